From an optimization exercise on the open Yosys and OpenROAD flow, aimed at small area; shortcuts taken in it are not production practice. Where RTL was checked, it was by simulation tests only, not by an equivalence proof against the original. Order is by start time. A run may have started before the one above it ended, and the first run may already hold edits. Some runs may be left out. An edit can pass the tests and still lose a function that they never use. The RTL of runs 7 and 8 was laid out without a check of its function.

**flow/design.v**
```verilog
`timescale 1ns / 1ps
module pattern_rom(
    input clka,
    input rst,
    input ena,
    input wea,
    input [7:0] addra,
    input [27:0] dina,
    output reg [27:0] douta
    );
    reg [27:0] mem [0:255];
    initial $readmemh("pattern.hex", mem);
    always @ (posedge clka)
        if (rst)
            douta <= 28'd0;
        else if (ena)
            douta <= mem[addra];
endmodule
`timescale 1ns / 1ps
module masterCLK #(
    parameter [26:0] N0 = 27'd1408,       
    parameter [26:0] N1 = 27'd1200,       
    parameter [26:0] N2 = 27'd1000,       
    parameter [26:0] N3 = 27'd800,        
    parameter [26:0] N4 = 27'd602,        
    parameter [26:0] N5 = 27'd400,        
    parameter [26:0] N6 = 27'd200,        
    parameter [26:0] NSCROLL = 27'd500,   
    parameter [26:0] NFAST = 27'd3,       
    parameter [26:0] NBLINK = 27'd333,    
    parameter [26:0] NINIT = 27'd3        
    )(
    input clk, 
    input rst,
    output reg clock0,       
    output reg clock1,       
    output reg clock2,       
    output reg clock3,       
    output reg clock4,       
    output reg clock5,       
    output reg clock6,       
    output reg clockScroll,  
    output reg clockFast,    
    output reg clockBlink,   
    output reg clockInit,    
    output scrollRise,
    output fastRise,
    output initRise
    );
     reg [26:0] counter0;
     reg [26:0] counter1;
     reg [26:0] counter2;
     reg [26:0] counter3;
     reg [26:0] counter4;
     reg [26:0] counter5;
     reg [26:0] counter6;
     reg [26:0] counterScroll;
     reg [26:0] counterBlink;
	  reg [26:0] fastCounter;
     reg [26:0] counterInit;
    assign scrollRise = ~rst & (counterScroll == NSCROLL) & ~clockScroll;
    assign fastRise   = ~rst & (fastCounter == NFAST) & ~clockFast;
    assign initRise   = ~rst & (counterInit == NINIT) & ~clockInit;
    always @ (posedge clk) 
    begin
        if (rst)
            begin
                clock0 <= 0;       
                clock1 <= 0;       
                clock2 <= 0;       
                clock3 <= 0;       
                clock4 <= 0;       
                clock5 <= 0;       
                clock6 <= 0;       
                clockScroll <= 0;  
                clockFast <= 0;    
                clockBlink <= 0;   
                clockInit <= 0;
                counter0 <= 'd0;
                counter1 <= 'd0;
                counter2 <= 'd0;
                counter3 <= 'd0;
                counter4 <= 'd0;
                counter5 <= 'd0;
                counter6 <= 'd0;
                counterScroll <= 'd0;
                counterBlink <= 'd0;
				    fastCounter <= 'd0;
                counterInit <= 'd0;
            end
        else
            begin
                if (counter0 == N0)  
                begin
                    clock0 <= ~clock0;
                    counter0 <= 'd0;
                end
                else
					counter0 <= counter0 + 'd1;
                if (counter1 == N1)  
                begin
                    clock1 <= ~clock1;
                    counter1 <= 'd0;
                end
                else
					counter1 <= counter1 + 'd1; 
                if (counter2 == N2)  
                begin
                    clock2 <= ~clock2;
                    counter2 <= 'd0;
                end
                else
                    counter2 <= counter2 + 'd1;
                if (counter3 == N3)  
                begin
                    clock3 <= ~clock3;
                    counter3 <= 'd0;
                end
                else
                    counter3 <= counter3 + 'd1;
                if (counter4 == N4)  
                begin
                    clock4 <= ~clock4;
                    counter4 <= 'd0;
                end
                else
                    counter4 <= counter4 + 'd1;
                if (counter5 == N5)  
                begin
                    clock5 <= ~clock5;
                    counter5 <= 'd0;
                end
                else
                    counter5 <= counter5 + 'd1;
                if (counter6 == N6)  
                begin
                    clock6 <= ~clock6;
                    counter6 <= 'd0;
                end
                else
                    counter6 <= counter6 + 'd1;
                if (counterScroll == NSCROLL)
                begin
                    clockScroll <= ~clockScroll;
				    counterScroll <= 'd0;
                end
                else
					counterScroll <= counterScroll + 'd1;  
                if (fastCounter == NFAST)
                begin
                    clockFast <= ~clockFast;
				    fastCounter <= 'd0;
                end
                else
					fastCounter <= fastCounter + 'd1;
                if (counterBlink == NBLINK) 
                begin
                    clockBlink <= ~clockBlink;
                    counterBlink <= 'd0;
                end
                else
                    counterBlink <= counterBlink + 'd1;
                if (counterInit == NINIT)
                begin
                    clockInit <= ~clockInit;
				    counterInit <= 'd0;
                end
                else
					counterInit <= counterInit + 'd1;
            end      
    end              
endmodule
`timescale 1ns / 1ps
module levels(
    input clk, 
    input [7:0] sw,
    input clock0,       
    input clock1,       
    input clock2,       
    input clock3,       
    input clock4,       
    input clock5,       
    input clock6,       
    output reg validStart,
    output reg clkOut,
    output lvlRise           
    );
    reg clkNext;
    always @ (*)
    begin
                case(sw)
                    8'b00000001: clkNext = clock0;
                    8'b00000011: clkNext = clock1;
                    8'b00000111: clkNext = clock2;
                    8'b00001111: clkNext = clock3;
                    8'b00011111: clkNext = clock4;
                    8'b00111111: clkNext = clock5;
                    8'b01111111: clkNext = clock6;
                    default:     clkNext = clock0;
                endcase
    end
    assign lvlRise = clkNext & ~clkOut;
    always @ (posedge clk)
    begin
                case(sw)
                    8'b00000001: 
                            begin
                                clkOut <= clock0;
                                validStart <= 1;
                            end
                    8'b00000011: 
                            begin
                                clkOut <= clock1;
                                validStart <= 1;
                            end
                    8'b00000111: 
                            begin
                                clkOut <= clock2;
                                validStart <= 1;
                            end
                    8'b00001111: 
                            begin
                                clkOut <= clock3;
                                validStart <= 1;
                            end
                    8'b00011111: 
                            begin
                                clkOut <= clock4;
                                validStart <= 1;
                            end
                    8'b00111111: 
                            begin
                                clkOut <= clock5;
                                validStart <= 1;
                            end
                    8'b01111111:
                            begin
                                clkOut <= clock6;
                                validStart <= 1;
                            end
                    default: 
                            begin
                                clkOut <= clock0;
                                validStart <= 0;
                            end
                endcase
    end
endmodule
`timescale 1ns / 1ps
module mainMenu(
    input clk,
    input rst,
    input btnM,
    input btnR,
    input btnL,
    input validStart,
    input [1:0] prevState,
    input newGameFlag,
	 input gameOver,
    output reg [1:0] state
    );
    always @ (posedge clk)
    if (rst || newGameFlag)
    begin
        state <= 2'b00;
    end
    else
        begin
            case(prevState)
                    2'b00:  
                        begin
                            if (btnM == 1 && validStart == 1 && gameOver == 0)
                                state <= 2'b01;  
                            else if (btnR == 1)
                                state <= 2'b10;  
                            else
                                state <= prevState;
                        end
                    2'b01:  
                        begin
                           state <= prevState;
                        end
                    2'b10:  
                        begin
                            if (btnL == 1)
                                state <= 2'b00;  
                            else
                                state <= prevState;
                        end
                    default: 
                            begin
                                state <= 2'b00;  
                            end
            endcase
    end
endmodule
`timescale 1ns / 1ps
module gameplay(
    input clk,            
	 input rst,            
    input lvlEn,          
    input initEn,         
    input fastEn,         
    input scrollEn,       
    input [1:0] state,
    input [1:0] random,
	input btnR,
	input btnM,
	input btnL,
	input btnU,
	input btnD,
	input hint,
    output reg [3:0] an,
    output reg [6:0] out,
	 output reg newGameFlag,
	 output reg gameOverOut
    );
    reg [27:0] assigne [49:0];  
    integer index;
    reg [7:0] sel0;  
    reg [7:0] sel1;  
    reg [7:0] sel2;  
    reg [7:0] sel3;  
    wire [27:0] outa0;
	wire [27:0] outa1;
	wire [27:0] outa2;
	wire [27:0] outa3;
    pattern_rom bm0(
        .clka(clk), .rst(rst), .ena(lvlEn),
        .wea(1'b0),
        .addra(sel0),
        .dina(28'b0),
        .douta(outa0)
    );
	 pattern_rom bm1(
        .clka(clk), .rst(rst), .ena(lvlEn),
        .wea(1'b0),
        .addra(sel1),
        .dina(28'b0),
        .douta(outa1)
    );
	 pattern_rom bm2(
        .clka(clk), .rst(rst), .ena(lvlEn),
        .wea(1'b0),
        .addra(sel2),
        .dina(28'b0),
        .douta(outa2)
    );
	 pattern_rom bm3(
        .clka(clk), .rst(rst), .ena(lvlEn),
        .wea(1'b0),
        .addra(sel3),
        .dina(28'b0),
        .douta(outa3)
    );
	reg [6:0] nameText0;
	reg [6:0] nameText1;
	reg [6:0] nameText2;
	reg [6:0] nameText3; 
	wire [6:0] hsvalueText0 = 7'b1000000;
	wire [6:0] hsvalueText1 = 7'b1000000;
	reg [6:0] hsvalueText2;
	reg [6:0] hsvalueText3;
	reg [6:0] hsCount;
	reg [1:0] textSel;
	reg [6:0] newhsCount;
	reg [2:0] newhsTextSel;
	reg [5:0] oldhs;
	reg [5:0] score;
	reg [6:0] temphsvalueText2;  
	reg [6:0] temphsvalueText3;  
	reg [1:0] trackInitial;
	reg [4:0] letterSel;
	wire [6:0] alphabet0 = 7'b0100000;
	wire [6:0] alphabet1 = 7'b0000011;
	wire [6:0] alphabet2 = 7'b1000110;
	wire [6:0] alphabet3 = 7'b0100001;
	wire [6:0] alphabet4 = 7'b0000110;
	wire [6:0] alphabet5 = 7'b0001110;
	wire [6:0] alphabet6 = 7'b1000010;
	wire [6:0] alphabet7 = 7'b0001001;
	wire [6:0] alphabet8 = 7'b1001111;
	wire [6:0] alphabet9 = 7'b1100001;
	wire [6:0] alphabet10 = 7'b0001010;
	wire [6:0] alphabet11 = 7'b1000111;
	wire [6:0] alphabet12 = 7'b1101010;
	wire [6:0] alphabet13 = 7'b1001000;
	wire [6:0] alphabet14 = 7'b1000000;
	wire [6:0] alphabet15 = 7'b0001100;
	wire [6:0] alphabet16 = 7'b0011000;
	wire [6:0] alphabet17 = 7'b1001100;
	wire [6:0] alphabet18 = 7'b0010010;
	wire [6:0] alphabet19 = 7'b0000111;
	wire [6:0] alphabet20 = 7'b1000001;
	wire [6:0] alphabet21 = 7'b1010001;
	wire [6:0] alphabet22 = 7'b1010101;
	wire [6:0] alphabet23 = 7'b0001001;
	wire [6:0] alphabet24 = 7'b0010001;
	wire [6:0] alphabet25 = 7'b0110100;
	reg gameOver;
    always @ (posedge clk) if (rst) begin index <= 0; sel0 <= 8'd0; sel1 <= 8'd50; sel2 <= 8'd100; sel3 <= 8'd150; end
    else if (initEn) begin
		if (gameOver == 1)
		begin
			index <= 0;
		end
		else if (state == 'b01 && index < 50) 
		begin
        sel0 <= sel0 + 1; 
		  sel1 <= sel1 + 1;
		  sel2 <= sel2 + 1;
		  sel3 <= sel3 + 1;
		  index <= index + 1;
		  case(random)
				2'b00: assigne[index] <= outa0;
				2'b01: assigne[index] <= outa1;
				2'b10: assigne[index] <= outa2;
				2'b11: assigne[index] <= outa3;
		  endcase
		end
	 end
	reg display;
	reg on;
	reg [5:0] loop;
	reg [5:0] max; 
	reg [27:0] msg;	 
	integer timer;
	reg allCorrect;
	reg [2:0] quickPause;
	reg newRd;
	reg timeUp;
	reg mistake;
	reg prevHint;
   reg scoreSet;
	always @ (posedge clk) if (rst) begin scoreSet <= 0; temphsvalueText2 <= 7'b1000000; temphsvalueText3 <= 7'b1000000; gameOver <= 0; max <= 6'b001001; score <= 0; timer <= 3; quickPause <= 3'b111; newRd <= 0; display <= 1; on <= 0; loop <= 0; prevHint <= 0; timeUp <= 0; end
    else if (lvlEn) begin
    if (gameOver == 1 && score > 0 && scoreSet == 0)
    begin
	 scoreSet <= 1;
                                if (score >= 'b010100)  
                                begin
                                    temphsvalueText2 <= 'b0100100;  
                                    if ((score - 'b010100) == 'b001001)  
                                        temphsvalueText3 <= 'b0011000;
                                    else if ((score - 'b010100) == 'b001000)  
                                        temphsvalueText3 <= 'b0000000;
                                    else if ((score - 'b010100) == 'b000111)  
                                        temphsvalueText3 <= 'b1111000;
                                    else if ((score - 'b010100) == 'b000110)  
                                        temphsvalueText3 <= 'b0000010;
                                    else if ((score - 'b010100) == 'b000101)  
                                        temphsvalueText3 <= 'b0010010;
                                    else if ((score - 'b010100) == 'b000100)  
                                        temphsvalueText3 <= 'b0011001;
                                    else if ((score - 'b010100) == 'b000011)  
                                        temphsvalueText3 <= 'b0110000;
                                    else if ((score - 'b010100) == 'b000010)  
                                        temphsvalueText3 <= 'b0100100;
                                    else if ((score - 'b010100) == 'b000001)  
                                        temphsvalueText3 <= 'b1111001;
                                    else if ((score - 'b010100) == 'b000000)  
                                        temphsvalueText3 <= 'b1000000;
                                end
                                else if (score >= 'b001010)  
                                begin
                                    temphsvalueText2 <= 'b1111001;  
                                    if ((score - 'b001010) == 'b001001)  
                                        temphsvalueText3 <= 'b0011000;
                                    else if ((score - 'b001010) == 'b001000)  
                                        temphsvalueText3 <= 'b0000000;
                                    else if ((score - 'b001010) == 'b000111)  
                                        temphsvalueText3 <= 'b1111000;
                                    else if ((score - 'b001010) == 'b000110)  
                                        temphsvalueText3 <= 'b0000010;
                                    else if ((score - 'b001010) == 'b000101)  
                                        temphsvalueText3 <= 'b0010010;
                                    else if ((score - 'b001010) == 'b000100)  
                                        temphsvalueText3 <= 'b0011001;
                                    else if ((score - 'b001010) == 'b000011)  
                                        temphsvalueText3 <= 'b0110000;
                                    else if ((score - 'b001010) == 'b000010)  
                                        temphsvalueText3 <= 'b0100100;
                                    else if ((score - 'b001010) == 'b000001)  
                                        temphsvalueText3 <= 'b1111001;
                                    else if ((score - 'b001010) == 'b000000)  
                                        temphsvalueText3 <= 'b1000000;
                                end
                                else
                                begin
                                    if ((score) == 'b001001)  
                                        temphsvalueText3 <= 'b0011000;
                                    else if ((score) == 'b001000)  
                                        temphsvalueText3 <= 'b0000000;
                                    else if ((score) == 'b000111)  
                                        temphsvalueText3 <= 'b1111000;
                                    else if ((score) == 'b000110)  
                                        temphsvalueText3 <= 'b0000010;
                                    else if ((score) == 'b000101)  
                                        temphsvalueText3 <= 'b0010010;
                                    else if ((score ) == 'b000100)  
                                        temphsvalueText3 <= 'b0011001;
                                    else if ((score) == 'b000011)  
                                        temphsvalueText3 <= 'b0110000;
                                    else if ((score) == 'b000010)  
                                        temphsvalueText3 <= 'b0100100;
                                    else if ((score) == 'b000001)  
                                        temphsvalueText3 <= 'b1111001;
                                    else if ((score) == 'b000000)  
                                        temphsvalueText3 <= 'b1000000;
                                end
    end
    else if (gameOver == 1 && score < oldhs && newhsTextSel >= 'b011)
    begin
        gameOver <= 0;
        max <= 'b000001; 
        score <= 0;
		  scoreSet <= 0;
        temphsvalueText2 <= 'b1000000;
        temphsvalueText3 <= 'b1000000;
    end
    else if (gameOver == 1 && score >= oldhs && newGameFlag == 1)
    begin
        gameOver <= 0;
        max <= 'b000001; 
        score <= 0;
		  scoreSet <= 0;
        temphsvalueText2 <= 'b1000000;
        temphsvalueText3 <= 'b1000000;
    end
	 if (state == 'b01 && index >= 50 && gameOver == 0)  
			begin
				if (newRd == 1)
				begin
					timer <= 3;
					quickPause <= 'b111;
					newRd <= 0;
				end
			else
				begin
					if (display == 1)  
					begin
						if (on == 0)
						begin
							on <= 1;
					   end
						else
						begin
							if (loop < max - 1)  
								loop <= loop + 1;
							else
							begin
								loop <= 0;
								max <= max + 1;
								display <= 0;
							end
							on <= 0;
					   end
						timer <= timer + 3;
					end
					else  
					begin
					   if (hint == 1 && prevHint == 0)
						begin
							newRd <= 1;
							display <= 1;
							max <= max - 1;
							prevHint <= 1;
						end
						if (allCorrect == 1)
						begin
							quickPause <= quickPause - 1;
							if (quickPause == 0)
							begin
								newRd <= 1;
								display <= 1;
							end
						end
						else if (timer > 0)
							timer <= timer - 1;
						else if ((hint == 0 && prevHint == 1) || mistake == 1 || timer == 0)  
						begin
							timeUp <= 1;
							quickPause <= quickPause - 1;
							if (quickPause == 0)
							begin
								newRd <= 1;
								prevHint <= 0;
								display <= 1;
								gameOver <= 1;
								score <= max - 2;
							end
						end
					end
				end
			end
	 end
	 integer verify;
	 reg [5:0] numRight;
	 reg press;
	 reg correct;
	 always @ (posedge clk) if (rst) begin verify <= 0; numRight <= 0; press <= 0; correct <= 0; allCorrect <= 0; mistake <= 0; msg <= 28'hfffffff; end
    else if (initEn) begin
	   if (newRd == 1 || gameOver == 1)
		begin
			verify <= 0;
			numRight <= 'b000000;
			press <= 0;
			correct <= 0;
			allCorrect <= 0;
			mistake <= 0;
			msg <= 'b1111111111111111111111111111;  
		end
		else if (state == 'b01 && display == 0)
		begin
		   if (timeUp == 1)
			begin
				msg <= 'b1000111100000000100100000110;  
			end
			else if (numRight == max - 1)
			begin
				msg <= 'b1000010100000010000000100001;  
				allCorrect <= 1;
			end
			else if (btnR && assigne[verify] == 'b1001100111100100001110000110 && ~btnM && ~btnL && ~btnU && ~btnD)
			begin
				press <= 1;
				correct <= 1;
				msg <= 'b1001100111100100001110000110;
			end
			else if (btnM && assigne[verify] == 'b1101010111100110000001111111 && ~btnR && ~btnL && ~btnU && ~btnD)
			begin
				press <= 1;
				correct <= 1;
				msg <= 'b1101010111100110000001111111;
			end
			else if (btnL && assigne[verify] == 'b1000111000011000011100000111 && ~btnM && ~btnR && ~btnU && ~btnD)
			begin
				press <= 1;
				correct <= 1;
				msg <= 'b1000111000011000011100000111;
			end
			else if (btnU && assigne[verify] == 'b1000001000110011111111111111 && ~btnM && ~btnL && ~btnR && ~btnD)
			begin
				press <= 1;
				correct <= 1;
				msg <= 'b1000001000110011111111111111;
			end
			else if (btnD && assigne[verify] == 'b1000000100000010101011001000 && ~btnM && ~btnL && ~btnU && ~btnR)
			begin
				press <= 1;
				correct <= 1;
				msg <= 'b1000000100000010101011001000;
			end
			else if (~btnD && ~btnM && ~btnL && ~btnU && ~btnR)  
			begin
				press <= 0;
				msg <= 'b1111111111111111111111111111;  
			end
			else  
			begin
				press <= 1;
				mistake <= 1;
				msg <= 'b1000111100000000100100000110;  
			end
			if (press == 0)
			begin
				if (correct == 1)
				begin
					numRight <= numRight + 1;
					verify <= verify + 1;
					correct <= 0;
				end
			end
		end
	 end
    reg [6:0] r;
    reg [6:0] mr;
    reg [6:0] ml;
    reg [6:0] l;
    reg [4:0] inner;
    always @ (posedge clk)
    if (rst) begin r <= 7'h7f; mr <= 7'h7f; ml <= 7'h7f; l <= 7'h7f; inner <= 0; end
    else if (scrollEn) begin
		if (state == 'b00)
		begin
                    case(inner)
                        'b00000: r <= 7'b1010101;
                        'b00001: r <= 7'b0000110;
                        'b00010: r <= 7'b1000111;
                        'b00011: r <= 7'b1000110;
                        'b00100: r <= 7'b1000000;
                        'b00101: r <= 7'b1101010;
                        'b00110: r <= 7'b0000110;
                        'b00111: r <= 7'b1111111;  
                        'b01000: r <= 7'b0000111;
                        'b01001: r <= 7'b1000000;
                        'b01010: r <= 7'b1111111;  
                        'b01011: r <= 7'b0010010;
                        'b01100: r <= 7'b1001111;
                        'b01101: r <= 7'b1101010;
                        'b01110: r <= 7'b1000000;
                        'b01111: r <= 7'b1001000;
                        'b10000: r <= 7'b1111111;  
                        'b10001: r <= 7'b0010010;
                        'b10010: r <= 7'b0100000;
                        'b10011: r <= 7'b0010001;
                        'b10100: r <= 7'b0010010;
                        'b10101: r <= 7'b1111111;  
                        'b10110: r <= 7'b1111111;  
                        'b10111: r <= 7'b1111111;  
                        'b11000: r <= 7'b1111111;  
                        'b11001: r <= 7'b1111111;  
                        'b11010: r <= 7'b1111111;  
                        'b11011: r <= 7'b1111111;  
                        'b11100: r <= 7'b1111111;  
                        'b11101: r <= 7'b1111111;  
                        'b11110: r <= 7'b1111111;  
                        'b11111: r <= 7'b1111111;  
                    endcase
                    inner <= inner + 1;
                    mr <= r;
                    ml <= mr;
                    l <= ml;
			end
    end
	reg [1:0] cnt;
	reg [0:0] btnDPrev;
	reg [0:0] btnUPrev;
	reg [0:0] btnRPrev;
	reg [0:0] btnMPrev;
	reg [0:0] btnLPrev;
	always @ (posedge clk) 
	if (rst) begin newGameFlag <= 0; btnDPrev <= 0; btnUPrev <= 0; btnRPrev <= 0; btnMPrev <= 0; btnLPrev <= 0; letterSel <= 0; trackInitial <= 0; nameText0 <= 7'b0100000; nameText1 <= 7'b0100000; nameText2 <= 7'b0100000; nameText3 <= 7'h7f; end
    else if (fastEn) begin
		if (gameOver == 1 && score >= oldhs && newhsTextSel >= 'b101) begin
			case(trackInitial)
				'b00:
				begin
					case (letterSel)
						'b00000:
						begin
							if (btnD == 1 && btnDPrev == 0)
							begin
								letterSel <= letterSel + 1;
								nameText0 <= alphabet1;
								btnDPrev <= 'b1;
							end
							else if (btnR == 1 && btnRPrev == 0)
							begin
								trackInitial <= trackInitial + 1;
								letterSel <= 'b00000;
								btnRPrev <= 1;
							end
							else if (btnM == 1 && btnMPrev == 0)
							begin
								btnMPrev <= 1;
								newGameFlag <= 1;
							end
							if (btnR == 0)
							begin
								btnRPrev <= 0;
							end
							if (btnM == 0)
							begin
								newGameFlag <= 0;
								btnMPrev <= 'b0;
							end
							if (btnD == 0)
							begin
								btnDPrev <= 'b0;
							end
							if (btnU == 0)
							begin
								btnUPrev <= 'b0;
							end
							if (btnL == 0)
							begin
								btnLPrev <= 'b0;
							end
						end
						'b00001:
						begin
							if (btnD == 1 && btnDPrev == 0)
							begin
								letterSel <= letterSel + 1;
								nameText0 <= alphabet2;
								btnDPrev <= 'b1;
							end
							else if (btnU == 1 && btnUPrev == 0)
							begin
								letterSel <= letterSel - 1;
								nameText0 <= alphabet0;
								btnUPrev <= 'b1;
							end
							else if (btnM == 1 && btnMPrev == 0)
							begin
								btnMPrev <= 1;
								newGameFlag <= 1;
							end
							else if (btnR == 1 && btnRPrev == 0)
							begin
								btnRPrev <= 1;
								trackInitial <= trackInitial + 1;
								letterSel <= 'b00000;
							end
							if (btnR == 0)
							begin
								btnRPrev <= 0;
							end
							if (btnM == 0)
							begin
								newGameFlag <= 0;
								btnMPrev <= 'b0;
							end
							if (btnD == 0)
							begin
								btnDPrev <= 'b0;
							end
							if (btnU == 0)
							begin
								btnUPrev <= 'b0;								
							end
							if (btnL == 0)
							begin
								btnLPrev <= 'b0;
							end
						end
						'b00010:
						begin
							if (btnD == 1 && btnDPrev == 0)
							begin
								letterSel <= letterSel + 1;
								nameText0 <= alphabet3;
								btnDPrev <= 'b1;
							end
							else if (btnU == 1 && btnUPrev == 0)
							begin
								letterSel <= letterSel - 1;
								nameText0 <= alphabet1;
								btnUPrev <= 'b1;
							end
							else if (btnM == 1 && btnMPrev == 0)
							begin
								btnMPrev <= 1;
								newGameFlag <= 1;
							end
							else if (btnR == 1 && btnRPrev == 0)
							begin
								trackInitial <= trackInitial + 1;
								letterSel <= 'b00000;
								btnRPrev <= 1;
							end
							if (btnR == 0)
							begin
								btnRPrev <= 0;
							end
							if (btnM == 0)
							begin
								newGameFlag <= 0;
								btnMPrev <= 'b0;
							end
							if (btnD == 0)
							begin
								btnDPrev <= 'b0;
							end
							if (btnU == 0)
							begin
								btnUPrev <= 'b0;
							end
							if (btnL == 0)
							begin
								btnLPrev <= 'b0;
							end
						end
						'b00011:
						begin
							if (btnD == 1 && btnDPrev == 0)
							begin
								letterSel <= letterSel + 1;
								nameText0 <= alphabet4;
								btnDPrev <= 'b1;
							end
							else if (btnU == 1 && btnUPrev == 0)
							begin
								letterSel <= letterSel - 1;
								nameText0 <= alphabet2;
								btnUPrev <= 'b1;
							end
							else if (btnM == 1 && btnMPrev == 0)
							begin
								btnMPrev <= 1;
								newGameFlag <= 1;
							end
							else if (btnR == 1 && btnRPrev == 0)
							begin
								trackInitial <= trackInitial + 1;
								letterSel <= 'b00000;
								btnRPrev <= 1;
							end
							if (btnR == 0)
							begin
								btnRPrev <= 0;
							end
							if (btnM == 0)
							begin
								newGameFlag <= 0;
								btnMPrev <= 'b0;
							end
							if (btnD == 0)
							begin
								btnDPrev <= 'b0;
							end
							if (btnU == 0)
							begin
								btnUPrev <= 'b0;
							end
							if (btnL == 0)
							begin
								btnLPrev <= 'b0;
							end
						end
						'b00100:
						begin
							if (btnD == 1 && btnDPrev == 0)
							begin
								letterSel <= letterSel + 1;
								nameText0 <= alphabet5;
								btnDPrev <= 'b1;
							end
							else if (btnU == 1 && btnUPrev == 0)
							begin
								letterSel <= letterSel - 1;
								nameText0 <= alphabet3;
								btnUPrev <= 'b1;
							end
							else if (btnM == 1 && btnMPrev == 0)
							begin
								btnMPrev <= 1;
								newGameFlag <= 1;
							end
							else if (btnR == 1 && btnRPrev == 0)
							begin
								trackInitial <= trackInitial + 1;
								letterSel <= 'b00000;
								btnRPrev <= 1;
							end
							if (btnR == 0)
							begin
								btnRPrev <= 0;
							end
							if (btnM == 0)
							begin
								newGameFlag <= 0;
								btnMPrev <= 'b0;
							end
							if (btnD == 0)
							begin
								btnDPrev <= 'b0;
							end
							if (btnU == 0)
							begin
								btnUPrev <= 'b0;
							end
							if (btnL == 0)
							begin
								btnLPrev <= 'b0;
							end
						end
						'b00101:
						begin
							if (btnD == 1 && btnDPrev == 0)
							begin
								letterSel <= letterSel + 1;
								nameText0 <= alphabet6;
								btnDPrev <= 'b1;
							end
							else if (btnU == 1 && btnUPrev == 0)
							begin
								letterSel <= letterSel - 1;
								nameText0 <= alphabet4;
								btnUPrev <= 'b1;
							end
							else if (btnM == 1 && btnMPrev == 0)
							begin
								btnMPrev <= 1;
								newGameFlag <= 1;
							end
							else if (btnR == 1 && btnRPrev == 0)
							begin
								trackInitial <= trackInitial + 1;
								letterSel <= 'b00000;
								btnRPrev <= 1;
							end
							if (btnR == 0)
							begin
								btnRPrev <= 0;
							end
							if (btnM == 0)
							begin
								newGameFlag <= 0;
								btnMPrev <= 'b0;
							end
							if (btnD == 0)
							begin
								btnDPrev <= 'b0;
							end
							if (btnU == 0)
							begin
								btnUPrev <= 'b0;
							end
							if (btnL == 0)
							begin
								btnLPrev <= 'b0;
							end
						end
						'b00110:
						begin
							if (btnD == 1 && btnDPrev == 0)
							begin
								letterSel <= letterSel + 1;
								nameText0 <= alphabet7;
								btnDPrev <= 'b1;
							end
							else if (btnU == 1 && btnUPrev == 0)
							begin
								letterSel <= letterSel - 1;
								nameText0 <= alphabet5;
								btnUPrev <= 'b1;
							end
							else if (btnM == 1 && btnMPrev == 0)
							begin
								btnMPrev <= 1;
								newGameFlag <= 1;
							end
							else if (btnR == 1 && btnRPrev == 0)
							begin
								trackInitial <= trackInitial + 1;
								letterSel <= 'b00000;
								btnRPrev <= 1;
							end
							if (btnR == 0)
							begin
								btnRPrev <= 0;
							end
							if (btnM == 0)
							begin
								newGameFlag <= 0;
								btnMPrev <= 'b0;
							end
							if (btnD == 0)
							begin
								btnDPrev <= 'b0;
							end
							if (btnU == 0)
							begin
								btnUPrev <= 'b0;
							end
							if (btnL == 0)
							begin
								btnLPrev <= 'b0;
							end
						end
						'b00111:
						begin
							if (btnD == 1 && btnDPrev == 0)
							begin
								letterSel <= letterSel + 1;
								nameText0 <= alphabet8;
								btnDPrev <= 'b1;
							end
							else if (btnU == 1 && btnUPrev == 0)
							begin
								letterSel <= letterSel - 1;
								nameText0 <= alphabet6;
								btnUPrev <= 'b1;
							end
							else if (btnM == 1 && btnMPrev == 0)
							begin
								btnMPrev <= 1;
								newGameFlag <= 1;
							end
							else if (btnR == 1 && btnRPrev == 0)
							begin
								trackInitial <= trackInitial + 1;
								letterSel <= 'b00000;
								btnRPrev <= 1;
							end
							if (btnR == 0)
							begin
								btnRPrev <= 0;
							end
							if (btnM == 0)
							begin
								newGameFlag <= 0;
								btnMPrev <= 'b0;
							end
							if (btnD == 0)
							begin
								btnDPrev <= 'b0;
							end
							if (btnU == 0)
							begin
								btnUPrev <= 'b0;
							end
							if (btnL == 0)
							begin
								btnLPrev <= 'b0;
							end
						end
						'b01000:
						begin
							if (btnD == 1 && btnDPrev == 0)
							begin
								letterSel <= letterSel + 1;
								nameText0 <= alphabet9;
								btnDPrev <= 'b1;
							end
							else if (btnU == 1 && btnUPrev == 0)
							begin
								letterSel <= letterSel - 1;
								nameText0 <= alphabet7;
								btnUPrev <= 'b1;
							end
							else if (btnM == 1 && btnMPrev == 0)
							begin
								btnMPrev <= 1;
								newGameFlag <= 1;
							end
							else if (btnR == 1 && btnRPrev == 0)
							begin
								trackInitial <= trackInitial + 1;
								letterSel <= 'b00000;
								btnRPrev <= 1;
							end
							if (btnR == 0)
							begin
								btnRPrev <= 0;
							end
							if (btnM == 0)
							begin
								newGameFlag <= 0;
								btnMPrev <= 'b0;
							end
							if (btnD == 0)
							begin
								btnDPrev <= 'b0;
							end
							if (btnU == 0)
							begin
								btnUPrev <= 'b0;
							end
							if (btnL == 0)
							begin
								btnLPrev <= 'b0;
							end
						end
						'b01001:
						begin
							if (btnD == 1 && btnDPrev == 0)
							begin
								letterSel <= letterSel + 1;
								nameText0 <= alphabet10;
								btnDPrev <= 'b1;
							end
							else if (btnU == 1 && btnUPrev == 0)
							begin
								letterSel <= letterSel - 1;
								nameText0 <= alphabet8;
								btnUPrev <= 'b1;
							end
							else if (btnM == 1 && btnMPrev == 0)
							begin
								btnMPrev <= 1;
								newGameFlag <= 1;
							end
							else if (btnR == 1 && btnRPrev == 0)
							begin
								trackInitial <= trackInitial + 1;
								letterSel <= 'b00000;
								btnRPrev <= 1;
							end
							if (btnR == 0)
							begin
								btnRPrev <= 0;
							end
							if (btnM == 0)
							begin
								newGameFlag <= 0;
								btnMPrev <= 'b0;
							end
							if (btnD == 0)
							begin
								btnDPrev <= 'b0;
							end
							if (btnU == 0)
							begin
								btnUPrev <= 'b0;
							end
							if (btnL == 0)
							begin
								btnLPrev <= 'b0;
							end
						end
						'b01010:
						begin
							if (btnD == 1 && btnDPrev == 0)
							begin
								letterSel <= letterSel + 1;
								nameText0 <= alphabet11;
								btnDPrev <= 'b1;
							end
							else if (btnU == 1 && btnUPrev == 0)
							begin
								letterSel <= letterSel - 1;
								nameText0 <= alphabet9;
								btnUPrev <= 'b1;
							end
							else if (btnM == 1 && btnMPrev == 0)
							begin
								btnMPrev <= 1;
								newGameFlag <= 1;
							end
							else if (btnR == 1 && btnRPrev == 0)
							begin
								trackInitial <= trackInitial + 1;
								letterSel <= 'b00000;
								btnRPrev <= 1;
							end
							if (btnR == 0)
							begin
								btnRPrev <= 0;
							end
							if (btnM == 0)
							begin
								newGameFlag <= 0;
								btnMPrev <= 'b0;
							end
							if (btnD == 0)
							begin
								btnDPrev <= 'b0;
							end
							if (btnU == 0)
							begin
								btnUPrev <= 'b0;
							end
							if (btnL == 0)
							begin
								btnLPrev <= 'b0;
							end
						end
						'b01011:
						begin
							if (btnD == 1 && btnDPrev == 0)
							begin
								letterSel <= letterSel + 1;
								nameText0 <= alphabet12;
								btnDPrev <= 'b1;
							end
							else if (btnU == 1 && btnUPrev == 0)
							begin
								letterSel <= letterSel - 1;
								nameText0 <= alphabet10;
								btnUPrev <= 'b1;
							end
							else if (btnM == 1 && btnMPrev == 0)
							begin
								btnMPrev <= 1;
								newGameFlag <= 1;
							end
							else if (btnR == 1 && btnRPrev == 0)
							begin
								trackInitial <= trackInitial + 1;
								letterSel <= 'b00000;
								btnRPrev <= 1;
							end
							if (btnR == 0)
							begin
								btnRPrev <= 0;
							end
							if (btnM == 0)
							begin
								newGameFlag <= 0;
								btnMPrev <= 'b0;
							end
							if (btnD == 0)
							begin
								btnDPrev <= 'b0;
							end
							if (btnU == 0)
							begin
								btnUPrev <= 'b0;
							end
							if (btnL == 0)
							begin
								btnLPrev <= 'b0;
							end
						end
						'b01100:
						begin
							if (btnD == 1 && btnDPrev == 0)
							begin
								letterSel <= letterSel + 1;
								nameText0 <= alphabet13;
								btnDPrev <= 'b1;
							end
							else if (btnU == 1 && btnUPrev == 0)
							begin
								letterSel <= letterSel - 1;
								nameText0 <= alphabet11;
								btnUPrev <= 'b1;
							end
							else if (btnM == 1 && btnMPrev == 0)
							begin
								btnMPrev <= 1;
								newGameFlag <= 1;
							end
							else if (btnR == 1 && btnRPrev == 0)
							begin
								trackInitial <= trackInitial + 1;
								letterSel <= 'b00000;
								btnRPrev <= 1;
							end
							if (btnR == 0)
							begin
								btnRPrev <= 0;
							end
							if (btnM == 0)
							begin
								newGameFlag <= 0;
								btnMPrev <= 'b0;
							end
							if (btnD == 0)
							begin
								btnDPrev <= 'b0;
							end
							if (btnU == 0)
							begin
								btnUPrev <= 'b0;
							end
							if (btnL == 0)
							begin
								btnLPrev <= 'b0;
							end
						end
						'b01101:
						begin
							if (btnD == 1 && btnDPrev == 0)
							begin
								letterSel <= letterSel + 1;
								nameText0 <= alphabet14;
								btnDPrev <= 'b1;
							end
							else if (btnU == 1 && btnUPrev == 0)
							begin
								letterSel <= letterSel - 1;
								nameText0 <= alphabet12;
								btnUPrev <= 'b1;
							end
							else if (btnM == 1 && btnMPrev == 0)
							begin
								btnMPrev <= 1;
								newGameFlag <= 1;
							end
							else if (btnR == 1 && btnRPrev == 0)
							begin
								trackInitial <= trackInitial + 1;
								letterSel <= 'b00000;
								btnRPrev <= 1;
							end
							if (btnR == 0)
							begin
								btnRPrev <= 0;
							end
							if (btnM == 0)
							begin
								newGameFlag <= 0;
								btnMPrev <= 'b0;
							end
							if (btnD == 0)
							begin
								btnDPrev <= 'b0;
							end
							if (btnU == 0)
							begin
								btnUPrev <= 'b0;
							end
							if (btnL == 0)
							begin
								btnLPrev <= 'b0;
							end
						end
						'b01110:
						begin
							if (btnD == 1 && btnDPrev == 0)
							begin
								letterSel <= letterSel + 1;
								nameText0 <= alphabet15;
								btnDPrev <= 'b1;
							end
							else if (btnU == 1 && btnUPrev == 0)
							begin
								letterSel <= letterSel - 1;
								nameText0 <= alphabet13;
								btnUPrev <= 'b1;
							end
							else if (btnM == 1 && btnMPrev == 0)
							begin
								btnMPrev <= 1;
								newGameFlag <= 1;
							end
							else if (btnR == 1 && btnRPrev == 0)
							begin
								trackInitial <= trackInitial + 1;
								letterSel <= 'b00000;
								btnRPrev <= 1;
							end
							if (btnR == 0)
							begin
								btnRPrev <= 0;
							end
							if (btnM == 0)
							begin
								newGameFlag <= 0;
								btnMPrev <= 'b0;
							end
							if (btnD == 0)
							begin
								btnDPrev <= 'b0;
							end
							if (btnU == 0)
							begin
								btnUPrev <= 'b0;
							end
							if (btnL == 0)
							begin
								btnLPrev <= 'b0;
							end
						end
						'b01111:
						begin
							if (btnD == 1 && btnDPrev == 0)
							begin
								letterSel <= letterSel + 1;
								nameText0 <= alphabet16;
								btnDPrev <= 'b1;
							end
							else if (btnU == 1 && btnUPrev == 0)
							begin
								letterSel <= letterSel - 1;
								nameText0 <= alphabet14;
								btnUPrev <= 'b1;
							end
							else if (btnM == 1 && btnMPrev == 0)
							begin
								btnMPrev <= 1;
								newGameFlag <= 1;
							end
							else if (btnR == 1 && btnRPrev == 0)
							begin
								trackInitial <= trackInitial + 1;
								letterSel <= 'b00000;
								btnRPrev <= 1;
							end
							if (btnR == 0)
							begin
								btnRPrev <= 0;
							end
							if (btnM == 0)
							begin
								newGameFlag <= 0;
								btnMPrev <= 'b0;
							end
							if (btnD == 0)
							begin
								btnDPrev <= 'b0;
							end
							if (btnU == 0)
							begin
								btnUPrev <= 'b0;
							end
							if (btnL == 0)
							begin
								btnLPrev <= 'b0;
							end
						end
						'b10000:
						begin
							if (btnD == 1 && btnDPrev == 0)
							begin
								letterSel <= letterSel + 1;
								nameText0 <= alphabet17;
								btnDPrev <= 'b1;
							end
							else if (btnU == 1 && btnUPrev == 0)
							begin
								letterSel <= letterSel - 1;
								nameText0 <= alphabet15;
								btnUPrev <= 'b1;
							end
							else if (btnM == 1 && btnMPrev == 0)
							begin
								btnMPrev <= 1;
								newGameFlag <= 1;
							end
							else if (btnR == 1 && btnRPrev == 0)
							begin
								trackInitial <= trackInitial + 1;
								letterSel <= 'b00000;
								btnRPrev <= 1;
							end
							if (btnR == 0)
							begin
								btnRPrev <= 0;
							end
							if (btnM == 0)
							begin
								newGameFlag <= 0;
								btnMPrev <= 'b0;
							end
							if (btnD == 0)
							begin
								btnDPrev <= 'b0;
							end
							if (btnU == 0)
							begin
								btnUPrev <= 'b0;
							end
							if (btnL == 0)
							begin
								btnLPrev <= 'b0;
							end
						end
						'b10001:
						begin
							if (btnD == 1 && btnDPrev == 0)
							begin
								letterSel <= letterSel + 1;
								nameText0 <= alphabet18;
								btnDPrev <= 'b1;
							end
							else if (btnU == 1 && btnUPrev == 0)
							begin
								letterSel <= letterSel - 1;
								nameText0 <= alphabet16;
								btnUPrev <= 'b1;
							end
							else if (btnM == 1 && btnMPrev == 0)
							begin
								btnMPrev <= 1;
								newGameFlag <= 1;
							end
							else if (btnR == 1 && btnRPrev == 0)
							begin
								trackInitial <= trackInitial + 1;
								letterSel <= 'b00000;
								btnRPrev <= 1;
							end
							if (btnR == 0)
							begin
								btnRPrev <= 0;
							end
							if (btnM == 0)
							begin
								newGameFlag <= 0;
								btnMPrev <= 'b0;
							end
							if (btnD == 0)
							begin
								btnDPrev <= 'b0;
							end
							if (btnU == 0)
							begin
								btnUPrev <= 'b0;
							end
							if (btnL == 0)
							begin
								btnLPrev <= 'b0;
							end
						end
						'b10010:
						begin
							if (btnD == 1 && btnDPrev == 0)
							begin
								letterSel <= letterSel + 1;
								nameText0 <= alphabet19;
								btnDPrev <= 'b1;
							end
							else if (btnU == 1 && btnUPrev == 0)
							begin
								letterSel <= letterSel - 1;
								nameText0 <= alphabet17;
								btnUPrev <= 'b1;
							end
							else if (btnM == 1 && btnMPrev == 0)
							begin
								btnMPrev <= 1;
								newGameFlag <= 1;
							end
							else if (btnR == 1 && btnRPrev == 0)
							begin
								trackInitial <= trackInitial + 1;
								letterSel <= 'b00000;
								btnRPrev <= 1;
							end
							if (btnR == 0)
							begin
								btnRPrev <= 0;
							end
							if (btnM == 0)
							begin
								newGameFlag <= 0;
								btnMPrev <= 'b0;
							end
							if (btnD == 0)
							begin
								btnDPrev <= 'b0;
							end
							if (btnU == 0)
							begin
								btnUPrev <= 'b0;
							end
							if (btnL == 0)
							begin
								btnLPrev <= 'b0;
							end
						end
						'b10011:
						begin
							if (btnD == 1 && btnDPrev == 0)
							begin
								letterSel <= letterSel + 1;
								nameText0 <= alphabet20;
								btnDPrev <= 'b1;
							end
							else if (btnU == 1 && btnUPrev == 0)
							begin
								letterSel <= letterSel - 1;
								nameText0 <= alphabet18;
								btnUPrev <= 'b1;
							end
							else if (btnM == 1 && btnMPrev == 0)
							begin
								btnMPrev <= 1;
								newGameFlag <= 1;
							end
							else if (btnR == 1 && btnRPrev == 0)
							begin
								trackInitial <= trackInitial + 1;
								letterSel <= 'b00000;
								btnRPrev <= 1;
							end
							if (btnR == 0)
							begin
								btnRPrev <= 0;
							end
							if (btnM == 0)
							begin
								newGameFlag <= 0;
								btnMPrev <= 'b0;
							end
							if (btnD == 0)
							begin
								btnDPrev <= 'b0;
							end
							if (btnU == 0)
							begin
								btnUPrev <= 'b0;
							end
							if (btnL == 0)
							begin
								btnLPrev <= 'b0;
							end
						end
						'b10100:
						begin
							if (btnD == 1 && btnDPrev == 0)
							begin
								letterSel <= letterSel + 1;
								nameText0 <= alphabet21;
								btnDPrev <= 'b1;
							end
							else if (btnU == 1 && btnUPrev == 0)
							begin
								letterSel <= letterSel - 1;
								nameText0 <= alphabet19;
								btnUPrev <= 'b1;
							end
							else if (btnM == 1 && btnMPrev == 0)
							begin
								btnMPrev <= 1;
								newGameFlag <= 1;
							end
							else if (btnR == 1 && btnRPrev == 0)
							begin
								trackInitial <= trackInitial + 1;
								letterSel <= 'b00000;
								btnRPrev <= 1;
							end
							if (btnR == 0)
							begin
								btnRPrev <= 0;
							end
							if (btnM == 0)
							begin
								newGameFlag <= 0;
								btnMPrev <= 'b0;
							end
							if (btnD == 0)
							begin
								btnDPrev <= 'b0;
							end
							if (btnU == 0)
							begin
								btnUPrev <= 'b0;
							end
							if (btnL == 0)
							begin
								btnLPrev <= 'b0;
							end
						end
						'b10101:
						begin
							if (btnD == 1 && btnDPrev == 0)
							begin
								letterSel <= letterSel + 1;
								nameText0 <= alphabet22;
								btnDPrev <= 'b1;
							end
							else if (btnU == 1 && btnUPrev == 0)
							begin
								letterSel <= letterSel - 1;
								nameText0 <= alphabet20;
								btnUPrev <= 'b1;
							end
							else if (btnM == 1 && btnMPrev == 0)
							begin
								btnMPrev <= 1;
								newGameFlag <= 1;
							end
							else if (btnR == 1 && btnRPrev == 0)
							begin
								trackInitial <= trackInitial + 1;
								letterSel <= 'b00000;
								btnRPrev <= 1;
							end
							if (btnR == 0)
							begin
								btnRPrev <= 0;
							end
							if (btnM == 0)
							begin
								newGameFlag <= 0;
								btnMPrev <= 'b0;
							end
							if (btnD == 0)
							begin
								btnDPrev <= 'b0;
							end
							if (btnU == 0)
							begin
								btnUPrev <= 'b0;
							end
							if (btnL == 0)
							begin
								btnLPrev <= 'b0;
							end
						end
						'b10110:
						begin
							if (btnD == 1 && btnDPrev == 0)
							begin
								letterSel <= letterSel + 1;
								nameText0 <= alphabet23;
								btnDPrev <= 'b1;
							end
							else if (btnU == 1 && btnUPrev == 0)
							begin
								letterSel <= letterSel - 1;
								nameText0 <= alphabet21;
								btnUPrev <= 'b1;
							end
							else if (btnM == 1 && btnMPrev == 0)
							begin
								btnMPrev <= 1;
								newGameFlag <= 1;
							end
							else if (btnR == 1 && btnRPrev == 0)
							begin
								trackInitial <= trackInitial + 1;
								letterSel <= 'b00000;
								btnRPrev <= 1;
							end
							if (btnR == 0)
							begin
								btnRPrev <= 0;
							end
							if (btnM == 0)
							begin
								newGameFlag <= 0;
								btnMPrev <= 'b0;
							end
							if (btnD == 0)
							begin
								btnDPrev <= 'b0;
							end
							if (btnU == 0)
							begin
								btnUPrev <= 'b0;
							end
							if (btnL == 0)
							begin
								btnLPrev <= 'b0;
							end
						end
						'b10111:
						begin
							if (btnD == 1 && btnDPrev == 0)
							begin
								letterSel <= letterSel + 1;
								nameText0 <= alphabet24;
								btnDPrev <= 'b1;
							end
							else if (btnU == 1 && btnUPrev == 0)
							begin
								letterSel <= letterSel - 1;
								nameText0 <= alphabet22;
								btnUPrev <= 'b1;
							end
							else if (btnM == 1 && btnMPrev == 0)
							begin
								btnMPrev <= 1;
								newGameFlag <= 1;
							end
							else if (btnR == 1 && btnRPrev == 0)
							begin
								trackInitial <= trackInitial + 1;
								letterSel <= 'b00000;
								btnRPrev <= 1;
							end
							if (btnR == 0)
							begin
								btnRPrev <= 0;
							end
							if (btnM == 0)
							begin
								newGameFlag <= 0;
								btnMPrev <= 'b0;
							end
							if (btnD == 0)
							begin
								btnDPrev <= 'b0;
							end
							if (btnU == 0)
							begin
								btnUPrev <= 'b0;
							end
							if (btnL == 0)
							begin
								btnLPrev <= 'b0;
							end
						end
						'b11000:
						begin
							if (btnD == 1 && btnDPrev == 0)
							begin
								letterSel <= letterSel + 1;
								nameText0 <= alphabet25;
								btnDPrev <= 'b1;
							end
							else if (btnU == 1 && btnUPrev == 0)
							begin
								letterSel <= letterSel - 1;
								nameText0 <= alphabet23;
								btnUPrev <= 'b1;
							end
							else if (btnM == 1 && btnMPrev == 0)
							begin
								btnMPrev <= 1;
								newGameFlag <= 1;
							end
							else if (btnR == 1 && btnRPrev == 0)
							begin
								trackInitial <= trackInitial + 1;
								letterSel <= 'b00000;
								btnRPrev <= 1;
							end
							if (btnR == 0)
							begin
								btnRPrev <= 0;
							end
							if (btnM == 0)
							begin
								newGameFlag <= 0;
								btnMPrev <= 'b0;
							end
							if (btnD == 0)
							begin
								btnDPrev <= 'b0;
							end
							if (btnU == 0)
							begin
								btnUPrev <= 'b0;
							end
							if (btnL == 0)
							begin
								btnLPrev <= 'b0;
							end
						end
						'b11001:
						begin							
							if (btnU == 1 && btnUPrev == 0)
							begin
								letterSel <= letterSel - 1;
								nameText0 <= alphabet24;
								btnUPrev <= 'b1;
							end
							else if (btnM == 1 && btnMPrev == 0)
							begin
								btnMPrev <= 1;
								newGameFlag <= 1;
							end
							else if (btnR == 1 && btnRPrev == 0)
							begin
								trackInitial <= trackInitial + 1;
								letterSel <= 'b00000;
								btnRPrev <= 1;
							end
							if (btnR == 0)
							begin
								btnRPrev <= 0;
							end
							if (btnM == 0)
							begin
								newGameFlag <= 0;
								btnMPrev <= 'b0;
							end
							if (btnU == 0)
							begin
								btnUPrev <= 'b0;
							end
							if (btnD == 0)
							begin
								btnDPrev <= 'b0;
							end
							if (btnL == 0)
							begin
								btnLPrev <= 'b0;
							end
						end
					endcase
				end
				'b01:
				begin
					case (letterSel)
						'b00000:
						begin
							if (btnD == 1 && btnDPrev == 0)
							begin
								letterSel <= letterSel + 1;
								nameText1 <= alphabet1;
								btnDPrev <= 'b1;
							end
							else if (btnR == 1 && btnRPrev == 0)
							begin
								btnRPrev <= 1;
								trackInitial <= trackInitial + 1;
								letterSel <= 'b00000;
							end							
							else if (btnM == 1 && btnMPrev == 0)
							begin
								btnMPrev <= 1;
								newGameFlag <= 1;
							end
							else if (btnL == 1 && btnLPrev == 0)
							begin
								btnLPrev <= 1;
								trackInitial <= trackInitial - 1;
								letterSel <= 'b00000;
							end
							if (btnR == 0)
							begin
								btnRPrev <= 'b0;
							end
							if (btnL == 0)
							begin
								btnLPrev <= 'b0;						
							end
							if (btnM == 0)
							begin
								newGameFlag <= 0;
								btnMPrev <= 'b0;
							end
							if (btnD == 0)
							begin
								btnDPrev <= 'b0;
							end
							if (btnU == 0)
							begin
								btnUPrev <= 'b0;
							end
						end
						'b00001:
						begin
							if (btnD == 1 && btnDPrev == 0)
							begin
								letterSel <= letterSel + 1;
								nameText1 <= alphabet2;
								btnDPrev <= 'b1;
							end
							else if (btnU == 1 && btnUPrev == 0)
							begin
								letterSel <= letterSel - 1;
								nameText1 <= alphabet0;
								btnUPrev <= 'b1;
							end
							else if (btnM == 1 && btnMPrev == 0)
							begin
								btnMPrev <= 1;
								newGameFlag <= 1;
							end
							else if (btnL == 1 && btnLPrev == 0)
							begin
								btnLPrev <= 1;
								trackInitial <= trackInitial - 1;
								letterSel <= 'b00000;
							end
							else if (btnR == 1 && btnRPrev == 0)
							begin
								btnRPrev <= 1;
								trackInitial <= trackInitial + 1;
								letterSel <= 'b00000;
							end
							if (btnR == 0)
							begin
								btnRPrev <= 0;
							end
							if (btnL == 0)
							begin
								btnLPrev <= 'b0;						
							end
							if (btnM == 0)
							begin
								newGameFlag <= 0;
								btnMPrev <= 'b0;
							end
							if (btnD == 0)
							begin
								btnDPrev <= 'b0;
							end
							if (btnU == 0)
							begin
								btnUPrev <= 'b0;
							end
						end
						'b00010:
						begin
							if (btnD == 1 && btnDPrev == 0)
							begin
								letterSel <= letterSel + 1;
								nameText1 <= alphabet3;
								btnDPrev <= 'b1;
							end
							else if (btnU == 1 && btnUPrev == 0)
							begin
								letterSel <= letterSel - 1;
								nameText1 <= alphabet1;
								btnUPrev <= 'b1;
							end
							else if (btnM == 1 && btnMPrev == 0)
							begin
								btnMPrev <= 1;
								newGameFlag <= 1;
							end
							else if (btnL == 1 && btnLPrev == 0)
							begin
								btnLPrev <= 1;
								trackInitial <= trackInitial - 1;
								letterSel <= 'b00000;
							end
							else if (btnR == 1 && btnRPrev == 0)
							begin
								btnRPrev <= 1;
								trackInitial <= trackInitial + 1;
								letterSel <= 'b00000;
							end
							if (btnR == 0)
							begin
								btnRPrev <= 0;
							end
							if (btnL == 0)
							begin
								btnLPrev <= 'b0;						
							end
							if (btnM == 0)
							begin
								newGameFlag <= 0;
								btnMPrev <= 'b0;
							end
							if (btnD == 0)
							begin
								btnDPrev <= 'b0;
							end
							if (btnU == 0)
							begin
								btnUPrev <= 'b0;
							end
						end
						'b00011:
						begin
							if (btnD == 1 && btnDPrev == 0)
							begin
								letterSel <= letterSel + 1;
								nameText1 <= alphabet4;
								btnDPrev <= 'b1;
							end
							else if (btnU == 1 && btnUPrev == 0)
							begin
								letterSel <= letterSel - 1;
								nameText1 <= alphabet2;
								btnUPrev <= 'b1;
							end
							else if (btnM == 1 && btnMPrev == 0)
							begin
								btnMPrev <= 1;
								newGameFlag <= 1;
							end
							else if (btnL == 1 && btnLPrev == 0)
							begin
								btnLPrev <= 1;
								trackInitial <= trackInitial - 1;
								letterSel <= 'b00000;
							end
							else if (btnR == 1 && btnRPrev == 0)
							begin
								btnRPrev <= 1;
								trackInitial <= trackInitial + 1;
								letterSel <= 'b00000;
							end
							if (btnR == 0)
							begin
								btnRPrev <= 0;
							end
							if (btnL == 0)
							begin
								btnLPrev <= 'b0;						
							end
							if (btnM == 0)
							begin
								newGameFlag <= 0;
								btnMPrev <= 'b0;
							end
							if (btnD == 0)
							begin
								btnDPrev <= 'b0;
							end
							if (btnU == 0)
							begin
								btnUPrev <= 'b0;
							end
						end
						'b00100:
						begin
							if (btnD == 1 && btnDPrev == 0)
							begin
								letterSel <= letterSel + 1;
								nameText1 <= alphabet5;
								btnDPrev <= 'b1;
							end
							else if (btnU == 1 && btnUPrev == 0)
							begin
								letterSel <= letterSel - 1;
								nameText1 <= alphabet3;
								btnUPrev <= 'b1;
							end
							else if (btnM == 1 && btnMPrev == 0)
							begin
								btnMPrev <= 1;
								newGameFlag <= 1;
							end
							else if (btnL == 1 && btnLPrev == 0)
							begin
								btnLPrev <= 1;
								trackInitial <= trackInitial - 1;
								letterSel <= 'b00000;
							end
							else if (btnR == 1 && btnRPrev == 0)
							begin
								btnRPrev <= 1;
								trackInitial <= trackInitial + 1;
								letterSel <= 'b00000;
							end
							if (btnR == 0)
							begin
								btnRPrev <= 0;
							end
							if (btnL == 0)
							begin
								btnLPrev <= 'b0;						
							end
							if (btnM == 0)
							begin
								newGameFlag <= 0;
								btnMPrev <= 'b0;
							end
							if (btnD == 0)
							begin
								btnDPrev <= 'b0;
							end
							if (btnU == 0)
							begin
								btnUPrev <= 'b0;
							end
						end
						'b00101:
						begin
							if (btnD == 1 && btnDPrev == 0)
							begin
								letterSel <= letterSel + 1;
								nameText1 <= alphabet6;
								btnDPrev <= 'b1;
							end
							else if (btnU == 1 && btnUPrev == 0)
							begin
								letterSel <= letterSel - 1;
								nameText1 <= alphabet4;
								btnUPrev <= 'b1;
							end
							else if (btnM == 1 && btnMPrev == 0)
							begin
								btnMPrev <= 1;
								newGameFlag <= 1;
							end
							else if (btnL == 1 && btnLPrev == 0)
							begin
								btnLPrev <= 1;
								trackInitial <= trackInitial - 1;
								letterSel <= 'b00000;
							end
							else if (btnR == 1 && btnRPrev == 0)
							begin
								btnRPrev <= 1;
								trackInitial <= trackInitial + 1;
								letterSel <= 'b00000;
							end
							if (btnR == 0)
							begin
								btnRPrev <= 0;
							end
							if (btnL == 0)
							begin
								btnLPrev <= 'b0;						
							end
							if (btnM == 0)
							begin
								newGameFlag <= 0;
								btnMPrev <= 'b0;
							end
							if (btnD == 0)
							begin
								btnDPrev <= 'b0;
							end
							if (btnU == 0)
							begin
								btnUPrev <= 'b0;
							end
						end
						'b00110:
						begin
							if (btnD == 1 && btnDPrev == 0)
							begin
								letterSel <= letterSel + 1;
								nameText1 <= alphabet7;
								btnDPrev <= 'b1;
							end
							else if (btnU == 1 && btnUPrev == 0)
							begin
								letterSel <= letterSel - 1;
								nameText1 <= alphabet5;
								btnUPrev <= 'b1;
							end
							else if (btnM == 1 && btnMPrev == 0)
							begin
								btnMPrev <= 1;
								newGameFlag <= 1;
							end
							else if (btnL == 1 && btnLPrev == 0)
							begin
								btnLPrev <= 1;
								trackInitial <= trackInitial - 1;
								letterSel <= 'b00000;
							end
							else if (btnR == 1 && btnRPrev == 0)
							begin
								btnRPrev <= 1;
								trackInitial <= trackInitial + 1;
								letterSel <= 'b00000;
							end
							if (btnR == 0)
							begin
								btnRPrev <= 0;
							end
							if (btnL == 0)
							begin
								btnLPrev <= 'b0;						
							end
							if (btnM == 0)
							begin
								newGameFlag <= 0;
								btnMPrev <= 'b0;
							end
							if (btnD == 0)
							begin
								btnDPrev <= 'b0;
							end
							if (btnU == 0)
							begin
								btnUPrev <= 'b0;
							end
						end
						'b00111:
						begin
							if (btnD == 1 && btnDPrev == 0)
							begin
								letterSel <= letterSel + 1;
								nameText1 <= alphabet8;
								btnDPrev <= 'b1;
							end
							else if (btnU == 1 && btnUPrev == 0)
							begin
								letterSel <= letterSel - 1;
								nameText1 <= alphabet6;
								btnUPrev <= 'b1;
							end
							else if (btnM == 1 && btnMPrev == 0)
							begin
								btnMPrev <= 1;
								newGameFlag <= 1;
							end
							else if (btnL == 1 && btnLPrev == 0)
							begin
								btnLPrev <= 1;
								trackInitial <= trackInitial - 1;
								letterSel <= 'b00000;
							end
							else if (btnR == 1 && btnRPrev == 0)
							begin
								btnRPrev <= 1;
								trackInitial <= trackInitial + 1;
								letterSel <= 'b00000;
							end
							if (btnR == 0)
							begin
								btnRPrev <= 0;
							end
							if (btnL == 0)
							begin
								btnLPrev <= 'b0;						
							end
							if (btnM == 0)
							begin
								newGameFlag <= 0;
								btnMPrev <= 'b0;
							end
							if (btnD == 0)
							begin
								btnDPrev <= 'b0;
							end
							if (btnU == 0)
							begin
								btnUPrev <= 'b0;
							end
						end
						'b01000:
						begin
							if (btnD == 1 && btnDPrev == 0)
							begin
								letterSel <= letterSel + 1;
								nameText1 <= alphabet9;
								btnDPrev <= 'b1;
							end
							else if (btnU == 1 && btnUPrev == 0)
							begin
								letterSel <= letterSel - 1;
								nameText1 <= alphabet7;
								btnUPrev <= 'b1;
							end
							else if (btnM == 1 && btnMPrev == 0)
							begin
								btnMPrev <= 1;
								newGameFlag <= 1;
							end
							else if (btnL == 1 && btnLPrev == 0)
							begin
								btnLPrev <= 1;
								trackInitial <= trackInitial - 1;
								letterSel <= 'b00000;
							end
							else if (btnR == 1 && btnRPrev == 0)
							begin
								btnRPrev <= 1;
								trackInitial <= trackInitial + 1;
								letterSel <= 'b00000;
							end
							if (btnR == 0)
							begin
								btnRPrev <= 0;
							end
							if (btnL == 0)
							begin
								btnLPrev <= 'b0;						
							end
							if (btnM == 0)
							begin
								newGameFlag <= 0;
								btnMPrev <= 'b0;
							end
							if (btnD == 0)
							begin
								btnDPrev <= 'b0;
							end
							if (btnU == 0)
							begin
								btnUPrev <= 'b0;
							end
						end
						'b01001:
						begin
							if (btnD == 1 && btnDPrev == 0)
							begin
								letterSel <= letterSel + 1;
								nameText1 <= alphabet10;
								btnDPrev <= 'b1;
							end
							else if (btnU == 1 && btnUPrev == 0)
							begin
								letterSel <= letterSel - 1;
								nameText1 <= alphabet8;
								btnUPrev <= 'b1;
							end
							else if (btnM == 1 && btnMPrev == 0)
							begin
								btnMPrev <= 1;
								newGameFlag <= 1;
							end
							else if (btnL == 1 && btnLPrev == 0)
							begin
								btnLPrev <= 1;
								trackInitial <= trackInitial - 1;
								letterSel <= 'b00000;
							end
							else if (btnR == 1 && btnRPrev == 0)
							begin
								btnRPrev <= 1;
								trackInitial <= trackInitial + 1;
								letterSel <= 'b00000;
							end
							if (btnR == 0)
							begin
								btnRPrev <= 0;
							end
							if (btnL == 0)
							begin
								btnLPrev <= 'b0;						
							end
							if (btnM == 0)
							begin
								newGameFlag <= 0;
								btnMPrev <= 'b0;
							end
							if (btnD == 0)
							begin
								btnDPrev <= 'b0;
							end
							if (btnU == 0)
							begin
								btnUPrev <= 'b0;
							end
						end
						'b01010:
						begin
							if (btnD == 1 && btnDPrev == 0)
							begin
								letterSel <= letterSel + 1;
								nameText1 <= alphabet11;
								btnDPrev <= 'b1;
							end
							else if (btnU == 1 && btnUPrev == 0)
							begin
								letterSel <= letterSel - 1;
								nameText1 <= alphabet9;
								btnUPrev <= 'b1;
							end
							else if (btnM == 1 && btnMPrev == 0)
							begin
								btnMPrev <= 1;
								newGameFlag <= 1;
							end
							else if (btnL == 1 && btnLPrev == 0)
							begin
								btnLPrev <= 1;
								trackInitial <= trackInitial - 1;
								letterSel <= 'b00000;
							end
							else if (btnR == 1 && btnRPrev == 0)
							begin
								btnRPrev <= 1;
								trackInitial <= trackInitial + 1;
								letterSel <= 'b00000;
							end
							if (btnR == 0)
							begin
								btnRPrev <= 0;
							end
							if (btnL == 0)
							begin
								btnLPrev <= 'b0;						
							end
							if (btnM == 0)
							begin
								newGameFlag <= 0;
								btnMPrev <= 'b0;
							end
							if (btnD == 0)
							begin
								btnDPrev <= 'b0;
							end
							if (btnU == 0)
							begin
								btnUPrev <= 'b0;
							end
						end
						'b01011:
						begin
							if (btnD == 1 && btnDPrev == 0)
							begin
								letterSel <= letterSel + 1;
								nameText1 <= alphabet12;
								btnDPrev <= 'b1;
							end
							else if (btnU == 1 && btnUPrev == 0)
							begin
								letterSel <= letterSel - 1;
								nameText1 <= alphabet10;
								btnUPrev <= 'b1;
							end
							else if (btnM == 1 && btnMPrev == 0)
							begin
								btnMPrev <= 1;
								newGameFlag <= 1;
							end
							else if (btnL == 1 && btnLPrev == 0)
							begin
								btnLPrev <= 1;
								trackInitial <= trackInitial - 1;
								letterSel <= 'b00000;
							end
							else if (btnR == 1 && btnRPrev == 0)
							begin
								btnRPrev <= 1;
								trackInitial <= trackInitial + 1;
								letterSel <= 'b00000;
							end
							if (btnR == 0)
							begin
								btnRPrev <= 0;
							end
							if (btnL == 0)
							begin
								btnLPrev <= 'b0;						
							end
							if (btnM == 0)
							begin
								newGameFlag <= 0;
								btnMPrev <= 'b0;
							end
							if (btnD == 0)
							begin
								btnDPrev <= 'b0;
							end
							if (btnU == 0)
							begin
								btnUPrev <= 'b0;
							end
						end
						'b01100:
						begin
							if (btnD == 1 && btnDPrev == 0)
							begin
								letterSel <= letterSel + 1;
								nameText1 <= alphabet13;
								btnDPrev <= 'b1;
							end
							else if (btnU == 1 && btnUPrev == 0)
							begin
								letterSel <= letterSel - 1;
								nameText1 <= alphabet11;
								btnUPrev <= 'b1;
							end
							else if (btnM == 1 && btnMPrev == 0)
							begin
								btnMPrev <= 1;
								newGameFlag <= 1;
							end
							else if (btnL == 1 && btnLPrev == 0)
							begin
								btnLPrev <= 1;
								trackInitial <= trackInitial - 1;
								letterSel <= 'b00000;
							end
							else if (btnR == 1 && btnRPrev == 0)
							begin
								btnRPrev <= 1;
								trackInitial <= trackInitial + 1;
								letterSel <= 'b00000;
							end
							if (btnR == 0)
							begin
								btnRPrev <= 0;
							end
							if (btnL == 0)
							begin
								btnLPrev <= 'b0;						
							end
							if (btnM == 0)
							begin
								newGameFlag <= 0;
								btnMPrev <= 'b0;
							end
							if (btnD == 0)
							begin
								btnDPrev <= 'b0;
							end
							if (btnU == 0)
							begin
								btnUPrev <= 'b0;
							end
						end
						'b01101:
						begin
							if (btnD == 1 && btnDPrev == 0)
							begin
								letterSel <= letterSel + 1;
								nameText1 <= alphabet14;
								btnDPrev <= 'b1;
							end
							else if (btnU == 1 && btnUPrev == 0)
							begin
								letterSel <= letterSel - 1;
								nameText1 <= alphabet12;
								btnUPrev <= 'b1;
							end
							else if (btnM == 1 && btnMPrev == 0)
							begin
								btnMPrev <= 1;
								newGameFlag <= 1;
							end
							else if (btnL == 1 && btnLPrev == 0)
							begin
								btnLPrev <= 1;
								trackInitial <= trackInitial - 1;
								letterSel <= 'b00000;
							end
							else if (btnR == 1 && btnRPrev == 0)
							begin
								btnRPrev <= 1;
								trackInitial <= trackInitial + 1;
								letterSel <= 'b00000;
							end
							if (btnR == 0)
							begin
								btnRPrev <= 0;
							end
							if (btnL == 0)
							begin
								btnLPrev <= 'b0;						
							end
							if (btnM == 0)
							begin
								newGameFlag <= 0;
								btnMPrev <= 'b0;
							end
							if (btnD == 0)
							begin
								btnDPrev <= 'b0;
							end
							if (btnU == 0)
							begin
								btnUPrev <= 'b0;
							end
						end
						'b01110:
						begin
							if (btnD == 1 && btnDPrev == 0)
							begin
								letterSel <= letterSel + 1;
								nameText1 <= alphabet15;
								btnDPrev <= 'b1;
							end
							else if (btnU == 1 && btnUPrev == 0)
							begin
								letterSel <= letterSel - 1;
								nameText1 <= alphabet13;
								btnUPrev <= 'b1;
							end
							else if (btnM == 1 && btnMPrev == 0)
							begin
								btnMPrev <= 1;
								newGameFlag <= 1;
							end
							else if (btnL == 1 && btnLPrev == 0)
							begin
								btnLPrev <= 1;
								trackInitial <= trackInitial - 1;
								letterSel <= 'b00000;
							end
							else if (btnR == 1 && btnRPrev == 0)
							begin
								btnRPrev <= 1;
								trackInitial <= trackInitial + 1;
								letterSel <= 'b00000;
							end
							if (btnR == 0)
							begin
								btnRPrev <= 0;
							end
							if (btnL == 0)
							begin
								btnLPrev <= 'b0;						
							end
							if (btnM == 0)
							begin
								newGameFlag <= 0;
								btnMPrev <= 'b0;
							end
							if (btnD == 0)
							begin
								btnDPrev <= 'b0;
							end
							if (btnU == 0)
							begin
								btnUPrev <= 'b0;
							end
						end
						'b01111:
						begin
							if (btnD == 1 && btnDPrev == 0)
							begin
								letterSel <= letterSel + 1;
								nameText1 <= alphabet16;
								btnDPrev <= 'b1;
							end
							else if (btnU == 1 && btnUPrev == 0)
							begin
								letterSel <= letterSel - 1;
								nameText1 <= alphabet14;
								btnUPrev <= 'b1;
							end
							else if (btnM == 1 && btnMPrev == 0)
							begin
								btnMPrev <= 1;
								newGameFlag <= 1;
							end
							else if (btnL == 1 && btnLPrev == 0)
							begin
								btnLPrev <= 1;
								trackInitial <= trackInitial - 1;
								letterSel <= 'b00000;
							end
							else if (btnR == 1 && btnRPrev == 0)
							begin
								btnRPrev <= 1;
								trackInitial <= trackInitial + 1;
								letterSel <= 'b00000;
							end
							if (btnR == 0)
							begin
								btnRPrev <= 0;
							end
							if (btnL == 0)
							begin
								btnLPrev <= 'b0;						
							end
							if (btnM == 0)
							begin
								newGameFlag <= 0;
								btnMPrev <= 'b0;
							end
							if (btnD == 0)
							begin
								btnDPrev <= 'b0;
							end
							if (btnU == 0)
							begin
								btnUPrev <= 'b0;
							end
						end
						'b10000:
						begin
							if (btnD == 1 && btnDPrev == 0)
							begin
								letterSel <= letterSel + 1;
								nameText1 <= alphabet17;
								btnDPrev <= 'b1;
							end
							else if (btnU == 1 && btnUPrev == 0)
							begin
								letterSel <= letterSel - 1;
								nameText1 <= alphabet15;
								btnUPrev <= 'b1;
							end
							else if (btnM == 1 && btnMPrev == 0)
							begin
								btnMPrev <= 1;
								newGameFlag <= 1;
							end
							else if (btnL == 1 && btnLPrev == 0)
							begin
								btnLPrev <= 1;
								trackInitial <= trackInitial - 1;
								letterSel <= 'b00000;
							end
							else if (btnR == 1 && btnRPrev == 0)
							begin
								btnRPrev <= 1;
								trackInitial <= trackInitial + 1;
								letterSel <= 'b00000;
							end
							if (btnR == 0)
							begin
								btnRPrev <= 0;
							end
							if (btnL == 0)
							begin
								btnLPrev <= 'b0;						
							end
							if (btnM == 0)
							begin
								newGameFlag <= 0;
								btnMPrev <= 'b0;
							end
							if (btnD == 0)
							begin
								btnDPrev <= 'b0;
							end
							if (btnU == 0)
							begin
								btnUPrev <= 'b0;
							end
						end
						'b10001:
						begin
							if (btnD == 1 && btnDPrev == 0)
							begin
								letterSel <= letterSel + 1;
								nameText1 <= alphabet18;
								btnDPrev <= 'b1;
							end
							else if (btnU == 1 && btnUPrev == 0)
							begin
								letterSel <= letterSel - 1;
								nameText1 <= alphabet16;
								btnUPrev <= 'b1;
							end
							else if (btnM == 1 && btnMPrev == 0)
							begin
								btnMPrev <= 1;
								newGameFlag <= 1;
							end
							else if (btnL == 1 && btnLPrev == 0)
							begin
								btnLPrev <= 1;
								trackInitial <= trackInitial - 1;
								letterSel <= 'b00000;
							end
							else if (btnR == 1 && btnRPrev == 0)
							begin
								btnRPrev <= 1;
								trackInitial <= trackInitial + 1;
								letterSel <= 'b00000;
							end
							if (btnR == 0)
							begin
								btnRPrev <= 0;
							end
							if (btnL == 0)
							begin
								btnLPrev <= 'b0;						
							end
							if (btnM == 0)
							begin
								newGameFlag <= 0;
								btnMPrev <= 'b0;
							end
							if (btnD == 0)
							begin
								btnDPrev <= 'b0;
							end
							if (btnU == 0)
							begin
								btnUPrev <= 'b0;
							end
						end
						'b10010:
						begin
							if (btnD == 1 && btnDPrev == 0)
							begin
								letterSel <= letterSel + 1;
								nameText1 <= alphabet19;
								btnDPrev <= 'b1;
							end
							else if (btnU == 1 && btnUPrev == 0)
							begin
								letterSel <= letterSel - 1;
								nameText1 <= alphabet17;
								btnUPrev <= 'b1;
							end
							else if (btnM == 1 && btnMPrev == 0)
							begin
								btnMPrev <= 1;
								newGameFlag <= 1;
							end
							else if (btnL == 1 && btnLPrev == 0)
							begin
								btnLPrev <= 1;
								trackInitial <= trackInitial - 1;
								letterSel <= 'b00000;
							end
							else if (btnR == 1 && btnRPrev == 0)
							begin
								btnRPrev <= 1;
								trackInitial <= trackInitial + 1;
								letterSel <= 'b00000;
							end
							if (btnR == 0)
							begin
								btnRPrev <= 0;
							end
							if (btnL == 0)
							begin
								btnLPrev <= 'b0;						
							end
							if (btnM == 0)
							begin
								newGameFlag <= 0;
								btnMPrev <= 'b0;
							end
							if (btnD == 0)
							begin
								btnDPrev <= 'b0;
							end
							if (btnU == 0)
							begin
								btnUPrev <= 'b0;
							end
						end
						'b10011:
						begin
							if (btnD == 1 && btnDPrev == 0)
							begin
								letterSel <= letterSel + 1;
								nameText1 <= alphabet20;
								btnDPrev <= 'b1;
							end
							else if (btnU == 1 && btnUPrev == 0)
							begin
								letterSel <= letterSel - 1;
								nameText1 <= alphabet18;
								btnUPrev <= 'b1;
							end
							else if (btnM == 1 && btnMPrev == 0)
							begin
								btnMPrev <= 1;
								newGameFlag <= 1;
							end
							else if (btnL == 1 && btnLPrev == 0)
							begin
								btnLPrev <= 1;
								trackInitial <= trackInitial - 1;
								letterSel <= 'b00000;
							end
							else if (btnR == 1 && btnRPrev == 0)
							begin
								btnRPrev <= 1;
								trackInitial <= trackInitial + 1;
								letterSel <= 'b00000;
							end
							if (btnR == 0)
							begin
								btnRPrev <= 0;
							end
							if (btnL == 0)
							begin
								btnLPrev <= 'b0;						
							end
							if (btnM == 0)
							begin
								newGameFlag <= 0;
								btnMPrev <= 'b0;
							end
							if (btnD == 0)
							begin
								btnDPrev <= 'b0;
							end
							if (btnU == 0)
							begin
								btnUPrev <= 'b0;
							end
						end
						'b10100:
						begin
							if (btnD == 1 && btnDPrev == 0)
							begin
								letterSel <= letterSel + 1;
								nameText1 <= alphabet21;
								btnDPrev <= 'b1;
							end
							else if (btnU == 1 && btnUPrev == 0)
							begin
								letterSel <= letterSel - 1;
								nameText1 <= alphabet19;
								btnUPrev <= 'b1;
							end
							else if (btnM == 1 && btnMPrev == 0)
							begin
								btnMPrev <= 1;
								newGameFlag <= 1;
							end
							else if (btnL == 1 && btnLPrev == 0)
							begin
								btnLPrev <= 1;
								trackInitial <= trackInitial - 1;
								letterSel <= 'b00000;
							end
							else if (btnR == 1 && btnRPrev == 0)
							begin
								btnRPrev <= 1;
								trackInitial <= trackInitial + 1;
								letterSel <= 'b00000;
							end
							if (btnR == 0)
							begin
								btnRPrev <= 0;
							end
							if (btnL == 0)
							begin
								btnLPrev <= 'b0;						
							end
							if (btnM == 0)
							begin
								newGameFlag <= 0;
								btnMPrev <= 'b0;
							end
							if (btnD == 0)
							begin
								btnDPrev <= 'b0;
							end
							if (btnU == 0)
							begin
								btnUPrev <= 'b0;
							end
						end
						'b10101:
						begin
							if (btnD == 1 && btnDPrev == 0)
							begin
								letterSel <= letterSel + 1;
								nameText1 <= alphabet22;
								btnDPrev <= 'b1;
							end
							else if (btnU == 1 && btnUPrev == 0)
							begin
								letterSel <= letterSel - 1;
								nameText1 <= alphabet20;
								btnUPrev <= 'b1;
							end
							else if (btnM == 1 && btnMPrev == 0)
							begin
								btnMPrev <= 1;
								newGameFlag <= 1;
							end
							else if (btnL == 1 && btnLPrev == 0)
							begin
								btnLPrev <= 1;
								trackInitial <= trackInitial - 1;
								letterSel <= 'b00000;
							end
							else if (btnR == 1 && btnRPrev == 0)
							begin
								btnRPrev <= 1;
								trackInitial <= trackInitial + 1;
								letterSel <= 'b00000;
							end
							if (btnR == 0)
							begin
								btnRPrev <= 0;
							end
							if (btnL == 0)
							begin
								btnLPrev <= 'b0;						
							end
							if (btnM == 0)
							begin
								newGameFlag <= 0;
								btnMPrev <= 'b0;
							end
							if (btnD == 0)
							begin
								btnDPrev <= 'b0;
							end
							if (btnU == 0)
							begin
								btnUPrev <= 'b0;
							end
						end
						'b10110:
						begin
							if (btnD == 1 && btnDPrev == 0)
							begin
								letterSel <= letterSel + 1;
								nameText1 <= alphabet23;
								btnDPrev <= 'b1;
							end
							else if (btnU == 1 && btnUPrev == 0)
							begin
								letterSel <= letterSel - 1;
								nameText1 <= alphabet21;
								btnUPrev <= 'b1;
							end
							else if (btnM == 1 && btnMPrev == 0)
							begin
								btnMPrev <= 1;
								newGameFlag <= 1;
							end
							else if (btnL == 1 && btnLPrev == 0)
							begin
								btnLPrev <= 1;
								trackInitial <= trackInitial - 1;
								letterSel <= 'b00000;
							end
							else if (btnR == 1 && btnRPrev == 0)
							begin
								btnRPrev <= 1;
								trackInitial <= trackInitial + 1;
								letterSel <= 'b00000;
							end
							if (btnR == 0)
							begin
								btnRPrev <= 0;
							end
							if (btnL == 0)
							begin
								btnLPrev <= 'b0;						
							end
							if (btnM == 0)
							begin
								newGameFlag <= 0;
								btnMPrev <= 'b0;
							end
							if (btnD == 0)
							begin
								btnDPrev <= 'b0;
							end
							if (btnU == 0)
							begin
								btnUPrev <= 'b0;
							end
						end
						'b10111:
						begin
							if (btnD == 1 && btnDPrev == 0)
							begin
								letterSel <= letterSel + 1;
								nameText1 <= alphabet24;
								btnDPrev <= 'b1;
							end
							else if (btnU == 1 && btnUPrev == 0)
							begin
								letterSel <= letterSel - 1;
								nameText1 <= alphabet22;
								btnUPrev <= 'b1;
							end
							else if (btnM == 1 && btnMPrev == 0)
							begin
								btnMPrev <= 1;
								newGameFlag <= 1;
							end
							else if (btnL == 1 && btnLPrev == 0)
							begin
								btnLPrev <= 1;
								trackInitial <= trackInitial - 1;
								letterSel <= 'b00000;
							end
							else if (btnR == 1 && btnRPrev == 0)
							begin
								btnRPrev <= 1;
								trackInitial <= trackInitial + 1;
								letterSel <= 'b00000;
							end
							if (btnR == 0)
							begin
								btnRPrev <= 0;
							end
							if (btnL == 0)
							begin
								btnLPrev <= 'b0;						
							end
							if (btnM == 0)
							begin
								newGameFlag <= 0;
								btnMPrev <= 'b0;
							end
							if (btnD == 0)
							begin
								btnDPrev <= 'b0;
							end
							if (btnU == 0)
							begin
								btnUPrev <= 'b0;
							end
						end
						'b11000:
						begin
							if (btnD == 1 && btnDPrev == 0)
							begin
								letterSel <= letterSel + 1;
								nameText1 <= alphabet25;
								btnDPrev <= 'b1;
							end
							else if (btnU == 1 && btnUPrev == 0)
							begin
								letterSel <= letterSel - 1;
								nameText1 <= alphabet23;
								btnUPrev <= 'b1;
							end
							else if (btnM == 1 && btnMPrev == 0)
							begin
								btnMPrev <= 1;
								newGameFlag <= 1;
							end
							else if (btnL == 1 && btnLPrev == 0)
							begin
								btnLPrev <= 1;
								trackInitial <= trackInitial - 1;
								letterSel <= 'b00000;
							end
							else if (btnR == 1 && btnRPrev == 0)
							begin
								btnRPrev <= 1;
								trackInitial <= trackInitial + 1;
								letterSel <= 'b00000;
							end
							if (btnR == 0)
							begin
								btnRPrev <= 0;
							end
							if (btnL == 0)
							begin
								btnLPrev <= 'b0;						
							end
							if (btnM == 0)
							begin
								newGameFlag <= 0;
								btnMPrev <= 'b0;
							end
							if (btnD == 0)
							begin
								btnDPrev <= 'b0;
							end
							if (btnU == 0)
							begin
								btnUPrev <= 'b0;
							end
						end
						'b11001:
						begin
							if (btnU == 1 && btnUPrev == 0)
							begin
								letterSel <= letterSel - 1;
								nameText1 <= alphabet24;
								btnUPrev <= 'b1;
							end
							else if (btnM == 1 && btnMPrev == 0)
							begin
								btnMPrev <= 1;
								newGameFlag <= 1;
							end
							else if (btnL == 1 && btnLPrev == 0)
							begin
								btnLPrev <= 1;
								trackInitial <= trackInitial - 1;
								letterSel <= 'b00000;
							end
							else if (btnR == 1 && btnRPrev == 0)
							begin
								btnRPrev <= 1;
								trackInitial <= trackInitial + 1;
								letterSel <= 'b00000;
							end
							if (btnR == 0)
							begin
								btnRPrev <= 0;
							end
							if (btnL == 0)
							begin
								btnLPrev <= 'b0;						
							end
							if (btnM == 0)
							begin
								newGameFlag <= 0;
								btnMPrev <= 'b0;
							end
							if (btnU == 0)
							begin
								btnUPrev <= 'b0;
							end
							if (btnD == 0)
							begin
								btnDPrev <= 'b0;
							end
						end
					endcase
				end
				'b10:
				begin
					case (letterSel)
						'b00000:
						begin
							if (btnD == 1 && btnDPrev == 0)
							begin
								letterSel <= letterSel + 1;
								nameText2 <= alphabet1;
								btnDPrev <= 'b1;
							end
							else if (btnL == 1 && btnLPrev == 0)
							begin
								btnLPrev <= 1;
								trackInitial <= trackInitial - 1;
								letterSel <= 'b00000;
							end
							else if (btnM == 1 && btnMPrev == 0)
							begin
								btnMPrev <= 1;
								newGameFlag <= 1;
							end
							if (btnL == 0)
							begin
								btnLPrev <= 'b0;
							end
							if (btnM == 0)
							begin
								newGameFlag <= 0;
								btnMPrev <= 'b0;
							end
							if (btnD == 0)
							begin
								btnDPrev <= 'b0;
							end
							if (btnU == 0)
							begin
								btnUPrev <= 'b0;
							end
							if (btnR == 0)
							begin
								btnRPrev <= 'b0;
							end
						end
						'b00001:
						begin
							if (btnD == 1 && btnDPrev == 0)
							begin
								letterSel <= letterSel + 1;
								nameText2 <= alphabet2;
								btnDPrev <= 'b1;
							end
							else if (btnU == 1 && btnUPrev == 0)
							begin
								letterSel <= letterSel - 1;
								nameText2 <= alphabet0;
								btnUPrev <= 'b1;
							end
							else if (btnM == 1 && btnMPrev == 0)
							begin
								btnMPrev <= 1;
								newGameFlag <= 1;
							end
							else if (btnL == 1 && btnLPrev == 0)
							begin
								btnLPrev <= 1;
								trackInitial <= trackInitial -1;
								letterSel <= 'b00000;								
							end
							if (btnL == 0)
							begin
								btnLPrev <= 'b0;
							end
							if (btnM == 0)
							begin
								newGameFlag <= 0;
								btnMPrev <= 'b0;
							end
							if (btnD == 0)
							begin
								btnDPrev <= 'b0;
							end
							if (btnU == 0)
							begin
								btnUPrev <= 'b0;
							end
							if (btnR == 0)
							begin
								btnRPrev <= 'b0;
							end
						end
						'b00010:
						begin
							if (btnD == 1 && btnDPrev == 0)
							begin
								letterSel <= letterSel + 1;
								nameText2 <= alphabet3;
								btnDPrev <= 'b1;
							end
							else if (btnU == 1 && btnUPrev == 0)
							begin
								letterSel <= letterSel - 1;
								nameText2 <= alphabet1;
								btnUPrev <= 'b1;
							end
							else if (btnM == 1 && btnMPrev == 0)
							begin
								btnMPrev <= 1;
								newGameFlag <= 1;
							end
							else if (btnL == 1 && btnLPrev == 0)
							begin
								btnLPrev <= 1;
								trackInitial <= trackInitial -1;
								letterSel <= 'b00000;								
							end
							if (btnL == 0)
							begin
								btnLPrev <= 'b0;
							end
							if (btnR == 0)
							begin
								btnRPrev <= 'b0;
							end
							if (btnM == 0)
							begin
								newGameFlag <= 0;
								btnMPrev <= 'b0;
							end
							if (btnD == 0)
							begin
								btnDPrev <= 'b0;
							end
							if (btnU == 0)
							begin
								btnUPrev <= 'b0;
							end
						end
						'b00011:
						begin
							if (btnD == 1 && btnDPrev == 0)
							begin
								letterSel <= letterSel + 1;
								nameText2 <= alphabet4;
								btnDPrev <= 'b1;
							end
							else if (btnU == 1 && btnUPrev == 0)
							begin
								letterSel <= letterSel - 1;
								nameText2 <= alphabet2;
								btnUPrev <= 'b1;
							end
							else if (btnM == 1 && btnMPrev == 0)
							begin
								btnMPrev <= 1;
								newGameFlag <= 1;
							end
							else if (btnL == 1 && btnLPrev == 0)
							begin
								btnLPrev <= 1;
								trackInitial <= trackInitial -1;
								letterSel <= 'b00000;								
							end
							if (btnL == 0)
							begin
								btnLPrev <= 'b0;
							end
							if (btnR == 0)
							begin
								btnRPrev <= 'b0;
							end
							if (btnM == 0)
							begin
								newGameFlag <= 0;
								btnMPrev <= 'b0;
							end
							if (btnD == 0)
							begin
								btnDPrev <= 'b0;
							end
							if (btnU == 0)
							begin
								btnUPrev <= 'b0;
							end
						end
						'b00100:
						begin
							if (btnD == 1 && btnDPrev == 0)
							begin
								letterSel <= letterSel + 1;
								nameText2 <= alphabet5;
								btnDPrev <= 'b1;
							end
							else if (btnU == 1 && btnUPrev == 0)
							begin
								letterSel <= letterSel - 1;
								nameText2 <= alphabet3;
								btnUPrev <= 'b1;
							end
							else if (btnM == 1 && btnMPrev == 0)
							begin
								btnMPrev <= 1;
								newGameFlag <= 1;
							end
							else if (btnL == 1 && btnLPrev == 0)
							begin
								btnLPrev <= 1;
								trackInitial <= trackInitial -1;								
								letterSel <= 'b00000;
							end
							if (btnL == 0)
							begin
								btnLPrev <= 'b0;
							end
							if (btnR == 0)
							begin
								btnRPrev <= 'b0;
							end
							if (btnM == 0)
							begin
								newGameFlag <= 0;
								btnMPrev <= 'b0;
							end
							if (btnD == 0)
							begin
								btnDPrev <= 'b0;
							end
							if (btnU == 0)
							begin
								btnUPrev <= 'b0;
							end
						end
						'b00101:
						begin
							if (btnD == 1 && btnDPrev == 0)
							begin
								letterSel <= letterSel + 1;
								nameText2 <= alphabet6;
								btnDPrev <= 'b1;
							end
							else if (btnU == 1 && btnUPrev == 0)
							begin
								letterSel <= letterSel - 1;
								nameText2 <= alphabet4;
								btnUPrev <= 'b1;
							end
							else if (btnM == 1 && btnMPrev == 0)
							begin
								btnMPrev <= 1;
								newGameFlag <= 1;
							end
							else if (btnL == 1 && btnLPrev == 0)
							begin
								btnLPrev <= 1;
								trackInitial <= trackInitial -1;
								letterSel <= 'b00000;								
							end
							if (btnL == 0)
							begin
								btnLPrev <= 'b0;
							end
							if (btnR == 0)
							begin
								btnRPrev <= 'b0;
							end
							if (btnM == 0)
							begin
								newGameFlag <= 0;
								btnMPrev <= 'b0;
							end
							if (btnD == 0)
							begin
								btnDPrev <= 'b0;
							end
							if (btnU == 0)
							begin
								btnUPrev <= 'b0;
							end
						end
						'b00110:
						begin
							if (btnD == 1 && btnDPrev == 0)
							begin
								letterSel <= letterSel + 1;
								nameText2 <= alphabet7;
								btnDPrev <= 'b1;
							end
							else if (btnU == 1 && btnUPrev == 0)
							begin
								letterSel <= letterSel - 1;
								nameText2 <= alphabet5;
								btnUPrev <= 'b1;
							end
							else if (btnM == 1 && btnMPrev == 0)
							begin
								btnMPrev <= 1;
								newGameFlag <= 1;
							end
							else if (btnL == 1 && btnLPrev == 0)
							begin
								btnLPrev <= 1;
								trackInitial <= trackInitial -1;
								letterSel <= 'b00000;								
							end
							if (btnL == 0)
							begin
								btnLPrev <= 'b0;
							end
							if (btnR == 0)
							begin
								btnRPrev <= 'b0;
							end
							if (btnM == 0)
							begin
								newGameFlag <= 0;
								btnMPrev <= 'b0;
							end
							if (btnD == 0)
							begin
								btnDPrev <= 'b0;
							end
							if (btnU == 0)
							begin
								btnUPrev <= 'b0;
							end
						end
						'b00111:
						begin
							if (btnD == 1 && btnDPrev == 0)
							begin
								letterSel <= letterSel + 1;
								nameText2 <= alphabet8;
								btnDPrev <= 'b1;
							end
							else if (btnU == 1 && btnUPrev == 0)
							begin
								letterSel <= letterSel - 1;
								nameText2 <= alphabet6;
								btnUPrev <= 'b1;
							end
							else if (btnM == 1 && btnMPrev == 0)
							begin
								btnMPrev <= 1;
								newGameFlag <= 1;
							end
							else if (btnL == 1 && btnLPrev == 0)
							begin
								btnLPrev <= 1;
								trackInitial <= trackInitial -1;
								letterSel <= 'b00000;								
							end
							if (btnL == 0)
							begin
								btnLPrev <= 'b0;
							end
							if (btnR == 0)
							begin
								btnRPrev <= 'b0;
							end
							if (btnM == 0)
							begin
								newGameFlag <= 0;
								btnMPrev <= 'b0;
							end
							if (btnD == 0)
							begin
								btnDPrev <= 'b0;
							end
							if (btnU == 0)
							begin
								btnUPrev <= 'b0;
							end
						end
						'b01000:
						begin
							if (btnD == 1 && btnDPrev == 0)
							begin
								letterSel <= letterSel + 1;
								nameText2 <= alphabet9;
								btnDPrev <= 'b1;
							end
							else if (btnU == 1 && btnUPrev == 0)
							begin
								letterSel <= letterSel - 1;
								nameText2 <= alphabet7;
								btnUPrev <= 'b1;
							end
							else if (btnM == 1 && btnMPrev == 0)
							begin
								btnMPrev <= 1;
								newGameFlag <= 1;
							end
							else if (btnL == 1 && btnLPrev == 0)
							begin
								btnLPrev <= 1;
								trackInitial <= trackInitial -1;
								letterSel <= 'b00000;								
							end
							if (btnL == 0)
							begin
								btnLPrev <= 'b0;
							end
							if (btnR == 0)
							begin
								btnRPrev <= 'b0;
							end
							if (btnM == 0)
							begin
								newGameFlag <= 0;
								btnMPrev <= 'b0;
							end
							if (btnD == 0)
							begin
								btnDPrev <= 'b0;
							end
							if (btnU == 0)
							begin
								btnUPrev <= 'b0;
							end
						end
						'b01001:
						begin
							if (btnD == 1 && btnDPrev == 0)
							begin
								letterSel <= letterSel + 1;
								nameText2 <= alphabet10;
								btnDPrev <= 'b1;
							end
							else if (btnU == 1 && btnUPrev == 0)
							begin
								letterSel <= letterSel - 1;
								nameText2 <= alphabet8;
								btnUPrev <= 'b1;
							end
							else if (btnM == 1 && btnMPrev == 0)
							begin
								btnMPrev <= 1;
								newGameFlag <= 1;
							end
							else if (btnL == 1 && btnLPrev == 0)
							begin
								btnLPrev <= 1;
								trackInitial <= trackInitial -1;
								letterSel <= 'b00000;								
							end
							if (btnL == 0)
							begin
								btnLPrev <= 'b0;
							end
							if (btnR == 0)
							begin
								btnRPrev <= 'b0;
							end
							if (btnM == 0)
							begin
								newGameFlag <= 0;
								btnMPrev <= 'b0;
							end
							if (btnD == 0)
							begin
								btnDPrev <= 'b0;
							end
							if (btnU == 0)
							begin
								btnUPrev <= 'b0;
							end
						end
						'b01010:
						begin
							if (btnD == 1 && btnDPrev == 0)
							begin
								letterSel <= letterSel + 1;
								nameText2 <= alphabet11;
								btnDPrev <= 'b1;
							end
							else if (btnU == 1 && btnUPrev == 0)
							begin
								letterSel <= letterSel - 1;
								nameText2 <= alphabet9;
								btnUPrev <= 'b1;
							end
							else if (btnM == 1 && btnMPrev == 0)
							begin
								btnMPrev <= 1;
								newGameFlag <= 1;
							end
							else if (btnL == 1 && btnLPrev == 0)
							begin
								btnLPrev <= 1;
								trackInitial <= trackInitial -1;								
								letterSel <= 'b00000;
							end
							if (btnL == 0)
							begin
								btnLPrev <= 'b0;
							end
							if (btnR == 0)
							begin
								btnRPrev <= 'b0;
							end
							if (btnM == 0)
							begin
								newGameFlag <= 0;
								btnMPrev <= 'b0;
							end
							if (btnD == 0)
							begin
								btnDPrev <= 'b0;
							end
							if (btnU == 0)
							begin
								btnUPrev <= 'b0;
							end
						end
						'b01011:
						begin
							if (btnD == 1 && btnDPrev == 0)
							begin
								letterSel <= letterSel + 1;
								nameText2 <= alphabet12;
								btnDPrev <= 'b1;
							end
							else if (btnU == 1 && btnUPrev == 0)
							begin
								letterSel <= letterSel - 1;
								nameText2 <= alphabet10;
								btnUPrev <= 'b1;
							end
							else if (btnM == 1 && btnMPrev == 0)
							begin
								btnMPrev <= 1;
								newGameFlag <= 1;
							end
							else if (btnL == 1 && btnLPrev == 0)
							begin
								btnLPrev <= 1;
								trackInitial <= trackInitial -1;
								letterSel <= 'b00000;								
							end
							if (btnL == 0)
							begin
								btnLPrev <= 'b0;
							end
							if (btnR == 0)
							begin
								btnRPrev <= 'b0;
							end
							if (btnM == 0)
							begin
								newGameFlag <= 0;
								btnMPrev <= 'b0;
							end
							if (btnD == 0)
							begin
								btnDPrev <= 'b0;
							end
							if (btnU == 0)
							begin
								btnUPrev <= 'b0;
							end
						end
						'b01100:
						begin
							if (btnD == 1 && btnDPrev == 0)
							begin
								letterSel <= letterSel + 1;
								nameText2 <= alphabet13;
								btnDPrev <= 'b1;
							end
							else if (btnU == 1 && btnUPrev == 0)
							begin
								letterSel <= letterSel - 1;
								nameText2 <= alphabet11;
								btnUPrev <= 'b1;
							end
							else if (btnM == 1 && btnMPrev == 0)
							begin
								btnMPrev <= 1;
								newGameFlag <= 1;
							end
							else if (btnL == 1 && btnLPrev == 0)
							begin
								btnLPrev <= 1;
								trackInitial <= trackInitial -1;								
								letterSel <= 'b00000;
							end
							if (btnL == 0)
							begin
								btnLPrev <= 'b0;
							end
							if (btnR == 0)
							begin
								btnRPrev <= 'b0;
							end
							if (btnM == 0)
							begin
								newGameFlag <= 0;
								btnMPrev <= 'b0;
							end
							if (btnD == 0)
							begin
								btnDPrev <= 'b0;
							end
							if (btnU == 0)
							begin
								btnUPrev <= 'b0;
							end
						end
						'b01101:
						begin
							if (btnD == 1 && btnDPrev == 0)
							begin
								letterSel <= letterSel + 1;
								nameText2 <= alphabet14;
								btnDPrev <= 'b1;
							end
							else if (btnU == 1 && btnUPrev == 0)
							begin
								letterSel <= letterSel - 1;
								nameText2 <= alphabet12;
								btnUPrev <= 'b1;
							end
							else if (btnM == 1 && btnMPrev == 0)
							begin
								btnMPrev <= 1;
								newGameFlag <= 1;
							end
							else if (btnL == 1 && btnLPrev == 0)
							begin
								btnLPrev <= 1;
								trackInitial <= trackInitial -1;	
								letterSel <= 'b00000;							
							end
							if (btnL == 0)
							begin
								btnLPrev <= 'b0;
							end
							if (btnR == 0)
							begin
								btnRPrev <= 'b0;
							end
							if (btnM == 0)
							begin
								newGameFlag <= 0;
								btnMPrev <= 'b0;
							end
							if (btnD == 0)
							begin
								btnDPrev <= 'b0;
							end
							if (btnU == 0)
							begin
								btnUPrev <= 'b0;
							end
						end
						'b01110:
						begin
							if (btnD == 1 && btnDPrev == 0)
							begin
								letterSel <= letterSel + 1;
								nameText2 <= alphabet15;
								btnDPrev <= 'b1;
							end
							else if (btnU == 1 && btnUPrev == 0)
							begin
								letterSel <= letterSel - 1;
								nameText2 <= alphabet13;
								btnUPrev <= 'b1;
							end
							else if (btnM == 1 && btnMPrev == 0)
							begin
								btnMPrev <= 1;
								newGameFlag <= 1;
							end
							else if (btnL == 1 && btnLPrev == 0)
							begin
								btnLPrev <= 1;
								trackInitial <= trackInitial -1;	
								letterSel <= 'b00000;							
							end
							if (btnL == 0)
							begin
								btnLPrev <= 'b0;
							end
							if (btnR == 0)
							begin
								btnRPrev <= 'b0;
							end
							if (btnM == 0)
							begin
								newGameFlag <= 0;
								btnMPrev <= 'b0;
							end
							if (btnD == 0)
							begin
								btnDPrev <= 'b0;
							end
							if (btnU == 0)
							begin
								btnUPrev <= 'b0;
							end
						end
						'b01111:
						begin
							if (btnD == 1 && btnDPrev == 0)
							begin
								letterSel <= letterSel + 1;
								nameText2 <= alphabet16;
								btnDPrev <= 'b1;
							end
							else if (btnU == 1 && btnUPrev == 0)
							begin
								letterSel <= letterSel - 1;
								nameText2 <= alphabet14;
								btnUPrev <= 'b1;
							end
							else if (btnM == 1 && btnMPrev == 0)
							begin
								btnMPrev <= 1;
								newGameFlag <= 1;
							end
							else if (btnL == 1 && btnLPrev == 0)
							begin
								btnLPrev <= 1;
								trackInitial <= trackInitial -1;								
								letterSel <= 'b00000;
							end
							if (btnL == 0)
							begin
								btnLPrev <= 'b0;
							end
							if (btnR == 0)
							begin
								btnRPrev <= 'b0;
							end
							if (btnM == 0)
							begin
								newGameFlag <= 0;
								btnMPrev <= 'b0;
							end
							if (btnD == 0)
							begin
								btnDPrev <= 'b0;
							end
							if (btnU == 0)
							begin
								btnUPrev <= 'b0;
							end
						end
						'b10000:
						begin
							if (btnD == 1 && btnDPrev == 0)
							begin
								letterSel <= letterSel + 1;
								nameText2 <= alphabet17;
								btnDPrev <= 'b1;
							end
							else if (btnU == 1 && btnUPrev == 0)
							begin
								letterSel <= letterSel - 1;
								nameText2 <= alphabet15;
								btnUPrev <= 'b1;
							end
							else if (btnM == 1 && btnMPrev == 0)
							begin
								btnMPrev <= 1;
								newGameFlag <= 1;
							end
							else if (btnL == 1 && btnLPrev == 0)
							begin
								btnLPrev <= 1;
								trackInitial <= trackInitial -1;	
								letterSel <= 'b00000;							
							end
							if (btnL == 0)
							begin
								btnLPrev <= 'b0;
							end
							if (btnR == 0)
							begin
								btnRPrev <= 'b0;
							end
							if (btnM == 0)
							begin
								newGameFlag <= 0;
								btnMPrev <= 'b0;
							end
							if (btnD == 0)
							begin
								btnDPrev <= 'b0;
							end
							if (btnU == 0)
							begin
								btnUPrev <= 'b0;
							end
						end
						'b10001:
						begin
							if (btnD == 1 && btnDPrev == 0)
							begin
								letterSel <= letterSel + 1;
								nameText2 <= alphabet18;
								btnDPrev <= 'b1;
							end
							else if (btnU == 1 && btnUPrev == 0)
							begin
								letterSel <= letterSel - 1;
								nameText2 <= alphabet16;
								btnUPrev <= 'b1;
							end
							else if (btnM == 1 && btnMPrev == 0)
							begin
								btnMPrev <= 1;
								newGameFlag <= 1;
							end
							else if (btnL == 1 && btnLPrev == 0)
							begin
								btnLPrev <= 1;
								trackInitial <= trackInitial -1;	
								letterSel <= 'b00000;							
							end
							if (btnL == 0)
							begin
								btnLPrev <= 'b0;
							end
							if (btnR == 0)
							begin
								btnRPrev <= 'b0;
							end
							if (btnM == 0)
							begin
								newGameFlag <= 0;
								btnMPrev <= 'b0;
							end
							if (btnD == 0)
							begin
								btnDPrev <= 'b0;
							end
							if (btnU == 0)
							begin
								btnUPrev <= 'b0;
							end
						end
						'b10010:
						begin
							if (btnD == 1 && btnDPrev == 0)
							begin
								letterSel <= letterSel + 1;
								nameText2 <= alphabet19;
								btnDPrev <= 'b1;
							end
							else if (btnU == 1 && btnUPrev == 0)
							begin
								letterSel <= letterSel - 1;
								nameText2 <= alphabet17;
								btnUPrev <= 'b1;
							end
							else if (btnM == 1 && btnMPrev == 0)
							begin
								btnMPrev <= 1;
								newGameFlag <= 1;
							end
							else if (btnL == 1 && btnLPrev == 0)
							begin
								btnLPrev <= 1;
								trackInitial <= trackInitial -1;	
								letterSel <= 'b00000;							
							end
							if (btnL == 0)
							begin
								btnLPrev <= 'b0;
							end
							if (btnR == 0)
							begin
								btnRPrev <= 'b0;
							end
							if (btnM == 0)
							begin
								newGameFlag <= 0;
								btnMPrev <= 'b0;
							end
							if (btnD == 0)
							begin
								btnDPrev <= 'b0;
							end
							if (btnU == 0)
							begin
								btnUPrev <= 'b0;
							end
						end
						'b10011:
						begin
							if (btnD == 1 && btnDPrev == 0)
							begin
								letterSel <= letterSel + 1;
								nameText2 <= alphabet20;
								btnDPrev <= 'b1;
							end
							else if (btnU == 1 && btnUPrev == 0)
							begin
								letterSel <= letterSel - 1;
								nameText2 <= alphabet18;
								btnUPrev <= 'b1;
							end
							else if (btnM == 1 && btnMPrev == 0)
							begin
								btnMPrev <= 1;
								newGameFlag <= 1;
							end
							else if (btnL == 1 && btnLPrev == 0)
							begin
								btnLPrev <= 1;
								trackInitial <= trackInitial -1;
								letterSel <= 'b00000;								
							end
							if (btnL == 0)
							begin
								btnLPrev <= 'b0;
							end
							if (btnR == 0)
							begin
								btnRPrev <= 'b0;
							end
							if (btnM == 0)
							begin
								newGameFlag <= 0;
								btnMPrev <= 'b0;
							end
							if (btnD == 0)
							begin
								btnDPrev <= 'b0;
							end
							if (btnU == 0)
							begin
								btnUPrev <= 'b0;
							end
						end
						'b10100:
						begin
							if (btnD == 1 && btnDPrev == 0)
							begin
								letterSel <= letterSel + 1;
								nameText2 <= alphabet21;
								btnDPrev <= 'b1;
							end
							else if (btnU == 1 && btnUPrev == 0)
							begin
								letterSel <= letterSel - 1;
								nameText2 <= alphabet19;
								btnUPrev <= 'b1;
							end
							else if (btnM == 1 && btnMPrev == 0)
							begin
								btnMPrev <= 1;
								newGameFlag <= 1;
							end
							else if (btnL == 1 && btnLPrev == 0)
							begin
								btnLPrev <= 1;
								trackInitial <= trackInitial -1;	
								letterSel <= 'b00000;							
							end
							if (btnL == 0)
							begin
								btnLPrev <= 'b0;
							end
							if (btnR == 0)
							begin
								btnRPrev <= 'b0;
							end
							if (btnM == 0)
							begin
								newGameFlag <= 0;
								btnMPrev <= 'b0;
							end
							if (btnD == 0)
							begin
								btnDPrev <= 'b0;
							end
							if (btnU == 0)
							begin
								btnUPrev <= 'b0;
							end
						end
						'b10101:
						begin
							if (btnD == 1 && btnDPrev == 0)
							begin
								letterSel <= letterSel + 1;
								nameText2 <= alphabet22;
								btnDPrev <= 'b1;
							end
							else if (btnU == 1 && btnUPrev == 0)
							begin
								letterSel <= letterSel - 1;
								nameText2 <= alphabet20;
								btnUPrev <= 'b1;
							end
							else if (btnM == 1 && btnMPrev == 0)
							begin
								btnMPrev <= 1;
								newGameFlag <= 1;
							end
							else if (btnL == 1 && btnLPrev == 0)
							begin
								btnLPrev <= 1;
								trackInitial <= trackInitial -1;
								letterSel <= 'b00000;								
							end
							if (btnL == 0)
							begin
								btnLPrev <= 'b0;
							end
							if (btnR == 0)
							begin
								btnRPrev <= 'b0;
							end
							if (btnM == 0)
							begin
								newGameFlag <= 0;
								btnMPrev <= 'b0;
							end
							if (btnD == 0)
							begin
								btnDPrev <= 'b0;
							end
							if (btnU == 0)
							begin
								btnUPrev <= 'b0;
							end
						end
						'b10110:
						begin
							if (btnD == 1 && btnDPrev == 0)
							begin
								letterSel <= letterSel + 1;
								nameText2 <= alphabet23;
								btnDPrev <= 'b1;
							end
							else if (btnU == 1 && btnUPrev == 0)
							begin
								letterSel <= letterSel - 1;
								nameText2 <= alphabet21;
								btnUPrev <= 'b1;
							end
							else if (btnM == 1 && btnMPrev == 0)
							begin
								btnMPrev <= 1;
								newGameFlag <= 1;
							end
							else if (btnL == 1 && btnLPrev == 0)
							begin
								btnLPrev <= 1;
								trackInitial <= trackInitial -1;	
								letterSel <= 'b00000;							
							end
							if (btnL == 0)
							begin
								btnLPrev <= 'b0;
							end
							if (btnR == 0)
							begin
								btnRPrev <= 'b0;
							end
							if (btnM == 0)
							begin
								newGameFlag <= 0;
								btnMPrev <= 'b0;
							end
							if (btnD == 0)
							begin
								btnDPrev <= 'b0;
							end
							if (btnU == 0)
							begin
								btnUPrev <= 'b0;
							end
						end
						'b10111:
						begin
							if (btnD == 1 && btnDPrev == 0)
							begin
								letterSel <= letterSel + 1;
								nameText2 <= alphabet24;
								btnDPrev <= 'b1;
							end
							else if (btnU == 1 && btnUPrev == 0)
							begin
								letterSel <= letterSel - 1;
								nameText2 <= alphabet22;
								btnUPrev <= 'b1;
							end
							else if (btnM == 1 && btnMPrev == 0)
							begin
								btnMPrev <= 1;
								newGameFlag <= 1;
							end
							else if (btnL == 1 && btnLPrev == 0)
							begin
								btnLPrev <= 1;
								trackInitial <= trackInitial -1;	
								letterSel <= 'b00000;							
							end
							if (btnL == 0)
							begin
								btnLPrev <= 'b0;
							end
							if (btnR == 0)
							begin
								btnRPrev <= 'b0;
							end
							if (btnM == 0)
							begin
								newGameFlag <= 0;
								btnMPrev <= 'b0;
							end
							if (btnD == 0)
							begin
								btnDPrev <= 'b0;
							end
							if (btnU == 0)
							begin
								btnUPrev <= 'b0;
							end
						end
						'b11000:
						begin
							if (btnD == 1 && btnDPrev == 0)
							begin
								letterSel <= letterSel + 1;
								nameText2 <= alphabet25;
								btnDPrev <= 'b1;
							end
							else if (btnU == 1 && btnUPrev == 0)
							begin
								letterSel <= letterSel - 1;
								nameText2 <= alphabet23;
								btnUPrev <= 'b1;
							end
							else if (btnM == 1 && btnMPrev == 0)
							begin
								btnMPrev <= 1;
								newGameFlag <= 1;
							end
							else if (btnL == 1 && btnLPrev == 0)
							begin
								btnLPrev <= 1;
								trackInitial <= trackInitial -1;	
								letterSel <= 'b00000;							
							end
							if (btnL == 0)
							begin
								btnLPrev <= 'b0;
							end
							if (btnR == 0)
							begin
								btnRPrev <= 'b0;
							end
							if (btnM == 0)
							begin
								newGameFlag <= 0;
								btnMPrev <= 'b0;
							end
							if (btnD == 0)
							begin
								btnDPrev <= 'b0;
							end
							if (btnU == 0)
							begin
								btnUPrev <= 'b0;
							end
						end
						'b11001:
						begin							
							if (btnU == 1 && btnUPrev == 0)
							begin
								letterSel <= letterSel - 1;
								nameText2 <= alphabet24;
								btnUPrev <= 'b1;
							end
							else if (btnM == 1 && btnMPrev == 0)
							begin
								btnMPrev <= 1;
								newGameFlag <= 1;
							end
							else if (btnL == 1 && btnLPrev == 0)
							begin
								btnLPrev <= 1;
								trackInitial <= trackInitial -1;	
								letterSel <= 'b00000;							
							end
							if (btnL == 0)
							begin
								btnLPrev <= 'b0;
							end
							if (btnR == 0)
							begin
								btnRPrev <= 'b0;
							end
							if (btnM == 0)
							begin
								newGameFlag <= 0;
								btnMPrev <= 'b0;
							end
							if (btnU == 0)
							begin
								btnUPrev <= 'b0;
							end
							if (btnD == 0)
							begin
								btnDPrev <= 'b0;
							end
						end
					endcase
				end
			endcase
		end 
        else if (gameOver == 1 && score < oldhs)
        begin
            if (newhsTextSel == 'b011)
            begin
                newGameFlag <= 1;
            end
		  end
		  else if (gameOver == 0 && btnM == 0)
		  begin
				newGameFlag <= 0;
				btnMPrev <= 0;
				letterSel <= 'b00000;
				trackInitial <= 2'b00;
				nameText0 <= 7'b0100000;
				nameText1 <= 7'b0100000;
				nameText2 <= 7'b0100000;
				nameText3 <= 7'b1111111; 
		  end
	end
	always @ (posedge clk) if (rst) begin gameOverOut <= 0; out <= 7'h7f; an <= 4'hf; cnt <= 0; newhsTextSel <= 0; newhsCount <= 0; hsCount <= 0; textSel <= 0; oldhs <= 0; hsvalueText2 <= 7'b1000000; hsvalueText3 <= 7'b1000000; end
    else if (fastEn) begin
		gameOverOut <= gameOver;
		if (state == 'b00)
		begin
                newhsTextSel <= 'b000;
                newhsCount <= 5'b00000;
                hsCount <= 5'b00000;
                textSel <= 'b00;
	        case(cnt)        
	        	'b00: begin
	                out <= r;
	                an <= 4'b1110;
	      	        cnt <= cnt + 1;
				end
	        	'b01: begin
	                out <= mr;
	                an <= 4'b1101;
	                cnt <= cnt + 1;
				end
	        	'b10: begin
	                out <= ml;
	                an <= 4'b1011;
	                cnt <= cnt + 1;
	            end
	        	'b11: begin
	                out <= l;
	                an <= 4'b0111;
	                cnt <= cnt + 1;
	            end             
	        endcase
		end
		else if (state == 'b10)
		begin
		    case(textSel)
		    	'b00:
		    	begin
				    case(cnt)        
			        	'b00: begin
			                out <= 'b0001001;  
			                an <= 4'b1110;
			      	       	cnt <= cnt + 1;
						end
			        	'b01: begin
			                out <= 'b1000010;  
			                an <= 4'b1101;
			                cnt <= cnt + 1;
						end
			        	'b10: begin
			                out <= 'b1001111;  
			                an <= 4'b1011;
			                cnt <= cnt + 1;
			            end
			        	'b11: begin
			                out <= 'b0001001;  
			                an <= 4'b0111;
			                cnt <= cnt + 1;
			            end             
			        endcase
			    end
			    'b01:
		    	begin
				    case(cnt)        
			        	'b00: begin
			                out <= 'b1001100;  
			                an <= 4'b1110;
			      	        cnt <= cnt + 1;
						end
			        	'b01: begin
			                out <= 'b1000000;  
			                an <= 4'b1101;
			                cnt <= cnt + 1;
						end
			        	'b10: begin
			                out <= 'b1000110;  
			                an <= 4'b1011;
			                cnt <= cnt + 1;
			            end
			        	'b11: begin
			                out <= 'b0010010;  
			                an <= 4'b0111;
			                cnt <= cnt + 1;
			            end             
			        endcase
			    end
			    'b10:
		    	begin
				    case(cnt)        
			        	'b00: begin
			                out <= nameText3;
			                an <= 4'b1110;
			      	        cnt <= cnt + 1;
						end
			        	'b01: begin
			                out <= nameText2;
			                an <= 4'b1101;
			                cnt <= cnt + 1;
						end
			        	'b10: begin
			                out <= nameText1;
			                an <= 4'b1011;
			                cnt <= cnt + 1;
			            end
			        	'b11: begin
			                out <= nameText0;
			                an <= 4'b0111;
			                cnt <= cnt + 1;
			            end             
			        endcase
			    end
			    'b11:
		    	begin
				    case(cnt)        
			        	'b00: begin
			                out <= hsvalueText3;
			                an <= 4'b1110;
			      	        cnt <= cnt + 1;
						end
			        	'b01: begin
			                out <= hsvalueText2;
			                an <= 4'b1101;
			                cnt <= cnt + 1;
						end
			        	'b10: begin
			                out <= hsvalueText1;
			                an <= 4'b1011;
			                cnt <= cnt + 1;
			            end
			        	'b11: begin
			                out <= hsvalueText0;
			                an <= 4'b0111;
			                cnt <= cnt + 1;
			            end             
			        endcase
			    end
	        endcase
	        if (hsCount != 5'b11111)
	        begin
	        	hsCount <= hsCount + 1;
	        end
	        else
	        begin
	        	hsCount <= 5'b00000;
	        	textSel <= textSel + 1;
	        end
		end
		else if (gameOver == 1)
		begin
			if (score >= oldhs)
			begin
				oldhs <= score;
				hsvalueText2 <= temphsvalueText2;
				hsvalueText3 <= temphsvalueText3;
				case(newhsTextSel)
			    	'b000:
			    	begin
					    case(cnt)        
				        	'b00: begin
				                out <= 'b1111111;  
				                an <= 4'b1110;
				      	       	cnt <= cnt + 1;
							end
				        	'b01: begin
				                out <= 'b1010101;  
				                an <= 4'b1101;
				                cnt <= cnt + 1;
							end
				        	'b10: begin
				                out <= 'b0000110;  
				                an <= 4'b1011;
				                cnt <= cnt + 1;
				            end
				        	'b11: begin
				                out <= 'b1001000;  
				                an <= 4'b0111;
				                cnt <= cnt + 1;
				            end             
				        endcase
				    end
				    'b001:
			    	begin
					    case(cnt)        
				        	'b00: begin
				                out <= 'b0001001;  
				                an <= 4'b1110;
				      	       	cnt <= cnt + 1;
							end
				        	'b01: begin
				                out <= 'b1000010;  
				                an <= 4'b1101;
				                cnt <= cnt + 1;
							end
				        	'b10: begin
				                out <= 'b1001111;  
				                an <= 4'b1011;
				                cnt <= cnt + 1;
				            end
				        	'b11: begin
				                out <= 'b0001001;  
				                an <= 4'b0111;
				                cnt <= cnt + 1;
				            end             
				        endcase
				    end
				    'b010:
			    	begin
					    case(cnt)        
				        	'b00: begin
				                out <= 'b1001100;  
				                an <= 4'b1110;
				      	        cnt <= cnt + 1;
							end
				        	'b01: begin
				                out <= 'b1000000;  
				                an <= 4'b1101;
				                cnt <= cnt + 1;
							end
				        	'b10: begin
				                out <= 'b1000110;  
				                an <= 4'b1011;
				                cnt <= cnt + 1;
				            end
				        	'b11: begin
				                out <= 'b0010010;  
				                an <= 4'b0111;
				                cnt <= cnt + 1;
				            end             
				        endcase
				    end
				    'b011:
				    begin
				    	case(cnt)        
				        	'b00: begin
				                out <= temphsvalueText3;  
				                an <= 4'b1110;
				      	        cnt <= cnt + 1;
							end
				        	'b01: begin
				                out <= temphsvalueText2;  
				                an <= 4'b1101;
				                cnt <= cnt + 1;
							end
				        	'b10: begin				        	
				                out <= 'b1000000;  
				                an <= 4'b1011;
				                cnt <= cnt + 1;
				            end
				        	'b11: begin
				                out <= 'b1000000;  
				                an <= 4'b0111;
				                cnt <= cnt + 1;
				            end             
				        endcase
				    end
				    'b100:
				    begin
				    	case(cnt)        
				        	'b00: begin
				                out <= 'b1001100;  
				                an <= 4'b1110;
				      	        cnt <= cnt + 1;
							end
				        	'b01: begin
				                out <= 'b0000111;  
				                an <= 4'b1101;
				                cnt <= cnt + 1;
							end
				        	'b10: begin				        	
				                out <= 'b1001000;  
				                an <= 4'b1011;
				                cnt <= cnt + 1;
				            end
				        	'b11: begin
				                out <= 'b0000110;  
				                an <= 4'b0111;
				                cnt <= cnt + 1;
				            end             
				        endcase
				    end
				    'b101:
				    begin
				    	case(cnt)        
				        	'b00: begin
				                out <= 'b0000110;  
				                an <= 4'b1110;
				      	        cnt <= cnt + 1;
							end
				        	'b01: begin
				                out <= 'b1101010;  
				                an <= 4'b1101;
				                cnt <= cnt + 1;
							end
				        	'b10: begin				        	
				                out <= 'b0100000;  
				                an <= 4'b1011;
				                cnt <= cnt + 1;
				            end
				        	'b11: begin
				                out <= 'b1001000;  
				                an <= 4'b0111;
				                cnt <= cnt + 1;
				            end             
				        endcase
				    end
				    'b110:				 				     
				    begin
				    	case(cnt)        
				        	'b00: begin
				                out <= 'b1111111;  
				                an <= 4'b1110;
				      	        cnt <= cnt + 1;
							end
				        	'b01: begin
				                out <= nameText2; 
				                an <= 4'b1101;
				                cnt <= cnt + 1;
							end
				        	'b10: begin				        	
				                out <= nameText1; 
				                an <= 4'b1011;
				                cnt <= cnt + 1;
				            end
				        	'b11: begin
				                out <= nameText0; 
				                an <= 4'b0111;
				                cnt <= cnt + 1;
				            end             
				        endcase
				    end
				endcase
			end
			else
			begin
				case (newhsTextSel)
					'b000:
					begin
						case(cnt)        
				        	'b00: begin
				                out <= 'b1001100;  
				                an <= 4'b1110;
				      	        cnt <= cnt + 1;
							end
				        	'b01: begin
				                out <= 'b1000001;  
				                an <= 4'b1101;
				                cnt <= cnt + 1;
							end
				        	'b10: begin				        	
				                out <= 'b1000000;  
				                an <= 4'b1011;
				                cnt <= cnt + 1;
				            end
				        	'b11: begin
				                out <= 'b0010001;  
				                an <= 4'b0111;
				                cnt <= cnt + 1;
				            end             
				        endcase
						 end
					'b001:
					begin
						case(cnt)        
				        	'b00: begin
				                out <= 'b1001100;  
				                an <= 4'b1110;
				      	        cnt <= cnt + 1;
							end
				        	'b01: begin
				                out <= 'b1000000;  
				                an <= 4'b1101;
				                cnt <= cnt + 1;
							end
				        	'b10: begin
				                out <= 'b1000110;  
				                an <= 4'b1011;
				                cnt <= cnt + 1;
				            end
				        	'b11: begin
				                out <= 'b0010010;  
				                an <= 4'b0111;
				                cnt <= cnt + 1;
				            end             
				        endcase
					end
					'b010:
					begin
						case(cnt)        
				        	'b00: begin
				                out <= temphsvalueText3;  
				                an <= 4'b1110;
				      	        cnt <= cnt + 1;
							end
				        	'b01: begin
				                out <= temphsvalueText2;  
				                an <= 4'b1101;
				                cnt <= cnt + 1;
							end
				        	'b10: begin				        	
				                out <= 'b1000000;  
				                an <= 4'b1011;
				                cnt <= cnt + 1;
				            end
				        	'b11: begin
				                out <= 'b1000000;  
				                an <= 4'b0111;
				                cnt <= cnt + 1;
				            end             
				        endcase
					end
				endcase
			end
			if (newhsCount != 5'b11111)
	        begin
	        	newhsCount <= newhsCount + 1;
	        end
	        else if (newhsTextSel < 'b110)
	        begin
	        	newhsCount <= 5'b00000;
	        	newhsTextSel <= newhsTextSel + 1;
	        end
		end
		else if (on == 0)
		begin
			if (display == 1)		 
			begin
				out <= 7'b1111111;	 
				an <= 4'b1111;
			end
			else						 
			begin
				case(cnt)
					'b00: begin
						out <= msg[6:0];
						an <= 4'b1110;
						cnt <= cnt + 1;
					end
					'b01: begin
						out <= msg[13:7];
						an <= 4'b1101;
						cnt <= cnt + 1;
					end
					'b10: begin
						out <= msg[20:14];
						an <= 4'b1011;
						cnt <= cnt + 1;
					end
					'b11: begin
						out <= msg[27:21];
						an <= 4'b0111;
						cnt <= cnt + 1;
					end
				endcase
			end
		end
		else	 
		begin
			case(cnt)
				'b00: begin
					out <= assigne[loop][6:0];
					an <= 4'b1110;
					cnt <= cnt + 1;
				end
				'b01: begin
					out <= assigne[loop][13:7];
					an <= 4'b1101;
					cnt <= cnt + 1;
				end
				'b10: begin
					out <= assigne[loop][20:14];
					an <= 4'b1011;
					cnt <= cnt + 1;
				end
				'b11: begin
					out <= assigne[loop][27:21];
					an <= 4'b0111;
					cnt <= cnt + 1;
				end
			endcase
		end
	end
endmodule
`timescale 1ns / 1ps
module master #(
    parameter DIV_W = 3
    )(
    input clk,
    input rst,
	 input btnM, input btnL, input btnR, input btnU, input btnD,
	 input [7:0] sw,
	 output [7:0] led,
    output [6:0] out,
    output [3:0] an
    );
	 reg [1:0] random;
    wire clock0;       
    wire clock1;       
    wire clock2;       
    wire clock3;       
    wire clock4;       
    wire clock5;       
    wire clock6;       
    wire clockScroll;
    wire clockFast;
    wire clockBlink;
    wire clockInit;
    wire scrollRise, fastRise, initRise, lvlRise;
    wire validStart;
	 wire [1:0] state;
	 wire gameOver;
	 wire clkOut;
    wire newGameFlag;
   wire [DIV_W:0] clk_dv_inc;
   reg [DIV_W-1:0]  clk_dv;
   reg         clk_en;
   reg         clk_en_d;
   reg [7:0]   inst_wd;
   reg         inst_vldR;
	reg         inst_vldM;
	reg         inst_vldL;
	reg         inst_vldU;
	reg         inst_vldD;
   reg [2:0]   step_dR;
	reg [2:0]   step_dM;
	reg [2:0]   step_dL;
	reg [2:0]   step_dU;
	reg [2:0]   step_dD;
	reg rOut;
	reg mOut;
	reg lOut;
	reg uOut;
	reg dOut;
   assign clk_dv_inc = clk_dv + 1;
   always @ (posedge clk)
     if (rst)
       begin
          clk_dv   <= 0;
          clk_en   <= 1'b0;
          clk_en_d <= 1'b0;
       end
     else
       begin
          clk_dv   <= clk_dv_inc[DIV_W-1:0];
          clk_en   <= clk_dv_inc[DIV_W];
          clk_en_d <= clk_en;
       end
   always @ (posedge clk)
     if (rst)
       begin
          step_dR[2:0]  <= 0;
			 step_dM[2:0]  <= 0;
			 step_dL[2:0]  <= 0;
			 step_dU[2:0]  <= 0;
			 step_dD[2:0]  <= 0;
       end
     else if (clk_en)
       begin
          step_dR[2:0]  <= {btnR, step_dR[2:1]};
			 step_dM[2:0]  <= {btnM, step_dM[2:1]};
			 step_dL[2:0]  <= {btnL, step_dL[2:1]};
			 step_dU[2:0]  <= {btnU, step_dU[2:1]};
			 step_dD[2:0]  <= {btnD, step_dD[2:1]};
       end
   always @ (posedge clk)
     if (rst)
	  begin
       inst_vldR <= 1'b0;
		 inst_vldM <= 1'b0;
		 inst_vldL <= 1'b0;
		 inst_vldU <= 1'b0;
		 inst_vldD <= 1'b0;
	  end
     else
	  begin
       inst_vldR <= ~step_dR[0] & step_dR[1] & clk_en_d;
		 inst_vldM <= ~step_dM[0] & step_dM[1] & clk_en_d;
		 inst_vldL <= ~step_dL[0] & step_dL[1] & clk_en_d;
		 inst_vldU <= ~step_dU[0] & step_dU[1] & clk_en_d;
		 inst_vldD <= ~step_dD[0] & step_dD[1] & clk_en_d;
	  end
   always @ (posedge clk)
    if (rst)
    begin
        rOut <= 0; mOut <= 0; lOut <= 0; uOut <= 0; dOut <= 0;
    end
    else
    begin
        if (inst_vldR)
				rOut <= 1;
		  else
				rOut <= 0;
		  if (inst_vldM)
				mOut <= 1;
		  else
				mOut <= 0;
		  if (inst_vldL)
				lOut <= 1;
		  else
				lOut <= 0;
		  if (inst_vldU)
				uOut <= 1;
		  else
				uOut <= 0;
		  if (inst_vldD)
				dOut <= 1;
		  else
				dOut <= 0;
    end   
	 always @ (posedge clk)
	 if (rst)
		random <= 2'b00;
	 else
	 begin
		if (btnR || btnL || btnM || btnU || btnD)
			random <= random + 1;
	 end
    assign led = sw;
    masterCLK myCLK (
          .clk (clk),
		    .rst (rst),
          .clock0 (clock0),       
          .clock1 (clock1),       
          .clock2 (clock2),       
          .clock3 (clock3),       
          .clock4 (clock4),       
          .clock5 (clock5),       
          .clock6 (clock6),       
          .clockScroll(clockScroll),  
          .clockFast(clockFast),      
          .clockBlink(clockBlink),    
          .clockInit(clockInit),      
          .scrollRise(scrollRise),
          .fastRise(fastRise),
          .initRise(initRise)
        );
    levels theLevels(
        .clk(clk), 
        .sw (sw),
        .clock0(clock0),       
        .clock1(clock1),       
        .clock2(clock2),       
        .clock3(clock3),       
        .clock4(clock4),       
        .clock5(clock5),       
        .clock6(clock6),       
        .validStart(validStart),
        .clkOut(clkOut),
        .lvlRise(lvlRise)
    );
    mainMenu mm(
        .clk (clk),
        .rst (rst),
        .btnM (mOut),
        .btnR(rOut),
        .btnL(lOut),
        .validStart(validStart),
        .prevState (state),
		  .newGameFlag(newGameFlag),
		  .gameOver(gameOver),
        .state(state)
    );
	gameplay gp(
    .clk(clk),
    .rst(rst),
    .lvlEn(lvlRise),
    .initEn(initRise),
    .fastEn(fastRise),
    .scrollEn(scrollRise),
    .state(state),
	 .random(random),
	 .btnR(rOut),
	 .btnM(mOut),
	 .btnL(lOut),
	 .btnU(uOut),
	 .btnD(dOut),
	 .hint(sw[7]),
    .an(an),
    .out(out),
	 .newGameFlag(newGameFlag),
	 .gameOverOut(gameOver)
    );			
endmodule
```
**flow/pattern.hex**
```
8e18707
8233fff
8102ac8
8102ac8
d5e607f
8e18707
8233fff
8102ac8
8102ac8
8233fff
d5e607f
d5e607f
8e18707
8e18707
8e18707
8102ac8
8e18707
8233fff
d5e607f
8e18707
8102ac8
8233fff
8233fff
8e18707
d5e607f
8102ac8
8233fff
8102ac8
99e4386
d5e607f
8e18707
99e4386
8e18707
8e18707
d5e607f
8102ac8
8233fff
8233fff
8233fff
99e4386
8e18707
8e18707
8102ac8
99e4386
d5e607f
d5e607f
8102ac8
99e4386
8233fff
8e18707
99e4386
8102ac8
8102ac8
8233fff
8102ac8
d5e607f
8233fff
99e4386
d5e607f
8102ac8
8e18707
99e4386
8233fff
8233fff
99e4386
8102ac8
8e18707
8102ac8
8102ac8
8102ac8
8102ac8
99e4386
d5e607f
8102ac8
d5e607f
8233fff
8102ac8
99e4386
d5e607f
8233fff
d5e607f
8233fff
8233fff
99e4386
8e18707
d5e607f
d5e607f
8233fff
99e4386
8102ac8
8102ac8
8102ac8
d5e607f
8e18707
8e18707
99e4386
99e4386
8e18707
8102ac8
8233fff
99e4386
8e18707
99e4386
8102ac8
8e18707
8102ac8
8e18707
8e18707
8233fff
8233fff
8233fff
99e4386
d5e607f
d5e607f
d5e607f
8102ac8
8e18707
8233fff
8102ac8
8e18707
d5e607f
8e18707
8233fff
8102ac8
d5e607f
8102ac8
8102ac8
d5e607f
99e4386
8e18707
8e18707
d5e607f
8e18707
8e18707
8e18707
99e4386
d5e607f
8e18707
99e4386
99e4386
d5e607f
99e4386
8102ac8
8e18707
99e4386
d5e607f
d5e607f
8233fff
d5e607f
99e4386
8e18707
8102ac8
d5e607f
8233fff
8233fff
8102ac8
8233fff
d5e607f
d5e607f
99e4386
8102ac8
99e4386
8102ac8
d5e607f
8102ac8
8233fff
d5e607f
8233fff
99e4386
8233fff
99e4386
8233fff
8102ac8
8102ac8
8233fff
d5e607f
d5e607f
8233fff
8102ac8
8e18707
d5e607f
8e18707
8e18707
8233fff
8e18707
d5e607f
99e4386
d5e607f
8102ac8
d5e607f
8233fff
8102ac8
d5e607f
d5e607f
d5e607f
8233fff
8e18707
99e4386
8233fff
8e18707
0000000
0000000
0000000
0000000
0000000
0000000
0000000
0000000
0000000
0000000
0000000
0000000
0000000
0000000
0000000
0000000
0000000
0000000
0000000
0000000
0000000
0000000
0000000
0000000
0000000
0000000
0000000
0000000
0000000
0000000
0000000
0000000
0000000
0000000
0000000
0000000
0000000
0000000
0000000
0000000
0000000
0000000
0000000
0000000
0000000
0000000
0000000
0000000
0000000
0000000
0000000
0000000
0000000
0000000
0000000
0000000
```
**flow/run.sh**
```bash
#!/bin/bash
# synth_recipe.tcl (not shown) runs the flow's synth.tcl, then flattens the netlist and writes it again
# the make line also repeats each setting of config.mk as NAME=value (left out here)
make -C /OpenROAD-flow-scripts/flow DESIGN_CONFIG=/design/flow/config.mk WORK_HOME=/design/flow/orfs CLKGATE_MAP_FILE= SYNTH_SCRIPT=/design/flow/synth_recipe.tcl finish
```
**flow/config.mk**
```make
export PLATFORM = sky130hd
export DESIGN_NAME = master
export DESIGN_NICKNAME = master
export VERILOG_FILES = /design/flow/design.v
export SDC_FILE = /design/flow/constraint.sdc
export NUM_CORES = 4
export LEC_CHECK = 0
export CAP_MARGIN = 20
export CORE_MARGIN = 2
export CORE_UTILIZATION = 40
export SLEW_MARGIN = 20
export SYNTH_MEMORY_MAX_BITS = 16384
```
**flow/constraint.sdc**
```tcl
create_clock -name core_clock -period 10.0 [get_ports {clk}]
set_input_delay 2.0000 -clock core_clock [delete_from_list [all_inputs] [get_ports {clk}]]
set_output_delay 2.0000 -clock core_clock [all_outputs]
set_load 0.01 [all_outputs]
```
==> results of run 1 <==
## critical path: stages, from the launching register on
cell	delay, ns
dfxtp_4	0.59
buf_4	0.64
buf_4	0.77
mux4_2	0.47
a22o_1	0.26
a221oi_1	0.58
o211ai_1	0.50
or4b_4	0.68
nor4_4	0.44
o21bai_1	0.28
or4_1	0.20
a21oi_1	0.06
## layout make-up
cell class / instances / area share [%]
clock inverters: 92 / 0.938
repair buffers: 248 / 2.04
multi-input cells: 6931 / 47.9
flip-flops and latches: 1589 / 40.2
inverters: 161 / 0.596
clock buffers: 222 / 4.60
diodes: 1 / 0.00246
well taps: 3026 / 3.72
## worst paths after layout
path	to	slack [ns]	startpoint	cells past startpoint
worst max-delay path	gp.mistake	4.32	register	11
worst min-delay path	inst_vldM	0.42	step_dM[0]	1
worst max register to register	gp.mistake	4.32	register	11
worst min register to register	inst_vldM	0.42	step_dM[0]	1
## cell families (layout without fill, tap and decap cells)
| group | after synthesis | in the layout | share of synthesized area, % |
|---|---|---|---|
| simple gates | 3273 | 3273 | 16.1 |
| buf+inv | 907 | 723 | 3.99 |
| other cells | 0 | 1 | 0 |
| compound gates | 2454 | 2454 | 16.8 |
| mux | 676 | 676 | 13.5 |
| flops | 1589 | 1589 | 43.9 |
| xor+xnor | 347 | 347 | 3.27 |
| fa+ha+maj | 181 | 181 | 2.44 |
## layout by cell type (no fill, tap or decap), types with 79 or more instances in the layout
cell / netlist / final
mux2i_1: 177 / 177
buf_4: 20 / 207
o22ai_1: 97 / 97
edfxtp_1: 900 / 900
nand2_1: 1027 / 1026
a211oi_1: 150 / 149
mux4_2: 461 / 461
xor2_1: 212 / 212
a22oi_1: 113 / 113
nand2b_1: 80 / 79
o21ai_0: 575 / 573
a21oi_1: 696 / 689
xnor2_1: 135 / 135
dfxtp_1: 689 / 662
nand3_1: 336 / 335
a31oi_1: 129 / 129
nor2_1: 1047 / 995
clkbuf_16: 0 / 172
inv_1: 144 / 144
nor2b_1: 94 / 91
nand4_1: 98 / 98
nor3_1: 165 / 165
o211ai_1: 127 / 127
and3_1: 94 / 93
ha_1: 181 / 179
## metal layers
| metal | track usage, % | up-vias |
|---|---|---|
| met5 | 0 | - |
| met2 | 40.7 | 4777 |
| met3 | 5.87 | 865 |
| met1 | 37.6 | 39200 |
| li1 | - | 34900 |
| met4 | 10.8 | 6 |
## per-stage QoR
step | util, % | hold slack (ns) | instances | worst slack (ns)
floorplan | - | 0.396 | 9427 | 4.87
detailed placement | 41.6 | 0.414 | 12000 | 3.89
finish | 44.1 | 0.421 | 12300 | 4.32
CTS | 44.1 | 0.419 | 12300 | 4.58
global route | 44.1 | 0.443 | 12300 | 4.31
global placement | 41.6 | 0.407 | 12000 | 3.92
## registers in the layout (all words and copies together), names as in the netlist, 8 cells and up, named ones only
signal	flops
myCLK.counter0	27
gp.bm3.douta	18
myCLK.counter5	27
gp.bm2.douta	18
gp.bm0.douta	18
myCLK.counter4	27
myCLK.counterInit	27
myCLK.counter1	27
gp.sel0	8
gp.timer	32
gp.sel2	8
gp.sel1	8
myCLK.counter2	27
gp.assigne	900
gp.bm1.douta	18
gp.msg	21
gp.index	32
gp.sel3	8
myCLK.counter3	27
myCLK.fastCounter	27
myCLK.counterScroll	27
myCLK.counter6	27
==> results.txt, run 1 <==
Max clock buf depth: 3
initial antenna violation count: 5
yosys warns: 6
Register Area: 40900 um2
first-pass GRT wire length: 492000 um
Initial DRC Count: 11900
area grow syn2layout: 9.45%
min Tclk post-route: 5.68 ns
WS Path Type: register to register
Antenna Nets Post-Route: 0
Std-Cell Rows: 176
Hold Crit Class: register to register
DRC violations left: 0
Worst setup EP type: register
Met3 Routed Length: 36000 um
Met1 Routed Length: 134000 um
period utilization: 56.8%
Crit path required time: 10.70 ns
WL/cell: 26.9 um
Synthesized Nets: 9623
Post-synth EDFFs: 900
ys flop type: edfxtp_1
H-tree lvl count: 4
clk_skew: 0.0583 ns
relative slew slack: 25.1%
Post-CTS Resized: 0
maxcap violations: 0
multi-input logic area: 48800 um2
TritonCTS Buffers: 169
vias in the first global route: 75600
Worst-Margin Slew: 1.11 ns
initial core utilization: 40.3%
final hold violations: 0
synth top area cells: edfxtp_1 29%, dfxtp_1 15%, mux4_2 11%, nor2_1 4.2%, nand2_1 4.1%
Setup Viol. Count Final: 0
Mapped Cells: 9427
dpl hpwl: 220000 um
pin count of the biggest net entering global routing: 137
Root Driver: clkbuf_16
Yosys cell types: 98
Startpoint Class: register
total track usage: 27.0%
Core ar.: 231000 um2
Slew Limit Fails: 0
CTS tree: yes
Fillers: 21500
Top Ports: 34
Clock Latency Late Sink: 0.85 ns
WL met2: 145000 um
Synth top area share: 29.1%
final non-filler cell area: 102000 um2
most frequent cell after synthesis: nor2_1
die width: 486 um
Overflow after GRT: 0
CTS Sinks: 1589
IO Port Bufs: 33
worst path arrival time: 6.38 ns
mean post-synth cell area: 9.86 um2
sequential area share after synthesis: 43.9%
Async S/R FF share, synth: 0%
FMAX: 176 MHz
status: timing/DRC/antenna clean
Clk pin slew, worst setup/hold paths: 0.06 ns
flops & latches, synth: 1589
placed cell area: 96000 um2
Final nets: 9296
Post-CTS Hold Buffers: 0
Die Y: 486 um
Synth top cells by count: 1047 x nor2_1, 1027 x nand2_1, 900 x edfxtp_1
critical-path maximum fanout: 53
Setup TNS: 0 ns
Die ar.: 236000 um2
Top Layer Used: met5
RSZ-0062 raised after global routing: no
Routed WL: 330000 um
Vias: 79700
Via density: 6.50
largest area contributor in the netlist: edfxtp_1
Post-Syn Area: 93000 um2
share of cells above drive strength 1: 12.5%
1st-pass router iterations: 9
Final GP Congestion: 1.01
postcts setup bufs: 0
Power of run 1 is not shown: the default activity estimate is doubtful for this run.
==> run 2, diff against run 1 <==
==> flow/design.v (replaced) <==
`timescale 1ns / 1ps
module pattern_rom(
    input  [7:0] addr,
    output [2:0] code
    );
    reg [27:0] mem [0:255];
    initial $readmemh("pattern.hex", mem);
    wire [27:0] w = mem[addr];
    assign code = {w[7], w[3], w[0]};
endmodule
`timescale 1ns / 1ps
module divider #(parameter W = 11, parameter [W-1:0] N = 1408) (
    input clk,
    input rst,
    output reg clock,
    output wrap
    );
    reg [W-1:0] counter;
    assign wrap = (counter & N) == N;
    always @ (posedge clk)
        if (rst) begin
            counter <= 0;
            clock <= 1'b0;
        end else if (wrap) begin
            counter <= 0;
            clock <= ~clock;
        end else
            counter <= counter + 1'b1;
endmodule
module masterCLK(
    input clk,
    input rst,
    output clock0, output clock1, output clock2, output clock3,
    output clock4, output clock5, output clock6,
    output scrollRise
    );
    wire w0, w1, w2, w3, w4, w5, w6, ws;
    wire clockScroll;
    divider #(11, 11'd1408) d0 (clk, rst, clock0, w0);
    divider #(11, 11'd1200) d1 (clk, rst, clock1, w1);
    divider #(10, 10'd1000) d2 (clk, rst, clock2, w2);
    divider #(10, 10'd800)  d3 (clk, rst, clock3, w3);
    divider #(10, 10'd602)  d4 (clk, rst, clock4, w4);
    divider #(9,  9'd400)   d5 (clk, rst, clock5, w5);
    divider #(8,  8'd200)   d6 (clk, rst, clock6, w6);
    divider #(9,  9'd500)   ds (clk, rst, clockScroll, ws);
    assign scrollRise = ws & ~clockScroll;
endmodule
`timescale 1ns / 1ps
module levels(
    input clk,
    input [7:0] sw,
    input clock0, input clock1, input clock2, input clock3,
    input clock4, input clock5, input clock6,
    output reg validStart,
    output lvlRise           
    );
    reg clkOut;
    reg clkNext;
    reg valid;
    always @ (*)
        case (sw)
            8'b00000001: begin clkNext = clock0; valid = 1'b1; end
            8'b00000011: begin clkNext = clock1; valid = 1'b1; end
            8'b00000111: begin clkNext = clock2; valid = 1'b1; end
            8'b00001111: begin clkNext = clock3; valid = 1'b1; end
            8'b00011111: begin clkNext = clock4; valid = 1'b1; end
            8'b00111111: begin clkNext = clock5; valid = 1'b1; end
            8'b01111111: begin clkNext = clock6; valid = 1'b1; end
            default:     begin clkNext = clock0; valid = 1'b0; end
        endcase
    assign lvlRise = clkNext & ~clkOut;
    always @ (posedge clk) begin
        clkOut <= clkNext;
        validStart <= valid;
    end
endmodule
`timescale 1ns / 1ps
module mainMenu(
    input clk,
    input rst,
    input btnM,
    input btnR,
    input btnL,
    input validStart,
    input newGameFlag,
    input gameOver,
    output reg [1:0] state
    );
    always @ (posedge clk)
        if (rst || newGameFlag)
            state <= 2'b00;
        else
            case (state)
                2'b00: if (btnM && validStart && !gameOver) state <= 2'b01;
                       else if (btnR) state <= 2'b10;
                2'b01: ;
                2'b10: if (btnL) state <= 2'b00;
                default: state <= 2'b00;
            endcase
endmodule
`timescale 1ns / 1ps
module gameplay(
    input clk,
    input rst,
    input lvlEn,
    input fastEn,         
    input scrollEn,
    input [1:0] state,
    input [1:0] random,
    input btnR,
    input btnM,
    input btnL,
    input btnU,
    input btnD,
    input hint,
    output [3:0] an,
    output reg [6:0] out,
    output reg newGameFlag,
    output reg gameOverOut
    );
    localparam [2:0] C_UP = 3'b111, C_DOWN = 3'b110, C_LEFT = 3'b001,
                     C_RITE = 3'b100, C_MID = 3'b011, C_ZERO = 3'b000;
    localparam [2:0] M_BLANK = 3'b000, M_LOSE = 3'b010, M_GOOD = 3'b101;
    reg [2:0] assigne [0:49];
    reg [5:0] index;
    reg [7:0] sel;
    reg [7:0] snap;
    reg       snapV;
    reg gameOver;
    reg display, on, newRd, timeUp, prevHint, scoreSet, allCorrect;
    reg [5:0] loop, max, score, oldhs;
    reg [8:0] timer;
    reg [2:0] quickPause;
    reg [2:0] newhsTextSel;
    always @ (posedge clk)
        if (rst)
            snapV <= 1'b0;
        else if (lvlEn) begin
            snapV <= 1'b1;
            snap <= sel;
        end
    reg [7:0] offs;
    always @ (*)
        case (random)
            2'b00: offs = 8'd0;
            2'b01: offs = 8'd50;
            2'b10: offs = 8'd100;
            2'b11: offs = 8'd150;
        endcase
    wire [2:0] romCode;
    pattern_rom rom (.addr(snap + offs), .code(romCode));
    wire [2:0] newCode = snapV ? romCode : C_ZERO;
    always @ (posedge clk)
        if (rst) begin
            index <= 6'd0;
            sel <= 8'd0;
        end else if (fastEn) begin
            if (gameOver)
                index <= 6'd0;
            else if (state == 2'b01 && index < 6'd50) begin
                sel <= sel + 8'd1;
                index <= index + 6'd1;
                assigne[index] <= newCode;
            end
        end
    reg [5:0] numRight;
    wire [2:0] rd = assigne[on ? loop : numRight];
    always @ (posedge clk)
        if (rst) begin
            scoreSet <= 1'b0; gameOver <= 1'b0; max <= 6'd9; score <= 6'd0;
            timer <= 9'd3; quickPause <= 3'b111; newRd <= 1'b0; display <= 1'b1;
            on <= 1'b0; loop <= 6'd0; prevHint <= 1'b0; timeUp <= 1'b0;
        end else if (lvlEn) begin
            if (gameOver && score > 0 && !scoreSet)
                scoreSet <= 1'b1;
            else if ((gameOver && score < oldhs && newhsTextSel >= 3'b011) ||
                     (gameOver && score >= oldhs && newGameFlag)) begin
                gameOver <= 1'b0;
                max <= 6'd1;
                score <= 6'd0;
                scoreSet <= 1'b0;
            end
            if (state == 2'b01 && index >= 6'd50 && !gameOver) begin
                if (newRd) begin
                    timer <= 9'd3;
                    quickPause <= 3'b111;
                    newRd <= 1'b0;
                end else if (display) begin
                    if (!on)
                        on <= 1'b1;
                    else begin
                        if (loop < max - 1)
                            loop <= loop + 6'd1;
                        else begin
                            loop <= 6'd0;
                            max <= max + 6'd1;
                            display <= 1'b0;
                        end
                        on <= 1'b0;
                    end
                    timer <= timer + 9'd3;
                end else begin
                    if (hint && !prevHint) begin
                        newRd <= 1'b1;
                        display <= 1'b1;
                        max <= max - 6'd1;
                        prevHint <= 1'b1;
                    end
                    if (allCorrect) begin
                        quickPause <= quickPause - 3'd1;
                        if (quickPause == 3'd0) begin
                            newRd <= 1'b1;
                            display <= 1'b1;
                        end
                    end else if (timer != 9'd0)
                        timer <= timer - 9'd1;
                    else begin
                        timeUp <= 1'b1;
                        quickPause <= quickPause - 3'd1;
                        if (quickPause == 3'd0) begin
                            newRd <= 1'b1;
                            prevHint <= 1'b0;
                            display <= 1'b1;
                            gameOver <= 1'b1;
                            score <= max - 6'd2;
                        end
                    end
                end
            end
        end
    reg press, correct;
    reg [2:0] msg;
    wire oneBtn = ({btnR, btnM, btnL, btnU, btnD} == 5'b10000) ||
                  ({btnR, btnM, btnL, btnU, btnD} == 5'b01000) ||
                  ({btnR, btnM, btnL, btnU, btnD} == 5'b00100) ||
                  ({btnR, btnM, btnL, btnU, btnD} == 5'b00010) ||
                  ({btnR, btnM, btnL, btnU, btnD} == 5'b00001);
    wire [2:0] btnCode = btnR ? C_RITE : btnM ? C_MID : btnL ? C_LEFT :
                         btnU ? C_UP : C_DOWN;
    wire noBtn = ~(btnR | btnM | btnL | btnU | btnD);
    always @ (posedge clk)
        if (rst) begin
            numRight <= 6'd0; press <= 1'b0; correct <= 1'b0;
            allCorrect <= 1'b0; msg <= M_BLANK;
        end else if (fastEn) begin
            if (newRd || gameOver) begin
                numRight <= 6'd0; press <= 1'b0; correct <= 1'b0;
                allCorrect <= 1'b0; msg <= M_BLANK;
            end else if (state == 2'b01 && !display) begin
                if (timeUp)
                    msg <= M_LOSE;
                else if (numRight == max - 1) begin
                    msg <= M_GOOD;
                    allCorrect <= 1'b1;
                end else if (oneBtn && rd == btnCode) begin
                    press <= 1'b1;
                    correct <= 1'b1;
                    msg <= btnCode;
                end else if (noBtn) begin
                    press <= 1'b0;
                    msg <= M_BLANK;
                end else begin
                    press <= 1'b1;
                    msg <= M_LOSE;
                end
                if (!press && correct) begin
                    numRight <= numRight + 6'd1;
                    correct <= 1'b0;
                end
            end
        end
    reg [4:0] inner;
    always @ (posedge clk)
        if (rst)
            inner <= 5'd0;
        else if (scrollEn && state == 2'b00)
            inner <= inner + 5'd1;
    function [6:0] welcome;
        input [4:0] i;
        case (i)
            5'd0:  welcome = 7'b1010101;  
            5'd1:  welcome = 7'b0000110;  
            5'd2:  welcome = 7'b1000111;  
            5'd3:  welcome = 7'b1000110;  
            5'd4:  welcome = 7'b1000000;  
            5'd5:  welcome = 7'b1101010;  
            5'd6:  welcome = 7'b0000110;  
            5'd8:  welcome = 7'b0000111;  
            5'd9:  welcome = 7'b1000000;  
            5'd11: welcome = 7'b0010010;  
            5'd12: welcome = 7'b1001111;  
            5'd13: welcome = 7'b1101010;  
            5'd14: welcome = 7'b1000000;  
            5'd15: welcome = 7'b1001000;  
            5'd17: welcome = 7'b0010010;  
            5'd18: welcome = 7'b0100000;  
            5'd19: welcome = 7'b0010001;  
            5'd20: welcome = 7'b0010010;  
            default: welcome = 7'b1111111;
        endcase
    endfunction
    reg btnDPrev, btnUPrev, btnRPrev, btnMPrev, btnLPrev;
    reg [4:0] letterSel;
    reg [1:0] trackInitial;
    reg [4:0] name0, name1, name2;    
    wire nameEdit = gameOver && score >= oldhs && newhsTextSel >= 3'b101;
    wire dEv = btnD && !btnDPrev && letterSel != 5'd25;
    wire uEv = btnU && !btnUPrev && letterSel != 5'd0;
    wire mEv = btnM && !btnMPrev;
    wire rEv = btnR && !btnRPrev && trackInitial != 2'd2;
    wire lEv = btnL && !btnLPrev && trackInitial != 2'd0;
    wire ls0 = letterSel == 5'd0;
    reg [4:0] newLetter;
    always @ (*)
        newLetter = dEv ? letterSel + 5'd1 : letterSel - 5'd1;
    always @ (posedge clk)
        if (rst) begin
            newGameFlag <= 1'b0;
            btnDPrev <= 1'b0; btnUPrev <= 1'b0; btnRPrev <= 1'b0;
            btnMPrev <= 1'b0; btnLPrev <= 1'b0;
            letterSel <= 5'd0; trackInitial <= 2'd0;
            name0 <= 5'd0; name1 <= 5'd0; name2 <= 5'd0;
        end else if (fastEn) begin
            if (nameEdit) begin
                if (trackInitial != 2'd3 && letterSel <= 5'd25) begin
                    if (dEv || uEv) begin
                        letterSel <= newLetter;
                        case (trackInitial)
                            2'd0: name0 <= newLetter;
                            2'd1: name1 <= newLetter;
                            default: name2 <= newLetter;
                        endcase
                        if (dEv) btnDPrev <= 1'b1;
                        else btnUPrev <= 1'b1;
                    end else if (ls0 && rEv) begin
                        trackInitial <= trackInitial + 2'd1;
                        letterSel <= 5'd0;
                        btnRPrev <= 1'b1;
                    end else if (ls0 && trackInitial == 2'd2 && lEv) begin
                        trackInitial <= trackInitial - 2'd1;
                        letterSel <= 5'd0;
                        btnLPrev <= 1'b1;
                    end else if (mEv) begin
                        btnMPrev <= 1'b1;
                        newGameFlag <= 1'b1;
                    end else if (lEv) begin
                        trackInitial <= trackInitial - 2'd1;
                        letterSel <= 5'd0;
                        btnLPrev <= 1'b1;
                    end else if (!ls0 && rEv) begin
                        trackInitial <= trackInitial + 2'd1;
                        letterSel <= 5'd0;
                        btnRPrev <= 1'b1;
                    end
                    if (!btnR) btnRPrev <= 1'b0;
                    if (!btnM) begin newGameFlag <= 1'b0; btnMPrev <= 1'b0; end
                    if (!btnD) btnDPrev <= 1'b0;
                    if (!btnU) btnUPrev <= 1'b0;
                    if (!btnL) btnLPrev <= 1'b0;
                end
            end else if (gameOver && score < oldhs) begin
                if (newhsTextSel == 3'b011)
                    newGameFlag <= 1'b1;
            end else if (!gameOver && !btnM) begin
                newGameFlag <= 1'b0;
                btnMPrev <= 1'b0;
                letterSel <= 5'd0;
                trackInitial <= 2'd0;
                name0 <= 5'd0; name1 <= 5'd0; name2 <= 5'd0;
            end
        end
    function [6:0] alphabet;
        input [4:0] i;
        case (i)
            5'd0:  alphabet = 7'b0100000;
            5'd1:  alphabet = 7'b0000011;
            5'd2:  alphabet = 7'b1000110;
            5'd3:  alphabet = 7'b0100001;
            5'd4:  alphabet = 7'b0000110;
            5'd5:  alphabet = 7'b0001110;
            5'd6:  alphabet = 7'b1000010;
            5'd7:  alphabet = 7'b0001001;
            5'd8:  alphabet = 7'b1001111;
            5'd9:  alphabet = 7'b1100001;
            5'd10: alphabet = 7'b0001010;
            5'd11: alphabet = 7'b1000111;
            5'd12: alphabet = 7'b1101010;
            5'd13: alphabet = 7'b1001000;
            5'd14: alphabet = 7'b1000000;
            5'd15: alphabet = 7'b0001100;
            5'd16: alphabet = 7'b0011000;
            5'd17: alphabet = 7'b1001100;
            5'd18: alphabet = 7'b0010010;
            5'd19: alphabet = 7'b0000111;
            5'd20: alphabet = 7'b1000001;
            5'd21: alphabet = 7'b1010001;
            5'd22: alphabet = 7'b1010101;
            5'd23: alphabet = 7'b0001001;
            5'd24: alphabet = 7'b0010001;
            5'd25: alphabet = 7'b0110100;
            default: alphabet = 7'bxxxxxxx;
        endcase
    endfunction
    function [6:0] digit;
        input [3:0] d;
        case (d)
            4'd0: digit = 7'b1000000;
            4'd1: digit = 7'b1111001;
            4'd2: digit = 7'b0100100;
            4'd3: digit = 7'b0110000;
            4'd4: digit = 7'b0011001;
            4'd5: digit = 7'b0010010;
            4'd6: digit = 7'b0000010;
            4'd7: digit = 7'b1111000;
            4'd8: digit = 7'b0000000;
            4'd9: digit = 7'b0011000;
            default: digit = 7'bxxxxxxx;
        endcase
    endfunction
    function [27:0] word;
        input isMsg;
        input [2:0] c;
        case ({isMsg, c})
            {1'b0, C_UP}, {1'b1, C_UP}:     word = 28'h8233fff;
            {1'b0, C_DOWN}, {1'b1, C_DOWN}: word = 28'h8102ac8;
            {1'b0, C_LEFT}, {1'b1, C_LEFT}: word = 28'h8e18707;
            {1'b0, C_RITE}, {1'b1, C_RITE}: word = 28'h99e4386;
            {1'b0, C_MID}, {1'b1, C_MID}:   word = 28'hd5e607f;
            {1'b0, C_ZERO}:                 word = 28'h0000000;
            {1'b1, M_BLANK}:                word = 28'hfffffff;
            {1'b1, M_LOSE}:                 word = 28'h8f00906;
            {1'b1, M_GOOD}:                 word = 28'h8502021;
            default:                        word = 28'hxxxxxxx;
        endcase
    endfunction
    reg [1:0] cnt;
    reg blank;                     
    reg [6:0] hsCount;             
    reg [4:0] newhsCount;
    reg hsSet;                     
    assign an = blank ? 4'b1111 : ~(4'b0001 << (cnt - 2'd1));
    wire [5:0] num = (state == 2'b10) ? (hsSet ? oldhs : 6'd0)
                                      : (scoreSet ? score : 6'd0);
    wire [6:0] tens = num >= 6'd20 ? 7'b0100100 :
                      num >= 6'd10 ? 7'b1111001 : 7'b1000000;
    wire [3:0] onesVal = num >= 6'd20 ? num - 6'd20 :
                         num >= 6'd10 ? num - 6'd10 : num;
    wire [6:0] ones = num >= 6'd30 ? 7'b1000000 : digit(onesVal);
    localparam [6:0] SP = 7'b1111111, cH = 7'b0001001, cG = 7'b1000010,
        cI = 7'b1001111, cR = 7'b1001100, cO = 7'b1000000, cC = 7'b1000110,
        cS = 7'b0010010, cW = 7'b1010101, cE = 7'b0000110, cN = 7'b1001000,
        cT = 7'b0000111, cM = 7'b1101010, cA = 7'b0100000, cU = 7'b1000001,
        cY = 7'b0010001, c0 = 7'b1000000;
    function [6:0] screen;
        input [2:0] s;
        input [1:0] c;
        input [6:0] n2, n1, n0, o, t;
        case ({s, c})
            {3'd0, 2'd0}: screen = cH; {3'd0, 2'd1}: screen = cG;
            {3'd0, 2'd2}: screen = cI; {3'd0, 2'd3}: screen = cH;
            {3'd1, 2'd0}: screen = cR; {3'd1, 2'd1}: screen = cO;
            {3'd1, 2'd2}: screen = cC; {3'd1, 2'd3}: screen = cS;
            {3'd2, 2'd0}: screen = SP; {3'd2, 2'd1}: screen = n2;
            {3'd2, 2'd2}: screen = n1; {3'd2, 2'd3}: screen = n0;
            {3'd3, 2'd0}: screen = o;  {3'd3, 2'd1}: screen = t;
            {3'd3, 2'd2}: screen = c0; {3'd3, 2'd3}: screen = c0;
            {3'd4, 2'd0}: screen = SP; {3'd4, 2'd1}: screen = cW;
            {3'd4, 2'd2}: screen = cE; {3'd4, 2'd3}: screen = cN;
            {3'd5, 2'd0}: screen = cR; {3'd5, 2'd1}: screen = cT;
            {3'd5, 2'd2}: screen = cN; {3'd5, 2'd3}: screen = cE;
            {3'd6, 2'd0}: screen = cE; {3'd6, 2'd1}: screen = cM;
            {3'd6, 2'd2}: screen = cA; {3'd6, 2'd3}: screen = cN;
            {3'd7, 2'd0}: screen = cR; {3'd7, 2'd1}: screen = cU;
            {3'd7, 2'd2}: screen = cO; {3'd7, 2'd3}: screen = cY;
        endcase
    endfunction
    reg [2:0] scr;
    reg useScr, upd;
    reg [6:0] val;
    wire [27:0] wd = word(!on, on ? rd : msg);
    wire highScore = score >= oldhs;
    always @ (*) begin
        scr = 3'd0; useScr = 1'b0; upd = 1'b0;
        val = SP;
        if (state == 2'b00) begin
            upd = 1'b1;
            val = welcome(inner - 5'd1 - {3'd0, cnt});
        end else if (state == 2'b10) begin
            upd = 1'b1; useScr = 1'b1;
            scr = {1'b0, hsCount[6:5]};
        end else if (gameOver) begin
            useScr = 1'b1;
            if (highScore) begin
                upd = newhsTextSel != 3'd7;
                case (newhsTextSel)
                    3'd0: scr = 3'd4;
                    3'd1: scr = 3'd0;
                    3'd2: scr = 3'd1;
                    3'd3: scr = 3'd3;
                    3'd4: scr = 3'd5;
                    3'd5: scr = 3'd6;
                    default: scr = 3'd2;
                endcase
            end else begin
                upd = newhsTextSel < 3'd3;
                case (newhsTextSel)
                    3'd0: scr = 3'd7;
                    3'd1: scr = 3'd1;
                    default: scr = 3'd3;
                endcase
            end
        end else if (!on && display) begin
            upd = 1'b0;
        end else begin
            upd = 1'b1;
            val = wd[7*cnt +: 7];
        end
        if (useScr)
            val = screen(scr, cnt, alphabet(name2), alphabet(name1),
                         alphabet(name0), ones, tens);
    end
    always @ (posedge clk)
        if (rst) begin
            gameOverOut <= 1'b0; out <= 7'h7f; blank <= 1'b1; cnt <= 2'd0;
            newhsTextSel <= 3'd0; newhsCount <= 5'd0; hsCount <= 7'd0;
            oldhs <= 6'd0; hsSet <= 1'b0;
        end else if (fastEn) begin
            gameOverOut <= gameOver;
            if (state == 2'b00) begin
                newhsTextSel <= 3'd0;
                newhsCount <= 5'd0;
                hsCount <= 7'd0;
            end else if (state == 2'b10)
                hsCount <= hsCount + 7'd1;
            else if (gameOver) begin
                if (highScore) begin
                    oldhs <= score;
                    hsSet <= scoreSet;
                end
                if (newhsCount != 5'b11111)
                    newhsCount <= newhsCount + 5'd1;
                else if (newhsTextSel < 3'b110) begin
                    newhsCount <= 5'd0;
                    newhsTextSel <= newhsTextSel + 3'd1;
                end
            end else if (!on && display) begin
                out <= 7'b1111111;
                blank <= 1'b1;
            end
            if (upd) begin
                out <= val;
                blank <= 1'b0;
                cnt <= cnt + 2'd1;
            end
        end
endmodule
`timescale 1ns / 1ps
module master(
    input clk,
    input rst,
    input btnM, input btnL, input btnR, input btnU, input btnD,
    input [7:0] sw,
    output [7:0] led,
    output [6:0] out,
    output [3:0] an
    );
    reg [2:0] clk_dv;
    reg       clk_en;
    reg [2:0] step_dR, step_dM, step_dL, step_dU, step_dD;
    reg [1:0] random;
    always @ (posedge clk)
        if (rst) begin
            clk_dv <= 3'd0;
            clk_en <= 1'b0;
        end else begin
            clk_dv <= clk_dv + 3'd1;
            clk_en <= (clk_dv == 3'd7);
        end
    always @ (posedge clk)
        if (rst) begin
            step_dR <= 0; step_dM <= 0; step_dL <= 0; step_dU <= 0; step_dD <= 0;
        end else if (clk_en) begin
            step_dR <= {btnR, step_dR[2:1]};
            step_dM <= {btnM, step_dM[2:1]};
            step_dL <= {btnL, step_dL[2:1]};
            step_dU <= {btnU, step_dU[2:1]};
            step_dD <= {btnD, step_dD[2:1]};
        end
    wire fastEn = (clk_dv == 3'd3);
    wire rOut = fastEn & ~step_dR[0] & step_dR[1];
    wire mOut = fastEn & ~step_dM[0] & step_dM[1];
    wire lOut = fastEn & ~step_dL[0] & step_dL[1];
    wire uOut = fastEn & ~step_dU[0] & step_dU[1];
    wire dOut = fastEn & ~step_dD[0] & step_dD[1];
    always @ (posedge clk)
        if (rst)
            random <= 2'b00;
        else if (btnR || btnL || btnM || btnU || btnD)
            random <= random + 2'd1;
    assign led = sw;
    wire clock0, clock1, clock2, clock3, clock4, clock5, clock6;
    wire scrollRise, lvlRise, validStart;
    wire [1:0] state;
    wire gameOver, newGameFlag;
    masterCLK myCLK (
        .clk(clk), .rst(rst),
        .clock0(clock0), .clock1(clock1), .clock2(clock2), .clock3(clock3),
        .clock4(clock4), .clock5(clock5), .clock6(clock6),
        .scrollRise(scrollRise)
    );
    levels theLevels (
        .clk(clk), .sw(sw),
        .clock0(clock0), .clock1(clock1), .clock2(clock2), .clock3(clock3),
        .clock4(clock4), .clock5(clock5), .clock6(clock6),
        .validStart(validStart), .lvlRise(lvlRise)
    );
    mainMenu mm (
        .clk(clk), .rst(rst),
        .btnM(mOut), .btnR(rOut), .btnL(lOut),
        .validStart(validStart),
        .newGameFlag(newGameFlag), .gameOver(gameOver),
        .state(state)
    );
    gameplay gp (
        .clk(clk), .rst(rst),
        .lvlEn(lvlRise), .fastEn(fastEn), .scrollEn(scrollRise),
        .state(state), .random(random),
        .btnR(rOut), .btnM(mOut), .btnL(lOut), .btnU(uOut), .btnD(dOut),
        .hint(sw[7]),
        .an(an), .out(out),
        .newGameFlag(newGameFlag), .gameOverOut(gameOver)
    );
endmodule
==> results.txt, run 2 <==
min Tclk post-route: 5.43 ns (was 5.68 ns)
die width: 250 um (was 486 um)
worst hold start: clk_dv[0] (was step_dM[0])
Die Y: 250 um (was 486 um)
status: timing/DRC/antenna clean (unchanged)
Largest regs: gp.assigne (150), myCLK.d0.counter (11), myCLK.d1.counter (11) (was gp.assigne (900), gp.index (32), gp.timer (32))
Max clock buf depth: 3 (unchanged)
Setup crit start: gp.cnt[0]
Final GP Congestion: 0.901 (was 1.01)
reg-to-reg slack, setup: 4.59 ns (was 4.32 ns)
cell count of the worst reg-to-reg path: 20 (was 11)
Yosys cell types: 95 (was 98)
postcts setup bufs: 0 (unchanged)
dpl hpwl: 44500 um (was 220000 um)
Hold Crit Class: register to register (unchanged)
Post-CTS Hold Buffers: 0 (unchanged)
Antenna Nets Post-Route: 0 (unchanged)
Top Ports: 34 (unchanged)
commonest non-fill, non-tap cell in the layout: nor2_1 (was nand2_1)
total track usage: 20.1% (was 27.0%)
synth top area cells: dfxtp_1 22%, edfxtp_1 20%, ha_1 6.2%, nor2_1 5.8%, nand2_1 4.4% (was edfxtp_1 29%, dfxtp_1 15%, mux4_2 11%, nor2_1 4.2%, nand2_1 4.1%)
Clk pin slew, worst setup/hold paths: 0.06 ns (about the same)
most frequent cell after synthesis: nor2_1 (unchanged)
sequential area share after synthesis: 41.2% (was 43.9%)
Synth top cells by count: 374 x nor2_1, 281 x nand2_1, 262 x dfxtp_1 (was 1047 x nor2_1, 1027 x nand2_1, 900 x edfxtp_1)
CTS tree: yes (unchanged)
Root Driver: clkbuf_16 (unchanged)
Core ar.: 60100 um2 (was 231000 um2)
Synth top area share: 21.7% (was 29.1%)
Mapped Cells: 2747 (was 9427)
yosys warns: 13 (was 6)
most frequent cells in the layout: 374 x nor2_1, 281 x nand2_1, 261 x dfxtp_1 (was 1026 x nand2_1, 995 x nor2_1, 900 x edfxtp_1)
worst path arrival time: 3.43 ns (was 6.38 ns)
Synthesized Nets: 2885 (was 9623)
Hold Crit Depth: 1 (unchanged)
Largest register FFs: 150 (was 900)
Setup Viol. Count Final: 0 (unchanged)
Largest Register: gp.assigne (unchanged)
period utilization: 54.3% (was 56.8%)
Die ar.: 62500 um2 (was 236000 um2)
FMAX: 184 MHz (was 176 MHz)
flops & latches, synth: 420 (was 1589)
# diodes: 0 (was 1)
IO Port Bufs: 33 (unchanged)
CTS Sinks: 420 (was 1589)
clk_skew: 0.0195 ns (was 0.0583 ns)
first-pass GRT wire length: 104000 um (was 492000 um)
pin count of the biggest net entering global routing: 59 (was 137)
reg2reg start: gp.loop[0]
critical-path maximum fanout: 28 (was 53)
Setup TNS: 0 ns (unchanged)
Final nets: 2838 (was 9296)
H-tree lvl count: 2 (was 4)
Async S/R FF share, synth: 0% (unchanged)
Slew Limit Fails: 0 (unchanged)
Initial DRC Count: 1771 (was 11900)
1st-pass router iterations: 7 (was 9)
TritonCTS Buffers: 47 (was 169)
Post-CTS Resized: 0 (unchanged)
final hold violations: 0 (unchanged)
Post-Syn Area: 24200 um2 (was 93000 um2)
Post-synth EDFFs: 158 (was 900)
vias in the first global route: 19400 (was 75600)
Overflow after GRT: 0 (unchanged)
Startpoint Class: register (unchanged)
Std-Cell Rows: 90 (was 176)
share of cells above drive strength 1: 7.05% (was 12.5%)
area grow syn2layout: 10.1% (was 9.45%)
maxcap violations: 0 (unchanged)
DRC violations left: 0 (unchanged)
initial core utilization: 40.3% (about the same)
mean post-synth cell area: 8.82 um2 (was 9.86 um2)
Clock Latency Late Sink: 0.58 ns (was 0.85 ns)
Worst setup EP type: output port (was register)
Routed WL: 64400 um (was 330000 um)
WS Path Type: register to output port (was register to register)
relative slew slack: 22.3% (was 25.1%)
Worst-Margin Slew: 1.15 ns (was 1.11 ns)
initial antenna violation count: 0 (was 5)
Vias: 20500 (was 79700)
WL/cell: 18.3 um (was 26.9 um)
Crit path required time: 8.00 ns (was 10.70 ns)
Via density: 5.83 (was 6.50)
ys flop type: dfxtp_1 (was edfxtp_1)
largest area contributor in the netlist: dfxtp_1 (was edfxtp_1)
RSZ-0062 raised after global routing: no (unchanged)
## run 2: cell count changes in the layout (fill, tap and decap cells not counted), moves of 420 or more
cell      before  now
mux4_2       461   15
a21oi_1      689  154
nor2_1       995  374
o21ai_0      573  153
nand2_1     1026  281
edfxtp_1     900  158
## run 2: final cells by class
cell class / count / area (um2)
clock buffer: 56 / 1280
clock inverter: 31 / 303
fill: 5803 / 33500
inverter: 101 / 379
multi-input combinational: 2070 / 13200
sequential: 420 / 9990
tap: 782 / 978
timing repair buffer: 60 / 534
## run 2: cells by family (layout without fill, tap and decap cells)
group	count (synthesis)	count (layout)	synth area share [%]
buffers and inverters	257	248	4.42
flip-flops	420	420	41.2
adder cells (fa/ha/maj)	123	123	6.45
AO/OA/AOI/OAI	664	664	17.9
XOR/XNOR	128	128	4.68
AND/OR/NAND/NOR	1048	1048	19.9
multiplexers	107	107	5.41
## run 2: routing by layer
metal  wire, um  vias up  global-route usage [%]  part of all wire (%)
li1           -     9834                       -                     -
met1      28900     9898                    27.3                    45
met2      29900      702                    33.0                    46
met3       4200       90                    3.13                   6.5
met4       1400        0                    5.97                   2.2
met5          0        -                       0                     0
## run 2: critical path, cell delays in order, from the launching register on
cell	delay, ns
dfxtp_1	0.93
clkinv_1	0.62
ha_1	0.58
nand2b_1	0.16
clkdlybuf4s50_1	0.54
## run 2: metrics by stage
step / instance area (um2) / instances / hold WS (ns) / utilization, % / setup WS (ns)
6_report: 26700 / 3520 / 0.422 / 44.4 / 4.57
5_1_grt: 26700 / 3520 / 0.451 / 44.4 / 4.13
4_1_cts: 26700 / 3520 / 0.425 / 44.3 / 4.62
3_5_place_dp: 25100 / 3433 / 0.412 / 41.7 / 4.65
3_3_place_gp: 25100 / 3433 / 0.400 / 41.7 / 4.73
2_1_floorplan: 24200 / 2747 / 0.390 / - / 4.33
## run 2: worst paths after layout
path                to
min reg2reg  clk_dv[0]
max              an[3]
max reg2reg  gp.out[4]
min          clk_dv[0]
Power of run 2 is not shown: the default activity estimate is doubtful for this run.
==> run 3, diff against run 2 <==
--- a/flow/design.v
+++ b/flow/design.v
@@ -9,41 +9,97 @@
     assign code = {w[7], w[3], w[0]};
 endmodule
 `timescale 1ns / 1ps
-module divider #(parameter W = 11, parameter [W-1:0] N = 1408) (
-    input clk,
-    input rst,
-    output reg clock,
-    output wrap
-    );
-    reg [W-1:0] counter;
-    assign wrap = (counter & N) == N;
-    always @ (posedge clk)
-        if (rst) begin
-            counter <= 0;
-            clock <= 1'b0;
-        end else if (wrap) begin
-            counter <= 0;
-            clock <= ~clock;
-        end else
-            counter <= counter + 1'b1;
-endmodule
 module masterCLK(
     input clk,
     input rst,
-    output clock0, output clock1, output clock2, output clock3,
-    output clock4, output clock5, output clock6,
+    output reg clock0, output reg clock1, output reg clock2, output reg clock3,
+    output reg clock4, output reg clock5, output reg clock6,
     output scrollRise
     );
-    wire w0, w1, w2, w3, w4, w5, w6, ws;
-    wire clockScroll;
-    divider #(11, 11'd1408) d0 (clk, rst, clock0, w0);
-    divider #(11, 11'd1200) d1 (clk, rst, clock1, w1);
-    divider #(10, 10'd1000) d2 (clk, rst, clock2, w2);
-    divider #(10, 10'd800)  d3 (clk, rst, clock3, w3);
-    divider #(10, 10'd602)  d4 (clk, rst, clock4, w4);
-    divider #(9,  9'd400)   d5 (clk, rst, clock5, w5);
-    divider #(8,  8'd200)   d6 (clk, rst, clock6, w6);
-    divider #(9,  9'd500)   ds (clk, rst, clockScroll, ws);
+    reg clockScroll;
+    reg [1:0] c3, c9;
+    wire c3last = c3[1];
+    wire c9last = c9[1];
+    always @ (posedge clk)
+        if (rst) begin
+            c3 <= 2'b00;
+            c9 <= 2'b00;
+        end else begin
+            c3 <= {c3[0], ~(c3[1] | c3[0])};
+            if (c3last)
+                c9 <= {c9[0], ~(c9[1] | c9[0])};
+        end
+    reg [10:0] c1409;
+    wire c1409last = c1409[0] & ~c1409[1] & ~c1409[4] & c1409[5] & c1409[7] & ~c1409[8] & ~c1409[9] & c1409[10];
+    always @ (posedge clk)
+        if (rst || c1409last)
+            c1409 <= 11'h18;
+        else
+            c1409 <= {c1409[9:0], ~(c1409[10] ^ c1409[8])};
+    reg [10:0] c1201;
+    wire c1201last = ~c1201[0] & c1201[1] & c1201[3] & c1201[4] & ~c1201[5] & ~c1201[6] & ~c1201[8] & ~c1201[10];
+    always @ (posedge clk)
+        if (rst || c1201last)
+            c1201 <= 11'h0;
+        else
+            c1201 <= {c1201[9:0], ~(c1201[10] ^ c1201[8])};
+    reg [9:0] c1001;
+    wire c1001last = c1001[0] & c1001[1] & c1001[2] & c1001[4] & c1001[5] & ~c1001[6] & c1001[7] & c1001[8];
+    always @ (posedge clk)
+        if (rst || c1001last)
+            c1001 <= 10'h1bb;
+        else
+            c1001 <= {c1001[8:0], ~(c1001[9] ^ c1001[6])};
+    reg [8:0] c401;
+    wire c401last = c401[0] & c401[1] & c401[2] & c401[4] & c401[5] & c401[6] & c401[8];
+    always @ (posedge clk)
+        if (rst || c401last)
+            c401 <= 9'h6;
+        else
+            c401 <= {c401[7:0], ~(c401[8] ^ c401[4])};
+    reg [6:0] c67;
+    wire c67last = ~c67[1] & c67[2] & ~c67[4] & c67[5];
+    always @ (posedge clk)
+        if (rst || c67last)
+            c67 <= 7'hc;
+        else
+            c67 <= {c67[5:0], ~(c67[6] ^ c67[5])};
+    reg [6:0] c89;
+    wire c89last = ~c89[2] & ~c89[3] & ~c89[4] & c89[5] & ~c89[6];
+    always @ (posedge clk)
+        if (rst || c89last)
+            c89 <= 7'h0;
+        else
+            c89 <= {c89[5:0], ~(c89[6] ^ c89[5])};
+    reg [7:0] c167;
+    wire c167last = c167[2] & c167[4] & c167[5] & c167[6] & c167[7];
+    always @ (posedge clk)
+        if (rst || c167last)
+            c167 <= 8'h49;
+        else
+            c167 <= {c167[6:0], ~(c167[7] ^ c167[5] ^ c167[4] ^ c167[3])};
+    wire w0 = c1409last;
+    wire w1 = c1201last;
+    wire w2 = c1001last;
+    wire w3 = c9last & c3last & c89last;
+    wire w4 = c9last & c3last & c67last;
+    wire w5 = c401last;
+    wire w6 = c3last & c67last;
+    wire ws = c3last & c167last;
+    always @ (posedge clk)
+        if (rst) begin
+            clock0 <= 1'b0; clock1 <= 1'b0; clock2 <= 1'b0; clock3 <= 1'b0;
+            clock4 <= 1'b0; clock5 <= 1'b0; clock6 <= 1'b0; clockScroll <= 1'b0;
+        end else begin
+            clock0 <= clock0 ^ w0;
+            clock1 <= clock1 ^ w1;
+            clock2 <= clock2 ^ w2;
+            clock3 <= clock3 ^ w3;
+            clock4 <= clock4 ^ w4;
+            clock5 <= clock5 ^ w5;
+            clock6 <= clock6 ^ w6;
+            clockScroll <= clockScroll ^ ws;
+        end
     assign scrollRise = ws & ~clockScroll;
 endmodule
 `timescale 1ns / 1ps
@@ -115,7 +171,7 @@
     input btnD,
     input hint,
     output [3:0] an,
-    output reg [6:0] out,
+    output reg [6:0] out,   
     output reg newGameFlag,
     output reg gameOverOut
     );
@@ -276,30 +332,6 @@
             inner <= 5'd0;
         else if (scrollEn && state == 2'b00)
             inner <= inner + 5'd1;
-    function [6:0] welcome;
-        input [4:0] i;
-        case (i)
-            5'd0:  welcome = 7'b1010101;  
-            5'd1:  welcome = 7'b0000110;  
-            5'd2:  welcome = 7'b1000111;  
-            5'd3:  welcome = 7'b1000110;  
-            5'd4:  welcome = 7'b1000000;  
-            5'd5:  welcome = 7'b1101010;  
-            5'd6:  welcome = 7'b0000110;  
-            5'd8:  welcome = 7'b0000111;  
-            5'd9:  welcome = 7'b1000000;  
-            5'd11: welcome = 7'b0010010;  
-            5'd12: welcome = 7'b1001111;  
-            5'd13: welcome = 7'b1101010;  
-            5'd14: welcome = 7'b1000000;  
-            5'd15: welcome = 7'b1001000;  
-            5'd17: welcome = 7'b0010010;  
-            5'd18: welcome = 7'b0100000;  
-            5'd19: welcome = 7'b0010001;  
-            5'd20: welcome = 7'b0010010;  
-            default: welcome = 7'b1111111;
-        endcase
-    endfunction
     reg btnDPrev, btnUPrev, btnRPrev, btnMPrev, btnLPrev;
     reg [4:0] letterSel;
     reg [1:0] trackInitial;
@@ -370,119 +402,157 @@
                 name0 <= 5'd0; name1 <= 5'd0; name2 <= 5'd0;
             end
         end
-    function [6:0] alphabet;
+    localparam [5:0] kA = 6'd0, kC = 6'd2, kD = 6'd3, kE = 6'd4, kF = 6'd5,
+        kG = 6'd6, kH = 6'd7, kI = 6'd8, kL = 6'd11, kM = 6'd12, kN = 6'd13,
+        kO = 6'd14, kP = 6'd15, kR = 6'd17, kS = 6'd18, kT = 6'd19, kU = 6'd20,
+        kW = 6'd22, kY = 6'd24,
+        kSP = 6'd32, k1 = 6'd33, k2 = 6'd34, k3 = 6'd35, k4 = 6'd36,
+        k6 = 6'd38, k7 = 6'd39, k8 = 6'd40, k9 = 6'd41;
+    function [6:0] glyph;
+        input [5:0] k;
+        case (k)
+            6'd0:  glyph = 7'b0100000;
+            6'd1:  glyph = 7'b0000011;
+            6'd2:  glyph = 7'b1000110;
+            6'd3:  glyph = 7'b0100001;
+            6'd4:  glyph = 7'b0000110;
+            6'd5:  glyph = 7'b0001110;
+            6'd6:  glyph = 7'b1000010;
+            6'd7:  glyph = 7'b0001001;
+            6'd8:  glyph = 7'b1001111;
+            6'd9:  glyph = 7'b1100001;
+            6'd10: glyph = 7'b0001010;
+            6'd11: glyph = 7'b1000111;
+            6'd12: glyph = 7'b1101010;
+            6'd13: glyph = 7'b1001000;
+            6'd14: glyph = 7'b1000000;
+            6'd15: glyph = 7'b0001100;
+            6'd16: glyph = 7'b0011000;
+            6'd17: glyph = 7'b1001100;
+            6'd18: glyph = 7'b0010010;
+            6'd19: glyph = 7'b0000111;
+            6'd20: glyph = 7'b1000001;
+            6'd21: glyph = 7'b1010001;
+            6'd22: glyph = 7'b1010101;
+            6'd23: glyph = 7'b0001001;
+            6'd24: glyph = 7'b0010001;
+            6'd25: glyph = 7'b0110100;
+            6'd32: glyph = 7'b1111111;
+            6'd33: glyph = 7'b1111001;
+            6'd34: glyph = 7'b0100100;
+            6'd35: glyph = 7'b0110000;
+            6'd36: glyph = 7'b0011001;
+            6'd38: glyph = 7'b0000010;
+            6'd39: glyph = 7'b1111000;
+            6'd40: glyph = 7'b0000000;
+            6'd41: glyph = 7'b0011000;
+            default: glyph = 7'bxxxxxxx;
+        endcase
+    endfunction
+    function [5:0] welcome;
         input [4:0] i;
         case (i)
-            5'd0:  alphabet = 7'b0100000;
-            5'd1:  alphabet = 7'b0000011;
-            5'd2:  alphabet = 7'b1000110;
-            5'd3:  alphabet = 7'b0100001;
-            5'd4:  alphabet = 7'b0000110;
-            5'd5:  alphabet = 7'b0001110;
-            5'd6:  alphabet = 7'b1000010;
-            5'd7:  alphabet = 7'b0001001;
-            5'd8:  alphabet = 7'b1001111;
-            5'd9:  alphabet = 7'b1100001;
-            5'd10: alphabet = 7'b0001010;
-            5'd11: alphabet = 7'b1000111;
-            5'd12: alphabet = 7'b1101010;
-            5'd13: alphabet = 7'b1001000;
-            5'd14: alphabet = 7'b1000000;
-            5'd15: alphabet = 7'b0001100;
-            5'd16: alphabet = 7'b0011000;
-            5'd17: alphabet = 7'b1001100;
-            5'd18: alphabet = 7'b0010010;
-            5'd19: alphabet = 7'b0000111;
-            5'd20: alphabet = 7'b1000001;
-            5'd21: alphabet = 7'b1010001;
-            5'd22: alphabet = 7'b1010101;
-            5'd23: alphabet = 7'b0001001;
-            5'd24: alphabet = 7'b0010001;
-            5'd25: alphabet = 7'b0110100;
-            default: alphabet = 7'bxxxxxxx;
+            5'd0:  welcome = kW;
+            5'd1:  welcome = kE;
+            5'd2:  welcome = kL;
+            5'd3:  welcome = kC;
+            5'd4:  welcome = kO;
+            5'd5:  welcome = kM;
+            5'd6:  welcome = kE;
+            5'd8:  welcome = kT;
+            5'd9:  welcome = kO;
+            5'd11: welcome = kS;
+            5'd12: welcome = kI;
+            5'd13: welcome = kM;
+            5'd14: welcome = kO;
+            5'd15: welcome = kN;
+            5'd17: welcome = kS;
+            5'd18: welcome = kA;
+            5'd19: welcome = kY;
+            5'd20: welcome = kS;
+            default: welcome = kSP;
         endcase
     endfunction
-    function [6:0] digit;
+    function [5:0] digit;
         input [3:0] d;
         case (d)
-            4'd0: digit = 7'b1000000;
-            4'd1: digit = 7'b1111001;
-            4'd2: digit = 7'b0100100;
-            4'd3: digit = 7'b0110000;
-            4'd4: digit = 7'b0011001;
-            4'd5: digit = 7'b0010010;
-            4'd6: digit = 7'b0000010;
-            4'd7: digit = 7'b1111000;
-            4'd8: digit = 7'b0000000;
-            4'd9: digit = 7'b0011000;
-            default: digit = 7'bxxxxxxx;
+            4'd0: digit = kO;
+            4'd1: digit = k1;
+            4'd2: digit = k2;
+            4'd3: digit = k3;
+            4'd4: digit = k4;
+            4'd5: digit = kS;
+            4'd6: digit = k6;
+            4'd7: digit = k7;
+            4'd8: digit = k8;
+            4'd9: digit = k9;
+            default: digit = 6'bxxxxxx;
         endcase
     endfunction
-    function [27:0] word;
+    function [5:0] wordChar;
         input isMsg;
         input [2:0] c;
+        input [1:0] p;
         case ({isMsg, c})
-            {1'b0, C_UP}, {1'b1, C_UP}:     word = 28'h8233fff;
-            {1'b0, C_DOWN}, {1'b1, C_DOWN}: word = 28'h8102ac8;
-            {1'b0, C_LEFT}, {1'b1, C_LEFT}: word = 28'h8e18707;
-            {1'b0, C_RITE}, {1'b1, C_RITE}: word = 28'h99e4386;
-            {1'b0, C_MID}, {1'b1, C_MID}:   word = 28'hd5e607f;
-            {1'b0, C_ZERO}:                 word = 28'h0000000;
-            {1'b1, M_BLANK}:                word = 28'hfffffff;
-            {1'b1, M_LOSE}:                 word = 28'h8f00906;
-            {1'b1, M_GOOD}:                 word = 28'h8502021;
-            default:                        word = 28'hxxxxxxx;
+            {1'b0, C_UP}, {1'b1, C_UP}:     wordChar = p == 2'd3 ? kU : p == 2'd2 ? kP : kSP;
+            {1'b0, C_DOWN}, {1'b1, C_DOWN}: wordChar = p == 2'd3 ? kO : p == 2'd2 ? kO : p == 2'd1 ? kW : kN;
+            {1'b0, C_LEFT}, {1'b1, C_LEFT}: wordChar = p == 2'd3 ? kL : p == 2'd2 ? kE : p == 2'd1 ? kF : kT;
+            {1'b0, C_RITE}, {1'b1, C_RITE}: wordChar = p == 2'd3 ? kR : p == 2'd2 ? k1 : p == 2'd1 ? kT : kE;
+            {1'b0, C_MID}, {1'b1, C_MID}:   wordChar = p == 2'd3 ? kM : p == 2'd2 ? k1 : p == 2'd1 ? kO : kSP;
+            {1'b0, C_ZERO}:                 wordChar = k8;
+            {1'b1, M_BLANK}:                wordChar = kSP;
+            {1'b1, M_LOSE}:                 wordChar = p == 2'd3 ? kL : p == 2'd2 ? kO : p == 2'd1 ? kS : kE;
+            {1'b1, M_GOOD}:                 wordChar = p == 2'd3 ? kG : p == 2'd2 ? kO : p == 2'd1 ? kO : kD;
+            default:                        wordChar = 6'bxxxxxx;
         endcase
     endfunction
     reg [1:0] cnt;
     reg blank;                     
+    reg [5:0] outChar;
     reg [6:0] hsCount;             
     reg [4:0] newhsCount;
     reg hsSet;                     
     assign an = blank ? 4'b1111 : ~(4'b0001 << (cnt - 2'd1));
+    always @ (*) out = glyph(outChar);
     wire [5:0] num = (state == 2'b10) ? (hsSet ? oldhs : 6'd0)
                                       : (scoreSet ? score : 6'd0);
-    wire [6:0] tens = num >= 6'd20 ? 7'b0100100 :
-                      num >= 6'd10 ? 7'b1111001 : 7'b1000000;
-    wire [3:0] onesVal = num >= 6'd20 ? num - 6'd20 :
-                         num >= 6'd10 ? num - 6'd10 : num;
-    wire [6:0] ones = num >= 6'd30 ? 7'b1000000 : digit(onesVal);
-    localparam [6:0] SP = 7'b1111111, cH = 7'b0001001, cG = 7'b1000010,
-        cI = 7'b1001111, cR = 7'b1001100, cO = 7'b1000000, cC = 7'b1000110,
-        cS = 7'b0010010, cW = 7'b1010101, cE = 7'b0000110, cN = 7'b1001000,
-        cT = 7'b0000111, cM = 7'b1101010, cA = 7'b0100000, cU = 7'b1000001,
-        cY = 7'b0010001, c0 = 7'b1000000;
-    function [6:0] screen;
+    reg [1:0] tensVal;
+    reg [3:0] onesVal;
+    always @ (*) begin
+        if (num >= 6'd30) begin tensVal = 2'd2; onesVal = 4'd0; end
+        else if (num >= 6'd20) begin tensVal = 2'd2; onesVal = num - 6'd20; end
+        else if (num >= 6'd10) begin tensVal = 2'd1; onesVal = num - 6'd10; end
+        else begin tensVal = 2'd0; onesVal = num[3:0]; end
+    end
+    function [5:0] fixedChar;
         input [2:0] s;
         input [1:0] c;
-        input [6:0] n2, n1, n0, o, t;
         case ({s, c})
-            {3'd0, 2'd0}: screen = cH; {3'd0, 2'd1}: screen = cG;
-            {3'd0, 2'd2}: screen = cI; {3'd0, 2'd3}: screen = cH;
-            {3'd1, 2'd0}: screen = cR; {3'd1, 2'd1}: screen = cO;
-            {3'd1, 2'd2}: screen = cC; {3'd1, 2'd3}: screen = cS;
-            {3'd2, 2'd0}: screen = SP; {3'd2, 2'd1}: screen = n2;
-            {3'd2, 2'd2}: screen = n1; {3'd2, 2'd3}: screen = n0;
-            {3'd3, 2'd0}: screen = o;  {3'd3, 2'd1}: screen = t;
-            {3'd3, 2'd2}: screen = c0; {3'd3, 2'd3}: screen = c0;
-            {3'd4, 2'd0}: screen = SP; {3'd4, 2'd1}: screen = cW;
-            {3'd4, 2'd2}: screen = cE; {3'd4, 2'd3}: screen = cN;
-            {3'd5, 2'd0}: screen = cR; {3'd5, 2'd1}: screen = cT;
-            {3'd5, 2'd2}: screen = cN; {3'd5, 2'd3}: screen = cE;
-            {3'd6, 2'd0}: screen = cE; {3'd6, 2'd1}: screen = cM;
-            {3'd6, 2'd2}: screen = cA; {3'd6, 2'd3}: screen = cN;
-            {3'd7, 2'd0}: screen = cR; {3'd7, 2'd1}: screen = cU;
-            {3'd7, 2'd2}: screen = cO; {3'd7, 2'd3}: screen = cY;
+            {3'd0, 2'd0}: fixedChar = kH; {3'd0, 2'd1}: fixedChar = kG;
+            {3'd0, 2'd2}: fixedChar = kI; {3'd0, 2'd3}: fixedChar = kH;
+            {3'd1, 2'd0}: fixedChar = kR; {3'd1, 2'd1}: fixedChar = kO;
+            {3'd1, 2'd2}: fixedChar = kC; {3'd1, 2'd3}: fixedChar = kS;
+            {3'd2, 2'd0}: fixedChar = kSP;
+            {3'd4, 2'd0}: fixedChar = kSP; {3'd4, 2'd1}: fixedChar = kW;
+            {3'd4, 2'd2}: fixedChar = kE; {3'd4, 2'd3}: fixedChar = kN;
+            {3'd5, 2'd0}: fixedChar = kR; {3'd5, 2'd1}: fixedChar = kT;
+            {3'd5, 2'd2}: fixedChar = kN; {3'd5, 2'd3}: fixedChar = kE;
+            {3'd6, 2'd0}: fixedChar = kE; {3'd6, 2'd1}: fixedChar = kM;
+            {3'd6, 2'd2}: fixedChar = kA; {3'd6, 2'd3}: fixedChar = kN;
+            {3'd7, 2'd0}: fixedChar = kR; {3'd7, 2'd1}: fixedChar = kU;
+            {3'd7, 2'd2}: fixedChar = kO; {3'd7, 2'd3}: fixedChar = kY;
+            default: fixedChar = 6'bxxxxxx;
         endcase
     endfunction
     reg [2:0] scr;
     reg useScr, upd;
-    reg [6:0] val;
-    wire [27:0] wd = word(!on, on ? rd : msg);
+    reg [5:0] val;
     wire highScore = score >= oldhs;
+    wire [4:0] nameSel = cnt == 2'd1 ? name2 : cnt == 2'd2 ? name1 : name0;
+    wire [3:0] digSel = cnt == 2'd0 ? onesVal : cnt == 2'd1 ? {2'd0, tensVal} : 4'd0;
     always @ (*) begin
         scr = 3'd0; useScr = 1'b0; upd = 1'b0;
-        val = SP;
+        val = kSP;
         if (state == 2'b00) begin
             upd = 1'b1;
             val = welcome(inner - 5'd1 - {3'd0, cnt});
@@ -514,15 +584,15 @@
             upd = 1'b0;
         end else begin
             upd = 1'b1;
-            val = wd[7*cnt +: 7];
+            val = wordChar(!on, on ? rd : msg, cnt);
         end
         if (useScr)
-            val = screen(scr, cnt, alphabet(name2), alphabet(name1),
-                         alphabet(name0), ones, tens);
+            val = (scr == 3'd2 && cnt != 2'd0) ? {1'b0, nameSel} :
+                  (scr == 3'd3) ? digit(digSel) : fixedChar(scr, cnt);
     end
     always @ (posedge clk)
         if (rst) begin
-            gameOverOut <= 1'b0; out <= 7'h7f; blank <= 1'b1; cnt <= 2'd0;
+            gameOverOut <= 1'b0; outChar <= kSP; blank <= 1'b1; cnt <= 2'd0;
             newhsTextSel <= 3'd0; newhsCount <= 5'd0; hsCount <= 7'd0;
             oldhs <= 6'd0; hsSet <= 1'b0;
         end else if (fastEn) begin
@@ -545,11 +615,11 @@
                     newhsTextSel <= newhsTextSel + 3'd1;
                 end
             end else if (!on && display) begin
-                out <= 7'b1111111;
+                outChar <= kSP;
                 blank <= 1'b1;
             end
             if (upd) begin
-                out <= val;
+                outChar <= val;
                 blank <= 1'b0;
                 cnt <= cnt + 2'd1;
             end
--- a/flow/config.mk
+++ b/flow/config.mk
@@ -5,6 +5,7 @@
 export SDC_FILE = /design/flow/constraint.sdc
 export NUM_CORES = 4
 export LEC_CHECK = 0
+export ABC_AREA = 1
 export CAP_MARGIN = 20
 export CORE_MARGIN = 2
 export CORE_UTILIZATION = 40
==> results.txt, run 3 <==
status: timing/DRC/antenna clean (unchanged)
Final nets: 2904 (was 2838)
IO Port Bufs: 33 (unchanged)
commonest non-fill, non-tap cell in the layout: nand2_1 (was nor2_1)
Worst setup EP type: output port (unchanged)
Crit path max-delay family: buffers and inverters (unchanged)
Root Driver: clkbuf_16 (unchanged)
Largest regs: gp.assigne (150), myCLK.c1201 (11), myCLK.c1409 (11) (was gp.assigne (150), myCLK.d0.counter (11), myCLK.d1.counter (11))
final hold violations: 0 (unchanged)
Post-CTS Resized: 0 (unchanged)
TritonCTS Buffers: 45 (was 47)
WS Path Type: primary input to output port (was register to output port)
Crit path buffers/inverters: 2 (unchanged)
Initial DRC Count: 1354 (was 1771)
Max clock buf depth: 3 (unchanged)
total track usage: 19.5% (was 20.1%)
die width: 235 um (was 250 um)
yosys warns: 6 (was 13)
H-tree lvl count: 2 (unchanged)
Post-synth EDFFs: 158 (unchanged)
period utilization: 51.8% (was 54.3%)
Via density: 5.27 (was 5.83)
Async S/R FF share, synth: 0% (unchanged)
Die Y: 235 um (was 250 um)
critical path's slowest cell: clkdlybuf4s50_1 (was dfxtp_1)
Post-Syn Area: 21400 um2 (was 24200 um2)
maxcap violations: 0 (unchanged)
most frequent cell after synthesis: nand2_1 (was nor2_1)
Core ar.: 52800 um2 (was 60100 um2)
pin count of the biggest net entering global routing: 81 (was 59)
Synth top cells by count: 541 x nand2_1, 386 x inv_1, 312 x nor2_1 (was 374 x nor2_1, 281 x nand2_1, 262 x dfxtp_1)
postcts setup bufs: 0 (unchanged)
min Tclk post-route: 5.18 ns (was 5.43 ns)
Synthesized Nets: 2901 (was 2885)
Slew Limit Fails: 0 (unchanged)
Mapped Cells: 2788 (was 2747)
vias in the first global route: 17800 (was 19400)
Worst-Margin Slew: 0.983 ns (was 1.15 ns)
first-pass GRT wire length: 89600 um (was 104000 um)
sequential area share after synthesis: 44.3% (was 41.2%)
Cell Chain, Critical Path: clkdlybuf4s50_1 -> clkdlybuf4s50_1 (was clkinv_1 -> ha_1 -> nand2b_1 -> clkdlybuf4s50_1)
largest area contributor in the netlist: edfxtp_1 (was dfxtp_1)
# diodes: 0 (unchanged)
1st-pass router iterations: 6 (was 7)
worst path arrival time: 3.18 ns (was 3.43 ns)
flops & latches, synth: 394 (was 420)
dpl hpwl: 37200 um (was 44500 um)
mean post-synth cell area: 7.67 um2 (was 8.82 um2)
most frequent cells in the layout: 541 x nand2_1, 386 x inv_1, 312 x nor2_1 (was 374 x nor2_1, 281 x nand2_1, 261 x dfxtp_1)
CTS tree: yes (unchanged)
ys flop type: dfxtp_1 (unchanged)
area grow syn2layout: 10.9% (was 10.1%)
Synth top area share: 22.2% (was 21.7%)
Crit path required time: 8.00 ns (about the same)
Die ar.: 55400 um2 (was 62500 um2)
CTS Sinks: 394 (was 420)
critical-path maximum fanout: 6 (was 28)
relative slew slack: 34.3% (was 22.3%)
initial antenna violation count: 0 (unchanged)
RSZ-0062 raised after global routing: no (unchanged)
Setup Viol. Count Final: 0 (unchanged)
reg-to-reg slack, setup: 4.93 ns (was 4.59 ns)
Std-Cell Rows: 84 (was 90)
clk_skew: 0.0280 ns (was 0.0195 ns)
worst stage delay on the critical path: 0.59 ns (was 0.93 ns)
Yosys cell types: 63 (was 95)
Fillers: 5327 (was 5803)
Clock Latency Late Sink: 0.59 ns (was 0.58 ns)
Hold Crit Class: register to register (unchanged)
Setup TNS: 0 ns (unchanged)
Routed WL: 54400 um (was 64400 um)
Top Ports: 34 (unchanged)
Vias: 18500 (was 20500)
Final GP Congestion: 0.888 (was 0.901)
synth top area cells: edfxtp_1 22%, dfxtp_1 22%, nand2_1 9.5%, inv_1 6.8%, nand3_1 6.4% (was dfxtp_1 22%, edfxtp_1 20%, ha_1 6.2%, nor2_1 5.8%, nand2_1 4.4%)
Register Area: 9470 um2 (was 9990 um2)
share of cells above drive strength 1: 5.63% (was 7.05%)
Clk pin slew, worst setup/hold paths: 0.06 ns (about the same)
Post-CTS Hold Buffers: 0 (unchanged)
multi-input logic area: 9990 um2 (was 13200 um2)
Overflow after GRT: 0 (unchanged)
Largest Register: gp.assigne (unchanged)
Largest register FFs: 150 (unchanged)
Startpoint Class: primary input (was register)
initial core utilization: 40.6% (was 40.3%)
WL/cell: 15.5 um (was 18.3 um)
Antenna Nets Post-Route: 0 (unchanged)
FMAX: 193 MHz (was 184 MHz)
DRC violations left: 0 (unchanged)
Most common cell on crit path: clkdlybuf4s50_1
[run 3: worst paths after layout]
check	to	cells after the start	from
setup / recovery	led[7]	2	sw[7]
hold / removal	myCLK.c1201[3]	2	myCLK.c1201[2]
setup reg to reg	out[1]	32	gp.on
hold reg to reg	myCLK.c1201[3]	2	myCLK.c1201[2]
[run 3: routing by layer]
| metal | share of wire, % | track usage [%] |
|---|---|---|
| met5 | 0 | 0 |
| met4 | 2.4 | 5.98 |
| met3 | 5.8 | 2.81 |
| met2 | 46 | 33.0 |
| met1 | 45 | 25.7 |
[run 3: final cells by class]
cell class | count | area share [%]
clock buffers | 59 | 5.13
clock inverters | 22 | 1.03
inverters | 401 | 6.36
multi-input cells | 1903 | 42.1
flip-flops and latches | 394 | 39.9
well taps | 688 | 3.63
repair buffers | 46 | 1.87
[run 3: tightest hold or removal path, stage by stage (launching register included)]
cell and delay [ns]:
dfxtp_1 0.29, inv_1 0.04, nor2_1 0.03
[run 3: cell families (layout without fill, tap and decap cells)]
logic type | Yosys count | count (layout) | synth area share, %
AO/OA/AOI/OAI | 472 | 472 | 12.5
adder cells (fa/ha/maj) | 98 | 98 | 5.84
XOR/XNOR | 37 | 37 | 1.51
buffers and inverters | 491 | 528 | 9.27
AND/OR/NAND/NOR | 1296 | 1296 | 26.6
flip-flops | 394 | 394 | 44.3
[run 3: metrics by stage]
step	std cells	hold WS, ns	worst slack, ns	instance area [um2]	utilization (%)
6_report	3513	0.405	4.82	23700	45.0
3_3_place_gp	3431	0.396	4.64	22200	42.2
3_5_place_dp	3431	0.401	4.47	22200	42.2
4_1_cts	3512	0.410	4.81	23700	44.9
5_1_grt	3513	0.419	4.31	23700	45.0
2_1_floorplan	2788	0.390	4.48	21400	-
Power of run 3 is not shown: the default activity estimate is doubtful for this run.
==> run 4, diff against run 3 <==
--- a/flow/config.mk
+++ b/flow/config.mk
@@ -8,6 +8,6 @@
 export ABC_AREA = 1
 export CAP_MARGIN = 20
 export CORE_MARGIN = 2
-export CORE_UTILIZATION = 40
+export CORE_UTILIZATION = 70
 export SLEW_MARGIN = 20
 export SYNTH_MEMORY_MAX_BITS = 16384
==> results.txt, run 4 <==
share of cells above drive strength 1: 5.22% (was 5.63%)
Post-Syn Area: 21400 um2 (unchanged)
reg-to-reg slack, setup: 4.35 ns (was 4.93 ns)
initial antenna violation count: 0 (unchanged)
critical-path maximum fanout: 72 (was 6)
Vias: 19200 (was 18500)
Core ar.: 30300 um2 (was 52800 um2)
critical path's slowest cell: dfxtp_1 (was clkdlybuf4s50_1)
Yosys cell types: 63 (unchanged)
area grow syn2layout: 8.26% (was 10.9%)
Largest regs: gp.assigne (150), myCLK.c1201 (11), myCLK.c1409 (11) (unchanged)
Most common cell on crit path: nand2_1 (was clkdlybuf4s50_1)
placed cell area: 21900 um2 (was 22200 um2)
period utilization: 56.5% (was 51.8%)
Startpoint Class: register (was primary input)
WS Path Type: register to register (was primary input to output port)
relative slew slack: 27.2% (was 34.3%)
Synth top area share: 22.2% (unchanged)
Clk pin slew, worst setup/hold paths: 0.07 ns (was 0.06 ns)
IO Port Bufs: 33 (unchanged)
worst stage delay on the critical path: 1.04 ns (was 0.59 ns)
Initial DRC Count: 1861 (was 1354)
synth top area cells: edfxtp_1 22%, dfxtp_1 22%, nand2_1 9.5%, inv_1 6.8%, nand3_1 6.4% (unchanged)
Post-CTS Resized: 0 (unchanged)
# diodes: 0 (unchanged)
vias in the first global route: 18500 (was 17800)
TritonCTS Buffers: 40 (was 45)
Crit path max-delay family: simple AND/OR/NAND/NOR gates (was buffers and inverters)
min Tclk post-route: 5.65 ns (was 5.18 ns)
ys flop type: dfxtp_1 (unchanged)
CTS Sinks: 394 (unchanged)
initial core utilization: 70.5% (was 40.6%)
Std-Cell Rows: 64 (was 84)
RR Endpoint: out[1] (unchanged)
Worst setup EP type: register (was output port)
Setup TNS: 0 ns (unchanged)
Register Area: 9470 um2 (unchanged)
die width: 179 um (was 235 um)
1st-pass router iterations: 8 (was 6)
Die Y: 179 um (was 235 um)
clk_skew: 0.0229 ns (was 0.0280 ns)
RSZ-0062 raised after global routing: no (unchanged)
CP endpoint: out[1] (was led[7])
Crit path required time: 10.45 ns (was 8.00 ns)
Mapped Cells: 2788 (unchanged)
Antenna Nets Post-Route: 0 (unchanged)
Overflow after GRT: 0 (unchanged)
most frequent cell after synthesis: nand2_1 (unchanged)
Crit path buffers/inverters: 3 (was 2)
Largest register FFs: 150 (unchanged)
first-pass GRT wire length: 89100 um (was 89600 um)
Fillers: 2209 (was 5327)
flops & latches, synth: 394 (unchanged)
status: timing/DRC/antenna clean (unchanged)
Final GP Congestion: 0.948 (was 0.888)
mean post-synth cell area: 7.67 um2 (unchanged)
WP depth: 31 (was 2)
CTS tree: yes (unchanged)
final non-filler cell area: 23200 um2 (was 23700 um2)
Setup crit start: gp.on (was sw[7])
total track usage: 34.4% (was 19.5%)
Finished Layout Cells: 3210 (was 3513)
reg2reg start: gp.on (unchanged)
Async S/R FF share, synth: 0% (unchanged)
Post-synth EDFFs: 158 (unchanged)
Synthesized Nets: 2901 (unchanged)
Slew Limit Fails: 0 (unchanged)
most frequent cells in the layout: 541 x nand2_1, 386 x inv_1, 312 x nor2_1 (unchanged)
Root Driver: clkbuf_16 (unchanged)
multi-input logic area: 9980 um2 (was 9990 um2)
WL/cell: 17.2 um (was 15.5 um)
DRC violations left: 0 (unchanged)
FMAX: 177 MHz (was 193 MHz)
worst path arrival time: 6.10 ns (was 3.18 ns)
commonest non-fill, non-tap cell in the layout: nand2_1 (unchanged)
Max clock buf depth: 3 (unchanged)
yosys warns: 6 (unchanged)
Largest Register: gp.assigne (unchanged)
Die ar.: 32000 um2 (was 55400 um2)
Synth top cells by count: 541 x nand2_1, 386 x inv_1, 312 x nor2_1 (unchanged)
Via density: 6.00 (was 5.27)
final hold violations: 0 (unchanged)
Setup Viol. Count Final: 0 (unchanged)
dpl hpwl: 37600 um (was 37200 um)
maxcap violations: 0 (unchanged)
Worst-Margin Slew: 1.09 ns (was 0.983 ns)
Post-CTS Hold Buffers: 0 (unchanged)
Hold Crit Class: register to register (unchanged)
postcts setup bufs: 0 (unchanged)
sequential area share after synthesis: 44.3% (unchanged)
Routed WL: 55100 um (was 54400 um)
largest area contributor in the netlist: edfxtp_1 (unchanged)
pin count of the biggest net entering global routing: 80 (was 81)
H-tree lvl count: 2 (unchanged)
Clock Latency Late Sink: 0.55 ns (was 0.59 ns)
Final nets: 2896 (was 2904)
placed instance count: 3137 (was 3431)
worst hold start: myCLK.c401[3] (was myCLK.c1201[2])
Top Ports: 34 (unchanged)
cell count of the worst reg-to-reg path: 31 (was 32)
[run 4: cell counts after synthesis]
Identical to the previous run, type by type.
[run 4: per-layer routing]
metal  part of all wire, %  GRT usage [%]
met1                    40           43.5
met2                    48           58.6
met3                   8.2           5.07
met4                   4.0           15.5
met5                     0              0
[run 4: kinds of logic (layout without fill, tap and decap cells)]
group	count (synthesis)	count (layout)	share of synthesized area (%)
fa+ha+maj	98	98	5.84
buf+inv	491	517	9.27
flops	394	394	44.3
simple gates	1296	1296	26.6
xor+xnor	37	37	1.51
compound gates	472	472	12.5
[run 4: layout make-up]
cell class	count	area share, %
clock buffer	56	4.80
clock inverter	17	0.832
inverter	401	6.52
multi-input combinational	1903	43.1
sequential	394	40.9
tap	396	2.14
timing repair buffer	43	1.73
[run 4: worst min-delay path, stage by stage (launching register included)]
cell	delay, ns
dfxtp_1	0.30
inv_1	0.04
nor2_1	0.03
[run 4: worst min-delay path by stage]
stage / to / slack, ns / cells after the start
after global placement: myCLK.c1201[8] / 0.39 / 2
after CTS: myCLK.c1201[8] / 0.41 / 2
final: myCLK.c401[4] / 0.41 / 2
after detailed placement: myCLK.c167[1] / 0.41 / 2
after floorplan: clk_dv[0] / 0.39 / 1
after global routing: myCLK.c1201[8] / 0.43 / 2
[run 4: per-stage QoR]
step / setup slack, ns / utilization (%) / hold slack, ns
after floorplan: 4.48 / - / 0.390
final: 4.35 / 76.3 / 0.409
after detailed placement: 4.50 / 72.0 / 0.405
after global routing: 3.82 / 76.3 / 0.431
after CTS: 4.52 / 76.3 / 0.410
after global placement: 4.54 / 72.0 / 0.394
Power of run 4 is not shown: the default activity estimate is doubtful for this run.
==> run 5, diff against run 4 <==
==> flow/flow/run.sh (new file) <==
#!/bin/bash
# Own layout flow: the standard synthesis, then the combinational logic
# of its netlist is mapped again by ABC for area (flip-flops, their names and
# cell types are kept as the standard synthesis made them), then the standard flow's
# standard layout from floorplan to finish on that netlist.
set -euo pipefail
W=$PWD
R=$W/orfs/results/${FLOW_PLATFORM:-sky130hd}/master/base
L=$W/orfs/logs/${FLOW_PLATFORM:-sky130hd}/master/base
YOSYS=$(command -v yosys || echo /OpenROAD-flow-scripts/tools/install/yosys/bin/yosys)

bash standard.sh synth > $W/standard_synth.log 2>&1

# the don't-use cells that ORFS gave ABC
grep -o -- '-dont_use [A-Za-z0-9_]*' $L/1_2_yosys.log | sort -u | tr '\n' ' ' > $W/dont_use.txt || true

cp $R/1_2_yosys.v $W/1_2_yosys_standard.v
REABC_IN=$W/1_2_yosys_standard.v REABC_OUT=$R/1_2_yosys.v \
REABC_LIB=$FLOW_HOME/platforms/sky130hd/lib/sky130_fd_sc_hd__tt_025C_1v80.lib \
REABC_DONTUSE=$W/dont_use.txt REABC_SCRIPT=$W/flow/area.abc \
  $YOSYS -c $W/flow/reabc.tcl > $W/reabc.log 2>&1

# lay out the new netlist
rm -f $R/1_synth.odb $R/1_synth.sdc
touch $R/1_2_yosys.v
bash standard.sh finish > $W/standard_finish.log 2>&1
==> flow/flow/area.abc (new file) <==
strash
&get -n
&dch -f
&nf -R 1000
&put
==> flow/flow/reabc.tcl (new file) <==
# Map the combinational logic of the standard synthesis netlist again with
# ABC, for area. Flip-flop cells are black boxes here, so they keep their
# instance names and cell types; nothing merges or removes them.
set lib $::env(REABC_LIB)
yosys read_liberty -ignore_miss_func $lib
yosys setattr -mod -set blackbox 1 sky130_fd_sc_hd__df* sky130_fd_sc_hd__edf* sky130_fd_sc_hd__sdf* sky130_fd_sc_hd__sedf* sky130_fd_sc_hd__dl*
yosys read_verilog $::env(REABC_IN)
yosys hierarchy -top master
yosys tee -o $::env(REABC_OUT).before.stat stat -liberty $lib
yosys flatten
yosys hierarchy -top master
yosys opt_clean -purge
yosys abc -script $::env(REABC_SCRIPT) -liberty $lib {*}[exec cat $::env(REABC_DONTUSE)]
yosys opt_clean -purge
# cell definitions again (black boxes), for the tie cells, buffers and check
yosys read_liberty -lib -overwrite $lib
yosys hilomap -singleton -hicell sky130_fd_sc_hd__conb_1 HI -locell sky130_fd_sc_hd__conb_1 LO
yosys insbuf -buf sky130_fd_sc_hd__buf_4 A X
yosys splitnets
yosys opt_clean -purge
yosys tee -o $::env(REABC_OUT).after.stat stat -liberty $lib
yosys check -assert
yosys write_verilog -noattr -nohex -nodec $::env(REABC_OUT)
==> flow/standard.sh (new file) <==
#!/bin/bash
# synth_recipe.tcl (not shown) runs the flow's synth.tcl, then flattens the netlist and writes it again
# the make line also repeats each setting of config.mk as NAME=value (left out here)
make -C /OpenROAD-flow-scripts/flow DESIGN_CONFIG=/design/flow/config.mk WORK_HOME=/design/flow/orfs CLKGATE_MAP_FILE= SYNTH_SCRIPT=/design/flow/synth_recipe.tcl "${@:-finish}"
--- a/flow/config.mk
+++ b/flow/config.mk
@@ -8,6 +8,6 @@
 export ABC_AREA = 1
 export CAP_MARGIN = 20
 export CORE_MARGIN = 2
-export CORE_UTILIZATION = 70
+export CORE_UTILIZATION = 40
 export SLEW_MARGIN = 20
 export SYNTH_MEMORY_MAX_BITS = 16384
removed: flow/run.sh
==> results.txt, run 5 <==
Worst-Margin Slew: 1.10 ns (was 1.09 ns)
Root Driver: clkbuf_16 (unchanged)
Antenna Nets Post-Route: 0 (unchanged)
RSZ-0062 raised after global routing: no (unchanged)
Fillers: 4275 (was 2209)
first-pass GRT wire length: 78700 um (was 89100 um)
CTS tree: yes (unchanged)
final setup margin: 2.39 ns (was 4.35 ns)
Largest Register: gp.assigne (unchanged)
Die ar.: 47300 um2 (was 32000 um2)
Std-Cell Rows: 78 (was 64)
placed cell area: 19500 um2 (was 21900 um2)
vias in the first global route: 15000 (was 18500)
Final GP Congestion: 0.901 (was 0.948)
TritonCTS Buffers: 44 (was 40)
status: timing/DRC/antenna clean (unchanged)
Mapped Cells: 1957 (was 2788)
yosys warns: 6 (unchanged)
commonest non-fill, non-tap cell in the layout: nor2_1 (was nand2_1)
met1 usage: 27.6% (was 43.5%)
Setup WS pre-CTS: 2.53 ns (was 4.50 ns)
postcts setup bufs: 0 (unchanged)
Final nets: 2066 (was 2896)
final non-filler cell area: 20900 um2 (was 23200 um2)
FMAX: 131 MHz (was 177 MHz)
Setup Viol. Count Final: 0 (unchanged)
mean post-synth cell area: 9.33 um2 (was 7.67 um2)
Post-CTS Hold Buffers: 0 (unchanged)
H-tree lvl count: 2 (unchanged)
critical path's slowest cell: dfxtp_1 (unchanged)
worst path arrival time: 8.06 ns (was 6.10 ns)
Max clock buf depth: 3 (unchanged)
Post-CTS Resized: 0 (unchanged)
WS Path Type: register to register (unchanged)
IO Port Bufs: 33 (unchanged)
initial core utilization: 40.4% (was 70.5%)
WL/cell: 17.9 um (was 17.2 um)
CTS Sinks: 394 (unchanged)
Worst setup EP type: register (unchanged)
total track usage: 20.4% (was 34.4%)
dpl hpwl: 31700 um (was 37600 um)
Die Y: 218 um (was 179 um)
Startpoint Class: register (unchanged)
Routed WL: 48100 um (was 55100 um)
Crit path buffers/inverters: 1 (was 3)
Overflow after GRT: 0 (unchanged)
Crit path max-delay family: compound AO/OA/AOI/OAI gates (was simple AND/OR/NAND/NOR gates)
period utilization: 76.1% (was 56.5%)
Slew Limit Fails: 0 (unchanged)
worst stage delay on the critical path: 1.00 ns (was 1.04 ns)
most frequent cells in the layout: 280 x nor2_1, 236 x dfxtp_1, 200 x nand2_1 (was 541 x nand2_1, 386 x inv_1, 312 x nor2_1)
Clk pin slew, worst setup/hold paths: 0.06 ns (was 0.07 ns)
Vias: 15400 (was 19200)
initial antenna violation count: 0 (unchanged)
Clock Latency Late Sink: 0.58 ns (was 0.55 ns)
met2 Usage GRT: 33.3% (was 58.6%)
Cell Chain, Critical Path: mux2_2 -> buf_4 -> a21oi_1 -> a221oi_1 -> a21oi_1 -> a221oi_1 -> a21oi_1 -> a21oi_1 -> mux2i_1 -> and3_1 -> or2_0 -> or4_1 -> o21a_1 -> a221oi_1 -> o31ai_1 -> and2_0 -> nor3_1 -> o21ai_0 -> a221oi_1 -> o22ai_1
Initial DRC Count: 1487 (was 1861)
clk_skew: 0.0177 ns (was 0.0229 ns)
Via density: 5.76 (was 6.00)
Synthesized Nets: 1972 (was 2901)
min Tclk post-route: 7.61 ns (was 5.65 ns)
pin count of the biggest net entering global routing: 75 (was 80)
# diodes: 0 (unchanged)
global routing usage on met3: 2.45% (was 5.07%)
Core ar.: 45200 um2 (was 30300 um2)
area grow syn2layout: 14.5% (was 8.26%)
final hold violations: 0 (unchanged)
Largest regs: gp.assigne (150), myCLK.c1201 (11), myCLK.c1409 (11) (unchanged)
Setup TNS: 0 ns (unchanged)
Hold Crit Class: register to register (unchanged)
Crit path required time: 10.45 ns (about the same)
share of cells above drive strength 1: 4.52% (was 5.22%)
Top Usage Layer GRT: met2 (unchanged)
Largest register FFs: 150 (unchanged)
1st-pass router iterations: 6 (was 8)
maxcap violations: 0 (unchanged)
die width: 218 um (was 179 um)
relative slew slack: 26.2% (was 27.2%)
Top Ports: 34 (unchanged)
Post-Syn Area: 18300 um2 (was 21400 um2)
DRC violations left: 0 (unchanged)
critical-path maximum fanout: 44 (was 72)
[run 5: worst register-to-register path, stage by stage, from the launching register on]
cell      delay, ns
dfxtp_1        1.00
mux2_2         0.91
buf_4          0.45
a21oi_1        0.12
a221oi_1       0.28
a21oi_1        0.09
a221oi_1       0.29
a21oi_1        0.06
a21oi_1        0.48
mux2i_1        0.28
and3_1         0.30
or2_0          0.24
or4_1          0.68
o21a_1         0.25
a221oi_1       0.27
o31ai_1        0.13
and2_0         0.28
nor3_1         0.58
o21ai_0        0.24
a221oi_1       0.42
o22ai_1        0.13
[run 5: path summary, 6_finish.rpt]
kind         slack (ns)  cells past startpoint     endpoint         from
max                2.39                     20       out[3]        gp.on
min                0.41                      1  myCLK.c3[0]  myCLK.c3[0]
max reg2reg        2.39                     20       out[3]        gp.on
min reg2reg        0.41                      1  myCLK.c3[0]  myCLK.c3[0]
[run 5: final cells by class]
type / instances / area [um2] / area share [%]
Clock buffer: 56 / 1200 / 5.73
Tap cell: 600 / 751 / 3.59
Multi-Input combinational cell: 1529 / 8670 / 41.5
Sequential cell: 394 / 9470 / 45.3
Clock inverter: 20 / 210 / 1.01
Inverter: 26 / 97.6 / 0.467
Timing Repair Buffer: 56 / 500 / 2.40
[run 5: routing by layer]
layer,vias to the layer above,routed length (um)
li1,7487,-
met1,7406,22100
met2,465,22200
met3,90,2430
met4,0,1330
met5,-,0
[run 5: metrics by stage]
stage / util, % / hold slack, ns / instances
floorplan: - / 0.383 / 1957
global route: 46.2 / 0.424 / 2681
global placement: 43.1 / 0.392 / 2605
CTS: 46.2 / 0.411 / 2681
detailed placement: 43.1 / 0.403 / 2605
finish: 46.2 / 0.410 / 2681
Power of run 5 is not shown: the default activity estimate is doubtful for this run.
==> run 6, diff against run 5 <==
--- a/flow/config.mk
+++ b/flow/config.mk
@@ -8,6 +8,6 @@
 export ABC_AREA = 1
 export CAP_MARGIN = 20
 export CORE_MARGIN = 2
-export CORE_UTILIZATION = 40
+export CORE_UTILIZATION = 70
 export SLEW_MARGIN = 20
 export SYNTH_MEMORY_MAX_BITS = 16384
==> results.txt, run 6 <==
Crit path required time: 10.44 ns (was 10.45 ns)
share of cells above drive strength 1: 4.05% (was 4.52%)
dpl hpwl: 31600 um (was 31700 um)
Hold Crit Class: register to register (unchanged)
Cell Chain, Critical Path: mux2i_4 -> buf_4 -> o21ai_0 -> o22ai_1 -> a21oi_1 -> a221oi_1 -> a21oi_1 -> a21oi_1 -> mux2i_1 -> and3_1 -> or2_0 -> or4_1 -> o21a_1 -> a221oi_1 -> o31ai_1 -> and2_0 -> nor2b_1 -> or3_1 -> and2_0 -> o31ai_1 -> a21oi_1 -> o32ai_1 (was mux2_2 -> buf_4 -> a21oi_1 -> a221oi_1 -> a21oi_1 -> a221oi_1 -> a21oi_1 -> a21oi_1 -> mux2i_1 -> and3_1 -> or2_0 -> or4_1 -> o21a_1 -> a221oi_1 -> o31ai_1 -> and2_0 -> nor3_1 -> o21ai_0 -> a221oi_1 -> o22ai_1)
Overflow after GRT: 0 (unchanged)
Worst setup EP type: register (unchanged)
Std-Cell Rows: 59 (was 78)
# diodes: 0 (unchanged)
RSZ-0062 raised after global routing: no (unchanged)
commonest non-fill, non-tap cell in the layout: nor2_1 (unchanged)
worst path arrival time: 8.08 ns (was 8.06 ns)
Largest regs: gp.assigne (150), myCLK.c1201 (11), myCLK.c1409 (11) (unchanged)
Worst-Margin Slew: 1.00 ns (was 1.10 ns)
Clk pin slew, worst setup/hold paths: 0.06 ns (about the same)
Antenna Nets Post-Route: 0 (unchanged)
mean post-synth cell area: 9.33 um2 (unchanged)
Most common cell on crit path: a21oi_1
initial core utilization: 70.6% (was 40.4%)
Setup TNS: 0 ns (unchanged)
final hold violations: 0 (unchanged)
Final nets: 2061 (was 2066)
min Tclk post-route: 7.64 ns (was 7.61 ns)
1st-pass router iterations: 6 (unchanged)
initial antenna violation count: 0 (unchanged)
Vias: 16200 (was 15400)
most frequent cells in the layout: 280 x nor2_1, 236 x dfxtp_1, 200 x nand2_1 (unchanged)
Root Driver: clkbuf_16 (unchanged)
worst stage delay on the critical path: 0.98 ns (was 1.00 ns)
Largest register FFs: 150 (unchanged)
total track usage: 34.8% (was 20.4%)
Post-CTS Resized: 0 (unchanged)
relative slew slack: 33.0% (was 26.2%)
Die Y: 165 um (was 218 um)
yosys warns: 6 (unchanged)
vias in the first global route: 14900 (was 15000)
critical path's slowest cell: dfxtp_1 (unchanged)
Synthesized Nets: 1972 (unchanged)
Max clock buf depth: 3 (unchanged)
Slew Limit Fails: 0 (unchanged)
clk_skew: 0.0267 ns (was 0.0177 ns)
Final GP Congestion: 1.01 (was 0.901)
Startpoint Class: register (unchanged)
Crit path buffers/inverters: 1 (unchanged)
Die ar.: 27400 um2 (was 47300 um2)
IO Port Bufs: 33 (unchanged)
Setup crit start: gp.on (unchanged)
DRC violations left: 0 (unchanged)
worst hold start: myCLK.c3[0] (unchanged)
Largest Register: gp.assigne (unchanged)
CTS Sinks: 394 (unchanged)
area grow syn2layout: 12.1% (was 14.5%)
Core ar.: 25800 um2 (was 45200 um2)
Initial DRC Count: 2230 (was 1487)
Mapped Cells: 1957 (unchanged)
Setup Viol. Count Final: 0 (unchanged)
period utilization: 76.4% (was 76.1%)
Post-CTS Hold Buffers: 0 (unchanged)
Top Ports: 34 (unchanged)
critical-path maximum fanout: 50 (was 44)
maxcap violations: 0 (unchanged)
Crit path max-delay family: compound AO/OA/AOI/OAI gates (unchanged)
CTS tree: yes (unchanged)
reg2reg start: gp.on (unchanged)
status: timing/DRC/antenna clean (unchanged)
WS Path Type: register to register (unchanged)
H-tree lvl count: 2 (unchanged)
Via density: 6.70 (was 5.76)
postcts setup bufs: 0 (unchanged)
WL/cell: 20.0 um (was 17.9 um)
pin count of the biggest net entering global routing: 72 (was 75)
Routed WL: 48300 um (was 48100 um)
Post-Syn Area: 18300 um2 (unchanged)
FMAX: 131 MHz (about the same)
Clock Latency Late Sink: 0.54 ns (was 0.58 ns)
die width: 165 um (was 218 um)
first-pass GRT wire length: 75800 um (was 78700 um)
TritonCTS Buffers: 40 (was 44)
[run 6: changes by cell type in the layout (fill, tap and decap cells not counted), sizes merged]
| cell | previous run | this run |
|---|---|---|
| clkbuf | 56 | 64 |
| inv | 2 | 1 |
| bufinv | 4 | 3 |
| buf | 24 | 23 |
| clkinvlp | 1 | 0 |
| clkinv | 39 | 29 |
[run 6: metal layers]
metal	GRT usage, %	share of wire (%)	routed length, um
met2	55.8	46	22200
met5	0	0	0
met1	47.1	40	19200
met3	7.04	11	5280
met4	13.0	3.4	1640
[run 6: area by class of cell]
class | instances | area, um2
Timing Repair Buffer | 55 | 493
Tap cell | 335 | 419
Inverter | 26 | 97.6
Fill cell | 1667 | 5380
Multi-Input combinational cell | 1529 | 8680
Sequential cell | 394 | 9470
Clock buffer | 64 | 1180
Clock inverter | 7 | 125
[run 6: path summary, 6_finish.rpt]
kind	slack, ns	cells after the start	end
worst min register to register	0.41	1	myCLK.c3[0]
worst max register to register	2.36	22	out[1]
worst min-delay path	0.41	1	myCLK.c3[0]
worst max-delay path	2.36	22	out[1]
[run 6: through the flow]
stage / instance area (um2) / setup WS [ns] / util, % / cells / hold WS, ns
floorplan: 18300 / 1.81 / - / 1957 / 0.383
global placement: 19100 / 2.90 / 74.1 / 2339 / 0.392
detailed placement: 19100 / 2.61 / 74.1 / 2339 / 0.394
CTS: 20500 / 2.59 / 79.2 / 2410 / 0.414
global route: 20500 / 1.97 / 79.2 / 2410 / 0.432
finish: 20500 / 2.36 / 79.2 / 2410 / 0.412
[run 6: worst reg2reg max path: stages (launching register included)]
cell	delay [ns]
dfxtp_1	0.98
mux2i_4	0.85
buf_4	0.60
o21ai_0	0.18
o22ai_1	0.22
a21oi_1	0.10
a221oi_1	0.49
a21oi_1	0.08
a21oi_1	0.30
mux2i_1	0.21
and3_1	0.30
or2_0	0.26
or4_1	0.68
o21a_1	0.26
a221oi_1	0.27
o31ai_1	0.13
and2_0	0.29
nor2b_1	0.25
or3_1	0.42
and2_0	0.23
o31ai_1	0.09
a21oi_1	0.10
o32ai_1	0.26
Power of run 6 is not shown: the default activity estimate is doubtful for this run.
==> run 7, diff against run 6 <==
--- a/flow/design.v
+++ b/flow/design.v
@@ -178,7 +178,6 @@
     localparam [2:0] C_UP = 3'b111, C_DOWN = 3'b110, C_LEFT = 3'b001,
                      C_RITE = 3'b100, C_MID = 3'b011, C_ZERO = 3'b000;
     localparam [2:0] M_BLANK = 3'b000, M_LOSE = 3'b010, M_GOOD = 3'b101;
-    reg [2:0] assigne [0:49];
     reg [5:0] index;
     reg [7:0] sel;
     reg [7:0] snap;
@@ -207,6 +206,7 @@
     wire [2:0] romCode;
     pattern_rom rom (.addr(snap + offs), .code(romCode));
     wire [2:0] newCode = snapV ? romCode : C_ZERO;
+    wire store = fastEn && !gameOver && state == 2'b01 && index < 6'd50;
     always @ (posedge clk)
         if (rst) begin
             index <= 6'd0;
@@ -217,11 +217,29 @@
             else if (state == 2'b01 && index < 6'd50) begin
                 sel <= sel + 8'd1;
                 index <= index + 6'd1;
-                assigne[index] <= newCode;
             end
         end
+    reg [152:0] ring;
+    reg [5:0] u;
+    always @ (posedge clk) begin
+        ring <= {ring[149:0], store ? newCode : ring[152:150]};
+        if (store && index == 6'd0)
+            u <= 6'd0;
+        else
+            u <= (u >= 6'd19) ? u - 6'd19 : u + 6'd32;
+    end
     reg [5:0] numRight;
-    wire [2:0] rd = assigne[on ? loop : numRight];
+    wire [5:0] rdp = on ? loop : numRight;
+    wire [6:0] rdiff = {1'b0, u} - {1'b0, rdp};
+    wire [5:0] rj = rdiff[6] ? rdiff[5:0] + 6'd51 : rdiff[5:0];
+    wire [2:0] slot8 [0:50];
+    genvar gk;
+    generate
+        for (gk = 0; gk < 51; gk = gk + 1) begin : g_slot
+            assign slot8[gk] = ring[3 * ((8 * gk) % 51) +: 3];
+        end
+    endgenerate
+    wire [2:0] rd = slot8[rj];
     always @ (posedge clk)
         if (rst) begin
             scoreSet <= 1'b0; gameOver <= 1'b0; max <= 6'd9; score <= 6'd0;
@@ -408,47 +426,72 @@
         kW = 6'd22, kY = 6'd24,
         kSP = 6'd32, k1 = 6'd33, k2 = 6'd34, k3 = 6'd35, k4 = 6'd36,
         k6 = 6'd38, k7 = 6'd39, k8 = 6'd40, k9 = 6'd41;
-    function [6:0] glyph;
-        input [5:0] k;
-        case (k)
-            6'd0:  glyph = 7'b0100000;
-            6'd1:  glyph = 7'b0000011;
-            6'd2:  glyph = 7'b1000110;
-            6'd3:  glyph = 7'b0100001;
-            6'd4:  glyph = 7'b0000110;
-            6'd5:  glyph = 7'b0001110;
-            6'd6:  glyph = 7'b1000010;
-            6'd7:  glyph = 7'b0001001;
-            6'd8:  glyph = 7'b1001111;
-            6'd9:  glyph = 7'b1100001;
-            6'd10: glyph = 7'b0001010;
-            6'd11: glyph = 7'b1000111;
-            6'd12: glyph = 7'b1101010;
-            6'd13: glyph = 7'b1001000;
-            6'd14: glyph = 7'b1000000;
-            6'd15: glyph = 7'b0001100;
-            6'd16: glyph = 7'b0011000;
-            6'd17: glyph = 7'b1001100;
-            6'd18: glyph = 7'b0010010;
-            6'd19: glyph = 7'b0000111;
-            6'd20: glyph = 7'b1000001;
-            6'd21: glyph = 7'b1010001;
-            6'd22: glyph = 7'b1010101;
-            6'd23: glyph = 7'b0001001;
-            6'd24: glyph = 7'b0010001;
-            6'd25: glyph = 7'b0110100;
-            6'd32: glyph = 7'b1111111;
-            6'd33: glyph = 7'b1111001;
-            6'd34: glyph = 7'b0100100;
-            6'd35: glyph = 7'b0110000;
-            6'd36: glyph = 7'b0011001;
-            6'd38: glyph = 7'b0000010;
-            6'd39: glyph = 7'b1111000;
-            6'd40: glyph = 7'b0000000;
-            6'd41: glyph = 7'b0011000;
-            default: glyph = 7'bxxxxxxx;
-        endcase
-    endfunction
+    localparam [447:0] GLYPHS = {
+        7'b1111111,  
+        7'b1111111,  
+        7'b1111111,  
+        7'b1111111,  
+        7'b1111111,  
+        7'b1111111,  
+        7'b1111111,  
+        7'b1111111,  
+        7'b1111111,  
+        7'b1111111,  
+        7'b1111111,  
+        7'b1111111,  
+        7'b1111111,  
+        7'b1111111,  
+        7'b1111111,  
+        7'b1111111,  
+        7'b1111111,  
+        7'b1111111,  
+        7'b1111111,  
+        7'b1111111,  
+        7'b1111111,  
+        7'b1111111,  
+        7'b0011000,  
+        7'b0000000,  
+        7'b1111000,  
+        7'b0000010,  
+        7'b1111111,  
+        7'b0011001,  
+        7'b0110000,  
+        7'b0100100,  
+        7'b1111001,  
+        7'b1111111,  
+        7'b1111111,  
+        7'b1111111,  
+        7'b1111111,  
+        7'b1111111,  
+        7'b1111111,  
+        7'b1111111,  
+        7'b0110100,  
+        7'b0010001,  
+        7'b0001001,  
+        7'b1010101,  
+        7'b1010001,  
+        7'b1000001,  
+        7'b0000111,  
+        7'b0010010,  
+        7'b1001100,  
+        7'b0011000,  
+        7'b0001100,  
+        7'b1000000,  
+        7'b1001000,  
+        7'b1101010,  
+        7'b1000111,  
+        7'b0001010,  
+        7'b1100001,  
+        7'b1001111,  
+        7'b0001001,  
+        7'b1000010,  
+        7'b0001110,  
+        7'b0000110,  
+        7'b0100001,  
+        7'b1000110,  
+        7'b0000011,  
+        7'b0100000   
+    };
     function [5:0] welcome;
         input [4:0] i;
         case (i)
@@ -513,7 +556,7 @@
     reg [4:0] newhsCount;
     reg hsSet;                     
     assign an = blank ? 4'b1111 : ~(4'b0001 << (cnt - 2'd1));
-    always @ (*) out = glyph(outChar);
+    always @ (*) out = GLYPHS[7 * outChar +: 7];
     wire [5:0] num = (state == 2'b10) ? (hsSet ? oldhs : 6'd0)
                                       : (scoreSet ? score : 6'd0);
     reg [1:0] tensVal;
--- a/flow/config.mk
+++ b/flow/config.mk
@@ -9,5 +9,6 @@
 export CAP_MARGIN = 20
 export CORE_MARGIN = 2
 export CORE_UTILIZATION = 70
+export CTS_BUF_LIST = sky130_fd_sc_hd__clkbuf_8
 export SLEW_MARGIN = 20
 export SYNTH_MEMORY_MAX_BITS = 16384
==> results.txt, run 7 <==
status: timing/DRC/antenna clean (unchanged)
Synthesized Nets: 1973 (was 1972)
worst path arrival time: 7.34 ns (was 8.08 ns)
cell count of the worst reg-to-reg path: 24 (was 22)
Die ar.: 25400 um2 (was 27400 um2)
Crit path buffers/inverters: 0 (was 1)
WHS: 0.345 ns (was 0.412 ns)
Largest regs: gp.ring (153), myCLK.c1201 (11), myCLK.c1409 (11) (was gp.assigne (150), myCLK.c1201 (11), myCLK.c1409 (11))
clk_skew: 0.0457 ns (was 0.0267 ns)
yosys warns: 6 (unchanged)
Overflow after GRT: 0 (unchanged)
1st-pass router iterations: 10 (was 6)
dpl hpwl: 33200 um (was 31600 um)
Post-Syn Area: 16900 um2 (was 18300 um2)
min Tclk post-route: 6.88 ns (was 7.64 ns)
CTS Sinks: 396 (was 394)
relative slew slack: 19.8% (was 33.0%)
Initial DRC Count: 2953 (was 2230)
Setup TNS: 0 ns (unchanged)
Slew Limit Fails: 0 (unchanged)
period utilization: 68.8% (was 76.4%)
Crit path required time: 10.46 ns (was 10.44 ns)
WS Path Type: register to register (unchanged)
Mapped Cells: 1958 (was 1957)
Worst setup EP type: register (unchanged)
TritonCTS Buffers: 59 (was 40)
WL/cell: 21.3 um (was 20.0 um)
reg-to-reg slack, setup: 3.12 ns (was 2.36 ns)
FMAX: 145 MHz (was 131 MHz)
Setup Viol. Count Final: 0 (unchanged)
DRC violations left: 0 (unchanged)
Most common cell on crit path: o21ai_0 (was a21oi_1)
Finished Layout Cells: 2419 (was 2410)
Final GP Congestion: 0.963 (was 1.01)
share of cells above drive strength 1: 4.81% (was 4.05%)
IO Port Bufs: 33 (unchanged)
reg2reg start: gp.on (unchanged)
first-pass GRT wire length: 80700 um (was 75800 um)
area grow syn2layout: 12.2% (was 12.1%)
placed cell area: 17600 um2 (was 19100 um2)
Die Y: 159 um (was 165 um)
total track usage: 38.7% (was 34.8%)
Max clock buf depth: 3 (unchanged)
Top Ports: 34 (unchanged)
final hold violations: 0 (unchanged)
Post-CTS Resized: 0 (unchanged)
initial antenna violation count: 0 (unchanged)
mean post-synth cell area: 8.63 um2 (was 9.33 um2)
Final nets: 2066 (was 2061)
RR Endpoint: gp.outChar[1] (was out[1])
Cell Chain, Critical Path: mux2i_1 -> nor2_1 -> o21ai_0 -> nand3_1 -> a31oi_1 -> a31o_1 -> o21ai_0 -> and2_0 -> nand2_1 -> nor3_1 -> nor4_1 -> o211ai_1 -> nor2_1 -> o2111ai_1 -> nor2_1 -> mux2_1 -> nand2b_1 -> nor2b_1 -> and2_0 -> or3_1 -> o21ai_0 -> o21ai_0 -> nand4_1 -> a21oi_1 (was mux2i_4 -> buf_4 -> o21ai_0 -> o22ai_1 -> a21oi_1 -> a221oi_1 -> a21oi_1 -> a21oi_1 -> mux2i_1 -> and3_1 -> or2_0 -> or4_1 -> o21a_1 -> a221oi_1 -> o31ai_1 -> and2_0 -> nor2b_1 -> or3_1 -> and2_0 -> o31ai_1 -> a21oi_1 -> o32ai_1)
Routed WL: 51600 um (was 48300 um)
Clk pin slew, worst setup/hold paths: 0.07 ns (was 0.06 ns)
RSZ-0062 raised after global routing: no (unchanged)
Worst-Margin Slew: 1.20 ns (was 1.00 ns)
pin count of the biggest net entering global routing: 84 (was 72)
Post-CTS Hold Buffers: 0 (unchanged)
most frequent cells in the layout: 388 x dfxtp_1, 264 x nor2_1, 194 x nand2_1 (was 280 x nor2_1, 236 x dfxtp_1, 200 x nand2_1)
initial core utilization: 71.5% (was 70.6%)
critical-path maximum fanout: 20 (was 50)
postcts setup bufs: 0 (unchanged)
Startpoint Class: register (unchanged)
Hold Crit Class: register to register (unchanged)
Root Driver: clkbuf_8 (was clkbuf_16)
H-tree lvl count: 2 (unchanged)
final non-filler cell area: 19000 um2 (was 20500 um2)
Hold Crit Depth: 0 (was 1)
Largest Register: gp.ring (was gp.assigne)
worst hold start: gp.ring[78] (was myCLK.c3[0])
Crit path max-delay family: simple AND/OR/NAND/NOR gates (was compound AO/OA/AOI/OAI gates)
Std-Cell Rows: 56 (was 59)
WP depth: 24 (was 22)
vias in the first global route: 15500 (was 14900)
placed instance count: 2309 (was 2339)
Clock Latency Late Sink: 0.63 ns (was 0.54 ns)
Antenna Nets Post-Route: 0 (unchanged)
maxcap violations: 0 (unchanged)
Vias: 16500 (was 16200)
Largest register FFs: 153 (was 150)
commonest non-fill, non-tap cell in the layout: dfxtp_1 (was nor2_1)
Core ar.: 23600 um2 (was 25800 um2)
die width: 159 um (was 165 um)
worst stage delay on the critical path: 0.80 ns (was 0.98 ns)
CTS tree: yes (unchanged)
Via density: 6.83 (was 6.70)
critical path's slowest cell: dfxtp_1 (unchanged)
# diodes: 0 (unchanged)
Worst Hold End: gp.ring[81] (was myCLK.c3[0])
-- run 7: cell count changes in the layout (fill, tap and decap cells not counted), moves of 9 or more --
cell,previous run,this run
nand4_1,7,18
inv_1,0,14
clkbuf_16,41,0
buf_4,23,8
nor3_1,72,85
a22o_1,6,15
a31oi_1,26,38
nand3_1,51,73
clkbuf_8,7,72
clkbuf_1,16,0
a21oi_1,184,138
dfxtp_1,236,388
edfxtp_1,158,8
nor2_1,280,264
-- run 7: routing by layer --
layer	vias up	part of all wire [%]	global-route usage (%)	wire, um
li1	7377	-	-	-
met1	7592	38	49.8	19700
met2	1262	46	63.3	23700
met3	282	11	6.69	5430
met4	0	5.4	19.2	2790
met5	-	0	0	0
-- run 7: worst max path at each step --
stage          slack, ns       endpoint  start
6_report            3.12  gp.outChar[1]  gp.on
5_1_grt             2.57  gp.outChar[2]  gp.on
4_1_cts             3.35  gp.outChar[2]  gp.on
3_5_place_dp        3.38  gp.outChar[1]  gp.on
3_3_place_gp        3.57  gp.outChar[2]  gp.on
2_1_floorplan       4.47  gp.outChar[2]  gp.on
-- run 7: area by class of cell --
type	count	area, um2
Clock buffer	72	991
Clock inverter	38	334
Fill cell	1425	4660
Inverter	26	97.6
Multi-Input combinational cell	1528	8740
Sequential cell	396	8010
Tap cell	319	399
Timing Repair Buffer	40	380
-- run 7: stage by stage --
stage,setup WS [ns],utilization [%]
floorplan,4.47,-
global placement,3.57,74.6
detailed placement,3.38,74.6
CTS,3.35,80.2
global route,2.57,80.3
finish,3.12,80.3
Power of run 7 is not shown: the default activity estimate is doubtful for this run.
==> run 8, diff against run 7 <==
--- a/flow/config.mk
+++ b/flow/config.mk
@@ -9,6 +9,6 @@
 export CAP_MARGIN = 20
 export CORE_MARGIN = 2
 export CORE_UTILIZATION = 70
-export CTS_BUF_LIST = sky130_fd_sc_hd__clkbuf_8
+export CTS_BUF_LIST = sky130_fd_sc_hd__clkbuf_4
 export SLEW_MARGIN = 20
 export SYNTH_MEMORY_MAX_BITS = 16384
==> results.txt, run 8 <==
status: timing/DRC/antenna clean (unchanged)
Largest register FFs: 153 (unchanged)
Met3 Routed Length: 5450 um (was 5430 um)
Die Y: 159 um (unchanged)
WL met2: 24000 um (was 23700 um)
Met1 Routed Length: 20100 um (was 19700 um)
Worst-Margin Slew: 1.21 ns (was 1.20 ns)
WS Path Type: register to register (unchanged)
total track usage: 39.8% (was 38.7%)
initial antenna violation count: 1 (was 0)
yosys warns: 6 (unchanged)
Max clock buf depth: 3 (unchanged)
Top Ports: 34 (unchanged)
Core ar.: 23600 um2 (unchanged)
Largest Register: gp.ring (unchanged)
maxcap violations: 0 (unchanged)
TritonCTS Buffers: 93 (was 59)
postcts setup bufs: 0 (unchanged)
Mapped Cells: 1958 (unchanged)
1st-pass router iterations: 9 (was 10)
CP endpoint: gp.outChar[2] (was gp.outChar[1])
CTS tree: yes (unchanged)
clk_skew: 0.0793 ns (was 0.0457 ns)
commonest non-fill, non-tap cell in the layout: dfxtp_1 (unchanged)
most frequent cells in the layout: 388 x dfxtp_1, 264 x nor2_1, 194 x nand2_1 (unchanged)
Synthesized Nets: 1973 (unchanged)
area grow syn2layout: 11.2% (was 12.2%)
Post-Syn Area: 16900 um2 (unchanged)
Die ar.: 25400 um2 (unchanged)
initial core utilization: 71.5% (unchanged)
RR Endpoint: gp.outChar[2] (was gp.outChar[1])
Std-Cell Rows: 56 (unchanged)
worst stage delay on the critical path: 0.79 ns (was 0.80 ns)
Vias: 16800 (was 16500)
Final nets: 2100 (was 2066)
critical-path maximum fanout: 20 (unchanged)
reg2reg start: gp.on (unchanged)
pin count of the biggest net entering global routing: 84 (unchanged)
Post-CTS Resized: 0 (unchanged)
worst path arrival time: 7.57 ns (was 7.34 ns)
Setup Viol. Count Final: 0 (unchanged)
Setup crit start: gp.on (unchanged)
relative slew slack: 18.7% (was 19.8%)
Startpoint Class: register (unchanged)
final hold violations: 0 (unchanged)
Clock Latency Late Sink: 0.76 ns (was 0.63 ns)
Setup TNS: 0 ns (unchanged)
cell count of the worst reg-to-reg path: 24 (unchanged)
Post-CTS Hold Buffers: 0 (unchanged)
H-tree lvl count: 3 (was 2)
Most common cell on crit path: nor2_1 (was o21ai_0)
Hold Crit Class: register to register (unchanged)
Top Layer Used: met4 (unchanged)
first-pass GRT wire length: 82900 um (was 80700 um)
Final GP Congestion: 0.963 (unchanged)
CTS Sinks: 396 (unchanged)
Via density: 6.81 (was 6.83)
period utilization: 69.3% (was 68.8%)
Largest regs: gp.ring (153), myCLK.c1201 (11), myCLK.c1409 (11) (unchanged)
Slew Limit Fails: 0 (unchanged)
RSZ-0062 raised after global routing: no (unchanged)
Antenna Nets Post-Route: 0 (unchanged)
WL/cell: 21.3 um (about the same)
die width: 159 um (unchanged)
DRC violations left: 0 (unchanged)
min Tclk post-route: 6.93 ns (was 6.88 ns)
share of cells above drive strength 1: 7.12% (was 4.81%)
Initial DRC Count: 2931 (was 2953)
vias in the first global route: 16100 (was 15500)
Clk pin slew, worst setup/hold paths: 0.07 ns (about the same)
critical path's slowest cell: dfxtp_1 (unchanged)
Cell Chain, Critical Path: mux2i_1 -> nor2_1 -> o21ai_0 -> nand3_1 -> a31oi_1 -> a31o_1 -> nor2_1 -> mux2_1 -> or2_0 -> nor2_1 -> nor2_1 -> nand3_1 -> nor3_1 -> o22ai_1 -> nor2_1 -> mux2_1 -> nand2b_1 -> nor2b_1 -> nor3_1 -> a221oi_1 -> a41o_1 -> a211oi_1 -> a21oi_1 -> nor2_1 (was mux2i_1 -> nor2_1 -> o21ai_0 -> nand3_1 -> a31oi_1 -> a31o_1 -> o21ai_0 -> and2_0 -> nand2_1 -> nor3_1 -> nor4_1 -> o211ai_1 -> nor2_1 -> o2111ai_1 -> nor2_1 -> mux2_1 -> nand2b_1 -> nor2b_1 -> and2_0 -> or3_1 -> o21ai_0 -> o21ai_0 -> nand4_1 -> a21oi_1)
Crit path required time: 10.64 ns (was 10.46 ns)
dpl hpwl: 33200 um (unchanged)
reg-to-reg slack, setup: 3.07 ns (was 3.12 ns)
FMAX: 144 MHz (was 145 MHz)
Root Driver: clkbuf_4 (was clkbuf_8)
IO Port Bufs: 33 (unchanged)
mean post-synth cell area: 8.63 um2 (unchanged)
Routed WL: 52500 um (was 51600 um)
Overflow after GRT: 0 (unchanged)
Worst setup EP type: register (unchanged)
[run 8: how the worst min path moves through the flow]
stage                     cells past startpoint      endpoint  slack, ns         start
after floorplan                               0  gp.ring[103]       0.32  gp.ring[100]
after global placement                        0  gp.ring[138]       0.33  gp.ring[135]
after detailed placement                      0  gp.ring[133]       0.34  gp.ring[130]
after CTS                                     0  gp.ring[120]       0.32  gp.ring[117]
after global routing                          0   gp.ring[16]       0.33   gp.ring[13]
final                                         0  gp.ring[106]       0.32  gp.ring[103]
[run 8: worst max-delay path, delay by kind of cell (launching register included)]
family           cells  cell delay, ns
AO/OA/AOI/OAI        8            1.96
AND/OR/NAND/NOR     13            2.97
multiplexers         3            1.12
flip-flops           1            0.79
[run 8: stage by stage]
step | std cells | util (%) | cell area, um2 | setup WS (ns) | hold WS, ns
final | 2468 | 79.6 | 18800 | 3.07 | 0.317
after global routing | 2468 | 79.6 | 18800 | 2.56 | 0.327
after CTS | 2467 | 79.5 | 18800 | 3.32 | 0.324
after detailed placement | 2309 | 74.6 | 17600 | 3.38 | 0.337
after global placement | 2309 | 74.6 | 17600 | 3.57 | 0.334
after floorplan | 1958 | - | 16900 | 4.47 | 0.323
[run 8: metal layers]
metal  global-route usage (%)  vias up
met3                     9.14      314
met2                     64.5     1285
met5                        0        -
met4                     20.2        0
li1                         -     7483
met1                     50.2     7718
[run 8: layout make-up]
class                      count  area, um2
clock buffer                 128        961
sequential                   396       8010
clock inverter                30        201
inverter                      26       97.6
antenna                        1       2.50
fill                        1480       4820
multi-input combinational   1528       8740
timing repair buffer          40        380
tap                          319        399
Power of run 8 is not shown: the default activity estimate is doubtful for this run.
==> run 9, diff against run 8 <==
--- a/flow/design.v
+++ b/flow/design.v
@@ -184,7 +184,9 @@
     reg       snapV;
     reg gameOver;
     reg display, on, newRd, timeUp, prevHint, scoreSet, allCorrect;
-    reg [5:0] loop, max, score, oldhs;
+    reg [5:0] loop, max, oldhs;
+    reg scoreAdj;
+    wire [5:0] score = gameOver ? max - 6'd2 + {5'd0, scoreAdj} : 6'd0;
     reg [8:0] timer;
     reg [2:0] quickPause;
     reg [2:0] newhsTextSel;
@@ -242,7 +244,7 @@
     wire [2:0] rd = slot8[rj];
     always @ (posedge clk)
         if (rst) begin
-            scoreSet <= 1'b0; gameOver <= 1'b0; max <= 6'd9; score <= 6'd0;
+            scoreSet <= 1'b0; gameOver <= 1'b0; max <= 6'd9; scoreAdj <= 1'b0;
             timer <= 9'd3; quickPause <= 3'b111; newRd <= 1'b0; display <= 1'b1;
             on <= 1'b0; loop <= 6'd0; prevHint <= 1'b0; timeUp <= 1'b0;
         end else if (lvlEn) begin
@@ -252,7 +254,6 @@
                      (gameOver && score >= oldhs && newGameFlag)) begin
                 gameOver <= 1'b0;
                 max <= 6'd1;
-                score <= 6'd0;
                 scoreSet <= 1'b0;
             end
             if (state == 2'b01 && index >= 6'd50 && !gameOver) begin
@@ -297,7 +298,7 @@
                             prevHint <= 1'b0;
                             display <= 1'b1;
                             gameOver <= 1'b1;
-                            score <= max - 6'd2;
+                            scoreAdj <= hint && !prevHint;
                         end
                     end
                 end
--- a/flow/config.mk
+++ b/flow/config.mk
@@ -9,6 +9,8 @@
 export CAP_MARGIN = 20
 export CORE_MARGIN = 2
 export CORE_UTILIZATION = 70
-export CTS_BUF_LIST = sky130_fd_sc_hd__clkbuf_4
+export CTS_BUF_LIST = sky130_fd_sc_hd__clkbuf_8
+export CTS_CLUSTER_DIAMETER = 60
+export CTS_CLUSTER_SIZE = 16
 export SLEW_MARGIN = 20
 export SYNTH_MEMORY_MAX_BITS = 16384
==> results.txt, run 9 <==
Root Driver: clkbuf_8 (was clkbuf_4)
dpl hpwl: 31100 um (was 33200 um)
Synthesized Nets: 1945 (was 1973)
Std-Cell Rows: 56 (unchanged)
min Tclk post-route: 7.26 ns (was 6.93 ns)
Setup TNS: 0 ns (unchanged)
Fillers: 1688 (was 1480)
critical-path maximum fanout: 26 (was 20)
vias in the first global route: 14200 (was 16100)
worst path arrival time: 7.73 ns (was 7.57 ns)
CTS Sinks: 391 (was 396)
Post-CTS Resized: 0 (unchanged)
status: timing/DRC/antenna clean (unchanged)
Largest register FFs: 153 (unchanged)
mean post-synth cell area: 8.67 um2 (was 8.63 um2)
most frequent cells in the layout: 383 x dfxtp_1, 241 x nor2_1, 171 x nand2_1 (was 388 x dfxtp_1, 264 x nor2_1, 194 x nand2_1)
Top Ports: 34 (unchanged)
Setup Viol. Count Final: 0 (unchanged)
Slew Limit Fails: 0 (unchanged)
Clock Latency Late Sink: 0.62 ns (was 0.76 ns)
commonest non-fill, non-tap cell in the layout: dfxtp_1 (unchanged)
share of cells above drive strength 1: 2.78% (was 7.12%)
area grow syn2layout: 7.92% (was 11.2%)
Final nets: 2018 (was 2100)
initial core utilization: 71.3% (was 71.5%)
IO Port Bufs: 33 (unchanged)
Finished Layout Cells: 2331 (was 2468)
postcts setup bufs: 0 (unchanged)
Largest Register: gp.ring (unchanged)
TritonCTS Buffers: 31 (was 93)
Antenna Nets Post-Route: 0 (unchanged)
Routed WL: 44000 um (was 52500 um)
FMAX: 138 MHz (was 144 MHz)
Clk pin slew, worst setup/hold paths: 0.10 ns (was 0.07 ns)
WHS: 0.342 ns (was 0.317 ns)
Via density: 6.58 (was 6.81)
die width: 159 um (about the same)
CP endpoint: gp.outChar[3] (was gp.outChar[2])
initial antenna violation count: 0 (was 1)
Crit path required time: 10.48 ns (was 10.64 ns)
Final GP Congestion: 0.985 (was 0.963)
1st-pass router iterations: 6 (was 9)
final hold violations: 0 (unchanged)
WS Path Type: register to register (unchanged)
Die ar.: 25200 um2 (was 25400 um2)
Startpoint Class: register (unchanged)
Post-CTS Hold Buffers: 0 (unchanged)
Die Y: 159 um (about the same)
clk_skew: 0.0200 ns (was 0.0793 ns)
final non-filler cell area: 18100 um2 (was 18800 um2)
Post-Syn Area: 16700 um2 (was 16900 um2)
Worst setup EP type: register (unchanged)
RR Endpoint: gp.outChar[3] (was gp.outChar[2])
pin count of the biggest net entering global routing: 93 (was 84)
first-pass GRT wire length: 71200 um (was 82900 um)
DRC violations left: 0 (unchanged)
Hold Crit Class: register to register (unchanged)
CTS tree: yes (unchanged)
cell count of the worst reg-to-reg path: 25 (was 24)
maxcap violations: 0 (unchanged)
Largest regs: gp.ring (153), myCLK.c1201 (11), myCLK.c1409 (11) (unchanged)
Setup crit start: gp.on (unchanged)
WL/cell: 18.9 um (was 21.3 um)
reg-to-reg slack, setup: 2.74 ns (was 3.07 ns)
placed instance count: 2289 (was 2309)
period utilization: 72.6% (was 69.3%)
RSZ-0062 raised after global routing: no (unchanged)
Max clock buf depth: 3 (unchanged)
total track usage: 34.9% (was 39.8%)
Mapped Cells: 1930 (was 1958)
# diodes: 0 (was 1)
Overflow after GRT: 0 (unchanged)
H-tree lvl count: 1 (was 3)
yosys warns: 6 (unchanged)
Vias: 15300 (was 16800)
reg2reg start: gp.on (unchanged)
Core ar.: 23500 um2 (was 23600 um2)
Initial DRC Count: 1541 (was 2931)
Worst-Margin Slew: 1.04 ns (was 1.21 ns)
relative slew slack: 30.5% (was 18.7%)
placed cell area: 17500 um2 (was 17600 um2)
==> run 9: through the flow <==
step                      worst slack, ns  util (%)
after CTS                            2.95      76.9
after floorplan                      3.70         -
final                                2.74      76.9
after detailed placement             3.01      74.6
after global placement               3.38      74.6
after global routing                 2.09      76.9
==> run 9: metal layers <==
metal	share of wire (%)	global-route usage (%)	up-vias	wire length (um)
li1	-	-	7283	-
met1	42	46.3	7136	18300
met2	46	57.5	767	20400
met3	7.7	4.52	163	3400
met4	4.4	15.3	0	1920
met5	0	0	-	0
==> run 9: worst min path at each step <==
stage | startpoint | endpoint | slack [ns] | depth (start not counted)
after floorplan | gp.ring[105] | gp.ring[108] | 0.32 | 0
final | gp.ring[85] | gp.ring[88] | 0.34 | 0
after CTS | gp.ring[51] | gp.ring[54] | 0.35 | 0
after detailed placement | gp.ring[110] | gp.ring[113] | 0.34 | 0
after global placement | gp.ring[40] | gp.ring[43] | 0.33 | 0
after global routing | gp.ring[140] | gp.ring[143] | 0.35 | 0
==> run 9: area by class of cell <==
class	instances	area (um2)	share of cell area (%)
Sequential cell	391	7910	43.8
Clock inverter	11	119	0.658
Inverter	14	52.6	0.291
Tap cell	319	399	2.21
Multi-Input combinational cell	1517	8710	48.2
Clock buffer	31	427	2.36
Timing Repair Buffer	48	440	2.44
==> run 9: worst max-delay path: stages (launching register included) <==
cell	delay [ns]
dfxtp_1	0.79
mux2i_1	0.39
xnor2_1	0.19
nand2b_1	0.14
nand3_1	0.11
nand3_1	0.10
nand3_1	0.08
o21ai_0	0.31
nand3_1	0.19
xnor2_1	0.74
nor2_1	0.08
buf_4	0.27
nor2_1	0.58
buf_4	0.35
o211ai_1	0.13
nor4_1	0.40
a21oi_1	0.24
and2_0	0.25
o21bai_1	0.21
and2_0	0.24
nor3_1	0.41
clkinv_1	0.21
o21ai_0	0.34
a41oi_1	0.08
o211ai_1	0.19
a21oi_1	0.08
Power of run 9 is not shown: the default activity estimate is doubtful for this run.
==> run 10, diff against run 9 <==
--- a/flow/config.mk
+++ b/flow/config.mk
@@ -9,8 +9,8 @@
 export CAP_MARGIN = 20
 export CORE_MARGIN = 2
 export CORE_UTILIZATION = 70
-export CTS_BUF_LIST = sky130_fd_sc_hd__clkbuf_8
-export CTS_CLUSTER_DIAMETER = 60
-export CTS_CLUSTER_SIZE = 16
+export CTS_BUF_LIST = sky130_fd_sc_hd__clkbuf_16
+export CTS_CLUSTER_DIAMETER = 80
+export CTS_CLUSTER_SIZE = 30
 export SLEW_MARGIN = 20
 export SYNTH_MEMORY_MAX_BITS = 16384
==> results.txt, run 10 <==
share of cells above drive strength 1: 1.86% (was 2.78%)
Most common cell on crit path: nand3_1 (unchanged)
maxcap violations: 0 (unchanged)
Post-CTS Hold Buffers: 0 (unchanged)
commonest non-fill, non-tap cell in the layout: dfxtp_1 (unchanged)
RR Endpoint: gp.outChar[3] (unchanged)
relative slew slack: 25.2% (was 30.5%)
critical path's slowest cell: dfxtp_1 (unchanged)
Worst-Margin Slew: 1.11 ns (was 1.04 ns)
Crit path max-delay family: simple AND/OR/NAND/NOR gates (unchanged)
Largest regs: gp.ring (153), myCLK.c1201 (11), myCLK.c1409 (11) (unchanged)
CTS tree: yes (unchanged)
Final nets: 2004 (was 2018)
vias in the first global route: 14100 (was 14200)
first-pass GRT wire length: 70500 um (was 71200 um)
status: timing/DRC/antenna clean (unchanged)
Die Y: 159 um (unchanged)
Post-CTS Resized: 0 (unchanged)
Hold Crit Depth: 0 (unchanged)
Vias: 15300 (about the same)
Die ar.: 25200 um2 (unchanged)
Post-Syn Area: 16700 um2 (unchanged)
DRC violations left: 0 (unchanged)
Via density: 6.63 (was 6.58)
dpl hpwl: 31100 um (unchanged)
Hold Crit Class: register to register (unchanged)
die width: 159 um (unchanged)
clk_skew: 0.0315 ns (was 0.0200 ns)
Setup TNS: 0 ns (unchanged)
Largest Register: gp.ring (unchanged)
Fillers: 1701 (was 1688)
Synthesized Nets: 1945 (unchanged)
Crit path required time: 10.39 ns (was 10.48 ns)
min Tclk post-route: 7.23 ns (was 7.26 ns)
Worst setup EP type: register (unchanged)
initial core utilization: 71.3% (unchanged)
worst hold start: gp.ring[30] (was gp.ring[85])
total track usage: 34.6% (was 34.9%)
Root Driver: clkbuf_16 (was clkbuf_8)
Largest register FFs: 153 (unchanged)
TritonCTS Buffers: 17 (was 31)
final hold violations: 0 (unchanged)
worst path arrival time: 7.62 ns (was 7.73 ns)
reg-to-reg slack, setup: 2.77 ns (was 2.74 ns)
Overflow after GRT: 0 (unchanged)
Std-Cell Rows: 56 (unchanged)
pin count of the biggest net entering global routing: 93 (unchanged)
RSZ-0062 raised after global routing: no (unchanged)
yosys warns: 6 (unchanged)
worst stage delay on the critical path: 0.79 ns (about the same)
Setup Viol. Count Final: 0 (unchanged)
Startpoint Class: register (unchanged)
Routed WL: 43800 um (was 44000 um)
Final GP Congestion: 0.985 (unchanged)
Crit path buffers/inverters: 3 (unchanged)
cell count of the worst reg-to-reg path: 25 (unchanged)
H-tree lvl count: 1 (unchanged)
Mapped Cells: 1930 (unchanged)
WS Path Type: register to register (unchanged)
postcts setup bufs: 0 (unchanged)
period utilization: 72.3% (was 72.6%)
initial antenna violation count: 0 (unchanged)
most frequent cells in the layout: 383 x dfxtp_1, 241 x nor2_1, 171 x nand2_1 (unchanged)
area grow syn2layout: 7.60% (was 7.92%)
CTS Sinks: 391 (unchanged)
Core ar.: 23500 um2 (unchanged)
1st-pass router iterations: 8 (was 6)
FMAX: 138 MHz (about the same)
Worst Hold End: gp.ring[33] (was gp.ring[88])
Clock Latency Late Sink: 0.54 ns (was 0.62 ns)
IO Port Bufs: 33 (unchanged)
Antenna Nets Post-Route: 0 (unchanged)
Max clock buf depth: 3 (unchanged)
mean post-synth cell area: 8.67 um2 (unchanged)
Slew Limit Fails: 0 (unchanged)
Initial DRC Count: 1674 (was 1541)
Clk pin slew, worst setup/hold paths: 0.11 ns (was 0.10 ns)
WL/cell: 18.9 um (about the same)
# diodes: 0 (unchanged)
Top Ports: 34 (unchanged)
critical-path maximum fanout: 26 (unchanged)
reg2reg start: gp.on (unchanged)
## run 10: metal layers
| metal | routed length (um) | global-route usage, % | vias up |
|---|---|---|---|
| met5 | 0 | 0 | - |
| met4 | 1820 | 14.7 | 0 |
| met3 | 3170 | 3.76 | 154 |
| met2 | 20500 | 57.1 | 721 |
| met1 | 18400 | 46.2 | 7197 |
| li1 | - | - | 7252 |
## run 10: worst max-delay path by stage
stage                     startpoint            end  slack, ns  cells after the start
final                          gp.on  gp.outChar[3]       2.77                     25
after global routing           gp.on  gp.outChar[3]       2.09                     25
after CTS                      gp.on  gp.outChar[3]       2.96                     25
after detailed placement       gp.on  gp.outChar[3]       3.01                     25
after global placement         gp.on  gp.outChar[3]       3.38                     25
after floorplan                gp.on  gp.outChar[3]       3.70                     24
## run 10: per-stage QoR
step / hold WS [ns] / area (um2) / worst slack [ns] / cells / utilization [%]
detailed placement: 0.336 / 17500 / 3.01 / 2289 / 74.6
global placement: 0.333 / 17500 / 3.38 / 2289 / 74.6
CTS: 0.354 / 18000 / 2.96 / 2312 / 76.7
floorplan: 0.323 / 16700 / 3.70 / 1930 / -
finish: 0.353 / 18000 / 2.77 / 2312 / 76.7
global route: 0.362 / 18000 / 2.09 / 2312 / 76.7
## run 10: cell type report
cell class	instances	area [um2]	area share, %
clock buffers	17	425	2.36
clock inverters	6	66.3	0.368
inverters	14	52.6	0.292
multi-input cells	1517	8710	48.4
flip-flops and latches	391	7910	43.9
well taps	319	399	2.22
repair buffers	48	440	2.45
Power of run 10 is not shown: the default activity estimate is doubtful for this run.
==> run 11, diff against run 10 <==
==> flow/flow/area.abc (replaced) <==
strash
&get -n
&deepsyn -J 50 -T 240
&put
&get -n
&deepsyn -J 50 -T 240
&put
&get -n
&dch -f
&nf -R 1000
&put
--- a/flow/config.mk
+++ b/flow/config.mk
@@ -9,8 +9,8 @@
 export CAP_MARGIN = 20
 export CORE_MARGIN = 2
 export CORE_UTILIZATION = 70
-export CTS_BUF_LIST = sky130_fd_sc_hd__clkbuf_16
-export CTS_CLUSTER_DIAMETER = 80
-export CTS_CLUSTER_SIZE = 30
+export CTS_BUF_LIST = sky130_fd_sc_hd__clkbuf_8
+export CTS_CLUSTER_DIAMETER = 60
+export CTS_CLUSTER_SIZE = 16
 export SLEW_MARGIN = 20
 export SYNTH_MEMORY_MAX_BITS = 16384
==> results.txt, run 11 <==
worst path arrival time: 8.51 ns (was 7.62 ns)
Worst setup EP type: register (unchanged)
multi-input logic area: 7600 um2 (was 8710 um2)
reg2reg start: gp.on (unchanged)
FMAX: 125 MHz (was 138 MHz)
final setup margin: 1.98 ns (was 2.77 ns)
Met3 Routed Length: 3140 um (was 3170 um)
yosys warns: 6 (unchanged)
Clk pin slew, worst setup/hold paths: 0.09 ns (was 0.11 ns)
Via density: 6.40 (was 6.63)
RSZ-0062 raised after global routing: no (unchanged)
Post-CTS Hold Buffers: 0 (unchanged)
min Tclk post-route: 8.02 ns (was 7.23 ns)
WL met2: 17000 um (was 20500 um)
Clock Latency Late Sink: 0.62 ns (was 0.54 ns)
Startpoint Class: register (unchanged)
Initial DRC Count: 1700 (was 1674)
Fillers: 1543 (was 1701)
Die Y: 154 um (was 159 um)
WS Path Type: register to register (unchanged)
Largest regs: gp.ring (153), myCLK.c1201 (11), myCLK.c1409 (11) (unchanged)
Most common cell on crit path: a21oi_1 (was nand3_1)
status: timing/DRC/antenna clean (unchanged)
Max clock buf depth: 3 (unchanged)
Largest Register: gp.ring (unchanged)
CTS tree: yes (unchanged)
Worst-Margin Slew: 1.07 ns (was 1.11 ns)
dpl hpwl: 27500 um (was 31100 um)
RR Endpoint: gp.outChar[4] (was gp.outChar[3])
final hold violations: 0 (unchanged)
share of cells above drive strength 1: 2.43% (was 1.86%)
reg-to-reg slack, setup: 1.98 ns (was 2.77 ns)
H-tree lvl count: 1 (unchanged)
WL/cell: 18.1 um (was 18.9 um)
first-pass GRT wire length: 61700 um (was 70500 um)
WP depth: 30 (was 25)
CP endpoint: gp.outChar[4] (was gp.outChar[3])
maxcap violations: 0 (unchanged)
Mapped Cells: 1745 (was 1930)
postcts setup bufs: 0 (unchanged)
most frequent cells in the layout: 383 x dfxtp_1, 217 x nor2_1, 174 x nand2_1 (was 383 x dfxtp_1, 241 x nor2_1, 171 x nand2_1)
Setup TNS: 0 ns (unchanged)
initial antenna violation count: 0 (unchanged)
Crit path buffers/inverters: 0 (was 3)
Slew Limit Fails: 0 (unchanged)
Hold Crit Class: register to register (unchanged)
total track usage: 31.3% (was 34.6%)
Die ar.: 23600 um2 (was 25200 um2)
Setup Viol. Count Final: 0 (unchanged)
period utilization: 80.2% (was 72.3%)
Crit path required time: 10.49 ns (was 10.39 ns)
pin count of the biggest net entering global routing: 79 (was 93)
Met1 Routed Length: 16900 um (was 18400 um)
relative slew slack: 28.0% (was 25.2%)
Setup crit start: gp.on (unchanged)
1st-pass router iterations: 20 (was 8)
DRC violations left: 0 (unchanged)
Final GP Congestion: 0.974 (was 0.985)
initial core utilization: 71.6% (was 71.3%)
worst stage delay on the critical path: 0.80 ns (was 0.79 ns)
Top Ports: 34 (unchanged)
area grow syn2layout: 7.58% (was 7.60%)
Synthesized Nets: 1760 (was 1945)
commonest non-fill, non-tap cell in the layout: dfxtp_1 (unchanged)
Antenna Nets Post-Route: 0 (unchanged)
# diodes: 0 (unchanged)
TritonCTS Buffers: 31 (was 17)
clk_skew: 0.0437 ns (was 0.0315 ns)
Post-CTS Resized: 0 (unchanged)
cell count of the worst reg-to-reg path: 30 (was 25)
Overflow after GRT: 0 (unchanged)
Setup WS pre-CTS: 2.24 ns (was 3.01 ns)
critical-path maximum fanout: 16 (was 26)
Largest register FFs: 153 (unchanged)
Std-Cell Rows: 54 (was 56)
mean post-synth cell area: 8.98 um2 (was 8.67 um2)
IO Port Bufs: 33 (unchanged)
Routed WL: 37900 um (was 43800 um)
Root Driver: clkbuf_8 (was clkbuf_16)
Vias: 13400 (was 15300)
vias in the first global route: 12600 (was 14100)
Final nets: 1822 (was 2004)
die width: 154 um (was 159 um)
Top Layer Used: met4 (unchanged)
critical path's slowest cell: nor2_1 (was dfxtp_1)
Post-Syn Area: 15700 um2 (was 16700 um2)
Crit path max-delay family: compound AO/OA/AOI/OAI gates (was simple AND/OR/NAND/NOR gates)
Core ar.: 21900 um2 (was 23500 um2)
Register Area: 7910 um2 (unchanged)
CTS Sinks: 391 (unchanged)
run 11: worst register-to-register path: cells and delay by family (launching register included):
family	cells	cell delay, ns
and+or+nand+nor	12	2.75
muxes	2	0.54
AOI/OAI and AO/OA	14	3.06
adders and majority gates	2	0.80
DFF	1	0.76
run 11: worst min path at each step:
stage | start | to | cells past startpoint
after floorplan | gp.ring[134] | gp.ring[137] | 0
after global placement | gp.ring[107] | gp.ring[110] | 0
after detailed placement | gp.ring[11] | gp.ring[14] | 0
after CTS | gp.ring[125] | gp.ring[128] | 0
after global routing | gp.ring[17] | gp.ring[20] | 0
final | gp.ring[125] | gp.ring[128] | 0
run 11: layout make-up:
class | instances | share of cell area (%)
inverters | 27 | 0.601
well taps | 280 | 2.08
multi-input cells | 1319 | 45.1
repair buffers | 37 | 2.12
clock inverters | 8 | 0.586
flip-flops and latches | 391 | 46.9
clock buffers | 32 | 2.61
run 11: per-stage QoR:
step	std cells	hold slack (ns)	utilization, %	cell area, um2
finish	2094	0.327	77.0	16900
global placement	2054	0.335	74.5	16300
floorplan	1745	0.330	-	15700
global route	2094	0.358	77.0	16900
CTS	2094	0.335	77.0	16900
detailed placement	2054	0.337	74.5	16300
run 11: routing by layer:
metal	vias up	GRT usage, %
met3	98	5.07
met5	-	0
met4	0	8.74
met1	6201	44.1
li1	6470	-
met2	626	50.2
Power of run 11 is not shown: the default activity estimate is doubtful for this run.
==> run 12, diff against run 11 <==
--- a/flow/flow/run.sh
+++ b/flow/flow/run.sh
@@ -23,4 +23,4 @@
 # lay out the new netlist
 rm -f $R/1_synth.odb $R/1_synth.sdc
 touch $R/1_2_yosys.v
-bash standard.sh finish > $W/standard_finish.log 2>&1
+bash standard.sh finish "BUFFER_PORTS_ARGS=-buffer_cell sky130_fd_sc_hd__buf_1" > $W/standard_finish.log 2>&1
==> results.txt, run 12 <==
status: timing/DRC/antenna clean (unchanged)
Hold Crit Class: register to register (unchanged)
Post-CTS Resized: 0 (unchanged)
Max clock buf depth: 3 (unchanged)
WHS: 0.346 ns (was 0.327 ns)
CTS tree: yes (unchanged)
min Tclk post-route: 7.93 ns (was 8.02 ns)
Slew Limit Fails: 0 (unchanged)
pin count of the biggest net entering global routing: 79 (unchanged)
Overflow after GRT: 0 (unchanged)
worst stage delay on the critical path: 0.80 ns (about the same)
Vias: 13300 (was 13400)
critical-path maximum fanout: 16 (unchanged)
Std-Cell Rows: 54 (unchanged)
Routed WL: 37100 um (was 37900 um)
area grow syn2layout: 5.85% (was 7.58%)
Post-Syn Area: 15700 um2 (unchanged)
Post-CTS Hold Buffers: 0 (unchanged)
Worst-Margin Slew: 1.12 ns (was 1.07 ns)
initial antenna violation count: 0 (unchanged)
Largest regs: gp.ring (153), myCLK.c1201 (11), myCLK.c1409 (11) (unchanged)
yosys warns: 6 (unchanged)
TritonCTS Buffers: 29 (was 31)
Most common cell on crit path: a21oi_1 (unchanged)
Die Y: 154 um (unchanged)
Crit path required time: 10.48 ns (was 10.49 ns)
Via density: 6.35 (was 6.40)
mean post-synth cell area: 8.98 um2 (unchanged)
die width: 154 um (unchanged)
commonest non-fill, non-tap cell in the layout: dfxtp_1 (unchanged)
IO Port Bufs: 33 (unchanged)
CP endpoint: gp.outChar[4] (unchanged)
Setup Viol. Count Final: 0 (unchanged)
Largest Register: gp.ring (unchanged)
Core ar.: 21900 um2 (unchanged)
most frequent cells in the layout: 383 x dfxtp_1, 217 x nor2_1, 174 x nand2_1 (unchanged)
maxcap violations: 0 (unchanged)
postcts setup bufs: 0 (unchanged)
DRC violations left: 0 (unchanged)
RSZ-0062 raised after global routing: no (unchanged)
initial core utilization: 71.6% (unchanged)
1st-pass router iterations: 10 (was 20)
Initial DRC Count: 1632 (was 1700)
Setup TNS: 0 ns (unchanged)
Startpoint Class: register (unchanged)
Antenna Nets Post-Route: 0 (unchanged)
Worst setup EP type: register (unchanged)
total track usage: 31.1% (was 31.3%)
share of cells above drive strength 1: 2.26% (was 2.43%)
Register Area: 7910 um2 (unchanged)
relative slew slack: 25.1% (was 28.0%)
cell count of the worst reg-to-reg path: 30 (unchanged)
Final GP Congestion: 0.974 (about the same)
Fillers: 1592 (was 1543)
Top Ports: 34 (unchanged)
period utilization: 79.3% (was 80.2%)
vias in the first global route: 12500 (was 12600)
Root Driver: clkbuf_8 (unchanged)
RR Endpoint: gp.outChar[4] (unchanged)
CTS Sinks: 391 (unchanged)
Synthesized Nets: 1760 (unchanged)
worst path arrival time: 8.41 ns (was 8.51 ns)
reg2reg start: gp.on (unchanged)
Clock Latency Late Sink: 0.60 ns (was 0.62 ns)
clk_skew: 0.0202 ns (was 0.0437 ns)
# diodes: 0 (unchanged)
multi-input logic area: 7600 um2 (unchanged)
WL/cell: 17.8 um (was 18.1 um)
first-pass GRT wire length: 61500 um (was 61700 um)
H-tree lvl count: 1 (unchanged)
FMAX: 126 MHz (was 125 MHz)
Mapped Cells: 1745 (unchanged)
reg-to-reg slack, setup: 2.07 ns (was 1.98 ns)
WS Path Type: register to register (unchanged)
final hold violations: 0 (unchanged)
dpl hpwl: 27200 um (was 27500 um)
Final nets: 1821 (was 1822)
Die ar.: 23600 um2 (unchanged)
critical path's slowest cell: nor2_1 (unchanged)
Setup crit start: gp.on (unchanged)
Largest register FFs: 153 (unchanged)
Clk pin slew, worst setup/hold paths: 0.09 ns (about the same)
run 12: worst max-delay path, delay by kind of cell, from the launching register on:
kind / cells / cell delay (ns)
compound gates: 14 / 2.99
fa+ha+maj: 2 / 0.81
flops: 1 / 0.75
mux: 2 / 0.55
simple gates: 12 / 2.73
run 12: cell type report:
class,count,area share (%)
clock buffers,31,2.57
clock inverters,5,0.211
inverters,27,0.611
multi-input cells,1319,45.8
flip-flops and latches,391,47.7
well taps,280,2.11
repair buffers,38,0.996
run 12: worst min-delay path by stage:
stage | startpoint | to | slack [ns] | cells past startpoint
after floorplan | gp.ring[134] | gp.ring[137] | 0.33 | 0
after global placement | gp.ring[107] | gp.ring[110] | 0.34 | 0
after detailed placement | gp.ring[86] | gp.ring[89] | 0.34 | 0
after CTS | gp.ring[104] | gp.ring[107] | 0.35 | 0
after global routing | gp.ring[18] | gp.ring[21] | 0.36 | 0
final | gp.ring[27] | gp.ring[30] | 0.35 | 0
run 12: metrics by stage:
stage | std cells | setup WS (ns) | cell area [um2] | utilization [%]
floorplan | 1745 | 3.41 | 15700 | -
global placement | 2055 | 2.60 | 16100 | 73.7
detailed placement | 2055 | 2.31 | 16100 | 73.7
CTS | 2091 | 2.25 | 16600 | 75.8
global route | 2091 | 1.42 | 16600 | 75.8
finish | 2091 | 2.07 | 16600 | 75.8
run 12: layer usage:
metal | share of wire (%) | wire length [um] | global-route usage, %
met4 | 3.0 | 1120 | 9.70
met3 | 8.6 | 3180 | 5.36
met2 | 44 | 16500 | 48.8
met5 | 0 | 0 | 0
met1 | 44 | 16400 | 44.1
Power of run 12 is not shown: the default activity estimate is doubtful for this run.
==> run 13, diff against run 12 <==
--- a/flow/design.v
+++ b/flow/design.v
@@ -189,7 +189,9 @@
     wire [5:0] score = gameOver ? max - 6'd2 + {5'd0, scoreAdj} : 6'd0;
     reg [8:0] timer;
     reg [2:0] quickPause;
-    reg [2:0] newhsTextSel;
+    reg [7:0] scrCount;
+    wire [2:0] newhsTextSel = scrCount[7:5];
+    wire [6:0] hsCount = scrCount[6:0];    
     always @ (posedge clk)
         if (rst)
             snapV <= 1'b0;
@@ -553,8 +555,6 @@
     reg [1:0] cnt;
     reg blank;                     
     reg [5:0] outChar;
-    reg [6:0] hsCount;             
-    reg [4:0] newhsCount;
     reg hsSet;                     
     assign an = blank ? 4'b1111 : ~(4'b0001 << (cnt - 2'd1));
     always @ (*) out = GLYPHS[7 * outChar +: 7];
@@ -637,26 +637,24 @@
     always @ (posedge clk)
         if (rst) begin
             gameOverOut <= 1'b0; outChar <= kSP; blank <= 1'b1; cnt <= 2'd0;
-            newhsTextSel <= 3'd0; newhsCount <= 5'd0; hsCount <= 7'd0;
+            scrCount <= 8'd0;
             oldhs <= 6'd0; hsSet <= 1'b0;
         end else if (fastEn) begin
             gameOverOut <= gameOver;
             if (state == 2'b00) begin
-                newhsTextSel <= 3'd0;
-                newhsCount <= 5'd0;
-                hsCount <= 7'd0;
+                scrCount <= 8'd0;
             end else if (state == 2'b10)
-                hsCount <= hsCount + 7'd1;
+                scrCount <= {1'b0, scrCount[6:0] + 7'd1};
             else if (gameOver) begin
                 if (highScore) begin
                     oldhs <= score;
                     hsSet <= scoreSet;
                 end
-                if (newhsCount != 5'b11111)
-                    newhsCount <= newhsCount + 5'd1;
-                else if (newhsTextSel < 3'b110) begin
-                    newhsCount <= 5'd0;
-                    newhsTextSel <= newhsTextSel + 3'd1;
+                if (scrCount[4:0] != 5'b11111)
+                    scrCount[4:0] <= scrCount[4:0] + 5'd1;
+                else if (scrCount[7:5] < 3'b110) begin
+                    scrCount[4:0] <= 5'd0;
+                    scrCount[7:5] <= scrCount[7:5] + 3'd1;
                 end
             end else if (!on && display) begin
                 outChar <= kSP;
--- a/flow/config.mk
+++ b/flow/config.mk
@@ -8,7 +8,7 @@
 export ABC_AREA = 1
 export CAP_MARGIN = 20
 export CORE_MARGIN = 2
-export CORE_UTILIZATION = 70
+export CORE_UTILIZATION = 85
 export CTS_BUF_LIST = sky130_fd_sc_hd__clkbuf_8
 export CTS_CLUSTER_DIAMETER = 60
 export CTS_CLUSTER_SIZE = 16
==> results.txt, run 13 <==
die width: 139 um (was 154 um)
area grow syn2layout: 5.57% (was 5.85%)
Clk pin slew, worst setup/hold paths: 0.10 ns (was 0.09 ns)
Startpoint Class: register (unchanged)
Initial DRC Count: 2672 (was 1632)
worst path arrival time: 8.75 ns (was 8.41 ns)
Setup TNS: 0 ns (unchanged)
Finished Layout Cells: 2053 (was 2091)
Post-Syn Area: 15600 um2 (was 15700 um2)
Crit path max-delay family: compound AO/OA/AOI/OAI gates (unchanged)
# diodes: 0 (unchanged)
Clock Latency Late Sink: 0.61 ns (was 0.60 ns)
Post-CTS Resized: 0 (unchanged)
clk_skew: 0.0194 ns (was 0.0202 ns)
Via density: 7.35 (was 6.35)
TritonCTS Buffers: 28 (was 29)
Largest regs: gp.ring (153), myCLK.c1201 (11), myCLK.c1409 (11) (unchanged)
mean post-synth cell area: 8.86 um2 (was 8.98 um2)
RR Endpoint: gp.outChar[5] (was gp.outChar[4])
cell count of the worst reg-to-reg path: 26 (was 30)
Worst setup EP type: register (unchanged)
CTS tree: yes (unchanged)
maxcap violations: 0 (unchanged)
Largest Register: gp.ring (unchanged)
Std-Cell Rows: 49 (was 54)
Die Y: 139 um (was 154 um)
worst stage delay on the critical path: 0.81 ns (was 0.80 ns)
total track usage: 45.8% (was 31.1%)
Util after Layout: 91.5% (was 75.8%)
vias in the first global route: 14400 (was 12500)
placed cell area: 16000 um2 (was 16100 um2)
commonest non-fill, non-tap cell in the layout: dfxtp_1 (unchanged)
Setup Viol. Count Final: 0 (unchanged)
initial core utilization: 86.6% (was 71.6%)
Vias: 15100 (was 13300)
pin count of the biggest net entering global routing: 58 (was 79)
relative slew slack: 25.4% (was 25.1%)
yosys warns: 6 (unchanged)
postcts setup bufs: 0 (unchanged)
Final nets: 1835 (was 1821)
first-pass GRT wire length: 73100 um (was 61500 um)
Top Ports: 34 (unchanged)
final hold violations: 0 (unchanged)
Post-CTS Hold Buffers: 0 (unchanged)
1st-pass router iterations: 12 (was 10)
Routed WL: 45600 um (was 37100 um)
placed instance count: 2019 (was 2055)
Largest register FFs: 153 (unchanged)
Hold Crit Depth: 0 (unchanged)
initial antenna violation count: 0 (unchanged)
Final GP Congestion: 1.08 (was 0.974)
Die ar.: 19400 um2 (was 23600 um2)
Synthesized Nets: 1772 (was 1760)
dpl hpwl: 29600 um (was 27200 um)
most frequent cells in the layout: 376 x dfxtp_1, 204 x nor2_1, 185 x nand2_1 (was 383 x dfxtp_1, 217 x nor2_1, 174 x nand2_1)
Mapped Cells: 1757 (was 1745)
reg-to-reg slack, setup: 1.73 ns (was 2.07 ns)
critical-path maximum fanout: 17 (was 16)
Worst Hold End: gp.ring[49] (was gp.ring[30])
critical path's slowest cell: dfxtp_1 (was nor2_1)
RSZ-0062 raised after global routing: no (unchanged)
CTS Sinks: 384 (was 391)
Crit path buffers/inverters: 1 (was 0)
min Tclk post-route: 8.27 ns (was 7.93 ns)
DRC violations left: 0 (unchanged)
IO Port Bufs: 33 (unchanged)
final non-filler cell area: 16400 um2 (was 16600 um2)
FMAX: 121 MHz (was 126 MHz)
Crit path required time: 10.48 ns (about the same)
Hold Crit Class: register to register (unchanged)
status: timing/DRC/antenna clean (unchanged)
Core ar.: 18000 um2 (was 21900 um2)
worst hold start: gp.ring[46] (was gp.ring[27])
Max clock buf depth: 3 (unchanged)
Slew Limit Fails: 0 (unchanged)
Root Driver: clkbuf_8 (unchanged)
Overflow after GRT: 0 (unchanged)
Most common cell on crit path: a21oi_1 (unchanged)
Worst-Margin Slew: 1.11 ns (was 1.12 ns)
reg2reg start: gp.on (unchanged)
WL/cell: 22.2 um (was 17.8 um)
Antenna Nets Post-Route: 0 (unchanged)
share of cells above drive strength 1: 2.41% (was 2.26%)
period utilization: 82.7% (was 79.3%)
H-tree lvl count: 1 (unchanged)
WS Path Type: register to register (unchanged)
[run 13: metal layers]
metal	global-route usage (%)	vias to the layer above	share of wire [%]
met5	0	-	0
met1	56.4	6886	35
li1	-	6528	-
met3	10.4	382	11
met4	24.0	0	6.6
met2	75.3	1286	47
[run 13: through the flow]
stage	setup slack (ns)	hold slack, ns
after floorplan	3.57	0.326
after global placement	3.01	0.335
after detailed placement	2.46	0.337
after CTS	2.25	0.357
after global routing	1.43	0.362
final	1.73	0.351
[run 13: cell type report]
| class | count | area, um2 |
|---|---|---|
| clock inverters | 4 | 25.0 |
| well taps | 229 | 287 |
| flip-flops and latches | 384 | 7770 |
| repair buffers | 41 | 188 |
| clock buffers | 30 | 413 |
| multi-input cells | 1326 | 7600 |
| fillers | 755 | 1530 |
| inverters | 39 | 146 |
[run 13: how the worst max path moves through the flow]
stage          slack [ns]  start  cells past startpoint            end
3_3_place_gp         3.01  gp.on                     25  gp.outChar[5]
4_1_cts              2.25  gp.on                     26  gp.outChar[5]
3_5_place_dp         2.46  gp.on                     26  gp.outChar[5]
5_1_grt              1.43  gp.on                     27  gp.outChar[5]
2_1_floorplan        3.57  gp.on                     25  gp.outChar[5]
6_report             1.73  gp.on                     26  gp.outChar[5]
Power of run 13 is not shown: the default activity estimate is doubtful for this run.
==> run 14, diff against run 13 <==
==> flow/flow/run.sh (replaced) <==
#!/bin/bash
# Own layout flow: the standard synthesis, then the combinational logic
# of its netlist is mapped again by ABC for area (flip-flops, their names and
# cell types are kept as the standard synthesis made them), then the standard flow's
# standard layout from floorplan to finish on that netlist, with the
# smallest buffer cell for the port buffers.
set -euo pipefail
W=$PWD
R=$W/orfs/results/${FLOW_PLATFORM:-sky130hd}/master/base
L=$W/orfs/logs/${FLOW_PLATFORM:-sky130hd}/master/base
YOSYS=$(command -v yosys || echo /OpenROAD-flow-scripts/tools/install/yosys/bin/yosys)
LIB=$FLOW_HOME/platforms/sky130hd/lib/sky130_fd_sc_hd__tt_025C_1v80.lib

bash standard.sh synth > $W/standard_synth.log 2>&1

# the don't-use cells that ORFS gave ABC
grep -o -- '-dont_use [A-Za-z0-9_]*' $L/1_2_yosys.log | sort -u | tr '\n' ' ' > $W/dont_use.txt || true
cp $R/1_2_yosys.v $W/1_2_yosys_standard.v

# three ABC runs with different random seeds, in parallel; keep the smallest
for s in 0 1 2; do
  REABC_IN=$W/1_2_yosys_standard.v REABC_OUT=$W/reabc$s.v REABC_LIB=$LIB \
  REABC_DONTUSE=$W/dont_use.txt REABC_SCRIPT=$W/flow/area$s.abc \
    $YOSYS -c $W/flow/reabc.tcl > $W/reabc$s.log 2>&1 &
done
wait
best=""; bestarea=""
for s in 0 1 2; do
  a=$(grep "Chip area for module" $W/reabc$s.v.after.stat | head -1 | awk '{print $NF}')
  echo "seed $s: $a" >> $W/reabc_choice.txt
  if [[ -z "$best" ]] || awk -v a="$a" -v b="$bestarea" 'BEGIN{exit !(a < b)}'; then
    best=$s; bestarea=$a
  fi
done
echo "chosen: seed $best ($bestarea)" >> $W/reabc_choice.txt
cp $W/reabc$best.v $R/1_2_yosys.v

# lay out the new netlist
rm -f $R/1_synth.odb $R/1_synth.sdc
touch $R/1_2_yosys.v
bash standard.sh finish "BUFFER_PORTS_ARGS=-buffer_cell sky130_fd_sc_hd__buf_1" > $W/standard_finish.log 2>&1
==> flow/flow/area0.abc (new file) <==
strash
&get -n
&deepsyn -S 0 -J 200 -T 900
&put
&get -n
&deepsyn -S 0 -J 200 -T 900
&put
&get -n
&dch -f
&nf -R 1000
&put
==> flow/flow/area1.abc (new file) <==
strash
&get -n
&deepsyn -S 1 -J 200 -T 900
&put
&get -n
&deepsyn -S 1 -J 200 -T 900
&put
&get -n
&dch -f
&nf -R 1000
&put
==> flow/flow/area2.abc (new file) <==
strash
&get -n
&deepsyn -S 2 -J 200 -T 900
&put
&get -n
&deepsyn -S 2 -J 200 -T 900
&put
&get -n
&dch -f
&nf -R 1000
&put
--- a/flow/config.mk
+++ b/flow/config.mk
@@ -8,7 +8,7 @@
 export ABC_AREA = 1
 export CAP_MARGIN = 20
 export CORE_MARGIN = 2
-export CORE_UTILIZATION = 85
+export CORE_UTILIZATION = 70
 export CTS_BUF_LIST = sky130_fd_sc_hd__clkbuf_8
 export CTS_CLUSTER_DIAMETER = 60
 export CTS_CLUSTER_SIZE = 16
removed: flow/flow/area.abc
==> results.txt, run 14 <==
status: timing/DRC/antenna clean (unchanged)
Core ar.: 21600 um2 (was 18000 um2)
postcts setup bufs: 0 (unchanged)
Mapped Cells: 1697 (was 1757)
Hold Crit Class: register to register (unchanged)
relative slew slack: 27.7% (was 25.4%)
Slew Limit Fails: 0 (unchanged)
Fillers: 1620 (was 755)
area grow syn2layout: 6.60% (was 5.57%)
Met1 Routed Length: 16100 um (about the same)
Worst setup EP type: register (unchanged)
Top Layer Used: met4 (unchanged)
Root Driver: clkbuf_8 (unchanged)
final non-filler cell area: 16300 um2 (was 16400 um2)
maxcap violations: 0 (unchanged)
die width: 152 um (was 139 um)
H-tree lvl count: 1 (unchanged)
IO Port Bufs: 33 (unchanged)
Top Ports: 34 (unchanged)
Die Y: 152 um (was 139 um)
yosys warns: 6 (unchanged)
Post-CTS Hold Buffers: 0 (unchanged)
Std-Cell Rows: 54 (was 49)
Via density: 6.35 (was 7.35)
Routed WL: 35900 um (was 45600 um)
Largest register FFs: 153 (unchanged)
Clk pin slew, worst setup/hold paths: 0.10 ns (about the same)
period utilization: 82.2% (was 82.7%)
Vias: 13000 (was 15100)
Die ar.: 23000 um2 (was 19400 um2)
multi-input logic area: 7320 um2 (was 7600 um2)
Final nets: 1774 (was 1835)
Met3 Routed Length: 3020 um (was 5190 um)
final setup margin: 1.78 ns (was 1.73 ns)
Setup Viol. Count Final: 0 (unchanged)
worst path arrival time: 8.72 ns (was 8.75 ns)
worst stage delay on the critical path: 0.86 ns (was 0.81 ns)
CTS Sinks: 384 (unchanged)
Crit path buffers/inverters: 2 (was 1)
Largest regs: gp.ring (153), myCLK.c1201 (11), myCLK.c1409 (11) (unchanged)
Worst-Margin Slew: 1.08 ns (was 1.11 ns)
critical path's slowest cell: nor2_1 (was dfxtp_1)
pin count of the biggest net entering global routing: 76 (was 58)
share of cells above drive strength 1: 2.77% (was 2.41%)
Clock Latency Late Sink: 0.61 ns (about the same)
most frequent cells in the layout: 376 x dfxtp_1, 191 x nor2_1, 178 x nand2_1 (was 376 x dfxtp_1, 204 x nor2_1, 185 x nand2_1)
vias in the first global route: 11500 (was 14400)
TritonCTS Buffers: 30 (was 28)
clk_skew: 0.0234 ns (was 0.0194 ns)
Setup TNS: 0 ns (unchanged)
initial core utilization: 70.6% (was 86.6%)
Synthesized Nets: 1712 (was 1772)
dpl hpwl: 25500 um (was 29600 um)
initial antenna violation count: 0 (unchanged)
mean post-synth cell area: 9.00 um2 (was 8.86 um2)
commonest non-fill, non-tap cell in the layout: dfxtp_1 (unchanged)
Overflow after GRT: 0 (unchanged)
placed cell area: 15700 um2 (was 16000 um2)
Register Area: 7770 um2 (unchanged)
final hold violations: 0 (unchanged)
Setup WS pre-CTS: 2.15 ns (was 2.46 ns)
critical-path maximum fanout: 17 (unchanged)
placed instance count: 2007 (was 2019)
min Tclk post-route: 8.22 ns (was 8.27 ns)
FMAX: 122 MHz (was 121 MHz)
Finished Layout Cells: 2049 (was 2053)
Initial DRC Count: 1500 (was 2672)
CTS tree: yes (unchanged)
first-pass GRT wire length: 56900 um (was 73100 um)
DRC violations left: 0 (unchanged)
WL met2: 15900 um (was 21300 um)
Final GP Congestion: 0.960 (was 1.08)
# diodes: 0 (unchanged)
WL/cell: 17.5 um (was 22.2 um)
Antenna Nets Post-Route: 0 (unchanged)
RSZ-0062 raised after global routing: no (unchanged)
Largest Register: gp.ring (unchanged)
Post-Syn Area: 15300 um2 (was 15600 um2)
Most common cell on crit path: o21ai_0 (was a21oi_1)
Post-CTS Resized: 0 (unchanged)
Crit path max-delay family: compound AO/OA/AOI/OAI gates (unchanged)
Crit path required time: 10.50 ns (was 10.48 ns)
Startpoint Class: register (unchanged)
total track usage: 30.4% (was 45.8%)
Max clock buf depth: 3 (unchanged)
WS Path Type: register to register (unchanged)
1st-pass router iterations: 6 (was 12)
==> run 14: cell count changes in the layout (fill, tap and decap cells not counted), moves of 8 or more <==
cell,change
a22oi_1,-22
nor2_1,-13
a211oi_1,-12
nand3_1,-11
o21a_1,-10
a222oi_1,+9
and3_1,+9
o21ai_0,-9
or3_1,+8
==> run 14: layer usage <==
metal	track usage, %	up-vias
li1	-	6303
met1	43.6	6068
met2	47.0	559
met3	5.09	87
met4	9.86	0
met5	0	-
==> run 14: per-stage QoR <==
step / hold slack [ns] / util [%]
5_1_grt: 0.349 / 75.3
2_1_floorplan: 0.330 / -
3_5_place_dp: 0.338 / 72.7
3_3_place_gp: 0.334 / 72.7
4_1_cts: 0.351 / 75.2
6_report: 0.343 / 75.3
==> run 14: layout make-up <==
cell class | instances | area share [%]
clock buffers | 33 | 2.79
clock inverters | 9 | 0.531
inverters | 34 | 0.784
multi-input cells | 1271 | 45.0
flip-flops and latches | 384 | 47.7
well taps | 280 | 2.15
repair buffers | 38 | 1.01
==> run 14: path summary, 6_finish.rpt <==
check | startpoint | end | slack (ns) | cells past startpoint
setup / recovery | gp.on | gp.outChar[0] | 1.78 | 32
hold / removal | gp.ring[54] | gp.ring[57] | 0.34 | 0
setup reg to reg | gp.on | gp.outChar[0] | 1.78 | 32
hold reg to reg | gp.ring[54] | gp.ring[57] | 0.34 | 0
Power of run 14 is not shown: the default activity estimate is doubtful for this run.
==> run 15, diff against run 14 <==
--- a/flow/design.v
+++ b/flow/design.v
@@ -178,15 +178,15 @@
     localparam [2:0] C_UP = 3'b111, C_DOWN = 3'b110, C_LEFT = 3'b001,
                      C_RITE = 3'b100, C_MID = 3'b011, C_ZERO = 3'b000;
     localparam [2:0] M_BLANK = 3'b000, M_LOSE = 3'b010, M_GOOD = 3'b101;
-    reg [5:0] index;
+    reg loading, full;
     reg [7:0] sel;
     reg [7:0] snap;
     reg       snapV;
     reg gameOver;
     reg display, on, newRd, timeUp, prevHint, scoreSet, allCorrect;
-    reg [5:0] loop, max, oldhs;
+    reg [5:0] loop, max1, oldhs;    
     reg scoreAdj;
-    wire [5:0] score = gameOver ? max - 6'd2 + {5'd0, scoreAdj} : 6'd0;
+    wire [5:0] score = max1 - 6'd1 + {5'd0, scoreAdj};
     reg [8:0] timer;
     reg [2:0] quickPause;
     reg [7:0] scrCount;
@@ -210,24 +210,30 @@
     wire [2:0] romCode;
     pattern_rom rom (.addr(snap + offs), .code(romCode));
     wire [2:0] newCode = snapV ? romCode : C_ZERO;
-    wire store = fastEn && !gameOver && state == 2'b01 && index < 6'd50;
+    wire store = fastEn && !gameOver && state == 2'b01 && !full;
     always @ (posedge clk)
         if (rst) begin
-            index <= 6'd0;
+            loading <= 1'b0;
+            full <= 1'b0;
             sel <= 8'd0;
         end else if (fastEn) begin
-            if (gameOver)
-                index <= 6'd0;
-            else if (state == 2'b01 && index < 6'd50) begin
+            if (gameOver) begin
+                loading <= 1'b0;
+                full <= 1'b0;
+            end else if (state == 2'b01 && !full) begin
                 sel <= sel + 8'd1;
-                index <= index + 6'd1;
+                if (loading && u == 6'd17) begin
+                    loading <= 1'b0;
+                    full <= 1'b1;
+                end else
+                    loading <= 1'b1;
             end
         end
     reg [152:0] ring;
     reg [5:0] u;
     always @ (posedge clk) begin
         ring <= {ring[149:0], store ? newCode : ring[152:150]};
-        if (store && index == 6'd0)
+        if (store && !loading)
             u <= 6'd0;
         else
             u <= (u >= 6'd19) ? u - 6'd19 : u + 6'd32;
@@ -246,7 +252,7 @@
     wire [2:0] rd = slot8[rj];
     always @ (posedge clk)
         if (rst) begin
-            scoreSet <= 1'b0; gameOver <= 1'b0; max <= 6'd9; scoreAdj <= 1'b0;
+            scoreSet <= 1'b0; gameOver <= 1'b0; max1 <= 6'd8; scoreAdj <= 1'b0;
             timer <= 9'd3; quickPause <= 3'b111; newRd <= 1'b0; display <= 1'b1;
             on <= 1'b0; loop <= 6'd0; prevHint <= 1'b0; timeUp <= 1'b0;
         end else if (lvlEn) begin
@@ -255,10 +261,10 @@
             else if ((gameOver && score < oldhs && newhsTextSel >= 3'b011) ||
                      (gameOver && score >= oldhs && newGameFlag)) begin
                 gameOver <= 1'b0;
-                max <= 6'd1;
+                max1 <= 6'd0;
                 scoreSet <= 1'b0;
             end
-            if (state == 2'b01 && index >= 6'd50 && !gameOver) begin
+            if (full && !gameOver) begin
                 if (newRd) begin
                     timer <= 9'd3;
                     quickPause <= 3'b111;
@@ -267,11 +273,11 @@
                     if (!on)
                         on <= 1'b1;
                     else begin
-                        if (loop < max - 1)
+                        if (loop < max1)
                             loop <= loop + 6'd1;
                         else begin
                             loop <= 6'd0;
-                            max <= max + 6'd1;
+                            max1 <= max1 + 6'd1;
                             display <= 1'b0;
                         end
                         on <= 1'b0;
@@ -281,7 +287,7 @@
                     if (hint && !prevHint) begin
                         newRd <= 1'b1;
                         display <= 1'b1;
-                        max <= max - 6'd1;
+                        max1 <= max1 - 6'd1;
                         prevHint <= 1'b1;
                     end
                     if (allCorrect) begin
@@ -324,10 +330,10 @@
             if (newRd || gameOver) begin
                 numRight <= 6'd0; press <= 1'b0; correct <= 1'b0;
                 allCorrect <= 1'b0; msg <= M_BLANK;
-            end else if (state == 2'b01 && !display) begin
+            end else if (!display) begin    
                 if (timeUp)
                     msg <= M_LOSE;
-                else if (numRight == max - 1) begin
+                else if (numRight == max1) begin
                     msg <= M_GOOD;
                     allCorrect <= 1'b1;
                 end else if (oneBtn && rd == btnCode) begin
@@ -347,10 +353,10 @@
                 end
             end
         end
-    reg [4:0] inner;
+    reg [4:0] inner;    
     always @ (posedge clk)
         if (rst)
-            inner <= 5'd0;
+            inner <= 5'd31;
         else if (scrollEn && state == 2'b00)
             inner <= inner + 5'd1;
     reg btnDPrev, btnUPrev, btnRPrev, btnMPrev, btnLPrev;
@@ -376,7 +382,7 @@
             name0 <= 5'd0; name1 <= 5'd0; name2 <= 5'd0;
         end else if (fastEn) begin
             if (nameEdit) begin
-                if (trackInitial != 2'd3 && letterSel <= 5'd25) begin
+                begin
                     if (dEv || uEv) begin
                         letterSel <= newLetter;
                         case (trackInitial)
@@ -599,14 +605,14 @@
         val = kSP;
         if (state == 2'b00) begin
             upd = 1'b1;
-            val = welcome(inner - 5'd1 - {3'd0, cnt});
+            val = welcome(inner - {3'd0, cnt});
         end else if (state == 2'b10) begin
             upd = 1'b1; useScr = 1'b1;
             scr = {1'b0, hsCount[6:5]};
         end else if (gameOver) begin
             useScr = 1'b1;
             if (highScore) begin
-                upd = newhsTextSel != 3'd7;
+                upd = 1'b1;                    
                 case (newhsTextSel)
                     3'd0: scr = 3'd4;
                     3'd1: scr = 3'd0;
==> results.txt, run 15 <==
Initial DRC Count: 1322 (was 1500)
die width: 151 um (was 152 um)
Final nets: 1743 (was 1774)
Post-CTS Resized: 0 (unchanged)
1st-pass router iterations: 10 (was 6)
WL/cell: 18.0 um (was 17.5 um)
Post-CTS Hold Buffers: 0 (unchanged)
WS Path Type: register to register (unchanged)
worst stage delay on the critical path: 0.77 ns (was 0.86 ns)
Largest Register: gp.ring (unchanged)
FMAX: 138 MHz (was 122 MHz)
Setup Viol. Count Final: 0 (unchanged)
Top Ports: 34 (unchanged)
min Tclk post-route: 7.26 ns (was 8.22 ns)
Overflow after GRT: 0 (unchanged)
initial core utilization: 71.6% (was 70.6%)
Util after Layout: 75.8% (was 75.3%)
critical path's slowest cell: dfxtp_1 (was nor2_1)
Worst-Margin Slew: 1.06 ns (was 1.08 ns)
Core ar.: 21200 um2 (was 21600 um2)
# diodes: 0 (unchanged)
Hold Crit Class: register to register (unchanged)
Vias: 12900 (was 13000)
Routed WL: 36100 um (was 35900 um)
IO Port Bufs: 33 (unchanged)
initial antenna violation count: 0 (unchanged)
Antenna Nets Post-Route: 0 (unchanged)
worst path arrival time: 7.75 ns (was 8.72 ns)
relative slew slack: 28.9% (was 27.7%)
Worst setup EP type: register (unchanged)
CTS Sinks: 380 (was 384)
final hold violations: 0 (unchanged)
postcts setup bufs: 0 (unchanged)
Most common cell on crit path: nor2_1 (was o21ai_0)
critical-path maximum fanout: 17 (unchanged)
Synthesized Nets: 1681 (was 1712)
most frequent cells in the layout: 372 x dfxtp_1, 196 x nor2_1, 158 x nand2_1 (was 376 x dfxtp_1, 191 x nor2_1, 178 x nand2_1)
commonest non-fill, non-tap cell in the layout: dfxtp_1 (unchanged)
Setup WS pre-CTS: 3.06 ns (was 2.15 ns)
final setup margin: 2.74 ns (was 1.78 ns)
pin count of the biggest net entering global routing: 58 (was 76)
RSZ-0062 raised after global routing: no (unchanged)
vias in the first global route: 11800 (was 11500)
H-tree lvl count: 1 (unchanged)
Crit path required time: 10.49 ns (was 10.50 ns)
DRC violations left: 0 (unchanged)
area grow syn2layout: 5.92% (was 6.60%)
maxcap violations: 0 (unchanged)
period utilization: 72.6% (was 82.2%)
mean post-synth cell area: 9.09 um2 (was 9.00 um2)
first-pass GRT wire length: 58100 um (was 56900 um)
total track usage: 31.3% (was 30.4%)
dpl hpwl: 25800 um (was 25500 um)
clk_skew: 0.0259 ns (was 0.0234 ns)
Final GP Congestion: 0.961 (was 0.960)
Via density: 6.41 (was 6.35)
Std-Cell Rows: 53 (was 54)
Startpoint Class: register (unchanged)
Mapped Cells: 1666 (was 1697)
Clk pin slew, worst setup/hold paths: 0.10 ns (about the same)
WHS: 0.340 ns (was 0.343 ns)
TritonCTS Buffers: 28 (was 30)
Largest register FFs: 153 (unchanged)
share of cells above drive strength 1: 2.25% (was 2.77%)
Post-Syn Area: 15100 um2 (was 15300 um2)
CTS tree: yes (unchanged)
Die Y: 151 um (was 152 um)
Setup TNS: 0 ns (unchanged)
Largest regs: gp.ring (153), myCLK.c1201 (11), myCLK.c1409 (11) (unchanged)
Slew Limit Fails: 0 (unchanged)
yosys warns: 6 (unchanged)
status: timing/DRC/antenna clean (unchanged)
Max clock buf depth: 3 (unchanged)
Die ar.: 22800 um2 (was 23000 um2)
Root Driver: clkbuf_8 (unchanged)
Clock Latency Late Sink: 0.59 ns (was 0.61 ns)
## run 15: changes by cell type in the layout (fill, tap and decap cells not counted), moves of 6 or more
cell,before,now
a31oi_1,18,26
nor3_1,79,70
nand4_1,17,11
mux2_1,3,9
a211oi_1,9,19
o21ai_0,111,92
o211ai_1,13,4
a22o_1,33,26
a311oi_1,6,0
clkinv_1,34,44
and2_0,48,56
or3_1,20,9
nand2_1,178,158
## run 15: path summary, 6_finish.rpt
path | start | to | slack, ns | cells after the start
max | gp.on | gp.outChar[0] | 2.74 | 30
max reg2reg | gp.on | gp.outChar[0] | 2.74 | 30
min | gp.ring[146] | gp.ring[149] | 0.34 | 0
min reg2reg | gp.ring[146] | gp.ring[149] | 0.34 | 0
## run 15: worst max-delay path: cells and delay by family (launching register included)
family                     cells  cell delay (ns)
DFF                            1             0.77
adders and majority gates      1             0.39
muxes                          3             0.68
and+or+nand+nor               14             2.86
AOI/OAI and AO/OA             12             2.44
## run 15: cell type report
type,count,area (um2)
sequential,380,7690
multi-input combinational,1234,7230
timing repair buffer,40,176
clock inverter,6,36.3
tap,275,344
clock buffer,29,399
fill,1521,5120
inverter,44,165
## run 15: layer usage
metal | part of all wire (%) | GRT usage, %
met5 | 0 | 0
met4 | 2.7 | 9.39
met3 | 9.4 | 6.11
met2 | 44 | 49.2
met1 | 44 | 44.0
## run 15: stage by stage
step,area [um2],std cells
after global placement,15600,1972
after global routing,16000,2008
after floorplan,15100,1666
after CTS,16000,2008
after detailed placement,15600,1973
final,16000,2008
Power of run 15 is not shown: the default activity estimate is doubtful for this run.
==> run 16, diff against run 15 <==
--- a/flow/flow/run.sh
+++ b/flow/flow/run.sh
@@ -17,15 +17,15 @@
 grep -o -- '-dont_use [A-Za-z0-9_]*' $L/1_2_yosys.log | sort -u | tr '\n' ' ' > $W/dont_use.txt || true
 cp $R/1_2_yosys.v $W/1_2_yosys_standard.v
 
-# three ABC runs with different random seeds, in parallel; keep the smallest
-for s in 0 1 2; do
+# four ABC runs with different random seeds, in parallel; keep the smallest
+for s in 0 1 2 3; do
   REABC_IN=$W/1_2_yosys_standard.v REABC_OUT=$W/reabc$s.v REABC_LIB=$LIB \
   REABC_DONTUSE=$W/dont_use.txt REABC_SCRIPT=$W/flow/area$s.abc \
     $YOSYS -c $W/flow/reabc.tcl > $W/reabc$s.log 2>&1 &
 done
 wait
 best=""; bestarea=""
-for s in 0 1 2; do
+for s in 0 1 2 3; do
   a=$(grep "Chip area for module" $W/reabc$s.v.after.stat | head -1 | awk '{print $NF}')
   echo "seed $s: $a" >> $W/reabc_choice.txt
   if [[ -z "$best" ]] || awk -v a="$a" -v b="$bestarea" 'BEGIN{exit !(a < b)}'; then
==> flow/flow/area0.abc (replaced) <==
strash
&get -n
&deepsyn -S 0 -J 300 -T 1200
&put
&get -n
&deepsyn -S 0 -J 300 -T 1200
&put
&get -n
&dch -f
&nf -R 1000
&put
==> flow/flow/area1.abc (replaced) <==
strash
&get -n
&deepsyn -S 1 -J 300 -T 1200
&put
&get -n
&deepsyn -S 1 -J 300 -T 1200
&put
&get -n
&dch -f
&nf -R 1000
&put
==> flow/flow/area2.abc (replaced) <==
strash
&get -n
&deepsyn -S 2 -J 300 -T 1200
&put
&get -n
&deepsyn -S 2 -J 300 -T 1200
&put
&get -n
&dch -f
&nf -R 1000
&put
==> flow/flow/area3.abc (new file) <==
strash
&get -n
&deepsyn -S 3 -J 300 -T 1200
&put
&get -n
&deepsyn -S 3 -J 300 -T 1200
&put
&get -n
&dch -f
&nf -R 1000
&put
==> results.txt, run 16 <==
status: timing/DRC/antenna clean (unchanged)
reg-to-reg slack, setup: 2.23 ns (was 2.74 ns)
Crit path required time: 10.43 ns (was 10.49 ns)
CTS tree: yes (unchanged)
Fillers: 1452 (was 1521)
TritonCTS Buffers: 34 (was 28)
worst stage delay on the critical path: 0.82 ns (was 0.77 ns)
Hold Crit Class: register to register (unchanged)
Final nets: 1755 (was 1743)
Slew Limit Fails: 0 (unchanged)
Worst setup EP type: register (unchanged)
initial core utilization: 71.3% (was 71.6%)
Final GP Congestion: 0.972 (was 0.961)
Overflow after GRT: 0 (unchanged)
min Tclk post-route: 7.77 ns (was 7.26 ns)
Synthesized Nets: 1677 (was 1681)
worst hold start: gp.ring[25] (was gp.ring[146])
1st-pass router iterations: 7 (was 10)
Vias: 13200 (was 12900)
RR Endpoint: gp.outChar[5] (was gp.outChar[0])
Top Ports: 34 (unchanged)
Largest regs: gp.ring (153), myCLK.c1201 (11), myCLK.c1409 (11) (unchanged)
Post-CTS Hold Buffers: 0 (unchanged)
placed instance count: 1979 (was 1973)
Antenna Nets Post-Route: 0 (unchanged)
final hold violations: 0 (unchanged)
Routed WL: 38500 um (was 36100 um)
mean post-synth cell area: 9.05 um2 (was 9.09 um2)
Die ar.: 22700 um2 (was 22800 um2)
vias in the first global route: 12100 (was 11800)
Die Y: 151 um (about the same)
Setup TNS: 0 ns (unchanged)
Setup Viol. Count Final: 0 (unchanged)
Via density: 6.51 (was 6.41)
critical-path maximum fanout: 20 (was 17)
Post-CTS Resized: 0 (unchanged)
Mapped Cells: 1662 (was 1666)
Clk pin slew, worst setup/hold paths: 0.09 ns (was 0.10 ns)
yosys warns: 6 (unchanged)
Util after Layout: 76.8% (was 75.8%)
CTS Sinks: 380 (unchanged)
maxcap violations: 0 (unchanged)
period utilization: 77.7% (was 72.6%)
total track usage: 33.0% (was 31.3%)
WL/cell: 19.0 um (was 18.0 um)
Setup crit start: gp.on (unchanged)
Startpoint Class: register (unchanged)
WS Path Type: register to register (unchanged)
initial antenna violation count: 0 (unchanged)
# diodes: 0 (unchanged)
Clock Latency Late Sink: 0.59 ns (about the same)
die width: 151 um (about the same)
postcts setup bufs: 0 (unchanged)
most frequent cells in the layout: 372 x dfxtp_1, 184 x nor2_1, 170 x nand2_1 (was 372 x dfxtp_1, 196 x nor2_1, 158 x nand2_1)
Core ar.: 21100 um2 (was 21200 um2)
H-tree lvl count: 2 (was 1)
commonest non-fill, non-tap cell in the layout: dfxtp_1 (unchanged)
first-pass GRT wire length: 60700 um (was 58100 um)
Largest register FFs: 153 (unchanged)
dpl hpwl: 26900 um (was 25800 um)
Finished Layout Cells: 2028 (was 2008)
critical path's slowest cell: o22ai_1 (was dfxtp_1)
share of cells above drive strength 1: 3.76% (was 2.25%)
Std-Cell Rows: 53 (unchanged)
pin count of the biggest net entering global routing: 53 (was 58)
Initial DRC Count: 1258 (was 1322)
area grow syn2layout: 7.71% (was 5.92%)
reg2reg start: gp.on (unchanged)
Worst-Margin Slew: 1.06 ns (about the same)
Post-Syn Area: 15000 um2 (was 15100 um2)
relative slew slack: 29.4% (was 28.9%)
Largest Register: gp.ring (unchanged)
CP endpoint: gp.outChar[5] (was gp.outChar[0])
WHS: 0.324 ns (was 0.340 ns)
IO Port Bufs: 33 (unchanged)
RSZ-0062 raised after global routing: no (unchanged)
Root Driver: clkbuf_8 (unchanged)
clk_skew: 0.0528 ns (was 0.0259 ns)
FMAX: 129 MHz (was 138 MHz)
cell count of the worst reg-to-reg path: 27 (was 30)
Max clock buf depth: 3 (unchanged)
worst path arrival time: 8.20 ns (was 7.75 ns)
DRC violations left: 0 (unchanged)
==> run 16: cell type report <==
class | count | area [um2] | share of cell area [%]
tap | 275 | 344 | 2.12
clock buffer | 34 | 468 | 2.89
timing repair buffer | 50 | 253 | 1.56
inverter | 35 | 131 | 0.811
sequential | 380 | 7690 | 47.4
multi-input combinational | 1239 | 7170 | 44.3
clock inverter | 15 | 149 | 0.919
==> run 16: worst min-delay path by stage <==
stage	slack, ns	endpoint	depth (start not counted)
floorplan	0.33	gp.ring[101]	0
global placement	0.33	gp.ring[32]	0
detailed placement	0.34	gp.ring[13]	0
CTS	0.32	gp.ring[28]	0
global route	0.34	gp.ring[28]	0
finish	0.32	gp.ring[28]	0
==> run 16: through the flow <==
stage / instance area, um2 / setup slack, ns
global placement: 15600 / 2.75
global route: 16200 / 1.64
detailed placement: 15600 / 2.46
finish: 16200 / 2.23
floorplan: 15000 / 3.20
CTS: 16200 / 2.44
==> run 16: critical path: cells and delay by family, from the launching register on <==
kind	cells	cell delay, ns
compound gates	14	3.57
xor+xnor	1	0.34
fa+ha+maj	2	1.02
flops	1	0.72
mux	1	0.34
simple gates	9	1.65
==> run 16: per-layer routing <==
metal,up-vias,global-route usage (%),routed length (um)
met2,664,53.5,17500
met5,-,0,0
met1,6129,44.8,16300
met4,0,11.2,1230
met3,140,5.85,3460
li1,6269,-,-
Power of run 16 is not shown: the default activity estimate is doubtful for this run.
==> run 17, diff against run 16 <==
--- a/flow/design.v
+++ b/flow/design.v
@@ -436,28 +436,28 @@
         kSP = 6'd32, k1 = 6'd33, k2 = 6'd34, k3 = 6'd35, k4 = 6'd36,
         k6 = 6'd38, k7 = 6'd39, k8 = 6'd40, k9 = 6'd41;
     localparam [447:0] GLYPHS = {
-        7'b1111111,  
-        7'b1111111,  
-        7'b1111111,  
-        7'b1111111,  
-        7'b1111111,  
-        7'b1111111,  
-        7'b1111111,  
-        7'b1111111,  
-        7'b1111111,  
-        7'b1111111,  
-        7'b1111111,  
-        7'b1111111,  
-        7'b1111111,  
-        7'b1111111,  
-        7'b1111111,  
-        7'b1111111,  
-        7'b1111111,  
-        7'b1111111,  
-        7'b1111111,  
-        7'b1111111,  
-        7'b1111111,  
-        7'b1111111,  
+        7'bxxxxxxx,  
+        7'bxxxxxxx,  
+        7'bxxxxxxx,  
+        7'bxxxxxxx,  
+        7'bxxxxxxx,  
+        7'bxxxxxxx,  
+        7'bxxxxxxx,  
+        7'bxxxxxxx,  
+        7'bxxxxxxx,  
+        7'bxxxxxxx,  
+        7'bxxxxxxx,  
+        7'bxxxxxxx,  
+        7'bxxxxxxx,  
+        7'bxxxxxxx,  
+        7'bxxxxxxx,  
+        7'bxxxxxxx,  
+        7'bxxxxxxx,  
+        7'bxxxxxxx,  
+        7'bxxxxxxx,  
+        7'bxxxxxxx,  
+        7'bxxxxxxx,  
+        7'bxxxxxxx,  
         7'b0011000,  
         7'b0000000,  
         7'b1111000,  
@@ -468,12 +468,12 @@
         7'b0100100,  
         7'b1111001,  
         7'b1111111,  
-        7'b1111111,  
-        7'b1111111,  
-        7'b1111111,  
-        7'b1111111,  
-        7'b1111111,  
-        7'b1111111,  
+        7'bxxxxxxx,  
+        7'bxxxxxxx,  
+        7'bxxxxxxx,  
+        7'bxxxxxxx,  
+        7'bxxxxxxx,  
+        7'bxxxxxxx,  
         7'b0110100,  
         7'b0010001,  
         7'b0001001,  
==> flow/flow/area0.abc (replaced) <==
strash
&get -n
&deepsyn -S 4 -J 300 -T 1200
&put
&get -n
&deepsyn -S 4 -J 300 -T 1200
&put
&get -n
&dch -f
&nf -R 1000
&put
==> flow/flow/area1.abc (replaced) <==
strash
&get -n
&deepsyn -S 5 -J 300 -T 1200
&put
&get -n
&deepsyn -S 5 -J 300 -T 1200
&put
&get -n
&dch -f
&nf -R 1000
&put
==> flow/flow/area2.abc (replaced) <==
strash
&get -n
&deepsyn -S 6 -J 300 -T 1200
&put
&get -n
&deepsyn -S 6 -J 300 -T 1200
&put
&get -n
&dch -f
&nf -R 1000
&put
==> flow/flow/area3.abc (replaced) <==
strash
&get -n
&deepsyn -S 7 -J 300 -T 1200
&put
&get -n
&deepsyn -S 7 -J 300 -T 1200
&put
&get -n
&dch -f
&nf -R 1000
&put
==> results.txt, run 17 <==
first-pass GRT wire length: 60100 um (was 60700 um)
final hold violations: 0 (unchanged)
most frequent cells in the layout: 372 x dfxtp_1, 184 x nor2_1, 155 x nand2_1 (was 372 x dfxtp_1, 184 x nor2_1, 170 x nand2_1)
initial core utilization: 71.5% (was 71.3%)
CP endpoint: gp.outChar[5] (unchanged)
total track usage: 32.8% (was 33.0%)
Final GP Congestion: 0.938 (was 0.972)
Mapped Cells: 1647 (was 1662)
min Tclk post-route: 7.95 ns (was 7.77 ns)
clk_skew: 0.0185 ns (was 0.0528 ns)
Std-Cell Rows: 53 (unchanged)
Largest register FFs: 153 (unchanged)
critical-path maximum fanout: 18 (was 20)
RR Endpoint: gp.outChar[5] (unchanged)
# diodes: 0 (unchanged)
area grow syn2layout: 6.92% (was 7.71%)
Setup WS pre-CTS: 2.12 ns (was 2.46 ns)
cell count of the worst reg-to-reg path: 29 (was 27)
Register Area: 7690 um2 (unchanged)
Post-CTS Resized: 0 (unchanged)
reg2reg start: gp.on (unchanged)
worst path arrival time: 8.50 ns (was 8.20 ns)
1st-pass router iterations: 8 (was 7)
initial antenna violation count: 0 (unchanged)
Root Driver: clkbuf_8 (unchanged)
Hold Crit Depth: 0 (unchanged)
Most common cell on crit path: maj3_1
Final nets: 1728 (was 1755)
Routed WL: 37000 um (was 38500 um)
final setup margin: 2.05 ns (was 2.23 ns)
maxcap violations: 0 (unchanged)
Fillers: 1447 (was 1452)
period utilization: 79.5% (was 77.7%)
status: timing/DRC/antenna clean (unchanged)
DRC violations left: 0 (unchanged)
Largest Register: gp.ring (unchanged)
worst stage delay on the critical path: 0.77 ns (was 0.82 ns)
WL/cell: 18.6 um (was 19.0 um)
Util after Layout: 76.4% (was 76.8%)
Via density: 6.35 (was 6.51)
Vias: 12700 (was 13200)
critical path's slowest cell: nor2_1 (was o22ai_1)
dpl hpwl: 26600 um (was 26900 um)
mean post-synth cell area: 9.12 um2 (was 9.05 um2)
Top Ports: 34 (unchanged)
CTS tree: yes (unchanged)
FMAX: 126 MHz (was 129 MHz)
Post-CTS Hold Buffers: 0 (unchanged)
RSZ-0062 raised after global routing: no (unchanged)
Slew Limit Fails: 0 (unchanged)
Synthesized Nets: 1662 (was 1677)
Crit path required time: 10.55 ns (was 10.43 ns)
Antenna Nets Post-Route: 0 (unchanged)
H-tree lvl count: 1 (was 2)
Clock Latency Late Sink: 0.61 ns (was 0.59 ns)
Die Y: 150 um (was 151 um)
Die ar.: 22600 um2 (was 22700 um2)
final non-filler cell area: 16100 um2 (was 16200 um2)
Core ar.: 21000 um2 (was 21100 um2)
vias in the first global route: 12000 (was 12100)
commonest non-fill, non-tap cell in the layout: dfxtp_1 (unchanged)
multi-input logic area: 7090 um2 (was 7170 um2)
yosys warns: 6 (unchanged)
CTS Sinks: 380 (unchanged)
Startpoint Class: register (unchanged)
Setup Viol. Count Final: 0 (unchanged)
TritonCTS Buffers: 30 (was 34)
WS Path Type: register to register (unchanged)
Initial DRC Count: 1239 (was 1258)
placed cell area: 15500 um2 (was 15600 um2)
reg-to-reg slack, setup: 2.05 ns (was 2.23 ns)
Setup crit start: gp.on (unchanged)
Worst-Margin Slew: 1.02 ns (was 1.06 ns)
Overflow after GRT: 0 (unchanged)
Setup TNS: 0 ns (unchanged)
postcts setup bufs: 0 (unchanged)
Hold Crit Class: register to register (unchanged)
pin count of the biggest net entering global routing: 60 (was 53)
Worst setup EP type: register (unchanged)
Clk pin slew, worst setup/hold paths: 0.10 ns (was 0.09 ns)
Post-Syn Area: 15000 um2 (about the same)
Largest regs: gp.ring (153), myCLK.c1201 (11), myCLK.c1409 (11) (unchanged)
IO Port Bufs: 33 (unchanged)
Max clock buf depth: 3 (unchanged)
relative slew slack: 31.7% (was 29.4%)
share of cells above drive strength 1: 2.91% (was 3.76%)
die width: 150 um (was 151 um)
==> run 17: changes by cell type in the layout (fill, tap and decap cells not counted), sizes merged, moves of 9 or more <==
cell,previous run,this run
buf,50,41
clkinv,40,50
nand2,170,155
or2,17,28
nand2b,19,33
a21oi,138,100
==> run 17: critical path, delay by kind of cell, from the launching register on <==
family          cells  cell delay, ns
simple gates       12            2.74
compound gates     11            2.49
fa+ha+maj           4            1.62
flops               1            0.74
xor+xnor            1            0.22
buf+inv             1            0.08
==> run 17: routing by layer <==
| metal | part of all wire (%) | wire length (um) | GRT usage [%] |
|---|---|---|---|
| met1 | 43 | 15800 | 44.8 |
| met2 | 46 | 17100 | 54.2 |
| met3 | 8.3 | 3070 | 4.33 |
| met4 | 2.9 | 1090 | 10.7 |
| met5 | 0 | 0 | 0 |
==> run 17: how the worst min path moves through the flow <==
stage / slack (ns) / end / startpoint
floorplan: 0.33 / gp.ring[127] / gp.ring[124]
finish: 0.35 / gp.ring[60] / gp.ring[57]
global route: 0.36 / gp.ring[87] / gp.ring[84]
CTS: 0.34 / gp.ring[87] / gp.ring[84]
detailed placement: 0.34 / gp.ring[143] / gp.ring[140]
global placement: 0.34 / gp.ring[10] / gp.ring[7]
==> run 17: metrics by stage <==
stage,cells,hold slack [ns]
4_1_cts,1996,0.337
5_1_grt,1996,0.359
3_3_place_gp,1956,0.335
3_5_place_dp,1956,0.337
2_1_floorplan,1647,0.326
6_report,1996,0.346
==> run 17: final cells by class <==
class / count / area share (%)
Multi-Input combinational cell: 1209 / 44.2
Timing Repair Buffer: 42 / 1.22
Clock buffer: 32 / 2.74
Clock inverter: 8 / 0.717
Sequential cell: 380 / 47.9
Tap cell: 275 / 2.14
Inverter: 50 / 1.17
Power of run 17 is not shown: the default activity estimate is doubtful for this run.
==> run 18, diff against run 17 <==
--- a/flow/flow/run.sh
+++ b/flow/flow/run.sh
@@ -17,15 +17,15 @@
 grep -o -- '-dont_use [A-Za-z0-9_]*' $L/1_2_yosys.log | sort -u | tr '\n' ' ' > $W/dont_use.txt || true
 cp $R/1_2_yosys.v $W/1_2_yosys_standard.v
 
-# four ABC runs with different random seeds, in parallel; keep the smallest
-for s in 0 1 2 3; do
+# three ABC runs with different random seeds, in parallel; keep the smallest
+for s in 0 1 2; do
   REABC_IN=$W/1_2_yosys_standard.v REABC_OUT=$W/reabc$s.v REABC_LIB=$LIB \
   REABC_DONTUSE=$W/dont_use.txt REABC_SCRIPT=$W/flow/area$s.abc \
     $YOSYS -c $W/flow/reabc.tcl > $W/reabc$s.log 2>&1 &
 done
 wait
 best=""; bestarea=""
-for s in 0 1 2 3; do
+for s in 0 1 2; do
   a=$(grep "Chip area for module" $W/reabc$s.v.after.stat | head -1 | awk '{print $NF}')
   echo "seed $s: $a" >> $W/reabc_choice.txt
   if [[ -z "$best" ]] || awk -v a="$a" -v b="$bestarea" 'BEGIN{exit !(a < b)}'; then
==> flow/flow/area0.abc (replaced) <==
strash
&get -n
&deepsyn -S 0 -J 200 -T 900
&put
&get -n
&deepsyn -S 0 -J 200 -T 900
&put
&get -n
&dch -f
&nf -R 1000
&put
==> flow/flow/area1.abc (replaced) <==
strash
&get -n
&deepsyn -S 1 -J 200 -T 900
&put
&get -n
&deepsyn -S 1 -J 200 -T 900
&put
&get -n
&dch -f
&nf -R 1000
&put
==> flow/flow/area2.abc (replaced) <==
strash
&get -n
&deepsyn -S 2 -J 200 -T 900
&put
&get -n
&deepsyn -S 2 -J 200 -T 900
&put
&get -n
&dch -f
&nf -R 1000
&put
removed: flow/flow/area3.abc
==> results.txt, run 18 <==
status: timing/DRC/antenna clean (unchanged)
initial core utilization: 71.5% (about the same)
Crit path buffers/inverters: 0 (was 1)
Via density: 6.46 (was 6.35)
pin count of the biggest net entering global routing: 68 (was 60)
Max clock buf depth: 3 (unchanged)
Top Ports: 34 (unchanged)
Hold Crit Class: register to register (unchanged)
WS Path Type: register to register (unchanged)
Post-CTS Hold Buffers: 0 (unchanged)
critical path's slowest cell: dfxtp_1 (was nor2_1)
cell count of the worst reg-to-reg path: 26 (was 29)
Final GP Congestion: 0.964 (was 0.938)
clk_skew: 0.0271 ns (was 0.0185 ns)
Post-CTS Resized: 0 (unchanged)
reg2reg start: gp.on (unchanged)
RSZ-0062 raised after global routing: no (unchanged)
Setup TNS: 0 ns (unchanged)
RR Endpoint: gp.outChar[5] (unchanged)
Post-Syn Area: 15000 um2 (about the same)
Slew Limit Fails: 0 (unchanged)
critical-path maximum fanout: 18 (unchanged)
share of cells above drive strength 1: 2.90% (was 2.91%)
Worst setup EP type: register (unchanged)
FMAX: 130 MHz (was 126 MHz)
die width: 151 um (was 150 um)
Vias: 12900 (was 12700)
vias in the first global route: 12100 (was 12000)
H-tree lvl count: 1 (unchanged)
Crit path required time: 10.48 ns (was 10.55 ns)
total track usage: 32.7% (was 32.8%)
Routed WL: 37400 um (was 37000 um)
period utilization: 77.0% (was 79.5%)
TritonCTS Buffers: 30 (unchanged)
Mapped Cells: 1646 (was 1647)
Synthesized Nets: 1661 (was 1662)
Overflow after GRT: 0 (unchanged)
# diodes: 0 (unchanged)
DRC violations left: 0 (unchanged)
IO Port Bufs: 33 (unchanged)
Worst-Margin Slew: 1.02 ns (about the same)
WL/cell: 18.7 um (was 18.6 um)
area grow syn2layout: 6.96% (was 6.92%)
dpl hpwl: 26400 um (was 26600 um)
Worst Hold End: gp.ring[98] (was gp.ring[60])
Fillers: 1457 (was 1447)
Util after Layout: 76.5% (was 76.4%)
initial antenna violation count: 1 (was 0)
Root Driver: clkbuf_8 (unchanged)
Setup Viol. Count Final: 0 (unchanged)
Initial DRC Count: 1076 (was 1239)
CTS Sinks: 380 (unchanged)
most frequent cells in the layout: 372 x dfxtp_1, 199 x nor2_1, 143 x nand2_1 (was 372 x dfxtp_1, 184 x nor2_1, 155 x nand2_1)
Largest Register: gp.ring (unchanged)
maxcap violations: 0 (unchanged)
worst stage delay on the critical path: 0.80 ns (was 0.77 ns)
1st-pass router iterations: 9 (was 8)
mean post-synth cell area: 9.14 um2 (was 9.12 um2)
postcts setup bufs: 0 (unchanged)
Antenna Nets Post-Route: 0 (unchanged)
Core ar.: 21000 um2 (unchanged)
Largest regs: gp.ring (153), myCLK.c1201 (11), myCLK.c1409 (11) (unchanged)
Die Y: 151 um (was 150 um)
first-pass GRT wire length: 60100 um (about the same)
WHS: 0.355 ns (was 0.346 ns)
final non-filler cell area: 16100 um2 (about the same)
Die ar.: 22700 um2 (was 22600 um2)
Crit path max-delay family: simple AND/OR/NAND/NOR gates (unchanged)
Largest register FFs: 153 (unchanged)
yosys warns: 6 (unchanged)
Clk pin slew, worst setup/hold paths: 0.10 ns (about the same)
reg-to-reg slack, setup: 2.30 ns (was 2.05 ns)
Clock Latency Late Sink: 0.60 ns (was 0.61 ns)
Hold Crit Depth: 0 (unchanged)
Std-Cell Rows: 53 (unchanged)
placed cell area: 15500 um2 (about the same)
commonest non-fill, non-tap cell in the layout: dfxtp_1 (unchanged)
relative slew slack: 31.6% (was 31.7%)
Final nets: 1728 (unchanged)
Most common cell on crit path: maj3_1 (unchanged)
worst hold start: gp.ring[95] (was gp.ring[57])
worst path arrival time: 8.17 ns (was 8.50 ns)
min Tclk post-route: 7.70 ns (was 7.95 ns)
Startpoint Class: register (unchanged)
CTS tree: yes (unchanged)
final hold violations: 0 (unchanged)
run 18: how the worst max path moves through the flow:
stage / slack [ns] / startpoint / end / cells after the start
2_1_floorplan: 3.58 / gp.on / gp.outChar[5] / 27
3_3_place_gp: 2.67 / gp.on / gp.outChar[5] / 26
3_5_place_dp: 2.42 / gp.on / gp.outChar[5] / 26
4_1_cts: 2.40 / gp.on / gp.outChar[5] / 26
5_1_grt: 1.73 / gp.on / gp.outChar[5] / 27
6_report: 2.30 / gp.on / gp.outChar[5] / 26
run 18: metrics by stage:
stage / setup slack [ns] / std cells
2_1_floorplan: 3.58 / 1646
3_3_place_gp: 2.67 / 1956
3_5_place_dp: 2.42 / 1956
4_1_cts: 2.40 / 1999
5_1_grt: 1.73 / 1999
6_report: 2.30 / 1999
run 18: routing by layer:
metal  vias up  wire length [um]  global-route usage [%]
li1       6139                 -                       -
met1      6051             15900                    43.5
met2       631             17300                    55.3
met3        99              3200                    5.55
met4         2               982                    9.15
met5         -                 8                       0
run 18: layout make-up:
| type | count | area (um2) | share of cell area [%] |
|---|---|---|---|
| tap | 275 | 344 | 2.14 |
| inverter | 25 | 93.8 | 0.583 |
| timing repair buffer | 43 | 203 | 1.26 |
| clock buffer | 30 | 413 | 2.57 |
| sequential | 380 | 7690 | 47.8 |
| multi-input combinational | 1233 | 7200 | 44.8 |
| clock inverter | 13 | 141 | 0.879 |
Power of run 18 is not shown: the default activity estimate is doubtful for this run.

separate check: timing with driven ports:
No port has a modelled driver above. Below, the same layouts with a new extraction and two added sets of constraints.
Step 1 (the two cells are an assumption about what drives the block):
set clk [get_ports {clk}]
set_driving_cell -lib_cell sky130_fd_sc_hd__clkbuf_16 $clk
set_driving_cell -lib_cell sky130_fd_sc_hd__buf_2 [delete_from_list [all_inputs] $clk]
Step 2 times the ports against the registers' clock, not the clock port: input delays grow and output delays shrink by t, the midpoint of the rising clock arrivals with the driver on.
Three values: no drivers, after step 1, after step 2; two values: the first two.
| run | t (ns) | setup slack, ns | worst hold slack (ns) | worst setup path after step 2 | worst slew at a driven data input, ns |
|---|---|---|---|---|---|
| run 1 | 0.912 | 4.322 / 4.322 / 3.992 | 0.421 / 0.421 / 0.421 | input to register | 0.05 |
| run 2 | 0.636 | 4.566 / 4.505 / 4.590 | 0.422 / 0.422 / 0.422 | register to register | 0.04 |
| run 3 | 0.632 | 4.817 / 4.793 / 4.426 | 0.405 / 0.405 / 0.405 | input to register | 0.03 |
| run 4 | 0.595 | 4.352 / 4.352 / 4.258 | 0.409 / 0.409 / 0.409 | input to register | 0.03 |
| run 5 | 0.628 | 2.390 / 2.390 / 2.390 | 0.410 / 0.410 / 0.410 | register to register | 0.03 |
| run 6 | 0.581 | 2.363 / 2.363 / 2.363 | 0.412 / 0.412 / 0.412 | register to register | 0.03 |
| run 7 | 0.657 | 3.124 / 3.124 / 3.124 | 0.345 / 0.345 / 0.345 | register to register | 0.04 |
| run 8 | 0.769 | 3.065 / 3.065 / 3.065 | 0.317 / 0.317 / 0.317 | register to register | 0.04 |
| run 9 | 0.661 | 2.741 / 2.741 / 2.741 | 0.342 / 0.342 / 0.342 | register to register | 0.04 |
| run 10 | 0.577 | 2.769 / 2.769 / 2.769 | 0.353 / 0.353 / 0.353 | register to register | 0.04 |
| run 11 | 0.644 | 1.983 / 1.983 / 1.983 | 0.327 / 0.327 / 0.327 | register to register | 0.04 |
| run 12 | 0.633 | 2.072 / 2.072 / 2.072 | 0.346 / 0.346 / 0.346 | register to register | 0.05 |
| run 13 | 0.651 | 1.734 / 1.734 / 1.734 | 0.351 / 0.351 / 0.351 | register to register | 0.05 |
| run 14 | 0.641 | 1.785 / 1.785 / 1.785 | 0.343 / 0.343 / 0.343 | register to register | 0.04 |
| run 15 | 0.623 | 2.741 / 2.741 / 2.741 | 0.340 / 0.340 / 0.340 | register to register | 0.04 |
| run 16 | 0.605 | 2.229 / 2.229 / 2.229 | 0.324 / 0.324 / 0.324 | register to register | 0.10 |
| run 17 | 0.642 | 2.049 / 2.049 / 2.049 | 0.346 / 0.346 / 0.346 | register to register | 0.04 |
| run 18 | 0.635 | 2.305 / 2.305 / 2.305 | 0.355 / 0.355 / 0.355 | register to register | 0.04 |
After both steps every run listed still meets setup and hold. For run 3, which loses most, drivers alone change the setup slack by -0.024 ns; drivers and shift together by -0.391 ns.
